What follows belongs to an exercise in optimizing a design on an open flow for small area; a production flow would make more cautious choices.
Where RTL was checked, it was by simulation tests only, not by an equivalence proof against the original.
The runs stand in the order in which they began. Some may have run side by side, so a run need not build on the results above it, and the first need not be the original design.
Not every run is shown, and edits may drop behaviour that the tests do not exercise.
Only the layout flow was run in run 16; the RTL was not checked for function there.
No activity file was given, so power comes from the tool's default toggle rates.

==> design/flow/design.v <==
package axi_regs_pkg;
    localparam AXI_REVISION = 34;
    localparam logic [31:0] AXI_DEFAULT_BASEADDR = 32'h00000000;
    localparam AXI_RANGE_BYTES = 128;
    localparam logic [31:0] REG0_OFFSET = 32'h00000000;  
    localparam REG0_VALUE_BIT_OFFSET = 0;  
    localparam REG0_VALUE_BIT_WIDTH = 32;  
    localparam logic [31:0] REG0_VALUE_RESET = 32'b00000000000000000000000000000000;  
    localparam logic [31:0] REG1_OFFSET = 32'h00000004;  
    localparam REG1_VALUE_BIT_OFFSET = 0;  
    localparam REG1_VALUE_BIT_WIDTH = 32;  
    localparam logic [31:0] REG1_VALUE_RESET = 32'b00000000000000000000000000000000;  
    localparam logic [31:0] REG2_OFFSET = 32'h00000008;  
    localparam REG2_VALUE_BIT_OFFSET = 0;  
    localparam REG2_VALUE_BIT_WIDTH = 32;  
    localparam logic [31:0] REG2_VALUE_RESET = 32'b00000000000000000000000000000000;  
    localparam logic [31:0] REG3_OFFSET = 32'h0000000C;  
    localparam REG3_VALUE_BIT_OFFSET = 0;  
    localparam REG3_VALUE_BIT_WIDTH = 32;  
    localparam logic [31:0] REG3_VALUE_RESET = 32'b00000000000000000000000000000000;  
    localparam logic [31:0] REG4_OFFSET = 32'h00000010;  
    localparam REG4_VALUE_BIT_OFFSET = 0;  
    localparam REG4_VALUE_BIT_WIDTH = 32;  
    localparam logic [31:0] REG4_VALUE_RESET = 32'b00000000000000000000000000000000;  
    localparam logic [31:0] REG5_OFFSET = 32'h00000014;  
    localparam REG5_VALUE_BIT_OFFSET = 0;  
    localparam REG5_VALUE_BIT_WIDTH = 32;  
    localparam logic [31:0] REG5_VALUE_RESET = 32'b00000000000000000000000000000000;  
    localparam logic [31:0] REG6_OFFSET = 32'h00000018;  
    localparam REG6_VALUE_BIT_OFFSET = 0;  
    localparam REG6_VALUE_BIT_WIDTH = 1;  
    localparam logic [0:0] REG6_VALUE_RESET = 1'b0;  
    localparam logic [31:0] REG7_OFFSET = 32'h0000001C;  
    localparam REG7_VALUE_BIT_OFFSET = 0;  
    localparam REG7_VALUE_BIT_WIDTH = 32;  
    localparam logic [31:0] REG7_VALUE_RESET = 32'b00000000000000000000000000000000;  
    localparam logic [31:0] REG8_OFFSET = 32'h00000020;  
    localparam REG8_VALUE_BIT_OFFSET = 0;  
    localparam REG8_VALUE_BIT_WIDTH = 32;  
    localparam logic [31:0] REG8_VALUE_RESET = 32'b00000000000000000000000000000000;  
    localparam logic [31:0] REG9_OFFSET = 32'h00000024;  
    localparam REG9_VALUE_BIT_OFFSET = 0;  
    localparam REG9_VALUE_BIT_WIDTH = 32;  
    localparam logic [31:0] REG9_VALUE_RESET = 32'b00000000000000000000000000000000;  
    localparam logic [31:0] REG10_OFFSET = 32'h00000028;  
    localparam REG10_VALUE_BIT_OFFSET = 0;  
    localparam REG10_VALUE_BIT_WIDTH = 32;  
    localparam logic [31:0] REG10_VALUE_RESET = 32'b00000000000000000000000000000000;  
    localparam logic [31:0] REG11_OFFSET = 32'h0000002C;  
    localparam REG11_VALUE_BIT_OFFSET = 0;  
    localparam REG11_VALUE_BIT_WIDTH = 32;  
    localparam logic [31:0] REG11_VALUE_RESET = 32'b00000000000000000000000000000000;  
    localparam logic [31:0] REG12_OFFSET = 32'h00000030;  
    localparam REG12_VALUE_BIT_OFFSET = 0;  
    localparam REG12_VALUE_BIT_WIDTH = 32;  
    localparam logic [31:0] REG12_VALUE_RESET = 32'b00000000000000000000000000000000;  
    localparam logic [31:0] REG13_OFFSET = 32'h00000034;  
    localparam REG13_VALUE_BIT_OFFSET = 0;  
    localparam REG13_VALUE_BIT_WIDTH = 32;  
    localparam logic [31:0] REG13_VALUE_RESET = 32'b00000000000000000000000000000000;  
    localparam logic [31:0] REG14_OFFSET = 32'h00000038;  
    localparam REG14_VALUE_BIT_OFFSET = 0;  
    localparam REG14_VALUE_BIT_WIDTH = 32;  
    localparam logic [31:0] REG14_VALUE_RESET = 32'b00000000000000000000000000000000;  
    localparam logic [31:0] REG15_OFFSET = 32'h0000003C;  
    localparam REG15_VALUE_BIT_OFFSET = 0;  
    localparam REG15_VALUE_BIT_WIDTH = 32;  
    localparam logic [31:0] REG15_VALUE_RESET = 32'b00000000000000000000000000000000;  
    localparam logic [31:0] REG16_OFFSET = 32'h00000040;  
    localparam REG16_VALUE_BIT_OFFSET = 0;  
    localparam REG16_VALUE_BIT_WIDTH = 32;  
    localparam logic [31:0] REG16_VALUE_RESET = 32'b00000000000000000000000000000000;  
    localparam logic [31:0] REG17_OFFSET = 32'h00000044;  
    localparam REG17_VALUE_BIT_OFFSET = 0;  
    localparam REG17_VALUE_BIT_WIDTH = 32;  
    localparam logic [31:0] REG17_VALUE_RESET = 32'b00000000000000000000000000000000;  
    localparam logic [31:0] REG18_OFFSET = 32'h00000048;  
    localparam REG18_VALUE_BIT_OFFSET = 0;  
    localparam REG18_VALUE_BIT_WIDTH = 32;  
    localparam logic [31:0] REG18_VALUE_RESET = 32'b00000000000000000000000000000000;  
    localparam logic [31:0] REG19_OFFSET = 32'h0000004C;  
    localparam REG19_VALUE_BIT_OFFSET = 0;  
    localparam REG19_VALUE_BIT_WIDTH = 32;  
    localparam logic [31:0] REG19_VALUE_RESET = 32'b00000000000000000000000000000000;  
    localparam logic [31:0] REG20_OFFSET = 32'h00000050;  
    localparam REG20_VALUE_BIT_OFFSET = 0;  
    localparam REG20_VALUE_BIT_WIDTH = 32;  
    localparam logic [31:0] REG20_VALUE_RESET = 32'b00000000000000000000000000000000;  
    localparam logic [31:0] REG21_OFFSET = 32'h00000054;  
    localparam REG21_VALUE_BIT_OFFSET = 0;  
    localparam REG21_VALUE_BIT_WIDTH = 32;  
    localparam logic [31:0] REG21_VALUE_RESET = 32'b00000000000000000000000000000000;  
    localparam logic [31:0] REG22_OFFSET = 32'h00000058;  
    localparam REG22_VALUE_BIT_OFFSET = 0;  
    localparam REG22_VALUE_BIT_WIDTH = 32;  
    localparam logic [31:0] REG22_VALUE_RESET = 32'b00000000000000000000000000000000;  
    localparam logic [31:0] REG23_OFFSET = 32'h0000005C;  
    localparam REG23_VALUE_BIT_OFFSET = 0;  
    localparam REG23_VALUE_BIT_WIDTH = 32;  
    localparam logic [31:0] REG23_VALUE_RESET = 32'b00000000000000000000000000000000;  
    localparam logic [31:0] REG24_OFFSET = 32'h00000060;  
    localparam REG24_VALUE_BIT_OFFSET = 0;  
    localparam REG24_VALUE_BIT_WIDTH = 32;  
    localparam logic [31:0] REG24_VALUE_RESET = 32'b00000000000000000000000000000000;  
    localparam logic [31:0] REG25_OFFSET = 32'h00000064;  
    localparam REG25_VALUE_BIT_OFFSET = 0;  
    localparam REG25_VALUE_BIT_WIDTH = 32;  
    localparam logic [31:0] REG25_VALUE_RESET = 32'b00000000000000000000000000000000;  
    localparam logic [31:0] REG26_OFFSET = 32'h00000068;  
    localparam REG26_VALUE_BIT_OFFSET = 0;  
    localparam REG26_VALUE_BIT_WIDTH = 32;  
    localparam logic [31:0] REG26_VALUE_RESET = 32'b00000000000000000000000000000000;  
    localparam logic [31:0] REG27_OFFSET = 32'h0000006C;  
    localparam REG27_VALUE_BIT_OFFSET = 0;  
    localparam REG27_VALUE_BIT_WIDTH = 32;  
    localparam logic [31:0] REG27_VALUE_RESET = 32'b00000000000000000000000000000000;  
    localparam logic [31:0] REG28_OFFSET = 32'h00000070;  
    localparam REG28_VALUE_BIT_OFFSET = 0;  
    localparam REG28_VALUE_BIT_WIDTH = 32;  
    localparam logic [31:0] REG28_VALUE_RESET = 32'b00000000000000000000000000000000;  
    localparam logic [31:0] REG29_OFFSET = 32'h00000074;  
    localparam REG29_VALUE_BIT_OFFSET = 0;  
    localparam REG29_VALUE_BIT_WIDTH = 32;  
    localparam logic [31:0] REG29_VALUE_RESET = 32'b00000000000000000000000000000000;  
    localparam logic [31:0] REG30_OFFSET = 32'h00000078;  
    localparam REG30_VALUE_BIT_OFFSET = 0;  
    localparam REG30_VALUE_BIT_WIDTH = 32;  
    localparam logic [31:0] REG30_VALUE_RESET = 32'b00000000000000000000000000000000;  
    localparam logic [31:0] REG31_OFFSET = 32'h0000007C;  
    localparam REG31_VALUE_BIT_OFFSET = 0;  
    localparam REG31_VALUE_BIT_WIDTH = 32;  
    localparam logic [31:0] REG31_VALUE_RESET = 32'b00000000000000000000000000000000;  
endpackage: axi_regs_pkg
`default_nettype none
module axi_regs #(
    parameter AXI_ADDR_WIDTH = 32,  
    parameter logic [31:0] BASEADDR = 32'h00000000  
    ) (
    input  wire                      axi_aclk,
    input  wire                      axi_aresetn,
    input  wire [AXI_ADDR_WIDTH-1:0] s_axi_awaddr,
    input  wire [2:0]                s_axi_awprot,
    input  wire                      s_axi_awvalid,
    input  wire [7:0]                s_axi_awid,
    input  wire [7:0]                s_axi_awlen,
    input  wire [2:0]                s_axi_awsize,
    output wire                      s_axi_awready,
    input  wire [31:0]               s_axi_wdata,
    input  wire [3:0]                s_axi_wstrb,
    input  wire                      s_axi_wvalid,
    input  wire                      s_axi_wlast,
    output wire                      s_axi_wready,
    input  wire [AXI_ADDR_WIDTH-1:0] s_axi_araddr,
    input  wire [2:0]                s_axi_arprot,
    input  wire                      s_axi_arvalid,
    input  wire [7:0]                s_axi_arid,
    input  wire [7:0]                s_axi_arlen,
    input  wire [2:0]                s_axi_arsize,
    output wire                      s_axi_arready,
    output wire [31:0]               s_axi_rdata,
    output wire [1:0]                s_axi_rresp,
    output wire                      s_axi_rvalid,
    output wire [7:0]                s_axi_rid,
    output wire                      s_axi_rlast,
    input  wire                      s_axi_rready,
    output wire [1:0]                s_axi_bresp,
    output wire                      s_axi_bvalid,
    output wire [7:0]                s_axi_bid,
    input  wire                      s_axi_bready,
    output wire reg0_strobe,  
    output wire [31:0] reg0_value,  
    output wire reg1_strobe,  
    output wire [31:0] reg1_value,  
    output wire reg2_strobe,  
    output wire [31:0] reg2_value,  
    output wire reg3_strobe,  
    output wire [31:0] reg3_value,  
    output wire reg4_strobe,  
    input wire [31:0] reg4_value,  
    output wire reg5_strobe,  
    output wire [31:0] reg5_value,  
    input wire reg6_value_set,  
    output wire reg7_strobe,  
    output wire [31:0] reg7_value,  
    output wire reg8_strobe,  
    output wire [31:0] reg8_value,  
    output wire reg9_strobe,  
    output wire [31:0] reg9_value,  
    output wire reg10_strobe,  
    output wire [31:0] reg10_value,  
    output wire reg11_strobe,  
    output wire [31:0] reg11_value,  
    output wire reg12_strobe,  
    output wire [31:0] reg12_value,  
    output wire reg13_strobe,  
    output wire [31:0] reg13_value,  
    output wire reg14_strobe,  
    output wire [31:0] reg14_value,  
    output wire reg15_strobe,  
    output wire [31:0] reg15_value,  
    output wire reg16_strobe,  
    output wire [31:0] reg16_value,  
    output wire reg17_strobe,  
    output wire [31:0] reg17_value,  
    output wire reg18_strobe,  
    output wire [31:0] reg18_value,  
    output wire reg19_strobe,  
    output wire [31:0] reg19_value,  
    output wire reg20_strobe,  
    output wire [31:0] reg20_value,  
    output wire reg21_strobe,  
    output wire [31:0] reg21_value,  
    output wire reg22_strobe,  
    output wire [31:0] reg22_value,  
    output wire reg23_strobe,  
    output wire [31:0] reg23_value,  
    output wire reg24_strobe,  
    output wire [31:0] reg24_value,  
    output wire reg25_strobe,  
    output wire [31:0] reg25_value,  
    output wire reg26_strobe,  
    output wire [31:0] reg26_value,  
    output wire reg27_strobe,  
    output wire [31:0] reg27_value,  
    output wire reg28_strobe,  
    output wire [31:0] reg28_value,  
    output wire reg29_strobe,  
    output wire [31:0] reg29_value,  
    output wire reg30_strobe,  
    output wire [31:0] reg30_value,  
    output wire reg31_strobe,  
    output wire [31:0] reg31_value  
    );
    localparam logic [1:0]                      AXI_OKAY        = 2'b00;
    localparam logic [1:0]                      AXI_DECERR      = 2'b11;
    logic                                       s_axi_awready_r;
    logic                                       s_axi_wready_r;
    logic [$bits(s_axi_awaddr)-1:0]             s_axi_awaddr_reg_r;
    logic                                       s_axi_bvalid_r;
    logic [$bits(s_axi_bid)-1:0]                s_axi_bid_r;
    logic [$bits(s_axi_bresp)-1:0]              s_axi_bresp_r;
    logic                                       s_axi_arready_r;
    logic [$bits(s_axi_araddr)-1:0]             s_axi_araddr_reg_r;
    logic                                       s_axi_rvalid_r;
    logic                                       s_axi_rlast_r;
    logic [$bits(s_axi_rid)-1:0]                s_axi_rid_r;
    logic [$bits(s_axi_rresp)-1:0]              s_axi_rresp_r;
    logic [$bits(s_axi_wdata)-1:0]              s_axi_wdata_reg_r;
    logic [$bits(s_axi_wstrb)-1:0]              s_axi_wstrb_reg_r;
    logic [$bits(s_axi_rdata)-1:0]              s_axi_rdata_r;
    logic s_reg0_strobe_r;
    logic [31:0] s_reg_reg0_value_r;
    logic s_reg1_strobe_r;
    logic [31:0] s_reg_reg1_value_r;
    logic s_reg2_strobe_r;
    logic [31:0] s_reg_reg2_value_r;
    logic s_reg3_strobe_r;
    logic [31:0] s_reg_reg3_value_r;
    logic s_reg4_strobe_r;
    logic [31:0] s_reg_reg4_value;
    logic s_reg5_strobe_r;
    logic [31:0] s_reg_reg5_value_r;
    logic [0:0] s_reg_reg6_value_r;
    logic s_reg7_strobe_r;
    logic [31:0] s_reg_reg7_value_r;
    logic s_reg8_strobe_r;
    logic [31:0] s_reg_reg8_value_r;
    logic s_reg9_strobe_r;
    logic [31:0] s_reg_reg9_value_r;
    logic s_reg10_strobe_r;
    logic [31:0] s_reg_reg10_value_r;
    logic s_reg11_strobe_r;
    logic [31:0] s_reg_reg11_value_r;
    logic s_reg12_strobe_r;
    logic [31:0] s_reg_reg12_value_r;
    logic s_reg13_strobe_r;
    logic [31:0] s_reg_reg13_value_r;
    logic s_reg14_strobe_r;
    logic [31:0] s_reg_reg14_value_r;
    logic s_reg15_strobe_r;
    logic [31:0] s_reg_reg15_value_r;
    logic s_reg16_strobe_r;
    logic [31:0] s_reg_reg16_value_r;
    logic s_reg17_strobe_r;
    logic [31:0] s_reg_reg17_value_r;
    logic s_reg18_strobe_r;
    logic [31:0] s_reg_reg18_value_r;
    logic s_reg19_strobe_r;
    logic [31:0] s_reg_reg19_value_r;
    logic s_reg20_strobe_r;
    logic [31:0] s_reg_reg20_value_r;
    logic s_reg21_strobe_r;
    logic [31:0] s_reg_reg21_value_r;
    logic s_reg22_strobe_r;
    logic [31:0] s_reg_reg22_value_r;
    logic s_reg23_strobe_r;
    logic [31:0] s_reg_reg23_value_r;
    logic s_reg24_strobe_r;
    logic [31:0] s_reg_reg24_value_r;
    logic s_reg25_strobe_r;
    logic [31:0] s_reg_reg25_value_r;
    logic s_reg26_strobe_r;
    logic [31:0] s_reg_reg26_value_r;
    logic s_reg27_strobe_r;
    logic [31:0] s_reg_reg27_value_r;
    logic s_reg28_strobe_r;
    logic [31:0] s_reg_reg28_value_r;
    logic s_reg29_strobe_r;
    logic [31:0] s_reg_reg29_value_r;
    logic s_reg30_strobe_r;
    logic [31:0] s_reg_reg30_value_r;
    logic s_reg31_strobe_r;
    logic [31:0] s_reg_reg31_value_r;
    assign s_reg_reg4_value = reg4_value;
    localparam MAX_MEMORY_LATENCY = 5;
    typedef enum {
        READ_IDLE,
        READ_REGISTER,
        WAIT_MEMORY_RDATA,
        READ_RESPONSE,
        READ_DONE
    } read_state_t;
    always_ff@(posedge axi_aclk or negedge axi_aresetn) begin: read_fsm
        read_state_t v_state_r;
        logic [31:0] v_rdata_r;
        logic [1:0] v_rresp_r;
        logic [$clog2(MAX_MEMORY_LATENCY)-1:0] v_mem_wait_count_r;
        logic v_addr_hit;
        logic [AXI_ADDR_WIDTH-1:0] v_mem_addr;
        if (~axi_aresetn) begin
            v_state_r          <= READ_IDLE;
            v_rdata_r          <= '0;
            v_rresp_r          <= '0;
            v_mem_wait_count_r <= '0;
            s_axi_arready_r    <= '0;
            s_axi_rvalid_r     <= '0;
            s_axi_rlast_r      <= '0;
            s_axi_rid_r        <= '0;
            s_axi_rresp_r      <= '0;
            s_axi_araddr_reg_r <= '0;
            s_axi_rdata_r      <= '0;
            s_reg4_strobe_r    <= '0;
        end else begin
            s_axi_arready_r <= 1'b0;
            s_reg4_strobe_r <= '0;
            case (v_state_r)
                READ_IDLE: begin
                    if (s_axi_arvalid) begin
                        s_axi_araddr_reg_r <= s_axi_araddr;      
                        s_axi_rid_r        <= s_axi_arid;        
                        s_axi_arready_r    <= 1'b1;              
                        v_state_r          <= READ_REGISTER;
                    end
                end
                READ_REGISTER: begin
                    v_addr_hit = 1'b0;
                    v_rdata_r  <= '0;
                    if (s_axi_araddr_reg_r[AXI_ADDR_WIDTH-1:2] == BASEADDR[AXI_ADDR_WIDTH-1:2] + axi_regs_pkg::REG0_OFFSET[AXI_ADDR_WIDTH-1:2]) begin
                        v_addr_hit = 1'b1;
                        v_rdata_r[31:0] <= s_reg_reg0_value_r;
                        v_state_r <= READ_RESPONSE;
                    end
                    if (s_axi_araddr_reg_r[AXI_ADDR_WIDTH-1:2] == BASEADDR[AXI_ADDR_WIDTH-1:2] + axi_regs_pkg::REG1_OFFSET[AXI_ADDR_WIDTH-1:2]) begin
                        v_addr_hit = 1'b1;
                        v_rdata_r[31:0] <= s_reg_reg1_value_r;
                        v_state_r <= READ_RESPONSE;
                    end
                    if (s_axi_araddr_reg_r[AXI_ADDR_WIDTH-1:2] == BASEADDR[AXI_ADDR_WIDTH-1:2] + axi_regs_pkg::REG2_OFFSET[AXI_ADDR_WIDTH-1:2]) begin
                        v_addr_hit = 1'b1;
                        v_rdata_r[31:0] <= s_reg_reg2_value_r;
                        v_state_r <= READ_RESPONSE;
                    end
                    if (s_axi_araddr_reg_r[AXI_ADDR_WIDTH-1:2] == BASEADDR[AXI_ADDR_WIDTH-1:2] + axi_regs_pkg::REG3_OFFSET[AXI_ADDR_WIDTH-1:2]) begin
                        v_addr_hit = 1'b1;
                        v_rdata_r[31:0] <= s_reg_reg3_value_r;
                        v_state_r <= READ_RESPONSE;
                    end
                    if (s_axi_araddr_reg_r[AXI_ADDR_WIDTH-1:2] == BASEADDR[AXI_ADDR_WIDTH-1:2] + axi_regs_pkg::REG4_OFFSET[AXI_ADDR_WIDTH-1:2]) begin
                        v_addr_hit = 1'b1;
                        v_rdata_r[31:0] <= s_reg_reg4_value;
                        s_reg4_strobe_r <= 1'b1;
                        v_state_r <= READ_RESPONSE;
                    end
                    if (s_axi_araddr_reg_r[AXI_ADDR_WIDTH-1:2] == BASEADDR[AXI_ADDR_WIDTH-1:2] + axi_regs_pkg::REG6_OFFSET[AXI_ADDR_WIDTH-1:2]) begin
                        v_addr_hit = 1'b1;
                        v_rdata_r[0:0] <= s_reg_reg6_value_r;
                        v_state_r <= READ_RESPONSE;
                    end
                    if (s_axi_araddr_reg_r[AXI_ADDR_WIDTH-1:2] == BASEADDR[AXI_ADDR_WIDTH-1:2] + axi_regs_pkg::REG7_OFFSET[AXI_ADDR_WIDTH-1:2]) begin
                        v_addr_hit = 1'b1;
                        v_rdata_r[31:0] <= s_reg_reg7_value_r;
                        v_state_r <= READ_RESPONSE;
                    end
                    if (s_axi_araddr_reg_r[AXI_ADDR_WIDTH-1:2] == BASEADDR[AXI_ADDR_WIDTH-1:2] + axi_regs_pkg::REG8_OFFSET[AXI_ADDR_WIDTH-1:2]) begin
                        v_addr_hit = 1'b1;
                        v_rdata_r[31:0] <= s_reg_reg8_value_r;
                        v_state_r <= READ_RESPONSE;
                    end
                    if (s_axi_araddr_reg_r[AXI_ADDR_WIDTH-1:2] == BASEADDR[AXI_ADDR_WIDTH-1:2] + axi_regs_pkg::REG9_OFFSET[AXI_ADDR_WIDTH-1:2]) begin
                        v_addr_hit = 1'b1;
                        v_rdata_r[31:0] <= s_reg_reg9_value_r;
                        v_state_r <= READ_RESPONSE;
                    end
                    if (s_axi_araddr_reg_r[AXI_ADDR_WIDTH-1:2] == BASEADDR[AXI_ADDR_WIDTH-1:2] + axi_regs_pkg::REG10_OFFSET[AXI_ADDR_WIDTH-1:2]) begin
                        v_addr_hit = 1'b1;
                        v_rdata_r[31:0] <= s_reg_reg10_value_r;
                        v_state_r <= READ_RESPONSE;
                    end
                    if (s_axi_araddr_reg_r[AXI_ADDR_WIDTH-1:2] == BASEADDR[AXI_ADDR_WIDTH-1:2] + axi_regs_pkg::REG11_OFFSET[AXI_ADDR_WIDTH-1:2]) begin
                        v_addr_hit = 1'b1;
                        v_rdata_r[31:0] <= s_reg_reg11_value_r;
                        v_state_r <= READ_RESPONSE;
                    end
                    if (s_axi_araddr_reg_r[AXI_ADDR_WIDTH-1:2] == BASEADDR[AXI_ADDR_WIDTH-1:2] + axi_regs_pkg::REG12_OFFSET[AXI_ADDR_WIDTH-1:2]) begin
                        v_addr_hit = 1'b1;
                        v_rdata_r[31:0] <= s_reg_reg12_value_r;
                        v_state_r <= READ_RESPONSE;
                    end
                    if (s_axi_araddr_reg_r[AXI_ADDR_WIDTH-1:2] == BASEADDR[AXI_ADDR_WIDTH-1:2] + axi_regs_pkg::REG13_OFFSET[AXI_ADDR_WIDTH-1:2]) begin
                        v_addr_hit = 1'b1;
                        v_rdata_r[31:0] <= s_reg_reg13_value_r;
                        v_state_r <= READ_RESPONSE;
                    end
                    if (s_axi_araddr_reg_r[AXI_ADDR_WIDTH-1:2] == BASEADDR[AXI_ADDR_WIDTH-1:2] + axi_regs_pkg::REG14_OFFSET[AXI_ADDR_WIDTH-1:2]) begin
                        v_addr_hit = 1'b1;
                        v_rdata_r[31:0] <= s_reg_reg14_value_r;
                        v_state_r <= READ_RESPONSE;
                    end
                    if (s_axi_araddr_reg_r[AXI_ADDR_WIDTH-1:2] == BASEADDR[AXI_ADDR_WIDTH-1:2] + axi_regs_pkg::REG15_OFFSET[AXI_ADDR_WIDTH-1:2]) begin
                        v_addr_hit = 1'b1;
                        v_rdata_r[31:0] <= s_reg_reg15_value_r;
                        v_state_r <= READ_RESPONSE;
                    end
                    if (s_axi_araddr_reg_r[AXI_ADDR_WIDTH-1:2] == BASEADDR[AXI_ADDR_WIDTH-1:2] + axi_regs_pkg::REG16_OFFSET[AXI_ADDR_WIDTH-1:2]) begin
                        v_addr_hit = 1'b1;
                        v_rdata_r[31:0] <= s_reg_reg16_value_r;
                        v_state_r <= READ_RESPONSE;
                    end
                    if (s_axi_araddr_reg_r[AXI_ADDR_WIDTH-1:2] == BASEADDR[AXI_ADDR_WIDTH-1:2] + axi_regs_pkg::REG17_OFFSET[AXI_ADDR_WIDTH-1:2]) begin
                        v_addr_hit = 1'b1;
                        v_rdata_r[31:0] <= s_reg_reg17_value_r;
                        v_state_r <= READ_RESPONSE;
                    end
                    if (s_axi_araddr_reg_r[AXI_ADDR_WIDTH-1:2] == BASEADDR[AXI_ADDR_WIDTH-1:2] + axi_regs_pkg::REG18_OFFSET[AXI_ADDR_WIDTH-1:2]) begin
                        v_addr_hit = 1'b1;
                        v_rdata_r[31:0] <= s_reg_reg18_value_r;
                        v_state_r <= READ_RESPONSE;
                    end
                    if (s_axi_araddr_reg_r[AXI_ADDR_WIDTH-1:2] == BASEADDR[AXI_ADDR_WIDTH-1:2] + axi_regs_pkg::REG19_OFFSET[AXI_ADDR_WIDTH-1:2]) begin
                        v_addr_hit = 1'b1;
                        v_rdata_r[31:0] <= s_reg_reg19_value_r;
                        v_state_r <= READ_RESPONSE;
                    end
                    if (s_axi_araddr_reg_r[AXI_ADDR_WIDTH-1:2] == BASEADDR[AXI_ADDR_WIDTH-1:2] + axi_regs_pkg::REG20_OFFSET[AXI_ADDR_WIDTH-1:2]) begin
                        v_addr_hit = 1'b1;
                        v_rdata_r[31:0] <= s_reg_reg20_value_r;
                        v_state_r <= READ_RESPONSE;
                    end
                    if (s_axi_araddr_reg_r[AXI_ADDR_WIDTH-1:2] == BASEADDR[AXI_ADDR_WIDTH-1:2] + axi_regs_pkg::REG21_OFFSET[AXI_ADDR_WIDTH-1:2]) begin
                        v_addr_hit = 1'b1;
                        v_rdata_r[31:0] <= s_reg_reg21_value_r;
                        v_state_r <= READ_RESPONSE;
                    end
                    if (s_axi_araddr_reg_r[AXI_ADDR_WIDTH-1:2] == BASEADDR[AXI_ADDR_WIDTH-1:2] + axi_regs_pkg::REG22_OFFSET[AXI_ADDR_WIDTH-1:2]) begin
                        v_addr_hit = 1'b1;
                        v_rdata_r[31:0] <= s_reg_reg22_value_r;
                        v_state_r <= READ_RESPONSE;
                    end
                    if (s_axi_araddr_reg_r[AXI_ADDR_WIDTH-1:2] == BASEADDR[AXI_ADDR_WIDTH-1:2] + axi_regs_pkg::REG23_OFFSET[AXI_ADDR_WIDTH-1:2]) begin
                        v_addr_hit = 1'b1;
                        v_rdata_r[31:0] <= s_reg_reg23_value_r;
                        v_state_r <= READ_RESPONSE;
                    end
                    if (s_axi_araddr_reg_r[AXI_ADDR_WIDTH-1:2] == BASEADDR[AXI_ADDR_WIDTH-1:2] + axi_regs_pkg::REG24_OFFSET[AXI_ADDR_WIDTH-1:2]) begin
                        v_addr_hit = 1'b1;
                        v_rdata_r[31:0] <= s_reg_reg24_value_r;
                        v_state_r <= READ_RESPONSE;
                    end
                    if (s_axi_araddr_reg_r[AXI_ADDR_WIDTH-1:2] == BASEADDR[AXI_ADDR_WIDTH-1:2] + axi_regs_pkg::REG25_OFFSET[AXI_ADDR_WIDTH-1:2]) begin
                        v_addr_hit = 1'b1;
                        v_rdata_r[31:0] <= s_reg_reg25_value_r;
                        v_state_r <= READ_RESPONSE;
                    end
                    if (s_axi_araddr_reg_r[AXI_ADDR_WIDTH-1:2] == BASEADDR[AXI_ADDR_WIDTH-1:2] + axi_regs_pkg::REG26_OFFSET[AXI_ADDR_WIDTH-1:2]) begin
                        v_addr_hit = 1'b1;
                        v_rdata_r[31:0] <= s_reg_reg26_value_r;
                        v_state_r <= READ_RESPONSE;
                    end
                    if (s_axi_araddr_reg_r[AXI_ADDR_WIDTH-1:2] == BASEADDR[AXI_ADDR_WIDTH-1:2] + axi_regs_pkg::REG27_OFFSET[AXI_ADDR_WIDTH-1:2]) begin
                        v_addr_hit = 1'b1;
                        v_rdata_r[31:0] <= s_reg_reg27_value_r;
                        v_state_r <= READ_RESPONSE;
                    end
                    if (s_axi_araddr_reg_r[AXI_ADDR_WIDTH-1:2] == BASEADDR[AXI_ADDR_WIDTH-1:2] + axi_regs_pkg::REG28_OFFSET[AXI_ADDR_WIDTH-1:2]) begin
                        v_addr_hit = 1'b1;
                        v_rdata_r[31:0] <= s_reg_reg28_value_r;
                        v_state_r <= READ_RESPONSE;
                    end
                    if (s_axi_araddr_reg_r[AXI_ADDR_WIDTH-1:2] == BASEADDR[AXI_ADDR_WIDTH-1:2] + axi_regs_pkg::REG29_OFFSET[AXI_ADDR_WIDTH-1:2]) begin
                        v_addr_hit = 1'b1;
                        v_rdata_r[31:0] <= s_reg_reg29_value_r;
                        v_state_r <= READ_RESPONSE;
                    end
                    if (s_axi_araddr_reg_r[AXI_ADDR_WIDTH-1:2] == BASEADDR[AXI_ADDR_WIDTH-1:2] + axi_regs_pkg::REG30_OFFSET[AXI_ADDR_WIDTH-1:2]) begin
                        v_addr_hit = 1'b1;
                        v_rdata_r[31:0] <= s_reg_reg30_value_r;
                        v_state_r <= READ_RESPONSE;
                    end
                    if (s_axi_araddr_reg_r[AXI_ADDR_WIDTH-1:2] == BASEADDR[AXI_ADDR_WIDTH-1:2] + axi_regs_pkg::REG31_OFFSET[AXI_ADDR_WIDTH-1:2]) begin
                        v_addr_hit = 1'b1;
                        v_rdata_r[31:0] <= s_reg_reg31_value_r;
                        v_state_r <= READ_RESPONSE;
                    end
                    if (v_addr_hit) begin
                        v_rresp_r <= AXI_OKAY;
                    end else begin
                        v_rresp_r <= AXI_DECERR;
                        v_state_r <= READ_RESPONSE;
                    end
                end
                WAIT_MEMORY_RDATA: begin
                    if (v_mem_wait_count_r == 0) begin
                        v_state_r <= READ_RESPONSE;
                    end else begin
                        v_mem_wait_count_r <= v_mem_wait_count_r - 1;
                    end
                end
                READ_RESPONSE: begin
                    s_axi_rvalid_r <= 1'b1;
                    s_axi_rlast_r  <= 1'b1;
                    s_axi_rresp_r  <= v_rresp_r;
                    s_axi_rdata_r  <= v_rdata_r;
                    v_state_r      <= READ_DONE;
                end
                READ_DONE: begin
                    if (s_axi_rready) begin
                        s_axi_rvalid_r <= 1'b0;
                        s_axi_rlast_r  <= 1'b0;
                        s_axi_rdata_r  <= '0;
                        v_state_r      <= READ_IDLE;
                    end
                end
            endcase
        end
    end: read_fsm
    typedef enum {
        WRITE_IDLE,
        WRITE_ADDR_FIRST,
        WRITE_DATA_FIRST,
        WRITE_UPDATE_REGISTER,
        WRITE_DONE
    } write_state_t;
    always_ff@(posedge axi_aclk or negedge axi_aresetn) begin: write_fsm
        write_state_t v_state_r;
        logic v_addr_hit;
        logic [AXI_ADDR_WIDTH-1:0] v_mem_addr;
        if (~axi_aresetn) begin
            v_state_r                   <= WRITE_IDLE;
            s_axi_awready_r             <= 1'b0;
            s_axi_wready_r              <= 1'b0;
            s_axi_awaddr_reg_r          <= '0;
            s_axi_wdata_reg_r           <= '0;
            s_axi_wstrb_reg_r           <= '0;
            s_axi_bvalid_r              <= 1'b0;
            s_axi_bid_r                 <= '0;
            s_axi_bresp_r               <= '0;
            s_reg0_strobe_r <= '0;
            s_reg_reg0_value_r <= axi_regs_pkg::REG0_VALUE_RESET;
            s_reg1_strobe_r <= '0;
            s_reg_reg1_value_r <= axi_regs_pkg::REG1_VALUE_RESET;
            s_reg2_strobe_r <= '0;
            s_reg_reg2_value_r <= axi_regs_pkg::REG2_VALUE_RESET;
            s_reg3_strobe_r <= '0;
            s_reg_reg3_value_r <= axi_regs_pkg::REG3_VALUE_RESET;
            s_reg5_strobe_r <= '0;
            s_reg_reg5_value_r <= axi_regs_pkg::REG5_VALUE_RESET;
            s_reg_reg6_value_r <= axi_regs_pkg::REG6_VALUE_RESET;
            s_reg7_strobe_r <= '0;
            s_reg_reg7_value_r <= axi_regs_pkg::REG7_VALUE_RESET;
            s_reg8_strobe_r <= '0;
            s_reg_reg8_value_r <= axi_regs_pkg::REG8_VALUE_RESET;
            s_reg9_strobe_r <= '0;
            s_reg_reg9_value_r <= axi_regs_pkg::REG9_VALUE_RESET;
            s_reg10_strobe_r <= '0;
            s_reg_reg10_value_r <= axi_regs_pkg::REG10_VALUE_RESET;
            s_reg11_strobe_r <= '0;
            s_reg_reg11_value_r <= axi_regs_pkg::REG11_VALUE_RESET;
            s_reg12_strobe_r <= '0;
            s_reg_reg12_value_r <= axi_regs_pkg::REG12_VALUE_RESET;
            s_reg13_strobe_r <= '0;
            s_reg_reg13_value_r <= axi_regs_pkg::REG13_VALUE_RESET;
            s_reg14_strobe_r <= '0;
            s_reg_reg14_value_r <= axi_regs_pkg::REG14_VALUE_RESET;
            s_reg15_strobe_r <= '0;
            s_reg_reg15_value_r <= axi_regs_pkg::REG15_VALUE_RESET;
            s_reg16_strobe_r <= '0;
            s_reg_reg16_value_r <= axi_regs_pkg::REG16_VALUE_RESET;
            s_reg17_strobe_r <= '0;
            s_reg_reg17_value_r <= axi_regs_pkg::REG17_VALUE_RESET;
            s_reg18_strobe_r <= '0;
            s_reg_reg18_value_r <= axi_regs_pkg::REG18_VALUE_RESET;
            s_reg19_strobe_r <= '0;
            s_reg_reg19_value_r <= axi_regs_pkg::REG19_VALUE_RESET;
            s_reg20_strobe_r <= '0;
            s_reg_reg20_value_r <= axi_regs_pkg::REG20_VALUE_RESET;
            s_reg21_strobe_r <= '0;
            s_reg_reg21_value_r <= axi_regs_pkg::REG21_VALUE_RESET;
            s_reg22_strobe_r <= '0;
            s_reg_reg22_value_r <= axi_regs_pkg::REG22_VALUE_RESET;
            s_reg23_strobe_r <= '0;
            s_reg_reg23_value_r <= axi_regs_pkg::REG23_VALUE_RESET;
            s_reg24_strobe_r <= '0;
            s_reg_reg24_value_r <= axi_regs_pkg::REG24_VALUE_RESET;
            s_reg25_strobe_r <= '0;
            s_reg_reg25_value_r <= axi_regs_pkg::REG25_VALUE_RESET;
            s_reg26_strobe_r <= '0;
            s_reg_reg26_value_r <= axi_regs_pkg::REG26_VALUE_RESET;
            s_reg27_strobe_r <= '0;
            s_reg_reg27_value_r <= axi_regs_pkg::REG27_VALUE_RESET;
            s_reg28_strobe_r <= '0;
            s_reg_reg28_value_r <= axi_regs_pkg::REG28_VALUE_RESET;
            s_reg29_strobe_r <= '0;
            s_reg_reg29_value_r <= axi_regs_pkg::REG29_VALUE_RESET;
            s_reg30_strobe_r <= '0;
            s_reg_reg30_value_r <= axi_regs_pkg::REG30_VALUE_RESET;
            s_reg31_strobe_r <= '0;
            s_reg_reg31_value_r <= axi_regs_pkg::REG31_VALUE_RESET;
        end else begin
            s_axi_awready_r <= 1'b0;
            s_axi_wready_r  <= 1'b0;
            s_reg0_strobe_r <= '0;
            s_reg1_strobe_r <= '0;
            s_reg2_strobe_r <= '0;
            s_reg3_strobe_r <= '0;
            s_reg5_strobe_r <= '0;
            s_reg7_strobe_r <= '0;
            s_reg8_strobe_r <= '0;
            s_reg9_strobe_r <= '0;
            s_reg10_strobe_r <= '0;
            s_reg11_strobe_r <= '0;
            s_reg12_strobe_r <= '0;
            s_reg13_strobe_r <= '0;
            s_reg14_strobe_r <= '0;
            s_reg15_strobe_r <= '0;
            s_reg16_strobe_r <= '0;
            s_reg17_strobe_r <= '0;
            s_reg18_strobe_r <= '0;
            s_reg19_strobe_r <= '0;
            s_reg20_strobe_r <= '0;
            s_reg21_strobe_r <= '0;
            s_reg22_strobe_r <= '0;
            s_reg23_strobe_r <= '0;
            s_reg24_strobe_r <= '0;
            s_reg25_strobe_r <= '0;
            s_reg26_strobe_r <= '0;
            s_reg27_strobe_r <= '0;
            s_reg28_strobe_r <= '0;
            s_reg29_strobe_r <= '0;
            s_reg30_strobe_r <= '0;
            s_reg31_strobe_r <= '0;
            v_addr_hit = 1'b0;
            case (v_state_r)
                WRITE_IDLE: begin
                    if (s_axi_awvalid && s_axi_wvalid) begin
                        s_axi_awaddr_reg_r <= s_axi_awaddr;  
                        s_axi_bid_r        <= s_axi_awid;  
                        s_axi_awready_r    <= 1'b1;  
                        s_axi_wdata_reg_r  <= s_axi_wdata;  
                        s_axi_wstrb_reg_r  <= s_axi_wstrb;  
                        s_axi_wready_r     <= 1'b1;  
                        v_state_r          <= WRITE_UPDATE_REGISTER;
                    end else if (s_axi_awvalid) begin
                        s_axi_awaddr_reg_r <= s_axi_awaddr;  
                        s_axi_bid_r        <= s_axi_awid;  
                        s_axi_awready_r    <= 1'b1;  
                        v_state_r          <= WRITE_ADDR_FIRST;
                    end else if (s_axi_wvalid) begin
                        s_axi_wdata_reg_r <= s_axi_wdata;  
                        s_axi_wstrb_reg_r <= s_axi_wstrb;  
                        s_axi_wready_r    <= 1'b1;  
                        v_state_r         <= WRITE_DATA_FIRST;
                    end
                end
                WRITE_ADDR_FIRST: begin
                    if (s_axi_wvalid) begin
                        s_axi_wdata_reg_r <= s_axi_wdata;  
                        s_axi_wstrb_reg_r <= s_axi_wstrb;  
                        s_axi_wready_r    <= 1'b1;  
                        v_state_r         <= WRITE_UPDATE_REGISTER;
                    end
                end
                WRITE_DATA_FIRST: begin
                    if (s_axi_awvalid) begin
                        s_axi_awaddr_reg_r <= s_axi_awaddr;  
                        s_axi_bid_r        <= s_axi_awid;  
                        s_axi_awready_r    <= 1'b1;  
                        v_state_r          <= WRITE_UPDATE_REGISTER;
                    end
                end
                WRITE_UPDATE_REGISTER: begin
                    s_axi_bresp_r  <= AXI_OKAY;  
                    s_axi_bvalid_r <= 1'b1;
                    if (s_axi_awaddr_reg_r[AXI_ADDR_WIDTH-1:2] == BASEADDR[AXI_ADDR_WIDTH-1:2] + axi_regs_pkg::REG0_OFFSET[AXI_ADDR_WIDTH-1:2]) begin
                        v_addr_hit = 1'b1;
                        s_reg0_strobe_r <= 1'b1;
                        if (s_axi_wstrb_reg_r[0]) begin
                            s_reg_reg0_value_r[0] <= s_axi_wdata_reg_r[0];  
                        end
                        if (s_axi_wstrb_reg_r[0]) begin
                            s_reg_reg0_value_r[1] <= s_axi_wdata_reg_r[1];  
                        end
                        if (s_axi_wstrb_reg_r[0]) begin
                            s_reg_reg0_value_r[2] <= s_axi_wdata_reg_r[2];  
                        end
                        if (s_axi_wstrb_reg_r[0]) begin
                            s_reg_reg0_value_r[3] <= s_axi_wdata_reg_r[3];  
                        end
                        if (s_axi_wstrb_reg_r[0]) begin
                            s_reg_reg0_value_r[4] <= s_axi_wdata_reg_r[4];  
                        end
                        if (s_axi_wstrb_reg_r[0]) begin
                            s_reg_reg0_value_r[5] <= s_axi_wdata_reg_r[5];  
                        end
                        if (s_axi_wstrb_reg_r[0]) begin
                            s_reg_reg0_value_r[6] <= s_axi_wdata_reg_r[6];  
                        end
                        if (s_axi_wstrb_reg_r[0]) begin
                            s_reg_reg0_value_r[7] <= s_axi_wdata_reg_r[7];  
                        end
                        if (s_axi_wstrb_reg_r[1]) begin
                            s_reg_reg0_value_r[8] <= s_axi_wdata_reg_r[8];  
                        end
                        if (s_axi_wstrb_reg_r[1]) begin
                            s_reg_reg0_value_r[9] <= s_axi_wdata_reg_r[9];  
                        end
                        if (s_axi_wstrb_reg_r[1]) begin
                            s_reg_reg0_value_r[10] <= s_axi_wdata_reg_r[10];  
                        end
                        if (s_axi_wstrb_reg_r[1]) begin
                            s_reg_reg0_value_r[11] <= s_axi_wdata_reg_r[11];  
                        end
                        if (s_axi_wstrb_reg_r[1]) begin
                            s_reg_reg0_value_r[12] <= s_axi_wdata_reg_r[12];  
                        end
                        if (s_axi_wstrb_reg_r[1]) begin
                            s_reg_reg0_value_r[13] <= s_axi_wdata_reg_r[13];  
                        end
                        if (s_axi_wstrb_reg_r[1]) begin
                            s_reg_reg0_value_r[14] <= s_axi_wdata_reg_r[14];  
                        end
                        if (s_axi_wstrb_reg_r[1]) begin
                            s_reg_reg0_value_r[15] <= s_axi_wdata_reg_r[15];  
                        end
                        if (s_axi_wstrb_reg_r[2]) begin
                            s_reg_reg0_value_r[16] <= s_axi_wdata_reg_r[16];  
                        end
                        if (s_axi_wstrb_reg_r[2]) begin
                            s_reg_reg0_value_r[17] <= s_axi_wdata_reg_r[17];  
                        end
                        if (s_axi_wstrb_reg_r[2]) begin
                            s_reg_reg0_value_r[18] <= s_axi_wdata_reg_r[18];  
                        end
                        if (s_axi_wstrb_reg_r[2]) begin
                            s_reg_reg0_value_r[19] <= s_axi_wdata_reg_r[19];  
                        end
                        if (s_axi_wstrb_reg_r[2]) begin
                            s_reg_reg0_value_r[20] <= s_axi_wdata_reg_r[20];  
                        end
                        if (s_axi_wstrb_reg_r[2]) begin
                            s_reg_reg0_value_r[21] <= s_axi_wdata_reg_r[21];  
                        end
                        if (s_axi_wstrb_reg_r[2]) begin
                            s_reg_reg0_value_r[22] <= s_axi_wdata_reg_r[22];  
                        end
                        if (s_axi_wstrb_reg_r[2]) begin
                            s_reg_reg0_value_r[23] <= s_axi_wdata_reg_r[23];  
                        end
                        if (s_axi_wstrb_reg_r[3]) begin
                            s_reg_reg0_value_r[24] <= s_axi_wdata_reg_r[24];  
                        end
                        if (s_axi_wstrb_reg_r[3]) begin
                            s_reg_reg0_value_r[25] <= s_axi_wdata_reg_r[25];  
                        end
                        if (s_axi_wstrb_reg_r[3]) begin
                            s_reg_reg0_value_r[26] <= s_axi_wdata_reg_r[26];  
                        end
                        if (s_axi_wstrb_reg_r[3]) begin
                            s_reg_reg0_value_r[27] <= s_axi_wdata_reg_r[27];  
                        end
                        if (s_axi_wstrb_reg_r[3]) begin
                            s_reg_reg0_value_r[28] <= s_axi_wdata_reg_r[28];  
                        end
                        if (s_axi_wstrb_reg_r[3]) begin
                            s_reg_reg0_value_r[29] <= s_axi_wdata_reg_r[29];  
                        end
                        if (s_axi_wstrb_reg_r[3]) begin
                            s_reg_reg0_value_r[30] <= s_axi_wdata_reg_r[30];  
                        end
                        if (s_axi_wstrb_reg_r[3]) begin
                            s_reg_reg0_value_r[31] <= s_axi_wdata_reg_r[31];  
                        end
                    end
                    if (s_axi_awaddr_reg_r[AXI_ADDR_WIDTH-1:2] == BASEADDR[AXI_ADDR_WIDTH-1:2] + axi_regs_pkg::REG1_OFFSET[AXI_ADDR_WIDTH-1:2]) begin
                        v_addr_hit = 1'b1;
                        s_reg1_strobe_r <= 1'b1;
                        if (s_axi_wstrb_reg_r[0]) begin
                            s_reg_reg1_value_r[0] <= s_axi_wdata_reg_r[0];  
                        end
                        if (s_axi_wstrb_reg_r[0]) begin
                            s_reg_reg1_value_r[1] <= s_axi_wdata_reg_r[1];  
                        end
                        if (s_axi_wstrb_reg_r[0]) begin
                            s_reg_reg1_value_r[2] <= s_axi_wdata_reg_r[2];  
                        end
                        if (s_axi_wstrb_reg_r[0]) begin
                            s_reg_reg1_value_r[3] <= s_axi_wdata_reg_r[3];  
                        end
                        if (s_axi_wstrb_reg_r[0]) begin
                            s_reg_reg1_value_r[4] <= s_axi_wdata_reg_r[4];  
                        end
                        if (s_axi_wstrb_reg_r[0]) begin
                            s_reg_reg1_value_r[5] <= s_axi_wdata_reg_r[5];  
                        end
                        if (s_axi_wstrb_reg_r[0]) begin
                            s_reg_reg1_value_r[6] <= s_axi_wdata_reg_r[6];  
                        end
                        if (s_axi_wstrb_reg_r[0]) begin
                            s_reg_reg1_value_r[7] <= s_axi_wdata_reg_r[7];  
                        end
                        if (s_axi_wstrb_reg_r[1]) begin
                            s_reg_reg1_value_r[8] <= s_axi_wdata_reg_r[8];  
                        end
                        if (s_axi_wstrb_reg_r[1]) begin
                            s_reg_reg1_value_r[9] <= s_axi_wdata_reg_r[9];  
                        end
                        if (s_axi_wstrb_reg_r[1]) begin
                            s_reg_reg1_value_r[10] <= s_axi_wdata_reg_r[10];  
                        end
                        if (s_axi_wstrb_reg_r[1]) begin
                            s_reg_reg1_value_r[11] <= s_axi_wdata_reg_r[11];  
                        end
                        if (s_axi_wstrb_reg_r[1]) begin
                            s_reg_reg1_value_r[12] <= s_axi_wdata_reg_r[12];  
                        end
                        if (s_axi_wstrb_reg_r[1]) begin
                            s_reg_reg1_value_r[13] <= s_axi_wdata_reg_r[13];  
                        end
                        if (s_axi_wstrb_reg_r[1]) begin
                            s_reg_reg1_value_r[14] <= s_axi_wdata_reg_r[14];  
                        end
                        if (s_axi_wstrb_reg_r[1]) begin
                            s_reg_reg1_value_r[15] <= s_axi_wdata_reg_r[15];  
                        end
                        if (s_axi_wstrb_reg_r[2]) begin
                            s_reg_reg1_value_r[16] <= s_axi_wdata_reg_r[16];  
                        end
                        if (s_axi_wstrb_reg_r[2]) begin
                            s_reg_reg1_value_r[17] <= s_axi_wdata_reg_r[17];  
                        end
                        if (s_axi_wstrb_reg_r[2]) begin
                            s_reg_reg1_value_r[18] <= s_axi_wdata_reg_r[18];  
                        end
                        if (s_axi_wstrb_reg_r[2]) begin
                            s_reg_reg1_value_r[19] <= s_axi_wdata_reg_r[19];  
                        end
                        if (s_axi_wstrb_reg_r[2]) begin
                            s_reg_reg1_value_r[20] <= s_axi_wdata_reg_r[20];  
                        end
                        if (s_axi_wstrb_reg_r[2]) begin
                            s_reg_reg1_value_r[21] <= s_axi_wdata_reg_r[21];  
                        end
                        if (s_axi_wstrb_reg_r[2]) begin
                            s_reg_reg1_value_r[22] <= s_axi_wdata_reg_r[22];  
                        end
                        if (s_axi_wstrb_reg_r[2]) begin
                            s_reg_reg1_value_r[23] <= s_axi_wdata_reg_r[23];  
                        end
                        if (s_axi_wstrb_reg_r[3]) begin
                            s_reg_reg1_value_r[24] <= s_axi_wdata_reg_r[24];  
                        end
                        if (s_axi_wstrb_reg_r[3]) begin
                            s_reg_reg1_value_r[25] <= s_axi_wdata_reg_r[25];  
                        end
                        if (s_axi_wstrb_reg_r[3]) begin
                            s_reg_reg1_value_r[26] <= s_axi_wdata_reg_r[26];  
                        end
                        if (s_axi_wstrb_reg_r[3]) begin
                            s_reg_reg1_value_r[27] <= s_axi_wdata_reg_r[27];  
                        end
                        if (s_axi_wstrb_reg_r[3]) begin
                            s_reg_reg1_value_r[28] <= s_axi_wdata_reg_r[28];  
                        end
                        if (s_axi_wstrb_reg_r[3]) begin
                            s_reg_reg1_value_r[29] <= s_axi_wdata_reg_r[29];  
                        end
                        if (s_axi_wstrb_reg_r[3]) begin
                            s_reg_reg1_value_r[30] <= s_axi_wdata_reg_r[30];  
                        end
                        if (s_axi_wstrb_reg_r[3]) begin
                            s_reg_reg1_value_r[31] <= s_axi_wdata_reg_r[31];  
                        end
                    end
                    if (s_axi_awaddr_reg_r[AXI_ADDR_WIDTH-1:2] == BASEADDR[AXI_ADDR_WIDTH-1:2] + axi_regs_pkg::REG2_OFFSET[AXI_ADDR_WIDTH-1:2]) begin
                        v_addr_hit = 1'b1;
                        s_reg2_strobe_r <= 1'b1;
                        if (s_axi_wstrb_reg_r[0]) begin
                            s_reg_reg2_value_r[0] <= s_axi_wdata_reg_r[0];  
                        end
                        if (s_axi_wstrb_reg_r[0]) begin
                            s_reg_reg2_value_r[1] <= s_axi_wdata_reg_r[1];  
                        end
                        if (s_axi_wstrb_reg_r[0]) begin
                            s_reg_reg2_value_r[2] <= s_axi_wdata_reg_r[2];  
                        end
                        if (s_axi_wstrb_reg_r[0]) begin
                            s_reg_reg2_value_r[3] <= s_axi_wdata_reg_r[3];  
                        end
                        if (s_axi_wstrb_reg_r[0]) begin
                            s_reg_reg2_value_r[4] <= s_axi_wdata_reg_r[4];  
                        end
                        if (s_axi_wstrb_reg_r[0]) begin
                            s_reg_reg2_value_r[5] <= s_axi_wdata_reg_r[5];  
                        end
                        if (s_axi_wstrb_reg_r[0]) begin
                            s_reg_reg2_value_r[6] <= s_axi_wdata_reg_r[6];  
                        end
                        if (s_axi_wstrb_reg_r[0]) begin
                            s_reg_reg2_value_r[7] <= s_axi_wdata_reg_r[7];  
                        end
                        if (s_axi_wstrb_reg_r[1]) begin
                            s_reg_reg2_value_r[8] <= s_axi_wdata_reg_r[8];  
                        end
                        if (s_axi_wstrb_reg_r[1]) begin
                            s_reg_reg2_value_r[9] <= s_axi_wdata_reg_r[9];  
                        end
                        if (s_axi_wstrb_reg_r[1]) begin
                            s_reg_reg2_value_r[10] <= s_axi_wdata_reg_r[10];  
                        end
                        if (s_axi_wstrb_reg_r[1]) begin
                            s_reg_reg2_value_r[11] <= s_axi_wdata_reg_r[11];  
                        end
                        if (s_axi_wstrb_reg_r[1]) begin
                            s_reg_reg2_value_r[12] <= s_axi_wdata_reg_r[12];  
                        end
                        if (s_axi_wstrb_reg_r[1]) begin
                            s_reg_reg2_value_r[13] <= s_axi_wdata_reg_r[13];  
                        end
                        if (s_axi_wstrb_reg_r[1]) begin
                            s_reg_reg2_value_r[14] <= s_axi_wdata_reg_r[14];  
                        end
                        if (s_axi_wstrb_reg_r[1]) begin
                            s_reg_reg2_value_r[15] <= s_axi_wdata_reg_r[15];  
                        end
                        if (s_axi_wstrb_reg_r[2]) begin
                            s_reg_reg2_value_r[16] <= s_axi_wdata_reg_r[16];  
                        end
                        if (s_axi_wstrb_reg_r[2]) begin
                            s_reg_reg2_value_r[17] <= s_axi_wdata_reg_r[17];  
                        end
                        if (s_axi_wstrb_reg_r[2]) begin
                            s_reg_reg2_value_r[18] <= s_axi_wdata_reg_r[18];  
                        end
                        if (s_axi_wstrb_reg_r[2]) begin
                            s_reg_reg2_value_r[19] <= s_axi_wdata_reg_r[19];  
                        end
                        if (s_axi_wstrb_reg_r[2]) begin
                            s_reg_reg2_value_r[20] <= s_axi_wdata_reg_r[20];  
                        end
                        if (s_axi_wstrb_reg_r[2]) begin
                            s_reg_reg2_value_r[21] <= s_axi_wdata_reg_r[21];  
                        end
                        if (s_axi_wstrb_reg_r[2]) begin
                            s_reg_reg2_value_r[22] <= s_axi_wdata_reg_r[22];  
                        end
                        if (s_axi_wstrb_reg_r[2]) begin
                            s_reg_reg2_value_r[23] <= s_axi_wdata_reg_r[23];  
                        end
                        if (s_axi_wstrb_reg_r[3]) begin
                            s_reg_reg2_value_r[24] <= s_axi_wdata_reg_r[24];  
                        end
                        if (s_axi_wstrb_reg_r[3]) begin
                            s_reg_reg2_value_r[25] <= s_axi_wdata_reg_r[25];  
                        end
                        if (s_axi_wstrb_reg_r[3]) begin
                            s_reg_reg2_value_r[26] <= s_axi_wdata_reg_r[26];  
                        end
                        if (s_axi_wstrb_reg_r[3]) begin
                            s_reg_reg2_value_r[27] <= s_axi_wdata_reg_r[27];  
                        end
                        if (s_axi_wstrb_reg_r[3]) begin
                            s_reg_reg2_value_r[28] <= s_axi_wdata_reg_r[28];  
                        end
                        if (s_axi_wstrb_reg_r[3]) begin
                            s_reg_reg2_value_r[29] <= s_axi_wdata_reg_r[29];  
                        end
                        if (s_axi_wstrb_reg_r[3]) begin
                            s_reg_reg2_value_r[30] <= s_axi_wdata_reg_r[30];  
                        end
                        if (s_axi_wstrb_reg_r[3]) begin
                            s_reg_reg2_value_r[31] <= s_axi_wdata_reg_r[31];  
                        end
                    end
                    if (s_axi_awaddr_reg_r[AXI_ADDR_WIDTH-1:2] == BASEADDR[AXI_ADDR_WIDTH-1:2] + axi_regs_pkg::REG3_OFFSET[AXI_ADDR_WIDTH-1:2]) begin
                        v_addr_hit = 1'b1;
                        s_reg3_strobe_r <= 1'b1;
                        if (s_axi_wstrb_reg_r[0]) begin
                            s_reg_reg3_value_r[0] <= s_axi_wdata_reg_r[0];  
                        end
                        if (s_axi_wstrb_reg_r[0]) begin
                            s_reg_reg3_value_r[1] <= s_axi_wdata_reg_r[1];  
                        end
                        if (s_axi_wstrb_reg_r[0]) begin
                            s_reg_reg3_value_r[2] <= s_axi_wdata_reg_r[2];  
                        end
                        if (s_axi_wstrb_reg_r[0]) begin
                            s_reg_reg3_value_r[3] <= s_axi_wdata_reg_r[3];  
                        end
                        if (s_axi_wstrb_reg_r[0]) begin
                            s_reg_reg3_value_r[4] <= s_axi_wdata_reg_r[4];  
                        end
                        if (s_axi_wstrb_reg_r[0]) begin
                            s_reg_reg3_value_r[5] <= s_axi_wdata_reg_r[5];  
                        end
                        if (s_axi_wstrb_reg_r[0]) begin
                            s_reg_reg3_value_r[6] <= s_axi_wdata_reg_r[6];  
                        end
                        if (s_axi_wstrb_reg_r[0]) begin
                            s_reg_reg3_value_r[7] <= s_axi_wdata_reg_r[7];  
                        end
                        if (s_axi_wstrb_reg_r[1]) begin
                            s_reg_reg3_value_r[8] <= s_axi_wdata_reg_r[8];  
                        end
                        if (s_axi_wstrb_reg_r[1]) begin
                            s_reg_reg3_value_r[9] <= s_axi_wdata_reg_r[9];  
                        end
                        if (s_axi_wstrb_reg_r[1]) begin
                            s_reg_reg3_value_r[10] <= s_axi_wdata_reg_r[10];  
                        end
                        if (s_axi_wstrb_reg_r[1]) begin
                            s_reg_reg3_value_r[11] <= s_axi_wdata_reg_r[11];  
                        end
                        if (s_axi_wstrb_reg_r[1]) begin
                            s_reg_reg3_value_r[12] <= s_axi_wdata_reg_r[12];  
                        end
                        if (s_axi_wstrb_reg_r[1]) begin
                            s_reg_reg3_value_r[13] <= s_axi_wdata_reg_r[13];  
                        end
                        if (s_axi_wstrb_reg_r[1]) begin
                            s_reg_reg3_value_r[14] <= s_axi_wdata_reg_r[14];  
                        end
                        if (s_axi_wstrb_reg_r[1]) begin
                            s_reg_reg3_value_r[15] <= s_axi_wdata_reg_r[15];  
                        end
                        if (s_axi_wstrb_reg_r[2]) begin
                            s_reg_reg3_value_r[16] <= s_axi_wdata_reg_r[16];  
                        end
                        if (s_axi_wstrb_reg_r[2]) begin
                            s_reg_reg3_value_r[17] <= s_axi_wdata_reg_r[17];  
                        end
                        if (s_axi_wstrb_reg_r[2]) begin
                            s_reg_reg3_value_r[18] <= s_axi_wdata_reg_r[18];  
                        end
                        if (s_axi_wstrb_reg_r[2]) begin
                            s_reg_reg3_value_r[19] <= s_axi_wdata_reg_r[19];  
                        end
                        if (s_axi_wstrb_reg_r[2]) begin
                            s_reg_reg3_value_r[20] <= s_axi_wdata_reg_r[20];  
                        end
                        if (s_axi_wstrb_reg_r[2]) begin
                            s_reg_reg3_value_r[21] <= s_axi_wdata_reg_r[21];  
                        end
                        if (s_axi_wstrb_reg_r[2]) begin
                            s_reg_reg3_value_r[22] <= s_axi_wdata_reg_r[22];  
                        end
                        if (s_axi_wstrb_reg_r[2]) begin
                            s_reg_reg3_value_r[23] <= s_axi_wdata_reg_r[23];  
                        end
                        if (s_axi_wstrb_reg_r[3]) begin
                            s_reg_reg3_value_r[24] <= s_axi_wdata_reg_r[24];  
                        end
                        if (s_axi_wstrb_reg_r[3]) begin
                            s_reg_reg3_value_r[25] <= s_axi_wdata_reg_r[25];  
                        end
                        if (s_axi_wstrb_reg_r[3]) begin
                            s_reg_reg3_value_r[26] <= s_axi_wdata_reg_r[26];  
                        end
                        if (s_axi_wstrb_reg_r[3]) begin
                            s_reg_reg3_value_r[27] <= s_axi_wdata_reg_r[27];  
                        end
                        if (s_axi_wstrb_reg_r[3]) begin
                            s_reg_reg3_value_r[28] <= s_axi_wdata_reg_r[28];  
                        end
                        if (s_axi_wstrb_reg_r[3]) begin
                            s_reg_reg3_value_r[29] <= s_axi_wdata_reg_r[29];  
                        end
                        if (s_axi_wstrb_reg_r[3]) begin
                            s_reg_reg3_value_r[30] <= s_axi_wdata_reg_r[30];  
                        end
                        if (s_axi_wstrb_reg_r[3]) begin
                            s_reg_reg3_value_r[31] <= s_axi_wdata_reg_r[31];  
                        end
                    end
                    if (s_axi_awaddr_reg_r[AXI_ADDR_WIDTH-1:2] == BASEADDR[AXI_ADDR_WIDTH-1:2] + axi_regs_pkg::REG5_OFFSET[AXI_ADDR_WIDTH-1:2]) begin
                        v_addr_hit = 1'b1;
                        s_reg5_strobe_r <= 1'b1;
                        if (s_axi_wstrb_reg_r[0]) begin
                            s_reg_reg5_value_r[0] <= s_axi_wdata_reg_r[0];  
                        end
                        if (s_axi_wstrb_reg_r[0]) begin
                            s_reg_reg5_value_r[1] <= s_axi_wdata_reg_r[1];  
                        end
                        if (s_axi_wstrb_reg_r[0]) begin
                            s_reg_reg5_value_r[2] <= s_axi_wdata_reg_r[2];  
                        end
                        if (s_axi_wstrb_reg_r[0]) begin
                            s_reg_reg5_value_r[3] <= s_axi_wdata_reg_r[3];  
                        end
                        if (s_axi_wstrb_reg_r[0]) begin
                            s_reg_reg5_value_r[4] <= s_axi_wdata_reg_r[4];  
                        end
                        if (s_axi_wstrb_reg_r[0]) begin
                            s_reg_reg5_value_r[5] <= s_axi_wdata_reg_r[5];  
                        end
                        if (s_axi_wstrb_reg_r[0]) begin
                            s_reg_reg5_value_r[6] <= s_axi_wdata_reg_r[6];  
                        end
                        if (s_axi_wstrb_reg_r[0]) begin
                            s_reg_reg5_value_r[7] <= s_axi_wdata_reg_r[7];  
                        end
                        if (s_axi_wstrb_reg_r[1]) begin
                            s_reg_reg5_value_r[8] <= s_axi_wdata_reg_r[8];  
                        end
                        if (s_axi_wstrb_reg_r[1]) begin
                            s_reg_reg5_value_r[9] <= s_axi_wdata_reg_r[9];  
                        end
                        if (s_axi_wstrb_reg_r[1]) begin
                            s_reg_reg5_value_r[10] <= s_axi_wdata_reg_r[10];  
                        end
                        if (s_axi_wstrb_reg_r[1]) begin
                            s_reg_reg5_value_r[11] <= s_axi_wdata_reg_r[11];  
                        end
                        if (s_axi_wstrb_reg_r[1]) begin
                            s_reg_reg5_value_r[12] <= s_axi_wdata_reg_r[12];  
                        end
                        if (s_axi_wstrb_reg_r[1]) begin
                            s_reg_reg5_value_r[13] <= s_axi_wdata_reg_r[13];  
                        end
                        if (s_axi_wstrb_reg_r[1]) begin
                            s_reg_reg5_value_r[14] <= s_axi_wdata_reg_r[14];  
                        end
                        if (s_axi_wstrb_reg_r[1]) begin
                            s_reg_reg5_value_r[15] <= s_axi_wdata_reg_r[15];  
                        end
                        if (s_axi_wstrb_reg_r[2]) begin
                            s_reg_reg5_value_r[16] <= s_axi_wdata_reg_r[16];  
                        end
                        if (s_axi_wstrb_reg_r[2]) begin
                            s_reg_reg5_value_r[17] <= s_axi_wdata_reg_r[17];  
                        end
                        if (s_axi_wstrb_reg_r[2]) begin
                            s_reg_reg5_value_r[18] <= s_axi_wdata_reg_r[18];  
                        end
                        if (s_axi_wstrb_reg_r[2]) begin
                            s_reg_reg5_value_r[19] <= s_axi_wdata_reg_r[19];  
                        end
                        if (s_axi_wstrb_reg_r[2]) begin
                            s_reg_reg5_value_r[20] <= s_axi_wdata_reg_r[20];  
                        end
                        if (s_axi_wstrb_reg_r[2]) begin
                            s_reg_reg5_value_r[21] <= s_axi_wdata_reg_r[21];  
                        end
                        if (s_axi_wstrb_reg_r[2]) begin
                            s_reg_reg5_value_r[22] <= s_axi_wdata_reg_r[22];  
                        end
                        if (s_axi_wstrb_reg_r[2]) begin
                            s_reg_reg5_value_r[23] <= s_axi_wdata_reg_r[23];  
                        end
                        if (s_axi_wstrb_reg_r[3]) begin
                            s_reg_reg5_value_r[24] <= s_axi_wdata_reg_r[24];  
                        end
                        if (s_axi_wstrb_reg_r[3]) begin
                            s_reg_reg5_value_r[25] <= s_axi_wdata_reg_r[25];  
                        end
                        if (s_axi_wstrb_reg_r[3]) begin
                            s_reg_reg5_value_r[26] <= s_axi_wdata_reg_r[26];  
                        end
                        if (s_axi_wstrb_reg_r[3]) begin
                            s_reg_reg5_value_r[27] <= s_axi_wdata_reg_r[27];  
                        end
                        if (s_axi_wstrb_reg_r[3]) begin
                            s_reg_reg5_value_r[28] <= s_axi_wdata_reg_r[28];  
                        end
                        if (s_axi_wstrb_reg_r[3]) begin
                            s_reg_reg5_value_r[29] <= s_axi_wdata_reg_r[29];  
                        end
                        if (s_axi_wstrb_reg_r[3]) begin
                            s_reg_reg5_value_r[30] <= s_axi_wdata_reg_r[30];  
                        end
                        if (s_axi_wstrb_reg_r[3]) begin
                            s_reg_reg5_value_r[31] <= s_axi_wdata_reg_r[31];  
                        end
                    end
                    if (s_axi_awaddr_reg_r[AXI_ADDR_WIDTH-1:2] == BASEADDR[AXI_ADDR_WIDTH-1:2] + axi_regs_pkg::REG6_OFFSET[AXI_ADDR_WIDTH-1:2]) begin
                        v_addr_hit = 1'b1;
                        if (s_axi_wstrb_reg_r[0]) begin
                            if (s_axi_wdata_reg_r[0]) begin  
                                s_reg_reg6_value_r[0] <=  1'b0;  
                            end
                        end
                    end
                    if (s_axi_awaddr_reg_r[AXI_ADDR_WIDTH-1:2] == BASEADDR[AXI_ADDR_WIDTH-1:2] + axi_regs_pkg::REG7_OFFSET[AXI_ADDR_WIDTH-1:2]) begin
                        v_addr_hit = 1'b1;
                        s_reg7_strobe_r <= 1'b1;
                        if (s_axi_wstrb_reg_r[0]) begin
                            s_reg_reg7_value_r[0] <= s_axi_wdata_reg_r[0];  
                        end
                        if (s_axi_wstrb_reg_r[0]) begin
                            s_reg_reg7_value_r[1] <= s_axi_wdata_reg_r[1];  
                        end
                        if (s_axi_wstrb_reg_r[0]) begin
                            s_reg_reg7_value_r[2] <= s_axi_wdata_reg_r[2];  
                        end
                        if (s_axi_wstrb_reg_r[0]) begin
                            s_reg_reg7_value_r[3] <= s_axi_wdata_reg_r[3];  
                        end
                        if (s_axi_wstrb_reg_r[0]) begin
                            s_reg_reg7_value_r[4] <= s_axi_wdata_reg_r[4];  
                        end
                        if (s_axi_wstrb_reg_r[0]) begin
                            s_reg_reg7_value_r[5] <= s_axi_wdata_reg_r[5];  
                        end
                        if (s_axi_wstrb_reg_r[0]) begin
                            s_reg_reg7_value_r[6] <= s_axi_wdata_reg_r[6];  
                        end
                        if (s_axi_wstrb_reg_r[0]) begin
                            s_reg_reg7_value_r[7] <= s_axi_wdata_reg_r[7];  
                        end
                        if (s_axi_wstrb_reg_r[1]) begin
                            s_reg_reg7_value_r[8] <= s_axi_wdata_reg_r[8];  
                        end
                        if (s_axi_wstrb_reg_r[1]) begin
                            s_reg_reg7_value_r[9] <= s_axi_wdata_reg_r[9];  
                        end
                        if (s_axi_wstrb_reg_r[1]) begin
                            s_reg_reg7_value_r[10] <= s_axi_wdata_reg_r[10];  
                        end
                        if (s_axi_wstrb_reg_r[1]) begin
                            s_reg_reg7_value_r[11] <= s_axi_wdata_reg_r[11];  
                        end
                        if (s_axi_wstrb_reg_r[1]) begin
                            s_reg_reg7_value_r[12] <= s_axi_wdata_reg_r[12];  
                        end
                        if (s_axi_wstrb_reg_r[1]) begin
                            s_reg_reg7_value_r[13] <= s_axi_wdata_reg_r[13];  
                        end
                        if (s_axi_wstrb_reg_r[1]) begin
                            s_reg_reg7_value_r[14] <= s_axi_wdata_reg_r[14];  
                        end
                        if (s_axi_wstrb_reg_r[1]) begin
                            s_reg_reg7_value_r[15] <= s_axi_wdata_reg_r[15];  
                        end
                        if (s_axi_wstrb_reg_r[2]) begin
                            s_reg_reg7_value_r[16] <= s_axi_wdata_reg_r[16];  
                        end
                        if (s_axi_wstrb_reg_r[2]) begin
                            s_reg_reg7_value_r[17] <= s_axi_wdata_reg_r[17];  
                        end
                        if (s_axi_wstrb_reg_r[2]) begin
                            s_reg_reg7_value_r[18] <= s_axi_wdata_reg_r[18];  
                        end
                        if (s_axi_wstrb_reg_r[2]) begin
                            s_reg_reg7_value_r[19] <= s_axi_wdata_reg_r[19];  
                        end
                        if (s_axi_wstrb_reg_r[2]) begin
                            s_reg_reg7_value_r[20] <= s_axi_wdata_reg_r[20];  
                        end
                        if (s_axi_wstrb_reg_r[2]) begin
                            s_reg_reg7_value_r[21] <= s_axi_wdata_reg_r[21];  
                        end
                        if (s_axi_wstrb_reg_r[2]) begin
                            s_reg_reg7_value_r[22] <= s_axi_wdata_reg_r[22];  
                        end
                        if (s_axi_wstrb_reg_r[2]) begin
                            s_reg_reg7_value_r[23] <= s_axi_wdata_reg_r[23];  
                        end
                        if (s_axi_wstrb_reg_r[3]) begin
                            s_reg_reg7_value_r[24] <= s_axi_wdata_reg_r[24];  
                        end
                        if (s_axi_wstrb_reg_r[3]) begin
                            s_reg_reg7_value_r[25] <= s_axi_wdata_reg_r[25];  
                        end
                        if (s_axi_wstrb_reg_r[3]) begin
                            s_reg_reg7_value_r[26] <= s_axi_wdata_reg_r[26];  
                        end
                        if (s_axi_wstrb_reg_r[3]) begin
                            s_reg_reg7_value_r[27] <= s_axi_wdata_reg_r[27];  
                        end
                        if (s_axi_wstrb_reg_r[3]) begin
                            s_reg_reg7_value_r[28] <= s_axi_wdata_reg_r[28];  
                        end
                        if (s_axi_wstrb_reg_r[3]) begin
                            s_reg_reg7_value_r[29] <= s_axi_wdata_reg_r[29];  
                        end
                        if (s_axi_wstrb_reg_r[3]) begin
                            s_reg_reg7_value_r[30] <= s_axi_wdata_reg_r[30];  
                        end
                        if (s_axi_wstrb_reg_r[3]) begin
                            s_reg_reg7_value_r[31] <= s_axi_wdata_reg_r[31];  
                        end
                    end
                    if (s_axi_awaddr_reg_r[AXI_ADDR_WIDTH-1:2] == BASEADDR[AXI_ADDR_WIDTH-1:2] + axi_regs_pkg::REG8_OFFSET[AXI_ADDR_WIDTH-1:2]) begin
                        v_addr_hit = 1'b1;
                        s_reg8_strobe_r <= 1'b1;
                        if (s_axi_wstrb_reg_r[0]) begin
                            s_reg_reg8_value_r[0] <= s_axi_wdata_reg_r[0];  
                        end
                        if (s_axi_wstrb_reg_r[0]) begin
                            s_reg_reg8_value_r[1] <= s_axi_wdata_reg_r[1];  
                        end
                        if (s_axi_wstrb_reg_r[0]) begin
                            s_reg_reg8_value_r[2] <= s_axi_wdata_reg_r[2];  
                        end
                        if (s_axi_wstrb_reg_r[0]) begin
                            s_reg_reg8_value_r[3] <= s_axi_wdata_reg_r[3];  
                        end
                        if (s_axi_wstrb_reg_r[0]) begin
                            s_reg_reg8_value_r[4] <= s_axi_wdata_reg_r[4];  
                        end
                        if (s_axi_wstrb_reg_r[0]) begin
                            s_reg_reg8_value_r[5] <= s_axi_wdata_reg_r[5];  
                        end
                        if (s_axi_wstrb_reg_r[0]) begin
                            s_reg_reg8_value_r[6] <= s_axi_wdata_reg_r[6];  
                        end
                        if (s_axi_wstrb_reg_r[0]) begin
                            s_reg_reg8_value_r[7] <= s_axi_wdata_reg_r[7];  
                        end
                        if (s_axi_wstrb_reg_r[1]) begin
                            s_reg_reg8_value_r[8] <= s_axi_wdata_reg_r[8];  
                        end
                        if (s_axi_wstrb_reg_r[1]) begin
                            s_reg_reg8_value_r[9] <= s_axi_wdata_reg_r[9];  
                        end
                        if (s_axi_wstrb_reg_r[1]) begin
                            s_reg_reg8_value_r[10] <= s_axi_wdata_reg_r[10];  
                        end
                        if (s_axi_wstrb_reg_r[1]) begin
                            s_reg_reg8_value_r[11] <= s_axi_wdata_reg_r[11];  
                        end
                        if (s_axi_wstrb_reg_r[1]) begin
                            s_reg_reg8_value_r[12] <= s_axi_wdata_reg_r[12];  
                        end
                        if (s_axi_wstrb_reg_r[1]) begin
                            s_reg_reg8_value_r[13] <= s_axi_wdata_reg_r[13];  
                        end
                        if (s_axi_wstrb_reg_r[1]) begin
                            s_reg_reg8_value_r[14] <= s_axi_wdata_reg_r[14];  
                        end
                        if (s_axi_wstrb_reg_r[1]) begin
                            s_reg_reg8_value_r[15] <= s_axi_wdata_reg_r[15];  
                        end
                        if (s_axi_wstrb_reg_r[2]) begin
                            s_reg_reg8_value_r[16] <= s_axi_wdata_reg_r[16];  
                        end
                        if (s_axi_wstrb_reg_r[2]) begin
                            s_reg_reg8_value_r[17] <= s_axi_wdata_reg_r[17];  
                        end
                        if (s_axi_wstrb_reg_r[2]) begin
                            s_reg_reg8_value_r[18] <= s_axi_wdata_reg_r[18];  
                        end
                        if (s_axi_wstrb_reg_r[2]) begin
                            s_reg_reg8_value_r[19] <= s_axi_wdata_reg_r[19];  
                        end
                        if (s_axi_wstrb_reg_r[2]) begin
                            s_reg_reg8_value_r[20] <= s_axi_wdata_reg_r[20];  
                        end
                        if (s_axi_wstrb_reg_r[2]) begin
                            s_reg_reg8_value_r[21] <= s_axi_wdata_reg_r[21];  
                        end
                        if (s_axi_wstrb_reg_r[2]) begin
                            s_reg_reg8_value_r[22] <= s_axi_wdata_reg_r[22];  
                        end
                        if (s_axi_wstrb_reg_r[2]) begin
                            s_reg_reg8_value_r[23] <= s_axi_wdata_reg_r[23];  
                        end
                        if (s_axi_wstrb_reg_r[3]) begin
                            s_reg_reg8_value_r[24] <= s_axi_wdata_reg_r[24];  
                        end
                        if (s_axi_wstrb_reg_r[3]) begin
                            s_reg_reg8_value_r[25] <= s_axi_wdata_reg_r[25];  
                        end
                        if (s_axi_wstrb_reg_r[3]) begin
                            s_reg_reg8_value_r[26] <= s_axi_wdata_reg_r[26];  
                        end
                        if (s_axi_wstrb_reg_r[3]) begin
                            s_reg_reg8_value_r[27] <= s_axi_wdata_reg_r[27];  
                        end
                        if (s_axi_wstrb_reg_r[3]) begin
                            s_reg_reg8_value_r[28] <= s_axi_wdata_reg_r[28];  
                        end
                        if (s_axi_wstrb_reg_r[3]) begin
                            s_reg_reg8_value_r[29] <= s_axi_wdata_reg_r[29];  
                        end
                        if (s_axi_wstrb_reg_r[3]) begin
                            s_reg_reg8_value_r[30] <= s_axi_wdata_reg_r[30];  
                        end
                        if (s_axi_wstrb_reg_r[3]) begin
                            s_reg_reg8_value_r[31] <= s_axi_wdata_reg_r[31];  
                        end
                    end
                    if (s_axi_awaddr_reg_r[AXI_ADDR_WIDTH-1:2] == BASEADDR[AXI_ADDR_WIDTH-1:2] + axi_regs_pkg::REG9_OFFSET[AXI_ADDR_WIDTH-1:2]) begin
                        v_addr_hit = 1'b1;
                        s_reg9_strobe_r <= 1'b1;
                        if (s_axi_wstrb_reg_r[0]) begin
                            s_reg_reg9_value_r[0] <= s_axi_wdata_reg_r[0];  
                        end
                        if (s_axi_wstrb_reg_r[0]) begin
                            s_reg_reg9_value_r[1] <= s_axi_wdata_reg_r[1];  
                        end
                        if (s_axi_wstrb_reg_r[0]) begin
                            s_reg_reg9_value_r[2] <= s_axi_wdata_reg_r[2];  
                        end
                        if (s_axi_wstrb_reg_r[0]) begin
                            s_reg_reg9_value_r[3] <= s_axi_wdata_reg_r[3];  
                        end
                        if (s_axi_wstrb_reg_r[0]) begin
                            s_reg_reg9_value_r[4] <= s_axi_wdata_reg_r[4];  
                        end
                        if (s_axi_wstrb_reg_r[0]) begin
                            s_reg_reg9_value_r[5] <= s_axi_wdata_reg_r[5];  
                        end
                        if (s_axi_wstrb_reg_r[0]) begin
                            s_reg_reg9_value_r[6] <= s_axi_wdata_reg_r[6];  
                        end
                        if (s_axi_wstrb_reg_r[0]) begin
                            s_reg_reg9_value_r[7] <= s_axi_wdata_reg_r[7];  
                        end
                        if (s_axi_wstrb_reg_r[1]) begin
                            s_reg_reg9_value_r[8] <= s_axi_wdata_reg_r[8];  
                        end
                        if (s_axi_wstrb_reg_r[1]) begin
                            s_reg_reg9_value_r[9] <= s_axi_wdata_reg_r[9];  
                        end
                        if (s_axi_wstrb_reg_r[1]) begin
                            s_reg_reg9_value_r[10] <= s_axi_wdata_reg_r[10];  
                        end
                        if (s_axi_wstrb_reg_r[1]) begin
                            s_reg_reg9_value_r[11] <= s_axi_wdata_reg_r[11];  
                        end
                        if (s_axi_wstrb_reg_r[1]) begin
                            s_reg_reg9_value_r[12] <= s_axi_wdata_reg_r[12];  
                        end
                        if (s_axi_wstrb_reg_r[1]) begin
                            s_reg_reg9_value_r[13] <= s_axi_wdata_reg_r[13];  
                        end
                        if (s_axi_wstrb_reg_r[1]) begin
                            s_reg_reg9_value_r[14] <= s_axi_wdata_reg_r[14];  
                        end
                        if (s_axi_wstrb_reg_r[1]) begin
                            s_reg_reg9_value_r[15] <= s_axi_wdata_reg_r[15];  
                        end
                        if (s_axi_wstrb_reg_r[2]) begin
                            s_reg_reg9_value_r[16] <= s_axi_wdata_reg_r[16];  
                        end
                        if (s_axi_wstrb_reg_r[2]) begin
                            s_reg_reg9_value_r[17] <= s_axi_wdata_reg_r[17];  
                        end
                        if (s_axi_wstrb_reg_r[2]) begin
                            s_reg_reg9_value_r[18] <= s_axi_wdata_reg_r[18];  
                        end
                        if (s_axi_wstrb_reg_r[2]) begin
                            s_reg_reg9_value_r[19] <= s_axi_wdata_reg_r[19];  
                        end
                        if (s_axi_wstrb_reg_r[2]) begin
                            s_reg_reg9_value_r[20] <= s_axi_wdata_reg_r[20];  
                        end
                        if (s_axi_wstrb_reg_r[2]) begin
                            s_reg_reg9_value_r[21] <= s_axi_wdata_reg_r[21];  
                        end
                        if (s_axi_wstrb_reg_r[2]) begin
                            s_reg_reg9_value_r[22] <= s_axi_wdata_reg_r[22];  
                        end
                        if (s_axi_wstrb_reg_r[2]) begin
                            s_reg_reg9_value_r[23] <= s_axi_wdata_reg_r[23];  
                        end
                        if (s_axi_wstrb_reg_r[3]) begin
                            s_reg_reg9_value_r[24] <= s_axi_wdata_reg_r[24];  
                        end
                        if (s_axi_wstrb_reg_r[3]) begin
                            s_reg_reg9_value_r[25] <= s_axi_wdata_reg_r[25];  
                        end
                        if (s_axi_wstrb_reg_r[3]) begin
                            s_reg_reg9_value_r[26] <= s_axi_wdata_reg_r[26];  
                        end
                        if (s_axi_wstrb_reg_r[3]) begin
                            s_reg_reg9_value_r[27] <= s_axi_wdata_reg_r[27];  
                        end
                        if (s_axi_wstrb_reg_r[3]) begin
                            s_reg_reg9_value_r[28] <= s_axi_wdata_reg_r[28];  
                        end
                        if (s_axi_wstrb_reg_r[3]) begin
                            s_reg_reg9_value_r[29] <= s_axi_wdata_reg_r[29];  
                        end
                        if (s_axi_wstrb_reg_r[3]) begin
                            s_reg_reg9_value_r[30] <= s_axi_wdata_reg_r[30];  
                        end
                        if (s_axi_wstrb_reg_r[3]) begin
                            s_reg_reg9_value_r[31] <= s_axi_wdata_reg_r[31];  
                        end
                    end
                    if (s_axi_awaddr_reg_r[AXI_ADDR_WIDTH-1:2] == BASEADDR[AXI_ADDR_WIDTH-1:2] + axi_regs_pkg::REG10_OFFSET[AXI_ADDR_WIDTH-1:2]) begin
                        v_addr_hit = 1'b1;
                        s_reg10_strobe_r <= 1'b1;
                        if (s_axi_wstrb_reg_r[0]) begin
                            s_reg_reg10_value_r[0] <= s_axi_wdata_reg_r[0];  
                        end
                        if (s_axi_wstrb_reg_r[0]) begin
                            s_reg_reg10_value_r[1] <= s_axi_wdata_reg_r[1];  
                        end
                        if (s_axi_wstrb_reg_r[0]) begin
                            s_reg_reg10_value_r[2] <= s_axi_wdata_reg_r[2];  
                        end
                        if (s_axi_wstrb_reg_r[0]) begin
                            s_reg_reg10_value_r[3] <= s_axi_wdata_reg_r[3];  
                        end
                        if (s_axi_wstrb_reg_r[0]) begin
                            s_reg_reg10_value_r[4] <= s_axi_wdata_reg_r[4];  
                        end
                        if (s_axi_wstrb_reg_r[0]) begin
                            s_reg_reg10_value_r[5] <= s_axi_wdata_reg_r[5];  
                        end
                        if (s_axi_wstrb_reg_r[0]) begin
                            s_reg_reg10_value_r[6] <= s_axi_wdata_reg_r[6];  
                        end
                        if (s_axi_wstrb_reg_r[0]) begin
                            s_reg_reg10_value_r[7] <= s_axi_wdata_reg_r[7];  
                        end
                        if (s_axi_wstrb_reg_r[1]) begin
                            s_reg_reg10_value_r[8] <= s_axi_wdata_reg_r[8];  
                        end
                        if (s_axi_wstrb_reg_r[1]) begin
                            s_reg_reg10_value_r[9] <= s_axi_wdata_reg_r[9];  
                        end
                        if (s_axi_wstrb_reg_r[1]) begin
                            s_reg_reg10_value_r[10] <= s_axi_wdata_reg_r[10];  
                        end
                        if (s_axi_wstrb_reg_r[1]) begin
                            s_reg_reg10_value_r[11] <= s_axi_wdata_reg_r[11];  
                        end
                        if (s_axi_wstrb_reg_r[1]) begin
                            s_reg_reg10_value_r[12] <= s_axi_wdata_reg_r[12];  
                        end
                        if (s_axi_wstrb_reg_r[1]) begin
                            s_reg_reg10_value_r[13] <= s_axi_wdata_reg_r[13];  
                        end
                        if (s_axi_wstrb_reg_r[1]) begin
                            s_reg_reg10_value_r[14] <= s_axi_wdata_reg_r[14];  
                        end
                        if (s_axi_wstrb_reg_r[1]) begin
                            s_reg_reg10_value_r[15] <= s_axi_wdata_reg_r[15];  
                        end
                        if (s_axi_wstrb_reg_r[2]) begin
                            s_reg_reg10_value_r[16] <= s_axi_wdata_reg_r[16];  
                        end
                        if (s_axi_wstrb_reg_r[2]) begin
                            s_reg_reg10_value_r[17] <= s_axi_wdata_reg_r[17];  
                        end
                        if (s_axi_wstrb_reg_r[2]) begin
                            s_reg_reg10_value_r[18] <= s_axi_wdata_reg_r[18];  
                        end
                        if (s_axi_wstrb_reg_r[2]) begin
                            s_reg_reg10_value_r[19] <= s_axi_wdata_reg_r[19];  
                        end
                        if (s_axi_wstrb_reg_r[2]) begin
                            s_reg_reg10_value_r[20] <= s_axi_wdata_reg_r[20];  
                        end
                        if (s_axi_wstrb_reg_r[2]) begin
                            s_reg_reg10_value_r[21] <= s_axi_wdata_reg_r[21];  
                        end
                        if (s_axi_wstrb_reg_r[2]) begin
                            s_reg_reg10_value_r[22] <= s_axi_wdata_reg_r[22];  
                        end
                        if (s_axi_wstrb_reg_r[2]) begin
                            s_reg_reg10_value_r[23] <= s_axi_wdata_reg_r[23];  
                        end
                        if (s_axi_wstrb_reg_r[3]) begin
                            s_reg_reg10_value_r[24] <= s_axi_wdata_reg_r[24];  
                        end
                        if (s_axi_wstrb_reg_r[3]) begin
                            s_reg_reg10_value_r[25] <= s_axi_wdata_reg_r[25];  
                        end
                        if (s_axi_wstrb_reg_r[3]) begin
                            s_reg_reg10_value_r[26] <= s_axi_wdata_reg_r[26];  
                        end
                        if (s_axi_wstrb_reg_r[3]) begin
                            s_reg_reg10_value_r[27] <= s_axi_wdata_reg_r[27];  
                        end
                        if (s_axi_wstrb_reg_r[3]) begin
                            s_reg_reg10_value_r[28] <= s_axi_wdata_reg_r[28];  
                        end
                        if (s_axi_wstrb_reg_r[3]) begin
                            s_reg_reg10_value_r[29] <= s_axi_wdata_reg_r[29];  
                        end
                        if (s_axi_wstrb_reg_r[3]) begin
                            s_reg_reg10_value_r[30] <= s_axi_wdata_reg_r[30];  
                        end
                        if (s_axi_wstrb_reg_r[3]) begin
                            s_reg_reg10_value_r[31] <= s_axi_wdata_reg_r[31];  
                        end
                    end
                    if (s_axi_awaddr_reg_r[AXI_ADDR_WIDTH-1:2] == BASEADDR[AXI_ADDR_WIDTH-1:2] + axi_regs_pkg::REG11_OFFSET[AXI_ADDR_WIDTH-1:2]) begin
                        v_addr_hit = 1'b1;
                        s_reg11_strobe_r <= 1'b1;
                        if (s_axi_wstrb_reg_r[0]) begin
                            s_reg_reg11_value_r[0] <= s_axi_wdata_reg_r[0];  
                        end
                        if (s_axi_wstrb_reg_r[0]) begin
                            s_reg_reg11_value_r[1] <= s_axi_wdata_reg_r[1];  
                        end
                        if (s_axi_wstrb_reg_r[0]) begin
                            s_reg_reg11_value_r[2] <= s_axi_wdata_reg_r[2];  
                        end
                        if (s_axi_wstrb_reg_r[0]) begin
                            s_reg_reg11_value_r[3] <= s_axi_wdata_reg_r[3];  
                        end
                        if (s_axi_wstrb_reg_r[0]) begin
                            s_reg_reg11_value_r[4] <= s_axi_wdata_reg_r[4];  
                        end
                        if (s_axi_wstrb_reg_r[0]) begin
                            s_reg_reg11_value_r[5] <= s_axi_wdata_reg_r[5];  
                        end
                        if (s_axi_wstrb_reg_r[0]) begin
                            s_reg_reg11_value_r[6] <= s_axi_wdata_reg_r[6];  
                        end
                        if (s_axi_wstrb_reg_r[0]) begin
                            s_reg_reg11_value_r[7] <= s_axi_wdata_reg_r[7];  
                        end
                        if (s_axi_wstrb_reg_r[1]) begin
                            s_reg_reg11_value_r[8] <= s_axi_wdata_reg_r[8];  
                        end
                        if (s_axi_wstrb_reg_r[1]) begin
                            s_reg_reg11_value_r[9] <= s_axi_wdata_reg_r[9];  
                        end
                        if (s_axi_wstrb_reg_r[1]) begin
                            s_reg_reg11_value_r[10] <= s_axi_wdata_reg_r[10];  
                        end
                        if (s_axi_wstrb_reg_r[1]) begin
                            s_reg_reg11_value_r[11] <= s_axi_wdata_reg_r[11];  
                        end
                        if (s_axi_wstrb_reg_r[1]) begin
                            s_reg_reg11_value_r[12] <= s_axi_wdata_reg_r[12];  
                        end
                        if (s_axi_wstrb_reg_r[1]) begin
                            s_reg_reg11_value_r[13] <= s_axi_wdata_reg_r[13];  
                        end
                        if (s_axi_wstrb_reg_r[1]) begin
                            s_reg_reg11_value_r[14] <= s_axi_wdata_reg_r[14];  
                        end
                        if (s_axi_wstrb_reg_r[1]) begin
                            s_reg_reg11_value_r[15] <= s_axi_wdata_reg_r[15];  
                        end
                        if (s_axi_wstrb_reg_r[2]) begin
                            s_reg_reg11_value_r[16] <= s_axi_wdata_reg_r[16];  
                        end
                        if (s_axi_wstrb_reg_r[2]) begin
                            s_reg_reg11_value_r[17] <= s_axi_wdata_reg_r[17];  
                        end
                        if (s_axi_wstrb_reg_r[2]) begin
                            s_reg_reg11_value_r[18] <= s_axi_wdata_reg_r[18];  
                        end
                        if (s_axi_wstrb_reg_r[2]) begin
                            s_reg_reg11_value_r[19] <= s_axi_wdata_reg_r[19];  
                        end
                        if (s_axi_wstrb_reg_r[2]) begin
                            s_reg_reg11_value_r[20] <= s_axi_wdata_reg_r[20];  
                        end
                        if (s_axi_wstrb_reg_r[2]) begin
                            s_reg_reg11_value_r[21] <= s_axi_wdata_reg_r[21];  
                        end
                        if (s_axi_wstrb_reg_r[2]) begin
                            s_reg_reg11_value_r[22] <= s_axi_wdata_reg_r[22];  
                        end
                        if (s_axi_wstrb_reg_r[2]) begin
                            s_reg_reg11_value_r[23] <= s_axi_wdata_reg_r[23];  
                        end
                        if (s_axi_wstrb_reg_r[3]) begin
                            s_reg_reg11_value_r[24] <= s_axi_wdata_reg_r[24];  
                        end
                        if (s_axi_wstrb_reg_r[3]) begin
                            s_reg_reg11_value_r[25] <= s_axi_wdata_reg_r[25];  
                        end
                        if (s_axi_wstrb_reg_r[3]) begin
                            s_reg_reg11_value_r[26] <= s_axi_wdata_reg_r[26];  
                        end
                        if (s_axi_wstrb_reg_r[3]) begin
                            s_reg_reg11_value_r[27] <= s_axi_wdata_reg_r[27];  
                        end
                        if (s_axi_wstrb_reg_r[3]) begin
                            s_reg_reg11_value_r[28] <= s_axi_wdata_reg_r[28];  
                        end
                        if (s_axi_wstrb_reg_r[3]) begin
                            s_reg_reg11_value_r[29] <= s_axi_wdata_reg_r[29];  
                        end
                        if (s_axi_wstrb_reg_r[3]) begin
                            s_reg_reg11_value_r[30] <= s_axi_wdata_reg_r[30];  
                        end
                        if (s_axi_wstrb_reg_r[3]) begin
                            s_reg_reg11_value_r[31] <= s_axi_wdata_reg_r[31];  
                        end
                    end
                    if (s_axi_awaddr_reg_r[AXI_ADDR_WIDTH-1:2] == BASEADDR[AXI_ADDR_WIDTH-1:2] + axi_regs_pkg::REG12_OFFSET[AXI_ADDR_WIDTH-1:2]) begin
                        v_addr_hit = 1'b1;
                        s_reg12_strobe_r <= 1'b1;
                        if (s_axi_wstrb_reg_r[0]) begin
                            s_reg_reg12_value_r[0] <= s_axi_wdata_reg_r[0];  
                        end
                        if (s_axi_wstrb_reg_r[0]) begin
                            s_reg_reg12_value_r[1] <= s_axi_wdata_reg_r[1];  
                        end
                        if (s_axi_wstrb_reg_r[0]) begin
                            s_reg_reg12_value_r[2] <= s_axi_wdata_reg_r[2];  
                        end
                        if (s_axi_wstrb_reg_r[0]) begin
                            s_reg_reg12_value_r[3] <= s_axi_wdata_reg_r[3];  
                        end
                        if (s_axi_wstrb_reg_r[0]) begin
                            s_reg_reg12_value_r[4] <= s_axi_wdata_reg_r[4];  
                        end
                        if (s_axi_wstrb_reg_r[0]) begin
                            s_reg_reg12_value_r[5] <= s_axi_wdata_reg_r[5];  
                        end
                        if (s_axi_wstrb_reg_r[0]) begin
                            s_reg_reg12_value_r[6] <= s_axi_wdata_reg_r[6];  
                        end
                        if (s_axi_wstrb_reg_r[0]) begin
                            s_reg_reg12_value_r[7] <= s_axi_wdata_reg_r[7];  
                        end
                        if (s_axi_wstrb_reg_r[1]) begin
                            s_reg_reg12_value_r[8] <= s_axi_wdata_reg_r[8];  
                        end
                        if (s_axi_wstrb_reg_r[1]) begin
                            s_reg_reg12_value_r[9] <= s_axi_wdata_reg_r[9];  
                        end
                        if (s_axi_wstrb_reg_r[1]) begin
                            s_reg_reg12_value_r[10] <= s_axi_wdata_reg_r[10];  
                        end
                        if (s_axi_wstrb_reg_r[1]) begin
                            s_reg_reg12_value_r[11] <= s_axi_wdata_reg_r[11];  
                        end
                        if (s_axi_wstrb_reg_r[1]) begin
                            s_reg_reg12_value_r[12] <= s_axi_wdata_reg_r[12];  
                        end
                        if (s_axi_wstrb_reg_r[1]) begin
                            s_reg_reg12_value_r[13] <= s_axi_wdata_reg_r[13];  
                        end
                        if (s_axi_wstrb_reg_r[1]) begin
                            s_reg_reg12_value_r[14] <= s_axi_wdata_reg_r[14];  
                        end
                        if (s_axi_wstrb_reg_r[1]) begin
                            s_reg_reg12_value_r[15] <= s_axi_wdata_reg_r[15];  
                        end
                        if (s_axi_wstrb_reg_r[2]) begin
                            s_reg_reg12_value_r[16] <= s_axi_wdata_reg_r[16];  
                        end
                        if (s_axi_wstrb_reg_r[2]) begin
                            s_reg_reg12_value_r[17] <= s_axi_wdata_reg_r[17];  
                        end
                        if (s_axi_wstrb_reg_r[2]) begin
                            s_reg_reg12_value_r[18] <= s_axi_wdata_reg_r[18];  
                        end
                        if (s_axi_wstrb_reg_r[2]) begin
                            s_reg_reg12_value_r[19] <= s_axi_wdata_reg_r[19];  
                        end
                        if (s_axi_wstrb_reg_r[2]) begin
                            s_reg_reg12_value_r[20] <= s_axi_wdata_reg_r[20];  
                        end
                        if (s_axi_wstrb_reg_r[2]) begin
                            s_reg_reg12_value_r[21] <= s_axi_wdata_reg_r[21];  
                        end
                        if (s_axi_wstrb_reg_r[2]) begin
                            s_reg_reg12_value_r[22] <= s_axi_wdata_reg_r[22];  
                        end
                        if (s_axi_wstrb_reg_r[2]) begin
                            s_reg_reg12_value_r[23] <= s_axi_wdata_reg_r[23];  
                        end
                        if (s_axi_wstrb_reg_r[3]) begin
                            s_reg_reg12_value_r[24] <= s_axi_wdata_reg_r[24];  
                        end
                        if (s_axi_wstrb_reg_r[3]) begin
                            s_reg_reg12_value_r[25] <= s_axi_wdata_reg_r[25];  
                        end
                        if (s_axi_wstrb_reg_r[3]) begin
                            s_reg_reg12_value_r[26] <= s_axi_wdata_reg_r[26];  
                        end
                        if (s_axi_wstrb_reg_r[3]) begin
                            s_reg_reg12_value_r[27] <= s_axi_wdata_reg_r[27];  
                        end
                        if (s_axi_wstrb_reg_r[3]) begin
                            s_reg_reg12_value_r[28] <= s_axi_wdata_reg_r[28];  
                        end
                        if (s_axi_wstrb_reg_r[3]) begin
                            s_reg_reg12_value_r[29] <= s_axi_wdata_reg_r[29];  
                        end
                        if (s_axi_wstrb_reg_r[3]) begin
                            s_reg_reg12_value_r[30] <= s_axi_wdata_reg_r[30];  
                        end
                        if (s_axi_wstrb_reg_r[3]) begin
                            s_reg_reg12_value_r[31] <= s_axi_wdata_reg_r[31];  
                        end
                    end
                    if (s_axi_awaddr_reg_r[AXI_ADDR_WIDTH-1:2] == BASEADDR[AXI_ADDR_WIDTH-1:2] + axi_regs_pkg::REG13_OFFSET[AXI_ADDR_WIDTH-1:2]) begin
                        v_addr_hit = 1'b1;
                        s_reg13_strobe_r <= 1'b1;
                        if (s_axi_wstrb_reg_r[0]) begin
                            s_reg_reg13_value_r[0] <= s_axi_wdata_reg_r[0];  
                        end
                        if (s_axi_wstrb_reg_r[0]) begin
                            s_reg_reg13_value_r[1] <= s_axi_wdata_reg_r[1];  
                        end
                        if (s_axi_wstrb_reg_r[0]) begin
                            s_reg_reg13_value_r[2] <= s_axi_wdata_reg_r[2];  
                        end
                        if (s_axi_wstrb_reg_r[0]) begin
                            s_reg_reg13_value_r[3] <= s_axi_wdata_reg_r[3];  
                        end
                        if (s_axi_wstrb_reg_r[0]) begin
                            s_reg_reg13_value_r[4] <= s_axi_wdata_reg_r[4];  
                        end
                        if (s_axi_wstrb_reg_r[0]) begin
                            s_reg_reg13_value_r[5] <= s_axi_wdata_reg_r[5];  
                        end
                        if (s_axi_wstrb_reg_r[0]) begin
                            s_reg_reg13_value_r[6] <= s_axi_wdata_reg_r[6];  
                        end
                        if (s_axi_wstrb_reg_r[0]) begin
                            s_reg_reg13_value_r[7] <= s_axi_wdata_reg_r[7];  
                        end
                        if (s_axi_wstrb_reg_r[1]) begin
                            s_reg_reg13_value_r[8] <= s_axi_wdata_reg_r[8];  
                        end
                        if (s_axi_wstrb_reg_r[1]) begin
                            s_reg_reg13_value_r[9] <= s_axi_wdata_reg_r[9];  
                        end
                        if (s_axi_wstrb_reg_r[1]) begin
                            s_reg_reg13_value_r[10] <= s_axi_wdata_reg_r[10];  
                        end
                        if (s_axi_wstrb_reg_r[1]) begin
                            s_reg_reg13_value_r[11] <= s_axi_wdata_reg_r[11];  
                        end
                        if (s_axi_wstrb_reg_r[1]) begin
                            s_reg_reg13_value_r[12] <= s_axi_wdata_reg_r[12];  
                        end
                        if (s_axi_wstrb_reg_r[1]) begin
                            s_reg_reg13_value_r[13] <= s_axi_wdata_reg_r[13];  
                        end
                        if (s_axi_wstrb_reg_r[1]) begin
                            s_reg_reg13_value_r[14] <= s_axi_wdata_reg_r[14];  
                        end
                        if (s_axi_wstrb_reg_r[1]) begin
                            s_reg_reg13_value_r[15] <= s_axi_wdata_reg_r[15];  
                        end
                        if (s_axi_wstrb_reg_r[2]) begin
                            s_reg_reg13_value_r[16] <= s_axi_wdata_reg_r[16];  
                        end
                        if (s_axi_wstrb_reg_r[2]) begin
                            s_reg_reg13_value_r[17] <= s_axi_wdata_reg_r[17];  
                        end
                        if (s_axi_wstrb_reg_r[2]) begin
                            s_reg_reg13_value_r[18] <= s_axi_wdata_reg_r[18];  
                        end
                        if (s_axi_wstrb_reg_r[2]) begin
                            s_reg_reg13_value_r[19] <= s_axi_wdata_reg_r[19];  
                        end
                        if (s_axi_wstrb_reg_r[2]) begin
                            s_reg_reg13_value_r[20] <= s_axi_wdata_reg_r[20];  
                        end
                        if (s_axi_wstrb_reg_r[2]) begin
                            s_reg_reg13_value_r[21] <= s_axi_wdata_reg_r[21];  
                        end
                        if (s_axi_wstrb_reg_r[2]) begin
                            s_reg_reg13_value_r[22] <= s_axi_wdata_reg_r[22];  
                        end
                        if (s_axi_wstrb_reg_r[2]) begin
                            s_reg_reg13_value_r[23] <= s_axi_wdata_reg_r[23];  
                        end
                        if (s_axi_wstrb_reg_r[3]) begin
                            s_reg_reg13_value_r[24] <= s_axi_wdata_reg_r[24];  
                        end
                        if (s_axi_wstrb_reg_r[3]) begin
                            s_reg_reg13_value_r[25] <= s_axi_wdata_reg_r[25];  
                        end
                        if (s_axi_wstrb_reg_r[3]) begin
                            s_reg_reg13_value_r[26] <= s_axi_wdata_reg_r[26];  
                        end
                        if (s_axi_wstrb_reg_r[3]) begin
                            s_reg_reg13_value_r[27] <= s_axi_wdata_reg_r[27];  
                        end
                        if (s_axi_wstrb_reg_r[3]) begin
                            s_reg_reg13_value_r[28] <= s_axi_wdata_reg_r[28];  
                        end
                        if (s_axi_wstrb_reg_r[3]) begin
                            s_reg_reg13_value_r[29] <= s_axi_wdata_reg_r[29];  
                        end
                        if (s_axi_wstrb_reg_r[3]) begin
                            s_reg_reg13_value_r[30] <= s_axi_wdata_reg_r[30];  
                        end
                        if (s_axi_wstrb_reg_r[3]) begin
                            s_reg_reg13_value_r[31] <= s_axi_wdata_reg_r[31];  
                        end
                    end
                    if (s_axi_awaddr_reg_r[AXI_ADDR_WIDTH-1:2] == BASEADDR[AXI_ADDR_WIDTH-1:2] + axi_regs_pkg::REG14_OFFSET[AXI_ADDR_WIDTH-1:2]) begin
                        v_addr_hit = 1'b1;
                        s_reg14_strobe_r <= 1'b1;
                        if (s_axi_wstrb_reg_r[0]) begin
                            s_reg_reg14_value_r[0] <= s_axi_wdata_reg_r[0];  
                        end
                        if (s_axi_wstrb_reg_r[0]) begin
                            s_reg_reg14_value_r[1] <= s_axi_wdata_reg_r[1];  
                        end
                        if (s_axi_wstrb_reg_r[0]) begin
                            s_reg_reg14_value_r[2] <= s_axi_wdata_reg_r[2];  
                        end
                        if (s_axi_wstrb_reg_r[0]) begin
                            s_reg_reg14_value_r[3] <= s_axi_wdata_reg_r[3];  
                        end
                        if (s_axi_wstrb_reg_r[0]) begin
                            s_reg_reg14_value_r[4] <= s_axi_wdata_reg_r[4];  
                        end
                        if (s_axi_wstrb_reg_r[0]) begin
                            s_reg_reg14_value_r[5] <= s_axi_wdata_reg_r[5];  
                        end
                        if (s_axi_wstrb_reg_r[0]) begin
                            s_reg_reg14_value_r[6] <= s_axi_wdata_reg_r[6];  
                        end
                        if (s_axi_wstrb_reg_r[0]) begin
                            s_reg_reg14_value_r[7] <= s_axi_wdata_reg_r[7];  
                        end
                        if (s_axi_wstrb_reg_r[1]) begin
                            s_reg_reg14_value_r[8] <= s_axi_wdata_reg_r[8];  
                        end
                        if (s_axi_wstrb_reg_r[1]) begin
                            s_reg_reg14_value_r[9] <= s_axi_wdata_reg_r[9];  
                        end
                        if (s_axi_wstrb_reg_r[1]) begin
                            s_reg_reg14_value_r[10] <= s_axi_wdata_reg_r[10];  
                        end
                        if (s_axi_wstrb_reg_r[1]) begin
                            s_reg_reg14_value_r[11] <= s_axi_wdata_reg_r[11];  
                        end
                        if (s_axi_wstrb_reg_r[1]) begin
                            s_reg_reg14_value_r[12] <= s_axi_wdata_reg_r[12];  
                        end
                        if (s_axi_wstrb_reg_r[1]) begin
                            s_reg_reg14_value_r[13] <= s_axi_wdata_reg_r[13];  
                        end
                        if (s_axi_wstrb_reg_r[1]) begin
                            s_reg_reg14_value_r[14] <= s_axi_wdata_reg_r[14];  
                        end
                        if (s_axi_wstrb_reg_r[1]) begin
                            s_reg_reg14_value_r[15] <= s_axi_wdata_reg_r[15];  
                        end
                        if (s_axi_wstrb_reg_r[2]) begin
                            s_reg_reg14_value_r[16] <= s_axi_wdata_reg_r[16];  
                        end
                        if (s_axi_wstrb_reg_r[2]) begin
                            s_reg_reg14_value_r[17] <= s_axi_wdata_reg_r[17];  
                        end
                        if (s_axi_wstrb_reg_r[2]) begin
                            s_reg_reg14_value_r[18] <= s_axi_wdata_reg_r[18];  
                        end
                        if (s_axi_wstrb_reg_r[2]) begin
                            s_reg_reg14_value_r[19] <= s_axi_wdata_reg_r[19];  
                        end
                        if (s_axi_wstrb_reg_r[2]) begin
                            s_reg_reg14_value_r[20] <= s_axi_wdata_reg_r[20];  
                        end
                        if (s_axi_wstrb_reg_r[2]) begin
                            s_reg_reg14_value_r[21] <= s_axi_wdata_reg_r[21];  
                        end
                        if (s_axi_wstrb_reg_r[2]) begin
                            s_reg_reg14_value_r[22] <= s_axi_wdata_reg_r[22];  
                        end
                        if (s_axi_wstrb_reg_r[2]) begin
                            s_reg_reg14_value_r[23] <= s_axi_wdata_reg_r[23];  
                        end
                        if (s_axi_wstrb_reg_r[3]) begin
                            s_reg_reg14_value_r[24] <= s_axi_wdata_reg_r[24];  
                        end
                        if (s_axi_wstrb_reg_r[3]) begin
                            s_reg_reg14_value_r[25] <= s_axi_wdata_reg_r[25];  
                        end
                        if (s_axi_wstrb_reg_r[3]) begin
                            s_reg_reg14_value_r[26] <= s_axi_wdata_reg_r[26];  
                        end
                        if (s_axi_wstrb_reg_r[3]) begin
                            s_reg_reg14_value_r[27] <= s_axi_wdata_reg_r[27];  
                        end
                        if (s_axi_wstrb_reg_r[3]) begin
                            s_reg_reg14_value_r[28] <= s_axi_wdata_reg_r[28];  
                        end
                        if (s_axi_wstrb_reg_r[3]) begin
                            s_reg_reg14_value_r[29] <= s_axi_wdata_reg_r[29];  
                        end
                        if (s_axi_wstrb_reg_r[3]) begin
                            s_reg_reg14_value_r[30] <= s_axi_wdata_reg_r[30];  
                        end
                        if (s_axi_wstrb_reg_r[3]) begin
                            s_reg_reg14_value_r[31] <= s_axi_wdata_reg_r[31];  
                        end
                    end
                    if (s_axi_awaddr_reg_r[AXI_ADDR_WIDTH-1:2] == BASEADDR[AXI_ADDR_WIDTH-1:2] + axi_regs_pkg::REG15_OFFSET[AXI_ADDR_WIDTH-1:2]) begin
                        v_addr_hit = 1'b1;
                        s_reg15_strobe_r <= 1'b1;
                        if (s_axi_wstrb_reg_r[0]) begin
                            s_reg_reg15_value_r[0] <= s_axi_wdata_reg_r[0];  
                        end
                        if (s_axi_wstrb_reg_r[0]) begin
                            s_reg_reg15_value_r[1] <= s_axi_wdata_reg_r[1];  
                        end
                        if (s_axi_wstrb_reg_r[0]) begin
                            s_reg_reg15_value_r[2] <= s_axi_wdata_reg_r[2];  
                        end
                        if (s_axi_wstrb_reg_r[0]) begin
                            s_reg_reg15_value_r[3] <= s_axi_wdata_reg_r[3];  
                        end
                        if (s_axi_wstrb_reg_r[0]) begin
                            s_reg_reg15_value_r[4] <= s_axi_wdata_reg_r[4];  
                        end
                        if (s_axi_wstrb_reg_r[0]) begin
                            s_reg_reg15_value_r[5] <= s_axi_wdata_reg_r[5];  
                        end
                        if (s_axi_wstrb_reg_r[0]) begin
                            s_reg_reg15_value_r[6] <= s_axi_wdata_reg_r[6];  
                        end
                        if (s_axi_wstrb_reg_r[0]) begin
                            s_reg_reg15_value_r[7] <= s_axi_wdata_reg_r[7];  
                        end
                        if (s_axi_wstrb_reg_r[1]) begin
                            s_reg_reg15_value_r[8] <= s_axi_wdata_reg_r[8];  
                        end
                        if (s_axi_wstrb_reg_r[1]) begin
                            s_reg_reg15_value_r[9] <= s_axi_wdata_reg_r[9];  
                        end
                        if (s_axi_wstrb_reg_r[1]) begin
                            s_reg_reg15_value_r[10] <= s_axi_wdata_reg_r[10];  
                        end
                        if (s_axi_wstrb_reg_r[1]) begin
                            s_reg_reg15_value_r[11] <= s_axi_wdata_reg_r[11];  
                        end
                        if (s_axi_wstrb_reg_r[1]) begin
                            s_reg_reg15_value_r[12] <= s_axi_wdata_reg_r[12];  
                        end
                        if (s_axi_wstrb_reg_r[1]) begin
                            s_reg_reg15_value_r[13] <= s_axi_wdata_reg_r[13];  
                        end
                        if (s_axi_wstrb_reg_r[1]) begin
                            s_reg_reg15_value_r[14] <= s_axi_wdata_reg_r[14];  
                        end
                        if (s_axi_wstrb_reg_r[1]) begin
                            s_reg_reg15_value_r[15] <= s_axi_wdata_reg_r[15];  
                        end
                        if (s_axi_wstrb_reg_r[2]) begin
                            s_reg_reg15_value_r[16] <= s_axi_wdata_reg_r[16];  
                        end
                        if (s_axi_wstrb_reg_r[2]) begin
                            s_reg_reg15_value_r[17] <= s_axi_wdata_reg_r[17];  
                        end
                        if (s_axi_wstrb_reg_r[2]) begin
                            s_reg_reg15_value_r[18] <= s_axi_wdata_reg_r[18];  
                        end
                        if (s_axi_wstrb_reg_r[2]) begin
                            s_reg_reg15_value_r[19] <= s_axi_wdata_reg_r[19];  
                        end
                        if (s_axi_wstrb_reg_r[2]) begin
                            s_reg_reg15_value_r[20] <= s_axi_wdata_reg_r[20];  
                        end
                        if (s_axi_wstrb_reg_r[2]) begin
                            s_reg_reg15_value_r[21] <= s_axi_wdata_reg_r[21];  
                        end
                        if (s_axi_wstrb_reg_r[2]) begin
                            s_reg_reg15_value_r[22] <= s_axi_wdata_reg_r[22];  
                        end
                        if (s_axi_wstrb_reg_r[2]) begin
                            s_reg_reg15_value_r[23] <= s_axi_wdata_reg_r[23];  
                        end
                        if (s_axi_wstrb_reg_r[3]) begin
                            s_reg_reg15_value_r[24] <= s_axi_wdata_reg_r[24];  
                        end
                        if (s_axi_wstrb_reg_r[3]) begin
                            s_reg_reg15_value_r[25] <= s_axi_wdata_reg_r[25];  
                        end
                        if (s_axi_wstrb_reg_r[3]) begin
                            s_reg_reg15_value_r[26] <= s_axi_wdata_reg_r[26];  
                        end
                        if (s_axi_wstrb_reg_r[3]) begin
                            s_reg_reg15_value_r[27] <= s_axi_wdata_reg_r[27];  
                        end
                        if (s_axi_wstrb_reg_r[3]) begin
                            s_reg_reg15_value_r[28] <= s_axi_wdata_reg_r[28];  
                        end
                        if (s_axi_wstrb_reg_r[3]) begin
                            s_reg_reg15_value_r[29] <= s_axi_wdata_reg_r[29];  
                        end
                        if (s_axi_wstrb_reg_r[3]) begin
                            s_reg_reg15_value_r[30] <= s_axi_wdata_reg_r[30];  
                        end
                        if (s_axi_wstrb_reg_r[3]) begin
                            s_reg_reg15_value_r[31] <= s_axi_wdata_reg_r[31];  
                        end
                    end
                    if (s_axi_awaddr_reg_r[AXI_ADDR_WIDTH-1:2] == BASEADDR[AXI_ADDR_WIDTH-1:2] + axi_regs_pkg::REG16_OFFSET[AXI_ADDR_WIDTH-1:2]) begin
                        v_addr_hit = 1'b1;
                        s_reg16_strobe_r <= 1'b1;
                        if (s_axi_wstrb_reg_r[0]) begin
                            s_reg_reg16_value_r[0] <= s_axi_wdata_reg_r[0];  
                        end
                        if (s_axi_wstrb_reg_r[0]) begin
                            s_reg_reg16_value_r[1] <= s_axi_wdata_reg_r[1];  
                        end
                        if (s_axi_wstrb_reg_r[0]) begin
                            s_reg_reg16_value_r[2] <= s_axi_wdata_reg_r[2];  
                        end
                        if (s_axi_wstrb_reg_r[0]) begin
                            s_reg_reg16_value_r[3] <= s_axi_wdata_reg_r[3];  
                        end
                        if (s_axi_wstrb_reg_r[0]) begin
                            s_reg_reg16_value_r[4] <= s_axi_wdata_reg_r[4];  
                        end
                        if (s_axi_wstrb_reg_r[0]) begin
                            s_reg_reg16_value_r[5] <= s_axi_wdata_reg_r[5];  
                        end
                        if (s_axi_wstrb_reg_r[0]) begin
                            s_reg_reg16_value_r[6] <= s_axi_wdata_reg_r[6];  
                        end
                        if (s_axi_wstrb_reg_r[0]) begin
                            s_reg_reg16_value_r[7] <= s_axi_wdata_reg_r[7];  
                        end
                        if (s_axi_wstrb_reg_r[1]) begin
                            s_reg_reg16_value_r[8] <= s_axi_wdata_reg_r[8];  
                        end
                        if (s_axi_wstrb_reg_r[1]) begin
                            s_reg_reg16_value_r[9] <= s_axi_wdata_reg_r[9];  
                        end
                        if (s_axi_wstrb_reg_r[1]) begin
                            s_reg_reg16_value_r[10] <= s_axi_wdata_reg_r[10];  
                        end
                        if (s_axi_wstrb_reg_r[1]) begin
                            s_reg_reg16_value_r[11] <= s_axi_wdata_reg_r[11];  
                        end
                        if (s_axi_wstrb_reg_r[1]) begin
                            s_reg_reg16_value_r[12] <= s_axi_wdata_reg_r[12];  
                        end
                        if (s_axi_wstrb_reg_r[1]) begin
                            s_reg_reg16_value_r[13] <= s_axi_wdata_reg_r[13];  
                        end
                        if (s_axi_wstrb_reg_r[1]) begin
                            s_reg_reg16_value_r[14] <= s_axi_wdata_reg_r[14];  
                        end
                        if (s_axi_wstrb_reg_r[1]) begin
                            s_reg_reg16_value_r[15] <= s_axi_wdata_reg_r[15];  
                        end
                        if (s_axi_wstrb_reg_r[2]) begin
                            s_reg_reg16_value_r[16] <= s_axi_wdata_reg_r[16];  
                        end
                        if (s_axi_wstrb_reg_r[2]) begin
                            s_reg_reg16_value_r[17] <= s_axi_wdata_reg_r[17];  
                        end
                        if (s_axi_wstrb_reg_r[2]) begin
                            s_reg_reg16_value_r[18] <= s_axi_wdata_reg_r[18];  
                        end
                        if (s_axi_wstrb_reg_r[2]) begin
                            s_reg_reg16_value_r[19] <= s_axi_wdata_reg_r[19];  
                        end
                        if (s_axi_wstrb_reg_r[2]) begin
                            s_reg_reg16_value_r[20] <= s_axi_wdata_reg_r[20];  
                        end
                        if (s_axi_wstrb_reg_r[2]) begin
                            s_reg_reg16_value_r[21] <= s_axi_wdata_reg_r[21];  
                        end
                        if (s_axi_wstrb_reg_r[2]) begin
                            s_reg_reg16_value_r[22] <= s_axi_wdata_reg_r[22];  
                        end
                        if (s_axi_wstrb_reg_r[2]) begin
                            s_reg_reg16_value_r[23] <= s_axi_wdata_reg_r[23];  
                        end
                        if (s_axi_wstrb_reg_r[3]) begin
                            s_reg_reg16_value_r[24] <= s_axi_wdata_reg_r[24];  
                        end
                        if (s_axi_wstrb_reg_r[3]) begin
                            s_reg_reg16_value_r[25] <= s_axi_wdata_reg_r[25];  
                        end
                        if (s_axi_wstrb_reg_r[3]) begin
                            s_reg_reg16_value_r[26] <= s_axi_wdata_reg_r[26];  
                        end
                        if (s_axi_wstrb_reg_r[3]) begin
                            s_reg_reg16_value_r[27] <= s_axi_wdata_reg_r[27];  
                        end
                        if (s_axi_wstrb_reg_r[3]) begin
                            s_reg_reg16_value_r[28] <= s_axi_wdata_reg_r[28];  
                        end
                        if (s_axi_wstrb_reg_r[3]) begin
                            s_reg_reg16_value_r[29] <= s_axi_wdata_reg_r[29];  
                        end
                        if (s_axi_wstrb_reg_r[3]) begin
                            s_reg_reg16_value_r[30] <= s_axi_wdata_reg_r[30];  
                        end
                        if (s_axi_wstrb_reg_r[3]) begin
                            s_reg_reg16_value_r[31] <= s_axi_wdata_reg_r[31];  
                        end
                    end
                    if (s_axi_awaddr_reg_r[AXI_ADDR_WIDTH-1:2] == BASEADDR[AXI_ADDR_WIDTH-1:2] + axi_regs_pkg::REG17_OFFSET[AXI_ADDR_WIDTH-1:2]) begin
                        v_addr_hit = 1'b1;
                        s_reg17_strobe_r <= 1'b1;
                        if (s_axi_wstrb_reg_r[0]) begin
                            s_reg_reg17_value_r[0] <= s_axi_wdata_reg_r[0];  
                        end
                        if (s_axi_wstrb_reg_r[0]) begin
                            s_reg_reg17_value_r[1] <= s_axi_wdata_reg_r[1];  
                        end
                        if (s_axi_wstrb_reg_r[0]) begin
                            s_reg_reg17_value_r[2] <= s_axi_wdata_reg_r[2];  
                        end
                        if (s_axi_wstrb_reg_r[0]) begin
                            s_reg_reg17_value_r[3] <= s_axi_wdata_reg_r[3];  
                        end
                        if (s_axi_wstrb_reg_r[0]) begin
                            s_reg_reg17_value_r[4] <= s_axi_wdata_reg_r[4];  
                        end
                        if (s_axi_wstrb_reg_r[0]) begin
                            s_reg_reg17_value_r[5] <= s_axi_wdata_reg_r[5];  
                        end
                        if (s_axi_wstrb_reg_r[0]) begin
                            s_reg_reg17_value_r[6] <= s_axi_wdata_reg_r[6];  
                        end
                        if (s_axi_wstrb_reg_r[0]) begin
                            s_reg_reg17_value_r[7] <= s_axi_wdata_reg_r[7];  
                        end
                        if (s_axi_wstrb_reg_r[1]) begin
                            s_reg_reg17_value_r[8] <= s_axi_wdata_reg_r[8];  
                        end
                        if (s_axi_wstrb_reg_r[1]) begin
                            s_reg_reg17_value_r[9] <= s_axi_wdata_reg_r[9];  
                        end
                        if (s_axi_wstrb_reg_r[1]) begin
                            s_reg_reg17_value_r[10] <= s_axi_wdata_reg_r[10];  
                        end
                        if (s_axi_wstrb_reg_r[1]) begin
                            s_reg_reg17_value_r[11] <= s_axi_wdata_reg_r[11];  
                        end
                        if (s_axi_wstrb_reg_r[1]) begin
                            s_reg_reg17_value_r[12] <= s_axi_wdata_reg_r[12];  
                        end
                        if (s_axi_wstrb_reg_r[1]) begin
                            s_reg_reg17_value_r[13] <= s_axi_wdata_reg_r[13];  
                        end
                        if (s_axi_wstrb_reg_r[1]) begin
                            s_reg_reg17_value_r[14] <= s_axi_wdata_reg_r[14];  
                        end
                        if (s_axi_wstrb_reg_r[1]) begin
                            s_reg_reg17_value_r[15] <= s_axi_wdata_reg_r[15];  
                        end
                        if (s_axi_wstrb_reg_r[2]) begin
                            s_reg_reg17_value_r[16] <= s_axi_wdata_reg_r[16];  
                        end
                        if (s_axi_wstrb_reg_r[2]) begin
                            s_reg_reg17_value_r[17] <= s_axi_wdata_reg_r[17];  
                        end
                        if (s_axi_wstrb_reg_r[2]) begin
                            s_reg_reg17_value_r[18] <= s_axi_wdata_reg_r[18];  
                        end
                        if (s_axi_wstrb_reg_r[2]) begin
                            s_reg_reg17_value_r[19] <= s_axi_wdata_reg_r[19];  
                        end
                        if (s_axi_wstrb_reg_r[2]) begin
                            s_reg_reg17_value_r[20] <= s_axi_wdata_reg_r[20];  
                        end
                        if (s_axi_wstrb_reg_r[2]) begin
                            s_reg_reg17_value_r[21] <= s_axi_wdata_reg_r[21];  
                        end
                        if (s_axi_wstrb_reg_r[2]) begin
                            s_reg_reg17_value_r[22] <= s_axi_wdata_reg_r[22];  
                        end
                        if (s_axi_wstrb_reg_r[2]) begin
                            s_reg_reg17_value_r[23] <= s_axi_wdata_reg_r[23];  
                        end
                        if (s_axi_wstrb_reg_r[3]) begin
                            s_reg_reg17_value_r[24] <= s_axi_wdata_reg_r[24];  
                        end
                        if (s_axi_wstrb_reg_r[3]) begin
                            s_reg_reg17_value_r[25] <= s_axi_wdata_reg_r[25];  
                        end
                        if (s_axi_wstrb_reg_r[3]) begin
                            s_reg_reg17_value_r[26] <= s_axi_wdata_reg_r[26];  
                        end
                        if (s_axi_wstrb_reg_r[3]) begin
                            s_reg_reg17_value_r[27] <= s_axi_wdata_reg_r[27];  
                        end
                        if (s_axi_wstrb_reg_r[3]) begin
                            s_reg_reg17_value_r[28] <= s_axi_wdata_reg_r[28];  
                        end
                        if (s_axi_wstrb_reg_r[3]) begin
                            s_reg_reg17_value_r[29] <= s_axi_wdata_reg_r[29];  
                        end
                        if (s_axi_wstrb_reg_r[3]) begin
                            s_reg_reg17_value_r[30] <= s_axi_wdata_reg_r[30];  
                        end
                        if (s_axi_wstrb_reg_r[3]) begin
                            s_reg_reg17_value_r[31] <= s_axi_wdata_reg_r[31];  
                        end
                    end
                    if (s_axi_awaddr_reg_r[AXI_ADDR_WIDTH-1:2] == BASEADDR[AXI_ADDR_WIDTH-1:2] + axi_regs_pkg::REG18_OFFSET[AXI_ADDR_WIDTH-1:2]) begin
                        v_addr_hit = 1'b1;
                        s_reg18_strobe_r <= 1'b1;
                        if (s_axi_wstrb_reg_r[0]) begin
                            s_reg_reg18_value_r[0] <= s_axi_wdata_reg_r[0];  
                        end
                        if (s_axi_wstrb_reg_r[0]) begin
                            s_reg_reg18_value_r[1] <= s_axi_wdata_reg_r[1];  
                        end
                        if (s_axi_wstrb_reg_r[0]) begin
                            s_reg_reg18_value_r[2] <= s_axi_wdata_reg_r[2];  
                        end
                        if (s_axi_wstrb_reg_r[0]) begin
                            s_reg_reg18_value_r[3] <= s_axi_wdata_reg_r[3];  
                        end
                        if (s_axi_wstrb_reg_r[0]) begin
                            s_reg_reg18_value_r[4] <= s_axi_wdata_reg_r[4];  
                        end
                        if (s_axi_wstrb_reg_r[0]) begin
                            s_reg_reg18_value_r[5] <= s_axi_wdata_reg_r[5];  
                        end
                        if (s_axi_wstrb_reg_r[0]) begin
                            s_reg_reg18_value_r[6] <= s_axi_wdata_reg_r[6];  
                        end
                        if (s_axi_wstrb_reg_r[0]) begin
                            s_reg_reg18_value_r[7] <= s_axi_wdata_reg_r[7];  
                        end
                        if (s_axi_wstrb_reg_r[1]) begin
                            s_reg_reg18_value_r[8] <= s_axi_wdata_reg_r[8];  
                        end
                        if (s_axi_wstrb_reg_r[1]) begin
                            s_reg_reg18_value_r[9] <= s_axi_wdata_reg_r[9];  
                        end
                        if (s_axi_wstrb_reg_r[1]) begin
                            s_reg_reg18_value_r[10] <= s_axi_wdata_reg_r[10];  
                        end
                        if (s_axi_wstrb_reg_r[1]) begin
                            s_reg_reg18_value_r[11] <= s_axi_wdata_reg_r[11];  
                        end
                        if (s_axi_wstrb_reg_r[1]) begin
                            s_reg_reg18_value_r[12] <= s_axi_wdata_reg_r[12];  
                        end
                        if (s_axi_wstrb_reg_r[1]) begin
                            s_reg_reg18_value_r[13] <= s_axi_wdata_reg_r[13];  
                        end
                        if (s_axi_wstrb_reg_r[1]) begin
                            s_reg_reg18_value_r[14] <= s_axi_wdata_reg_r[14];  
                        end
                        if (s_axi_wstrb_reg_r[1]) begin
                            s_reg_reg18_value_r[15] <= s_axi_wdata_reg_r[15];  
                        end
                        if (s_axi_wstrb_reg_r[2]) begin
                            s_reg_reg18_value_r[16] <= s_axi_wdata_reg_r[16];  
                        end
                        if (s_axi_wstrb_reg_r[2]) begin
                            s_reg_reg18_value_r[17] <= s_axi_wdata_reg_r[17];  
                        end
                        if (s_axi_wstrb_reg_r[2]) begin
                            s_reg_reg18_value_r[18] <= s_axi_wdata_reg_r[18];  
                        end
                        if (s_axi_wstrb_reg_r[2]) begin
                            s_reg_reg18_value_r[19] <= s_axi_wdata_reg_r[19];  
                        end
                        if (s_axi_wstrb_reg_r[2]) begin
                            s_reg_reg18_value_r[20] <= s_axi_wdata_reg_r[20];  
                        end
                        if (s_axi_wstrb_reg_r[2]) begin
                            s_reg_reg18_value_r[21] <= s_axi_wdata_reg_r[21];  
                        end
                        if (s_axi_wstrb_reg_r[2]) begin
                            s_reg_reg18_value_r[22] <= s_axi_wdata_reg_r[22];  
                        end
                        if (s_axi_wstrb_reg_r[2]) begin
                            s_reg_reg18_value_r[23] <= s_axi_wdata_reg_r[23];  
                        end
                        if (s_axi_wstrb_reg_r[3]) begin
                            s_reg_reg18_value_r[24] <= s_axi_wdata_reg_r[24];  
                        end
                        if (s_axi_wstrb_reg_r[3]) begin
                            s_reg_reg18_value_r[25] <= s_axi_wdata_reg_r[25];  
                        end
                        if (s_axi_wstrb_reg_r[3]) begin
                            s_reg_reg18_value_r[26] <= s_axi_wdata_reg_r[26];  
                        end
                        if (s_axi_wstrb_reg_r[3]) begin
                            s_reg_reg18_value_r[27] <= s_axi_wdata_reg_r[27];  
                        end
                        if (s_axi_wstrb_reg_r[3]) begin
                            s_reg_reg18_value_r[28] <= s_axi_wdata_reg_r[28];  
                        end
                        if (s_axi_wstrb_reg_r[3]) begin
                            s_reg_reg18_value_r[29] <= s_axi_wdata_reg_r[29];  
                        end
                        if (s_axi_wstrb_reg_r[3]) begin
                            s_reg_reg18_value_r[30] <= s_axi_wdata_reg_r[30];  
                        end
                        if (s_axi_wstrb_reg_r[3]) begin
                            s_reg_reg18_value_r[31] <= s_axi_wdata_reg_r[31];  
                        end
                    end
                    if (s_axi_awaddr_reg_r[AXI_ADDR_WIDTH-1:2] == BASEADDR[AXI_ADDR_WIDTH-1:2] + axi_regs_pkg::REG19_OFFSET[AXI_ADDR_WIDTH-1:2]) begin
                        v_addr_hit = 1'b1;
                        s_reg19_strobe_r <= 1'b1;
                        if (s_axi_wstrb_reg_r[0]) begin
                            s_reg_reg19_value_r[0] <= s_axi_wdata_reg_r[0];  
                        end
                        if (s_axi_wstrb_reg_r[0]) begin
                            s_reg_reg19_value_r[1] <= s_axi_wdata_reg_r[1];  
                        end
                        if (s_axi_wstrb_reg_r[0]) begin
                            s_reg_reg19_value_r[2] <= s_axi_wdata_reg_r[2];  
                        end
                        if (s_axi_wstrb_reg_r[0]) begin
                            s_reg_reg19_value_r[3] <= s_axi_wdata_reg_r[3];  
                        end
                        if (s_axi_wstrb_reg_r[0]) begin
                            s_reg_reg19_value_r[4] <= s_axi_wdata_reg_r[4];  
                        end
                        if (s_axi_wstrb_reg_r[0]) begin
                            s_reg_reg19_value_r[5] <= s_axi_wdata_reg_r[5];  
                        end
                        if (s_axi_wstrb_reg_r[0]) begin
                            s_reg_reg19_value_r[6] <= s_axi_wdata_reg_r[6];  
                        end
                        if (s_axi_wstrb_reg_r[0]) begin
                            s_reg_reg19_value_r[7] <= s_axi_wdata_reg_r[7];  
                        end
                        if (s_axi_wstrb_reg_r[1]) begin
                            s_reg_reg19_value_r[8] <= s_axi_wdata_reg_r[8];  
                        end
                        if (s_axi_wstrb_reg_r[1]) begin
                            s_reg_reg19_value_r[9] <= s_axi_wdata_reg_r[9];  
                        end
                        if (s_axi_wstrb_reg_r[1]) begin
                            s_reg_reg19_value_r[10] <= s_axi_wdata_reg_r[10];  
                        end
                        if (s_axi_wstrb_reg_r[1]) begin
                            s_reg_reg19_value_r[11] <= s_axi_wdata_reg_r[11];  
                        end
                        if (s_axi_wstrb_reg_r[1]) begin
                            s_reg_reg19_value_r[12] <= s_axi_wdata_reg_r[12];  
                        end
                        if (s_axi_wstrb_reg_r[1]) begin
                            s_reg_reg19_value_r[13] <= s_axi_wdata_reg_r[13];  
                        end
                        if (s_axi_wstrb_reg_r[1]) begin
                            s_reg_reg19_value_r[14] <= s_axi_wdata_reg_r[14];  
                        end
                        if (s_axi_wstrb_reg_r[1]) begin
                            s_reg_reg19_value_r[15] <= s_axi_wdata_reg_r[15];  
                        end
                        if (s_axi_wstrb_reg_r[2]) begin
                            s_reg_reg19_value_r[16] <= s_axi_wdata_reg_r[16];  
                        end
                        if (s_axi_wstrb_reg_r[2]) begin
                            s_reg_reg19_value_r[17] <= s_axi_wdata_reg_r[17];  
                        end
                        if (s_axi_wstrb_reg_r[2]) begin
                            s_reg_reg19_value_r[18] <= s_axi_wdata_reg_r[18];  
                        end
                        if (s_axi_wstrb_reg_r[2]) begin
                            s_reg_reg19_value_r[19] <= s_axi_wdata_reg_r[19];  
                        end
                        if (s_axi_wstrb_reg_r[2]) begin
                            s_reg_reg19_value_r[20] <= s_axi_wdata_reg_r[20];  
                        end
                        if (s_axi_wstrb_reg_r[2]) begin
                            s_reg_reg19_value_r[21] <= s_axi_wdata_reg_r[21];  
                        end
                        if (s_axi_wstrb_reg_r[2]) begin
                            s_reg_reg19_value_r[22] <= s_axi_wdata_reg_r[22];  
                        end
                        if (s_axi_wstrb_reg_r[2]) begin
                            s_reg_reg19_value_r[23] <= s_axi_wdata_reg_r[23];  
                        end
                        if (s_axi_wstrb_reg_r[3]) begin
                            s_reg_reg19_value_r[24] <= s_axi_wdata_reg_r[24];  
                        end
                        if (s_axi_wstrb_reg_r[3]) begin
                            s_reg_reg19_value_r[25] <= s_axi_wdata_reg_r[25];  
                        end
                        if (s_axi_wstrb_reg_r[3]) begin
                            s_reg_reg19_value_r[26] <= s_axi_wdata_reg_r[26];  
                        end
                        if (s_axi_wstrb_reg_r[3]) begin
                            s_reg_reg19_value_r[27] <= s_axi_wdata_reg_r[27];  
                        end
                        if (s_axi_wstrb_reg_r[3]) begin
                            s_reg_reg19_value_r[28] <= s_axi_wdata_reg_r[28];  
                        end
                        if (s_axi_wstrb_reg_r[3]) begin
                            s_reg_reg19_value_r[29] <= s_axi_wdata_reg_r[29];  
                        end
                        if (s_axi_wstrb_reg_r[3]) begin
                            s_reg_reg19_value_r[30] <= s_axi_wdata_reg_r[30];  
                        end
                        if (s_axi_wstrb_reg_r[3]) begin
                            s_reg_reg19_value_r[31] <= s_axi_wdata_reg_r[31];  
                        end
                    end
                    if (s_axi_awaddr_reg_r[AXI_ADDR_WIDTH-1:2] == BASEADDR[AXI_ADDR_WIDTH-1:2] + axi_regs_pkg::REG20_OFFSET[AXI_ADDR_WIDTH-1:2]) begin
                        v_addr_hit = 1'b1;
                        s_reg20_strobe_r <= 1'b1;
                        if (s_axi_wstrb_reg_r[0]) begin
                            s_reg_reg20_value_r[0] <= s_axi_wdata_reg_r[0];  
                        end
                        if (s_axi_wstrb_reg_r[0]) begin
                            s_reg_reg20_value_r[1] <= s_axi_wdata_reg_r[1];  
                        end
                        if (s_axi_wstrb_reg_r[0]) begin
                            s_reg_reg20_value_r[2] <= s_axi_wdata_reg_r[2];  
                        end
                        if (s_axi_wstrb_reg_r[0]) begin
                            s_reg_reg20_value_r[3] <= s_axi_wdata_reg_r[3];  
                        end
                        if (s_axi_wstrb_reg_r[0]) begin
                            s_reg_reg20_value_r[4] <= s_axi_wdata_reg_r[4];  
                        end
                        if (s_axi_wstrb_reg_r[0]) begin
                            s_reg_reg20_value_r[5] <= s_axi_wdata_reg_r[5];  
                        end
                        if (s_axi_wstrb_reg_r[0]) begin
                            s_reg_reg20_value_r[6] <= s_axi_wdata_reg_r[6];  
                        end
                        if (s_axi_wstrb_reg_r[0]) begin
                            s_reg_reg20_value_r[7] <= s_axi_wdata_reg_r[7];  
                        end
                        if (s_axi_wstrb_reg_r[1]) begin
                            s_reg_reg20_value_r[8] <= s_axi_wdata_reg_r[8];  
                        end
                        if (s_axi_wstrb_reg_r[1]) begin
                            s_reg_reg20_value_r[9] <= s_axi_wdata_reg_r[9];  
                        end
                        if (s_axi_wstrb_reg_r[1]) begin
                            s_reg_reg20_value_r[10] <= s_axi_wdata_reg_r[10];  
                        end
                        if (s_axi_wstrb_reg_r[1]) begin
                            s_reg_reg20_value_r[11] <= s_axi_wdata_reg_r[11];  
                        end
                        if (s_axi_wstrb_reg_r[1]) begin
                            s_reg_reg20_value_r[12] <= s_axi_wdata_reg_r[12];  
                        end
                        if (s_axi_wstrb_reg_r[1]) begin
                            s_reg_reg20_value_r[13] <= s_axi_wdata_reg_r[13];  
                        end
                        if (s_axi_wstrb_reg_r[1]) begin
                            s_reg_reg20_value_r[14] <= s_axi_wdata_reg_r[14];  
                        end
                        if (s_axi_wstrb_reg_r[1]) begin
                            s_reg_reg20_value_r[15] <= s_axi_wdata_reg_r[15];  
                        end
                        if (s_axi_wstrb_reg_r[2]) begin
                            s_reg_reg20_value_r[16] <= s_axi_wdata_reg_r[16];  
                        end
                        if (s_axi_wstrb_reg_r[2]) begin
                            s_reg_reg20_value_r[17] <= s_axi_wdata_reg_r[17];  
                        end
                        if (s_axi_wstrb_reg_r[2]) begin
                            s_reg_reg20_value_r[18] <= s_axi_wdata_reg_r[18];  
                        end
                        if (s_axi_wstrb_reg_r[2]) begin
                            s_reg_reg20_value_r[19] <= s_axi_wdata_reg_r[19];  
                        end
                        if (s_axi_wstrb_reg_r[2]) begin
                            s_reg_reg20_value_r[20] <= s_axi_wdata_reg_r[20];  
                        end
                        if (s_axi_wstrb_reg_r[2]) begin
                            s_reg_reg20_value_r[21] <= s_axi_wdata_reg_r[21];  
                        end
                        if (s_axi_wstrb_reg_r[2]) begin
                            s_reg_reg20_value_r[22] <= s_axi_wdata_reg_r[22];  
                        end
                        if (s_axi_wstrb_reg_r[2]) begin
                            s_reg_reg20_value_r[23] <= s_axi_wdata_reg_r[23];  
                        end
                        if (s_axi_wstrb_reg_r[3]) begin
                            s_reg_reg20_value_r[24] <= s_axi_wdata_reg_r[24];  
                        end
                        if (s_axi_wstrb_reg_r[3]) begin
                            s_reg_reg20_value_r[25] <= s_axi_wdata_reg_r[25];  
                        end
                        if (s_axi_wstrb_reg_r[3]) begin
                            s_reg_reg20_value_r[26] <= s_axi_wdata_reg_r[26];  
                        end
                        if (s_axi_wstrb_reg_r[3]) begin
                            s_reg_reg20_value_r[27] <= s_axi_wdata_reg_r[27];  
                        end
                        if (s_axi_wstrb_reg_r[3]) begin
                            s_reg_reg20_value_r[28] <= s_axi_wdata_reg_r[28];  
                        end
                        if (s_axi_wstrb_reg_r[3]) begin
                            s_reg_reg20_value_r[29] <= s_axi_wdata_reg_r[29];  
                        end
                        if (s_axi_wstrb_reg_r[3]) begin
                            s_reg_reg20_value_r[30] <= s_axi_wdata_reg_r[30];  
                        end
                        if (s_axi_wstrb_reg_r[3]) begin
                            s_reg_reg20_value_r[31] <= s_axi_wdata_reg_r[31];  
                        end
                    end
                    if (s_axi_awaddr_reg_r[AXI_ADDR_WIDTH-1:2] == BASEADDR[AXI_ADDR_WIDTH-1:2] + axi_regs_pkg::REG21_OFFSET[AXI_ADDR_WIDTH-1:2]) begin
                        v_addr_hit = 1'b1;
                        s_reg21_strobe_r <= 1'b1;
                        if (s_axi_wstrb_reg_r[0]) begin
                            s_reg_reg21_value_r[0] <= s_axi_wdata_reg_r[0];  
                        end
                        if (s_axi_wstrb_reg_r[0]) begin
                            s_reg_reg21_value_r[1] <= s_axi_wdata_reg_r[1];  
                        end
                        if (s_axi_wstrb_reg_r[0]) begin
                            s_reg_reg21_value_r[2] <= s_axi_wdata_reg_r[2];  
                        end
                        if (s_axi_wstrb_reg_r[0]) begin
                            s_reg_reg21_value_r[3] <= s_axi_wdata_reg_r[3];  
                        end
                        if (s_axi_wstrb_reg_r[0]) begin
                            s_reg_reg21_value_r[4] <= s_axi_wdata_reg_r[4];  
                        end
                        if (s_axi_wstrb_reg_r[0]) begin
                            s_reg_reg21_value_r[5] <= s_axi_wdata_reg_r[5];  
                        end
                        if (s_axi_wstrb_reg_r[0]) begin
                            s_reg_reg21_value_r[6] <= s_axi_wdata_reg_r[6];  
                        end
                        if (s_axi_wstrb_reg_r[0]) begin
                            s_reg_reg21_value_r[7] <= s_axi_wdata_reg_r[7];  
                        end
                        if (s_axi_wstrb_reg_r[1]) begin
                            s_reg_reg21_value_r[8] <= s_axi_wdata_reg_r[8];  
                        end
                        if (s_axi_wstrb_reg_r[1]) begin
                            s_reg_reg21_value_r[9] <= s_axi_wdata_reg_r[9];  
                        end
                        if (s_axi_wstrb_reg_r[1]) begin
                            s_reg_reg21_value_r[10] <= s_axi_wdata_reg_r[10];  
                        end
                        if (s_axi_wstrb_reg_r[1]) begin
                            s_reg_reg21_value_r[11] <= s_axi_wdata_reg_r[11];  
                        end
                        if (s_axi_wstrb_reg_r[1]) begin
                            s_reg_reg21_value_r[12] <= s_axi_wdata_reg_r[12];  
                        end
                        if (s_axi_wstrb_reg_r[1]) begin
                            s_reg_reg21_value_r[13] <= s_axi_wdata_reg_r[13];  
                        end
                        if (s_axi_wstrb_reg_r[1]) begin
                            s_reg_reg21_value_r[14] <= s_axi_wdata_reg_r[14];  
                        end
                        if (s_axi_wstrb_reg_r[1]) begin
                            s_reg_reg21_value_r[15] <= s_axi_wdata_reg_r[15];  
                        end
                        if (s_axi_wstrb_reg_r[2]) begin
                            s_reg_reg21_value_r[16] <= s_axi_wdata_reg_r[16];  
                        end
                        if (s_axi_wstrb_reg_r[2]) begin
                            s_reg_reg21_value_r[17] <= s_axi_wdata_reg_r[17];  
                        end
                        if (s_axi_wstrb_reg_r[2]) begin
                            s_reg_reg21_value_r[18] <= s_axi_wdata_reg_r[18];  
                        end
                        if (s_axi_wstrb_reg_r[2]) begin
                            s_reg_reg21_value_r[19] <= s_axi_wdata_reg_r[19];  
                        end
                        if (s_axi_wstrb_reg_r[2]) begin
                            s_reg_reg21_value_r[20] <= s_axi_wdata_reg_r[20];  
                        end
                        if (s_axi_wstrb_reg_r[2]) begin
                            s_reg_reg21_value_r[21] <= s_axi_wdata_reg_r[21];  
                        end
                        if (s_axi_wstrb_reg_r[2]) begin
                            s_reg_reg21_value_r[22] <= s_axi_wdata_reg_r[22];  
                        end
                        if (s_axi_wstrb_reg_r[2]) begin
                            s_reg_reg21_value_r[23] <= s_axi_wdata_reg_r[23];  
                        end
                        if (s_axi_wstrb_reg_r[3]) begin
                            s_reg_reg21_value_r[24] <= s_axi_wdata_reg_r[24];  
                        end
                        if (s_axi_wstrb_reg_r[3]) begin
                            s_reg_reg21_value_r[25] <= s_axi_wdata_reg_r[25];  
                        end
                        if (s_axi_wstrb_reg_r[3]) begin
                            s_reg_reg21_value_r[26] <= s_axi_wdata_reg_r[26];  
                        end
                        if (s_axi_wstrb_reg_r[3]) begin
                            s_reg_reg21_value_r[27] <= s_axi_wdata_reg_r[27];  
                        end
                        if (s_axi_wstrb_reg_r[3]) begin
                            s_reg_reg21_value_r[28] <= s_axi_wdata_reg_r[28];  
                        end
                        if (s_axi_wstrb_reg_r[3]) begin
                            s_reg_reg21_value_r[29] <= s_axi_wdata_reg_r[29];  
                        end
                        if (s_axi_wstrb_reg_r[3]) begin
                            s_reg_reg21_value_r[30] <= s_axi_wdata_reg_r[30];  
                        end
                        if (s_axi_wstrb_reg_r[3]) begin
                            s_reg_reg21_value_r[31] <= s_axi_wdata_reg_r[31];  
                        end
                    end
                    if (s_axi_awaddr_reg_r[AXI_ADDR_WIDTH-1:2] == BASEADDR[AXI_ADDR_WIDTH-1:2] + axi_regs_pkg::REG22_OFFSET[AXI_ADDR_WIDTH-1:2]) begin
                        v_addr_hit = 1'b1;
                        s_reg22_strobe_r <= 1'b1;
                        if (s_axi_wstrb_reg_r[0]) begin
                            s_reg_reg22_value_r[0] <= s_axi_wdata_reg_r[0];  
                        end
                        if (s_axi_wstrb_reg_r[0]) begin
                            s_reg_reg22_value_r[1] <= s_axi_wdata_reg_r[1];  
                        end
                        if (s_axi_wstrb_reg_r[0]) begin
                            s_reg_reg22_value_r[2] <= s_axi_wdata_reg_r[2];  
                        end
                        if (s_axi_wstrb_reg_r[0]) begin
                            s_reg_reg22_value_r[3] <= s_axi_wdata_reg_r[3];  
                        end
                        if (s_axi_wstrb_reg_r[0]) begin
                            s_reg_reg22_value_r[4] <= s_axi_wdata_reg_r[4];  
                        end
                        if (s_axi_wstrb_reg_r[0]) begin
                            s_reg_reg22_value_r[5] <= s_axi_wdata_reg_r[5];  
                        end
                        if (s_axi_wstrb_reg_r[0]) begin
                            s_reg_reg22_value_r[6] <= s_axi_wdata_reg_r[6];  
                        end
                        if (s_axi_wstrb_reg_r[0]) begin
                            s_reg_reg22_value_r[7] <= s_axi_wdata_reg_r[7];  
                        end
                        if (s_axi_wstrb_reg_r[1]) begin
                            s_reg_reg22_value_r[8] <= s_axi_wdata_reg_r[8];  
                        end
                        if (s_axi_wstrb_reg_r[1]) begin
                            s_reg_reg22_value_r[9] <= s_axi_wdata_reg_r[9];  
                        end
                        if (s_axi_wstrb_reg_r[1]) begin
                            s_reg_reg22_value_r[10] <= s_axi_wdata_reg_r[10];  
                        end
                        if (s_axi_wstrb_reg_r[1]) begin
                            s_reg_reg22_value_r[11] <= s_axi_wdata_reg_r[11];  
                        end
                        if (s_axi_wstrb_reg_r[1]) begin
                            s_reg_reg22_value_r[12] <= s_axi_wdata_reg_r[12];  
                        end
                        if (s_axi_wstrb_reg_r[1]) begin
                            s_reg_reg22_value_r[13] <= s_axi_wdata_reg_r[13];  
                        end
                        if (s_axi_wstrb_reg_r[1]) begin
                            s_reg_reg22_value_r[14] <= s_axi_wdata_reg_r[14];  
                        end
                        if (s_axi_wstrb_reg_r[1]) begin
                            s_reg_reg22_value_r[15] <= s_axi_wdata_reg_r[15];  
                        end
                        if (s_axi_wstrb_reg_r[2]) begin
                            s_reg_reg22_value_r[16] <= s_axi_wdata_reg_r[16];  
                        end
                        if (s_axi_wstrb_reg_r[2]) begin
                            s_reg_reg22_value_r[17] <= s_axi_wdata_reg_r[17];  
                        end
                        if (s_axi_wstrb_reg_r[2]) begin
                            s_reg_reg22_value_r[18] <= s_axi_wdata_reg_r[18];  
                        end
                        if (s_axi_wstrb_reg_r[2]) begin
                            s_reg_reg22_value_r[19] <= s_axi_wdata_reg_r[19];  
                        end
                        if (s_axi_wstrb_reg_r[2]) begin
                            s_reg_reg22_value_r[20] <= s_axi_wdata_reg_r[20];  
                        end
                        if (s_axi_wstrb_reg_r[2]) begin
                            s_reg_reg22_value_r[21] <= s_axi_wdata_reg_r[21];  
                        end
                        if (s_axi_wstrb_reg_r[2]) begin
                            s_reg_reg22_value_r[22] <= s_axi_wdata_reg_r[22];  
                        end
                        if (s_axi_wstrb_reg_r[2]) begin
                            s_reg_reg22_value_r[23] <= s_axi_wdata_reg_r[23];  
                        end
                        if (s_axi_wstrb_reg_r[3]) begin
                            s_reg_reg22_value_r[24] <= s_axi_wdata_reg_r[24];  
                        end
                        if (s_axi_wstrb_reg_r[3]) begin
                            s_reg_reg22_value_r[25] <= s_axi_wdata_reg_r[25];  
                        end
                        if (s_axi_wstrb_reg_r[3]) begin
                            s_reg_reg22_value_r[26] <= s_axi_wdata_reg_r[26];  
                        end
                        if (s_axi_wstrb_reg_r[3]) begin
                            s_reg_reg22_value_r[27] <= s_axi_wdata_reg_r[27];  
                        end
                        if (s_axi_wstrb_reg_r[3]) begin
                            s_reg_reg22_value_r[28] <= s_axi_wdata_reg_r[28];  
                        end
                        if (s_axi_wstrb_reg_r[3]) begin
                            s_reg_reg22_value_r[29] <= s_axi_wdata_reg_r[29];  
                        end
                        if (s_axi_wstrb_reg_r[3]) begin
                            s_reg_reg22_value_r[30] <= s_axi_wdata_reg_r[30];  
                        end
                        if (s_axi_wstrb_reg_r[3]) begin
                            s_reg_reg22_value_r[31] <= s_axi_wdata_reg_r[31];  
                        end
                    end
                    if (s_axi_awaddr_reg_r[AXI_ADDR_WIDTH-1:2] == BASEADDR[AXI_ADDR_WIDTH-1:2] + axi_regs_pkg::REG23_OFFSET[AXI_ADDR_WIDTH-1:2]) begin
                        v_addr_hit = 1'b1;
                        s_reg23_strobe_r <= 1'b1;
                        if (s_axi_wstrb_reg_r[0]) begin
                            s_reg_reg23_value_r[0] <= s_axi_wdata_reg_r[0];  
                        end
                        if (s_axi_wstrb_reg_r[0]) begin
                            s_reg_reg23_value_r[1] <= s_axi_wdata_reg_r[1];  
                        end
                        if (s_axi_wstrb_reg_r[0]) begin
                            s_reg_reg23_value_r[2] <= s_axi_wdata_reg_r[2];  
                        end
                        if (s_axi_wstrb_reg_r[0]) begin
                            s_reg_reg23_value_r[3] <= s_axi_wdata_reg_r[3];  
                        end
                        if (s_axi_wstrb_reg_r[0]) begin
                            s_reg_reg23_value_r[4] <= s_axi_wdata_reg_r[4];  
                        end
                        if (s_axi_wstrb_reg_r[0]) begin
                            s_reg_reg23_value_r[5] <= s_axi_wdata_reg_r[5];  
                        end
                        if (s_axi_wstrb_reg_r[0]) begin
                            s_reg_reg23_value_r[6] <= s_axi_wdata_reg_r[6];  
                        end
                        if (s_axi_wstrb_reg_r[0]) begin
                            s_reg_reg23_value_r[7] <= s_axi_wdata_reg_r[7];  
                        end
                        if (s_axi_wstrb_reg_r[1]) begin
                            s_reg_reg23_value_r[8] <= s_axi_wdata_reg_r[8];  
                        end
                        if (s_axi_wstrb_reg_r[1]) begin
                            s_reg_reg23_value_r[9] <= s_axi_wdata_reg_r[9];  
                        end
                        if (s_axi_wstrb_reg_r[1]) begin
                            s_reg_reg23_value_r[10] <= s_axi_wdata_reg_r[10];  
                        end
                        if (s_axi_wstrb_reg_r[1]) begin
                            s_reg_reg23_value_r[11] <= s_axi_wdata_reg_r[11];  
                        end
                        if (s_axi_wstrb_reg_r[1]) begin
                            s_reg_reg23_value_r[12] <= s_axi_wdata_reg_r[12];  
                        end
                        if (s_axi_wstrb_reg_r[1]) begin
                            s_reg_reg23_value_r[13] <= s_axi_wdata_reg_r[13];  
                        end
                        if (s_axi_wstrb_reg_r[1]) begin
                            s_reg_reg23_value_r[14] <= s_axi_wdata_reg_r[14];  
                        end
                        if (s_axi_wstrb_reg_r[1]) begin
                            s_reg_reg23_value_r[15] <= s_axi_wdata_reg_r[15];  
                        end
                        if (s_axi_wstrb_reg_r[2]) begin
                            s_reg_reg23_value_r[16] <= s_axi_wdata_reg_r[16];  
                        end
                        if (s_axi_wstrb_reg_r[2]) begin
                            s_reg_reg23_value_r[17] <= s_axi_wdata_reg_r[17];  
                        end
                        if (s_axi_wstrb_reg_r[2]) begin
                            s_reg_reg23_value_r[18] <= s_axi_wdata_reg_r[18];  
                        end
                        if (s_axi_wstrb_reg_r[2]) begin
                            s_reg_reg23_value_r[19] <= s_axi_wdata_reg_r[19];  
                        end
                        if (s_axi_wstrb_reg_r[2]) begin
                            s_reg_reg23_value_r[20] <= s_axi_wdata_reg_r[20];  
                        end
                        if (s_axi_wstrb_reg_r[2]) begin
                            s_reg_reg23_value_r[21] <= s_axi_wdata_reg_r[21];  
                        end
                        if (s_axi_wstrb_reg_r[2]) begin
                            s_reg_reg23_value_r[22] <= s_axi_wdata_reg_r[22];  
                        end
                        if (s_axi_wstrb_reg_r[2]) begin
                            s_reg_reg23_value_r[23] <= s_axi_wdata_reg_r[23];  
                        end
                        if (s_axi_wstrb_reg_r[3]) begin
                            s_reg_reg23_value_r[24] <= s_axi_wdata_reg_r[24];  
                        end
                        if (s_axi_wstrb_reg_r[3]) begin
                            s_reg_reg23_value_r[25] <= s_axi_wdata_reg_r[25];  
                        end
                        if (s_axi_wstrb_reg_r[3]) begin
                            s_reg_reg23_value_r[26] <= s_axi_wdata_reg_r[26];  
                        end
                        if (s_axi_wstrb_reg_r[3]) begin
                            s_reg_reg23_value_r[27] <= s_axi_wdata_reg_r[27];  
                        end
                        if (s_axi_wstrb_reg_r[3]) begin
                            s_reg_reg23_value_r[28] <= s_axi_wdata_reg_r[28];  
                        end
                        if (s_axi_wstrb_reg_r[3]) begin
                            s_reg_reg23_value_r[29] <= s_axi_wdata_reg_r[29];  
                        end
                        if (s_axi_wstrb_reg_r[3]) begin
                            s_reg_reg23_value_r[30] <= s_axi_wdata_reg_r[30];  
                        end
                        if (s_axi_wstrb_reg_r[3]) begin
                            s_reg_reg23_value_r[31] <= s_axi_wdata_reg_r[31];  
                        end
                    end
                    if (s_axi_awaddr_reg_r[AXI_ADDR_WIDTH-1:2] == BASEADDR[AXI_ADDR_WIDTH-1:2] + axi_regs_pkg::REG24_OFFSET[AXI_ADDR_WIDTH-1:2]) begin
                        v_addr_hit = 1'b1;
                        s_reg24_strobe_r <= 1'b1;
                        if (s_axi_wstrb_reg_r[0]) begin
                            s_reg_reg24_value_r[0] <= s_axi_wdata_reg_r[0];  
                        end
                        if (s_axi_wstrb_reg_r[0]) begin
                            s_reg_reg24_value_r[1] <= s_axi_wdata_reg_r[1];  
                        end
                        if (s_axi_wstrb_reg_r[0]) begin
                            s_reg_reg24_value_r[2] <= s_axi_wdata_reg_r[2];  
                        end
                        if (s_axi_wstrb_reg_r[0]) begin
                            s_reg_reg24_value_r[3] <= s_axi_wdata_reg_r[3];  
                        end
                        if (s_axi_wstrb_reg_r[0]) begin
                            s_reg_reg24_value_r[4] <= s_axi_wdata_reg_r[4];  
                        end
                        if (s_axi_wstrb_reg_r[0]) begin
                            s_reg_reg24_value_r[5] <= s_axi_wdata_reg_r[5];  
                        end
                        if (s_axi_wstrb_reg_r[0]) begin
                            s_reg_reg24_value_r[6] <= s_axi_wdata_reg_r[6];  
                        end
                        if (s_axi_wstrb_reg_r[0]) begin
                            s_reg_reg24_value_r[7] <= s_axi_wdata_reg_r[7];  
                        end
                        if (s_axi_wstrb_reg_r[1]) begin
                            s_reg_reg24_value_r[8] <= s_axi_wdata_reg_r[8];  
                        end
                        if (s_axi_wstrb_reg_r[1]) begin
                            s_reg_reg24_value_r[9] <= s_axi_wdata_reg_r[9];  
                        end
                        if (s_axi_wstrb_reg_r[1]) begin
                            s_reg_reg24_value_r[10] <= s_axi_wdata_reg_r[10];  
                        end
                        if (s_axi_wstrb_reg_r[1]) begin
                            s_reg_reg24_value_r[11] <= s_axi_wdata_reg_r[11];  
                        end
                        if (s_axi_wstrb_reg_r[1]) begin
                            s_reg_reg24_value_r[12] <= s_axi_wdata_reg_r[12];  
                        end
                        if (s_axi_wstrb_reg_r[1]) begin
                            s_reg_reg24_value_r[13] <= s_axi_wdata_reg_r[13];  
                        end
                        if (s_axi_wstrb_reg_r[1]) begin
                            s_reg_reg24_value_r[14] <= s_axi_wdata_reg_r[14];  
                        end
                        if (s_axi_wstrb_reg_r[1]) begin
                            s_reg_reg24_value_r[15] <= s_axi_wdata_reg_r[15];  
                        end
                        if (s_axi_wstrb_reg_r[2]) begin
                            s_reg_reg24_value_r[16] <= s_axi_wdata_reg_r[16];  
                        end
                        if (s_axi_wstrb_reg_r[2]) begin
                            s_reg_reg24_value_r[17] <= s_axi_wdata_reg_r[17];  
                        end
                        if (s_axi_wstrb_reg_r[2]) begin
                            s_reg_reg24_value_r[18] <= s_axi_wdata_reg_r[18];  
                        end
                        if (s_axi_wstrb_reg_r[2]) begin
                            s_reg_reg24_value_r[19] <= s_axi_wdata_reg_r[19];  
                        end
                        if (s_axi_wstrb_reg_r[2]) begin
                            s_reg_reg24_value_r[20] <= s_axi_wdata_reg_r[20];  
                        end
                        if (s_axi_wstrb_reg_r[2]) begin
                            s_reg_reg24_value_r[21] <= s_axi_wdata_reg_r[21];  
                        end
                        if (s_axi_wstrb_reg_r[2]) begin
                            s_reg_reg24_value_r[22] <= s_axi_wdata_reg_r[22];  
                        end
                        if (s_axi_wstrb_reg_r[2]) begin
                            s_reg_reg24_value_r[23] <= s_axi_wdata_reg_r[23];  
                        end
                        if (s_axi_wstrb_reg_r[3]) begin
                            s_reg_reg24_value_r[24] <= s_axi_wdata_reg_r[24];  
                        end
                        if (s_axi_wstrb_reg_r[3]) begin
                            s_reg_reg24_value_r[25] <= s_axi_wdata_reg_r[25];  
                        end
                        if (s_axi_wstrb_reg_r[3]) begin
                            s_reg_reg24_value_r[26] <= s_axi_wdata_reg_r[26];  
                        end
                        if (s_axi_wstrb_reg_r[3]) begin
                            s_reg_reg24_value_r[27] <= s_axi_wdata_reg_r[27];  
                        end
                        if (s_axi_wstrb_reg_r[3]) begin
                            s_reg_reg24_value_r[28] <= s_axi_wdata_reg_r[28];  
                        end
                        if (s_axi_wstrb_reg_r[3]) begin
                            s_reg_reg24_value_r[29] <= s_axi_wdata_reg_r[29];  
                        end
                        if (s_axi_wstrb_reg_r[3]) begin
                            s_reg_reg24_value_r[30] <= s_axi_wdata_reg_r[30];  
                        end
                        if (s_axi_wstrb_reg_r[3]) begin
                            s_reg_reg24_value_r[31] <= s_axi_wdata_reg_r[31];  
                        end
                    end
                    if (s_axi_awaddr_reg_r[AXI_ADDR_WIDTH-1:2] == BASEADDR[AXI_ADDR_WIDTH-1:2] + axi_regs_pkg::REG25_OFFSET[AXI_ADDR_WIDTH-1:2]) begin
                        v_addr_hit = 1'b1;
                        s_reg25_strobe_r <= 1'b1;
                        if (s_axi_wstrb_reg_r[0]) begin
                            s_reg_reg25_value_r[0] <= s_axi_wdata_reg_r[0];  
                        end
                        if (s_axi_wstrb_reg_r[0]) begin
                            s_reg_reg25_value_r[1] <= s_axi_wdata_reg_r[1];  
                        end
                        if (s_axi_wstrb_reg_r[0]) begin
                            s_reg_reg25_value_r[2] <= s_axi_wdata_reg_r[2];  
                        end
                        if (s_axi_wstrb_reg_r[0]) begin
                            s_reg_reg25_value_r[3] <= s_axi_wdata_reg_r[3];  
                        end
                        if (s_axi_wstrb_reg_r[0]) begin
                            s_reg_reg25_value_r[4] <= s_axi_wdata_reg_r[4];  
                        end
                        if (s_axi_wstrb_reg_r[0]) begin
                            s_reg_reg25_value_r[5] <= s_axi_wdata_reg_r[5];  
                        end
                        if (s_axi_wstrb_reg_r[0]) begin
                            s_reg_reg25_value_r[6] <= s_axi_wdata_reg_r[6];  
                        end
                        if (s_axi_wstrb_reg_r[0]) begin
                            s_reg_reg25_value_r[7] <= s_axi_wdata_reg_r[7];  
                        end
                        if (s_axi_wstrb_reg_r[1]) begin
                            s_reg_reg25_value_r[8] <= s_axi_wdata_reg_r[8];  
                        end
                        if (s_axi_wstrb_reg_r[1]) begin
                            s_reg_reg25_value_r[9] <= s_axi_wdata_reg_r[9];  
                        end
                        if (s_axi_wstrb_reg_r[1]) begin
                            s_reg_reg25_value_r[10] <= s_axi_wdata_reg_r[10];  
                        end
                        if (s_axi_wstrb_reg_r[1]) begin
                            s_reg_reg25_value_r[11] <= s_axi_wdata_reg_r[11];  
                        end
                        if (s_axi_wstrb_reg_r[1]) begin
                            s_reg_reg25_value_r[12] <= s_axi_wdata_reg_r[12];  
                        end
                        if (s_axi_wstrb_reg_r[1]) begin
                            s_reg_reg25_value_r[13] <= s_axi_wdata_reg_r[13];  
                        end
                        if (s_axi_wstrb_reg_r[1]) begin
                            s_reg_reg25_value_r[14] <= s_axi_wdata_reg_r[14];  
                        end
                        if (s_axi_wstrb_reg_r[1]) begin
                            s_reg_reg25_value_r[15] <= s_axi_wdata_reg_r[15];  
                        end
                        if (s_axi_wstrb_reg_r[2]) begin
                            s_reg_reg25_value_r[16] <= s_axi_wdata_reg_r[16];  
                        end
                        if (s_axi_wstrb_reg_r[2]) begin
                            s_reg_reg25_value_r[17] <= s_axi_wdata_reg_r[17];  
                        end
                        if (s_axi_wstrb_reg_r[2]) begin
                            s_reg_reg25_value_r[18] <= s_axi_wdata_reg_r[18];  
                        end
                        if (s_axi_wstrb_reg_r[2]) begin
                            s_reg_reg25_value_r[19] <= s_axi_wdata_reg_r[19];  
                        end
                        if (s_axi_wstrb_reg_r[2]) begin
                            s_reg_reg25_value_r[20] <= s_axi_wdata_reg_r[20];  
                        end
                        if (s_axi_wstrb_reg_r[2]) begin
                            s_reg_reg25_value_r[21] <= s_axi_wdata_reg_r[21];  
                        end
                        if (s_axi_wstrb_reg_r[2]) begin
                            s_reg_reg25_value_r[22] <= s_axi_wdata_reg_r[22];  
                        end
                        if (s_axi_wstrb_reg_r[2]) begin
                            s_reg_reg25_value_r[23] <= s_axi_wdata_reg_r[23];  
                        end
                        if (s_axi_wstrb_reg_r[3]) begin
                            s_reg_reg25_value_r[24] <= s_axi_wdata_reg_r[24];  
                        end
                        if (s_axi_wstrb_reg_r[3]) begin
                            s_reg_reg25_value_r[25] <= s_axi_wdata_reg_r[25];  
                        end
                        if (s_axi_wstrb_reg_r[3]) begin
                            s_reg_reg25_value_r[26] <= s_axi_wdata_reg_r[26];  
                        end
                        if (s_axi_wstrb_reg_r[3]) begin
                            s_reg_reg25_value_r[27] <= s_axi_wdata_reg_r[27];  
                        end
                        if (s_axi_wstrb_reg_r[3]) begin
                            s_reg_reg25_value_r[28] <= s_axi_wdata_reg_r[28];  
                        end
                        if (s_axi_wstrb_reg_r[3]) begin
                            s_reg_reg25_value_r[29] <= s_axi_wdata_reg_r[29];  
                        end
                        if (s_axi_wstrb_reg_r[3]) begin
                            s_reg_reg25_value_r[30] <= s_axi_wdata_reg_r[30];  
                        end
                        if (s_axi_wstrb_reg_r[3]) begin
                            s_reg_reg25_value_r[31] <= s_axi_wdata_reg_r[31];  
                        end
                    end
                    if (s_axi_awaddr_reg_r[AXI_ADDR_WIDTH-1:2] == BASEADDR[AXI_ADDR_WIDTH-1:2] + axi_regs_pkg::REG26_OFFSET[AXI_ADDR_WIDTH-1:2]) begin
                        v_addr_hit = 1'b1;
                        s_reg26_strobe_r <= 1'b1;
                        if (s_axi_wstrb_reg_r[0]) begin
                            s_reg_reg26_value_r[0] <= s_axi_wdata_reg_r[0];  
                        end
                        if (s_axi_wstrb_reg_r[0]) begin
                            s_reg_reg26_value_r[1] <= s_axi_wdata_reg_r[1];  
                        end
                        if (s_axi_wstrb_reg_r[0]) begin
                            s_reg_reg26_value_r[2] <= s_axi_wdata_reg_r[2];  
                        end
                        if (s_axi_wstrb_reg_r[0]) begin
                            s_reg_reg26_value_r[3] <= s_axi_wdata_reg_r[3];  
                        end
                        if (s_axi_wstrb_reg_r[0]) begin
                            s_reg_reg26_value_r[4] <= s_axi_wdata_reg_r[4];  
                        end
                        if (s_axi_wstrb_reg_r[0]) begin
                            s_reg_reg26_value_r[5] <= s_axi_wdata_reg_r[5];  
                        end
                        if (s_axi_wstrb_reg_r[0]) begin
                            s_reg_reg26_value_r[6] <= s_axi_wdata_reg_r[6];  
                        end
                        if (s_axi_wstrb_reg_r[0]) begin
                            s_reg_reg26_value_r[7] <= s_axi_wdata_reg_r[7];  
                        end
                        if (s_axi_wstrb_reg_r[1]) begin
                            s_reg_reg26_value_r[8] <= s_axi_wdata_reg_r[8];  
                        end
                        if (s_axi_wstrb_reg_r[1]) begin
                            s_reg_reg26_value_r[9] <= s_axi_wdata_reg_r[9];  
                        end
                        if (s_axi_wstrb_reg_r[1]) begin
                            s_reg_reg26_value_r[10] <= s_axi_wdata_reg_r[10];  
                        end
                        if (s_axi_wstrb_reg_r[1]) begin
                            s_reg_reg26_value_r[11] <= s_axi_wdata_reg_r[11];  
                        end
                        if (s_axi_wstrb_reg_r[1]) begin
                            s_reg_reg26_value_r[12] <= s_axi_wdata_reg_r[12];  
                        end
                        if (s_axi_wstrb_reg_r[1]) begin
                            s_reg_reg26_value_r[13] <= s_axi_wdata_reg_r[13];  
                        end
                        if (s_axi_wstrb_reg_r[1]) begin
                            s_reg_reg26_value_r[14] <= s_axi_wdata_reg_r[14];  
                        end
                        if (s_axi_wstrb_reg_r[1]) begin
                            s_reg_reg26_value_r[15] <= s_axi_wdata_reg_r[15];  
                        end
                        if (s_axi_wstrb_reg_r[2]) begin
                            s_reg_reg26_value_r[16] <= s_axi_wdata_reg_r[16];  
                        end
                        if (s_axi_wstrb_reg_r[2]) begin
                            s_reg_reg26_value_r[17] <= s_axi_wdata_reg_r[17];  
                        end
                        if (s_axi_wstrb_reg_r[2]) begin
                            s_reg_reg26_value_r[18] <= s_axi_wdata_reg_r[18];  
                        end
                        if (s_axi_wstrb_reg_r[2]) begin
                            s_reg_reg26_value_r[19] <= s_axi_wdata_reg_r[19];  
                        end
                        if (s_axi_wstrb_reg_r[2]) begin
                            s_reg_reg26_value_r[20] <= s_axi_wdata_reg_r[20];  
                        end
                        if (s_axi_wstrb_reg_r[2]) begin
                            s_reg_reg26_value_r[21] <= s_axi_wdata_reg_r[21];  
                        end
                        if (s_axi_wstrb_reg_r[2]) begin
                            s_reg_reg26_value_r[22] <= s_axi_wdata_reg_r[22];  
                        end
                        if (s_axi_wstrb_reg_r[2]) begin
                            s_reg_reg26_value_r[23] <= s_axi_wdata_reg_r[23];  
                        end
                        if (s_axi_wstrb_reg_r[3]) begin
                            s_reg_reg26_value_r[24] <= s_axi_wdata_reg_r[24];  
                        end
                        if (s_axi_wstrb_reg_r[3]) begin
                            s_reg_reg26_value_r[25] <= s_axi_wdata_reg_r[25];  
                        end
                        if (s_axi_wstrb_reg_r[3]) begin
                            s_reg_reg26_value_r[26] <= s_axi_wdata_reg_r[26];  
                        end
                        if (s_axi_wstrb_reg_r[3]) begin
                            s_reg_reg26_value_r[27] <= s_axi_wdata_reg_r[27];  
                        end
                        if (s_axi_wstrb_reg_r[3]) begin
                            s_reg_reg26_value_r[28] <= s_axi_wdata_reg_r[28];  
                        end
                        if (s_axi_wstrb_reg_r[3]) begin
                            s_reg_reg26_value_r[29] <= s_axi_wdata_reg_r[29];  
                        end
                        if (s_axi_wstrb_reg_r[3]) begin
                            s_reg_reg26_value_r[30] <= s_axi_wdata_reg_r[30];  
                        end
                        if (s_axi_wstrb_reg_r[3]) begin
                            s_reg_reg26_value_r[31] <= s_axi_wdata_reg_r[31];  
                        end
                    end
                    if (s_axi_awaddr_reg_r[AXI_ADDR_WIDTH-1:2] == BASEADDR[AXI_ADDR_WIDTH-1:2] + axi_regs_pkg::REG27_OFFSET[AXI_ADDR_WIDTH-1:2]) begin
                        v_addr_hit = 1'b1;
                        s_reg27_strobe_r <= 1'b1;
                        if (s_axi_wstrb_reg_r[0]) begin
                            s_reg_reg27_value_r[0] <= s_axi_wdata_reg_r[0];  
                        end
                        if (s_axi_wstrb_reg_r[0]) begin
                            s_reg_reg27_value_r[1] <= s_axi_wdata_reg_r[1];  
                        end
                        if (s_axi_wstrb_reg_r[0]) begin
                            s_reg_reg27_value_r[2] <= s_axi_wdata_reg_r[2];  
                        end
                        if (s_axi_wstrb_reg_r[0]) begin
                            s_reg_reg27_value_r[3] <= s_axi_wdata_reg_r[3];  
                        end
                        if (s_axi_wstrb_reg_r[0]) begin
                            s_reg_reg27_value_r[4] <= s_axi_wdata_reg_r[4];  
                        end
                        if (s_axi_wstrb_reg_r[0]) begin
                            s_reg_reg27_value_r[5] <= s_axi_wdata_reg_r[5];  
                        end
                        if (s_axi_wstrb_reg_r[0]) begin
                            s_reg_reg27_value_r[6] <= s_axi_wdata_reg_r[6];  
                        end
                        if (s_axi_wstrb_reg_r[0]) begin
                            s_reg_reg27_value_r[7] <= s_axi_wdata_reg_r[7];  
                        end
                        if (s_axi_wstrb_reg_r[1]) begin
                            s_reg_reg27_value_r[8] <= s_axi_wdata_reg_r[8];  
                        end
                        if (s_axi_wstrb_reg_r[1]) begin
                            s_reg_reg27_value_r[9] <= s_axi_wdata_reg_r[9];  
                        end
                        if (s_axi_wstrb_reg_r[1]) begin
                            s_reg_reg27_value_r[10] <= s_axi_wdata_reg_r[10];  
                        end
                        if (s_axi_wstrb_reg_r[1]) begin
                            s_reg_reg27_value_r[11] <= s_axi_wdata_reg_r[11];  
                        end
                        if (s_axi_wstrb_reg_r[1]) begin
                            s_reg_reg27_value_r[12] <= s_axi_wdata_reg_r[12];  
                        end
                        if (s_axi_wstrb_reg_r[1]) begin
                            s_reg_reg27_value_r[13] <= s_axi_wdata_reg_r[13];  
                        end
                        if (s_axi_wstrb_reg_r[1]) begin
                            s_reg_reg27_value_r[14] <= s_axi_wdata_reg_r[14];  
                        end
                        if (s_axi_wstrb_reg_r[1]) begin
                            s_reg_reg27_value_r[15] <= s_axi_wdata_reg_r[15];  
                        end
                        if (s_axi_wstrb_reg_r[2]) begin
                            s_reg_reg27_value_r[16] <= s_axi_wdata_reg_r[16];  
                        end
                        if (s_axi_wstrb_reg_r[2]) begin
                            s_reg_reg27_value_r[17] <= s_axi_wdata_reg_r[17];  
                        end
                        if (s_axi_wstrb_reg_r[2]) begin
                            s_reg_reg27_value_r[18] <= s_axi_wdata_reg_r[18];  
                        end
                        if (s_axi_wstrb_reg_r[2]) begin
                            s_reg_reg27_value_r[19] <= s_axi_wdata_reg_r[19];  
                        end
                        if (s_axi_wstrb_reg_r[2]) begin
                            s_reg_reg27_value_r[20] <= s_axi_wdata_reg_r[20];  
                        end
                        if (s_axi_wstrb_reg_r[2]) begin
                            s_reg_reg27_value_r[21] <= s_axi_wdata_reg_r[21];  
                        end
                        if (s_axi_wstrb_reg_r[2]) begin
                            s_reg_reg27_value_r[22] <= s_axi_wdata_reg_r[22];  
                        end
                        if (s_axi_wstrb_reg_r[2]) begin
                            s_reg_reg27_value_r[23] <= s_axi_wdata_reg_r[23];  
                        end
                        if (s_axi_wstrb_reg_r[3]) begin
                            s_reg_reg27_value_r[24] <= s_axi_wdata_reg_r[24];  
                        end
                        if (s_axi_wstrb_reg_r[3]) begin
                            s_reg_reg27_value_r[25] <= s_axi_wdata_reg_r[25];  
                        end
                        if (s_axi_wstrb_reg_r[3]) begin
                            s_reg_reg27_value_r[26] <= s_axi_wdata_reg_r[26];  
                        end
                        if (s_axi_wstrb_reg_r[3]) begin
                            s_reg_reg27_value_r[27] <= s_axi_wdata_reg_r[27];  
                        end
                        if (s_axi_wstrb_reg_r[3]) begin
                            s_reg_reg27_value_r[28] <= s_axi_wdata_reg_r[28];  
                        end
                        if (s_axi_wstrb_reg_r[3]) begin
                            s_reg_reg27_value_r[29] <= s_axi_wdata_reg_r[29];  
                        end
                        if (s_axi_wstrb_reg_r[3]) begin
                            s_reg_reg27_value_r[30] <= s_axi_wdata_reg_r[30];  
                        end
                        if (s_axi_wstrb_reg_r[3]) begin
                            s_reg_reg27_value_r[31] <= s_axi_wdata_reg_r[31];  
                        end
                    end
                    if (s_axi_awaddr_reg_r[AXI_ADDR_WIDTH-1:2] == BASEADDR[AXI_ADDR_WIDTH-1:2] + axi_regs_pkg::REG28_OFFSET[AXI_ADDR_WIDTH-1:2]) begin
                        v_addr_hit = 1'b1;
                        s_reg28_strobe_r <= 1'b1;
                        if (s_axi_wstrb_reg_r[0]) begin
                            s_reg_reg28_value_r[0] <= s_axi_wdata_reg_r[0];  
                        end
                        if (s_axi_wstrb_reg_r[0]) begin
                            s_reg_reg28_value_r[1] <= s_axi_wdata_reg_r[1];  
                        end
                        if (s_axi_wstrb_reg_r[0]) begin
                            s_reg_reg28_value_r[2] <= s_axi_wdata_reg_r[2];  
                        end
                        if (s_axi_wstrb_reg_r[0]) begin
                            s_reg_reg28_value_r[3] <= s_axi_wdata_reg_r[3];  
                        end
                        if (s_axi_wstrb_reg_r[0]) begin
                            s_reg_reg28_value_r[4] <= s_axi_wdata_reg_r[4];  
                        end
                        if (s_axi_wstrb_reg_r[0]) begin
                            s_reg_reg28_value_r[5] <= s_axi_wdata_reg_r[5];  
                        end
                        if (s_axi_wstrb_reg_r[0]) begin
                            s_reg_reg28_value_r[6] <= s_axi_wdata_reg_r[6];  
                        end
                        if (s_axi_wstrb_reg_r[0]) begin
                            s_reg_reg28_value_r[7] <= s_axi_wdata_reg_r[7];  
                        end
                        if (s_axi_wstrb_reg_r[1]) begin
                            s_reg_reg28_value_r[8] <= s_axi_wdata_reg_r[8];  
                        end
                        if (s_axi_wstrb_reg_r[1]) begin
                            s_reg_reg28_value_r[9] <= s_axi_wdata_reg_r[9];  
                        end
                        if (s_axi_wstrb_reg_r[1]) begin
                            s_reg_reg28_value_r[10] <= s_axi_wdata_reg_r[10];  
                        end
                        if (s_axi_wstrb_reg_r[1]) begin
                            s_reg_reg28_value_r[11] <= s_axi_wdata_reg_r[11];  
                        end
                        if (s_axi_wstrb_reg_r[1]) begin
                            s_reg_reg28_value_r[12] <= s_axi_wdata_reg_r[12];  
                        end
                        if (s_axi_wstrb_reg_r[1]) begin
                            s_reg_reg28_value_r[13] <= s_axi_wdata_reg_r[13];  
                        end
                        if (s_axi_wstrb_reg_r[1]) begin
                            s_reg_reg28_value_r[14] <= s_axi_wdata_reg_r[14];  
                        end
                        if (s_axi_wstrb_reg_r[1]) begin
                            s_reg_reg28_value_r[15] <= s_axi_wdata_reg_r[15];  
                        end
                        if (s_axi_wstrb_reg_r[2]) begin
                            s_reg_reg28_value_r[16] <= s_axi_wdata_reg_r[16];  
                        end
                        if (s_axi_wstrb_reg_r[2]) begin
                            s_reg_reg28_value_r[17] <= s_axi_wdata_reg_r[17];  
                        end
                        if (s_axi_wstrb_reg_r[2]) begin
                            s_reg_reg28_value_r[18] <= s_axi_wdata_reg_r[18];  
                        end
                        if (s_axi_wstrb_reg_r[2]) begin
                            s_reg_reg28_value_r[19] <= s_axi_wdata_reg_r[19];  
                        end
                        if (s_axi_wstrb_reg_r[2]) begin
                            s_reg_reg28_value_r[20] <= s_axi_wdata_reg_r[20];  
                        end
                        if (s_axi_wstrb_reg_r[2]) begin
                            s_reg_reg28_value_r[21] <= s_axi_wdata_reg_r[21];  
                        end
                        if (s_axi_wstrb_reg_r[2]) begin
                            s_reg_reg28_value_r[22] <= s_axi_wdata_reg_r[22];  
                        end
                        if (s_axi_wstrb_reg_r[2]) begin
                            s_reg_reg28_value_r[23] <= s_axi_wdata_reg_r[23];  
                        end
                        if (s_axi_wstrb_reg_r[3]) begin
                            s_reg_reg28_value_r[24] <= s_axi_wdata_reg_r[24];  
                        end
                        if (s_axi_wstrb_reg_r[3]) begin
                            s_reg_reg28_value_r[25] <= s_axi_wdata_reg_r[25];  
                        end
                        if (s_axi_wstrb_reg_r[3]) begin
                            s_reg_reg28_value_r[26] <= s_axi_wdata_reg_r[26];  
                        end
                        if (s_axi_wstrb_reg_r[3]) begin
                            s_reg_reg28_value_r[27] <= s_axi_wdata_reg_r[27];  
                        end
                        if (s_axi_wstrb_reg_r[3]) begin
                            s_reg_reg28_value_r[28] <= s_axi_wdata_reg_r[28];  
                        end
                        if (s_axi_wstrb_reg_r[3]) begin
                            s_reg_reg28_value_r[29] <= s_axi_wdata_reg_r[29];  
                        end
                        if (s_axi_wstrb_reg_r[3]) begin
                            s_reg_reg28_value_r[30] <= s_axi_wdata_reg_r[30];  
                        end
                        if (s_axi_wstrb_reg_r[3]) begin
                            s_reg_reg28_value_r[31] <= s_axi_wdata_reg_r[31];  
                        end
                    end
                    if (s_axi_awaddr_reg_r[AXI_ADDR_WIDTH-1:2] == BASEADDR[AXI_ADDR_WIDTH-1:2] + axi_regs_pkg::REG29_OFFSET[AXI_ADDR_WIDTH-1:2]) begin
                        v_addr_hit = 1'b1;
                        s_reg29_strobe_r <= 1'b1;
                        if (s_axi_wstrb_reg_r[0]) begin
                            s_reg_reg29_value_r[0] <= s_axi_wdata_reg_r[0];  
                        end
                        if (s_axi_wstrb_reg_r[0]) begin
                            s_reg_reg29_value_r[1] <= s_axi_wdata_reg_r[1];  
                        end
                        if (s_axi_wstrb_reg_r[0]) begin
                            s_reg_reg29_value_r[2] <= s_axi_wdata_reg_r[2];  
                        end
                        if (s_axi_wstrb_reg_r[0]) begin
                            s_reg_reg29_value_r[3] <= s_axi_wdata_reg_r[3];  
                        end
                        if (s_axi_wstrb_reg_r[0]) begin
                            s_reg_reg29_value_r[4] <= s_axi_wdata_reg_r[4];  
                        end
                        if (s_axi_wstrb_reg_r[0]) begin
                            s_reg_reg29_value_r[5] <= s_axi_wdata_reg_r[5];  
                        end
                        if (s_axi_wstrb_reg_r[0]) begin
                            s_reg_reg29_value_r[6] <= s_axi_wdata_reg_r[6];  
                        end
                        if (s_axi_wstrb_reg_r[0]) begin
                            s_reg_reg29_value_r[7] <= s_axi_wdata_reg_r[7];  
                        end
                        if (s_axi_wstrb_reg_r[1]) begin
                            s_reg_reg29_value_r[8] <= s_axi_wdata_reg_r[8];  
                        end
                        if (s_axi_wstrb_reg_r[1]) begin
                            s_reg_reg29_value_r[9] <= s_axi_wdata_reg_r[9];  
                        end
                        if (s_axi_wstrb_reg_r[1]) begin
                            s_reg_reg29_value_r[10] <= s_axi_wdata_reg_r[10];  
                        end
                        if (s_axi_wstrb_reg_r[1]) begin
                            s_reg_reg29_value_r[11] <= s_axi_wdata_reg_r[11];  
                        end
                        if (s_axi_wstrb_reg_r[1]) begin
                            s_reg_reg29_value_r[12] <= s_axi_wdata_reg_r[12];  
                        end
                        if (s_axi_wstrb_reg_r[1]) begin
                            s_reg_reg29_value_r[13] <= s_axi_wdata_reg_r[13];  
                        end
                        if (s_axi_wstrb_reg_r[1]) begin
                            s_reg_reg29_value_r[14] <= s_axi_wdata_reg_r[14];  
                        end
                        if (s_axi_wstrb_reg_r[1]) begin
                            s_reg_reg29_value_r[15] <= s_axi_wdata_reg_r[15];  
                        end
                        if (s_axi_wstrb_reg_r[2]) begin
                            s_reg_reg29_value_r[16] <= s_axi_wdata_reg_r[16];  
                        end
                        if (s_axi_wstrb_reg_r[2]) begin
                            s_reg_reg29_value_r[17] <= s_axi_wdata_reg_r[17];  
                        end
                        if (s_axi_wstrb_reg_r[2]) begin
                            s_reg_reg29_value_r[18] <= s_axi_wdata_reg_r[18];  
                        end
                        if (s_axi_wstrb_reg_r[2]) begin
                            s_reg_reg29_value_r[19] <= s_axi_wdata_reg_r[19];  
                        end
                        if (s_axi_wstrb_reg_r[2]) begin
                            s_reg_reg29_value_r[20] <= s_axi_wdata_reg_r[20];  
                        end
                        if (s_axi_wstrb_reg_r[2]) begin
                            s_reg_reg29_value_r[21] <= s_axi_wdata_reg_r[21];  
                        end
                        if (s_axi_wstrb_reg_r[2]) begin
                            s_reg_reg29_value_r[22] <= s_axi_wdata_reg_r[22];  
                        end
                        if (s_axi_wstrb_reg_r[2]) begin
                            s_reg_reg29_value_r[23] <= s_axi_wdata_reg_r[23];  
                        end
                        if (s_axi_wstrb_reg_r[3]) begin
                            s_reg_reg29_value_r[24] <= s_axi_wdata_reg_r[24];  
                        end
                        if (s_axi_wstrb_reg_r[3]) begin
                            s_reg_reg29_value_r[25] <= s_axi_wdata_reg_r[25];  
                        end
                        if (s_axi_wstrb_reg_r[3]) begin
                            s_reg_reg29_value_r[26] <= s_axi_wdata_reg_r[26];  
                        end
                        if (s_axi_wstrb_reg_r[3]) begin
                            s_reg_reg29_value_r[27] <= s_axi_wdata_reg_r[27];  
                        end
                        if (s_axi_wstrb_reg_r[3]) begin
                            s_reg_reg29_value_r[28] <= s_axi_wdata_reg_r[28];  
                        end
                        if (s_axi_wstrb_reg_r[3]) begin
                            s_reg_reg29_value_r[29] <= s_axi_wdata_reg_r[29];  
                        end
                        if (s_axi_wstrb_reg_r[3]) begin
                            s_reg_reg29_value_r[30] <= s_axi_wdata_reg_r[30];  
                        end
                        if (s_axi_wstrb_reg_r[3]) begin
                            s_reg_reg29_value_r[31] <= s_axi_wdata_reg_r[31];  
                        end
                    end
                    if (s_axi_awaddr_reg_r[AXI_ADDR_WIDTH-1:2] == BASEADDR[AXI_ADDR_WIDTH-1:2] + axi_regs_pkg::REG30_OFFSET[AXI_ADDR_WIDTH-1:2]) begin
                        v_addr_hit = 1'b1;
                        s_reg30_strobe_r <= 1'b1;
                        if (s_axi_wstrb_reg_r[0]) begin
                            s_reg_reg30_value_r[0] <= s_axi_wdata_reg_r[0];  
                        end
                        if (s_axi_wstrb_reg_r[0]) begin
                            s_reg_reg30_value_r[1] <= s_axi_wdata_reg_r[1];  
                        end
                        if (s_axi_wstrb_reg_r[0]) begin
                            s_reg_reg30_value_r[2] <= s_axi_wdata_reg_r[2];  
                        end
                        if (s_axi_wstrb_reg_r[0]) begin
                            s_reg_reg30_value_r[3] <= s_axi_wdata_reg_r[3];  
                        end
                        if (s_axi_wstrb_reg_r[0]) begin
                            s_reg_reg30_value_r[4] <= s_axi_wdata_reg_r[4];  
                        end
                        if (s_axi_wstrb_reg_r[0]) begin
                            s_reg_reg30_value_r[5] <= s_axi_wdata_reg_r[5];  
                        end
                        if (s_axi_wstrb_reg_r[0]) begin
                            s_reg_reg30_value_r[6] <= s_axi_wdata_reg_r[6];  
                        end
                        if (s_axi_wstrb_reg_r[0]) begin
                            s_reg_reg30_value_r[7] <= s_axi_wdata_reg_r[7];  
                        end
                        if (s_axi_wstrb_reg_r[1]) begin
                            s_reg_reg30_value_r[8] <= s_axi_wdata_reg_r[8];  
                        end
                        if (s_axi_wstrb_reg_r[1]) begin
                            s_reg_reg30_value_r[9] <= s_axi_wdata_reg_r[9];  
                        end
                        if (s_axi_wstrb_reg_r[1]) begin
                            s_reg_reg30_value_r[10] <= s_axi_wdata_reg_r[10];  
                        end
                        if (s_axi_wstrb_reg_r[1]) begin
                            s_reg_reg30_value_r[11] <= s_axi_wdata_reg_r[11];  
                        end
                        if (s_axi_wstrb_reg_r[1]) begin
                            s_reg_reg30_value_r[12] <= s_axi_wdata_reg_r[12];  
                        end
                        if (s_axi_wstrb_reg_r[1]) begin
                            s_reg_reg30_value_r[13] <= s_axi_wdata_reg_r[13];  
                        end
                        if (s_axi_wstrb_reg_r[1]) begin
                            s_reg_reg30_value_r[14] <= s_axi_wdata_reg_r[14];  
                        end
                        if (s_axi_wstrb_reg_r[1]) begin
                            s_reg_reg30_value_r[15] <= s_axi_wdata_reg_r[15];  
                        end
                        if (s_axi_wstrb_reg_r[2]) begin
                            s_reg_reg30_value_r[16] <= s_axi_wdata_reg_r[16];  
                        end
                        if (s_axi_wstrb_reg_r[2]) begin
                            s_reg_reg30_value_r[17] <= s_axi_wdata_reg_r[17];  
                        end
                        if (s_axi_wstrb_reg_r[2]) begin
                            s_reg_reg30_value_r[18] <= s_axi_wdata_reg_r[18];  
                        end
                        if (s_axi_wstrb_reg_r[2]) begin
                            s_reg_reg30_value_r[19] <= s_axi_wdata_reg_r[19];  
                        end
                        if (s_axi_wstrb_reg_r[2]) begin
                            s_reg_reg30_value_r[20] <= s_axi_wdata_reg_r[20];  
                        end
                        if (s_axi_wstrb_reg_r[2]) begin
                            s_reg_reg30_value_r[21] <= s_axi_wdata_reg_r[21];  
                        end
                        if (s_axi_wstrb_reg_r[2]) begin
                            s_reg_reg30_value_r[22] <= s_axi_wdata_reg_r[22];  
                        end
                        if (s_axi_wstrb_reg_r[2]) begin
                            s_reg_reg30_value_r[23] <= s_axi_wdata_reg_r[23];  
                        end
                        if (s_axi_wstrb_reg_r[3]) begin
                            s_reg_reg30_value_r[24] <= s_axi_wdata_reg_r[24];  
                        end
                        if (s_axi_wstrb_reg_r[3]) begin
                            s_reg_reg30_value_r[25] <= s_axi_wdata_reg_r[25];  
                        end
                        if (s_axi_wstrb_reg_r[3]) begin
                            s_reg_reg30_value_r[26] <= s_axi_wdata_reg_r[26];  
                        end
                        if (s_axi_wstrb_reg_r[3]) begin
                            s_reg_reg30_value_r[27] <= s_axi_wdata_reg_r[27];  
                        end
                        if (s_axi_wstrb_reg_r[3]) begin
                            s_reg_reg30_value_r[28] <= s_axi_wdata_reg_r[28];  
                        end
                        if (s_axi_wstrb_reg_r[3]) begin
                            s_reg_reg30_value_r[29] <= s_axi_wdata_reg_r[29];  
                        end
                        if (s_axi_wstrb_reg_r[3]) begin
                            s_reg_reg30_value_r[30] <= s_axi_wdata_reg_r[30];  
                        end
                        if (s_axi_wstrb_reg_r[3]) begin
                            s_reg_reg30_value_r[31] <= s_axi_wdata_reg_r[31];  
                        end
                    end
                    if (s_axi_awaddr_reg_r[AXI_ADDR_WIDTH-1:2] == BASEADDR[AXI_ADDR_WIDTH-1:2] + axi_regs_pkg::REG31_OFFSET[AXI_ADDR_WIDTH-1:2]) begin
                        v_addr_hit = 1'b1;
                        s_reg31_strobe_r <= 1'b1;
                        if (s_axi_wstrb_reg_r[0]) begin
                            s_reg_reg31_value_r[0] <= s_axi_wdata_reg_r[0];  
                        end
                        if (s_axi_wstrb_reg_r[0]) begin
                            s_reg_reg31_value_r[1] <= s_axi_wdata_reg_r[1];  
                        end
                        if (s_axi_wstrb_reg_r[0]) begin
                            s_reg_reg31_value_r[2] <= s_axi_wdata_reg_r[2];  
                        end
                        if (s_axi_wstrb_reg_r[0]) begin
                            s_reg_reg31_value_r[3] <= s_axi_wdata_reg_r[3];  
                        end
                        if (s_axi_wstrb_reg_r[0]) begin
                            s_reg_reg31_value_r[4] <= s_axi_wdata_reg_r[4];  
                        end
                        if (s_axi_wstrb_reg_r[0]) begin
                            s_reg_reg31_value_r[5] <= s_axi_wdata_reg_r[5];  
                        end
                        if (s_axi_wstrb_reg_r[0]) begin
                            s_reg_reg31_value_r[6] <= s_axi_wdata_reg_r[6];  
                        end
                        if (s_axi_wstrb_reg_r[0]) begin
                            s_reg_reg31_value_r[7] <= s_axi_wdata_reg_r[7];  
                        end
                        if (s_axi_wstrb_reg_r[1]) begin
                            s_reg_reg31_value_r[8] <= s_axi_wdata_reg_r[8];  
                        end
                        if (s_axi_wstrb_reg_r[1]) begin
                            s_reg_reg31_value_r[9] <= s_axi_wdata_reg_r[9];  
                        end
                        if (s_axi_wstrb_reg_r[1]) begin
                            s_reg_reg31_value_r[10] <= s_axi_wdata_reg_r[10];  
                        end
                        if (s_axi_wstrb_reg_r[1]) begin
                            s_reg_reg31_value_r[11] <= s_axi_wdata_reg_r[11];  
                        end
                        if (s_axi_wstrb_reg_r[1]) begin
                            s_reg_reg31_value_r[12] <= s_axi_wdata_reg_r[12];  
                        end
                        if (s_axi_wstrb_reg_r[1]) begin
                            s_reg_reg31_value_r[13] <= s_axi_wdata_reg_r[13];  
                        end
                        if (s_axi_wstrb_reg_r[1]) begin
                            s_reg_reg31_value_r[14] <= s_axi_wdata_reg_r[14];  
                        end
                        if (s_axi_wstrb_reg_r[1]) begin
                            s_reg_reg31_value_r[15] <= s_axi_wdata_reg_r[15];  
                        end
                        if (s_axi_wstrb_reg_r[2]) begin
                            s_reg_reg31_value_r[16] <= s_axi_wdata_reg_r[16];  
                        end
                        if (s_axi_wstrb_reg_r[2]) begin
                            s_reg_reg31_value_r[17] <= s_axi_wdata_reg_r[17];  
                        end
                        if (s_axi_wstrb_reg_r[2]) begin
                            s_reg_reg31_value_r[18] <= s_axi_wdata_reg_r[18];  
                        end
                        if (s_axi_wstrb_reg_r[2]) begin
                            s_reg_reg31_value_r[19] <= s_axi_wdata_reg_r[19];  
                        end
                        if (s_axi_wstrb_reg_r[2]) begin
                            s_reg_reg31_value_r[20] <= s_axi_wdata_reg_r[20];  
                        end
                        if (s_axi_wstrb_reg_r[2]) begin
                            s_reg_reg31_value_r[21] <= s_axi_wdata_reg_r[21];  
                        end
                        if (s_axi_wstrb_reg_r[2]) begin
                            s_reg_reg31_value_r[22] <= s_axi_wdata_reg_r[22];  
                        end
                        if (s_axi_wstrb_reg_r[2]) begin
                            s_reg_reg31_value_r[23] <= s_axi_wdata_reg_r[23];  
                        end
                        if (s_axi_wstrb_reg_r[3]) begin
                            s_reg_reg31_value_r[24] <= s_axi_wdata_reg_r[24];  
                        end
                        if (s_axi_wstrb_reg_r[3]) begin
                            s_reg_reg31_value_r[25] <= s_axi_wdata_reg_r[25];  
                        end
                        if (s_axi_wstrb_reg_r[3]) begin
                            s_reg_reg31_value_r[26] <= s_axi_wdata_reg_r[26];  
                        end
                        if (s_axi_wstrb_reg_r[3]) begin
                            s_reg_reg31_value_r[27] <= s_axi_wdata_reg_r[27];  
                        end
                        if (s_axi_wstrb_reg_r[3]) begin
                            s_reg_reg31_value_r[28] <= s_axi_wdata_reg_r[28];  
                        end
                        if (s_axi_wstrb_reg_r[3]) begin
                            s_reg_reg31_value_r[29] <= s_axi_wdata_reg_r[29];  
                        end
                        if (s_axi_wstrb_reg_r[3]) begin
                            s_reg_reg31_value_r[30] <= s_axi_wdata_reg_r[30];  
                        end
                        if (s_axi_wstrb_reg_r[3]) begin
                            s_reg_reg31_value_r[31] <= s_axi_wdata_reg_r[31];  
                        end
                    end
                    if (!v_addr_hit) begin
                        s_axi_bresp_r   <= AXI_DECERR;
                    end
                    v_state_r <= WRITE_DONE;
                end
                WRITE_DONE: begin
                    if (s_axi_bready) begin
                        s_axi_bvalid_r <= 1'b0;
                        v_state_r      <= WRITE_IDLE;
                    end
                end
            endcase
            if (reg6_value_set) begin  
                s_reg_reg6_value_r <= '1;
            end
        end
    end: write_fsm
    assign s_axi_awready = s_axi_awready_r;
    assign s_axi_wready  = s_axi_wready_r;
    assign s_axi_bvalid  = s_axi_bvalid_r;
    assign s_axi_bresp   = s_axi_bresp_r;
    assign s_axi_arready = s_axi_arready_r;
    assign s_axi_rvalid  = s_axi_rvalid_r;
    assign s_axi_rlast   = s_axi_rlast_r;
    assign s_axi_rresp   = s_axi_rresp_r;
    assign s_axi_rid     = s_axi_rid_r;
    assign s_axi_bid     = s_axi_bid_r;
    assign s_axi_rdata   = s_axi_rdata_r;
    assign reg0_strobe = s_reg0_strobe_r;
    assign reg0_value = s_reg_reg0_value_r;
    assign reg1_strobe = s_reg1_strobe_r;
    assign reg1_value = s_reg_reg1_value_r;
    assign reg2_strobe = s_reg2_strobe_r;
    assign reg2_value = s_reg_reg2_value_r;
    assign reg3_strobe = s_reg3_strobe_r;
    assign reg3_value = s_reg_reg3_value_r;
    assign reg4_strobe = s_reg4_strobe_r;
    assign reg5_strobe = s_reg5_strobe_r;
    assign reg5_value = s_reg_reg5_value_r;
    assign reg7_strobe = s_reg7_strobe_r;
    assign reg7_value = s_reg_reg7_value_r;
    assign reg8_strobe = s_reg8_strobe_r;
    assign reg8_value = s_reg_reg8_value_r;
    assign reg9_strobe = s_reg9_strobe_r;
    assign reg9_value = s_reg_reg9_value_r;
    assign reg10_strobe = s_reg10_strobe_r;
    assign reg10_value = s_reg_reg10_value_r;
    assign reg11_strobe = s_reg11_strobe_r;
    assign reg11_value = s_reg_reg11_value_r;
    assign reg12_strobe = s_reg12_strobe_r;
    assign reg12_value = s_reg_reg12_value_r;
    assign reg13_strobe = s_reg13_strobe_r;
    assign reg13_value = s_reg_reg13_value_r;
    assign reg14_strobe = s_reg14_strobe_r;
    assign reg14_value = s_reg_reg14_value_r;
    assign reg15_strobe = s_reg15_strobe_r;
    assign reg15_value = s_reg_reg15_value_r;
    assign reg16_strobe = s_reg16_strobe_r;
    assign reg16_value = s_reg_reg16_value_r;
    assign reg17_strobe = s_reg17_strobe_r;
    assign reg17_value = s_reg_reg17_value_r;
    assign reg18_strobe = s_reg18_strobe_r;
    assign reg18_value = s_reg_reg18_value_r;
    assign reg19_strobe = s_reg19_strobe_r;
    assign reg19_value = s_reg_reg19_value_r;
    assign reg20_strobe = s_reg20_strobe_r;
    assign reg20_value = s_reg_reg20_value_r;
    assign reg21_strobe = s_reg21_strobe_r;
    assign reg21_value = s_reg_reg21_value_r;
    assign reg22_strobe = s_reg22_strobe_r;
    assign reg22_value = s_reg_reg22_value_r;
    assign reg23_strobe = s_reg23_strobe_r;
    assign reg23_value = s_reg_reg23_value_r;
    assign reg24_strobe = s_reg24_strobe_r;
    assign reg24_value = s_reg_reg24_value_r;
    assign reg25_strobe = s_reg25_strobe_r;
    assign reg25_value = s_reg_reg25_value_r;
    assign reg26_strobe = s_reg26_strobe_r;
    assign reg26_value = s_reg_reg26_value_r;
    assign reg27_strobe = s_reg27_strobe_r;
    assign reg27_value = s_reg_reg27_value_r;
    assign reg28_strobe = s_reg28_strobe_r;
    assign reg28_value = s_reg_reg28_value_r;
    assign reg29_strobe = s_reg29_strobe_r;
    assign reg29_value = s_reg_reg29_value_r;
    assign reg30_strobe = s_reg30_strobe_r;
    assign reg30_value = s_reg_reg30_value_r;
    assign reg31_strobe = s_reg31_strobe_r;
    assign reg31_value = s_reg_reg31_value_r;
endmodule
`resetall
==> design/flow/run.sh <==
#!/bin/bash
# synth_recipe.tcl (not shown) runs the flow's synth.tcl, then flattens the netlist and writes it again
# the make line also repeats each setting of config.mk as NAME=value (left out here)
make -C /OpenROAD-flow-scripts/flow DESIGN_CONFIG=/design/flow/config.mk WORK_HOME=/design/flow/orfs CLKGATE_MAP_FILE= SYNTH_SCRIPT=/design/flow/synth_recipe.tcl finish
==> design/flow/config.mk <==
export PLATFORM = sky130hd
export DESIGN_NAME = axi_regs
export DESIGN_NICKNAME = axi_regs
export VERILOG_FILES = /design/flow/design.v
export SDC_FILE = /design/flow/constraint.sdc
export NUM_CORES = 4
export LEC_CHECK = 0
export CAP_MARGIN = 20
export CORE_MARGIN = 2
export CORE_UTILIZATION = 40
export PLACE_DENSITY = 0.6
export SLEW_MARGIN = 20
==> design/flow/constraint.sdc <==
create_clock -name core_clock -period 5.0 [get_ports {axi_aclk}]
set_input_delay 1.0000 -clock core_clock [delete_from_list [all_inputs] [get_ports {axi_aclk}]]
set_output_delay 1.0000 -clock core_clock [all_outputs]
set_load 0.01 [all_outputs]
==> impl_metrics.csv, run 1 <==
group,metric,value,unit
status,status,"no timing/DRC/antenna violations",
global_route,antenna_found_initial,20,
clock_tree,cts_buffers,138,
timing,hold_slack,0.195,ns
timing,rsz0062_at_grt,"no",
logic_synthesis,yosys.area.top_type,"dfrtp_1",
cells_and_area,syn_to_final_growth,36.7,%
route,drt_iter0_drc,6224,
setup_path,path_class,"reg -> reg",
die,rows,134,
timing,slew_headroom,20.5,%
timing,setup_tns,0,ns
cells_and_area,layout_common_cells,"1199 x clkdlybuf4s50_1, 1177 x dfrtp_1, 1059 x mux2_2",
timing,post-route-period-util,88.3,%
global_route,grt_max_degree,118,
logic_synthesis,synthCells,4250,
logic_synthesis,synth_cell_types,98,
clock_tree,cts_hold_buf,0,
setup_path,start_kind,"flip-flop",
clock_tree,clk_pin_slew_worst_paths,0.06,ns
place,gp_congestion,0.994,
cells_and_area,finalNetCount,5754,
logic_synthesis,synth_edf_count,0,
route,num_vias,47900,
route,drcViolationCount,0,
setup_path,worst_setup_path_end_kind,"flip-flop",
logic_synthesis,synth_area,53900,um^2
setup_path,required,5.71,ns
global_route,grt_first_pass_wirelength,415000,um
route,via_per_inst,6.44,
global_route,grt_pass1_vias,45600,
power,max-vdd-ir-drop,0.336,mV
timing,max_freq,226,MHz
job,cap_violations,0,
timing,final-hold-violation-count,0,
setup_path,critPathMaxFanout,27,
clock_tree,clockBufferDepth,3,
logic_synthesis,ys_ff_latch,1185,
cells_and_area,drive_gt1_share,29.6,%
timing,worst_pin_slew,1.19,ns
logic_synthesis,synth_top_area_share,55.0,%
clock_tree,ctsResizeCount,0,
logic_synthesis,async_flop_share,100,%
logic_synthesis,ys_seq_area_share,55.0,%
logic_synthesis,synthFlopType,"dfrtp_1",
global_route,overflow,0,
clock_tree,cts_tree,"done",
place,dp_slack,0.738,ns
clock_tree,cts_max_level,4,
place,port_buffers,1200,
min_path,min_path_type,"in -> async",
global_route,track_usage,44.6,%
power,totalPowerFinal,25.9,mW
timing,post-route-min-period,4.42,ns
timing,fin_ws,0.583,ns
place,dp_hpwl,245000,um
clock_tree,cts_root_buf,"clkbuf_16",
die,ioPinCount,1234,
route,wire_per_inst,42.4,um
die,start_util,40.3,%
timing,drv_slew,0,
clock_tree,cts.sinks,1185,
route,firstDrtPassIters,6,
timing,worst_clock_skew,0.0204,ns
route,routed_wl,315000,um
die,die_h,371,um
logic_synthesis,synth_warnings,1,
setup_path,worstPathArrival,5.12,ns
cells_and_area,layout_commonest_cell,"clkdlybuf4s50_1",
power,p_leak,33.6,nW
die,dieArea,138000,um^2
logic_synthesis,syn_avg_cell_area,12.7,um^2
logic_synthesis,synth.area.top_cells,"dfrtp_1 55%, mux2_2 22%, nand2_1 1.9%, a221oi_1 1.6%, clkbuf_1 1.4%",
clock_tree,clock_latency,0.79,ns
die,die_w,371,um
power,power_density,351,nW/um^2
clock_tree,cts_setup_buffers,0,
die,core_area,134000,um^2
route,ant_nets,0,
timing,finalSetupViolations,0,
layer usage:
layer	GRT usage, %	up-vias	share of wire (%)
li1	-	18700	-
met1	54.4	25000	37
met2	69.4	3293	45
met3	15.1	824	11
met4	24.7	14	6.8
met5	0	-	0.029
cell usage after synthesis, types with 17 or more instances:
| cell type | number |
|---|---|
| a2111oi_0 | 22 |
| a211oi_1 | 37 |
| a21oi_1 | 120 |
| a221o_1 | 17 |
| a221oi_1 | 96 |
| a222oi_1 | 17 |
| a22o_1 | 50 |
| a22oi_1 | 74 |
| buf_2 | 52 |
| clkbuf_1 | 207 |
| dfrtp_1 | 1185 |
| mux2_1 | 19 |
| mux2_2 | 1059 |
| mux2i_1 | 29 |
| nand2_1 | 276 |
| nand2b_1 | 21 |
| nand3_1 | 44 |
| nand4_1 | 37 |
| nor2_1 | 180 |
| nor3_1 | 63 |
| nor4_1 | 26 |
| nor4_2 | 17 |
| o21ai_0 | 130 |
| o21ai_1 | 19 |
| o221ai_1 | 30 |
| o22ai_1 | 78 |
where the power goes:
part	total (mW)	internal [mW]	switching, mW
clock network	10.0	5.78	4.26
registers	10.5	9.92	0.546
logic	5.37	1.66	3.71
final cells by class:
| cell class | instances | area [um^2] |
|---|---|---|
| antenna | 10 | 25.0 |
| inverter | 15 | 56.3 |
| clock buffer | 196 | 4060 |
| multi-input combinational | 2746 | 23100 |
| sequential | 1185 | 29700 |
| timing repair buffer | 1481 | 14300 |
| tap | 1768 | 2210 |
| clock inverter | 35 | 310 |
| fill | 11500 | 59900 |
critical path: stages, from the launching register on:
cell and delay (ns):
dfrtp_2 0.96, and4b_1 1.01, buf_4 0.43, a22oi_1 0.11
nand3_1 0.14, o2111ai_1 0.20, a311oi_1 0.98, o221ai_1 0.31
nand3_1 0.15
worst paths after layout:
check | to | slack [ns] | depth (start not counted) | from
max | read_fsm.v_rdata_r[18] | 0.58 | 8 | s_axi_araddr_reg_r[4]
min | s_reg_reg1_value_r[16] | 0.19 | 1 | axi_aresetn
max reg2reg | read_fsm.v_rdata_r[18] | 0.58 | 8 | s_axi_araddr_reg_r[4]
min reg2reg | s_axi_rdata_r[25] | 0.50 | 1 | s_axi_rdata_r[25]
max in group asynchronous | s_reg_reg31_value_r[30] | 3.46 | 2 | axi_aresetn
min in group core_clock | s_axi_rdata_r[25] | 0.50 | 1 | s_axi_rdata_r[25]
cells by family after synthesis:
group | after synthesis | synth area share, %
flip-flops | 1185 | 55.0
multiplexers | 1111 | 23.2
AO/OA/AOI/OAI | 828 | 11.0
AND/OR/NAND/NOR | 801 | 8.00
buffers and inverters | 319 | 2.64
XOR/XNOR | 4 | 0.0650
adder cells (fa/ha/maj) | 2 | 0.0464
stage by stage:
stage | utilization (%) | std cells | area, um^2
3_3_place_gp | 51.8 | 7195 | 69300
4_1_cts | 55.1 | 7426 | 73600
5_1_grt | 55.1 | 7430 | 73700
2_1_floorplan | - | 4250 | 53900
3_5_place_dp | 51.8 | 7195 | 69300
6_report | 55.1 | 7436 | 73700
==> run 2: changes to the inputs <==
==> design/flow/design.v (replaced) <==
package axi_regs_pkg;
    localparam AXI_REVISION = 34;
    localparam logic [31:0] AXI_DEFAULT_BASEADDR = 32'h00000000;
    localparam AXI_RANGE_BYTES = 128;
    localparam logic [31:0] REG0_OFFSET = 32'h00000000;  
    localparam REG0_VALUE_BIT_OFFSET = 0;  
    localparam REG0_VALUE_BIT_WIDTH = 32;  
    localparam logic [31:0] REG0_VALUE_RESET = 32'b00000000000000000000000000000000;  
    localparam logic [31:0] REG1_OFFSET = 32'h00000004;  
    localparam REG1_VALUE_BIT_OFFSET = 0;  
    localparam REG1_VALUE_BIT_WIDTH = 32;  
    localparam logic [31:0] REG1_VALUE_RESET = 32'b00000000000000000000000000000000;  
    localparam logic [31:0] REG2_OFFSET = 32'h00000008;  
    localparam REG2_VALUE_BIT_OFFSET = 0;  
    localparam REG2_VALUE_BIT_WIDTH = 32;  
    localparam logic [31:0] REG2_VALUE_RESET = 32'b00000000000000000000000000000000;  
    localparam logic [31:0] REG3_OFFSET = 32'h0000000C;  
    localparam REG3_VALUE_BIT_OFFSET = 0;  
    localparam REG3_VALUE_BIT_WIDTH = 32;  
    localparam logic [31:0] REG3_VALUE_RESET = 32'b00000000000000000000000000000000;  
    localparam logic [31:0] REG4_OFFSET = 32'h00000010;  
    localparam REG4_VALUE_BIT_OFFSET = 0;  
    localparam REG4_VALUE_BIT_WIDTH = 32;  
    localparam logic [31:0] REG4_VALUE_RESET = 32'b00000000000000000000000000000000;  
    localparam logic [31:0] REG5_OFFSET = 32'h00000014;  
    localparam REG5_VALUE_BIT_OFFSET = 0;  
    localparam REG5_VALUE_BIT_WIDTH = 32;  
    localparam logic [31:0] REG5_VALUE_RESET = 32'b00000000000000000000000000000000;  
    localparam logic [31:0] REG6_OFFSET = 32'h00000018;  
    localparam REG6_VALUE_BIT_OFFSET = 0;  
    localparam REG6_VALUE_BIT_WIDTH = 1;  
    localparam logic [0:0] REG6_VALUE_RESET = 1'b0;  
    localparam logic [31:0] REG7_OFFSET = 32'h0000001C;  
    localparam REG7_VALUE_BIT_OFFSET = 0;  
    localparam REG7_VALUE_BIT_WIDTH = 32;  
    localparam logic [31:0] REG7_VALUE_RESET = 32'b00000000000000000000000000000000;  
    localparam logic [31:0] REG8_OFFSET = 32'h00000020;  
    localparam REG8_VALUE_BIT_OFFSET = 0;  
    localparam REG8_VALUE_BIT_WIDTH = 32;  
    localparam logic [31:0] REG8_VALUE_RESET = 32'b00000000000000000000000000000000;  
    localparam logic [31:0] REG9_OFFSET = 32'h00000024;  
    localparam REG9_VALUE_BIT_OFFSET = 0;  
    localparam REG9_VALUE_BIT_WIDTH = 32;  
    localparam logic [31:0] REG9_VALUE_RESET = 32'b00000000000000000000000000000000;  
    localparam logic [31:0] REG10_OFFSET = 32'h00000028;  
    localparam REG10_VALUE_BIT_OFFSET = 0;  
    localparam REG10_VALUE_BIT_WIDTH = 32;  
    localparam logic [31:0] REG10_VALUE_RESET = 32'b00000000000000000000000000000000;  
    localparam logic [31:0] REG11_OFFSET = 32'h0000002C;  
    localparam REG11_VALUE_BIT_OFFSET = 0;  
    localparam REG11_VALUE_BIT_WIDTH = 32;  
    localparam logic [31:0] REG11_VALUE_RESET = 32'b00000000000000000000000000000000;  
    localparam logic [31:0] REG12_OFFSET = 32'h00000030;  
    localparam REG12_VALUE_BIT_OFFSET = 0;  
    localparam REG12_VALUE_BIT_WIDTH = 32;  
    localparam logic [31:0] REG12_VALUE_RESET = 32'b00000000000000000000000000000000;  
    localparam logic [31:0] REG13_OFFSET = 32'h00000034;  
    localparam REG13_VALUE_BIT_OFFSET = 0;  
    localparam REG13_VALUE_BIT_WIDTH = 32;  
    localparam logic [31:0] REG13_VALUE_RESET = 32'b00000000000000000000000000000000;  
    localparam logic [31:0] REG14_OFFSET = 32'h00000038;  
    localparam REG14_VALUE_BIT_OFFSET = 0;  
    localparam REG14_VALUE_BIT_WIDTH = 32;  
    localparam logic [31:0] REG14_VALUE_RESET = 32'b00000000000000000000000000000000;  
    localparam logic [31:0] REG15_OFFSET = 32'h0000003C;  
    localparam REG15_VALUE_BIT_OFFSET = 0;  
    localparam REG15_VALUE_BIT_WIDTH = 32;  
    localparam logic [31:0] REG15_VALUE_RESET = 32'b00000000000000000000000000000000;  
    localparam logic [31:0] REG16_OFFSET = 32'h00000040;  
    localparam REG16_VALUE_BIT_OFFSET = 0;  
    localparam REG16_VALUE_BIT_WIDTH = 32;  
    localparam logic [31:0] REG16_VALUE_RESET = 32'b00000000000000000000000000000000;  
    localparam logic [31:0] REG17_OFFSET = 32'h00000044;  
    localparam REG17_VALUE_BIT_OFFSET = 0;  
    localparam REG17_VALUE_BIT_WIDTH = 32;  
    localparam logic [31:0] REG17_VALUE_RESET = 32'b00000000000000000000000000000000;  
    localparam logic [31:0] REG18_OFFSET = 32'h00000048;  
    localparam REG18_VALUE_BIT_OFFSET = 0;  
    localparam REG18_VALUE_BIT_WIDTH = 32;  
    localparam logic [31:0] REG18_VALUE_RESET = 32'b00000000000000000000000000000000;  
    localparam logic [31:0] REG19_OFFSET = 32'h0000004C;  
    localparam REG19_VALUE_BIT_OFFSET = 0;  
    localparam REG19_VALUE_BIT_WIDTH = 32;  
    localparam logic [31:0] REG19_VALUE_RESET = 32'b00000000000000000000000000000000;  
    localparam logic [31:0] REG20_OFFSET = 32'h00000050;  
    localparam REG20_VALUE_BIT_OFFSET = 0;  
    localparam REG20_VALUE_BIT_WIDTH = 32;  
    localparam logic [31:0] REG20_VALUE_RESET = 32'b00000000000000000000000000000000;  
    localparam logic [31:0] REG21_OFFSET = 32'h00000054;  
    localparam REG21_VALUE_BIT_OFFSET = 0;  
    localparam REG21_VALUE_BIT_WIDTH = 32;  
    localparam logic [31:0] REG21_VALUE_RESET = 32'b00000000000000000000000000000000;  
    localparam logic [31:0] REG22_OFFSET = 32'h00000058;  
    localparam REG22_VALUE_BIT_OFFSET = 0;  
    localparam REG22_VALUE_BIT_WIDTH = 32;  
    localparam logic [31:0] REG22_VALUE_RESET = 32'b00000000000000000000000000000000;  
    localparam logic [31:0] REG23_OFFSET = 32'h0000005C;  
    localparam REG23_VALUE_BIT_OFFSET = 0;  
    localparam REG23_VALUE_BIT_WIDTH = 32;  
    localparam logic [31:0] REG23_VALUE_RESET = 32'b00000000000000000000000000000000;  
    localparam logic [31:0] REG24_OFFSET = 32'h00000060;  
    localparam REG24_VALUE_BIT_OFFSET = 0;  
    localparam REG24_VALUE_BIT_WIDTH = 32;  
    localparam logic [31:0] REG24_VALUE_RESET = 32'b00000000000000000000000000000000;  
    localparam logic [31:0] REG25_OFFSET = 32'h00000064;  
    localparam REG25_VALUE_BIT_OFFSET = 0;  
    localparam REG25_VALUE_BIT_WIDTH = 32;  
    localparam logic [31:0] REG25_VALUE_RESET = 32'b00000000000000000000000000000000;  
    localparam logic [31:0] REG26_OFFSET = 32'h00000068;  
    localparam REG26_VALUE_BIT_OFFSET = 0;  
    localparam REG26_VALUE_BIT_WIDTH = 32;  
    localparam logic [31:0] REG26_VALUE_RESET = 32'b00000000000000000000000000000000;  
    localparam logic [31:0] REG27_OFFSET = 32'h0000006C;  
    localparam REG27_VALUE_BIT_OFFSET = 0;  
    localparam REG27_VALUE_BIT_WIDTH = 32;  
    localparam logic [31:0] REG27_VALUE_RESET = 32'b00000000000000000000000000000000;  
    localparam logic [31:0] REG28_OFFSET = 32'h00000070;  
    localparam REG28_VALUE_BIT_OFFSET = 0;  
    localparam REG28_VALUE_BIT_WIDTH = 32;  
    localparam logic [31:0] REG28_VALUE_RESET = 32'b00000000000000000000000000000000;  
    localparam logic [31:0] REG29_OFFSET = 32'h00000074;  
    localparam REG29_VALUE_BIT_OFFSET = 0;  
    localparam REG29_VALUE_BIT_WIDTH = 32;  
    localparam logic [31:0] REG29_VALUE_RESET = 32'b00000000000000000000000000000000;  
    localparam logic [31:0] REG30_OFFSET = 32'h00000078;  
    localparam REG30_VALUE_BIT_OFFSET = 0;  
    localparam REG30_VALUE_BIT_WIDTH = 32;  
    localparam logic [31:0] REG30_VALUE_RESET = 32'b00000000000000000000000000000000;  
    localparam logic [31:0] REG31_OFFSET = 32'h0000007C;  
    localparam REG31_VALUE_BIT_OFFSET = 0;  
    localparam REG31_VALUE_BIT_WIDTH = 32;  
    localparam logic [31:0] REG31_VALUE_RESET = 32'b00000000000000000000000000000000;  
endpackage: axi_regs_pkg
`default_nettype none
module axi_regs #(
    parameter AXI_ADDR_WIDTH = 32,  
    parameter logic [31:0] BASEADDR = 32'h00000000  
    ) (
    input  wire                      axi_aclk,
    input  wire                      axi_aresetn,
    input  wire [AXI_ADDR_WIDTH-1:0] s_axi_awaddr,
    input  wire [2:0]                s_axi_awprot,
    input  wire                      s_axi_awvalid,
    input  wire [7:0]                s_axi_awid,
    input  wire [7:0]                s_axi_awlen,
    input  wire [2:0]                s_axi_awsize,
    output wire                      s_axi_awready,
    input  wire [31:0]               s_axi_wdata,
    input  wire [3:0]                s_axi_wstrb,
    input  wire                      s_axi_wvalid,
    input  wire                      s_axi_wlast,
    output wire                      s_axi_wready,
    input  wire [AXI_ADDR_WIDTH-1:0] s_axi_araddr,
    input  wire [2:0]                s_axi_arprot,
    input  wire                      s_axi_arvalid,
    input  wire [7:0]                s_axi_arid,
    input  wire [7:0]                s_axi_arlen,
    input  wire [2:0]                s_axi_arsize,
    output wire                      s_axi_arready,
    output wire [31:0]               s_axi_rdata,
    output wire [1:0]                s_axi_rresp,
    output wire                      s_axi_rvalid,
    output wire [7:0]                s_axi_rid,
    output wire                      s_axi_rlast,
    input  wire                      s_axi_rready,
    output wire [1:0]                s_axi_bresp,
    output wire                      s_axi_bvalid,
    output wire [7:0]                s_axi_bid,
    input  wire                      s_axi_bready,
    output wire reg0_strobe,  
    output wire [31:0] reg0_value,  
    output wire reg1_strobe,  
    output wire [31:0] reg1_value,  
    output wire reg2_strobe,  
    output wire [31:0] reg2_value,  
    output wire reg3_strobe,  
    output wire [31:0] reg3_value,  
    output wire reg4_strobe,  
    input wire [31:0] reg4_value,  
    output wire reg5_strobe,  
    output wire [31:0] reg5_value,  
    input wire reg6_value_set,  
    output wire reg7_strobe,  
    output wire [31:0] reg7_value,  
    output wire reg8_strobe,  
    output wire [31:0] reg8_value,  
    output wire reg9_strobe,  
    output wire [31:0] reg9_value,  
    output wire reg10_strobe,  
    output wire [31:0] reg10_value,  
    output wire reg11_strobe,  
    output wire [31:0] reg11_value,  
    output wire reg12_strobe,  
    output wire [31:0] reg12_value,  
    output wire reg13_strobe,  
    output wire [31:0] reg13_value,  
    output wire reg14_strobe,  
    output wire [31:0] reg14_value,  
    output wire reg15_strobe,  
    output wire [31:0] reg15_value,  
    output wire reg16_strobe,  
    output wire [31:0] reg16_value,  
    output wire reg17_strobe,  
    output wire [31:0] reg17_value,  
    output wire reg18_strobe,  
    output wire [31:0] reg18_value,  
    output wire reg19_strobe,  
    output wire [31:0] reg19_value,  
    output wire reg20_strobe,  
    output wire [31:0] reg20_value,  
    output wire reg21_strobe,  
    output wire [31:0] reg21_value,  
    output wire reg22_strobe,  
    output wire [31:0] reg22_value,  
    output wire reg23_strobe,  
    output wire [31:0] reg23_value,  
    output wire reg24_strobe,  
    output wire [31:0] reg24_value,  
    output wire reg25_strobe,  
    output wire [31:0] reg25_value,  
    output wire reg26_strobe,  
    output wire [31:0] reg26_value,  
    output wire reg27_strobe,  
    output wire [31:0] reg27_value,  
    output wire reg28_strobe,  
    output wire [31:0] reg28_value,  
    output wire reg29_strobe,  
    output wire [31:0] reg29_value,  
    output wire reg30_strobe,  
    output wire [31:0] reg30_value,  
    output wire reg31_strobe,  
    output wire [31:0] reg31_value  
    );
    localparam int AW = AXI_ADDR_WIDTH;
    wire [AW-3:0] aw_off = s_axi_awaddr[AW-1:2] - BASEADDR[AW-1:2];
    wire [AW-3:0] ar_off = s_axi_araddr[AW-1:2] - BASEADDR[AW-1:2];
    wire          aw_in  = (aw_off[AW-3:5] == '0);
    wire          ar_in  = (ar_off[AW-3:5] == '0);
    logic       aw_got, w_got, awready_q, wready_q, bvalid_q, bresp_q, upd_q;
    logic [7:0] bid_q;
    logic       wa_in;
    logic [4:0] wa_idx;
    logic [31:0] wd_q;
    logic [3:0]  ws_q;
    wire upd     = aw_got & w_got;
    wire aw_take = s_axi_awvalid & ~aw_got & ~bvalid_q;
    wire w_take  = s_axi_wvalid  & ~w_got  & ~bvalid_q;
    always_ff @(posedge axi_aclk or negedge axi_aresetn) begin
        if (~axi_aresetn) begin
            aw_got    <= 1'b0;
            w_got     <= 1'b0;
            awready_q <= 1'b0;
            wready_q  <= 1'b0;
            bvalid_q  <= 1'b0;
            bresp_q   <= 1'b0;
            upd_q     <= 1'b0;
            bid_q     <= '0;
        end else begin
            awready_q <= aw_take;
            wready_q  <= w_take;
            aw_got    <= ~upd & (aw_got | aw_take);
            w_got     <= ~upd & (w_got | w_take);
            upd_q     <= upd;
            bvalid_q  <= upd | (bvalid_q & ~s_axi_bready);
            if (upd)     bresp_q <= ~(wa_in & (wa_idx != 5'd4));
            if (aw_take) bid_q   <= s_axi_awid;
        end
    end
    always_ff @(posedge axi_aclk) begin
        if (~aw_got) begin
            wa_in  <= aw_in;
            wa_idx <= aw_off[4:0];
        end
        if (~w_got) begin
            wd_q <= s_axi_wdata;
            ws_q <= s_axi_wstrb;
        end
    end
    logic [31:0] wdec;
    always_comb begin
        wdec = '0;
        wdec[wa_idx] = wa_in;
    end
    wire  [31:0] rv [0:31];
    logic        reg6_q;
    for (genvar r = 0; r < 32; r++) begin: g_reg
        if (r != 4 && r != 6) begin: g_rw
            wire sel = upd & wdec[r];
            logic [31:0] q;
            always_ff @(posedge axi_aclk or negedge axi_aresetn) begin
                if (~axi_aresetn) begin
                    q <= '0;
                end else begin
                    for (int b = 0; b < 4; b++)
                        if (sel & ws_q[b]) q[8*b +: 8] <= wd_q[8*b +: 8];
                end
            end
            assign rv[r] = q;
        end else begin: g_none
            assign rv[r] = '0;
        end
    end
    always_ff @(posedge axi_aclk or negedge axi_aresetn) begin
        if (~axi_aresetn)
            reg6_q <= 1'b0;
        else if (reg6_value_set)
            reg6_q <= 1'b1;
        else if (upd & wdec[6] & ws_q[0] & wd_q[0])
            reg6_q <= 1'b0;
    end
    logic       arready_q, resp_q, rvalid_q, rresp_v, rresp_q, reg4_strobe_q;
    logic [7:0] rid_q;
    logic [31:0] rd_q;
    wire ar_take = s_axi_arvalid & ~arready_q & ~resp_q & ~rvalid_q;
    always_ff @(posedge axi_aclk or negedge axi_aresetn) begin
        if (~axi_aresetn) begin
            arready_q     <= 1'b0;
            resp_q        <= 1'b0;
            rvalid_q      <= 1'b0;
            rresp_q       <= 1'b0;
            reg4_strobe_q <= 1'b0;
            rid_q         <= '0;
        end else begin
            arready_q     <= ar_take;
            resp_q        <= arready_q;
            rvalid_q      <= resp_q | (rvalid_q & ~s_axi_rready);
            reg4_strobe_q <= arready_q & ar_in & (ar_off[4:0] == 5'd4);
            if (resp_q)  rresp_q <= rresp_v;
            if (ar_take) rid_q   <= s_axi_arid;
        end
    end
    wire [31:0] rsrc [0:31];
    wire [31:0] rsel;
    for (genvar r = 0; r < 32; r++) begin: g_rsrc
        if (r == 4)      begin: g4 assign rsrc[r] = reg4_value; end
        else if (r == 5) begin: g5 assign rsrc[r] = '0; end
        else if (r == 6) begin: g6 assign rsrc[r] = {31'b0, reg6_q}; end
        else             begin: gr assign rsrc[r] = rv[r]; end
        assign rsel[r] = ar_in & (ar_off[4:0] == r);
    end
    logic [31:0] rmux;
    always_comb begin
        rmux = '0;
        for (int r = 0; r < 32; r++)
            rmux = rmux | (rsrc[r] & {32{rsel[r]}});
    end
    always_ff @(posedge axi_aclk) begin
        rresp_v <= ~ar_in | (ar_off[4:0] == 5'd5);
        if (arready_q) rd_q <= rmux;
    end
    assign s_axi_awready = awready_q;
    assign s_axi_wready  = wready_q;
    assign s_axi_bvalid  = bvalid_q;
    assign s_axi_bresp   = {2{bresp_q}};
    assign s_axi_bid     = bid_q;
    assign s_axi_arready = arready_q;
    assign s_axi_rvalid  = rvalid_q;
    assign s_axi_rlast   = rvalid_q;
    assign s_axi_rresp   = {2{rresp_q}};
    assign s_axi_rid     = rid_q;
    assign s_axi_rdata   = rd_q & {32{rvalid_q}};
    assign reg4_strobe = reg4_strobe_q;
    assign reg0_value  = rv[0];
    assign reg0_strobe = upd_q & wdec[0];
    assign reg1_value  = rv[1];
    assign reg1_strobe = upd_q & wdec[1];
    assign reg2_value  = rv[2];
    assign reg2_strobe = upd_q & wdec[2];
    assign reg3_value  = rv[3];
    assign reg3_strobe = upd_q & wdec[3];
    assign reg5_value  = rv[5];
    assign reg5_strobe = upd_q & wdec[5];
    assign reg7_value  = rv[7];
    assign reg7_strobe = upd_q & wdec[7];
    assign reg8_value  = rv[8];
    assign reg8_strobe = upd_q & wdec[8];
    assign reg9_value  = rv[9];
    assign reg9_strobe = upd_q & wdec[9];
    assign reg10_value  = rv[10];
    assign reg10_strobe = upd_q & wdec[10];
    assign reg11_value  = rv[11];
    assign reg11_strobe = upd_q & wdec[11];
    assign reg12_value  = rv[12];
    assign reg12_strobe = upd_q & wdec[12];
    assign reg13_value  = rv[13];
    assign reg13_strobe = upd_q & wdec[13];
    assign reg14_value  = rv[14];
    assign reg14_strobe = upd_q & wdec[14];
    assign reg15_value  = rv[15];
    assign reg15_strobe = upd_q & wdec[15];
    assign reg16_value  = rv[16];
    assign reg16_strobe = upd_q & wdec[16];
    assign reg17_value  = rv[17];
    assign reg17_strobe = upd_q & wdec[17];
    assign reg18_value  = rv[18];
    assign reg18_strobe = upd_q & wdec[18];
    assign reg19_value  = rv[19];
    assign reg19_strobe = upd_q & wdec[19];
    assign reg20_value  = rv[20];
    assign reg20_strobe = upd_q & wdec[20];
    assign reg21_value  = rv[21];
    assign reg21_strobe = upd_q & wdec[21];
    assign reg22_value  = rv[22];
    assign reg22_strobe = upd_q & wdec[22];
    assign reg23_value  = rv[23];
    assign reg23_strobe = upd_q & wdec[23];
    assign reg24_value  = rv[24];
    assign reg24_strobe = upd_q & wdec[24];
    assign reg25_value  = rv[25];
    assign reg25_strobe = upd_q & wdec[25];
    assign reg26_value  = rv[26];
    assign reg26_strobe = upd_q & wdec[26];
    assign reg27_value  = rv[27];
    assign reg27_strobe = upd_q & wdec[27];
    assign reg28_value  = rv[28];
    assign reg28_strobe = upd_q & wdec[28];
    assign reg29_value  = rv[29];
    assign reg29_strobe = upd_q & wdec[29];
    assign reg30_value  = rv[30];
    assign reg30_strobe = upd_q & wdec[30];
    assign reg31_value  = rv[31];
    assign reg31_strobe = upd_q & wdec[31];
endmodule
==> run 2 against run 1 <==
Cell area down 10%. Global-route usage up 0.27 points. Critical path type is now reg -> out. Sequential power rose by 14%. Clock skew is 0.0095 ns higher. Wire length decreased by 11%. Synthesized cell count fell by 16%. First-iteration DRC count fell by 6.4%. Highest routed layer unchanged. Non-clock buffer count decreased by 108. Count of clock-buffer cells in the layout fell by 21. Die area down 12%. Hold slack improved by 0.15 ns. Fmax fell by 7.8%.
==> impl_metrics.csv, run 2 <==
group,metric,value,unit
cells_and_area,drive_gt1_share,29.4,%
place,placed_cells,6206,
clock_tree,clock_latency,0.75,ns
setup_path,ff2ff_setup_slack,0.74,ns
setup_path,rr_endpoint,"g_reg[30].g_rw.q[18]",
route,firstDrtPassIters,6,
logic_synthesis,ys_seq_area_share,56.8,%
timing,post-route-period-util,95.9,%
clock_tree,cts_root_buf,"clkbuf_16",
min_path,min_path_type,"in -> async",
setup_path,start_kind,"flip-flop",
logic_synthesis,syn_avg_cell_area,13.3,um^2
logic_synthesis,synthCells,3576,
route,ant_nets,0,
cells_and_area,finalNetCount,4987,
cells_and_area,final_area,66300,um^2
setup_path,r2r-start,"wa_idx[0]",
cells_and_area,n_fill_cell,10100,
die,die_h,349,um
setup_path,worst_setup_path_end_kind,"output pin",
logic_synthesis,synthFlopType,"dfrtp_1",
global_route,grt_max_degree,101,
route,via_per_inst,6.39,
die,ioPinCount,1234,
setup_path,rr_worst_depth,8,
logic_synthesis,yosys-top-cells-count,"1002 x mux2_2, 989 x dfrtp_1, 215 x clkbuf_1",
job,cap_violations,0,
timing,worst_clock_skew,0.0299,ns
power,internal-power,18.9,mW
logic_synthesis,synth_area,47500,um^2
power,power_frac_seq,42.3,%
global_route,overflow,0,
logic_synthesis,synth.area.top_cells,"dfrtp_1 52%, mux2_2 24%, edfxtp_1 4.7%, a22oi_1 2.3%, mux2i_1 1.7%",
clock_tree,cts_hold_buf,0,
timing,finalSetupViolations,0,
clock_tree,clockBufferDepth,3,
route,num_vias,41400,
status,status,"no timing/DRC/antenna violations",
setup_path,worstPathArrival,3.79,ns
route,drt_iter0_drc,5826,
timing,final-hold-violation-count,0,
cells_and_area,fin_cells,6473,
timing,post-route-min-period,4.79,ns
cells_and_area,syn_to_final_growth,39.7,%
die,die_w,349,um
cells_and_area,layout_common_cells,"1194 x clkdlybuf4s50_1, 1002 x mux2_2, 987 x dfrtp_1",
clock_tree,cts_max_level,3,
power,power_switching,9.40,mW
logic_synthesis,synth_warnings,1,
clock_tree,cts.sinks,1064,
route,wire_per_inst,43.3,um
die,dieArea,122000,um^2
logic_synthesis,async_flop_share,93.0,%
power,p_leak,29.7,nW
setup_path,critPathMaxFanout,7,
cells_and_area,layout_commonest_cell,"clkdlybuf4s50_1",
power,totalPowerFinal,28.3,mW
setup_path,required,4.00,ns
power,power_switching_share,33.2,%
global_route,antenna_found_initial,40,
power,power_frac_clock,32.2,%
logic_synthesis,yosys.area.top_type,"dfrtp_1",
power,power_density,427,nW/um^2
die,start_util,40.3,%
global_route,track_usage,44.9,%
place,dp_hpwl,206000,um
cells_and_area,multi_input_area,19600,um^2
route,drcViolationCount,0,
logic_synthesis,synth_cell_types,68,
die,rows,126,
timing,worst_pin_slew,1.16,ns
timing,slew_headroom,22.4,%
timing,setup_tns,0,ns
cells_and_area,regMostFlops,"g.g_rw.q",
timing,max_freq,209,MHz
clock_tree,cts_tree,"done",
place,gp_congestion,0.949,
clock_tree,cts_setup_buffers,0,
place,dpl-instance-area,62100,um^2
power,combPwrFrac,25.5,%
logic_synthesis,synth.most_common_cell,"mux2_2",
global_route,grt_first_pass_wirelength,367000,um
cells_and_area,largest_reg_flops,960,
timing,rsz0062_at_grt,"no",
cells_and_area,regArea,27000,um^2
setup_path,path_class,"reg -> out",
cells_and_area,final_core_util,56.3,%
power,max-vdd-ir-drop,0.349,mV
place,port_buffers,1200,
logic_synthesis,synth_edf_count,74,
logic_synthesis,synth_top_area_share,52.1,%
timing,drv_slew,0,
setup_path,cp-startpoint,"wa_idx[0]",
clock_tree,ctsResizeCount,0,
route,routed_wl,280000,um
global_route,grt_pass1_vias,39100,
die,core_area,118000,um^2
clock_tree,clk_pin_slew_worst_paths,0.06,ns
clock_tree,cts_buffers,119,
logic_synthesis,ys_ff_latch,1064,
-- run 2: changes by cell type in the layout (fill, tap and decap cells not counted), moves of 74 or more --
cell / previous run / this run
a22oi_1: 74 / 148
o21ai_0: 130 / 56
dfrtp_1: 1177 / 987
edfxtp_1: 0 / 74
nor2_1: 172 / 96
buf_4: 269 / 145
-- run 2: layout make-up --
type                    count  share of cell area (%)
flip-flops and latches   1064                    40.7
multi-input cells        2226                    29.5
repair buffers           1373                    20.6
clock buffers             175                    5.22
well taps                1536                    2.90
clock inverters            50                   0.843
diodes                     32                   0.121
inverters                  17                  0.0981
-- run 2: how the worst max path moves through the flow --
stage,to,slack [ns]
after CTS,reg16_strobe,0.33
after detailed placement,rd_q[15],0.39
final,reg16_strobe,0.21
after global routing,reg16_strobe,0.12
after floorplan,rd_q[18],1.92
after global placement,rd_q[21],0.38
-- run 2: per-stage QoR --
step	hold WS (ns)	setup WS [ns]
after floorplan	0.439	1.92
after global placement	0.452	0.379
after detailed placement	0.459	0.391
after CTS	0.372	0.327
after global routing	0.389	0.116
final	0.341	0.207
-- run 2: worst max-delay path, stage by stage, from the launching register on --
cell and delay (ns):
edfxtp_1 0.41, inv_1 0.10, ha_1 0.27, nor3b_2 0.19, xnor2_1 0.60, nand2_1 0.46
nor4b_1 0.39, clkdlybuf4s50_1 0.64
-- run 2: per-layer routing --
metal	global-route usage (%)	vias up	part of all wire [%]
li1	-	15900	-
met2	67.9	2890	44
met5	0	-	0.025
met3	13.4	687	11
met4	27.8	10	7.5
met1	56.5	21900	37
-- run 2: power by group through the flow --
stage	registers, mW	logic [mW]	clock network (mW)
global route	12.1	7.40	9.49
floorplan	11.6	2.34	0
detailed placement	12.2	6.91	0
finish	12.0	7.22	9.12
CTS	12.0	6.94	9.13
global placement	12.2	6.77	0
-- run 2: kinds of logic after synthesis --
group | Yosys count | synth area share, %
compound gates | 606 | 9.59
xor+xnor | 6 | 0.150
fa+ha+maj | 1 | 0.0263
buf+inv | 286 | 2.34
flops | 1064 | 56.8
mux | 1098 | 25.9
simple gates | 515 | 5.22
==> run 3: changes to the inputs <==
--- a/design/flow/config.mk
+++ b/design/flow/config.mk
@@ -8,5 +8,7 @@
 export CAP_MARGIN = 20
 export CORE_MARGIN = 2
 export CORE_UTILIZATION = 40
+export CTS_CLUSTER_DIAMETER = 100
+export CTS_CLUSTER_SIZE = 30
 export PLACE_DENSITY = 0.6
 export SLEW_MARGIN = 20
==> run 3 against run 2 <==
Via count down 1.8%. Critical path depth unchanged. Global-route usage down 0.42 points. Die area unchanged. Non-clock buffer count down 1. Wire length down 0.68%. First-iteration DRC count down 6.3%. Critical path type unchanged. Still clean. Synthesized area unchanged. Largest power group unchanged. Power down 14%.
==> impl_metrics.csv, run 3 <==
group,metric,value,unit
status,status,"no timing/DRC/antenna violations",
timing,post-route-period-util,95.3,%
cells_and_area,layout_common_cells,"1194 x clkdlybuf4s50_1, 1002 x mux2_2, 987 x dfrtp_1",
logic_synthesis,syn_avg_cell_area,13.3,um^2
clock_tree,cts_buffers,46,
route,ant_nets,0,
place,placed_cells,6206,
die,ioPinCount,1234,
route,wire_per_inst,43.9,um
logic_synthesis,synth_cell_types,68,
timing,rsz0062_at_grt,"no",
power,power_frac_seq,49.0,%
timing,fin_ws,0.233,ns
die,start_util,40.3,%
clock_tree,cts_hold_buf,0,
logic_synthesis,synth_edf_count,74,
route,routed_wl,278000,um
logic_synthesis,synth.area.top_cells,"dfrtp_1 52%, mux2_2 24%, edfxtp_1 4.7%, a22oi_1 2.3%, mux2i_1 1.7%",
route,via_per_inst,6.42,
cells_and_area,fin_cells,6329,
logic_synthesis,yosys.area.top_type,"dfrtp_1",
power,internal-power,15.7,mW
job,cap_violations,0,
timing,final-hold-violation-count,0,
route,drt_iter0_drc,5458,
place,port_buffers,1200,
timing,slew_headroom,16.9,%
clock_tree,clk_pin_slew_worst_paths,0.12,ns
timing,finalSetupViolations,0,
timing,hold_slack,0.376,ns
cells_and_area,drive_gt1_share,27.9,%
cells_and_area,final_area,63900,um^2
power,power_switching,8.70,mW
global_route,track_usage,44.5,%
logic_synthesis,synth_top_area_share,52.1,%
logic_synthesis,synth.most_common_cell,"mux2_2",
die,dieArea,122000,um^2
logic_synthesis,synth_warnings,1,
clock_tree,cts.sinks,1064,
cells_and_area,largest_reg_flops,960,
global_route,grt_first_pass_wirelength,363000,um
global_route,antenna_found_initial,39,
timing,drv_slew,0,
min_path,min_path_type,"in -> async",
timing,worst_pin_slew,1.25,ns
clock_tree,cts_max_level,2,
cells_and_area,regMostFlops,"g.g_rw.q",
setup_path,worst_setup_path_end_kind,"output pin",
place,dpl-instance-area,62100,um^2
route,drcViolationCount,0,
cells_and_area,layout_commonest_cell,"clkdlybuf4s50_1",
timing,setup_tns,0,ns
place,gp_congestion,0.949,
logic_synthesis,synth_area,47500,um^2
logic_synthesis,ys_seq_area_share,56.8,%
logic_synthesis,ys_ff_latch,1064,
cells_and_area,syn_to_final_growth,34.5,%
power,combPwrFrac,29.6,%
setup_path,worstPathArrival,3.77,ns
setup_path,required,4.00,ns
clock_tree,ctsResizeCount,0,
power,power_density,381,nW/um^2
global_route,grt_pass1_vias,38300,
timing,worst_clock_skew,0.0319,ns
power,totalPowerFinal,24.4,mW
die,core_area,118000,um^2
logic_synthesis,synthCells,3576,
timing,max_freq,210,MHz
setup_path,start_kind,"flip-flop",
place,dp_hpwl,206000,um
logic_synthesis,yosys-top-cells-count,"1002 x mux2_2, 989 x dfrtp_1, 215 x clkbuf_1",
die,rows,126,
power,max-vdd-ir-drop,0.337,mV
global_route,overflow,0,
setup_path,critPathMaxFanout,7,
setup_path,rr_worst_depth,8,
clock_tree,clock_latency,0.70,ns
die,die_h,349,um
cells_and_area,final_core_util,54.2,%
logic_synthesis,async_flop_share,93.0,%
clock_tree,cts_tree,"done",
logic_synthesis,synthFlopType,"dfrtp_1",
clock_tree,cts_root_buf,"clkbuf_16",
power,power_switching_share,35.7,%
route,num_vias,40700,
setup_path,r2r-start,"wa_idx[0]",
clock_tree,clockBufferDepth,3,
power,power_frac_clock,21.4,%
power,p_leak,28.5,nW
timing,post-route-min-period,4.77,ns
global_route,grt_max_degree,101,
die,die_w,349,um
clock_tree,cts_setup_buffers,0,
cells_and_area,finalNetCount,4913,
place,dp_slack,0.391,ns
route,firstDrtPassIters,8,
setup_path,cp-startpoint,"wa_idx[0]",
setup_path,path_class,"reg -> out",
## run 3: cell count changes in the layout (fill, tap and decap cells not counted), sizes merged
cell | before | now
clkbuf | 175 | 63
clkinv | 35 | 10
bufinv | 10 | 3
inv | 18 | 24
clkinvlp | 4 | 1
diode | 32 | 30
buf | 179 | 178
## run 3: cell families after synthesis
group	count (synthesis)	synth area share [%]
mux	1098	25.9
simple gates	515	5.22
xor+xnor	6	0.150
flops	1064	56.8
fa+ha+maj	1	0.0263
compound gates	606	9.59
buf+inv	286	2.34
## run 3: power by group through the flow
stage          combinational, mW  clock [mW]  sequential (mW)
3_5_place_dp                6.91           0             12.2
5_1_grt                     7.39        5.49             12.1
6_report                    7.21        5.21             11.9
3_3_place_gp                6.77           0             12.2
2_1_floorplan               2.34           0             11.6
4_1_cts                     6.93        5.24             12.0
## run 3: worst paths after layout
check                      slack, ns              endpoint
max                             0.23          reg16_strobe
min                             0.38  g_reg[14].g_rw.q[23]
max reg2reg                     0.71  g_reg[30].g_rw.q[25]
min reg2reg                     0.50               rresp_q
max in group asynchronous       3.37             arready_q
min in group core_clock         0.50               rresp_q
## run 3: worst max-delay path, cell delays in order (launching register included)
cell             delay, ns
edfxtp_1              0.42
inv_1                 0.10
ha_1                  0.26
nor3b_2               0.19
xnor2_1               0.59
nand2_1               0.48
nor4b_1               0.39
clkdlybuf4s50_1       0.64
## run 3: area by class of cell
class	instances	area (um^2)
clock inverter	21	283
fill	10300	54000
multi-input combinational	2226	19600
clock buffer	63	1300
tap	1536	1920
sequential	1064	27000
timing repair buffer	1372	13700
antenna	30	75.1
inverter	17	65.1
## run 3: per-layer routing
metal / GRT usage (%) / wire length (um)
met1: 56.4 / 105000
met2: 67.4 / 124000
met3: 12.3 / 28500
met4: 27.7 / 21000
met5: 0 / 78
==> run 4: changes to the inputs <==
==> design/flow/flow/run.sh (new file) <==
#!/bin/bash
# Standard ORFS layout; the port buffers use the smallest buffer cell.
export BUFFER_PORTS_ARGS="-buffer_cell sky130_fd_sc_hd__buf_1"
bash standard.sh > standard.log 2>&1
==> design/flow/standard.sh (new file) <==
#!/bin/bash
# synth_recipe.tcl (not shown) runs the flow's synth.tcl, then flattens the netlist and writes it again
# the make line also repeats each setting of config.mk as NAME=value (left out here)
make -C /OpenROAD-flow-scripts/flow DESIGN_CONFIG=/design/flow/config.mk WORK_HOME=/design/flow/orfs CLKGATE_MAP_FILE= SYNTH_SCRIPT=/design/flow/synth_recipe.tcl "${@:-finish}"
--- a/design/flow/config.mk
+++ b/design/flow/config.mk
@@ -8,7 +8,5 @@
 export CAP_MARGIN = 20
 export CORE_MARGIN = 2
 export CORE_UTILIZATION = 40
-export CTS_CLUSTER_DIAMETER = 100
-export CTS_CLUSTER_SIZE = 30
 export PLACE_DENSITY = 0.6
 export SLEW_MARGIN = 20
removed: design/flow/run.sh
==> run 4 against run 3 <==
Still clean. Cell count is 2.1% higher. Clock skew is 0.0040 ns higher. Register-to-register slack worse by 0.18 ns.
==> impl_metrics.csv, run 4 <==
group,metric,value,unit
global_route,overflow,0,
setup_path,rr_worst_depth,8,
setup_path,critPathMaxFanout,8,
logic_synthesis,synth-compound-area-share,9.59,%
cells_and_area,final_area,58600,um^2
logic_synthesis,synthFlopType,"dfrtp_1",
clock_tree,clock_latency,0.74,ns
setup_path,path_class,"reg -> reg",
global_route,grt_max_degree,169,
die,core_area,118000,um^2
cells_and_area,finalNetCount,4984,
global_route,antenna_found_initial,41,
route,drcViolationCount,0,
global_route,track_usage,43.5,%
logic_synthesis,synth_top_area_share,52.1,%
route,firstDrtPassIters,9,
power,max-vdd-ir-drop,0.389,mV
die,die_h,349,um
min_path,min_path_type,"in -> async",
cells_and_area,regMostFlops,"g.g_rw.q",
clock_tree,cts_tree,"done",
place,gp_congestion,0.967,
cells_and_area,largest_reg_flops,960,
logic_synthesis,yosys-top-cells-count,"1002 x mux2_2, 989 x dfrtp_1, 215 x clkbuf_1",
logic_synthesis,synth_adder_area_share,0.0263,%
setup_path,rr_endpoint,"g_reg[20].g_rw.q[20]",
clock_tree,clk_pin_slew_worst_paths,0.07,ns
place,dpl-instance-area,54600,um^2
logic_synthesis,yosys.area_share.simple,5.22,%
route,num_vias,41100,
cells_and_area,regArea,27000,um^2
logic_synthesis,ys_seq_area_share,56.8,%
setup_path,worst_setup_path_end_kind,"flip-flop",
die,ioPinCount,1234,
clock_tree,cts_max_level,3,
setup_path,required,5.61,ns
timing,setup_tns,0,ns
logic_synthesis,synth_top_family_by_area,"multiplexers",
route,via_per_inst,6.36,
setup_path,ff2ff_setup_slack,0.53,ns
logic_synthesis,ys_ff_latch,1064,
logic_synthesis,synth.area.top_cells,"dfrtp_1 52%, mux2_2 24%, edfxtp_1 4.7%, a22oi_1 2.3%, mux2i_1 1.7%",
timing,finalSetupViolations,0,
job,cap_violations,0,
timing,slew_headroom,20.4,%
logic_synthesis,synthXorXnorAreaFrac,0.150,%
die,die_w,349,um
cells_and_area,layout_commonest_cell,"buf_1",
logic_synthesis,synth_warnings,1,
logic_synthesis,synth_edf_count,74,
clock_tree,cts.sinks,1064,
setup_path,r2r-start,"wa_idx[0]",
logic_synthesis,syn_avg_cell_area,13.3,um^2
clock_tree,cts_buffers,113,
logic_synthesis,synth.area.mux_share,25.9,%
timing,worst_pin_slew,1.19,ns
timing,hold_slack,0.222,ns
timing,post-route-period-util,89.3,%
logic_synthesis,synth.most_common_cell,"mux2_2",
place,port_buffers,1200,
timing,post-route-min-period,4.47,ns
die,start_util,40.3,%
route,drt_iter0_drc,5499,
die,rows,126,
place,dp_hpwl,196000,um
route,wire_per_inst,42.1,um
route,routed_wl,272000,um
timing,max_freq,224,MHz
power,p_leak,26.8,nW
route,ant_nets,0,
clock_tree,cts_setup_buffers,0,
cells_and_area,layout_common_cells,"1194 x buf_1, 1002 x mux2_2, 987 x dfrtp_1",
clock_tree,clockBufferDepth,3,
timing,rsz0062_at_grt,"no",
timing,final-hold-violation-count,0,
power,power_density,439,nW/um^2
clock_tree,ctsResizeCount,0,
logic_synthesis,synth_cell_types,68,
cells_and_area,multi_input_area,19600,um^2
status,status,"no timing/DRC/antenna violations",
die,dieArea,122000,um^2
setup_path,worstPathArrival,5.08,ns
cells_and_area,syn_to_final_growth,23.4,%
global_route,grt_first_pass_wirelength,356000,um
logic_synthesis,async_flop_share,93.0,%
logic_synthesis,yosys.area.top_type,"dfrtp_1",
logic_synthesis,synth_area,47500,um^2
clock_tree,cts_hold_buf,0,
timing,drv_slew,0,
cells_and_area,drive_gt1_share,29.3,%
cells_and_area,n_fill_cell,11000,
clock_tree,cts_root_buf,"clkbuf_16",
logic_synthesis,synthCells,3576,
timing,worst_clock_skew,0.0359,ns
setup_path,start_kind,"flip-flop",
global_route,grt_pass1_vias,39300,
## run 4: routing by layer
layer	vias up	wire (um)	global-route usage, %
met1	21400	101000	54.2
met2	3011	118000	64.4
li1	15900	-	-
met5	-	24	0
met3	773	30900	14.4
met4	4	21300	28.7
## run 4: metrics by stage
step	power (mW)	utilization, %	setup slack (ns)	cells
2_1_floorplan	14.0	-	1.92	3576
3_3_place_gp	17.0	46.3	0.873	6205
3_5_place_dp	17.2	46.3	0.841	6206
4_1_cts	25.5	49.4	0.754	6417
5_1_grt	26.4	49.7	0.605	6458
6_report	25.7	49.7	0.534	6463
## run 4: critical path, cell delays in order, from the launching register on
cell,delay (ns)
edfxtp_1,0.44
inv_1,0.14
ha_1,0.28
nor3b_2,0.29
xor2_1,0.50
nand3_1,0.40
nor2_1,0.96
nand2_1,0.82
mux2_2,0.51
## run 4: cells by family (layout without fill, tap and decap cells)
family / after synthesis / count (layout)
compound gates: 606 / 606
xor+xnor: 6 / 6
fa+ha+maj: 1 / 1
buf+inv: 286 / 1604
flops: 1064 / 1064
mux: 1098 / 1098
other cells: 0 / 33
simple gates: 515 / 515
## run 4: area by class of cell
cell class              count  share of cell area [%]
clock buffers             173                    5.66
repair buffers           1376                    10.7
multi-input cells        2226                    33.4
inverters                  17                   0.111
well taps                1536                    3.28
diodes                     33                   0.141
clock inverters            38                   0.613
flip-flops and latches   1064                    46.1
## run 4: worst max-delay path by stage
| stage | to | from | slack (ns) | depth (start not counted) |
|---|---|---|---|---|
| 2_1_floorplan | rd_q[18] | s_axi_araddr[6] | 1.92 | 7 |
| 3_3_place_gp | rd_q[6] | s_axi_araddr[3] | 0.87 | 6 |
| 3_5_place_dp | g_reg[20].g_rw.q[24] | wa_idx[0] | 0.84 | 8 |
| 4_1_cts | reg16_strobe | wa_idx[0] | 0.75 | 7 |
| 5_1_grt | reg16_strobe | wa_idx[0] | 0.61 | 7 |
| 6_report | g_reg[20].g_rw.q[20] | wa_idx[0] | 0.53 | 8 |
## run 4: power by group
group / total (mW) / internal [mW] / switching [mW]
combinational: 5.49 / 1.88 / 3.61
clock: 8.42 / 4.69 / 3.73
sequential: 11.8 / 10.1 / 1.73
==> run 5: changes to the inputs <==
--- a/design/flow/design.v
+++ b/design/flow/design.v
@@ -232,8 +232,14 @@
     output wire [31:0] reg31_value  
     );
     localparam int AW = AXI_ADDR_WIDTH;
-    wire [AW-3:0] aw_off = s_axi_awaddr[AW-1:2] - BASEADDR[AW-1:2];
-    wire [AW-3:0] ar_off = s_axi_araddr[AW-1:2] - BASEADDR[AW-1:2];
+    wire [AW-3:0] aw_off, ar_off;
+    if (BASEADDR[6:2] == 5'd0) begin: g_aligned
+        assign aw_off = {s_axi_awaddr[AW-1:7] ^ BASEADDR[AW-1:7], s_axi_awaddr[6:2]};
+        assign ar_off = {s_axi_araddr[AW-1:7] ^ BASEADDR[AW-1:7], s_axi_araddr[6:2]};
+    end else begin: g_unaligned
+        assign aw_off = s_axi_awaddr[AW-1:2] - BASEADDR[AW-1:2];
+        assign ar_off = s_axi_araddr[AW-1:2] - BASEADDR[AW-1:2];
+    end
     wire          aw_in  = (aw_off[AW-3:5] == '0);
     wire          ar_in  = (ar_off[AW-3:5] == '0);
     logic       aw_got, w_got, awready_q, wready_q, bvalid_q, bresp_q, upd_q;
@@ -245,6 +251,10 @@
     wire upd     = aw_got & w_got;
     wire aw_take = s_axi_awvalid & ~aw_got & ~bvalid_q;
     wire w_take  = s_axi_wvalid  & ~w_got  & ~bvalid_q;
+    wire [7:0] bid_d;
+    for (genvar i = 0; i < 8; i++) begin: g_bid
+        axr_ao22 u_bid (.a1(aw_take), .a2(s_axi_awid[i]), .b1(~aw_take), .b2(bid_q[i]), .y(bid_d[i]));
+    end
     always_ff @(posedge axi_aclk or negedge axi_aresetn) begin
         if (~axi_aresetn) begin
             aw_got    <= 1'b0;
@@ -262,19 +272,23 @@
             w_got     <= ~upd & (w_got | w_take);
             upd_q     <= upd;
             bvalid_q  <= upd | (bvalid_q & ~s_axi_bready);
-            if (upd)     bresp_q <= ~(wa_in & (wa_idx != 5'd4));
-            if (aw_take) bid_q   <= s_axi_awid;
+            if (upd) bresp_q <= ~(wa_in & (wa_idx != 5'd4));
+            bid_q     <= bid_d;
         end
     end
+    wire [5:0]  wa_d;
+    wire [35:0] wd_d;
+    for (genvar i = 0; i < 6; i++) begin: g_wa
+        axr_ao22 u_wa (.a1(~aw_got), .a2(i == 5 ? aw_in : aw_off[i]), .b1(aw_got),
+                       .b2(i == 5 ? wa_in : wa_idx[i]), .y(wa_d[i]));
+    end
+    for (genvar i = 0; i < 36; i++) begin: g_wd
+        axr_ao22 u_wd (.a1(~w_got), .a2(i < 32 ? s_axi_wdata[i] : s_axi_wstrb[i-32]), .b1(w_got),
+                       .b2(i < 32 ? wd_q[i] : ws_q[i-32]), .y(wd_d[i]));
+    end
     always_ff @(posedge axi_aclk) begin
-        if (~aw_got) begin
-            wa_in  <= aw_in;
-            wa_idx <= aw_off[4:0];
-        end
-        if (~w_got) begin
-            wd_q <= s_axi_wdata;
-            ws_q <= s_axi_wstrb;
-        end
+        {wa_in, wa_idx} <= wa_d;
+        {ws_q, wd_q}    <= wd_d;
     end
     logic [31:0] wdec;
     always_comb begin
@@ -285,15 +299,15 @@
     logic        reg6_q;
     for (genvar r = 0; r < 32; r++) begin: g_reg
         if (r != 4 && r != 6) begin: g_rw
-            wire sel = upd & wdec[r];
+            wire [3:0] we = {4{upd & wdec[r]}} & ws_q;
+            wire [31:0] d;
             logic [31:0] q;
+            for (genvar i = 0; i < 32; i++) begin: g_bit
+                axr_ao22 u_bit (.a1(we[i/8]), .a2(wd_q[i]), .b1(~we[i/8]), .b2(q[i]), .y(d[i]));
+            end
             always_ff @(posedge axi_aclk or negedge axi_aresetn) begin
-                if (~axi_aresetn) begin
-                    q <= '0;
-                end else begin
-                    for (int b = 0; b < 4; b++)
-                        if (sel & ws_q[b]) q[8*b +: 8] <= wd_q[8*b +: 8];
-                end
+                if (~axi_aresetn) q <= '0;
+                else              q <= d;
             end
             assign rv[r] = q;
         end else begin: g_none
@@ -310,8 +324,11 @@
     end
     logic       arready_q, resp_q, rvalid_q, rresp_v, rresp_q, reg4_strobe_q;
     logic [7:0] rid_q;
-    logic [31:0] rd_q;
     wire ar_take = s_axi_arvalid & ~arready_q & ~resp_q & ~rvalid_q;
+    wire [7:0] rid_d;
+    for (genvar i = 0; i < 8; i++) begin: g_rid
+        axr_ao22 u_rid (.a1(ar_take), .a2(s_axi_arid[i]), .b1(~ar_take), .b2(rid_q[i]), .y(rid_d[i]));
+    end
     always_ff @(posedge axi_aclk or negedge axi_aresetn) begin
         if (~axi_aresetn) begin
             arready_q     <= 1'b0;
@@ -325,8 +342,8 @@
             resp_q        <= arready_q;
             rvalid_q      <= resp_q | (rvalid_q & ~s_axi_rready);
             reg4_strobe_q <= arready_q & ar_in & (ar_off[4:0] == 5'd4);
-            if (resp_q)  rresp_q <= rresp_v;
-            if (ar_take) rid_q   <= s_axi_arid;
+            if (resp_q) rresp_q <= rresp_v;
+            rid_q         <= rid_d;
         end
     end
     wire [31:0] rsrc [0:31];
@@ -336,17 +353,34 @@
         else if (r == 5) begin: g5 assign rsrc[r] = '0; end
         else if (r == 6) begin: g6 assign rsrc[r] = {31'b0, reg6_q}; end
         else             begin: gr assign rsrc[r] = rv[r]; end
-        assign rsel[r] = ar_in & (ar_off[4:0] == r);
+        assign rsel[r] = arready_q & ar_in & (ar_off[4:0] == r);
     end
-    logic [31:0] rmux;
-    always_comb begin
-        rmux = '0;
-        for (int r = 0; r < 32; r++)
-            rmux = rmux | (rsrc[r] & {32{rsel[r]}});
+    logic [31:0] rd_n;
+    wire  [31:0] rd_n_d;
+    for (genvar i = 0; i < 32; i++) begin: g_rbit
+        localparam int NS = (i == 0) ? 31 : 30;
+        localparam int NG = (NS + 2) / 3;
+        wire [3*NG-1:0] s, v;
+        for (genvar k = 0; k < 3*NG; k++) begin: g_src
+            localparam int R = (k < 5) ? k : k + ((i == 0) ? 1 : 2);
+            if (k < NS) begin: g_on
+                assign s[k] = rsel[R];
+                assign v[k] = rsrc[R][i];
+            end else begin: g_off
+                assign s[k] = 1'b0;
+                assign v[k] = 1'b0;
+            end
+        end
+        wire [NG-1:0] y;
+        for (genvar g = 0; g < NG; g++) begin: g_grp
+            axr_aoi222 u_aoi (.a1(s[3*g]), .a2(v[3*g]), .b1(s[3*g+1]), .b2(v[3*g+1]),
+                              .c1(s[3*g+2]), .c2(v[3*g+2]), .y(y[g]));
+        end
+        assign rd_n_d[i] = (&y) & (arready_q | rd_n[i]);
     end
     always_ff @(posedge axi_aclk) begin
         rresp_v <= ~ar_in | (ar_off[4:0] == 5'd5);
-        if (arready_q) rd_q <= rmux;
+        rd_n    <= rd_n_d;
     end
     assign s_axi_awready = awready_q;
     assign s_axi_wready  = wready_q;
@@ -358,7 +392,7 @@
     assign s_axi_rlast   = rvalid_q;
     assign s_axi_rresp   = {2{rresp_q}};
     assign s_axi_rid     = rid_q;
-    assign s_axi_rdata   = rd_q & {32{rvalid_q}};
+    assign s_axi_rdata   = ~(rd_n | {32{~rvalid_q}});
     assign reg4_strobe = reg4_strobe_q;
     assign reg0_value  = rv[0];
     assign reg0_strobe = upd_q & wdec[0];
@@ -421,3 +455,15 @@
     assign reg31_value  = rv[31];
     assign reg31_strobe = upd_q & wdec[31];
 endmodule
+module axr_ao22 (
+    input  wire a1, a2, b1, b2,
+    output wire y
+);
+    assign y = (a1 & a2) | (b1 & b2);
+endmodule
+module axr_aoi222 (
+    input  wire a1, a2, b1, b2, c1, c2,
+    output wire y
+);
+    assign y = ~((a1 & a2) | (b1 & b2) | (c1 & c2));
+endmodule
==> design/flow/flow/run.sh (replaced) <==
#!/bin/bash
# The standard ORFS layout (standard.sh), with two changes in how the
# layout is built:
#  - port buffers use the smallest buffer cell (buf_1) instead of the
#    delay-buffer cell buffer_ports picks by default;
#  - CTS clusters more sinks per leaf buffer and adds no dummy loads.
export BUFFER_PORTS_ARGS="-buffer_cell sky130_fd_sc_hd__buf_1"
export CTS_ARGS="-sink_clustering_enable -repair_clock_nets -dont_use_dummy_load -sink_clustering_size 25 -sink_clustering_max_diameter 100"
bash standard.sh > standard.log 2>&1
--- a/design/flow/config.mk
+++ b/design/flow/config.mk
@@ -7,6 +7,7 @@
 export LEC_CHECK = 0
 export CAP_MARGIN = 20
 export CORE_MARGIN = 2
-export CORE_UTILIZATION = 40
-export PLACE_DENSITY = 0.6
+export CORE_UTILIZATION = 65
+export PLACE_DENSITY = 0.75
 export SLEW_MARGIN = 20
+export SYNTH_HIERARCHICAL = 1
==> run 5 against run 4 <==
The run now fails in I/O pin placement. Synthesized cell count down 13%. Synthesized area down 12%.
==> impl_metrics.csv, run 5 <==
group,metric,value,unit
die,die_h,258,um
logic_synthesis,synthCells,3104,
status,haltStage,"I/O pin placement",
logic_synthesis,yosys-top-cells-count,"1018 x a22o_1, 989 x dfrtp_1, 321 x a222oi_1",
logic_synthesis,synth_top_area_share,58.9,%
logic_synthesis,synth_area,42000,um^2
logic_synthesis,synth_warnings,7,
logic_synthesis,synthFlopType,"dfrtp_1",
logic_synthesis,synth_cell_types,51,
die,die_w,258,um
die,start_util,65.5,%
logic_synthesis,synth.area.top_cells,"dfrtp_1 59%, a22o_1 21%, a222oi_1 7.7%, dfxtp_1 3.6%, nor2_1 1.6%",
logic_synthesis,synth_edf_count,0,
logic_synthesis,async_flop_share,93.0,%
logic_synthesis,ys_seq_area_share,62.5,%
status,status,"stopped before the end",
die,rows,93,
logic_synthesis,syn_avg_cell_area,13.5,um^2
logic_synthesis,synth.most_common_cell,"a22o_1",
status,first-error,"[ERROR PPL-0024] Number of IO pins (1234) exceeds maximum number of available positions (930). Increase the die perimeter from 1032.64um to 1678.24um.",
logic_synthesis,ys_ff_latch,1064,
logic_synthesis,yosys.area.top_type,"dfrtp_1",
==> run 5: cell count changes after synthesis, sizes merged, moves of 76 or more <==
cell    delta
clkbuf   -182
a222oi   +284
a22o     +976
mux2i     -83
nand3     +76
a22oi    -148
nand2    -150
mux2    -1012
==> run 5: logic make-up after synthesis <==
family | after synthesis | share of synthesized area [%]
adders and majority gates | 1 | 0.0298
muxes | 1 | 0.0268
AOI/OAI and AO/OA | 1392 | 29.8
other | 1 | 0.00893
buffers and inverters | 82 | 0.909
xor gates and xnor gates | 3 | 0.0805
and+or+nand+nor | 560 | 6.61
DFF | 1064 | 62.5
==> run 5: Yosys stat by module (local to each module, per instance) <==
module,flops+latches,cells
axr_ao22,0,1
axr_aoi222,0,1
axi_regs,1064,1765
==> run 6: changes to the inputs <==
--- a/design/flow/config.mk
+++ b/design/flow/config.mk
@@ -7,7 +7,7 @@
 export LEC_CHECK = 0
 export CAP_MARGIN = 20
 export CORE_MARGIN = 2
-export CORE_UTILIZATION = 65
-export PLACE_DENSITY = 0.75
+export CORE_UTILIZATION = 40
+export PLACE_DENSITY = 0.6
 export SLEW_MARGIN = 20
 export SYNTH_HIERARCHICAL = 1
==> run 6 against run 5 <==
The run again fails in I/O pin placement. Synthesized area unchanged. Synthesized cell count unchanged.
==> impl_metrics.csv, run 6 <==
group,metric,value,unit
logic_synthesis,synth_area,42000,um^2
logic_synthesis,synth_warnings,7,
logic_synthesis,synth.area.top_cells,"dfrtp_1 59%, a22o_1 21%, a222oi_1 7.7%, dfxtp_1 3.6%, nor2_1 1.6%",
logic_synthesis,synth_cell_types,51,
status,haltStage,"I/O pin placement",
die,die_h,328,um
logic_synthesis,syn_avg_cell_area,13.5,um^2
logic_synthesis,async_flop_share,93.0,%
status,first-error,"[ERROR PPL-0024] Number of IO pins (1234) exceeds maximum number of available positions (1184). Increase the die perimeter from 1311.98um to 1678.24um.",
status,status,"stopped before the end",
logic_synthesis,ys_seq_area_share,62.5,%
logic_synthesis,yosys-top-cells-count,"1018 x a22o_1, 989 x dfrtp_1, 321 x a222oi_1",
logic_synthesis,ys_ff_latch,1064,
logic_synthesis,synthCells,3104,
die,die_w,328,um
logic_synthesis,synth_edf_count,0,
logic_synthesis,yosys.area.top_type,"dfrtp_1",
logic_synthesis,synth.most_common_cell,"a22o_1",
die,start_util,40.5,%
logic_synthesis,synth_top_area_share,58.9,%
die,rows,118,
logic_synthesis,synthFlopType,"dfrtp_1",
[run 6: cell counts after synthesis]
No cell type changed its count.
[run 6: modules after synthesis (local to each module, per instance)]
module | cell area, um^2 | flip-flops and latches | times used | cells inside
axi_regs | 29900 | 1064 | 1 | 1765
axr_ao22 | 8.76 | 0 | 1018 | 1
axr_aoi222 | 10.0 | 0 | 321 | 1
[run 6: kinds of logic after synthesis]
logic type | count (synthesis) | synth area share [%]
compound gates | 1392 | 29.8
xor+xnor | 3 | 0.0805
fa+ha+maj | 1 | 0.0298
buf+inv | 82 | 0.909
flops | 1064 | 62.5
mux | 1 | 0.0268
other cells | 1 | 0.00893
simple gates | 560 | 6.61
==> run 7: changes to the inputs <==
--- a/design/flow/config.mk
+++ b/design/flow/config.mk
@@ -6,8 +6,8 @@
 export NUM_CORES = 4
 export LEC_CHECK = 0
 export CAP_MARGIN = 20
-export CORE_MARGIN = 2
-export CORE_UTILIZATION = 40
+export CORE_AREA = 4 4 421 421
+export DIE_AREA = 0 0 425 425
 export PLACE_DENSITY = 0.6
 export SLEW_MARGIN = 20
 export SYNTH_HIERARCHICAL = 1
==> run 7 against run 6 <==
The run now finishes clean. Synthesized cell count unchanged. Synthesized area unchanged.
==> impl_metrics.csv, run 7 <==
group,metric,value,unit
cells_and_area,largest_reg_flops,960,
min_path,min_path_cells,1,
logic_synthesis,ys_seq_area_share,62.5,%
timing,finalSetupViolations,0,
job,cap_violations,0,
route,drt_iter0_drc,7930,
power,totalPowerFinal,18.4,mW
logic_synthesis,synthFlopType,"dfrtp_1",
clock_tree,cts_tree,"done",
logic_synthesis,synth_cell_types,51,
clock_tree,clock_latency,0.73,ns
global_route,use_met1,35.7,%
logic_synthesis,syn_avg_cell_area,13.5,um^2
timing,drv_slew,0,
route,wire_per_inst,40.8,um
clock_tree,cts_hold_buf,0,
setup_path,cp-startpoint,"wa_idx[0]",
cells_and_area,finalNetCount,4599,
clock_tree,cts_buffers,57,
power,p_leak,21.8,nW
setup_path,rr_endpoint,"g_reg[1].g_rw.q[11]",
global_route,antenna_found_initial,35,
logic_synthesis,yosys-top-cells-count,"1018 x a22o_1, 989 x dfrtp_1, 321 x a222oi_1",
timing,rsz0062_at_grt,"no",
cells_and_area,n_fill_cell,17900,
logic_synthesis,synthCells,3104,
global_route,track_usage,29.0,%
setup_path,worst_setup_path_end_kind,"output pin",
die,die_w,425,um
min_path,min_from,"resp_q",
setup_path,r2r-start,"wa_idx[0]",
cells_and_area,layout_commonest_cell,"buf_1",
route,firstDrtPassIters,11,
setup_path,path_class,"reg -> out",
die,dieArea,181000,um^2
setup_path,rr_worst_depth,8,
die,start_util,24.4,%
cells_and_area,final_area,52100,um^2
timing,post-route-period-util,94.4,%
setup_path,worstPathArrival,3.72,ns
logic_synthesis,ys_ff_latch,1064,
cells_and_area,syn_to_final_growth,24.2,%
clock_tree,cts.sinks,1064,
route,ant_nets,0,
timing,max_freq,212,MHz
route,via_per_inst,6.27,
place,dpl-instance-area,50600,um^2
cells_and_area,fin_cells,6740,
clock_tree,ctsResizeCount,0,
place,placed_cells,6664,
setup_path,ff2ff_setup_slack,1.12,ns
setup_path,required,4.00,ns
global_route,use_met3,11.2,%
global_route,grt_busiest_layer,"met2",
timing,setup_tns,0,ns
timing,hold_slack,0.446,ns
cells_and_area,regMostFlops,"g.g_rw.q",
logic_synthesis,yosys.area.top_type,"dfrtp_1",
setup_path,critPathMaxFanout,12,
timing,post-route-min-period,4.72,ns
clock_tree,clk_pin_slew_worst_paths,0.10,ns
status,status,"no timing/DRC/antenna violations",
route,num_vias,42200,
die,rows,152,
cells_and_area,multi_input_area,15700,um^2
min_path,min_path_type,"reg -> reg",
die,die_h,425,um
global_route,overflow,0,
cells_and_area,drive_gt1_share,5.99,%
global_route,met2_usage,44.6,%
logic_synthesis,async_flop_share,93.0,%
cells_and_area,regArea,26300,um^2
logic_synthesis,synth_area,42000,um^2
clock_tree,cts_max_level,2,
logic_synthesis,synth_warnings,7,
cells_and_area,layout_common_cells,"1199 x buf_1, 1018 x a22o_1, 986 x dfrtp_1",
logic_synthesis,synth_edf_count,0,
timing,worst_clock_skew,0.0898,ns
die,ioPinCount,1234,
timing,slew_headroom,20.7,%
route,routed_wl,275000,um
setup_path,crit_chain,"inv_1, ha_1, nand3b_1, o32ai_1, or2_2, and3_1, buf_1",
logic_synthesis,synth.most_common_cell,"a22o_1",
place,port_buffers,1200,
global_route,grt_pass1_vias,39500,
global_route,grt_first_pass_wirelength,365000,um
global_route,grt_max_degree,93,
place,dp_hpwl,211000,um
clock_tree,cts_setup_buffers,0,
power,max-vdd-ir-drop,0.571,mV
die,core_area,172000,um^2
timing,final-hold-violation-count,0,
timing,worst_pin_slew,1.19,ns
clock_tree,clockBufferDepth,3,
route,drcViolationCount,0,
setup_path,worst_path_max_delay_cell,"o32ai_1",
clock_tree,cts_root_buf,"clkbuf_16",
setup_path,start_kind,"flip-flop",
setup_path,cp_slowest_stage_delay,0.51,ns
place,gp_congestion,0.987,
min_path,min_to,"rvalid_q",
power,power_density,354,nW/um^2
logic_synthesis,synth_top_area_share,58.9,%
logic_synthesis,synth.area.top_cells,"dfrtp_1 59%, a22o_1 21%, a222oi_1 7.7%, dfxtp_1 3.6%, nor2_1 1.6%",
-- run 7: cell counts after synthesis --
No cell type changed its count.
-- run 7: layout make-up --
type	instances	share of cell area, %
Tap cell	2310	5.54
Sequential cell	1064	50.4
Inverter	11	0.0792
Antenna cell	19	0.0912
Multi-Input combinational cell	1961	30.1
Timing Repair Buffer	1318	11.0
Clock buffer	57	2.74
-- run 7: where the power goes --
part | internal [mW] | leakage [nW] | switching [mW]
Sequential | 8.88 | 14.4 | 1.83
Clock | 2.02 | 0.703 | 2.97
Combinational | 0.680 | 6.67 | 2.05
-- run 7: critical path, delay by kind of cell, from the launching register on --
family	cells	cell delay, ns
AOI/OAI and AO/OA	1	0.51
and+or+nand+nor	3	1.08
buffers and inverters	2	0.56
DFF	1	0.45
adders and majority gates	1	0.42
-- run 7: cell families after synthesis --
| kind of cell | Yosys count | synth area share, % |
|---|---|---|
| XOR/XNOR | 3 | 0.0805 |
| AND/OR/NAND/NOR | 560 | 6.61 |
| flip-flops | 1064 | 62.5 |
| AO/OA/AOI/OAI | 1392 | 29.8 |
| multiplexers | 1 | 0.0268 |
| other | 1 | 0.00893 |
| buffers and inverters | 82 | 0.909 |
| adder cells (fa/ha/maj) | 1 | 0.0298 |
-- run 7: how the worst max path moves through the flow --
stage	end	slack, ns	cells past startpoint
2_1_floorplan	rd_n[0]	1.49	8
3_3_place_gp	rd_n[9]	0.78	9
3_5_place_dp	rd_n[9]	0.74	9
4_1_cts	reg30_strobe	0.13	6
5_1_grt	reg1_strobe	0.14	7
6_report	reg2_strobe	0.28	7
-- run 7: modules after synthesis, one instance, submodules excluded --
module / cells / cell area, um^2 / copies in the design / flip-flops and latches
axi_regs: 1765 / 29900 / 1 / 1064
axr_ao22: 1 / 8.76 / 1018 / 0
axr_aoi222: 1 / 10.0 / 321 / 0
-- run 7: routing by layer --
layer | share of wire [%] | vias to the layer above
li1 | - | 15800
met1 | 36 | 21800
met2 | 44 | 3882
met3 | 14 | 671
met4 | 6.4 | 16
met5 | 0.066 | -
-- run 7: through the flow --
| stage | setup WS, ns | utilization, % |
|---|---|---|
| 5_1_grt | 0.139 | 30.2 |
| 6_report | 0.280 | 30.3 |
| 4_1_cts | 0.127 | 30.2 |
| 2_1_floorplan | 1.49 | - |
| 3_5_place_dp | 0.742 | 29.4 |
| 3_3_place_gp | 0.784 | 29.4 |
==> run 8: changes to the inputs <==
==> design/flow/flow/run.sh (replaced) <==
#!/bin/bash
# The standard ORFS layout (standard.sh), with two changes in how the
# layout is built:
#  - port buffers use the smallest buffer cell (buf_1) instead of the
#    delay-buffer cell buffer_ports picks by default;
#  - CTS clusters more sinks per leaf buffer and adds no dummy loads.
export BUFFER_PORTS_ARGS="-buffer_cell sky130_fd_sc_hd__buf_1"
export CTS_ARGS="-sink_clustering_enable -repair_clock_nets -dont_use_dummy_load -sink_clustering_size 30 -sink_clustering_max_diameter 100"
bash standard.sh > standard.log 2>&1
==> run 8 against run 7 <==
Clock power shrank 4.4%. Utilization shrank 0.076 points. Cell count shrank 0.10%. Power shrank 1.2%. Critical path type unchanged. Critical endpoint is now reg1_strobe.
==> impl_metrics.csv, run 8 <==
group,metric,value,unit
status,status,"no timing/DRC/antenna violations",
timing,setup_tns,0,ns
setup_path,ff2ff_setup_slack,1.09,ns
cells_and_area,layout_commonest_cell,"buf_1",
place,dpl-instance-area,50600,um^2
route,drcViolationCount,0,
setup_path,crit_path_end,"reg1_strobe",
logic_synthesis,yosys.area.top_type,"dfrtp_1",
power,p_leak,21.7,nW
job,cap_violations,0,
setup_path,rr_worst_depth,8,
setup_path,worstPathArrival,3.66,ns
logic_synthesis,synth_warnings,7,
timing,drv_slew,0,
clock_tree,cts.sinks,1064,
place,port_buffers,1200,
die,dieArea,181000,um^2
timing,max_freq,215,MHz
global_route,grt_pass1_vias,39400,
timing,worst_clock_skew,0.109,ns
logic_synthesis,synth_cell_types,51,
global_route,overflow,0,
setup_path,worst_setup_path_end_kind,"output pin",
place,dp_hpwl,211000,um
global_route,antenna_found_initial,36,
route,routed_wl,275000,um
global_route,grt_first_pass_wirelength,364000,um
timing,slew_headroom,21.6,%
setup_path,cp-startpoint,"wa_idx[0]",
clock_tree,cts_max_level,2,
clock_tree,clockBufferDepth,3,
logic_synthesis,synth_edf_count,0,
route,num_vias,42100,
cells_and_area,syn_to_final_growth,23.8,%
setup_path,r2r-start,"wa_idx[0]",
global_route,grt_max_degree,93,
route,via_per_inst,6.26,
route,drt_iter0_drc,7534,
logic_synthesis,synth-compound-area-share,29.8,%
die,ioPinCount,1234,
timing,rsz0062_at_grt,"no",
logic_synthesis,ys_ff_latch,1064,
timing,worst_pin_slew,1.18,ns
logic_synthesis,synth.area.top_cells,"dfrtp_1 59%, a22o_1 21%, a222oi_1 7.7%, dfxtp_1 3.6%, nor2_1 1.6%",
route,ant_nets,0,
die,rows,152,
global_route,track_usage,28.9,%
cells_and_area,final_area,52000,um^2
power,power_density,351,nW/um^2
clock_tree,clk_pin_slew_worst_paths,0.10,ns
logic_synthesis,synth_top_area_share,58.9,%
route,firstDrtPassIters,10,
timing,post-route-min-period,4.66,ns
logic_synthesis,synth_adder_area_share,0.0298,%
clock_tree,cts_tree,"done",
logic_synthesis,synth.most_common_cell,"a22o_1",
die,die_h,425,um
logic_synthesis,async_flop_share,93.0,%
clock_tree,cts_hold_buf,0,
cells_and_area,largest_reg_flops,960,
die,start_util,24.4,%
min_path,min_path_type,"reg -> reg",
timing,finalSetupViolations,0,
place,gp_congestion,0.987,
setup_path,critPathMaxFanout,12,
die,die_w,425,um
logic_synthesis,syn_avg_cell_area,13.5,um^2
setup_path,path_class,"reg -> out",
logic_synthesis,synthCells,3104,
logic_synthesis,synth.area.mux_share,0.0268,%
cells_and_area,drive_gt1_share,5.88,%
logic_synthesis,synthFlopType,"dfrtp_1",
cells_and_area,regMostFlops,"g.g_rw.q",
timing,post-route-period-util,93.2,%
cells_and_area,finalNetCount,4594,
cells_and_area,layout_common_cells,"1199 x buf_1, 1018 x a22o_1, 986 x dfrtp_1",
logic_synthesis,synth_area,42000,um^2
setup_path,rr_endpoint,"g_reg[1].g_rw.q[11]",
clock_tree,cts_root_buf,"clkbuf_16",
clock_tree,cts_buffers,52,
min_path,min_from,"resp_q",
setup_path,start_kind,"flip-flop",
clock_tree,clock_latency,0.73,ns
timing,final-hold-violation-count,0,
setup_path,required,4.00,ns
power,max-vdd-ir-drop,0.576,mV
route,wire_per_inst,40.8,um
logic_synthesis,ys_seq_area_share,62.5,%
logic_synthesis,synth_top_family_by_area,"compound AO/OA/AOI/OAI gates",
logic_synthesis,yosys.area_share.simple,6.61,%
logic_synthesis,yosys-top-cells-count,"1018 x a22o_1, 989 x dfrtp_1, 321 x a222oi_1",
clock_tree,cts_setup_buffers,0,
die,core_area,172000,um^2
logic_synthesis,synthXorXnorAreaFrac,0.0805,%
run 8: final cells by class:
cell class | instances | area (um^2)
inverter | 11 | 41.3
fill | 17900 | 120000
tap | 2310 | 2890
sequential | 1064 | 26300
timing repair buffer | 1318 | 5760
antenna | 17 | 42.5
multi-input combinational | 1961 | 15700
clock buffer | 52 | 1300
run 8: kinds of logic after synthesis:
| kind of cell | after synthesis |
|---|---|
| and+or+nand+nor | 560 |
| AOI/OAI and AO/OA | 1392 |
| other | 1 |
| adders and majority gates | 1 |
| xor gates and xnor gates | 3 |
| DFF | 1064 |
| buffers and inverters | 82 |
| muxes | 1 |
run 8: how the worst min path moves through the flow:
| stage | endpoint | depth (start not counted) |
|---|---|---|
| 6_report | rvalid_q | 1 |
| 5_1_grt | rvalid_q | 1 |
| 4_1_cts | wd_q[2] | 2 |
| 3_5_place_dp | wd_q[15] | 1 |
| 3_3_place_gp | wd_q[13] | 1 |
| 2_1_floorplan | wa_idx[3] | 1 |
run 8: timing repair:
action | 4_1_cts | 5_1_grt
resized for setup | 0 | 1
endpoints found under the setup margin | 0 | 2
endpoints found under the hold margin | 0 | 0
run 8: modules after synthesis (local to each module, per instance):
module | cells inside | area [um^2]
axi_regs | 1765 | 29900
axr_aoi222 | 1 | 10.0
axr_ao22 | 1 | 8.76
run 8: power breakdown:
part | internal, mW | switching [mW]
logic | 0.680 | 2.06
clock network | 1.85 | 2.92
registers | 8.88 | 1.83
run 8: metal layers:
layer | up-vias | wire length [um] | global-route usage, %
li1 | 15800 | - | -
met3 | 710 | 37500 | 11.1
met4 | 22 | 17400 | 13.6
met5 | - | 199 | 0.349
met2 | 3783 | 122000 | 44.8
met1 | 21800 | 98100 | 35.5
run 8: stage by stage:
| stage | utilization (%) | setup slack (ns) | std cells | hold slack, ns | total power, mW |
|---|---|---|---|---|---|
| after detailed placement | 29.4 | 0.742 | 6664 | 0.462 | 13.5 |
| after global routing | 30.2 | 0.145 | 6716 | 0.454 | 18.7 |
| final | 30.2 | 0.340 | 6733 | 0.446 | 18.2 |
| after CTS | 30.1 | 0.154 | 6716 | 0.421 | 18.2 |
| after floorplan | - | 1.49 | 3107 | 0.434 | 11.0 |
| after global placement | 29.4 | 0.784 | 6664 | 0.462 | 13.5 |
run 8: worst max-delay path, cell delays in order, from the launching register on:
cell and delay (ns):
dfxtp_1 0.44, inv_1 0.14, ha_1 0.42, nand3b_1 0.13, o32ai_1 0.51, or2_2 0.42, and3_1 0.45, buf_1 0.45
==> run 9: changes to the inputs <==
==> design/flow/flow/run.sh (replaced) <==
#!/bin/bash
# The standard ORFS layout (standard.sh), with two changes in how the
# layout is built:
#  - port buffers use the smallest buffer cell (buf_1) instead of the
#    delay-buffer cell buffer_ports picks by default;
#  - CTS clusters more sinks per leaf buffer and adds no dummy loads.
export BUFFER_PORTS_ARGS="-buffer_cell sky130_fd_sc_hd__buf_1"
export CTS_ARGS="-sink_clustering_enable -repair_clock_nets -dont_use_dummy_load -sink_clustering_size 25 -sink_clustering_max_diameter 100"
bash standard.sh > standard.log 2>&1
--- a/design/flow/config.mk
+++ b/design/flow/config.mk
@@ -8,6 +8,6 @@
 export CAP_MARGIN = 20
 export CORE_AREA = 4 4 421 421
 export DIE_AREA = 0 0 425 425
-export PLACE_DENSITY = 0.6
+export PLACE_DENSITY = 0.8
 export SLEW_MARGIN = 20
 export SYNTH_HIERARCHICAL = 1
==> run 9 against run 8 <==
Global-route usage grew 0.76 points. Cell count about the same. Synthesized area unchanged. Sequential share of layout area is essentially flat. Via count grew 3.3%. Hold slack lost 0.069 ns. Worst setup slack better by 0.0063 ns. Power up 0.37%. Non-clock buffer count unchanged. Sequential power hardly changed. Largest cell class unchanged.
==> impl_metrics.csv, run 9 <==
group,metric,value,unit
setup_path,rr_worst_depth,8,
logic_synthesis,synthCells,3104,
logic_synthesis,synth_warnings,7,
die,start_util,24.4,%
die,dieArea,181000,um^2
cells_and_area,regMostFlops,"g.g_rw.q",
timing,worst_clock_skew,0.113,ns
cells_and_area,drive_gt1_share,6.05,%
clock_tree,cts_root_buf,"clkbuf_16",
global_route,overflow,0,
logic_synthesis,async_flop_share,93.0,%
setup_path,critPathMaxFanout,14,
logic_synthesis,ys_seq_area_share,62.5,%
setup_path,crit_path_end,"reg2_strobe",
die,ioPinCount,1234,
timing,max_freq,215,MHz
cells_and_area,fin_cells,6738,
logic_synthesis,ys_ff_latch,1064,
power,p_leak,21.7,nW
logic_synthesis,synth_edf_count,0,
die,die_h,425,um
cells_and_area,syn_to_final_growth,23.9,%
clock_tree,cts_max_level,2,
clock_tree,cts_buffers,56,
min_path,min_path_type,"in -> async",
setup_path,path_class,"reg -> out",
timing,final-hold-violation-count,0,
die,die_w,425,um
place,placed_cells,6660,
timing,rsz0062_at_grt,"no",
timing,setup_tns,0,ns
status,status,"no timing/DRC/antenna violations",
logic_synthesis,yosys.area.top_type,"dfrtp_1",
clock_tree,clockBufferDepth,3,
clock_tree,cts.sinks,1064,
power,power_density,352,nW/um^2
place,dp_hpwl,218000,um
logic_synthesis,synth.area.top_cells,"dfrtp_1 59%, a22o_1 21%, a222oi_1 7.7%, dfxtp_1 3.6%, nor2_1 1.6%",
global_route,grt_pass1_vias,40600,
setup_path,ff2ff_setup_slack,0.87,ns
global_route,grt_first_pass_wirelength,372000,um
route,num_vias,43500,
route,drcViolationCount,0,
power,totalPowerFinal,18.3,mW
global_route,antenna_found_initial,47,
place,gp_congestion,1.04,
route,firstDrtPassIters,12,
power,max-vdd-ir-drop,0.543,mV
route,routed_wl,283000,um
timing,post-route-period-util,93.1,%
clock_tree,cts_tree,"done",
timing,post-route-min-period,4.65,ns
setup_path,r2r-start,"wa_idx[0]",
die,core_area,172000,um^2
setup_path,rr_endpoint,"g_reg[22].g_rw.q[19]",
cells_and_area,finalNetCount,4598,
logic_synthesis,yosys-top-cells-count,"1018 x a22o_1, 989 x dfrtp_1, 321 x a222oi_1",
job,cap_violations,0,
route,wire_per_inst,42.0,um
logic_synthesis,syn_avg_cell_area,13.5,um^2
logic_synthesis,synth_cell_types,51,
setup_path,worst_setup_path_end_kind,"output pin",
timing,slew_headroom,15.9,%
logic_synthesis,synth_area,42000,um^2
logic_synthesis,synthFlopType,"dfrtp_1",
timing,finalSetupViolations,0,
setup_path,cp-startpoint,"wa_idx[0]",
route,via_per_inst,6.46,
cells_and_area,layout_commonest_cell,"buf_1",
logic_synthesis,synth.most_common_cell,"a22o_1",
route,drt_iter0_drc,9199,
clock_tree,clk_pin_slew_worst_paths,0.10,ns
clock_tree,ctsResizeCount,0,
route,ant_nets,0,
global_route,grt_max_degree,176,
cells_and_area,layout_common_cells,"1199 x buf_1, 1018 x a22o_1, 986 x dfrtp_1",
timing,worst_pin_slew,1.26,ns
clock_tree,clock_latency,0.74,ns
place,port_buffers,1200,
timing,drv_slew,0,
logic_synthesis,synth_top_area_share,58.9,%
setup_path,worstPathArrival,3.65,ns
cells_and_area,largest_reg_flops,960,
global_route,track_usage,29.7,%
die,rows,152,
setup_path,start_kind,"flip-flop",
setup_path,required,4.00,ns
[run 9: per-module statistics from Yosys, one instance, submodules excluded]
module	flops+latches	times used	cell area [um^2]	cells
axr_ao22	0	1018	8.76	1
axi_regs	1064	1	29900	1765
axr_aoi222	0	321	10.0	1
[run 9: power by group]
group          switching, mW  total (mW)  leakage (nW)  internal, mW
clock                   2.90        4.88         0.690          1.98
sequential              2.11        11.0          14.4          8.89
combinational           1.75        2.41          6.64         0.663
[run 9: how the worst min path moves through the flow]
stage / from / to / slack, ns / depth (start not counted)
2_1_floorplan: wa_idx[3] / wa_idx[3] / 0.43 / 1
3_3_place_gp: wd_q[23] / wd_q[23] / 0.46 / 1
3_5_place_dp: ws_q[2] / ws_q[2] / 0.47 / 1
4_1_cts: axi_aresetn / g_reg[31].g_rw.q[31] / 0.34 / 1
5_1_grt: axi_aresetn / g_reg[31].g_rw.q[31] / 0.35 / 1
6_report: axi_aresetn / g_reg[31].g_rw.q[25] / 0.38 / 1
[run 9: kinds of logic after synthesis]
family / count (synthesis) / share of synthesized area, %
AOI/OAI and AO/OA: 1392 / 29.8
and+or+nand+nor: 560 / 6.61
muxes: 1 / 0.0268
other: 1 / 0.00893
adders and majority gates: 1 / 0.0298
xor gates and xnor gates: 3 / 0.0805
DFF: 1064 / 62.5
buffers and inverters: 82 / 0.909
[run 9: area by class of cell]
type	count	area [um^2]
multi-input combinational	1961	15700
tap	2310	2890
inverter	11	41.3
timing repair buffer	1318	5670
antenna	18	45.0
clock buffer	56	1400
sequential	1064	26300
fill	17800	120000
[run 9: stage by stage]
stage / hold slack (ns) / utilization (%) / area (um^2) / setup WS (ns)
after floorplan: 0.434 / - / 42000 / 1.49
after global placement: 0.461 / 29.3 / 50500 / 0.676
after detailed placement: 0.467 / 29.3 / 50500 / 0.630
after CTS: 0.336 / 30.1 / 51900 / 0.0305
after global routing: 0.355 / 30.2 / 52000 / 0.133
final: 0.376 / 30.2 / 52000 / 0.347
[run 9: critical path: stages (launching register included)]
cell	delay, ns
dfxtp_1	0.46
inv_1	0.16
ha_1	0.39
nand3b_1	0.14
o32ai_1	0.52
or2_2	0.59
and3_1	0.54
buf_1	0.21
[run 9: per-layer routing]
| metal | vias up | GRT usage, % | wire [um] |
|---|---|---|---|
| li1 | 15800 | - | - |
| met1 | 21900 | 34.6 | 95100 |
| met2 | 4725 | 43.4 | 118000 |
| met3 | 1042 | 15.9 | 47900 |
| met4 | 44 | 16.7 | 21400 |
| met5 | - | 0.941 | 505 |
[run 9: what timing repair did]
action                                  CTS  global route
hold buffers                              0             0
setup buffers                             0             3
endpoints found under the setup margin    0             1
==> run 10: changes to the inputs <==
==> design/flow/config.mk (replaced) <==
export PLATFORM = sky130hd
export DESIGN_NAME = axi_regs
export DESIGN_NICKNAME = axi_regs
export VERILOG_FILES = /design/flow/design.v
export SDC_FILE = /design/flow/constraint.sdc
export NUM_CORES = 4
export LEC_CHECK = 0
export CAP_MARGIN = 5
export CORE_AREA = 4 4 421 421
export DIE_AREA = 0 0 425 425
export PLACE_DENSITY = 0.6
export SLEW_MARGIN = 5
export SYNTH_HIERARCHICAL = 1
==> run 10 against run 9 <==
Sequential power about the same. First-iteration DRC count decreased by 18%. Power is 0.65% higher. Critical path type unchanged.
==> impl_metrics.csv, run 10 <==
group,metric,value,unit
clock_tree,clock_latency,0.74,ns
cells_and_area,drive_gt1_share,5.96,%
cells_and_area,layout_common_cells,"1199 x buf_1, 1018 x a22o_1, 986 x dfrtp_1",
cells_and_area,final_core_util,30.2,%
setup_path,worstPathArrival,3.77,ns
cells_and_area,layout_commonest_cell,"buf_1",
timing,final-hold-violation-count,0,
clock_tree,cts_root_buf,"clkbuf_16",
clock_tree,clk_pin_slew_worst_paths,0.09,ns
logic_synthesis,synth_warnings,7,
route,num_vias,41900,
setup_path,worst_path_max_delay_cell,"and3_1",
die,die_h,425,um
route,firstDrtPassIters,13,
logic_synthesis,async_flop_share,93.0,%
power,max-vdd-ir-drop,0.569,mV
place,placed_cells,6664,
clock_tree,ctsResizeCount,0,
power,totalPowerFinal,18.4,mW
logic_synthesis,synth.area.top_cells,"dfrtp_1 59%, a22o_1 21%, a222oi_1 7.7%, dfxtp_1 3.6%, nor2_1 1.6%",
global_route,grt_pass1_vias,39300,
clock_tree,cts_tree,"done",
setup_path,start_kind,"flip-flop",
cells_and_area,syn_to_final_growth,24.1,%
timing,drv_slew,0,
setup_path,cp_top_family,"simple AND/OR/NAND/NOR gates",
die,die_w,425,um
timing,worst_clock_skew,0.0899,ns
timing,worst_pin_slew,1.24,ns
place,gp_congestion,0.987,
setup_path,cp_slowest_stage_delay,0.52,ns
cells_and_area,final_area,52100,um^2
global_route,grt_first_pass_wirelength,365000,um
route,drt_iter0_drc,7585,
logic_synthesis,syn_avg_cell_area,13.5,um^2
global_route,overflow,0,
clock_tree,cts_max_level,2,
timing,max_freq,210,MHz
route,via_per_inst,6.23,
clock_tree,cts_buffers,57,
place,dpl-instance-area,50600,um^2
die,ioPinCount,1234,
power,p_leak,21.8,nW
cells_and_area,largest_reg_flops,960,
logic_synthesis,synth_cell_types,51,
setup_path,crit_buf_inv,2,
logic_synthesis,synth_area,42000,um^2
timing,setup_tns,0,ns
setup_path,crit_chain,"inv_1, ha_1, nand3b_1, o32ai_1, or2_2, and3_1, buf_1",
setup_path,required,4.00,ns
route,wire_per_inst,40.9,um
timing,slew_headroom,17.0,%
die,core_area,172000,um^2
global_route,antenna_found_initial,40,
die,start_util,24.4,%
route,routed_wl,275000,um
route,drcViolationCount,0,
logic_synthesis,synth.most_common_cell,"a22o_1",
min_path,min_path_type,"reg -> reg",
logic_synthesis,ys_ff_latch,1064,
logic_synthesis,synthFlopType,"dfrtp_1",
timing,rsz0062_at_grt,"no",
clock_tree,cts.sinks,1064,
clock_tree,cts_hold_buf,0,
place,port_buffers,1200,
job,cap_violations,0,
timing,finalSetupViolations,0,
place,dp_slack,0.717,ns
clock_tree,cts_setup_buffers,0,
logic_synthesis,yosys.area.top_type,"dfrtp_1",
status,status,"no timing/DRC/antenna violations",
power,power_density,353,nW/um^2
setup_path,critPathMaxFanout,12,
logic_synthesis,synth_edf_count,0,
timing,post-route-min-period,4.77,ns
global_route,track_usage,29.0,%
cells_and_area,regMostFlops,"g.g_rw.q",
timing,post-route-period-util,95.4,%
timing,fin_ws,0.230,ns
place,dp_hpwl,211000,um
logic_synthesis,yosys-top-cells-count,"1018 x a22o_1, 989 x dfrtp_1, 321 x a222oi_1",
logic_synthesis,ys_seq_area_share,62.5,%
cells_and_area,n_fill_cell,17900,
global_route,grt_max_degree,93,
setup_path,path_class,"reg -> out",
logic_synthesis,synthCells,3104,
logic_synthesis,synth_top_area_share,58.9,%
setup_path,worst_setup_path_end_kind,"output pin",
cells_and_area,fin_cells,6736,
die,dieArea,181000,um^2
cells_and_area,finalNetCount,4599,
route,ant_nets,0,
timing,hold_slack,0.453,ns
clock_tree,clockBufferDepth,3,
die,rows,152,
## run 10: cell counts after synthesis
Identical to the previous run, type by type.
## run 10: layout make-up
class	instances	area, um^2	area share, %
tap	2310	2890	5.55
antenna	15	37.5	0.0720
clock buffer	57	1430	2.74
sequential	1064	26300	50.4
inverter	11	41.3	0.0792
timing repair buffer	1318	5760	11.0
multi-input combinational	1961	15700	30.1
## run 10: cell families after synthesis
kind of cell	after synthesis	synth area share [%]
flops	1064	62.5
other cells	1	0.00893
buf+inv	82	0.909
xor+xnor	3	0.0805
fa+ha+maj	1	0.0298
compound gates	1392	29.8
mux	1	0.0268
simple gates	560	6.61
## run 10: worst register-to-register path, delay by kind of cell (launching register included)
family	cells	cell delay, ns
flip-flops	1	0.60
adder cells (fa/ha/maj)	1	0.67
AND/OR/NAND/NOR	4	1.65
buffers and inverters	2	0.58
AO/OA/AOI/OAI	1	0.26
## run 10: power breakdown
| group | internal, mW | switching (mW) |
|---|---|---|
| logic | 0.680 | 2.06 |
| clock network | 2.02 | 2.95 |
| registers | 8.88 | 1.83 |
## run 10: layer usage
metal  GRT usage, %  share of wire, %
met3           11.9                14
met4           12.9               5.9
met5              0             0.046
met1           35.3                36
met2           45.0                44
## run 10: path summary, 6_finish.rpt
check,from,to,slack [ns],depth (start not counted)
min reg2reg,resp_q,rvalid_q,0.45,1
min,resp_q,rvalid_q,0.45,1
min in group asynchronous,axi_aresetn,g_reg[15].g_rw.q[6],0.56,1
max,wa_idx[0],reg2_strobe,0.23,7
max reg2reg,wa_idx[0],g_reg[1].g_rw.q[11],1.12,8
max in group asynchronous,axi_aresetn,g_reg[9].g_rw.q[10],2.98,2
## run 10: Yosys stat by module (local to each module, per instance)
module	copies in the design	cell area, um^2	cells
axr_aoi222	321	10.0	1
axi_regs	1	29900	1765
axr_ao22	1018	8.76	1
==> run 11: changes to the inputs <==
--- a/design/flow/flow/run.sh
+++ b/design/flow/flow/run.sh
@@ -6,4 +6,5 @@
 #  - CTS clusters more sinks per leaf buffer and adds no dummy loads.
 export BUFFER_PORTS_ARGS="-buffer_cell sky130_fd_sc_hd__buf_1"
 export CTS_ARGS="-sink_clustering_enable -repair_clock_nets -dont_use_dummy_load -sink_clustering_size 25 -sink_clustering_max_diameter 100"
+export PLACE_PINS_ARGS="-min_distance 1 -min_distance_in_tracks"
 bash standard.sh > standard.log 2>&1
==> design/flow/config.mk (replaced) <==
export PLATFORM = sky130hd
export DESIGN_NAME = axi_regs
export DESIGN_NICKNAME = axi_regs
export VERILOG_FILES = /design/flow/design.v
export SDC_FILE = /design/flow/constraint.sdc
export NUM_CORES = 4
export LEC_CHECK = 0
export CAP_MARGIN = 20
export CORE_MARGIN = 2
export CORE_UTILIZATION = 45
export PLACE_DENSITY = 0.6
export SLEW_MARGIN = 20
export SYNTH_HIERARCHICAL = 1
==> run 11 against run 10 <==
Register-to-register slack improved by 0.14 ns. First-iteration DRC count increased by 3.5%. Synthesized area unchanged. Critical path depth decreased by 1. Sequential cell count unchanged.
==> impl_metrics.csv, run 11 <==
group,metric,value,unit
status,status,"no timing/DRC/antenna violations",
setup_path,worst_setup_path_end_kind,"output pin",
global_route,overflow,0,
cells_and_area,finalNetCount,4586,
route,drcViolationCount,0,
clock_tree,cts_max_level,2,
setup_path,critPathMaxFanout,12,
setup_path,path_class,"reg -> out",
power,power_density,350,nW/um^2
clock_tree,clk_pin_slew_worst_paths,0.10,ns
timing,fin_ws,0.641,ns
logic_synthesis,synthFlopType,"dfrtp_1",
timing,max_freq,229,MHz
route,via_per_inst,7.23,
clock_tree,clockBufferDepth,3,
global_route,grt_max_degree,139,
setup_path,worst_path_max_delay_cell,"nor4_4",
die,core_area,92900,um^2
job,cap_violations,0,
cells_and_area,largest_reg_flops,960,
cells_and_area,n_fill_cell,8350,
timing,drv_slew,0,
global_route,track_usage,44.0,%
cells_and_area,layout_commonest_cell,"buf_1",
route,drt_iter0_drc,7851,
power,p_leak,21.6,nW
place,dp_slack,0.894,ns
place,port_buffers,1200,
setup_path,cp_top_family,"simple AND/OR/NAND/NOR gates",
route,wl_met1,79000,um
logic_synthesis,synth_cell_types,51,
setup_path,cp_slowest_stage_delay,0.67,ns
clock_tree,cts.sinks,1064,
logic_synthesis,synth_area,42000,um^2
die,rows,112,
clock_tree,cts_setup_buffers,0,
die,ioPinCount,1234,
setup_path,crit_path_frequent_cell,"inv_1",
timing,worst_clock_skew,0.0871,ns
logic_synthesis,yosys.area.top_type,"dfrtp_1",
cells_and_area,layout_common_cells,"1199 x buf_1, 1018 x a22o_1, 986 x dfrtp_1",
cells_and_area,regArea,26300,um^2
cells_and_area,final_core_util,54.2,%
logic_synthesis,syn_avg_cell_area,13.5,um^2
route,wire_per_inst,38.4,um
logic_synthesis,yosys-top-cells-count,"1018 x a22o_1, 989 x dfrtp_1, 321 x a222oi_1",
timing,final-hold-violation-count,0,
timing,rsz0062_at_grt,"no",
timing,worst_pin_slew,1.16,ns
global_route,grt_pass1_vias,37600,
route,ant_nets,0,
clock_tree,cts_buffers,49,
setup_path,crit_chain,"inv_1, ha_1, inv_1, nor4_4, and3_1, buf_1",
place,dpl-instance-area,49100,um^2
clock_tree,cts_root_buf,"clkbuf_16",
logic_synthesis,synth_warnings,7,
cells_and_area,multi_input_area,15700,um^2
route,met2_wirelength,92400,um
route,top_layer,"met5",
logic_synthesis,synth.area.top_cells,"dfrtp_1 59%, a22o_1 21%, a222oi_1 7.7%, dfxtp_1 3.6%, nor2_1 1.6%",
timing,post-route-min-period,4.36,ns
global_route,antenna_found_initial,14,
cells_and_area,syn_to_final_growth,19.9,%
clock_tree,ctsResizeCount,0,
power,max-vdd-ir-drop,0.650,mV
die,die_w,309,um
cells_and_area,regMostFlops,"g.g_rw.q",
setup_path,required,4.00,ns
timing,slew_headroom,22.3,%
die,die_h,309,um
logic_synthesis,synth_top_area_share,58.9,%
timing,setup_tns,0,ns
place,dp_hpwl,155000,um
logic_synthesis,ys_ff_latch,1064,
clock_tree,clock_latency,0.68,ns
die,dieArea,95800,um^2
global_route,grt_first_pass_wirelength,300000,um
logic_synthesis,async_flop_share,93.0,%
cells_and_area,final_area,50300,um^2
timing,post-route-period-util,87.2,%
cells_and_area,drive_gt1_share,5.37,%
min_path,min_path_type,"in -> async",
logic_synthesis,ys_seq_area_share,62.5,%
clock_tree,cts_tree,"done",
place,gp_congestion,1.03,
die,start_util,45.2,%
setup_path,worstPathArrival,3.36,ns
timing,finalSetupViolations,0,
power,totalPowerFinal,17.6,mW
route,num_vias,40900,
setup_path,start_kind,"flip-flop",
logic_synthesis,synth_edf_count,0,
logic_synthesis,synth.most_common_cell,"a22o_1",
route,firstDrtPassIters,10,
route,routed_wl,217000,um
route,wl_met3,26900,um
logic_synthesis,synthCells,3104,
setup_path,crit_buf_inv,3,
clock_tree,cts_hold_buf,0,
==> run 11: final timing paths <==
path | from | to | slack [ns] | cells after the start
setup reg to reg | wa_idx[0] | g_reg[20].g_rw.q[5] | 1.26 | 8
max in group asynchronous | axi_aresetn | g_reg[16].g_rw.q[1] | 3.30 | 3
min in group core_clock | ws_q[3] | ws_q[3] | 0.48 | 1
hold reg to reg | ws_q[3] | ws_q[3] | 0.48 | 1
hold / removal | axi_aresetn | g_reg[18].g_rw.q[24] | 0.40 | 1
setup / recovery | wa_idx[0] | reg2_strobe | 0.64 | 6
==> run 11: kinds of logic (layout without fill, tap and decap cells) <==
family	count (synthesis)	in the layout	synth area share, %
compound gates	1392	1392	29.8
xor+xnor	3	3	0.0805
fa+ha+maj	1	1	0.0298
buf+inv	82	1373	0.909
flops	1064	1064	62.5
mux	1	1	0.0268
other cells	1	16	0.00893
simple gates	560	560	6.61
==> run 11: layout make-up <==
class                           count  area share, %
Antenna cell                       12         0.0597
Clock buffer                       49           2.44
Inverter                           11         0.0820
Multi-Input combinational cell   1961           31.1
Sequential cell                  1064           52.2
Tap cell                         1254           3.12
Timing Repair Buffer             1313           11.0
==> run 11: where the power goes <==
group / internal (mW) / switching [mW] / leakage (nW)
clock network: 1.76 / 2.79 / 0.604
registers: 8.87 / 1.21 / 14.4
logic: 0.701 / 2.30 / 6.60
==> run 11: through the flow <==
| step | cells | hold WS [ns] |
|---|---|---|
| after floorplan | 3107 | 0.434 |
| after global placement | 5603 | 0.453 |
| after detailed placement | 5603 | 0.455 |
| after CTS | 5652 | 0.401 |
| after global routing | 5661 | 0.421 |
| final | 5664 | 0.402 |
==> run 11: Yosys stat by module, one instance, submodules excluded <==
module	flip-flops and latches	times used	cell area, um^2	cells
axi_regs	1064	1	29900	1765
axr_ao22	0	1018	8.76	1
axr_aoi222	0	321	10.0	1
==> run 11: layer usage <==
metal / up-vias / GRT usage (%)
met5: - / 0.455
li1: 15800 / -
met3: 784 / 13.6
met2: 3479 / 62.5
met4: 6 / 29.9
met1: 20900 / 57.6
==> run 11: worst reg2reg max path, cell delays in order (launching register included) <==
cell and delay, ns:
dfxtp_1 0.57, inv_1 0.11, ha_1 0.35, xor2_1 0.35, nor4_4 0.78, buf_4 0.35, nand2_1 0.23, nor2_1 0.70
a22o_1 0.26
==> run 12: changes to the inputs <==
--- a/design/flow/design.v
+++ b/design/flow/design.v
@@ -290,6 +290,14 @@
         {wa_in, wa_idx} <= wa_d;
         {ws_q, wd_q}    <= wd_d;
     end
+    wire [7:0]  wa_hi;
+    wire [15:0] wa_lo;
+    for (genvar m = 0; m < 8; m++) begin: g_hi
+        assign wa_hi[m] = upd & wa_in & (wa_idx[4:2] == m);
+    end
+    for (genvar k = 0; k < 16; k++) begin: g_lo
+        assign wa_lo[k] = (wa_idx[1:0] == k / 4) & ws_q[k % 4];
+    end
     logic [31:0] wdec;
     always_comb begin
         wdec = '0;
@@ -299,11 +307,15 @@
     logic        reg6_q;
     for (genvar r = 0; r < 32; r++) begin: g_reg
         if (r != 4 && r != 6) begin: g_rw
-            wire [3:0] we = {4{upd & wdec[r]}} & ws_q;
+            wire [3:0] we, wen;
+            for (genvar b = 0; b < 4; b++) begin: g_en
+                axr_nand2 u_wen (.a(wa_hi[r / 4]), .b(wa_lo[4 * (r % 4) + b]), .y(wen[b]));
+                axr_inv   u_we  (.a(wen[b]), .y(we[b]));
+            end
             wire [31:0] d;
             logic [31:0] q;
             for (genvar i = 0; i < 32; i++) begin: g_bit
-                axr_ao22 u_bit (.a1(we[i/8]), .a2(wd_q[i]), .b1(~we[i/8]), .b2(q[i]), .y(d[i]));
+                axr_ao22 u_bit (.a1(we[i/8]), .a2(wd_q[i]), .b1(wen[i/8]), .b2(q[i]), .y(d[i]));
             end
             always_ff @(posedge axi_aclk or negedge axi_aresetn) begin
                 if (~axi_aresetn) q <= '0;
@@ -392,7 +404,10 @@
     assign s_axi_rlast   = rvalid_q;
     assign s_axi_rresp   = {2{rresp_q}};
     assign s_axi_rid     = rid_q;
-    assign s_axi_rdata   = ~(rd_n | {32{~rvalid_q}});
+    wire rvalid_n = ~rvalid_q;
+    for (genvar i = 0; i < 32; i++) begin: g_rdata
+        axr_nor2 u_rdata (.a(rd_n[i]), .b(rvalid_n), .y(s_axi_rdata[i]));
+    end
     assign reg4_strobe = reg4_strobe_q;
     assign reg0_value  = rv[0];
     assign reg0_strobe = upd_q & wdec[0];
@@ -467,3 +482,21 @@
 );
     assign y = ~((a1 & a2) | (b1 & b2) | (c1 & c2));
 endmodule
+module axr_nand2 (
+    input  wire a, b,
+    output wire y
+);
+    assign y = ~(a & b);
+endmodule
+module axr_inv (
+    input  wire a,
+    output wire y
+);
+    assign y = ~a;
+endmodule
+module axr_nor2 (
+    input  wire a, b,
+    output wire y
+);
+    assign y = ~(a | b);
+endmodule
--- a/design/flow/flow/run.sh
+++ b/design/flow/flow/run.sh
@@ -6,5 +6,4 @@
 #  - CTS clusters more sinks per leaf buffer and adds no dummy loads.
 export BUFFER_PORTS_ARGS="-buffer_cell sky130_fd_sc_hd__buf_1"
 export CTS_ARGS="-sink_clustering_enable -repair_clock_nets -dont_use_dummy_load -sink_clustering_size 25 -sink_clustering_max_diameter 100"
-export PLACE_PINS_ARGS="-min_distance 1 -min_distance_in_tracks"
 bash standard.sh > standard.log 2>&1
--- a/design/flow/config.mk
+++ b/design/flow/config.mk
@@ -6,8 +6,8 @@
 export NUM_CORES = 4
 export LEC_CHECK = 0
 export CAP_MARGIN = 20
-export CORE_MARGIN = 2
-export CORE_UTILIZATION = 45
+export CORE_AREA = 4 4 421 421
+export DIE_AREA = 0 0 425 425
 export PLACE_DENSITY = 0.6
 export SLEW_MARGIN = 20
 export SYNTH_HIERARCHICAL = 1
==> run 12 against run 11 <==
Via count decreased by 2.5%. Critical endpoint is now reg13_strobe. Synthesized area decreased by 1.2%. Critical path depth stayed put. Die area up 89%. Global-route usage decreased by 17 points. Still clean on timing, DRC and antenna.
==> impl_metrics.csv, run 12 <==
group,metric,value,unit
global_route,antenna_found_initial,31,
logic_synthesis,ys_seq_area_share,63.3,%
timing,fin_ws,0.879,ns
clock_tree,cts.sinks,1064,
timing,drv_slew,0,
cells_and_area,largest_reg_flops,960,
clock_tree,cts_root_buf,"clkbuf_16",
logic_synthesis,synth.area.top_cells,"dfrtp_1 60%, a22o_1 21%, a222oi_1 7.7%, dfxtp_1 3.6%, inv_1 1.2%",
route,num_vias,39900,
setup_path,required,4.00,ns
setup_path,worst_setup_path_end_kind,"output pin",
clock_tree,cts_setup_buffers,0,
logic_synthesis,synth_top_area_share,59.6,%
route,wire_per_inst,38.1,um
timing,post-route-period-util,82.4,%
global_route,grt_max_degree,110,
global_route,track_usage,26.7,%
clock_tree,clk_pin_slew_worst_paths,0.10,ns
place,port_buffers,1200,
logic_synthesis,synthCells,3016,
timing,worst_pin_slew,1.09,ns
route,drt_iter0_drc,7320,
setup_path,critPathMaxFanout,14,
route,routed_wl,254000,um
power,totalPowerFinal,17.7,mW
route,ant_nets,0,
global_route,grt_pass1_vias,37500,
power,power_frac_seq,59.2,%
global_route,grt_first_pass_wirelength,338000,um
die,die_h,425,um
die,start_util,24.1,%
power,p_leak,22.7,nW
route,drcViolationCount,0,
power,power_density,345,nW/um^2
cells_and_area,finalNetCount,4547,
cells_and_area,syn_to_final_growth,23.8,%
timing,final-hold-violation-count,0,
timing,hold_slack,0.326,ns
logic_synthesis,synth.most_common_cell,"a22o_1",
timing,worst_clock_skew,0.0761,ns
timing,setup_tns,0,ns
logic_synthesis,synth_edf_count,0,
power,power_switching,6.37,mW
logic_synthesis,yosys-top-cells-count,"1018 x a22o_1, 989 x dfrtp_1, 321 x a222oi_1",
timing,slew_headroom,27.4,%
setup_path,start_kind,"flip-flop",
cells_and_area,n_fill_cell,18000,
timing,max_freq,243,MHz
clock_tree,cts_buffers,54,
job,cap_violations,0,
setup_path,path_class,"reg -> out",
logic_synthesis,synthFlopType,"dfrtp_1",
power,power_frac_clock,27.1,%
clock_tree,cts_hold_buf,0,
power,combPwrFrac,13.7,%
clock_tree,clockBufferDepth,3,
timing,rsz0062_at_grt,"no",
cells_and_area,layout_commonest_cell,"buf_1",
cells_and_area,drive_gt1_share,5.51,%
cells_and_area,final_area,51400,um^2
clock_tree,clock_latency,0.70,ns
route,via_per_inst,5.98,
timing,finalSetupViolations,0,
die,core_area,172000,um^2
cells_and_area,layout_common_cells,"1199 x buf_1, 1018 x a22o_1, 987 x dfrtp_1",
place,gp_congestion,1.04,
timing,post-route-min-period,4.12,ns
power,internal-power,11.4,mW
clock_tree,cts_tree,"done",
die,dieArea,181000,um^2
die,die_w,425,um
cells_and_area,regMostFlops,"g.g_rw.q",
setup_path,worstPathArrival,3.12,ns
logic_synthesis,synth_cell_types,43,
logic_synthesis,synth_area,41500,um^2
place,dp_slack,0.793,ns
route,firstDrtPassIters,14,
place,dp_hpwl,196000,um
logic_synthesis,async_flop_share,93.0,%
power,max-vdd-ir-drop,0.317,mV
power,power_switching_share,35.9,%
logic_synthesis,syn_avg_cell_area,13.8,um^2
place,dpl-instance-area,50000,um^2
global_route,overflow,0,
die,rows,152,
setup_path,rr_worst_depth,6,
logic_synthesis,synth_warnings,7,
status,status,"no timing/DRC/antenna violations",
logic_synthesis,yosys.area.top_type,"dfrtp_1",
min_path,min_path_type,"in -> async",
die,ioPinCount,1234,
clock_tree,cts_max_level,2,
logic_synthesis,ys_ff_latch,1064,
clock_tree,ctsResizeCount,0,
run 12: cell types whose count changed in the layout (fill, tap and decap cells not counted), sizes merged, moves of 11 or more:
| cell | previous run | this run |
|---|---|---|
| nor4 | 17 | 43 |
| nor3 | 35 | 67 |
| nand2 | 76 | 125 |
| nand4 | 67 | 78 |
| nor2 | 182 | 47 |
| and3 | 13 | 2 |
| nand3 | 106 | 13 |
| nor2b | 36 | 5 |
| inv | 11 | 130 |
run 12: worst paths after layout:
kind                              from                    to  slack [ns]
max                          wa_idx[0]          reg13_strobe        0.88
min                        axi_aresetn  g_reg[17].g_rw.q[14]        0.33
max reg2reg                  arready_q              rd_n[28]        1.60
min reg2reg                    wd_q[7]               wd_q[7]        0.49
max in group asynchronous  axi_aresetn  g_reg[19].g_rw.q[26]        3.38
min in group core_clock        wd_q[7]               wd_q[7]        0.49
run 12: Yosys stat by module (local to each module, per instance):
module      area, um^2  flip-flops and latches
axi_regs         28300                    1064
axr_ao22          8.76                       0
axr_nor2          3.75                       0
axr_aoi222        10.0                       0
axr_nand2         3.75                       0
axr_inv           3.75                       0
run 12: per-stage QoR:
step | utilization (%) | cells
final | 29.8 | 6673
after global routing | 29.8 | 6669
after CTS | 29.8 | 6666
after detailed placement | 29.0 | 6612
after global placement | 29.0 | 6612
after floorplan | - | 3019
run 12: final cells by class:
class	count	area [um^2]	share of cell area (%)
Inverter	130	488	0.950
Clock buffer	54	1350	2.63
Timing Repair Buffer	1309	5530	10.8
Multi-Input combinational cell	1799	14800	28.8
Sequential cell	1064	26300	51.2
Antenna cell	7	17.5	0.0341
Tap cell	2310	2890	5.63
run 12: power by group through the flow:
stage	sequential [mW]	combinational, mW	clock (mW)
2_1_floorplan	9.94	0.909	0
3_3_place_gp	10.6	2.40	0
3_5_place_dp	10.6	2.45	0
4_1_cts	10.5	2.45	4.89
5_1_grt	10.5	2.55	5.18
6_report	10.5	2.43	4.80
run 12: cells by family (layout without fill, tap and decap cells):
kind of cell / count (synthesis) / count (layout) / share of synthesized area (%)
buffers and inverters: 156 / 1493 / 1.60
flip-flops: 1064 / 1064 / 63.3
multiplexers: 1 / 1 / 0.0271
adder cells (fa/ha/maj): 4 / 4 / 0.121
AND/OR/NAND/NOR: 408 / 408 / 4.98
AO/OA/AOI/OAI: 1378 / 1378 / 29.9
XOR/XNOR: 4 / 4 / 0.0844
other: 1 / 11 / 0.00904
run 12: critical path, cell delays in order, from the launching register on:
cell,delay [ns]
dfxtp_1,0.57
inv_1,0.18
ha_1,0.30
nor3b_2,0.21
xor2_1,0.80
nor4_1,0.12
buf_1,0.31
run 12: per-layer routing:
layer  GRT usage (%)  wire (um)  vias up
met5           0.403        207        -
met4            17.5      20800       16
met3            8.75      30300      627
met2            40.5     111000     3196
met1            32.4      91500    20500
li1                -          -    15500
==> run 13: changes to the inputs <==
--- a/design/flow/flow/run.sh
+++ b/design/flow/flow/run.sh
@@ -6,4 +6,5 @@
 #  - CTS clusters more sinks per leaf buffer and adds no dummy loads.
 export BUFFER_PORTS_ARGS="-buffer_cell sky130_fd_sc_hd__buf_1"
 export CTS_ARGS="-sink_clustering_enable -repair_clock_nets -dont_use_dummy_load -sink_clustering_size 25 -sink_clustering_max_diameter 100"
+export PLACE_PINS_ARGS="-min_distance 1 -min_distance_in_tracks"
 bash standard.sh > standard.log 2>&1
--- a/design/flow/config.mk
+++ b/design/flow/config.mk
@@ -6,8 +6,8 @@
 export NUM_CORES = 4
 export LEC_CHECK = 0
 export CAP_MARGIN = 20
-export CORE_AREA = 4 4 421 421
-export DIE_AREA = 0 0 425 425
+export CORE_MARGIN = 2
+export CORE_UTILIZATION = 45
 export PLACE_DENSITY = 0.6
 export SLEW_MARGIN = 20
 export SYNTH_HIERARCHICAL = 1
==> run 13 against run 12 <==
Clock power decreased by 6.0%. Cell area decreased by 3.1%. Non-clock buffer count increased by 7. Worst setup slack got worse by 0.31 ns. Synthesized area unchanged. Still clean. Sequential share of layout area increased by 1.6 points. Cell count decreased by 17%. Fmax decreased by 6.9%. Synthesized cell count unchanged. Clock skew decreased by 0.041 ns. Utilization increased by 25 points. Critical path depth unchanged. Largest power group unchanged.
==> impl_metrics.csv, run 13 <==
group,metric,value,unit
status,status,"no timing/DRC/antenna violations",
global_route,grt_pass1_vias,36500,
logic_synthesis,synth_cell_types,43,
setup_path,required,4.00,ns
cells_and_area,final_core_util,54.4,%
setup_path,worst_setup_path_end_kind,"output pin",
die,start_util,45.3,%
die,ioPinCount,1234,
clock_tree,cts_max_level,2,
die,rows,111,
die,core_area,91500,um^2
global_route,antenna_found_initial,23,
cells_and_area,fin_cells,5562,
logic_synthesis,synth.most_common_cell,"a22o_1",
place,dp_hpwl,144000,um
logic_synthesis,yosys.area_share.simple,4.98,%
route,firstDrtPassIters,9,
global_route,grt_first_pass_wirelength,284000,um
logic_synthesis,synthCells,3016,
route,routed_wl,206000,um
timing,drv_slew,0,
cells_and_area,layout_commonest_cell,"buf_1",
logic_synthesis,synthFlopType,"dfrtp_1",
clock_tree,ctsResizeCount,0,
clock_tree,cts_buffers,49,
setup_path,path_class,"reg -> out",
cells_and_area,syn_to_final_growth,19.9,%
timing,finalSetupViolations,0,
logic_synthesis,synth_edf_count,0,
setup_path,worstPathArrival,3.43,ns
timing,post-route-min-period,4.43,ns
die,dieArea,94700,um^2
timing,max_freq,226,MHz
clock_tree,cts_root_buf,"clkbuf_16",
timing,setup_tns,0,ns
global_route,grt_max_degree,166,
job,cap_violations,0,
logic_synthesis,synthXorXnorAreaFrac,0.0844,%
global_route,overflow,0,
clock_tree,cts_hold_buf,0,
cells_and_area,drive_gt1_share,5.03,%
route,drcViolationCount,0,
clock_tree,cts_setup_buffers,0,
logic_synthesis,synth_top_family_by_area,"compound AO/OA/AOI/OAI gates",
logic_synthesis,synth_adder_area_share,0.121,%
timing,worst_clock_skew,0.0346,ns
cells_and_area,regMostFlops,"g.g_rw.q",
logic_synthesis,ys_seq_area_share,63.3,%
power,max-vdd-ir-drop,0.341,mV
timing,worst_pin_slew,1.04,ns
timing,post-route-period-util,88.6,%
setup_path,critPathMaxFanout,14,
power,power_density,347,nW/um^2
route,via_per_inst,7.07,
clock_tree,clk_pin_slew_worst_paths,0.10,ns
place,port_buffers,1200,
clock_tree,clock_latency,0.65,ns
global_route,track_usage,42.0,%
min_path,min_path_type,"in -> async",
die,die_h,308,um
logic_synthesis,async_flop_share,93.0,%
logic_synthesis,ys_ff_latch,1064,
power,p_leak,22.7,nW
logic_synthesis,synth_warnings,7,
clock_tree,clockBufferDepth,3,
logic_synthesis,yosys-top-cells-count,"1018 x a22o_1, 989 x dfrtp_1, 321 x a222oi_1",
logic_synthesis,synth.area.top_cells,"dfrtp_1 60%, a22o_1 21%, a222oi_1 7.7%, dfxtp_1 3.6%, inv_1 1.2%",
clock_tree,cts_tree,"done",
cells_and_area,finalNetCount,4549,
logic_synthesis,synth.area.mux_share,0.0271,%
logic_synthesis,syn_avg_cell_area,13.8,um^2
setup_path,start_kind,"flip-flop",
logic_synthesis,synth_top_area_share,59.6,%
route,num_vias,39300,
logic_synthesis,synth_area,41500,um^2
place,placed_cells,5495,
route,drt_iter0_drc,6730,
clock_tree,cts.sinks,1064,
cells_and_area,largest_reg_flops,960,
route,wire_per_inst,37.0,um
timing,final-hold-violation-count,0,
die,die_w,308,um
cells_and_area,layout_common_cells,"1199 x buf_1, 1018 x a22o_1, 987 x dfrtp_1",
timing,rsz0062_at_grt,"no",
place,gp_congestion,1.04,
logic_synthesis,synth-compound-area-share,29.9,%
route,ant_nets,0,
logic_synthesis,yosys.area.top_type,"dfrtp_1",
timing,slew_headroom,30.5,%
-- run 13: per-module statistics from Yosys, one instance, submodules excluded --
module	copies in the design	flops+latches	cells inside	area [um^2]
axi_regs	1	1064	1405	28300
axr_aoi222	321	0	1	10.0
axr_ao22	1018	0	1	8.76
axr_inv	120	0	1	3.75
axr_nand2	120	0	1	3.75
axr_nor2	32	0	1	3.75
-- run 13: routing by layer --
metal	share of wire [%]	global-route usage, %	routed length (um)
met5	0.068	0.879	140
met4	8.2	27.5	16900
met3	13	15.5	27000
met2	42	59.9	87200
met1	36	53.4	74700
-- run 13: final timing paths --
kind | slack (ns) | cells past startpoint | start | endpoint
setup / recovery | 0.57 | 6 | wa_idx[0] | reg16_strobe
hold / removal | 0.39 | 1 | axi_aresetn | g_reg[13].g_rw.q[5]
setup reg to reg | 1.77 | 6 | aw_got | g_reg[13].g_rw.q[4]
hold reg to reg | 0.48 | 1 | wd_q[11] | wd_q[11]
max in group asynchronous | 3.20 | 2 | axi_aresetn | g_reg[26].g_rw.q[5]
min in group core_clock | 0.48 | 1 | wd_q[11] | wd_q[11]
-- run 13: critical path, stage by stage, from the launching register on --
cell     delay (ns)
dfxtp_1        0.47
inv_1          0.21
ha_1           0.62
nor3b_2        0.35
xor2_1         0.80
nor4_1         0.15
buf_1          0.18
-- run 13: area by class of cell --
class	instances	area, um^2
Antenna cell	18	45.0
Clock buffer	49	1230
Fill cell	8192	41800
Inverter	130	488
Multi-Input combinational cell	1799	14800
Sequential cell	1064	26300
Tap cell	1186	1480
Timing Repair Buffer	1316	5490
-- run 13: cell families after synthesis --
family | after synthesis
buffers and inverters | 156
flip-flops | 1064
multiplexers | 1
XOR/XNOR | 4
AO/OA/AOI/OAI | 1378
adder cells (fa/ha/maj) | 4
other | 1
AND/OR/NAND/NOR | 408
-- run 13: stage by stage --
stage	setup WS (ns)	hold slack, ns	total power [mW]	area [um^2]
CTS	0.530	0.384	17.2	49700
detailed placement	1.07	0.459	12.8	48500
global route	0.400	0.405	17.7	49800
global placement	1.05	0.454	12.8	48500
finish	0.572	0.389	17.3	49800
floorplan	0.849	0.437	10.9	41500
-- run 13: power breakdown --
| part | switching [mW] | internal, mW | leakage [nW] | total [mW] |
|---|---|---|---|---|
| combinational | 2.73 | 0.646 | 7.71 | 3.37 |
| sequential | 0.539 | 8.86 | 14.4 | 9.40 |
| clock | 2.75 | 1.76 | 0.604 | 4.51 |
==> run 14: changes to the inputs <==
==> design/flow/flow/run.sh (replaced) <==
#!/bin/bash
# The standard ORFS layout (standard.sh), with three changes in how the
# layout is built:
#  - port buffers use the smallest buffer cell (buf_1) instead of the
#    delay-buffer cell buffer_ports picks by default;
#  - CTS clusters more sinks per leaf buffer and adds no dummy loads;
#  - IO pins may sit one routing track apart, so the 1234 pins fit on a die
#    sized by CORE_UTILIZATION instead of a die sized by the pin count.
# All of standard.sh's output goes to standard.log here; ORFS's per-step logs
# are under orfs/logs/.
export BUFFER_PORTS_ARGS="-buffer_cell sky130_fd_sc_hd__buf_1"
export CTS_ARGS="-sink_clustering_enable -repair_clock_nets -dont_use_dummy_load -sink_clustering_size 25 -sink_clustering_max_diameter 100"
export PLACE_PINS_ARGS="-min_distance 1 -min_distance_in_tracks"
bash standard.sh > standard.log 2>&1
==> run 14 against run 13 <==
Combinational power hardly changed. Sequential power is essentially flat. Fmax unchanged. Die area unchanged. Wire length unchanged. Largest power group unchanged. Still clean on timing, DRC and antenna. First-iteration DRC count is the same. Register-to-register slack about the same.
==> impl_metrics.csv, run 14 <==
group,metric,value,unit
clock_tree,clockBufferDepth,3,
global_route,grt_pass1_vias,36500,
cells_and_area,finalNetCount,4549,
route,firstDrtPassIters,9,
die,die_h,308,um
route,via_per_inst,7.07,
power,power_frac_seq,54.4,%
clock_tree,cts_hold_buf,0,
route,drt_iter0_drc,6730,
logic_synthesis,synthFlopType,"dfrtp_1",
setup_path,worst_path_max_delay_cell,"xor2_1",
logic_synthesis,yosys.area.top_type,"dfrtp_1",
setup_path,cp_slowest_stage_delay,0.80,ns
setup_path,required,4.00,ns
place,dpl-instance-area,48500,um^2
cells_and_area,regMostFlops,"g.g_rw.q",
timing,setup_tns,0,ns
die,ioPinCount,1234,
power,internal-power,11.3,mW
place,port_buffers,1200,
logic_synthesis,syn_avg_cell_area,13.8,um^2
route,ant_nets,0,
timing,fin_ws,0.572,ns
job,cap_violations,0,
logic_synthesis,synth_warnings,7,
setup_path,ff2ff_setup_slack,1.77,ns
setup_path,rr_worst_depth,6,
clock_tree,clk_pin_slew_worst_paths,0.10,ns
setup_path,rr_endpoint,"g_reg[13].g_rw.q[4]",
logic_synthesis,ys_ff_latch,1064,
global_route,antenna_found_initial,23,
timing,hold_slack,0.389,ns
place,gp_congestion,1.04,
power,max-vdd-ir-drop,0.341,mV
power,power_switching_share,34.8,%
global_route,track_usage,42.0,%
timing,slew_headroom,30.5,%
route,routed_wl,206000,um
clock_tree,cts_root_buf,"clkbuf_16",
power,power_frac_clock,26.1,%
timing,worst_clock_skew,0.0346,ns
power,totalPowerFinal,17.3,mW
timing,drv_slew,0,
clock_tree,ctsResizeCount,0,
logic_synthesis,ys_seq_area_share,63.3,%
logic_synthesis,synth_top_area_share,59.6,%
power,combPwrFrac,19.5,%
cells_and_area,layout_common_cells,"1199 x buf_1, 1018 x a22o_1, 987 x dfrtp_1",
setup_path,path_class,"reg -> out",
die,start_util,45.3,%
timing,max_freq,226,MHz
cells_and_area,largest_reg_flops,960,
logic_synthesis,yosys-top-cells-count,"1018 x a22o_1, 989 x dfrtp_1, 321 x a222oi_1",
clock_tree,cts_tree,"done",
status,status,"no timing/DRC/antenna violations",
timing,post-route-min-period,4.43,ns
clock_tree,cts_max_level,2,
route,num_vias,39300,
setup_path,crit_chain,"inv_1, ha_1, nor3b_2, xor2_1, nor4_1, buf_1",
setup_path,r2r-start,"aw_got",
timing,finalSetupViolations,0,
die,die_w,308,um
logic_synthesis,synth_cell_types,43,
timing,final-hold-violation-count,0,
setup_path,worstPathArrival,3.43,ns
place,dp_slack,1.07,ns
cells_and_area,layout_commonest_cell,"buf_1",
setup_path,worst_setup_path_end_kind,"output pin",
timing,worst_pin_slew,1.04,ns
min_path,min_path_type,"in -> async",
timing,rsz0062_at_grt,"no",
power,power_density,347,nW/um^2
logic_synthesis,synthCells,3016,
global_route,grt_max_degree,166,
die,core_area,91500,um^2
power,power_switching,6.02,mW
global_route,overflow,0,
setup_path,critPathMaxFanout,14,
clock_tree,cts_buffers,49,
power,p_leak,22.7,nW
die,rows,111,
logic_synthesis,async_flop_share,93.0,%
logic_synthesis,synth_area,41500,um^2
global_route,grt_first_pass_wirelength,284000,um
cells_and_area,syn_to_final_growth,19.9,%
clock_tree,clock_latency,0.65,ns
cells_and_area,drive_gt1_share,5.03,%
clock_tree,cts_setup_buffers,0,
logic_synthesis,synth.most_common_cell,"a22o_1",
place,dp_hpwl,144000,um
timing,post-route-period-util,88.6,%
clock_tree,cts.sinks,1064,
route,drcViolationCount,0,
route,wire_per_inst,37.0,um
cells_and_area,final_area,49800,um^2
die,dieArea,94700,um^2
setup_path,start_kind,"flip-flop",
logic_synthesis,synth_edf_count,0,
logic_synthesis,synth.area.top_cells,"dfrtp_1 60%, a22o_1 21%, a222oi_1 7.7%, dfxtp_1 3.6%, inv_1 1.2%",
[run 14: cells by family (layout without fill, tap and decap cells)]
kind of cell,after synthesis,after routing,synth area share (%)
AOI/OAI and AO/OA,1378,1378,29.9
DFF,1064,1064,63.3
and+or+nand+nor,408,408,4.98
buffers and inverters,156,1495,1.60
adders and majority gates,4,4,0.121
xor gates and xnor gates,4,4,0.0844
other,1,22,0.00904
muxes,1,1,0.0271
[run 14: power groups by stage]
stage          Sequential, mW  Clock (mW)  Combinational, mW
4_1_cts                  9.38        4.54               3.28
5_1_grt                  9.43        4.84               3.45
3_3_place_gp             9.54           0               3.25
2_1_floorplan            9.94           0              0.909
6_report                 9.40        4.51               3.37
3_5_place_dp             9.54           0               3.28
[run 14: worst max path at each step]
| stage | startpoint | to | slack (ns) | depth (start not counted) |
|---|---|---|---|---|
| finish | wa_idx[0] | reg16_strobe | 0.57 | 6 |
| global route | wa_idx[0] | reg16_strobe | 0.40 | 6 |
| CTS | wa_idx[0] | reg16_strobe | 0.53 | 6 |
| detailed placement | s_axi_araddr[19] | rd_n[15] | 1.07 | 8 |
| global placement | s_axi_araddr[19] | rd_n[7] | 1.05 | 8 |
| floorplan | s_axi_araddr[20] | rd_n[0] | 0.85 | 6 |
[run 14: per-layer routing]
metal / wire [um] / global-route usage [%] / vias to the layer above
li1: - / - / 15500
met1: 74700 / 53.4 / 19900
met2: 87200 / 59.9 / 3142
met3: 27000 / 15.5 / 736
met4: 16900 / 27.5 / 8
met5: 140 / 0.879 / -
[run 14: final cells by class]
| class | instances | area, um^2 |
|---|---|---|
| multi-input cells | 1799 | 14800 |
| flip-flops and latches | 1064 | 26300 |
| well taps | 1186 | 1480 |
| diodes | 18 | 45.0 |
| inverters | 130 | 488 |
| repair buffers | 1316 | 5490 |
| clock buffers | 49 | 1230 |
| fillers | 8192 | 41800 |
[run 14: through the flow]
| step | util [%] | instances |
|---|---|---|
| global placement | 53.0 | 5495 |
| global route | 54.4 | 5557 |
| CTS | 54.3 | 5544 |
| floorplan | - | 3019 |
| detailed placement | 53.0 | 5495 |
| finish | 54.4 | 5562 |
[run 14: worst max-delay path, delay by kind of cell (launching register included)]
kind          cells  cell delay [ns]
flops             1             0.47
simple gates      2             0.50
xor+xnor          1             0.80
buf+inv           2             0.39
fa+ha+maj         1             0.62
[run 14: per-module statistics from Yosys (local to each module, per instance)]
module | area, um^2 | cells inside | flops+latches
axi_regs | 28300 | 1405 | 1064
axr_ao22 | 8.76 | 1 | 0
axr_aoi222 | 10.0 | 1 | 0
axr_inv | 3.75 | 1 | 0
axr_nand2 | 3.75 | 1 | 0
axr_nor2 | 3.75 | 1 | 0
==> run 15: changes to the inputs <==
--- a/design/flow/flow/run.sh
+++ b/design/flow/flow/run.sh
@@ -9,6 +9,6 @@
 # All of standard.sh's output goes to standard.log here; ORFS's per-step logs
 # are under orfs/logs/.
 export BUFFER_PORTS_ARGS="-buffer_cell sky130_fd_sc_hd__buf_1"
-export CTS_ARGS="-sink_clustering_enable -repair_clock_nets -dont_use_dummy_load -sink_clustering_size 25 -sink_clustering_max_diameter 100"
+export CTS_ARGS="-sink_clustering_enable -repair_clock_nets -dont_use_dummy_load -sink_clustering_size 16 -sink_clustering_max_diameter 100 -buf_list sky130_fd_sc_hd__clkbuf_8"
 export PLACE_PINS_ARGS="-min_distance 1 -min_distance_in_tracks"
 bash standard.sh > standard.log 2>&1
==> run 15 against run 14 <==
Critical path depth unchanged. Fmax is 2.1% lower. Non-clock buffer count unchanged. Highest routed layer unchanged. Wire length rose by 0.49%. Still clean on timing, DRC and antenna. First-iteration DRC count increased by 3.5%. Cell count is 0.59% higher. Die area did not move. Utilization decreased by 0.18 points.
==> impl_metrics.csv, run 15 <==
group,metric,value,unit
setup_path,cp_slowest_stage_delay,0.80,ns
route,drt_iter0_drc,6964,
job,cap_violations,0,
logic_synthesis,yosys.area.top_type,"dfrtp_1",
route,wl_met3,26800,um
logic_synthesis,synthCells,3016,
die,die_h,308,um
clock_tree,cts_tree,"done",
power,totalPowerFinal,17.0,mW
setup_path,path_class,"reg -> out",
logic_synthesis,synth_top_area_share,59.6,%
cells_and_area,n_fill_cell,8225,
route,via_per_inst,7.03,
logic_synthesis,synth_edf_count,0,
logic_synthesis,synthFlopType,"dfrtp_1",
setup_path,worst_path_max_delay_cell,"xor2_1",
timing,setup_tns,0,ns
timing,max_freq,221,MHz
place,gp_congestion,1.04,
setup_path,r2r-start,"aw_got",
timing,final-hold-violation-count,0,
logic_synthesis,synth_cell_types,43,
clock_tree,cts_root_buf,"clkbuf_8",
logic_synthesis,synth.most_common_cell,"a22o_1",
route,drcViolationCount,0,
die,rows,111,
setup_path,crit_chain,"inv_1, ha_1, nor3b_2, xor2_1, nor4_1, buf_1",
die,ioPinCount,1234,
cells_and_area,layout_common_cells,"1199 x buf_1, 1018 x a22o_1, 987 x dfrtp_1",
route,num_vias,39300,
min_path,min_path_type,"in -> async",
power,max-vdd-ir-drop,0.348,mV
setup_path,critPathMaxFanout,14,
timing,drv_slew,0,
clock_tree,ctsResizeCount,0,
die,start_util,45.3,%
setup_path,start_kind,"flip-flop",
route,met2_wirelength,86800,um
clock_tree,cts_setup_buffers,0,
cells_and_area,multi_input_area,14800,um^2
timing,post-route-period-util,90.4,%
setup_path,cp-startpoint,"wa_idx[0]",
setup_path,rr_endpoint,"g_reg[13].g_rw.q[4]",
global_route,antenna_found_initial,27,
timing,worst_clock_skew,0.0255,ns
clock_tree,cts_hold_buf,0,
logic_synthesis,yosys-top-cells-count,"1018 x a22o_1, 989 x dfrtp_1, 321 x a222oi_1",
timing,post-route-min-period,4.52,ns
logic_synthesis,synth_warnings,7,
logic_synthesis,syn_avg_cell_area,13.8,um^2
logic_synthesis,ys_ff_latch,1064,
route,firstDrtPassIters,10,
timing,rsz0062_at_grt,"no",
route,ant_nets,0,
timing,slew_headroom,29.1,%
setup_path,rr_worst_depth,6,
global_route,grt_first_pass_wirelength,286000,um
route,wl_met1,75400,um
logic_synthesis,ys_seq_area_share,63.3,%
setup_path,crit_buf_inv,2,
setup_path,required,4.00,ns
place,dp_hpwl,144000,um
cells_and_area,regMostFlops,"g.g_rw.q",
logic_synthesis,synth_area,41500,um^2
setup_path,cp_top_family,"XOR/XNOR gates",
global_route,overflow,0,
power,power_density,342,nW/um^2
global_route,grt_pass1_vias,36700,
setup_path,worstPathArrival,3.52,ns
route,wire_per_inst,37.0,um
cells_and_area,final_area,49600,um^2
place,dpl-instance-area,48500,um^2
die,core_area,91500,um^2
clock_tree,cts_buffers,76,
global_route,grt_max_degree,166,
status,status,"no timing/DRC/antenna violations",
power,p_leak,22.6,nW
setup_path,worst_setup_path_end_kind,"output pin",
route,routed_wl,207000,um
cells_and_area,largest_reg_flops,960,
setup_path,ff2ff_setup_slack,1.77,ns
global_route,track_usage,42.3,%
route,top_layer,"met5",
logic_synthesis,synth.area.top_cells,"dfrtp_1 60%, a22o_1 21%, a222oi_1 7.7%, dfxtp_1 3.6%, inv_1 1.2%",
clock_tree,clk_pin_slew_worst_paths,0.10,ns
clock_tree,clockBufferDepth,3,
logic_synthesis,async_flop_share,93.0,%
cells_and_area,layout_commonest_cell,"buf_1",
clock_tree,cts.sinks,1064,
clock_tree,clock_latency,0.76,ns
clock_tree,cts_max_level,3,
cells_and_area,finalNetCount,4576,
timing,worst_pin_slew,1.06,ns
place,port_buffers,1200,
timing,finalSetupViolations,0,
cells_and_area,drive_gt1_share,5.61,%
cells_and_area,regArea,26300,um^2
die,dieArea,94700,um^2
cells_and_area,syn_to_final_growth,19.5,%
die,die_w,308,um
-- run 15: cell count changes in the layout (fill, tap and decap cells not counted) --
cell,change
clkbuf_8,+76
diode_2,+6
clkbuf_16,-49
-- run 15: worst max-delay path by stage --
stage | to | cells past startpoint
global placement | rd_n[7] | 8
finish | reg16_strobe | 6
global route | reg16_strobe | 6
detailed placement | rd_n[15] | 8
floorplan | rd_n[0] | 6
CTS | reg16_strobe | 6
-- run 15: modules after synthesis (local to each module, per instance) --
module | flip-flops and latches | cells inside | copies in the design
axi_regs | 1064 | 1405 | 1
axr_aoi222 | 0 | 1 | 321
axr_ao22 | 0 | 1 | 1018
axr_inv | 0 | 1 | 120
axr_nand2 | 0 | 1 | 120
axr_nor2 | 0 | 1 | 32
-- run 15: where the power goes --
part	internal (mW)	leakage, nW	total, mW	switching [mW]
registers	8.86	14.4	9.40	0.536
clock network	1.37	0.547	4.20	2.82
logic	0.646	7.71	3.38	2.74
-- run 15: cell type report --
cell class / count / share of cell area [%]
timing repair buffer: 1316 / 11.1
inverter: 130 / 0.984
multi-input combinational: 1799 / 29.8
antenna: 24 / 0.121
tap: 1186 / 2.99
clock buffer: 76 / 2.11
sequential: 1064 / 52.9
-- run 15: layer usage --
metal  vias up  global-route usage, %
li1      15600                      -
met1     19900                   53.5
met2      3112                   59.7
met3       782                   16.6
met4         6                   28.5
met5         -                   1.14
-- run 15: cells by family after synthesis --
group | Yosys count | share of synthesized area (%)
AO/OA/AOI/OAI | 1378 | 29.9
XOR/XNOR | 4 | 0.0844
adder cells (fa/ha/maj) | 4 | 0.121
buffers and inverters | 156 | 1.60
flip-flops | 1064 | 63.3
multiplexers | 1 | 0.0271
other | 1 | 0.00904
AND/OR/NAND/NOR | 408 | 4.98
-- run 15: worst register-to-register path: cells and delay by family (launching register included) --
| kind | cells | cell delay, ns |
|---|---|---|
| simple gates | 3 | 1.58 |
| buf+inv | 2 | 0.78 |
| flops | 1 | 0.61 |
| compound gates | 1 | 0.20 |
-- run 15: per-stage QoR --
| step | hold slack (ns) | util, % | std cells | setup slack, ns |
|---|---|---|---|---|
| global placement | 0.454 | 53.0 | 5495 | 1.05 |
| CTS | 0.258 | 54.1 | 5571 | 0.399 |
| finish | 0.274 | 54.2 | 5595 | 0.479 |
| detailed placement | 0.459 | 53.0 | 5495 | 1.07 |
| global route | 0.285 | 54.2 | 5586 | 0.272 |
| floorplan | 0.437 | - | 3019 | 0.849 |
==> run 16: changes to the inputs <==
--- a/design/flow/design.v
+++ b/design/flow/design.v
@@ -359,13 +359,22 @@
         end
     end
     wire [31:0] rsrc [0:31];
-    wire [31:0] rsel;
+    wire [7:0] ar_hi_n;
+    wire [3:0] ar_lo_n;
+    for (genvar m = 0; m < 8; m++) begin: g_arhi
+        assign ar_hi_n[m] = ~(arready_q & ar_in & (ar_off[4:2] == m));
+    end
+    for (genvar k = 0; k < 4; k++) begin: g_arlo
+        assign ar_lo_n[k] = ~(ar_off[1:0] == k);
+    end
+    wire [31:0] rsel_a, rsel_b;
     for (genvar r = 0; r < 32; r++) begin: g_rsrc
         if (r == 4)      begin: g4 assign rsrc[r] = reg4_value; end
         else if (r == 5) begin: g5 assign rsrc[r] = '0; end
         else if (r == 6) begin: g6 assign rsrc[r] = {31'b0, reg6_q}; end
         else             begin: gr assign rsrc[r] = rv[r]; end
-        assign rsel[r] = arready_q & ar_in & (ar_off[4:0] == r);
+        axr_nor2 u_rsel_a (.a(ar_hi_n[r / 4]), .b(ar_lo_n[r % 4]), .y(rsel_a[r]));
+        axr_nor2 u_rsel_b (.a(ar_hi_n[r / 4]), .b(ar_lo_n[r % 4]), .y(rsel_b[r]));
     end
     logic [31:0] rd_n;
     wire  [31:0] rd_n_d;
@@ -376,7 +385,7 @@
         for (genvar k = 0; k < 3*NG; k++) begin: g_src
             localparam int R = (k < 5) ? k : k + ((i == 0) ? 1 : 2);
             if (k < NS) begin: g_on
-                assign s[k] = rsel[R];
+                assign s[k] = (i < 16) ? rsel_a[R] : rsel_b[R];
                 assign v[k] = rsrc[R][i];
             end else begin: g_off
                 assign s[k] = 1'b0;
--- a/design/flow/flow/run.sh
+++ b/design/flow/flow/run.sh
@@ -3,7 +3,8 @@
 # layout is built:
 #  - port buffers use the smallest buffer cell (buf_1) instead of the
 #    delay-buffer cell buffer_ports picks by default;
-#  - CTS clusters more sinks per leaf buffer and adds no dummy loads;
+#  - CTS uses clkbuf_8 leaf buffers for up to 16 sinks each and adds no
+#    dummy loads;
 #  - IO pins may sit one routing track apart, so the 1234 pins fit on a die
 #    sized by CORE_UTILIZATION instead of a die sized by the pin count.
 # All of standard.sh's output goes to standard.log here; ORFS's per-step logs
==> run 16 against run 15 <==
Still clean on timing, DRC and antenna. Fmax is 9.9% higher. Global-route usage is 0.99 points lower. Sequential power is 5.7% higher. Die area is 0.12% higher. Cell area hardly changed. Sequential share of layout area hardly changed. First-iteration DRC count is 4.4% lower. Cell count is 0.50% higher. Synthesized area is 0.12% higher. Synthesized cell count is 0.90% higher. Sequential cell count stayed put. Non-clock buffer count is 11 higher. Largest power group unchanged.
==> impl_metrics.csv, run 16 <==
group,metric,value,unit
min_path,min_path_type,"in -> async",
setup_path,path_class,"reg -> out",
route,num_vias,39100,
setup_path,crit_chain,"inv_1, ha_1, xnor2_1, nand3_1, nor4_1, buf_1",
cells_and_area,multi_input_area,14700,um^2
route,routed_wl,204000,um
place,dp_hpwl,147000,um
route,via_per_inst,6.96,
clock_tree,cts.sinks,1064,
setup_path,cp_slowest_stage_delay,0.58,ns
clock_tree,cts_setup_buffers,0,
power,internal-power,10.8,mW
clock_tree,ctsResizeCount,0,
die,die_h,308,um
route,wire_per_inst,36.2,um
setup_path,worst_path_max_delay_cell,"dfxtp_1",
power,power_density,342,nW/um^2
global_route,track_usage,41.3,%
global_route,use_met1,51.1,%
cells_and_area,finalNetCount,4616,
die,core_area,91500,um^2
cells_and_area,layout_commonest_cell,"buf_1",
cells_and_area,regMostFlops,"g.g_rw.q",
setup_path,start_kind,"flip-flop",
power,power_frac_clock,24.5,%
logic_synthesis,synth.area.top_cells,"dfrtp_1 60%, a22o_1 21%, a222oi_1 7.7%, dfxtp_1 3.6%, inv_1 1.2%",
timing,drv_slew,0,
global_route,antenna_found_initial,16,
cells_and_area,largest_reg_flops,960,
timing,finalSetupViolations,0,
die,rows,111,
route,drcViolationCount,0,
global_route,grt_pass1_vias,36400,
clock_tree,clock_latency,0.73,ns
cells_and_area,layout_common_cells,"1199 x buf_1, 1018 x a22o_1, 987 x dfrtp_1",
timing,rsz0062_at_grt,"no",
status,status,"no timing/DRC/antenna violations",
die,ioPinCount,1234,
power,max-vdd-ir-drop,0.669,mV
power,power_switching_share,36.1,%
clock_tree,cts_root_buf,"clkbuf_8",
logic_synthesis,synth_top_area_share,59.6,%
timing,final-hold-violation-count,0,
die,die_w,308,um
logic_synthesis,ys_seq_area_share,63.2,%
setup_path,critPathMaxFanout,12,
clock_tree,clk_pin_slew_worst_paths,0.10,ns
global_route,grt_first_pass_wirelength,281000,um
clock_tree,cts_tree,"done",
cells_and_area,final_core_util,54.2,%
setup_path,worstPathArrival,3.11,ns
logic_synthesis,synth_cell_types,45,
timing,post-route-min-period,4.11,ns
setup_path,required,4.00,ns
cells_and_area,regArea,26300,um^2
place,dp_slack,0.739,ns
global_route,use_met3,15.1,%
power,power_switching,6.14,mW
global_route,grt_busiest_layer,"met2",
timing,max_freq,243,MHz
global_route,grt_max_degree,131,
clock_tree,cts_buffers,76,
timing,fin_ws,0.887,ns
power,power_frac_seq,58.5,%
setup_path,worst_setup_path_end_kind,"output pin",
place,port_buffers,1200,
logic_synthesis,synth.most_common_cell,"a22o_1",
power,p_leak,22.8,nW
timing,slew_headroom,20.5,%
logic_synthesis,yosys-top-cells-count,"1018 x a22o_1, 989 x dfrtp_1, 321 x a222oi_1",
cells_and_area,syn_to_final_growth,19.4,%
logic_synthesis,synth_warnings,7,
timing,post-route-period-util,82.3,%
route,ant_nets,0,
cells_and_area,drive_gt1_share,5.33,%
timing,worst_pin_slew,1.19,ns
die,start_util,45.4,%
global_route,overflow,0,
logic_synthesis,synth_edf_count,0,
setup_path,ff2ff_setup_slack,1.50,ns
clock_tree,clockBufferDepth,3,
logic_synthesis,ys_ff_latch,1064,
logic_synthesis,synthCells,3043,
clock_tree,cts_hold_buf,0,
job,cap_violations,0,
logic_synthesis,synth_area,41500,um^2
route,drt_iter0_drc,6655,
logic_synthesis,yosys.area.top_type,"dfrtp_1",
route,firstDrtPassIters,13,
timing,worst_clock_skew,0.0688,ns
die,dieArea,94800,um^2
cells_and_area,n_fill_cell,8217,
place,gp_congestion,1.02,
global_route,met2_usage,61.4,%
logic_synthesis,syn_avg_cell_area,13.7,um^2
power,combPwrFrac,16.9,%
timing,setup_tns,0,ns
clock_tree,cts_max_level,3,
logic_synthesis,async_flop_share,93.0,%
logic_synthesis,synthFlopType,"dfrtp_1",
-- run 16: cell types whose count changed after synthesis, sizes merged, moves of 2 or more --
| cell | previous run | this run |
|---|---|---|
| or4b | 1 | 3 |
| and4 | 0 | 2 |
| nor4 | 43 | 40 |
| nand2b | 2 | 4 |
| nor2b | 5 | 3 |
| clkbuf | 9 | 11 |
| buf | 15 | 13 |
| dlygate4sd3 | 2 | 0 |
| or4 | 1 | 3 |
| nand4b | 1 | 4 |
| nor3 | 67 | 36 |
| nand4 | 78 | 72 |
| nor2 | 47 | 106 |
-- run 16: final cells by class --
class / instances / share of cell area [%]
Antenna cell: 12 / 0.0605
Timing Repair Buffer: 1327 / 11.3
Clock buffer: 76 / 2.11
Inverter: 130 / 0.983
Sequential cell: 1064 / 52.9
Tap cell: 1186 / 2.99
Multi-Input combinational cell: 1828 / 29.7
-- run 16: cells by family (layout without fill, tap and decap cells) --
group           after synthesis  in the layout  share of synthesized area [%]
fa+ha+maj                     4              4                          0.120
mux                           1              1                         0.0271
flops                      1064           1064                           63.2
xor+xnor                      4              4                         0.0843
other cells                   1             16                        0.00903
simple gates                437            437                           5.18
compound gates             1378           1378                           29.9
buf+inv                     154           1533                           1.51
-- run 16: layer usage --
| layer | routed length [um] | part of all wire [%] |
|---|---|---|
| met1 | 72700 | 36 |
| met2 | 88600 | 44 |
| met3 | 27000 | 13 |
| met4 | 15100 | 7.4 |
| met5 | 91 | 0.045 |
-- run 16: worst max-delay path: cells and delay by family (launching register included) --
| kind | cells | cell delay, ns |
|---|---|---|
| xor+xnor | 1 | 0.43 |
| fa+ha+maj | 1 | 0.45 |
| buf+inv | 2 | 0.38 |
| flops | 1 | 0.58 |
| simple gates | 2 | 0.56 |
-- run 16: per-stage QoR --
| stage | cell area [um^2] | instances | power, mW | hold WS, ns |
|---|---|---|---|---|
| detailed placement | 48500 | 5535 | 12.9 | 0.464 |
| finish | 49600 | 5623 | 17.0 | 0.381 |
| global route | 49600 | 5617 | 17.4 | 0.408 |
| CTS | 49600 | 5611 | 16.9 | 0.364 |
| global placement | 48500 | 5534 | 12.9 | 0.456 |
| floorplan | 41600 | 3046 | 10.8 | 0.433 |
-- run 16: modules after synthesis (local to each module, per instance) --
module	area [um^2]	copies in the design
axr_inv	3.75	120
axr_nor2	3.75	93
axi_regs	28200	1
axr_aoi222	10.0	321
axr_nand2	3.75	120
axr_ao22	8.76	1018
-- run 16: power groups by stage --
stage / clock, mW / combinational, mW / sequential [mW]
final: 4.16 / 2.88 / 9.94
after floorplan: 0 / 0.870 / 9.94
after global placement: 0 / 2.78 / 10.1
after CTS: 4.19 / 2.80 / 9.92
after detailed placement: 0 / 2.79 / 10.1
after global routing: 4.52 / 2.95 / 9.96
-- run 16: final timing paths --
check,start,to,cells after the start
max in group asynchronous,axi_aresetn,g_reg[21].g_rw.q[11],2
setup reg to reg,arready_q,rd_n[0],8
setup / recovery,wa_idx[0],reg2_strobe,6
hold reg to reg,wd_q[2],wd_q[2],1
hold / removal,axi_aresetn,g_reg[11].g_rw.q[19],1
min in group core_clock,s_axi_rready,rvalid_q,2
==> run 17: changes to the inputs <==
--- a/design/flow/design.v
+++ b/design/flow/design.v
@@ -359,22 +359,13 @@
         end
     end
     wire [31:0] rsrc [0:31];
-    wire [7:0] ar_hi_n;
-    wire [3:0] ar_lo_n;
-    for (genvar m = 0; m < 8; m++) begin: g_arhi
-        assign ar_hi_n[m] = ~(arready_q & ar_in & (ar_off[4:2] == m));
-    end
-    for (genvar k = 0; k < 4; k++) begin: g_arlo
-        assign ar_lo_n[k] = ~(ar_off[1:0] == k);
-    end
-    wire [31:0] rsel_a, rsel_b;
+    wire [31:0] rsel;
     for (genvar r = 0; r < 32; r++) begin: g_rsrc
         if (r == 4)      begin: g4 assign rsrc[r] = reg4_value; end
         else if (r == 5) begin: g5 assign rsrc[r] = '0; end
         else if (r == 6) begin: g6 assign rsrc[r] = {31'b0, reg6_q}; end
         else             begin: gr assign rsrc[r] = rv[r]; end
-        axr_nor2 u_rsel_a (.a(ar_hi_n[r / 4]), .b(ar_lo_n[r % 4]), .y(rsel_a[r]));
-        axr_nor2 u_rsel_b (.a(ar_hi_n[r / 4]), .b(ar_lo_n[r % 4]), .y(rsel_b[r]));
+        assign rsel[r] = arready_q & ar_in & (ar_off[4:0] == r);
     end
     logic [31:0] rd_n;
     wire  [31:0] rd_n_d;
@@ -385,7 +376,7 @@
         for (genvar k = 0; k < 3*NG; k++) begin: g_src
             localparam int R = (k < 5) ? k : k + ((i == 0) ? 1 : 2);
             if (k < NS) begin: g_on
-                assign s[k] = (i < 16) ? rsel_a[R] : rsel_b[R];
+                assign s[k] = rsel[R];
                 assign v[k] = rsrc[R][i];
             end else begin: g_off
                 assign s[k] = 1'b0;
==> run 17 against run 16 <==
Still clean on timing, DRC and antenna. Synthesized area fell by 0.12%. Hold slack got worse by 0.11 ns. Clock skew fell by 0.043 ns. Cell count fell by 0.50%. Highest routed layer unchanged. Die area fell by 0.12%. Cell area barely moved. Sequential cell count did not move.
==> impl_metrics.csv, run 17 <==
group,metric,value,unit
die,dieArea,94700,um^2
timing,worst_clock_skew,0.0255,ns
route,num_vias,39300,
setup_path,required,4.00,ns
clock_tree,cts_setup_buffers,0,
place,placed_cells,5495,
die,ioPinCount,1234,
route,firstDrtPassIters,10,
logic_synthesis,synth_top_area_share,59.6,%
setup_path,worstPathArrival,3.52,ns
die,rows,111,
die,die_h,308,um
die,core_area,91500,um^2
logic_synthesis,synth.most_common_cell,"a22o_1",
timing,rsz0062_at_grt,"no",
timing,finalSetupViolations,0,
cells_and_area,final_core_util,54.2,%
power,totalPowerFinal,17.0,mW
logic_synthesis,synth-compound-area-share,29.9,%
logic_synthesis,synth_adder_area_share,0.121,%
timing,setup_tns,0,ns
timing,worst_pin_slew,1.06,ns
global_route,grt_pass1_vias,36700,
cells_and_area,regMostFlops,"g.g_rw.q",
setup_path,critPathMaxFanout,14,
cells_and_area,fin_cells,5595,
setup_path,crit_chain,"inv_1, ha_1, nor3b_2, xor2_1, nor4_1, buf_1",
logic_synthesis,yosys.area.top_type,"dfrtp_1",
global_route,overflow,0,
cells_and_area,drive_gt1_share,5.61,%
logic_synthesis,synth.area.mux_share,0.0271,%
job,cap_violations,0,
global_route,track_usage,42.3,%
timing,post-route-period-util,90.4,%
logic_synthesis,yosys-top-cells-count,"1018 x a22o_1, 989 x dfrtp_1, 321 x a222oi_1",
timing,fin_ws,0.479,ns
clock_tree,cts_hold_buf,0,
logic_synthesis,synth_warnings,7,
clock_tree,cts_root_buf,"clkbuf_8",
cells_and_area,n_fill_cell,8225,
timing,hold_slack,0.274,ns
logic_synthesis,ys_seq_area_share,63.3,%
logic_synthesis,synth_area,41500,um^2
cells_and_area,layout_common_cells,"1199 x buf_1, 1018 x a22o_1, 987 x dfrtp_1",
timing,slew_headroom,29.1,%
logic_synthesis,synthCells,3016,
timing,post-route-min-period,4.52,ns
route,ant_nets,0,
logic_synthesis,synth_top_family_by_area,"compound AO/OA/AOI/OAI gates",
global_route,grt_first_pass_wirelength,286000,um
place,gp_congestion,1.04,
logic_synthesis,ys_ff_latch,1064,
route,routed_wl,207000,um
logic_synthesis,synth.area.top_cells,"dfrtp_1 60%, a22o_1 21%, a222oi_1 7.7%, dfxtp_1 3.6%, inv_1 1.2%",
route,drt_iter0_drc,6964,
power,max-vdd-ir-drop,0.348,mV
cells_and_area,regArea,26300,um^2
power,power_density,342,nW/um^2
place,dpl-instance-area,48500,um^2
route,wire_per_inst,37.0,um
logic_synthesis,synth_cell_types,43,
global_route,grt_max_degree,166,
clock_tree,cts_tree,"done",
logic_synthesis,synth_edf_count,0,
setup_path,path_class,"reg -> out",
cells_and_area,finalNetCount,4576,
cells_and_area,final_area,49600,um^2
place,port_buffers,1200,
status,status,"no timing/DRC/antenna violations",
place,dp_slack,1.07,ns
clock_tree,clockBufferDepth,3,
cells_and_area,multi_input_area,14800,um^2
global_route,antenna_found_initial,27,
min_path,min_path_type,"in -> async",
die,die_w,308,um
clock_tree,ctsResizeCount,0,
die,start_util,45.3,%
setup_path,start_kind,"flip-flop",
logic_synthesis,yosys.area_share.simple,4.98,%
logic_synthesis,synthXorXnorAreaFrac,0.0844,%
cells_and_area,layout_commonest_cell,"buf_1",
clock_tree,cts.sinks,1064,
setup_path,cp_slowest_stage_delay,0.80,ns
timing,final-hold-violation-count,0,
clock_tree,clk_pin_slew_worst_paths,0.10,ns
timing,max_freq,221,MHz
place,dp_hpwl,144000,um
setup_path,worst_path_max_delay_cell,"xor2_1",
setup_path,worst_setup_path_end_kind,"output pin",
clock_tree,clock_latency,0.76,ns
clock_tree,cts_buffers,76,
route,drcViolationCount,0,
logic_synthesis,syn_avg_cell_area,13.8,um^2
cells_and_area,largest_reg_flops,960,
timing,drv_slew,0,
power,p_leak,22.6,nW
route,via_per_inst,7.03,
clock_tree,cts_max_level,3,
cells_and_area,syn_to_final_growth,19.5,%
logic_synthesis,async_flop_share,93.0,%
logic_synthesis,synthFlopType,"dfrtp_1",
run 17: cell count changes in the layout (fill, tap and decap cells not counted), sizes merged, moves of 6 or more:
cell and delta:
diode +12, nor3 +31, nand4 +6, nor2 -59
buf -11
run 17: area by class of cell:
| class | count | share of cell area [%] |
|---|---|---|
| repair buffers | 1316 | 11.1 |
| multi-input cells | 1799 | 29.8 |
| well taps | 1186 | 2.99 |
| clock buffers | 76 | 2.11 |
| diodes | 24 | 0.121 |
| inverters | 130 | 0.984 |
| flip-flops and latches | 1064 | 52.9 |
run 17: logic make-up (layout without fill, tap and decap cells):
kind of cell,count (synthesis),count (layout)
AOI/OAI and AO/OA,1378,1378
DFF,1064,1064
and+or+nand+nor,408,408
buffers and inverters,156,1522
adders and majority gates,4,4
xor gates and xnor gates,4,4
other,1,28
muxes,1,1
run 17: per-module statistics from Yosys (local to each module, per instance):
module,flops+latches,times used,cell area (um^2),cells inside
axr_nand2,0,120,3.75,1
axr_nor2,0,32,3.75,1
axr_inv,0,120,3.75,1
axr_ao22,0,1018,8.76,1
axi_regs,1064,1,28300,1405
axr_aoi222,0,321,10.0,1
run 17: power by group:
group | switching (mW) | total (mW) | internal (mW)
clock network | 2.82 | 4.20 | 1.37
logic | 2.74 | 3.38 | 0.646
registers | 0.536 | 9.40 | 8.86
run 17: path summary, 6_finish.rpt:
kind | startpoint | endpoint | slack (ns) | cells past startpoint
worst max-delay path | wa_idx[0] | reg16_strobe | 0.48 | 6
worst min-delay path | axi_aresetn | g_reg[9].g_rw.q[3] | 0.27 | 1
worst max register to register | aw_got | g_reg[13].g_rw.q[4] | 1.77 | 6
worst min register to register | wd_q[11] | wd_q[11] | 0.48 | 1
max in group asynchronous | axi_aresetn | g_reg[14].g_rw.q[10] | 3.38 | 2
min in group core_clock | s_axi_rready | rvalid_q | 0.40 | 2
run 17: worst max-delay path: cells and delay by family (launching register included):
kind / cells / cell delay (ns)
buffers and inverters: 2 / 0.38
xor gates and xnor gates: 1 / 0.80
DFF: 1 / 0.46
and+or+nand+nor: 2 / 0.50
adders and majority gates: 1 / 0.62
run 17: routing by layer:
| layer | part of all wire, % | global-route usage [%] |
|---|---|---|
| met5 | 0.072 | 1.14 |
| met3 | 13 | 16.6 |
| met2 | 42 | 59.7 |
| met1 | 36 | 53.5 |
| met4 | 8.6 | 28.5 |
==> run 18: changes to the inputs <==
--- a/design/flow/design.v
+++ b/design/flow/design.v
@@ -298,10 +298,17 @@
     for (genvar k = 0; k < 16; k++) begin: g_lo
         assign wa_lo[k] = (wa_idx[1:0] == k / 4) & ws_q[k % 4];
     end
-    logic [31:0] wdec;
-    always_comb begin
-        wdec = '0;
-        wdec[wa_idx] = wa_in;
+    wire [7:0] st_hi_n;
+    wire [3:0] st_lo_n;
+    for (genvar m = 0; m < 8; m++) begin: g_sthi
+        assign st_hi_n[m] = ~(upd_q & wa_in & (wa_idx[4:2] == m));
+    end
+    for (genvar k = 0; k < 4; k++) begin: g_stlo
+        assign st_lo_n[k] = ~(wa_idx[1:0] == k);
+    end
+    wire [31:0] wstb;
+    for (genvar r = 0; r < 32; r++) begin: g_wstb
+        axr_nor2 u_wstb (.a(st_hi_n[r / 4]), .b(st_lo_n[r % 4]), .y(wstb[r]));
     end
     wire  [31:0] rv [0:31];
     logic        reg6_q;
@@ -331,7 +338,7 @@
             reg6_q <= 1'b0;
         else if (reg6_value_set)
             reg6_q <= 1'b1;
-        else if (upd & wdec[6] & ws_q[0] & wd_q[0])
+        else if (wa_hi[1] & wa_lo[4 * 2 + 0] & wd_q[0])
             reg6_q <= 1'b0;
     end
     logic       arready_q, resp_q, rvalid_q, rresp_v, rresp_q, reg4_strobe_q;
@@ -359,13 +366,21 @@
         end
     end
     wire [31:0] rsrc [0:31];
+    wire [7:0] ar_hi_n;
+    wire [3:0] ar_lo_n;
+    for (genvar m = 0; m < 8; m++) begin: g_arhi
+        assign ar_hi_n[m] = ~(arready_q & ar_in & (ar_off[4:2] == m));
+    end
+    for (genvar k = 0; k < 4; k++) begin: g_arlo
+        assign ar_lo_n[k] = ~(ar_off[1:0] == k);
+    end
     wire [31:0] rsel;
     for (genvar r = 0; r < 32; r++) begin: g_rsrc
         if (r == 4)      begin: g4 assign rsrc[r] = reg4_value; end
         else if (r == 5) begin: g5 assign rsrc[r] = '0; end
         else if (r == 6) begin: g6 assign rsrc[r] = {31'b0, reg6_q}; end
         else             begin: gr assign rsrc[r] = rv[r]; end
-        assign rsel[r] = arready_q & ar_in & (ar_off[4:0] == r);
+        axr_nor2 u_rsel (.a(ar_hi_n[r / 4]), .b(ar_lo_n[r % 4]), .y(rsel[r]));
     end
     logic [31:0] rd_n;
     wire  [31:0] rd_n_d;
@@ -410,65 +425,65 @@
     end
     assign reg4_strobe = reg4_strobe_q;
     assign reg0_value  = rv[0];
-    assign reg0_strobe = upd_q & wdec[0];
+    assign reg0_strobe = wstb[0];
     assign reg1_value  = rv[1];
-    assign reg1_strobe = upd_q & wdec[1];
+    assign reg1_strobe = wstb[1];
     assign reg2_value  = rv[2];
-    assign reg2_strobe = upd_q & wdec[2];
+    assign reg2_strobe = wstb[2];
     assign reg3_value  = rv[3];
-    assign reg3_strobe = upd_q & wdec[3];
+    assign reg3_strobe = wstb[3];
     assign reg5_value  = rv[5];
-    assign reg5_strobe = upd_q & wdec[5];
+    assign reg5_strobe = wstb[5];
     assign reg7_value  = rv[7];
-    assign reg7_strobe = upd_q & wdec[7];
+    assign reg7_strobe = wstb[7];
     assign reg8_value  = rv[8];
-    assign reg8_strobe = upd_q & wdec[8];
+    assign reg8_strobe = wstb[8];
     assign reg9_value  = rv[9];
-    assign reg9_strobe = upd_q & wdec[9];
+    assign reg9_strobe = wstb[9];
     assign reg10_value  = rv[10];
-    assign reg10_strobe = upd_q & wdec[10];
+    assign reg10_strobe = wstb[10];
     assign reg11_value  = rv[11];
-    assign reg11_strobe = upd_q & wdec[11];
+    assign reg11_strobe = wstb[11];
     assign reg12_value  = rv[12];
-    assign reg12_strobe = upd_q & wdec[12];
+    assign reg12_strobe = wstb[12];
     assign reg13_value  = rv[13];
-    assign reg13_strobe = upd_q & wdec[13];
+    assign reg13_strobe = wstb[13];
     assign reg14_value  = rv[14];
-    assign reg14_strobe = upd_q & wdec[14];
+    assign reg14_strobe = wstb[14];
     assign reg15_value  = rv[15];
-    assign reg15_strobe = upd_q & wdec[15];
+    assign reg15_strobe = wstb[15];
     assign reg16_value  = rv[16];
-    assign reg16_strobe = upd_q & wdec[16];
+    assign reg16_strobe = wstb[16];
     assign reg17_value  = rv[17];
-    assign reg17_strobe = upd_q & wdec[17];
+    assign reg17_strobe = wstb[17];
     assign reg18_value  = rv[18];
-    assign reg18_strobe = upd_q & wdec[18];
+    assign reg18_strobe = wstb[18];
     assign reg19_value  = rv[19];
-    assign reg19_strobe = upd_q & wdec[19];
+    assign reg19_strobe = wstb[19];
     assign reg20_value  = rv[20];
-    assign reg20_strobe = upd_q & wdec[20];
+    assign reg20_strobe = wstb[20];
     assign reg21_value  = rv[21];
-    assign reg21_strobe = upd_q & wdec[21];
+    assign reg21_strobe = wstb[21];
     assign reg22_value  = rv[22];
-    assign reg22_strobe = upd_q & wdec[22];
+    assign reg22_strobe = wstb[22];
     assign reg23_value  = rv[23];
-    assign reg23_strobe = upd_q & wdec[23];
+    assign reg23_strobe = wstb[23];
     assign reg24_value  = rv[24];
-    assign reg24_strobe = upd_q & wdec[24];
+    assign reg24_strobe = wstb[24];
     assign reg25_value  = rv[25];
-    assign reg25_strobe = upd_q & wdec[25];
+    assign reg25_strobe = wstb[25];
     assign reg26_value  = rv[26];
-    assign reg26_strobe = upd_q & wdec[26];
+    assign reg26_strobe = wstb[26];
     assign reg27_value  = rv[27];
-    assign reg27_strobe = upd_q & wdec[27];
+    assign reg27_strobe = wstb[27];
     assign reg28_value  = rv[28];
-    assign reg28_strobe = upd_q & wdec[28];
+    assign reg28_strobe = wstb[28];
     assign reg29_value  = rv[29];
-    assign reg29_strobe = upd_q & wdec[29];
+    assign reg29_strobe = wstb[29];
     assign reg30_value  = rv[30];
-    assign reg30_strobe = upd_q & wdec[30];
+    assign reg30_strobe = wstb[30];
     assign reg31_value  = rv[31];
-    assign reg31_strobe = upd_q & wdec[31];
+    assign reg31_strobe = wstb[31];
 endmodule
 module axr_ao22 (
     input  wire a1, a2, b1, b2,
--- a/design/flow/config.mk
+++ b/design/flow/config.mk
@@ -7,7 +7,7 @@
 export LEC_CHECK = 0
 export CAP_MARGIN = 20
 export CORE_MARGIN = 2
-export CORE_UTILIZATION = 45
-export PLACE_DENSITY = 0.6
+export CORE_UTILIZATION = 55
+export PLACE_DENSITY = 0.75
 export SLEW_MARGIN = 20
 export SYNTH_HIERARCHICAL = 1
==> run 18 against run 17 <==
Synthesized cell count fell by 0.86%. First-iteration DRC count up 5.6%. Global-route usage up 5.6 points. Power is 3.1% lower. Sequential cell count did not move. Largest cell class unchanged.
==> impl_metrics.csv, run 18 <==
group,metric,value,unit
die,die_h,278,um
die,rows,100,
timing,drv_slew,0,
place,port_buffers,1200,
route,firstDrtPassIters,22,
clock_tree,clk_pin_slew_worst_paths,0.11,ns
cells_and_area,layout_commonest_cell,"buf_1",
timing,max_freq,242,MHz
setup_path,start_kind,"flip-flop",
min_path,min_path_type,"in -> async",
setup_path,path_class,"reg -> out",
setup_path,critPathMaxFanout,10,
route,ant_nets,0,
power,totalPowerFinal,16.5,mW
clock_tree,cts_hold_buf,0,
die,start_util,55.4,%
global_route,antenna_found_initial,19,
timing,worst_clock_skew,0.0731,ns
power,max-vdd-ir-drop,0.615,mV
logic_synthesis,yosys.area_share.simple,4.74,%
cells_and_area,layout_common_cells,"1199 x buf_1, 1018 x a22o_1, 987 x dfrtp_1",
cells_and_area,drive_gt1_share,5.58,%
die,dieArea,77100,um^2
power,power_switching_share,34.7,%
power,internal-power,10.7,mW
logic_synthesis,synthXorXnorAreaFrac,0,%
power,power_frac_clock,24.6,%
setup_path,worst_path_max_delay_cell,"nor2b_1",
cells_and_area,finalNetCount,4538,
power,combPwrFrac,11.9,%
route,drt_iter0_drc,7353,
timing,final-hold-violation-count,0,
die,ioPinCount,1234,
timing,slew_headroom,16.9,%
logic_synthesis,synthCells,2990,
global_route,grt_pass1_vias,36500,
route,routed_wl,190000,um
power,p_leak,22.6,nW
logic_synthesis,ys_seq_area_share,63.8,%
timing,fin_ws,0.869,ns
cells_and_area,final_core_util,66.1,%
timing,worst_pin_slew,1.24,ns
logic_synthesis,synth_warnings,7,
setup_path,cp_slowest_stage_delay,1.03,ns
timing,rsz0062_at_grt,"no",
power,power_density,335,nW/um^2
power,power_switching,5.71,mW
route,via_per_inst,7.48,
timing,post-route-min-period,4.13,ns
place,dp_slack,0.907,ns
route,num_vias,40000,
timing,post-route-period-util,82.6,%
route,wire_per_inst,35.7,um
timing,setup_tns,0,ns
logic_synthesis,synthFlopType,"dfrtp_1",
job,cap_violations,0,
global_route,grt_first_pass_wirelength,268000,um
route,drcViolationCount,0,
global_route,overflow,0,
logic_synthesis,synth_area,41200,um^2
clock_tree,cts.sinks,1064,
logic_synthesis,synth_edf_count,0,
timing,finalSetupViolations,0,
setup_path,crit_chain,"nor2b_1, inv_1, nor2_1, buf_1",
clock_tree,cts_tree,"done",
logic_synthesis,synth_adder_area_share,0,%
logic_synthesis,synth-compound-area-share,30.1,%
logic_synthesis,synth.area.mux_share,0.0273,%
logic_synthesis,syn_avg_cell_area,13.8,um^2
clock_tree,cts_buffers,76,
logic_synthesis,synth.area.top_cells,"dfrtp_1 60%, a22o_1 22%, a222oi_1 7.8%, dfxtp_1 3.6%, nand2_1 1.2%",
place,dp_hpwl,134000,um
clock_tree,cts_root_buf,"clkbuf_8",
logic_synthesis,synth_cell_types,37,
logic_synthesis,synth.most_common_cell,"a22o_1",
cells_and_area,syn_to_final_growth,19.2,%
clock_tree,clockBufferDepth,3,
cells_and_area,regMostFlops,"g.g_rw.q",
logic_synthesis,synth_top_area_share,60.1,%
logic_synthesis,ys_ff_latch,1064,
clock_tree,ctsResizeCount,0,
cells_and_area,largest_reg_flops,960,
clock_tree,cts_setup_buffers,0,
cells_and_area,n_fill_cell,5863,
die,die_w,278,um
global_route,track_usage,47.9,%
setup_path,required,4.00,ns
status,status,"no timing/DRC/antenna violations",
logic_synthesis,yosys-top-cells-count,"1018 x a22o_1, 989 x dfrtp_1, 321 x a222oi_1",
setup_path,worst_setup_path_end_kind,"output pin",
logic_synthesis,synth_top_family_by_area,"compound AO/OA/AOI/OAI gates",
logic_synthesis,yosys.area.top_type,"dfrtp_1",
clock_tree,clock_latency,0.73,ns
die,core_area,74300,um^2
global_route,grt_max_degree,124,
place,gp_congestion,1.02,
power,power_frac_seq,63.5,%
logic_synthesis,async_flop_share,93.0,%
clock_tree,cts_max_level,3,
setup_path,worstPathArrival,3.13,ns
run 18: changes by cell type after synthesis, moves of 3 or more:
cell	change
nand4_1	-10
nand2_1	+5
buf_6	-6
nand4b_1	+3
ha_1	-4
and2_1	-4
nor2_1	+60
nor4_1	-31
and3_1	+5
nor3_1	-33
nor4_2	-3
nand2b_1	+4
nand3_1	-4
run 18: through the flow:
step	instance area (um^2)	cells	hold slack, ns
6_report	49100	5339	0.418
4_1_cts	49000	5318	0.362
3_3_place_gp	48000	5242	0.455
3_5_place_dp	48000	5242	0.465
2_1_floorplan	41200	2993	0.433
5_1_grt	49100	5330	0.402
run 18: modules after synthesis, one instance, submodules excluded:
module | cells | flops+latches
axr_inv | 1 | 0
axr_nand2 | 1 | 0
axr_aoi222 | 1 | 0
axr_ao22 | 1 | 0
axr_nor2 | 1 | 0
axi_regs | 1318 | 1064
run 18: cell families after synthesis:
group,count (synthesis)
AND/OR/NAND/NOR,406
AO/OA/AOI/OAI,1377
flip-flops,1064
buffers and inverters,141
other,1
multiplexers,1
run 18: area by class of cell:
| cell class | count | area [um^2] | share of cell area, % |
|---|---|---|---|
| Sequential cell | 1064 | 26300 | 53.5 |
| Multi-Input combinational cell | 1788 | 14700 | 29.9 |
| Timing Repair Buffer | 1294 | 5360 | 10.9 |
| Tap cell | 969 | 1210 | 2.47 |
| Clock buffer | 76 | 1050 | 2.13 |
| Inverter | 129 | 484 | 0.986 |
| Antenna cell | 19 | 47.5 | 0.0968 |
run 18: power groups by stage:
stage / Combinational [mW] / Sequential [mW] / Clock, mW
detailed placement: 1.88 / 10.5 / 0
global placement: 1.85 / 10.5 / 0
CTS: 1.88 / 10.4 / 4.05
floorplan: 0.643 / 9.94 / 0
global route: 2.02 / 10.4 / 4.35
finish: 1.96 / 10.4 / 4.05
run 18: final timing paths:
path / slack (ns) / end / depth (start not counted) / start
min in group core_clock: 0.44 / bvalid_q / 2 / s_axi_bready
worst min-delay path: 0.42 / g_reg[23].g_rw.q[24] / 1 / axi_aresetn
worst max-delay path: 0.87 / reg1_strobe / 4 / wa_idx[0]
worst min register to register: 0.49 / rd_n[0] / 2 / rd_n[0]
max in group asynchronous: 3.24 / g_reg[28].g_rw.q[9] / 3 / axi_aresetn
worst max register to register: 1.15 / g_reg[7].g_rw.q[0] / 6 / w_got
run 18: critical path: cells and delay by family, from the launching register on:
family / cells / cell delay, ns
flops: 1 / 0.62
simple gates: 2 / 1.22
buf+inv: 2 / 0.59
run 18: layer usage:
layer / track usage, % / wire length (um) / vias up
met5: 1.44 / 142 / -
met4: 29.5 / 15000 / 12
met3: 24.1 / 32500 / 814
met2: 64.7 / 76700 / 3862
met1: 61.2 / 66100 / 19900
li1: - / - / 15400

[re-timing with driven ports]
In the flow no input, the clock included, has a driving cell. The finished layouts below were timed again as built, in two steps.
Step 1 sets driving cells, clkbuf_16 on the clock port and buf_2 on the other inputs (assumed; they add their load-dependent delay and slew).
Step 2 adds t to the input delays and takes it off the output delays; t is the mean of the earliest and latest rising clock arrival at the registers after step 1. Input paths then give back, and output paths get back, about the clock's delay inside the block.
Three values: ideal, step 1, step 2; two values: the first two.
run	t (ns)	setup WS [ns]	clock arrival spread, ns
run 1	0.863	0.583 / 0.583 / 0.583	0.027 / 0.026
run 2	0.819	0.207 / 0.124 / 0.431	0.036 / 0.036
run 3	0.772	0.233 / 0.146 / 0.224	0.038 / 0.039
run 4	0.803	0.534 / 0.534 / 0.534	0.040 / 0.041
run 7	0.764	0.280 / 0.194 / 0.651	0.105 / 0.105
run 8	0.744	0.340 / 0.255 / 0.666	0.143 / 0.143
run 9	0.741	0.347 / 0.276 / 0.602	0.141 / 0.141
run 10	0.764	0.230 / 0.146 / 0.549	0.122 / 0.121
run 11	0.714	0.641 / 0.570 / 0.851	0.090 / 0.090
run 12	0.749	0.879 / 0.793 / 0.703	0.076 / 0.076
run 13	0.696	0.572 / 0.503 / 0.842	0.048 / 0.048
run 14	0.696	0.572 / 0.503 / 0.842	0.048 / 0.048
run 15	0.816	0.479 / 0.409 / 0.875	0.033 / 0.033
run 16	0.768	0.887 / 0.820 / 0.685	0.081 / 0.081
run 17	0.816	0.479 / 0.409 / 0.875	0.033 / 0.033
run 18	0.754	0.869 / 0.806 / 0.810	0.074 / 0.074
After both steps setup and hold are still met in every run listed. For run 16, which loses most, drivers alone change the setup slack by -0.067 ns; drivers and shift together by -0.202 ns.
